Source: an optimization exercise on an open RTL-to-GDS flow (aim: small area and a short achievable clock period). Production flows keep margins and buffers that such runs may drop.
At most, simulation tests tie the RTL to the original design; equivalence was not proved.
The runs stand in the order in which they began. Some may have run side by side, so a run need not build on the results above it, and the first need not be the original design.
The series may have gaps, and a smaller design here may also do less where the tests do not look.
No functional check of the RTL was part of runs 4 to 6, 24 and 31.
Power is estimated from default activity; no workload was simulated.

### flow/design.v
module add1(
	input clk,
	input operation,
	input [15:0] x,y,
	output [15:0] z,	
	input [2:0]counter
	);
parameter add =0;
parameter multiply =1;
parameter mantissa_width 	= 10; 
parameter exp_width		    = 5;
parameter exponent_bias 	= 15;
wire x_sign, y_sign;
wire [exp_width-1:0] 		x_exp	,y_exp;
wire [mantissa_width-1:0] 	x_m	,y_m;
reg [mantissa_width:0] 		x_m_d	,y_m_d;
reg [mantissa_width+1:0] 	x_m_d_s	,y_m_d_s;
reg z_sign;
reg [exp_width-1:0] 		z_exp;
reg [mantissa_width-1:0]	z_m; 
reg [mantissa_width:0] 		z_m_d;  
reg carry;
assign {x_sign,x_exp,x_m} = x;
assign {y_sign,y_exp,y_m} = y;
assign z = {z_sign,z_exp,z_m};
wire [mantissa_width:0] x_m_h, y_m_h; 
reg [mantissa_width+1:0] z_m_h;
assign x_m_h = {1'b1,x_m};
assign y_m_h = {1'b1,y_m};
reg [(mantissa_width*2)+1:0] z_mult;  
always @ (posedge clk)
begin
	x_m_d_s = 0;
	y_m_d_s = 0;
	if(!counter)
	case (operation)
		add:
		begin 
			if (x_exp > y_exp) begin
				z_exp = x_exp;
				y_m_d = y_m_h>>	(x_exp-y_exp);
				x_m_d = x_m_h;				
				if (x_sign)		 
					z_sign = 1'b1;
				else z_sign = 1'b0;					
			end
			else if (x_exp < y_exp) begin
				z_exp = y_exp;
				x_m_d = x_m_h>>	(y_exp-x_exp);
				y_m_d = y_m_h;
				if (y_sign)
					z_sign = 1'b1;
				else z_sign = 1'b0;					
			end
			else  
			begin
				y_m_d = y_m_h;
				x_m_d = x_m_h;
				z_exp = x_exp;  
				z_sign = 1'b0;
			end
			if(x_sign!=y_sign)
			begin			
				if (x_sign) 
				begin 
					x_m_d = ~x_m_d + 1;
 					x_m_d_s ={1,x_m_d};
					y_m_d_s =y_m_d;	
				end
				if (y_sign) 
				begin
					y_m_d = ~y_m_d + 1;
					y_m_d_s = {1,y_m_d};  
					x_m_d_s = x_m_d;
				end
				z_m_h = y_m_d_s + x_m_d_s;
				z_m_h = ~z_m_h + 1;
			end
			else z_m_h = y_m_d + x_m_d;
			if (z_m_h[mantissa_width+1]==1) begin  
				z_m =z_m_h>>1'b1;
				z_exp = z_exp+1;
				if (z_m_h[0])	 
					z_m=z_m+1;
			end
			else if (z_m_h[mantissa_width]==1) begin  
			z_m =z_m_h;
			end
			else if (z_m_h[mantissa_width-1]==1)begin  
				z_m =z_m_h<<1'b1;
				z_exp = z_exp-1;
			end
			else if (z_m_h[mantissa_width-2]==1)begin  
				z_m =z_m_h<<1'd2;
				z_exp = z_exp-2;
			end
			if (z_m_h == 0 && z_sign ==0) begin
				z_exp =0;
				z_m =0;
			end
			if (x==0 && y==0) begin
				z_exp =0;
				z_m =0;
				z_sign =0;
			end
		end
		multiply:
		begin 
			z_exp = x_exp+y_exp-exponent_bias;
			z_mult = x_m_h*y_m_h;			
			z_m_h = z_mult[(mantissa_width*2)+1:mantissa_width];
			if (z_m_h[mantissa_width+1]==1) begin  
				z_m =z_m_h>>1'b1;
				z_exp = z_exp+1;
			end
			else if (z_m_h[mantissa_width]==1) begin  
				z_m =z_m_h;
			end
			else if (z_m_h[mantissa_width-1]==1)begin  
				z_m =z_m_h<<1'b1;
				z_exp = z_exp-1;
			end
			else if (z_m_h[mantissa_width-2]==1)begin  
				z_m =z_m_h<<1'd2;
				z_exp = z_exp-2;
			end
			z_sign = x_sign^y_sign;
			if (x==0||y==0) begin
				z_exp =0;
				z_m =0;
				z_sign =0;
			end
		end
		default: begin end
	endcase
end
endmodule
### flow/run.sh
#!/bin/bash
# synth_recipe.tcl (not shown) runs the flow's synth.tcl, then flattens the netlist and writes it again
# the make line also repeats each setting of config.mk as NAME=value (left out here)
make -C /OpenROAD-flow-scripts/flow DESIGN_CONFIG=/design/flow/config.mk WORK_HOME=/design/flow/orfs CLKGATE_MAP_FILE= SYNTH_SCRIPT=/design/flow/synth_recipe.tcl finish
### flow/config.mk
export PLATFORM = sky130hd
export DESIGN_NAME = add1
export DESIGN_NICKNAME = add1
export VERILOG_FILES = /design/flow/design.v
export SDC_FILE = /design/flow/constraint.sdc
export NUM_CORES = 4
export LEC_CHECK = 0
export CAP_MARGIN = 20
export CORE_MARGIN = 2
export CORE_UTILIZATION = 40
export PLACE_DENSITY = 0.6
export SLEW_MARGIN = 20
### flow/constraint.sdc
create_clock -name core_clock -period 8.5 [get_ports {clk}]
set_input_delay 1.7000 -clock core_clock [delete_from_list [all_inputs] [get_ports {clk}]]
set_output_delay 1.7000 -clock core_clock [all_outputs]
set_load 0.01 [all_outputs]
==> flow_summary_export.csv, run 1 <==
group,metric,value,unit
run_status,status,"complete, no violations",
timing,fin_hold_ws,2.24,ns
grt,grt_use_total,23.7,%
timing,finalSetupViolations,0,
grt,grt_max_degree,28,
power,powerDensity,318,nW/um^2
floorplanning,dieWidth,157,um
finish,fin_nets,1590,
finish,multiInputGateArea,8280,sq um
drt,wl_per_cell,17.5,um
cts,numClockSinks,16,
setup_path,slowest_delay,0.54,ns
drt,first_pass_iters,5,
floorplanning,core_region_area,23300,sq um
finish,seq_area,480,sq um
min_path,hp-start,"counter[2]",
finish,diodes,0,
finish,final_util,50.7,%
grt,grt_first_pass_wirelength,47000,um
grt,grt_pass1_vias,9007,
logic_synthesis,async_reset_ff_share,0,%
timing,rsz0062_at_grt,"no",
timing,tightest_slew,0.916,ns
finish,drive_above_1_share,20.1,%
drt,num_vias,9307,
timing,slew_headroom,38.5,%
logic_synthesis,synth_edf_count,16,
logic_synthesis,netlist_area,9390,sq um
finish,final_common_cell,"buf_4",
power,leakagePower,5.53,nW
cts,cts_buffers,3,
power,finalPower,3.74,mW
drt,via_per_inst,5.55,
setup_path,cp_slowest_cell,"clkdlybuf4s50_1",
cts,hold_buffers,0,
logic_synthesis,synth-seq-area-share,5.11,%
logic_synthesis,ys_ff_latch,16,
min_path,min_to,"z_exp[4]",
finish,design_area,11800,sq um
grt,overflow,0,
grt,antenna_found_initial,0,
setup_path,cp.required,8.50,ns
timing,finalHoldViolations,0,
setup_path,worstPathMaxFanout,19,
setup_path,crit_arrival,8.18,ns
floorplanning,num_rows,56,
logic_synthesis,synthCells,1165,
cts,cts.reportedPaths.clkPinSlew,0.05,ns
logic_synthesis,synth-main-ff-cell,"edfxtp_1",
setup_path,cpMostUsedCell,"buf_4",
timing,min_period_over_period,96.2,%
floorplanning,start_util,40.4,%
setup_path,endpoint_kind,"register",
drt,drcViolationCount,0,
logic_synthesis,ys_warn_count,3,
cts,clockBufferDepth,2,
min_path,hold_depth,2,
setup_path,path_class,"in2reg",
run,maxCapViolCount,0,
floorplanning,num_io_pins,53,
placement,placed_cell_area,11600,sq um
placement,gp_congestion,0.934,
timing,fin_crit,8.18,ns
placement,dpl.hpwl,24800,um
cts,clockRootBuffer,"clkbuf_16",
cts,cts_tree,"yes",
timing,fmax,0.122,GHz
drt,drtIter0Drc,563,
finish,final_cell_mix,"buf_4 (194), inv_1 (128), ha_1 (107)",
drt,ant_nets,0,
finish,fillers,2294,
cts,cts-htree-levels,1,
floorplanning,die-area,24700,sq um
min_path,hp-class,"in2reg",
floorplanning,fp.dieH,157,um
drt,routed_wl,29400,um
logic_synthesis,ys_types,93,
finish,area_growth,25.5,%
placement,io_buffers,52,
power,irDropWorstVdd,264,uV
timing,slew_violations,0,
setup_path,critPathLaunchType,"input port",
logic_synthesis,avgSynthCellArea,8.06,sq um
synthesized netlist by cell type, drive strengths merged (6+ instances only):
master / number / area, sq um
or3: 10 / 67.6
fa: 84 / 1680
nand4: 14 / 87.6
clkbuf: 46 / 173
a22oi: 8 / 60.1
nor2b: 9 / 56.3
ha: 108 / 1350
buf: 13 / 78.8
xor2: 21 / 184
o21ai: 40 / 200
nand2b: 10 / 65.1
nand3: 24 / 125
xnor2: 39 / 342
nor2: 71 / 267
nand2: 107 / 412
mux2i: 30 / 304
nor4: 15 / 93.8
a21oi: 56 / 284
and3: 6 / 37.5
o31ai: 11 / 96.3
o22ai: 18 / 113
a211o: 6 / 52.6
o211ai: 9 / 72.6
a21o: 32 / 240
mux2: 8 / 93.8
and2: 67 / 419
edfxtp: 16 / 480
a211oi: 17 / 145
nor3: 29 / 145
o21a: 8 / 60.1
a31oi: 13 / 133
inv: 128 / 480
mux4: 11 / 248
worst max-delay path by stage:
stage	from	end	cells past startpoint
2_1_floorplan	x[10]	z_m[0]	26
3_3_place_gp	y[10]	z_m[3]	23
3_5_place_dp	y[10]	z_m[3]	23
4_1_cts	y[10]	z_m[3]	25
5_1_grt	y[12]	z_m[1]	28
6_report	y[11]	z_m[1]	29
cells by family (layout without fill, tap and decap cells):
| logic type | after synthesis | in the layout | synth area share (%) |
|---|---|---|---|
| simple gates | 388 | 388 | 21.1 |
| compound gates | 272 | 272 | 21.2 |
| fa+ha+maj | 192 | 192 | 32.3 |
| buf+inv | 188 | 382 | 7.83 |
| xor+xnor | 60 | 60 | 5.59 |
| mux | 49 | 49 | 6.87 |
| flops | 16 | 16 | 5.11 |
state kept, by name, indices dropped and copies added (netlist names):
register	flops
z_m	10
z_sign	1
z_exp	5
critical path, delay by kind of cell:
family	cells	cell delay (ns)
compound gates	10	2.10
buf+inv	8	1.70
simple gates	7	1.45
fa+ha+maj	2	0.70
mux	1	0.32
xor+xnor	1	0.18
per-layer routing:
metal,vias up,part of all wire (%),GRT usage (%)
li1,4504,-,-
met2,326,44,38.1
met3,43,6.1,1.68
met5,-,0,0
met4,0,2.1,4.89
met1,4434,48,34.9
through the flow:
stage,TNS [ns],worst slack [ns],std cells
floorplan,0,0.0497,1165
global route,0,0.0131,1678
CTS,0,0.125,1674
finish,0,0.325,1678
global placement,-2.08,-0.201,1670
detailed placement,-3.91,-0.301,1670
cell type report:
type | count | share of cell area (%)
flip-flops and latches | 16 | 4.08
clock buffers | 3 | 0.637
well taps | 319 | 3.39
inverters | 129 | 4.11
multi-input cells | 961 | 70.3
repair buffers | 250 | 17.5
where the power goes:
part / total [mW] / internal [mW] / leakage, nW / switching (mW)
Sequential: 0.143 / 0.139 / 0.142 / 0.00456
Clock: 0.0893 / 0.0616 / 0.0370 / 0.0277
Combinational: 3.51 / 1.57 / 5.35 / 1.94
repair_timing:
action / in CTS / in global routing
endpoints found under the setup margin: 10 / 25
endpoints found under the hold margin: 0 / 0
setup buffers: 1 / 4
resized for setup: 0 / 25
pin swaps: 1 / 7
==> inputs of run 2 (changes only) <==
==> flow/design.v (replaced) <==
module add1(
	input clk,
	input operation,
	input [15:0] x,y,
	output [15:0] z,
	input [2:0]counter
	);
wire xs = x[15], ys = y[15];
wire [4:0] xe = x[14:10], ye = y[14:10];
wire [10:0] X = {1'b1, x[9:0]};
wire [10:0] Y = {1'b1, y[9:0]};
reg z_sign;
reg [4:0] z_exp;
reg [9:0] z_m;
assign z = {z_sign, z_exp, z_m};
wire [9:0] xm = x[9:0], ym = y[9:0];
wire pp0_0 = xm[0] & ym[0];
wire pp0_1 = xm[0] & ym[1];
wire pp0_2 = xm[0] & ym[2];
wire pp0_3 = xm[0] & ym[3];
wire pp0_4 = xm[0] & ym[4];
wire pp0_5 = xm[0] & ym[5];
wire pp0_6 = xm[0] & ym[6];
wire pp0_7 = xm[0] & ym[7];
wire pp0_8 = xm[0] & ym[8];
wire pp0_9 = xm[0] & ym[9];
wire pp1_0 = xm[1] & ym[0];
wire pp1_1 = xm[1] & ym[1];
wire pp1_2 = xm[1] & ym[2];
wire pp1_3 = xm[1] & ym[3];
wire pp1_4 = xm[1] & ym[4];
wire pp1_5 = xm[1] & ym[5];
wire pp1_6 = xm[1] & ym[6];
wire pp1_7 = xm[1] & ym[7];
wire pp1_8 = xm[1] & ym[8];
wire pp1_9 = xm[1] & ym[9];
wire pp2_0 = xm[2] & ym[0];
wire pp2_1 = xm[2] & ym[1];
wire pp2_2 = xm[2] & ym[2];
wire pp2_3 = xm[2] & ym[3];
wire pp2_4 = xm[2] & ym[4];
wire pp2_5 = xm[2] & ym[5];
wire pp2_6 = xm[2] & ym[6];
wire pp2_7 = xm[2] & ym[7];
wire pp2_8 = xm[2] & ym[8];
wire pp2_9 = xm[2] & ym[9];
wire pp3_0 = xm[3] & ym[0];
wire pp3_1 = xm[3] & ym[1];
wire pp3_2 = xm[3] & ym[2];
wire pp3_3 = xm[3] & ym[3];
wire pp3_4 = xm[3] & ym[4];
wire pp3_5 = xm[3] & ym[5];
wire pp3_6 = xm[3] & ym[6];
wire pp3_7 = xm[3] & ym[7];
wire pp3_8 = xm[3] & ym[8];
wire pp3_9 = xm[3] & ym[9];
wire pp4_0 = xm[4] & ym[0];
wire pp4_1 = xm[4] & ym[1];
wire pp4_2 = xm[4] & ym[2];
wire pp4_3 = xm[4] & ym[3];
wire pp4_4 = xm[4] & ym[4];
wire pp4_5 = xm[4] & ym[5];
wire pp4_6 = xm[4] & ym[6];
wire pp4_7 = xm[4] & ym[7];
wire pp4_8 = xm[4] & ym[8];
wire pp4_9 = xm[4] & ym[9];
wire pp5_0 = xm[5] & ym[0];
wire pp5_1 = xm[5] & ym[1];
wire pp5_2 = xm[5] & ym[2];
wire pp5_3 = xm[5] & ym[3];
wire pp5_4 = xm[5] & ym[4];
wire pp5_5 = xm[5] & ym[5];
wire pp5_6 = xm[5] & ym[6];
wire pp5_7 = xm[5] & ym[7];
wire pp5_8 = xm[5] & ym[8];
wire pp5_9 = xm[5] & ym[9];
wire pp6_0 = xm[6] & ym[0];
wire pp6_1 = xm[6] & ym[1];
wire pp6_2 = xm[6] & ym[2];
wire pp6_3 = xm[6] & ym[3];
wire pp6_4 = xm[6] & ym[4];
wire pp6_5 = xm[6] & ym[5];
wire pp6_6 = xm[6] & ym[6];
wire pp6_7 = xm[6] & ym[7];
wire pp6_8 = xm[6] & ym[8];
wire pp6_9 = xm[6] & ym[9];
wire pp7_0 = xm[7] & ym[0];
wire pp7_1 = xm[7] & ym[1];
wire pp7_2 = xm[7] & ym[2];
wire pp7_3 = xm[7] & ym[3];
wire pp7_4 = xm[7] & ym[4];
wire pp7_5 = xm[7] & ym[5];
wire pp7_6 = xm[7] & ym[6];
wire pp7_7 = xm[7] & ym[7];
wire pp7_8 = xm[7] & ym[8];
wire pp7_9 = xm[7] & ym[9];
wire pp8_0 = xm[8] & ym[0];
wire pp8_1 = xm[8] & ym[1];
wire pp8_2 = xm[8] & ym[2];
wire pp8_3 = xm[8] & ym[3];
wire pp8_4 = xm[8] & ym[4];
wire pp8_5 = xm[8] & ym[5];
wire pp8_6 = xm[8] & ym[6];
wire pp8_7 = xm[8] & ym[7];
wire pp8_8 = xm[8] & ym[8];
wire pp8_9 = xm[8] & ym[9];
wire pp9_0 = xm[9] & ym[0];
wire pp9_1 = xm[9] & ym[1];
wire pp9_2 = xm[9] & ym[2];
wire pp9_3 = xm[9] & ym[3];
wire pp9_4 = xm[9] & ym[4];
wire pp9_5 = xm[9] & ym[5];
wire pp9_6 = xm[9] & ym[6];
wire pp9_7 = xm[9] & ym[7];
wire pp9_8 = xm[9] & ym[8];
wire pp9_9 = xm[9] & ym[9];
wire t1, t2; assign t1 = pp0_9 ^ pp1_8; assign t2 = pp0_9 & pp1_8;
wire t3, t4; assign t3 = pp1_9 ^ pp2_8 ^ pp3_7; assign t4 = (pp1_9 & pp2_8) | (pp1_9 & pp3_7) | (pp2_8 & pp3_7);
wire t5, t6; assign t5 = pp4_6 ^ pp5_5; assign t6 = pp4_6 & pp5_5;
wire t7, t8; assign t7 = pp2_9 ^ pp3_8 ^ pp4_7; assign t8 = (pp2_9 & pp3_8) | (pp2_9 & pp4_7) | (pp3_8 & pp4_7);
wire t9, t10; assign t9 = pp5_6 ^ pp6_5; assign t10 = pp5_6 & pp6_5;
wire t11, t12; assign t11 = pp3_9 ^ pp4_8 ^ pp5_7; assign t12 = (pp3_9 & pp4_8) | (pp3_9 & pp5_7) | (pp4_8 & pp5_7);
wire t13, t14; assign t13 = pp0_6 ^ pp1_5; assign t14 = pp0_6 & pp1_5;
wire t15, t16; assign t15 = pp0_7 ^ pp1_6 ^ pp2_5; assign t16 = (pp0_7 & pp1_6) | (pp0_7 & pp2_5) | (pp1_6 & pp2_5);
wire t17, t18; assign t17 = pp3_4 ^ pp4_3; assign t18 = pp3_4 & pp4_3;
wire t19, t20; assign t19 = pp0_8 ^ pp1_7 ^ pp2_6; assign t20 = (pp0_8 & pp1_7) | (pp0_8 & pp2_6) | (pp1_7 & pp2_6);
wire t21, t22; assign t21 = pp3_5 ^ pp4_4 ^ pp5_3; assign t22 = (pp3_5 & pp4_4) | (pp3_5 & pp5_3) | (pp4_4 & pp5_3);
wire t23, t24; assign t23 = pp6_2 ^ pp7_1; assign t24 = pp6_2 & pp7_1;
wire t25, t26; assign t25 = pp2_7 ^ pp3_6 ^ pp4_5; assign t26 = (pp2_7 & pp3_6) | (pp2_7 & pp4_5) | (pp3_6 & pp4_5);
wire t27, t28; assign t27 = pp5_4 ^ pp6_3 ^ pp7_2; assign t28 = (pp5_4 & pp6_3) | (pp5_4 & pp7_2) | (pp6_3 & pp7_2);
wire t29, t30; assign t29 = pp8_1 ^ pp9_0 ^ t1; assign t30 = (pp8_1 & pp9_0) | (pp8_1 & t1) | (pp9_0 & t1);
wire t31, t32; assign t31 = pp6_4 ^ pp7_3 ^ pp8_2; assign t32 = (pp6_4 & pp7_3) | (pp6_4 & pp8_2) | (pp7_3 & pp8_2);
wire t33, t34; assign t33 = pp9_1 ^ xm[0] ^ ym[0]; assign t34 = (pp9_1 & xm[0]) | (pp9_1 & ym[0]) | (xm[0] & ym[0]);
wire t35, t36; assign t35 = t2 ^ t3 ^ t5; assign t36 = (t2 & t3) | (t2 & t5) | (t3 & t5);
wire t37, t38; assign t37 = pp7_4 ^ pp8_3 ^ pp9_2; assign t38 = (pp7_4 & pp8_3) | (pp7_4 & pp9_2) | (pp8_3 & pp9_2);
wire t39, t40; assign t39 = xm[1] ^ ym[1] ^ t4; assign t40 = (xm[1] & ym[1]) | (xm[1] & t4) | (ym[1] & t4);
wire t41, t42; assign t41 = t6 ^ t7 ^ t9; assign t42 = (t6 & t7) | (t6 & t9) | (t7 & t9);
wire t43, t44; assign t43 = pp6_6 ^ pp7_5 ^ pp8_4; assign t44 = (pp6_6 & pp7_5) | (pp6_6 & pp8_4) | (pp7_5 & pp8_4);
wire t45, t46; assign t45 = pp9_3 ^ xm[2] ^ ym[2]; assign t46 = (pp9_3 & xm[2]) | (pp9_3 & ym[2]) | (xm[2] & ym[2]);
wire t47, t48; assign t47 = t8 ^ t10 ^ t11; assign t48 = (t8 & t10) | (t8 & t11) | (t10 & t11);
wire t49, t50; assign t49 = pp4_9 ^ pp5_8 ^ pp6_7; assign t50 = (pp4_9 & pp5_8) | (pp4_9 & pp6_7) | (pp5_8 & pp6_7);
wire t51, t52; assign t51 = pp7_6 ^ pp8_5 ^ pp9_4; assign t52 = (pp7_6 & pp8_5) | (pp7_6 & pp9_4) | (pp8_5 & pp9_4);
wire t53, t54; assign t53 = xm[3] ^ ym[3] ^ t12; assign t54 = (xm[3] & ym[3]) | (xm[3] & t12) | (ym[3] & t12);
wire t55, t56; assign t55 = pp5_9 ^ pp6_8 ^ pp7_7; assign t56 = (pp5_9 & pp6_8) | (pp5_9 & pp7_7) | (pp6_8 & pp7_7);
wire t57, t58; assign t57 = pp8_6 ^ pp9_5 ^ xm[4]; assign t58 = (pp8_6 & pp9_5) | (pp8_6 & xm[4]) | (pp9_5 & xm[4]);
wire t59, t60; assign t59 = pp6_9 ^ pp7_8 ^ pp8_7; assign t60 = (pp6_9 & pp7_8) | (pp6_9 & pp8_7) | (pp7_8 & pp8_7);
wire t61, t62; assign t61 = pp0_4 ^ pp1_3; assign t62 = pp0_4 & pp1_3;
wire t63, t64; assign t63 = pp0_5 ^ pp1_4 ^ pp2_3; assign t64 = (pp0_5 & pp1_4) | (pp0_5 & pp2_3) | (pp1_4 & pp2_3);
wire t65, t66; assign t65 = pp3_2 ^ pp4_1; assign t66 = pp3_2 & pp4_1;
wire t67, t68; assign t67 = pp2_4 ^ pp3_3 ^ pp4_2; assign t68 = (pp2_4 & pp3_3) | (pp2_4 & pp4_2) | (pp3_3 & pp4_2);
wire t69, t70; assign t69 = pp5_1 ^ pp6_0 ^ t13; assign t70 = (pp5_1 & pp6_0) | (pp5_1 & t13) | (pp6_0 & t13);
wire t71, t72; assign t71 = pp5_2 ^ pp6_1 ^ pp7_0; assign t72 = (pp5_2 & pp6_1) | (pp5_2 & pp7_0) | (pp6_1 & pp7_0);
wire t73, t74; assign t73 = t14 ^ t15 ^ t17; assign t74 = (t14 & t15) | (t14 & t17) | (t15 & t17);
wire t75, t76; assign t75 = pp8_0 ^ t16 ^ t18; assign t76 = (pp8_0 & t16) | (pp8_0 & t18) | (t16 & t18);
wire t77, t78; assign t77 = t19 ^ t21 ^ t23; assign t78 = (t19 & t21) | (t19 & t23) | (t21 & t23);
wire t79, t80; assign t79 = t20 ^ t22 ^ t24; assign t80 = (t20 & t22) | (t20 & t24) | (t22 & t24);
wire t81, t82; assign t81 = t25 ^ t27 ^ t29; assign t82 = (t25 & t27) | (t25 & t29) | (t27 & t29);
wire t83, t84; assign t83 = t26 ^ t28 ^ t30; assign t84 = (t26 & t28) | (t26 & t30) | (t28 & t30);
wire t85, t86; assign t85 = t31 ^ t33 ^ t35; assign t86 = (t31 & t33) | (t31 & t35) | (t33 & t35);
wire t87, t88; assign t87 = t32 ^ t34 ^ t36; assign t88 = (t32 & t34) | (t32 & t36) | (t34 & t36);
wire t89, t90; assign t89 = t37 ^ t39 ^ t41; assign t90 = (t37 & t39) | (t37 & t41) | (t39 & t41);
wire t91, t92; assign t91 = t38 ^ t40 ^ t42; assign t92 = (t38 & t40) | (t38 & t42) | (t40 & t42);
wire t93, t94; assign t93 = t43 ^ t45 ^ t47; assign t94 = (t43 & t45) | (t43 & t47) | (t45 & t47);
wire t95, t96; assign t95 = t44 ^ t46 ^ t48; assign t96 = (t44 & t46) | (t44 & t48) | (t46 & t48);
wire t97, t98; assign t97 = t49 ^ t51 ^ t53; assign t98 = (t49 & t51) | (t49 & t53) | (t51 & t53);
wire t99, t100; assign t99 = ym[4] ^ t50 ^ t52; assign t100 = (ym[4] & t50) | (ym[4] & t52) | (t50 & t52);
wire t101, t102; assign t101 = t54 ^ t55 ^ t57; assign t102 = (t54 & t55) | (t54 & t57) | (t55 & t57);
wire t103, t104; assign t103 = pp9_6 ^ xm[5] ^ ym[5]; assign t104 = (pp9_6 & xm[5]) | (pp9_6 & ym[5]) | (xm[5] & ym[5]);
wire t105, t106; assign t105 = t56 ^ t58 ^ t59; assign t106 = (t56 & t58) | (t56 & t59) | (t58 & t59);
wire t107, t108; assign t107 = pp7_9 ^ pp8_8 ^ pp9_7; assign t108 = (pp7_9 & pp8_8) | (pp7_9 & pp9_7) | (pp8_8 & pp9_7);
wire t109, t110; assign t109 = xm[6] ^ ym[6] ^ t60; assign t110 = (xm[6] & ym[6]) | (xm[6] & t60) | (ym[6] & t60);
wire t111, t112; assign t111 = pp8_9 ^ pp9_8 ^ xm[7]; assign t112 = (pp8_9 & pp9_8) | (pp8_9 & xm[7]) | (pp9_8 & xm[7]);
wire t113, t114; assign t113 = pp0_3 ^ pp1_2; assign t114 = pp0_3 & pp1_2;
wire t115, t116; assign t115 = pp2_2 ^ pp3_1 ^ pp4_0; assign t116 = (pp2_2 & pp3_1) | (pp2_2 & pp4_0) | (pp3_1 & pp4_0);
wire t117, t118; assign t117 = pp5_0 ^ t62 ^ t63; assign t118 = (pp5_0 & t62) | (pp5_0 & t63) | (t62 & t63);
wire t119, t120; assign t119 = t64 ^ t66 ^ t67; assign t120 = (t64 & t66) | (t64 & t67) | (t66 & t67);
wire t121, t122; assign t121 = t68 ^ t70 ^ t71; assign t122 = (t68 & t70) | (t68 & t71) | (t70 & t71);
wire t123, t124; assign t123 = t72 ^ t74 ^ t75; assign t124 = (t72 & t74) | (t72 & t75) | (t74 & t75);
wire t125, t126; assign t125 = t76 ^ t78 ^ t79; assign t126 = (t76 & t78) | (t76 & t79) | (t78 & t79);
wire t127, t128; assign t127 = t80 ^ t82 ^ t83; assign t128 = (t80 & t82) | (t80 & t83) | (t82 & t83);
wire t129, t130; assign t129 = t84 ^ t86 ^ t87; assign t130 = (t84 & t86) | (t84 & t87) | (t86 & t87);
wire t131, t132; assign t131 = t88 ^ t90 ^ t91; assign t132 = (t88 & t90) | (t88 & t91) | (t90 & t91);
wire t133, t134; assign t133 = t92 ^ t94 ^ t95; assign t134 = (t92 & t94) | (t92 & t95) | (t94 & t95);
wire t135, t136; assign t135 = t96 ^ t98 ^ t99; assign t136 = (t96 & t98) | (t96 & t99) | (t98 & t99);
wire t137, t138; assign t137 = t100 ^ t102 ^ t103; assign t138 = (t100 & t102) | (t100 & t103) | (t102 & t103);
wire t139, t140; assign t139 = t104 ^ t106 ^ t107; assign t140 = (t104 & t106) | (t104 & t107) | (t106 & t107);
wire t141, t142; assign t141 = ym[7] ^ t108 ^ t110; assign t142 = (ym[7] & t108) | (ym[7] & t110) | (t108 & t110);
wire t143, t144; assign t143 = pp9_9 ^ xm[8] ^ ym[8]; assign t144 = (pp9_9 & xm[8]) | (pp9_9 & ym[8]) | (xm[8] & ym[8]);
wire t145, t146; assign t145 = pp0_2 ^ pp1_1; assign t146 = pp0_2 & pp1_1;
wire t147, t148; assign t147 = pp2_1 ^ pp3_0 ^ t113; assign t148 = (pp2_1 & pp3_0) | (pp2_1 & t113) | (pp3_0 & t113);
wire t149, t150; assign t149 = t61 ^ t114 ^ t115; assign t150 = (t61 & t114) | (t61 & t115) | (t114 & t115);
wire t151, t152; assign t151 = t65 ^ t116 ^ t117; assign t152 = (t65 & t116) | (t65 & t117) | (t116 & t117);
wire t153, t154; assign t153 = t69 ^ t118 ^ t119; assign t154 = (t69 & t118) | (t69 & t119) | (t118 & t119);
wire t155, t156; assign t155 = t73 ^ t120 ^ t121; assign t156 = (t73 & t120) | (t73 & t121) | (t120 & t121);
wire t157, t158; assign t157 = t77 ^ t122 ^ t123; assign t158 = (t77 & t122) | (t77 & t123) | (t122 & t123);
wire t159, t160; assign t159 = t81 ^ t124 ^ t125; assign t160 = (t81 & t124) | (t81 & t125) | (t124 & t125);
wire t161, t162; assign t161 = t85 ^ t126 ^ t127; assign t162 = (t85 & t126) | (t85 & t127) | (t126 & t127);
wire t163, t164; assign t163 = t89 ^ t128 ^ t129; assign t164 = (t89 & t128) | (t89 & t129) | (t128 & t129);
wire t165, t166; assign t165 = t93 ^ t130 ^ t131; assign t166 = (t93 & t130) | (t93 & t131) | (t130 & t131);
wire t167, t168; assign t167 = t97 ^ t132 ^ t133; assign t168 = (t97 & t132) | (t97 & t133) | (t132 & t133);
wire t169, t170; assign t169 = t101 ^ t134 ^ t135; assign t170 = (t101 & t134) | (t101 & t135) | (t134 & t135);
wire t171, t172; assign t171 = t105 ^ t136 ^ t137; assign t172 = (t105 & t136) | (t105 & t137) | (t136 & t137);
wire t173, t174; assign t173 = t109 ^ t138 ^ t139; assign t174 = (t109 & t138) | (t109 & t139) | (t138 & t139);
wire t175, t176; assign t175 = t111 ^ t140 ^ t141; assign t176 = (t111 & t140) | (t111 & t141) | (t140 & t141);
wire t177, t178; assign t177 = t112 ^ t142 ^ t143; assign t178 = (t112 & t142) | (t112 & t143) | (t142 & t143);
wire t179, t180; assign t179 = xm[9] ^ ym[9] ^ t144; assign t180 = (xm[9] & ym[9]) | (xm[9] & t144) | (ym[9] & t144);
wire [21:0] mr0 = {1'b0, 1'b1, t178, t176, t174, t172, t170, t168, t166, t164, t162, t160, t158, t156, t154, t152, t150, t148, t146, pp2_0, pp0_1, pp0_0};
wire [21:0] mr1 = {1'b0, t180, t179, t177, t175, t173, t171, t169, t167, t165, t163, t161, t159, t157, t155, t153, t151, t149, t147, t145, pp1_0, 1'b0};
wire [21:0] P = mr0 + mr1;
wire mh = P[21];
wire [9:0] m_man = mh ? P[20:11] : P[19:10];
wire [4:0] m_e0 = xe + ye + 5'd17;
wire [4:0] m_e1 = xe + ye + 5'd18;
wire [4:0] m_exp = mh ? m_e1 : m_e0;
wire m_zero = (x == 16'h0000) | (y == 16'h0000);
wire [5:0] dxy = {1'b0, xe} - {1'b0, ye};
wire [5:0] dyx = {1'b0, ye} - {1'b0, xe};
wire gt = dyx[5];                  
wire lt = dxy[5] ;                  
wire [4:0] sh = lt ? dyx[4:0] : dxy[4:0];
wire [10:0] B = lt ? Y : X;
wire [10:0] Sm = lt ? X : Y;
wire [10:0] S = Sm >> sh;
wire [4:0] ea = lt ? ye : xe;
wire sa = gt ? xs : (lt ? ys : 1'b0);
wire negB = lt ? ys : xs;
wire diff = xs ^ ys;
wire inv = diff;                
wire cin = diff & negB;         
wire oinv = diff & ~negB;       
wire [11:0] Sx = {1'b0, S} ^ {12{inv}};
wire [11:0] sum = {1'b0, B} + Sx + {11'd0, cin};
wire [11:0] H0 = sum ^ {12{oinv}};
wire Szero = (S == 11'd0);
wire [11:0] H = {H0[11] & ~(oinv & Szero), H0[10:0]};
reg [9:0] a_man;
reg [4:0] a_exp;
reg a_keep;
always @* begin
	a_keep = 1'b0;
	a_man = H[9:0];
	a_exp = ea;
	if (H[11]) begin
		a_man = H[10:1] + {9'd0, H[0]};
		a_exp = ea + 5'd1;
	end else if (H[10]) begin
		a_man = H[9:0];
	end else if (H[9]) begin
		a_man = {H[8:0], 1'b0};
		a_exp = ea - 5'd1;
	end else if (H[8]) begin
		a_man = H[9:0];
		a_exp = ea - 5'd2;
	end else begin
		a_keep = 1'b1;
	end
	if (H == 12'd0 && !sa) begin
		a_exp = 5'd0;
		a_man = 10'd0;
		a_keep = 1'b0;
	end
end
wire a_zero = (x == 16'h0000) & (y == 16'h0000);
always @(posedge clk) begin
	if (counter == 3'd0) begin
		if (operation) begin
			z_sign <= m_zero ? 1'b0 : xs ^ ys;
			z_exp <= m_zero ? 5'd0 : m_exp;
			z_m <= m_zero ? 10'd0 : m_man;
		end else begin
			z_sign <= a_zero ? 1'b0 : sa;
			z_exp <= a_zero ? 5'd0 : a_exp;
			if (a_zero) z_m <= 10'd0;
			else if (!a_keep) z_m <= a_man;
		end
	end
end
endmodule
==> run 2 against run 1 <==
Against the previous run: core utilization shrank 4.5 points; sequential share of layout area grew 1.5 points; cell area decreased by 27%; sequential power fell by 9%; largest cell class unchanged; cell count fell by 26%; highest routed layer unchanged; die area down 20%; still clean; worst hold slack gained 0.00098 ns; via count down 29%; non-clock buffer count decreased by 148; global-route usage is 2.3 points lower.
==> flow_summary_export.csv, run 2 <==
group,metric,value,unit
drt,drtIter0Drc,588,
placement,gp_congestion,0.888,
timing,tns,0,ns
finish,largest_register_ffs,10,
run_status,status,"complete, no violations",
logic_synthesis,synth-seq-area-share,6.42,%
cts,hold_buffers,0,
floorplanning,dieWidth,141,um
grt,antenna_found_initial,0,
logic_synthesis,synth_top_area_share,22.5,%
logic_synthesis,netlist_area,7480,sq um
setup_path,crit_arrival,7.89,ns
logic_synthesis,synth_area_leaders,"fa_1 (22%), ha_1 (11%), inv_1 (7.9%), edfxtp_1 (6.4%), nand2_1 (4.5%)",
logic_synthesis,synth_edf_count,16,
finish,area_growth,14.2,%
floorplanning,die-area,19800,sq um
timing,min_period_over_period,94.0,%
grt,grt_use_total,21.4,%
drt,first_pass_iters,5,
min_path,hold_depth,2,
setup_path,worstPathMaxFanout,10,
drt,met2_length,8950,um
logic_synthesis,synthCells,946,
logic_synthesis,synth-xor-area-share,6.05,%
floorplanning,fp.dieH,141,um
logic_synthesis,avgSynthCellArea,7.91,sq um
cts,clockRootBuffer,"clkbuf_16",
timing,slew_violations,0,
cts,cts_buffers,3,
cts,post_cts_buffers,0,
setup_path,cp.depth,25,
finish,fillers,1891,
finish,diodes,0,
drt,via_per_inst,5.35,
drt,wl_met3,1230,um
logic_synthesis,muxShareOfSynthArea,7.31,%
setup_path,slowest_delay,0.53,ns
logic_synthesis,synth_fa_ha_area_share,33.3,%
logic_synthesis,ys_warn_count,1,
placement,placed_cell_area,8460,sq um
finish,design_area,8540,sq um
min_path,hp-class,"in2reg",
power,leakagePower,4.04,nW
floorplanning,core_region_area,18500,sq um
logic_synthesis,ys_types,74,
drt,routed_wl,20900,um
drt,num_vias,6630,
grt,overflow,0,
finish,final_cell_mix,"inv_1 (157), nand2_1 (90), fa_1 (84)",
logic_synthesis,yosysTopAreaCell,"fa_1",
setup_path,cp_slowest_cell,"clkdlybuf4s50_1",
timing,fin_crit,7.99,ns
drt,wl_per_cell,16.9,um
floorplanning,start_util,40.4,%
timing,slew_headroom,29.1,%
setup_path,cp_top_family,"compound AO/OA/AOI/OAI gates",
power,irDropWorstVdd,116,uV
placement,dpl.hpwl,17300,um
finish,final_common_cell,"inv_1",
logic_synthesis,yosys-top-cells-count,"inv_1 (157), nand2_1 (90), fa_1 (84)",
cts,cts_tree,"yes",
logic_synthesis,synth-compound-area-share,16.6,%
setup_path,endpoint_kind,"register",
setup_path,path_class,"in2reg",
setup_path,cp.buffers_inverters,2,
finish,fin_nets,1192,
timing,finalSetupViolations,0,
drt,top_layer,"met4",
drt,ant_nets,0,
drt,wl_met1,10400,um
run,maxCapViolCount,0,
cts,clockBufferDepth,2,
logic_synthesis,synth_top_family_by_area,"adder cells",
setup_path,critPathLaunchType,"input port",
placement,io_buffers,52,
grt,grt_max_degree,30,
logic_synthesis,yosysMostFrequentCell,"inv_1",
timing,finalHoldViolations,0,
drt,drcViolationCount,0,
setup_path,cp.required,8.39,ns
power,powerDensity,257,nW/um^2
cts,cts.reportedPaths.clkPinSlew,0.04,ns
timing,rsz0062_at_grt,"no",
logic_synthesis,yosys.area_share.simple,19.6,%
finish,drive_above_1_share,8.26,%
cts,cts-htree-levels,1,
cts,numClockSinks,16,
floorplanning,num_rows,50,
logic_synthesis,async_reset_ff_share,0,%
timing,fmax,0.125,GHz
floorplanning,num_io_pins,53,
grt,grt_pass1_vias,6477,
logic_synthesis,ys_ff_latch,16,
logic_synthesis,synth-main-ff-cell,"edfxtp_1",
timing,tightest_slew,1.06,ns
timing,fin_hold_ws,2.24,ns
grt,grt_first_pass_wirelength,34300,um
[run 2: layer usage]
| layer | vias to the layer above | track usage (%) |
|---|---|---|
| met5 | - | 0 |
| met4 | 0 | 3.89 |
| met2 | 199 | 32.9 |
| li1 | 3255 | - |
| met1 | 3150 | 32.3 |
| met3 | 26 | 2.82 |
[run 2: path summary, 6_finish.rpt]
check | from | endpoint
min | counter[2] | z_exp[3]
max | y[14] | z_m[8]
[run 2: area by class of cell]
| class | count | area [sq um] | share of cell area (%) |
|---|---|---|---|
| multi-input cells | 726 | 6210 | 72.6 |
| clock buffers | 3 | 75.1 | 0.879 |
| well taps | 234 | 293 | 3.43 |
| inverters | 157 | 589 | 6.90 |
| flip-flops and latches | 16 | 480 | 5.62 |
| clock inverters | 1 | 3.75 | 0.0439 |
| repair buffers | 102 | 896 | 10.5 |
[run 2: timing repair]
action / 4_1_cts / 5_1_grt
endpoints found under the hold margin: 0 / 0
setup endpoints to repair: 0 / 1
gates resized for setup: 0 / 1
[run 2: through the flow]
step | utilization [%] | setup slack, ns | total power [mW] | instances
after global placement | 45.7 | 0.288 | 2.08 | 1235
after CTS | 46.1 | 0.444 | 2.19 | 1239
final | 46.1 | 0.508 | 2.20 | 1239
after floorplan | - | 0.928 | 1.61 | 946
after global routing | 46.1 | 0.0568 | 2.45 | 1239
after detailed placement | 45.7 | 0.190 | 2.09 | 1235
[run 2: cells by family (layout without fill, tap and decap cells)]
family | count (synthesis) | after routing
and+or+nand+nor | 294 | 294
buffers and inverters | 204 | 263
AOI/OAI and AO/OA | 185 | 185
adders and majority gates | 149 | 149
xor gates and xnor gates | 50 | 50
muxes | 48 | 48
DFF | 16 | 16
[run 2: power breakdown]
| part | internal, mW | total (mW) | switching, mW |
|---|---|---|---|
| clock | 0.0622 | 0.0887 | 0.0266 |
| combinational | 0.856 | 1.98 | 1.12 |
| sequential | 0.127 | 0.130 | 0.00311 |
| total | 1.05 | 2.20 | 1.15 |
==> inputs of run 3 (changes only) <==
==> flow/flow/run.sh (new file) <==
#!/bin/bash
# Own layout flow: the standard ORFS flow, with two changes:
#  - synthesis is synth_recipe.tcl unchanged except that the final ABC mapping uses
#    flow/abc.script (delay-constrained mapping with area recovery);
#  - ports are buffered with sky130_fd_sc_hd__buf_1 instead of the default buffer.
# Each tool's output goes to its own log in this folder and in orfs/logs.
set -euo pipefail
W=$PWD
# synthesis script: ORFS synth.tcl with the abc call taking our script
python3 - "$FLOW_HOME/scripts/synth.tcl" "$W/flow_synth_mod.tcl" <<'PY'
import sys
s = open(sys.argv[1]).read()
old = "  log_cmd abc {*}$abc_args\n"
assert s.count(old) == 1
new = "  set abc_args [lreplace $abc_args 1 1 $::env(MY_ABC_SCRIPT)]\n" + old
open(sys.argv[2], "w").write(s.replace(old, new))
PY
sed "s#source \$::env(SCRIPTS_DIR)/synth.tcl#source $W/flow_synth_mod.tcl#" synth_recipe.tcl > flow_synth.tcl
grep -q "flow_synth_mod.tcl" flow_synth.tcl
export MY_ABC_SCRIPT=$W/flow/abc.script
bash standard.sh SYNTH_SCRIPT=$W/flow_synth.tcl "BUFFER_PORTS_ARGS=-buffer_cell sky130_fd_sc_hd__buf_1" finish > flow_orfs.log 2>&1
test -f out/final.def
==> flow/flow/abc.script (new file) <==
strash
dch
map -D 5000
buffer -c
topo
stime -c
upsize -c
dnsize -c
==> flow/standard.sh (new file) <==
#!/bin/bash
# synth_recipe.tcl (not shown) runs the flow's synth.tcl, then flattens the netlist and writes it again
# the make line also repeats each setting of config.mk as NAME=value (left out here)
make -C /OpenROAD-flow-scripts/flow DESIGN_CONFIG=/design/flow/config.mk WORK_HOME=/design/flow/orfs CLKGATE_MAP_FILE= SYNTH_SCRIPT=/design/flow/synth_recipe.tcl "${@:-finish}"
removed: flow/run.sh
==> run 3 against run 2 <==
Against the previous run: die area decreased by 10%; critical path type unchanged; worst setup slack gained 0.20 ns; clock power decreased by 1%; core utilization is 2.1 points lower; highest routed layer unchanged; sequential power barely moved; first-iteration DRC count down 23%.
==> flow_summary_export.csv, run 3 <==
group,metric,value,unit
placement,gp_congestion,0.879,
finish,drive_above_1_share,7.04,%
finish,stdcell_count,1200,
timing,setup_slack,0.708,ns
cts,cts-htree-levels,1,
setup_path,crit_arrival,7.73,ns
cts,hold_buffers,0,
logic_synthesis,synth-seq-area-share,7.15,%
power,irDropWorstVdd,117,uV
timing,fmax,0.128,GHz
min_path,hp-class,"in2reg",
floorplanning,core_region_area,16500,sq um
logic_synthesis,netlist_area,6720,sq um
setup_path,endpoint_kind,"register",
drt,drcViolationCount,0,
drt,ant_nets,0,
floorplanning,die-area,17800,sq um
setup_path,path_class,"in2reg",
run_status,status,"complete, no violations",
logic_synthesis,synth_area_leaders,"fa_1 (25%), ha_1 (12%), inv_1 (10%), nand2_1 (7.5%), edfxtp_1 (7.2%)",
cts,clockRootBuffer,"clkbuf_16",
finish,area_growth,8.33,%
finish,final_util,44.0,%
placement,placed_cell_area,7170,sq um
floorplanning,num_rows,47,
timing,tightest_slew,0.908,ns
placement,dpl.hpwl,14700,um
drt,via_per_inst,5.03,
finish,final_common_cell,"inv_1",
drt,drtIter0Drc,451,
logic_synthesis,yosysTopAreaCell,"fa_1",
setup_path,cp.buffers_inverters,7,
power,finalPower,1.92,mW
logic_synthesis,async_reset_ff_share,0,%
finish,fin_nets,1167,
drt,routed_wl,17600,um
timing,slew_violations,0,
placement,post-place-ws,0.222,ns
placement,dp_cells,1195,
power,powerDensity,264,nW/um^2
finish,design_area,7280,sq um
floorplanning,dieWidth,134,um
placement,io_buffers,52,
setup_path,worstPathMaxFanout,38,
timing,fin_crit,7.79,ns
setup_path,critPathLaunchType,"input port",
grt,overflow,0,
grt,grt_pass1_vias,5833,
finish,final_cell_mix,"inv_1 (182), nand2_1 (135), nor2_1 (119)",
logic_synthesis,synthCells,931,
grt,antenna_found_initial,0,
timing,finalHoldViolations,0,
drt,num_vias,6034,
cts,numClockSinks,16,
finish,multiInputGateArea,5350,sq um
cts,cts_buffers,3,
grt,grt_use_total,20.2,%
timing,slew_headroom,39.0,%
setup_path,cp_top_family,"simple AND/OR/NAND/NOR gates",
finish,fillers,1734,
timing,finalSetupViolations,0,
logic_synthesis,synth_top_area_share,25.0,%
cts,clockBufferDepth,2,
setup_path,cp.required,8.44,ns
timing,tns,0,ns
cts,cts_tree,"yes",
run,maxCapViolCount,0,
setup_path,cp_slowest_cell,"ha_2",
logic_synthesis,yosys-top-cells-count,"inv_1 (182), nand2_1 (135), nor2_1 (119)",
grt,grt_first_pass_wirelength,29500,um
timing,min_period_over_period,91.7,%
drt,first_pass_iters,5,
logic_synthesis,ys_warn_count,1,
grt,grt_max_degree,39,
logic_synthesis,avgSynthCellArea,7.22,sq um
setup_path,slowest_delay,0.42,ns
floorplanning,num_io_pins,53,
finish,largest_register_ffs,10,
logic_synthesis,synth-main-ff-cell,"edfxtp_1",
logic_synthesis,synth_edf_count,16,
cts,cts.reportedPaths.clkPinSlew,0.05,ns
logic_synthesis,ys_types,52,
cts,cts_resized,0,
logic_synthesis,yosysMostFrequentCell,"inv_1",
finish,diodes,0,
logic_synthesis,ys_ff_latch,16,
power,leakagePower,3.59,nW
cts,post_cts_buffers,0,
timing,fin_hold_ws,1.86,ns
floorplanning,start_util,40.7,%
drt,wl_per_cell,14.7,um
floorplanning,fp.dieH,134,um
setup_path,cpMostUsedCell,"a21oi_1",
finish,seq_area,480,sq um
==> run 3: cell types whose count changed after synthesis, moves of 25 or more <==
cell,previous run,this run
nor2_1,66,119
and2_1,53,2
nand2_1,90,135
mux2i_1,31,3
inv_1,157,182
o21ai_0,36,61
==> run 3: worst paths after layout <==
path	from	to	slack, ns	depth (start not counted)
worst max-delay path	y[13]	z_m[8]	0.71	36
worst min-delay path	counter[0]	z_exp[2]	1.86	2
==> run 3: cell families after synthesis <==
kind of cell             synth area share, %
adder cells (fa/ha/maj)                 37.1
buffers and inverters                   13.7
multiplexers                           0.447
AO/OA/AOI/OAI                           14.7
XOR/XNOR                                6.71
flip-flops                              7.15
AND/OR/NAND/NOR                         20.2
==> run 3: per-layer routing <==
layer	wire, um	track usage, %	part of all wire [%]
met1	8550	29.7	49
met4	277	3.37	1.6
met3	908	2.25	5.2
met2	7880	32.6	45
met5	0	0	0
==> run 3: final cells by class <==
cell class | instances | area share (%)
multi-input combinational | 688 | 73.5
inverter | 205 | 10.6
sequential | 16 | 6.60
timing repair buffer | 67 | 4.40
tap | 220 | 3.78
clock buffer | 3 | 1.03
clock inverter | 1 | 0.0516
==> run 3: report_power, final <==
part	switching, mW	internal (mW)
clock	0.0255	0.0621
combinational	1.08	0.623
sequential	0.00287	0.127
==> inputs of run 4 (changes only) <==
--- a/flow/design.v
+++ b/flow/design.v
@@ -15,4 +15,277 @@
 assign z = {z_sign, z_exp, z_m};
 wire [9:0] xm = x[9:0], ym = y[9:0];
+wire [21:0] mr0, mr1;
+add1_mtree u_mt (.xm(xm), .ym(ym), .mr0(mr0), .mr1(mr1));
+wire mc_g0 = mr0[0] & mr1[0];
+wire mc_p0 = mr0[0] ^ mr1[0];
+wire mc_g1 = mr0[1] & mr1[1];
+wire mc_p1 = mr0[1] ^ mr1[1];
+wire mc_g2 = mr0[2] & mr1[2];
+wire mc_p2 = mr0[2] ^ mr1[2];
+wire mc_g3 = mr0[3] & mr1[3];
+wire mc_p3 = mr0[3] ^ mr1[3];
+wire mc_g4 = mr0[4] & mr1[4];
+wire mc_p4 = mr0[4] ^ mr1[4];
+wire mc_g5 = mr0[5] & mr1[5];
+wire mc_p5 = mr0[5] ^ mr1[5];
+wire mc_g6 = mr0[6] & mr1[6];
+wire mc_p6 = mr0[6] ^ mr1[6];
+wire mc_g7 = mr0[7] & mr1[7];
+wire mc_p7 = mr0[7] ^ mr1[7];
+wire mc_g8 = mr0[8] & mr1[8];
+wire mc_p8 = mr0[8] ^ mr1[8];
+wire mc_g9 = mr0[9] & mr1[9];
+wire mc_p9 = mr0[9] ^ mr1[9];
+wire mc_g10 = mr0[10] & mr1[10];
+wire mc_p10 = mr0[10] ^ mr1[10];
+wire mc_g11 = mr0[11] & mr1[11];
+wire mc_p11 = mr0[11] ^ mr1[11];
+wire mc_g12 = mr0[12] & mr1[12];
+wire mc_p12 = mr0[12] ^ mr1[12];
+wire mc_g13 = mr0[13] & mr1[13];
+wire mc_p13 = mr0[13] ^ mr1[13];
+wire mc_g14 = mr0[14] & mr1[14];
+wire mc_p14 = mr0[14] ^ mr1[14];
+wire mc_g15 = mr0[15] & mr1[15];
+wire mc_p15 = mr0[15] ^ mr1[15];
+wire mc_g16 = mr0[16] & mr1[16];
+wire mc_p16 = mr0[16] ^ mr1[16];
+wire mc_g17 = mr0[17] & mr1[17];
+wire mc_p17 = mr0[17] ^ mr1[17];
+wire mc_g18 = mr0[18] & mr1[18];
+wire mc_p18 = mr0[18] ^ mr1[18];
+wire mc_g19 = mr0[19] & mr1[19];
+wire mc_p19 = mr0[19] ^ mr1[19];
+wire mc_g20 = mr0[20] & mr1[20];
+wire mc_p20 = mr0[20] ^ mr1[20];
+wire mc_g21 = mr0[21] & mr1[21];
+wire mc_p21 = mr0[21] ^ mr1[21];
+wire mc_G0_1 = mc_g1 | (mc_p1 & mc_g0);
+wire mc_P0_1 = mc_p1 & mc_p0;
+wire mc_G0_3 = mc_g3 | (mc_p3 & mc_g2);
+wire mc_P0_3 = mc_p3 & mc_p2;
+wire mc_G0_5 = mc_g5 | (mc_p5 & mc_g4);
+wire mc_P0_5 = mc_p5 & mc_p4;
+wire mc_G0_7 = mc_g7 | (mc_p7 & mc_g6);
+wire mc_P0_7 = mc_p7 & mc_p6;
+wire mc_G0_9 = mc_g9 | (mc_p9 & mc_g8);
+wire mc_P0_9 = mc_p9 & mc_p8;
+wire mc_G0_11 = mc_g11 | (mc_p11 & mc_g10);
+wire mc_P0_11 = mc_p11 & mc_p10;
+wire mc_G0_13 = mc_g13 | (mc_p13 & mc_g12);
+wire mc_P0_13 = mc_p13 & mc_p12;
+wire mc_G0_15 = mc_g15 | (mc_p15 & mc_g14);
+wire mc_P0_15 = mc_p15 & mc_p14;
+wire mc_G0_17 = mc_g17 | (mc_p17 & mc_g16);
+wire mc_P0_17 = mc_p17 & mc_p16;
+wire mc_G0_19 = mc_g19 | (mc_p19 & mc_g18);
+wire mc_P0_19 = mc_p19 & mc_p18;
+wire mc_G0_21 = mc_g21 | (mc_p21 & mc_g20);
+wire mc_P0_21 = mc_p21 & mc_p20;
+wire mc_G1_2 = mc_g2 | (mc_p2 & mc_G0_1);
+wire mc_P1_2 = mc_p2 & mc_P0_1;
+wire mc_G1_3 = mc_G0_3 | (mc_P0_3 & mc_G0_1);
+wire mc_P1_3 = mc_P0_3 & mc_P0_1;
+wire mc_G1_6 = mc_g6 | (mc_p6 & mc_G0_5);
+wire mc_P1_6 = mc_p6 & mc_P0_5;
+wire mc_G1_7 = mc_G0_7 | (mc_P0_7 & mc_G0_5);
+wire mc_P1_7 = mc_P0_7 & mc_P0_5;
+wire mc_G1_10 = mc_g10 | (mc_p10 & mc_G0_9);
+wire mc_P1_10 = mc_p10 & mc_P0_9;
+wire mc_G1_11 = mc_G0_11 | (mc_P0_11 & mc_G0_9);
+wire mc_P1_11 = mc_P0_11 & mc_P0_9;
+wire mc_G1_14 = mc_g14 | (mc_p14 & mc_G0_13);
+wire mc_P1_14 = mc_p14 & mc_P0_13;
+wire mc_G1_15 = mc_G0_15 | (mc_P0_15 & mc_G0_13);
+wire mc_P1_15 = mc_P0_15 & mc_P0_13;
+wire mc_G1_18 = mc_g18 | (mc_p18 & mc_G0_17);
+wire mc_P1_18 = mc_p18 & mc_P0_17;
+wire mc_G1_19 = mc_G0_19 | (mc_P0_19 & mc_G0_17);
+wire mc_P1_19 = mc_P0_19 & mc_P0_17;
+wire mc_G2_4 = mc_g4 | (mc_p4 & mc_G1_3);
+wire mc_P2_4 = mc_p4 & mc_P1_3;
+wire mc_G2_5 = mc_G0_5 | (mc_P0_5 & mc_G1_3);
+wire mc_P2_5 = mc_P0_5 & mc_P1_3;
+wire mc_G2_6 = mc_G1_6 | (mc_P1_6 & mc_G1_3);
+wire mc_P2_6 = mc_P1_6 & mc_P1_3;
+wire mc_G2_7 = mc_G1_7 | (mc_P1_7 & mc_G1_3);
+wire mc_P2_7 = mc_P1_7 & mc_P1_3;
+wire mc_G2_12 = mc_g12 | (mc_p12 & mc_G1_11);
+wire mc_P2_12 = mc_p12 & mc_P1_11;
+wire mc_G2_13 = mc_G0_13 | (mc_P0_13 & mc_G1_11);
+wire mc_P2_13 = mc_P0_13 & mc_P1_11;
+wire mc_G2_14 = mc_G1_14 | (mc_P1_14 & mc_G1_11);
+wire mc_P2_14 = mc_P1_14 & mc_P1_11;
+wire mc_G2_15 = mc_G1_15 | (mc_P1_15 & mc_G1_11);
+wire mc_P2_15 = mc_P1_15 & mc_P1_11;
+wire mc_G2_20 = mc_g20 | (mc_p20 & mc_G1_19);
+wire mc_P2_20 = mc_p20 & mc_P1_19;
+wire mc_G2_21 = mc_G0_21 | (mc_P0_21 & mc_G1_19);
+wire mc_P2_21 = mc_P0_21 & mc_P1_19;
+wire mc_G3_8 = mc_g8 | (mc_p8 & mc_G2_7);
+wire mc_P3_8 = mc_p8 & mc_P2_7;
+wire mc_G3_9 = mc_G0_9 | (mc_P0_9 & mc_G2_7);
+wire mc_P3_9 = mc_P0_9 & mc_P2_7;
+wire mc_G3_10 = mc_G1_10 | (mc_P1_10 & mc_G2_7);
+wire mc_P3_10 = mc_P1_10 & mc_P2_7;
+wire mc_G3_11 = mc_G1_11 | (mc_P1_11 & mc_G2_7);
+wire mc_P3_11 = mc_P1_11 & mc_P2_7;
+wire mc_G3_12 = mc_G2_12 | (mc_P2_12 & mc_G2_7);
+wire mc_P3_12 = mc_P2_12 & mc_P2_7;
+wire mc_G3_13 = mc_G2_13 | (mc_P2_13 & mc_G2_7);
+wire mc_P3_13 = mc_P2_13 & mc_P2_7;
+wire mc_G3_14 = mc_G2_14 | (mc_P2_14 & mc_G2_7);
+wire mc_P3_14 = mc_P2_14 & mc_P2_7;
+wire mc_G3_15 = mc_G2_15 | (mc_P2_15 & mc_G2_7);
+wire mc_P3_15 = mc_P2_15 & mc_P2_7;
+wire mc_G4_16 = mc_g16 | (mc_p16 & mc_G3_15);
+wire mc_P4_16 = mc_p16 & mc_P3_15;
+wire mc_G4_17 = mc_G0_17 | (mc_P0_17 & mc_G3_15);
+wire mc_P4_17 = mc_P0_17 & mc_P3_15;
+wire mc_G4_18 = mc_G1_18 | (mc_P1_18 & mc_G3_15);
+wire mc_P4_18 = mc_P1_18 & mc_P3_15;
+wire mc_G4_19 = mc_G1_19 | (mc_P1_19 & mc_G3_15);
+wire mc_P4_19 = mc_P1_19 & mc_P3_15;
+wire mc_G4_20 = mc_G2_20 | (mc_P2_20 & mc_G3_15);
+wire mc_P4_20 = mc_P2_20 & mc_P3_15;
+wire mc_G4_21 = mc_G2_21 | (mc_P2_21 & mc_G3_15);
+wire mc_P4_21 = mc_P2_21 & mc_P3_15;
+wire [21:0] P = {(mc_p21 ^ mc_G4_20), (mc_p20 ^ mc_G4_19), (mc_p19 ^ mc_G4_18), (mc_p18 ^ mc_G4_17), (mc_p17 ^ mc_G4_16), (mc_p16 ^ mc_G3_15), (mc_p15 ^ mc_G3_14), (mc_p14 ^ mc_G3_13), (mc_p13 ^ mc_G3_12), (mc_p12 ^ mc_G3_11), (mc_p11 ^ mc_G3_10), (mc_p10 ^ mc_G3_9), (mc_p9 ^ mc_G3_8), (mc_p8 ^ mc_G2_7), (mc_p7 ^ mc_G2_6), (mc_p6 ^ mc_G2_5), (mc_p5 ^ mc_G2_4), (mc_p4 ^ mc_G1_3), (mc_p3 ^ mc_G1_2), (mc_p2 ^ mc_G0_1), (mc_p1 ^ mc_g0), (mc_p0 ^ 1'b0)};
+wire mh = P[21];
+wire [9:0] m_man = mh ? P[20:11] : P[19:10];
+wire [4:0] m_e0 = xe + ye + 5'd17;
+wire [4:0] m_e1 = xe + ye + 5'd18;
+wire [4:0] m_exp = mh ? m_e1 : m_e0;
+wire m_zero = (x == 16'h0000) | (y == 16'h0000);
+wire [5:0] dxy = {1'b0, xe} - {1'b0, ye};
+wire [5:0] dyx = {1'b0, ye} - {1'b0, xe};
+wire gt = dyx[5];                  
+wire lt = dxy[5] ;                  
+wire [4:0] sh = lt ? dyx[4:0] : dxy[4:0];
+wire [10:0] B = lt ? Y : X;
+wire [10:0] Sm = lt ? X : Y;
+wire [10:0] S = Sm >> sh;
+wire [4:0] ea = lt ? ye : xe;
+wire sa = gt ? xs : (lt ? ys : 1'b0);
+wire negB = lt ? ys : xs;
+wire diff = xs ^ ys;
+wire inv = diff;                
+wire cin = diff & negB;         
+wire oinv = diff & ~negB;       
+wire [11:0] Sx = {1'b0, S} ^ {12{inv}};
+wire [11:0] Ba = {1'b0, B};
+wire ac_g0 = Ba[0] & Sx[0];
+wire ac_p0 = Ba[0] ^ Sx[0];
+wire ac_g1 = Ba[1] & Sx[1];
+wire ac_p1 = Ba[1] ^ Sx[1];
+wire ac_g2 = Ba[2] & Sx[2];
+wire ac_p2 = Ba[2] ^ Sx[2];
+wire ac_g3 = Ba[3] & Sx[3];
+wire ac_p3 = Ba[3] ^ Sx[3];
+wire ac_g4 = Ba[4] & Sx[4];
+wire ac_p4 = Ba[4] ^ Sx[4];
+wire ac_g5 = Ba[5] & Sx[5];
+wire ac_p5 = Ba[5] ^ Sx[5];
+wire ac_g6 = Ba[6] & Sx[6];
+wire ac_p6 = Ba[6] ^ Sx[6];
+wire ac_g7 = Ba[7] & Sx[7];
+wire ac_p7 = Ba[7] ^ Sx[7];
+wire ac_g8 = Ba[8] & Sx[8];
+wire ac_p8 = Ba[8] ^ Sx[8];
+wire ac_g9 = Ba[9] & Sx[9];
+wire ac_p9 = Ba[9] ^ Sx[9];
+wire ac_g10 = Ba[10] & Sx[10];
+wire ac_p10 = Ba[10] ^ Sx[10];
+wire ac_g11 = Ba[11] & Sx[11];
+wire ac_p11 = Ba[11] ^ Sx[11];
+wire ac_G0c = ac_g0 | (ac_p0 & cin);
+wire ac_G0_1 = ac_g1 | (ac_p1 & ac_G0c);
+wire ac_P0_1 = ac_p1 & ac_p0;
+wire ac_G0_3 = ac_g3 | (ac_p3 & ac_g2);
+wire ac_P0_3 = ac_p3 & ac_p2;
+wire ac_G0_5 = ac_g5 | (ac_p5 & ac_g4);
+wire ac_P0_5 = ac_p5 & ac_p4;
+wire ac_G0_7 = ac_g7 | (ac_p7 & ac_g6);
+wire ac_P0_7 = ac_p7 & ac_p6;
+wire ac_G0_9 = ac_g9 | (ac_p9 & ac_g8);
+wire ac_P0_9 = ac_p9 & ac_p8;
+wire ac_G0_11 = ac_g11 | (ac_p11 & ac_g10);
+wire ac_P0_11 = ac_p11 & ac_p10;
+wire ac_G1_2 = ac_g2 | (ac_p2 & ac_G0_1);
+wire ac_P1_2 = ac_p2 & ac_P0_1;
+wire ac_G1_3 = ac_G0_3 | (ac_P0_3 & ac_G0_1);
+wire ac_P1_3 = ac_P0_3 & ac_P0_1;
+wire ac_G1_6 = ac_g6 | (ac_p6 & ac_G0_5);
+wire ac_P1_6 = ac_p6 & ac_P0_5;
+wire ac_G1_7 = ac_G0_7 | (ac_P0_7 & ac_G0_5);
+wire ac_P1_7 = ac_P0_7 & ac_P0_5;
+wire ac_G1_10 = ac_g10 | (ac_p10 & ac_G0_9);
+wire ac_P1_10 = ac_p10 & ac_P0_9;
+wire ac_G1_11 = ac_G0_11 | (ac_P0_11 & ac_G0_9);
+wire ac_P1_11 = ac_P0_11 & ac_P0_9;
+wire ac_G2_4 = ac_g4 | (ac_p4 & ac_G1_3);
+wire ac_P2_4 = ac_p4 & ac_P1_3;
+wire ac_G2_5 = ac_G0_5 | (ac_P0_5 & ac_G1_3);
+wire ac_P2_5 = ac_P0_5 & ac_P1_3;
+wire ac_G2_6 = ac_G1_6 | (ac_P1_6 & ac_G1_3);
+wire ac_P2_6 = ac_P1_6 & ac_P1_3;
+wire ac_G2_7 = ac_G1_7 | (ac_P1_7 & ac_G1_3);
+wire ac_P2_7 = ac_P1_7 & ac_P1_3;
+wire ac_G3_8 = ac_g8 | (ac_p8 & ac_G2_7);
+wire ac_P3_8 = ac_p8 & ac_P2_7;
+wire ac_G3_9 = ac_G0_9 | (ac_P0_9 & ac_G2_7);
+wire ac_P3_9 = ac_P0_9 & ac_P2_7;
+wire ac_G3_10 = ac_G1_10 | (ac_P1_10 & ac_G2_7);
+wire ac_P3_10 = ac_P1_10 & ac_P2_7;
+wire ac_G3_11 = ac_G1_11 | (ac_P1_11 & ac_G2_7);
+wire ac_P3_11 = ac_P1_11 & ac_P2_7;
+wire [11:0] sum = {(ac_p11 ^ ac_G3_10), (ac_p10 ^ ac_G3_9), (ac_p9 ^ ac_G3_8), (ac_p8 ^ ac_G2_7), (ac_p7 ^ ac_G2_6), (ac_p6 ^ ac_G2_5), (ac_p5 ^ ac_G2_4), (ac_p4 ^ ac_G1_3), (ac_p3 ^ ac_G1_2), (ac_p2 ^ ac_G0_1), (ac_p1 ^ ac_G0c), (ac_p0 ^ cin)};
+wire [11:0] H0 = sum ^ {12{oinv}};
+wire Szero = (S == 11'd0);
+wire [11:0] H = {H0[11] & ~(oinv & Szero), H0[10:0]};
+reg [9:0] a_man;
+reg [4:0] a_exp;
+reg a_keep;
+always @* begin
+	a_keep = 1'b0;
+	a_man = H[9:0];
+	a_exp = ea;
+	if (H[11]) begin
+		a_man = H[10:1] + {9'd0, H[0]};
+		a_exp = ea + 5'd1;
+	end else if (H[10]) begin
+		a_man = H[9:0];
+	end else if (H[9]) begin
+		a_man = {H[8:0], 1'b0};
+		a_exp = ea - 5'd1;
+	end else if (H[8]) begin
+		a_man = H[9:0];
+		a_exp = ea - 5'd2;
+	end else begin
+		a_keep = 1'b1;
+	end
+	if (H == 12'd0 && !sa) begin
+		a_exp = 5'd0;
+		a_man = 10'd0;
+		a_keep = 1'b0;
+	end
+end
+wire a_zero = (x == 16'h0000) & (y == 16'h0000);
+always @(posedge clk) begin
+	if (counter == 3'd0) begin
+		if (operation) begin
+			z_sign <= m_zero ? 1'b0 : xs ^ ys;
+			z_exp <= m_zero ? 5'd0 : m_exp;
+			z_m <= m_zero ? 10'd0 : m_man;
+		end else begin
+			z_sign <= a_zero ? 1'b0 : sa;
+			z_exp <= a_zero ? 5'd0 : a_exp;
+			if (a_zero) z_m <= 10'd0;
+			else if (!a_keep) z_m <= a_man;
+		end
+	end
+end
+endmodule
+module add1_mtree(input [9:0] xm, input [9:0] ym, output [21:0] mr0, output [21:0] mr1);
 wire pp0_0 = xm[0] & ym[0];
 wire pp0_1 = xm[0] & ym[1];
@@ -205,74 +478,5 @@
 wire t177, t178; assign t177 = t112 ^ t142 ^ t143; assign t178 = (t112 & t142) | (t112 & t143) | (t142 & t143);
 wire t179, t180; assign t179 = xm[9] ^ ym[9] ^ t144; assign t180 = (xm[9] & ym[9]) | (xm[9] & t144) | (ym[9] & t144);
-wire [21:0] mr0 = {1'b0, 1'b1, t178, t176, t174, t172, t170, t168, t166, t164, t162, t160, t158, t156, t154, t152, t150, t148, t146, pp2_0, pp0_1, pp0_0};
-wire [21:0] mr1 = {1'b0, t180, t179, t177, t175, t173, t171, t169, t167, t165, t163, t161, t159, t157, t155, t153, t151, t149, t147, t145, pp1_0, 1'b0};
-wire [21:0] P = mr0 + mr1;
-wire mh = P[21];
-wire [9:0] m_man = mh ? P[20:11] : P[19:10];
-wire [4:0] m_e0 = xe + ye + 5'd17;
-wire [4:0] m_e1 = xe + ye + 5'd18;
-wire [4:0] m_exp = mh ? m_e1 : m_e0;
-wire m_zero = (x == 16'h0000) | (y == 16'h0000);
-wire [5:0] dxy = {1'b0, xe} - {1'b0, ye};
-wire [5:0] dyx = {1'b0, ye} - {1'b0, xe};
-wire gt = dyx[5];                  
-wire lt = dxy[5] ;                  
-wire [4:0] sh = lt ? dyx[4:0] : dxy[4:0];
-wire [10:0] B = lt ? Y : X;
-wire [10:0] Sm = lt ? X : Y;
-wire [10:0] S = Sm >> sh;
-wire [4:0] ea = lt ? ye : xe;
-wire sa = gt ? xs : (lt ? ys : 1'b0);
-wire negB = lt ? ys : xs;
-wire diff = xs ^ ys;
-wire inv = diff;                
-wire cin = diff & negB;         
-wire oinv = diff & ~negB;       
-wire [11:0] Sx = {1'b0, S} ^ {12{inv}};
-wire [11:0] sum = {1'b0, B} + Sx + {11'd0, cin};
-wire [11:0] H0 = sum ^ {12{oinv}};
-wire Szero = (S == 11'd0);
-wire [11:0] H = {H0[11] & ~(oinv & Szero), H0[10:0]};
-reg [9:0] a_man;
-reg [4:0] a_exp;
-reg a_keep;
-always @* begin
-	a_keep = 1'b0;
-	a_man = H[9:0];
-	a_exp = ea;
-	if (H[11]) begin
-		a_man = H[10:1] + {9'd0, H[0]};
-		a_exp = ea + 5'd1;
-	end else if (H[10]) begin
-		a_man = H[9:0];
-	end else if (H[9]) begin
-		a_man = {H[8:0], 1'b0};
-		a_exp = ea - 5'd1;
-	end else if (H[8]) begin
-		a_man = H[9:0];
-		a_exp = ea - 5'd2;
-	end else begin
-		a_keep = 1'b1;
-	end
-	if (H == 12'd0 && !sa) begin
-		a_exp = 5'd0;
-		a_man = 10'd0;
-		a_keep = 1'b0;
-	end
-end
-wire a_zero = (x == 16'h0000) & (y == 16'h0000);
-always @(posedge clk) begin
-	if (counter == 3'd0) begin
-		if (operation) begin
-			z_sign <= m_zero ? 1'b0 : xs ^ ys;
-			z_exp <= m_zero ? 5'd0 : m_exp;
-			z_m <= m_zero ? 10'd0 : m_man;
-		end else begin
-			z_sign <= a_zero ? 1'b0 : sa;
-			z_exp <= a_zero ? 5'd0 : a_exp;
-			if (a_zero) z_m <= 10'd0;
-			else if (!a_keep) z_m <= a_man;
-		end
-	end
-end
+assign mr0 = {1'b0, 1'b1, t178, t176, t174, t172, t170, t168, t166, t164, t162, t160, t158, t156, t154, t152, t150, t148, t146, pp2_0, pp0_1, pp0_0};
+assign mr1 = {1'b0, t180, t179, t177, t175, t173, t171, t169, t167, t165, t163, t161, t159, t157, t155, t153, t151, t149, t147, t145, pp1_0, 1'b0};
 endmodule
==> flow/flow/run.sh (replaced) <==
#!/bin/bash
# Own layout flow: the standard ORFS flow (standard.sh) with these changes:
#  - synthesis is synth_recipe.tcl with ORFS synth.tcl patched (flow/patch_synth.py) so that
#    full/half adder cells are extracted only in the multiplier's reduction tree module
#    (add1_mtree), the design is flattened before flip-flop mapping, and the final ABC
#    mapping uses flow/abc.script (delay-constrained mapping with area recovery);
#  - ports are buffered with sky130_fd_sc_hd__buf_1.
# Registers and their names are those of the standard synthesis.
# Each tool's output goes to a log in this folder (and ORFS's own logs under orfs/logs).
set -euo pipefail
W=$PWD
python3 flow/patch_synth.py "$FLOW_HOME/scripts/synth.tcl" "$W/flow_synth_mod.tcl" > patch.log 2>&1
sed "s#source \$::env(SCRIPTS_DIR)/synth.tcl#source $W/flow_synth_mod.tcl#" synth_recipe.tcl > flow_synth.tcl
grep -q "flow_synth_mod.tcl" flow_synth.tcl
export MY_ABC_SCRIPT=$W/flow/abc.script
export MY_FA_MODULE=add1_mtree
bash standard.sh SYNTH_SCRIPT=$W/flow_synth.tcl synth > flow_synth.log 2>&1
bash standard.sh SYNTH_SCRIPT=$W/flow_synth.tcl "BUFFER_PORTS_ARGS=-buffer_cell sky130_fd_sc_hd__buf_1" finish > flow_layout.log 2>&1
test -f out/final.def
==> flow/flow/abc.script (replaced) <==
strash
dch
map -D 4000
buffer -c
topo
stime -c
upsize -c
dnsize -c
==> flow/flow/patch_synth.py (new file) <==
import sys
s = open(sys.argv[1]).read()
def rep(old, new):
    global s
    assert s.count(old) == 1, old
    s = s.replace(old, new)
# keep hierarchy through the fine step so adder extraction can be limited to one module
rep("  synth -flatten -run :fine {*}$synth_full_args\n", "  synth -run :fine {*}$synth_full_args\n")
# extract full/half adders only in the multiplier's reduction tree module
rep("  extract_fa {*}[dont_use_extract_fa_args]\n", "  extract_fa {*}[dont_use_extract_fa_args] $::env(MY_FA_MODULE)\n")
# then flatten before flip-flop mapping and the final ABC mapping
rep("# Technology mapping of latches\n", "flatten\nopt_clean -purge\n# Technology mapping of latches\n")
rep("  log_cmd abc {*}$abc_args\n", "  set abc_args [lreplace $abc_args 1 1 $::env(MY_ABC_SCRIPT)]\n  log_cmd abc {*}$abc_args\n")
open(sys.argv[2], 'w').write(s)
==> run 4 against run 3 <==
Against the previous run: still clean on timing, DRC and antenna; sequential power shrank 3%; global-route usage is 1.7 points higher; routed wire length down 2.2%; area after synthesis decreased by 9.9%; highest routed layer unchanged.
==> flow_summary_export.csv, run 4 <==
group,metric,value,unit
run_status,status,"complete, no violations",
cts,numClockSinks,16,
power,leakagePower,3.08,nW
run,maxCapViolCount,0,
logic_synthesis,yosysTopAreaCell,"fa_1",
floorplanning,die-area,16100,sq um
logic_synthesis,async_reset_ff_share,0,%
min_path,hp-class,"in2reg",
cts,cts_buffers,3,
logic_synthesis,netlist_area,6050,sq um
floorplanning,fp.dieH,127,um
setup_path,cp_slowest_cell,"fa_1",
cts,cts.reportedPaths.clkPinSlew,0.04,ns
timing,setup_slack,0.713,ns
drt,wl_per_cell,15.4,um
timing,fmax,0.128,GHz
logic_synthesis,ys_warn_count,1,
floorplanning,start_util,41.3,%
cts,cts-htree-levels,1,
placement,io_buffers,52,
power,p_sw_share,56.0,%
drt,num_vias,5727,
placement,dpl.hpwl,14700,um
finish,final_cell_mix,"inv_1 (151), nand2_1 (148), nor2_1 (147)",
cts,clockBufferDepth,2,
power,pwr-share-comb,86.7,%
power,irDropWorstVdd,106,uV
floorplanning,core_region_area,14600,sq um
timing,fin_crit,7.79,ns
setup_path,slowest_delay,0.41,ns
drt,routed_wl,17200,um
setup_path,crit_arrival,7.77,ns
setup_path,path_class,"in2reg",
drt,ant_nets,0,
setup_path,worstPathMaxFanout,9,
finish,area_growth,9.39,%
placement,post-place-ws,0.361,ns
power,pwr-share-clk,5.5,%
timing,finalSetupViolations,0,
setup_path,cp.required,8.49,ns
logic_synthesis,synth_edf_count,16,
finish,final_util,45.2,%
timing,tightest_slew,0.862,ns
cts,cts_tree,"yes",
cts,clockRootBuffer,"clkbuf_16",
logic_synthesis,synth_area_leaders,"fa_1 (26%), inv_1 (9.4%), nand2_1 (9.2%), nor2_1 (9.1%), edfxtp_1 (7.9%)",
logic_synthesis,synthCells,875,
power,p_switching,0.898,mW
finish,diodes,0,
grt,grt_max_degree,35,
drt,drcViolationCount,0,
finish,final_common_cell,"inv_1",
grt,grt_pass1_vias,5479,
drt,via_per_inst,5.12,
grt,grt_use_total,21.9,%
placement,gp_congestion,0.941,
logic_synthesis,ys_types,57,
logic_synthesis,yosysMostFrequentCell,"inv_1",
timing,slew_violations,0,
setup_path,endpoint_kind,"register",
grt,antenna_found_initial,0,
grt,grt_first_pass_wirelength,28200,um
timing,tns,0,ns
finish,fin_nets,1068,
logic_synthesis,yosys-top-cells-count,"inv_1 (151), nand2_1 (148), nor2_1 (147)",
power,powerDensity,242,nW/um^2
logic_synthesis,synth_top_area_share,26.5,%
finish,largest_register_ffs,10,
logic_synthesis,synth-main-ff-cell,"edfxtp_1",
timing,rsz0062_at_grt,"no",
logic_synthesis,avgSynthCellArea,6.92,sq um
finish,drive_above_1_share,7.49,%
drt,first_pass_iters,5,
timing,finalHoldViolations,0,
timing,slew_headroom,42.1,%
floorplanning,num_rows,44,
drt,drtIter0Drc,527,
finish,fillers,1574,
power,seqPwrFrac,7.9,%
power,p_int,0.705,mW
grt,overflow,0,
timing,min_period_over_period,91.6,%
floorplanning,num_io_pins,53,
floorplanning,dieWidth,127,um
logic_synthesis,synth-seq-area-share,7.94,%
setup_path,critPathLaunchType,"input port",
logic_synthesis,ys_ff_latch,16,
## run 4: timing repair
action                     in CTS  in global routing
resized for setup               0                  1
setup endpoints to repair       0                  1
buffers inserted                0                  0
hold buffers                    0                  0
## run 4: cell families after synthesis
family	share of synthesized area, %
muxes	0.496
buffers and inverters	12.1
and+or+nand+nor	24.9
adders and majority gates	29.4
DFF	7.94
xor gates and xnor gates	8.56
AOI/OAI and AO/OA	16.6
## run 4: worst max-delay path: cells and delay by family
kind	cells	cell delay [ns]
compound gates	15	2.33
simple gates	12	1.42
fa+ha+maj	3	1.19
buf+inv	7	1.13
## run 4: path summary, 6_finish.rpt
check	startpoint	end	slack, ns	cells past startpoint
min	counter[2]	z_exp[4]	1.85	2
max	x[2]	z_exp[4]	0.71	37
## run 4: power groups by stage
| stage | clock network [mW] | registers [mW] | logic, mW |
|---|---|---|---|
| 4_1_cts | 0.0886 | 0.127 | 1.39 |
| 2_1_floorplan | 0 | 0.136 | 1.08 |
| 3_3_place_gp | 0 | 0.128 | 1.38 |
| 6_report | 0.0874 | 0.126 | 1.39 |
| 5_1_grt | 0.0926 | 0.127 | 1.58 |
| 3_5_place_dp | 0 | 0.128 | 1.39 |
## run 4: cell type report
| type | count | area, sq um | share of cell area [%] |
|---|---|---|---|
| clock buffer | 3 | 75.1 | 1.13 |
| tap | 184 | 230 | 3.48 |
| multi-input combinational | 674 | 4840 | 73.1 |
| timing repair buffer | 74 | 360 | 5.44 |
| sequential | 16 | 480 | 7.26 |
| inverter | 168 | 634 | 9.58 |
## run 4: metal layers
| metal | track usage [%] | share of wire, % | vias up |
|---|---|---|---|
| li1 | - | - | 2884 |
| met1 | 31.6 | 47 | 2625 |
| met2 | 35.9 | 46 | 197 |
| met3 | 1.59 | 5.6 | 21 |
| met4 | 5.62 | 2.0 | 0 |
| met5 | 0 | 0 | - |
## run 4: per-stage QoR
stage	cell area (sq um)	power (mW)	hold WS [ns]	instances
after floorplan	6050	1.22	1.92	875
after global placement	6540	1.50	2.11	1116
after detailed placement	6540	1.51	2.11	1116
after CTS	6620	1.61	1.86	1119
after global routing	6620	1.80	1.89	1119
final	6620	1.60	1.85	1119
==> inputs of run 5 (changes only) <==
==> flow/design.v (replaced) <==
module add1(
	input clk,
	input operation,
	input [15:0] x,y,
	output [15:0] z,
	input [2:0]counter
	);
wire xs = x[15], ys = y[15];
wire [4:0] xe = x[14:10], ye = y[14:10];
wire [10:0] X = {1'b1, x[9:0]};
wire [10:0] Y = {1'b1, y[9:0]};
reg z_sign;
reg [4:0] z_exp;
reg [9:0] z_m;
assign z = {z_sign, z_exp, z_m};
wire [9:0] xm = x[9:0], ym = y[9:0];
wire ppn0_0 = ~(xm[0] & ym[0]);
wire ppn0_1 = ~(xm[0] & ym[1]);
wire ppn0_2 = ~(xm[0] & ym[2]);
wire ppn0_3 = ~(xm[0] & ym[3]);
wire ppn0_4 = ~(xm[0] & ym[4]);
wire ppn0_5 = ~(xm[0] & ym[5]);
wire ppn0_6 = ~(xm[0] & ym[6]);
wire ppn0_7 = ~(xm[0] & ym[7]);
wire ppn0_8 = ~(xm[0] & ym[8]);
wire ppn0_9 = ~(xm[0] & ym[9]);
wire ppn1_0 = ~(xm[1] & ym[0]);
wire ppn1_1 = ~(xm[1] & ym[1]);
wire ppn1_2 = ~(xm[1] & ym[2]);
wire ppn1_3 = ~(xm[1] & ym[3]);
wire ppn1_4 = ~(xm[1] & ym[4]);
wire ppn1_5 = ~(xm[1] & ym[5]);
wire ppn1_6 = ~(xm[1] & ym[6]);
wire ppn1_7 = ~(xm[1] & ym[7]);
wire ppn1_8 = ~(xm[1] & ym[8]);
wire ppn1_9 = ~(xm[1] & ym[9]);
wire ppn2_0 = ~(xm[2] & ym[0]);
wire ppn2_1 = ~(xm[2] & ym[1]);
wire ppn2_2 = ~(xm[2] & ym[2]);
wire ppn2_3 = ~(xm[2] & ym[3]);
wire ppn2_4 = ~(xm[2] & ym[4]);
wire ppn2_5 = ~(xm[2] & ym[5]);
wire ppn2_6 = ~(xm[2] & ym[6]);
wire ppn2_7 = ~(xm[2] & ym[7]);
wire ppn2_8 = ~(xm[2] & ym[8]);
wire ppn2_9 = ~(xm[2] & ym[9]);
wire ppn3_0 = ~(xm[3] & ym[0]);
wire ppn3_1 = ~(xm[3] & ym[1]);
wire ppn3_2 = ~(xm[3] & ym[2]);
wire ppn3_3 = ~(xm[3] & ym[3]);
wire ppn3_4 = ~(xm[3] & ym[4]);
wire ppn3_5 = ~(xm[3] & ym[5]);
wire ppn3_6 = ~(xm[3] & ym[6]);
wire ppn3_7 = ~(xm[3] & ym[7]);
wire ppn3_8 = ~(xm[3] & ym[8]);
wire ppn3_9 = ~(xm[3] & ym[9]);
wire ppn4_0 = ~(xm[4] & ym[0]);
wire ppn4_1 = ~(xm[4] & ym[1]);
wire ppn4_2 = ~(xm[4] & ym[2]);
wire ppn4_3 = ~(xm[4] & ym[3]);
wire ppn4_4 = ~(xm[4] & ym[4]);
wire ppn4_5 = ~(xm[4] & ym[5]);
wire ppn4_6 = ~(xm[4] & ym[6]);
wire ppn4_7 = ~(xm[4] & ym[7]);
wire ppn4_8 = ~(xm[4] & ym[8]);
wire ppn4_9 = ~(xm[4] & ym[9]);
wire ppn5_0 = ~(xm[5] & ym[0]);
wire ppn5_1 = ~(xm[5] & ym[1]);
wire ppn5_2 = ~(xm[5] & ym[2]);
wire ppn5_3 = ~(xm[5] & ym[3]);
wire ppn5_4 = ~(xm[5] & ym[4]);
wire ppn5_5 = ~(xm[5] & ym[5]);
wire ppn5_6 = ~(xm[5] & ym[6]);
wire ppn5_7 = ~(xm[5] & ym[7]);
wire ppn5_8 = ~(xm[5] & ym[8]);
wire ppn5_9 = ~(xm[5] & ym[9]);
wire ppn6_0 = ~(xm[6] & ym[0]);
wire ppn6_1 = ~(xm[6] & ym[1]);
wire ppn6_2 = ~(xm[6] & ym[2]);
wire ppn6_3 = ~(xm[6] & ym[3]);
wire ppn6_4 = ~(xm[6] & ym[4]);
wire ppn6_5 = ~(xm[6] & ym[5]);
wire ppn6_6 = ~(xm[6] & ym[6]);
wire ppn6_7 = ~(xm[6] & ym[7]);
wire ppn6_8 = ~(xm[6] & ym[8]);
wire ppn6_9 = ~(xm[6] & ym[9]);
wire ppn7_0 = ~(xm[7] & ym[0]);
wire ppn7_1 = ~(xm[7] & ym[1]);
wire ppn7_2 = ~(xm[7] & ym[2]);
wire ppn7_3 = ~(xm[7] & ym[3]);
wire ppn7_4 = ~(xm[7] & ym[4]);
wire ppn7_5 = ~(xm[7] & ym[5]);
wire ppn7_6 = ~(xm[7] & ym[6]);
wire ppn7_7 = ~(xm[7] & ym[7]);
wire ppn7_8 = ~(xm[7] & ym[8]);
wire ppn7_9 = ~(xm[7] & ym[9]);
wire ppn8_0 = ~(xm[8] & ym[0]);
wire ppn8_1 = ~(xm[8] & ym[1]);
wire ppn8_2 = ~(xm[8] & ym[2]);
wire ppn8_3 = ~(xm[8] & ym[3]);
wire ppn8_4 = ~(xm[8] & ym[4]);
wire ppn8_5 = ~(xm[8] & ym[5]);
wire ppn8_6 = ~(xm[8] & ym[6]);
wire ppn8_7 = ~(xm[8] & ym[7]);
wire ppn8_8 = ~(xm[8] & ym[8]);
wire ppn8_9 = ~(xm[8] & ym[9]);
wire ppn9_0 = ~(xm[9] & ym[0]);
wire ppn9_1 = ~(xm[9] & ym[1]);
wire ppn9_2 = ~(xm[9] & ym[2]);
wire ppn9_3 = ~(xm[9] & ym[3]);
wire ppn9_4 = ~(xm[9] & ym[4]);
wire ppn9_5 = ~(xm[9] & ym[5]);
wire ppn9_6 = ~(xm[9] & ym[6]);
wire ppn9_7 = ~(xm[9] & ym[7]);
wire ppn9_8 = ~(xm[9] & ym[8]);
wire ppn9_9 = ~(xm[9] & ym[9]);
wire [9:0] xmn = ~xm, ymn = ~ym;
wire tn1 = ~(ppn0_9 ^ ppn1_8);
wire tn2 = ppn0_9 | ppn1_8;
wire tn3, tn4;
add1_fa u_tn3 (.A(ppn1_9), .B(ppn2_8), .CIN(ppn3_7), .COUT(tn4), .SUM(tn3));
wire tn5 = ~(ppn4_6 ^ ppn5_5);
wire tn6 = ppn4_6 | ppn5_5;
wire tn7, tn8;
add1_fa u_tn7 (.A(ppn2_9), .B(ppn3_8), .CIN(ppn4_7), .COUT(tn8), .SUM(tn7));
wire tn9 = ~(ppn5_6 ^ ppn6_5);
wire tn10 = ppn5_6 | ppn6_5;
wire tn11, tn12;
add1_fa u_tn11 (.A(ppn3_9), .B(ppn4_8), .CIN(ppn5_7), .COUT(tn12), .SUM(tn11));
wire tn13 = ~(ppn0_6 ^ ppn1_5);
wire tn14 = ppn0_6 | ppn1_5;
wire tn15, tn16;
add1_fa u_tn15 (.A(ppn0_7), .B(ppn1_6), .CIN(ppn2_5), .COUT(tn16), .SUM(tn15));
wire tn17 = ~(ppn3_4 ^ ppn4_3);
wire tn18 = ppn3_4 | ppn4_3;
wire tn19, tn20;
add1_fa u_tn19 (.A(ppn0_8), .B(ppn1_7), .CIN(ppn2_6), .COUT(tn20), .SUM(tn19));
wire tn21, tn22;
add1_fa u_tn21 (.A(ppn3_5), .B(ppn4_4), .CIN(ppn5_3), .COUT(tn22), .SUM(tn21));
wire tn23 = ~(ppn6_2 ^ ppn7_1);
wire tn24 = ppn6_2 | ppn7_1;
wire tn25, tn26;
add1_fa u_tn25 (.A(ppn2_7), .B(ppn3_6), .CIN(ppn4_5), .COUT(tn26), .SUM(tn25));
wire tn27, tn28;
add1_fa u_tn27 (.A(ppn5_4), .B(ppn6_3), .CIN(ppn7_2), .COUT(tn28), .SUM(tn27));
wire tn29, tn30;
add1_fa u_tn29 (.A(ppn8_1), .B(ppn9_0), .CIN(tn1), .COUT(tn30), .SUM(tn29));
wire tn31, tn32;
add1_fa u_tn31 (.A(ppn6_4), .B(ppn7_3), .CIN(ppn8_2), .COUT(tn32), .SUM(tn31));
wire tn33, tn34;
add1_fa u_tn33 (.A(ppn9_1), .B(xmn[0]), .CIN(ymn[0]), .COUT(tn34), .SUM(tn33));
wire tn35, tn36;
add1_fa u_tn35 (.A(tn2), .B(tn3), .CIN(tn5), .COUT(tn36), .SUM(tn35));
wire tn37, tn38;
add1_fa u_tn37 (.A(ppn7_4), .B(ppn8_3), .CIN(ppn9_2), .COUT(tn38), .SUM(tn37));
wire tn39, tn40;
add1_fa u_tn39 (.A(xmn[1]), .B(ymn[1]), .CIN(tn4), .COUT(tn40), .SUM(tn39));
wire tn41, tn42;
add1_fa u_tn41 (.A(tn6), .B(tn7), .CIN(tn9), .COUT(tn42), .SUM(tn41));
wire tn43, tn44;
add1_fa u_tn43 (.A(ppn6_6), .B(ppn7_5), .CIN(ppn8_4), .COUT(tn44), .SUM(tn43));
wire tn45, tn46;
add1_fa u_tn45 (.A(ppn9_3), .B(xmn[2]), .CIN(ymn[2]), .COUT(tn46), .SUM(tn45));
wire tn47, tn48;
add1_fa u_tn47 (.A(tn8), .B(tn10), .CIN(tn11), .COUT(tn48), .SUM(tn47));
wire tn49, tn50;
add1_fa u_tn49 (.A(ppn4_9), .B(ppn5_8), .CIN(ppn6_7), .COUT(tn50), .SUM(tn49));
wire tn51, tn52;
add1_fa u_tn51 (.A(ppn7_6), .B(ppn8_5), .CIN(ppn9_4), .COUT(tn52), .SUM(tn51));
wire tn53, tn54;
add1_fa u_tn53 (.A(xmn[3]), .B(ymn[3]), .CIN(tn12), .COUT(tn54), .SUM(tn53));
wire tn55, tn56;
add1_fa u_tn55 (.A(ppn5_9), .B(ppn6_8), .CIN(ppn7_7), .COUT(tn56), .SUM(tn55));
wire tn57, tn58;
add1_fa u_tn57 (.A(ppn8_6), .B(ppn9_5), .CIN(xmn[4]), .COUT(tn58), .SUM(tn57));
wire tn59, tn60;
add1_fa u_tn59 (.A(ppn6_9), .B(ppn7_8), .CIN(ppn8_7), .COUT(tn60), .SUM(tn59));
wire tn61 = ~(ppn0_4 ^ ppn1_3);
wire tn62 = ppn0_4 | ppn1_3;
wire tn63, tn64;
add1_fa u_tn63 (.A(ppn0_5), .B(ppn1_4), .CIN(ppn2_3), .COUT(tn64), .SUM(tn63));
wire tn65 = ~(ppn3_2 ^ ppn4_1);
wire tn66 = ppn3_2 | ppn4_1;
wire tn67, tn68;
add1_fa u_tn67 (.A(ppn2_4), .B(ppn3_3), .CIN(ppn4_2), .COUT(tn68), .SUM(tn67));
wire tn69, tn70;
add1_fa u_tn69 (.A(ppn5_1), .B(ppn6_0), .CIN(tn13), .COUT(tn70), .SUM(tn69));
wire tn71, tn72;
add1_fa u_tn71 (.A(ppn5_2), .B(ppn6_1), .CIN(ppn7_0), .COUT(tn72), .SUM(tn71));
wire tn73, tn74;
add1_fa u_tn73 (.A(tn14), .B(tn15), .CIN(tn17), .COUT(tn74), .SUM(tn73));
wire tn75, tn76;
add1_fa u_tn75 (.A(ppn8_0), .B(tn16), .CIN(tn18), .COUT(tn76), .SUM(tn75));
wire tn77, tn78;
add1_fa u_tn77 (.A(tn19), .B(tn21), .CIN(tn23), .COUT(tn78), .SUM(tn77));
wire tn79, tn80;
add1_fa u_tn79 (.A(tn20), .B(tn22), .CIN(tn24), .COUT(tn80), .SUM(tn79));
wire tn81, tn82;
add1_fa u_tn81 (.A(tn25), .B(tn27), .CIN(tn29), .COUT(tn82), .SUM(tn81));
wire tn83, tn84;
add1_fa u_tn83 (.A(tn26), .B(tn28), .CIN(tn30), .COUT(tn84), .SUM(tn83));
wire tn85, tn86;
add1_fa u_tn85 (.A(tn31), .B(tn33), .CIN(tn35), .COUT(tn86), .SUM(tn85));
wire tn87, tn88;
add1_fa u_tn87 (.A(tn32), .B(tn34), .CIN(tn36), .COUT(tn88), .SUM(tn87));
wire tn89, tn90;
add1_fa u_tn89 (.A(tn37), .B(tn39), .CIN(tn41), .COUT(tn90), .SUM(tn89));
wire tn91, tn92;
add1_fa u_tn91 (.A(tn38), .B(tn40), .CIN(tn42), .COUT(tn92), .SUM(tn91));
wire tn93, tn94;
add1_fa u_tn93 (.A(tn43), .B(tn45), .CIN(tn47), .COUT(tn94), .SUM(tn93));
wire tn95, tn96;
add1_fa u_tn95 (.A(tn44), .B(tn46), .CIN(tn48), .COUT(tn96), .SUM(tn95));
wire tn97, tn98;
add1_fa u_tn97 (.A(tn49), .B(tn51), .CIN(tn53), .COUT(tn98), .SUM(tn97));
wire tn99, tn100;
add1_fa u_tn99 (.A(ymn[4]), .B(tn50), .CIN(tn52), .COUT(tn100), .SUM(tn99));
wire tn101, tn102;
add1_fa u_tn101 (.A(tn54), .B(tn55), .CIN(tn57), .COUT(tn102), .SUM(tn101));
wire tn103, tn104;
add1_fa u_tn103 (.A(ppn9_6), .B(xmn[5]), .CIN(ymn[5]), .COUT(tn104), .SUM(tn103));
wire tn105, tn106;
add1_fa u_tn105 (.A(tn56), .B(tn58), .CIN(tn59), .COUT(tn106), .SUM(tn105));
wire tn107, tn108;
add1_fa u_tn107 (.A(ppn7_9), .B(ppn8_8), .CIN(ppn9_7), .COUT(tn108), .SUM(tn107));
wire tn109, tn110;
add1_fa u_tn109 (.A(xmn[6]), .B(ymn[6]), .CIN(tn60), .COUT(tn110), .SUM(tn109));
wire tn111, tn112;
add1_fa u_tn111 (.A(ppn8_9), .B(ppn9_8), .CIN(xmn[7]), .COUT(tn112), .SUM(tn111));
wire tn113 = ~(ppn0_3 ^ ppn1_2);
wire tn114 = ppn0_3 | ppn1_2;
wire tn115, tn116;
add1_fa u_tn115 (.A(ppn2_2), .B(ppn3_1), .CIN(ppn4_0), .COUT(tn116), .SUM(tn115));
wire tn117, tn118;
add1_fa u_tn117 (.A(ppn5_0), .B(tn62), .CIN(tn63), .COUT(tn118), .SUM(tn117));
wire tn119, tn120;
add1_fa u_tn119 (.A(tn64), .B(tn66), .CIN(tn67), .COUT(tn120), .SUM(tn119));
wire tn121, tn122;
add1_fa u_tn121 (.A(tn68), .B(tn70), .CIN(tn71), .COUT(tn122), .SUM(tn121));
wire tn123, tn124;
add1_fa u_tn123 (.A(tn72), .B(tn74), .CIN(tn75), .COUT(tn124), .SUM(tn123));
wire tn125, tn126;
add1_fa u_tn125 (.A(tn76), .B(tn78), .CIN(tn79), .COUT(tn126), .SUM(tn125));
wire tn127, tn128;
add1_fa u_tn127 (.A(tn80), .B(tn82), .CIN(tn83), .COUT(tn128), .SUM(tn127));
wire tn129, tn130;
add1_fa u_tn129 (.A(tn84), .B(tn86), .CIN(tn87), .COUT(tn130), .SUM(tn129));
wire tn131, tn132;
add1_fa u_tn131 (.A(tn88), .B(tn90), .CIN(tn91), .COUT(tn132), .SUM(tn131));
wire tn133, tn134;
add1_fa u_tn133 (.A(tn92), .B(tn94), .CIN(tn95), .COUT(tn134), .SUM(tn133));
wire tn135, tn136;
add1_fa u_tn135 (.A(tn96), .B(tn98), .CIN(tn99), .COUT(tn136), .SUM(tn135));
wire tn137, tn138;
add1_fa u_tn137 (.A(tn100), .B(tn102), .CIN(tn103), .COUT(tn138), .SUM(tn137));
wire tn139, tn140;
add1_fa u_tn139 (.A(tn104), .B(tn106), .CIN(tn107), .COUT(tn140), .SUM(tn139));
wire tn141, tn142;
add1_fa u_tn141 (.A(ymn[7]), .B(tn108), .CIN(tn110), .COUT(tn142), .SUM(tn141));
wire tn143, tn144;
add1_fa u_tn143 (.A(ppn9_9), .B(xmn[8]), .CIN(ymn[8]), .COUT(tn144), .SUM(tn143));
wire tn145 = ~(ppn0_2 ^ ppn1_1);
wire tn146 = ppn0_2 | ppn1_1;
wire tn147, tn148;
add1_fa u_tn147 (.A(ppn2_1), .B(ppn3_0), .CIN(tn113), .COUT(tn148), .SUM(tn147));
wire tn149, tn150;
add1_fa u_tn149 (.A(tn61), .B(tn114), .CIN(tn115), .COUT(tn150), .SUM(tn149));
wire tn151, tn152;
add1_fa u_tn151 (.A(tn65), .B(tn116), .CIN(tn117), .COUT(tn152), .SUM(tn151));
wire tn153, tn154;
add1_fa u_tn153 (.A(tn69), .B(tn118), .CIN(tn119), .COUT(tn154), .SUM(tn153));
wire tn155, tn156;
add1_fa u_tn155 (.A(tn73), .B(tn120), .CIN(tn121), .COUT(tn156), .SUM(tn155));
wire tn157, tn158;
add1_fa u_tn157 (.A(tn77), .B(tn122), .CIN(tn123), .COUT(tn158), .SUM(tn157));
wire tn159, tn160;
add1_fa u_tn159 (.A(tn81), .B(tn124), .CIN(tn125), .COUT(tn160), .SUM(tn159));
wire tn161, tn162;
add1_fa u_tn161 (.A(tn85), .B(tn126), .CIN(tn127), .COUT(tn162), .SUM(tn161));
wire tn163, tn164;
add1_fa u_tn163 (.A(tn89), .B(tn128), .CIN(tn129), .COUT(tn164), .SUM(tn163));
wire tn165, tn166;
add1_fa u_tn165 (.A(tn93), .B(tn130), .CIN(tn131), .COUT(tn166), .SUM(tn165));
wire tn167, tn168;
add1_fa u_tn167 (.A(tn97), .B(tn132), .CIN(tn133), .COUT(tn168), .SUM(tn167));
wire tn169, tn170;
add1_fa u_tn169 (.A(tn101), .B(tn134), .CIN(tn135), .COUT(tn170), .SUM(tn169));
wire tn171, tn172;
add1_fa u_tn171 (.A(tn105), .B(tn136), .CIN(tn137), .COUT(tn172), .SUM(tn171));
wire tn173, tn174;
add1_fa u_tn173 (.A(tn109), .B(tn138), .CIN(tn139), .COUT(tn174), .SUM(tn173));
wire tn175, tn176;
add1_fa u_tn175 (.A(tn111), .B(tn140), .CIN(tn141), .COUT(tn176), .SUM(tn175));
wire tn177, tn178;
add1_fa u_tn177 (.A(tn112), .B(tn142), .CIN(tn143), .COUT(tn178), .SUM(tn177));
wire tn179, tn180;
add1_fa u_tn179 (.A(xmn[9]), .B(ymn[9]), .CIN(tn144), .COUT(tn180), .SUM(tn179));
wire [21:0] mr0 = {1'b0, ~tn180, ~tn178, ~tn176, ~tn174, ~tn172, ~tn170, ~tn168, ~tn166, ~tn164, ~tn162, ~tn160, ~tn158, ~tn156, ~tn154, ~tn152, ~tn150, ~tn148, ~tn146, ~ppn2_0, ~ppn0_1, ~ppn0_0};
wire [21:0] mr1 = {1'b0, 1'b1, ~tn179, ~tn177, ~tn175, ~tn173, ~tn171, ~tn169, ~tn167, ~tn165, ~tn163, ~tn161, ~tn159, ~tn157, ~tn155, ~tn153, ~tn151, ~tn149, ~tn147, ~tn145, ~ppn1_0, 1'b0};
wire [4:0] m_e0 = xe + ye + 5'd17;
wire [4:0] m_e1 = xe + ye + 5'd18;
wire [9:0] m_man;
wire [4:0] m_exp;
add1_mcpa u_mcpa (.mr0(mr0), .mr1(mr1), .e0(m_e0), .e1(m_e1), .m_man(m_man), .m_exp(m_exp));
wire m_zero = (x == 16'h0000) | (y == 16'h0000);
wire [5:0] dxy = {1'b0, xe} - {1'b0, ye};
wire [5:0] dyx = {1'b0, ye} - {1'b0, xe};
wire gt = dyx[5];                  
wire lt = dxy[5] ;                  
wire [4:0] sh = lt ? dyx[4:0] : dxy[4:0];
wire [10:0] B = lt ? Y : X;
wire [10:0] Sm = lt ? X : Y;
wire [10:0] S = Sm >> sh;
wire [4:0] ea = lt ? ye : xe;
wire sa = gt ? xs : (lt ? ys : 1'b0);
wire negB = lt ? ys : xs;
wire diff = xs ^ ys;
wire inv = diff;                
wire cin = diff & negB;         
wire oinv = diff & ~negB;       
wire [11:0] Sx = {1'b0, S} ^ {12{inv}};
wire [11:0] Ba = {1'b0, B};
wire ac_g0 = Ba[0] & Sx[0];
wire ac_p0 = Ba[0] ^ Sx[0];
wire ac_g1 = Ba[1] & Sx[1];
wire ac_p1 = Ba[1] ^ Sx[1];
wire ac_g2 = Ba[2] & Sx[2];
wire ac_p2 = Ba[2] ^ Sx[2];
wire ac_g3 = Ba[3] & Sx[3];
wire ac_p3 = Ba[3] ^ Sx[3];
wire ac_g4 = Ba[4] & Sx[4];
wire ac_p4 = Ba[4] ^ Sx[4];
wire ac_g5 = Ba[5] & Sx[5];
wire ac_p5 = Ba[5] ^ Sx[5];
wire ac_g6 = Ba[6] & Sx[6];
wire ac_p6 = Ba[6] ^ Sx[6];
wire ac_g7 = Ba[7] & Sx[7];
wire ac_p7 = Ba[7] ^ Sx[7];
wire ac_g8 = Ba[8] & Sx[8];
wire ac_p8 = Ba[8] ^ Sx[8];
wire ac_g9 = Ba[9] & Sx[9];
wire ac_p9 = Ba[9] ^ Sx[9];
wire ac_g10 = Ba[10] & Sx[10];
wire ac_p10 = Ba[10] ^ Sx[10];
wire ac_g11 = Ba[11] & Sx[11];
wire ac_p11 = Ba[11] ^ Sx[11];
wire ac_G0c = ac_g0 | (ac_p0 & cin);
wire ac_G0_1 = ac_g1 | (ac_p1 & ac_G0c);
wire ac_P0_1 = ac_p1 & ac_p0;
wire ac_G0_3 = ac_g3 | (ac_p3 & ac_g2);
wire ac_P0_3 = ac_p3 & ac_p2;
wire ac_G0_5 = ac_g5 | (ac_p5 & ac_g4);
wire ac_P0_5 = ac_p5 & ac_p4;
wire ac_G0_7 = ac_g7 | (ac_p7 & ac_g6);
wire ac_P0_7 = ac_p7 & ac_p6;
wire ac_G0_9 = ac_g9 | (ac_p9 & ac_g8);
wire ac_P0_9 = ac_p9 & ac_p8;
wire ac_G0_11 = ac_g11 | (ac_p11 & ac_g10);
wire ac_P0_11 = ac_p11 & ac_p10;
wire ac_G1_2 = ac_g2 | (ac_p2 & ac_G0_1);
wire ac_P1_2 = ac_p2 & ac_P0_1;
wire ac_G1_3 = ac_G0_3 | (ac_P0_3 & ac_G0_1);
wire ac_P1_3 = ac_P0_3 & ac_P0_1;
wire ac_G1_6 = ac_g6 | (ac_p6 & ac_G0_5);
wire ac_P1_6 = ac_p6 & ac_P0_5;
wire ac_G1_7 = ac_G0_7 | (ac_P0_7 & ac_G0_5);
wire ac_P1_7 = ac_P0_7 & ac_P0_5;
wire ac_G1_10 = ac_g10 | (ac_p10 & ac_G0_9);
wire ac_P1_10 = ac_p10 & ac_P0_9;
wire ac_G1_11 = ac_G0_11 | (ac_P0_11 & ac_G0_9);
wire ac_P1_11 = ac_P0_11 & ac_P0_9;
wire ac_G2_4 = ac_g4 | (ac_p4 & ac_G1_3);
wire ac_P2_4 = ac_p4 & ac_P1_3;
wire ac_G2_5 = ac_G0_5 | (ac_P0_5 & ac_G1_3);
wire ac_P2_5 = ac_P0_5 & ac_P1_3;
wire ac_G2_6 = ac_G1_6 | (ac_P1_6 & ac_G1_3);
wire ac_P2_6 = ac_P1_6 & ac_P1_3;
wire ac_G2_7 = ac_G1_7 | (ac_P1_7 & ac_G1_3);
wire ac_P2_7 = ac_P1_7 & ac_P1_3;
wire ac_G3_8 = ac_g8 | (ac_p8 & ac_G2_7);
wire ac_P3_8 = ac_p8 & ac_P2_7;
wire ac_G3_9 = ac_G0_9 | (ac_P0_9 & ac_G2_7);
wire ac_P3_9 = ac_P0_9 & ac_P2_7;
wire ac_G3_10 = ac_G1_10 | (ac_P1_10 & ac_G2_7);
wire ac_P3_10 = ac_P1_10 & ac_P2_7;
wire ac_G3_11 = ac_G1_11 | (ac_P1_11 & ac_G2_7);
wire ac_P3_11 = ac_P1_11 & ac_P2_7;
wire [11:0] sum = {(ac_p11 ^ ac_G3_10), (ac_p10 ^ ac_G3_9), (ac_p9 ^ ac_G3_8), (ac_p8 ^ ac_G2_7), (ac_p7 ^ ac_G2_6), (ac_p6 ^ ac_G2_5), (ac_p5 ^ ac_G2_4), (ac_p4 ^ ac_G1_3), (ac_p3 ^ ac_G1_2), (ac_p2 ^ ac_G0_1), (ac_p1 ^ ac_G0c), (ac_p0 ^ cin)};
wire [11:0] H0 = sum ^ {12{oinv}};
wire Szero = (S == 11'd0);
wire [11:0] H = {H0[11] & ~(oinv & Szero), H0[10:0]};
reg [9:0] a_man;
reg [4:0] a_exp;
reg a_keep;
always @* begin
	a_keep = 1'b0;
	a_man = H[9:0];
	a_exp = ea;
	if (H[11]) begin
		a_man = H[10:1] + {9'd0, H[0]};
		a_exp = ea + 5'd1;
	end else if (H[10]) begin
		a_man = H[9:0];
	end else if (H[9]) begin
		a_man = {H[8:0], 1'b0};
		a_exp = ea - 5'd1;
	end else if (H[8]) begin
		a_man = H[9:0];
		a_exp = ea - 5'd2;
	end else begin
		a_keep = 1'b1;
	end
	if (H == 12'd0 && !sa) begin
		a_exp = 5'd0;
		a_man = 10'd0;
		a_keep = 1'b0;
	end
end
wire a_zero = (x == 16'h0000) & (y == 16'h0000);
always @(posedge clk) begin
	if (counter == 3'd0) begin
		if (operation) begin
			z_sign <= m_zero ? 1'b0 : xs ^ ys;
			z_exp <= m_zero ? 5'd0 : m_exp;
			z_m <= m_zero ? 10'd0 : m_man;
		end else begin
			z_sign <= a_zero ? 1'b0 : sa;
			z_exp <= a_zero ? 5'd0 : a_exp;
			if (a_zero) z_m <= 10'd0;
			else if (!a_keep) z_m <= a_man;
		end
	end
end
endmodule
module add1_mcpa(input [21:0] mr0, input [21:0] mr1, input [4:0] e0, input [4:0] e1,
                 output [9:0] m_man, output [4:0] m_exp);
wire mc_g0 = mr0[0] & mr1[0];
wire mc_p0 = mr0[0] ^ mr1[0];
wire mc_g1 = mr0[1] & mr1[1];
wire mc_p1 = mr0[1] ^ mr1[1];
wire mc_g2 = mr0[2] & mr1[2];
wire mc_p2 = mr0[2] ^ mr1[2];
wire mc_g3 = mr0[3] & mr1[3];
wire mc_p3 = mr0[3] ^ mr1[3];
wire mc_g4 = mr0[4] & mr1[4];
wire mc_p4 = mr0[4] ^ mr1[4];
wire mc_g5 = mr0[5] & mr1[5];
wire mc_p5 = mr0[5] ^ mr1[5];
wire mc_g6 = mr0[6] & mr1[6];
wire mc_p6 = mr0[6] ^ mr1[6];
wire mc_g7 = mr0[7] & mr1[7];
wire mc_p7 = mr0[7] ^ mr1[7];
wire mc_g8 = mr0[8] & mr1[8];
wire mc_p8 = mr0[8] ^ mr1[8];
wire mc_g9 = mr0[9] & mr1[9];
wire mc_p9 = mr0[9] ^ mr1[9];
wire mc_g10 = mr0[10] & mr1[10];
wire mc_p10 = mr0[10] ^ mr1[10];
wire mc_g11 = mr0[11] & mr1[11];
wire mc_p11 = mr0[11] ^ mr1[11];
wire mc_g12 = mr0[12] & mr1[12];
wire mc_p12 = mr0[12] ^ mr1[12];
wire mc_g13 = mr0[13] & mr1[13];
wire mc_p13 = mr0[13] ^ mr1[13];
wire mc_g14 = mr0[14] & mr1[14];
wire mc_p14 = mr0[14] ^ mr1[14];
wire mc_g15 = mr0[15] & mr1[15];
wire mc_p15 = mr0[15] ^ mr1[15];
wire mc_g16 = mr0[16] & mr1[16];
wire mc_p16 = mr0[16] ^ mr1[16];
wire mc_g17 = mr0[17] & mr1[17];
wire mc_p17 = mr0[17] ^ mr1[17];
wire mc_g18 = mr0[18] & mr1[18];
wire mc_p18 = mr0[18] ^ mr1[18];
wire mc_g19 = mr0[19] & mr1[19];
wire mc_p19 = mr0[19] ^ mr1[19];
wire mc_g20 = mr0[20] & mr1[20];
wire mc_p20 = mr0[20] ^ mr1[20];
wire mc_g21 = mr0[21] & mr1[21];
wire mc_p21 = mr0[21] ^ mr1[21];
wire mc_G0_1 = mc_g1 | (mc_p1 & mc_g0);
wire mc_P0_1 = mc_p1 & mc_p0;
wire mc_G0_3 = mc_g3 | (mc_p3 & mc_g2);
wire mc_P0_3 = mc_p3 & mc_p2;
wire mc_G0_5 = mc_g5 | (mc_p5 & mc_g4);
wire mc_P0_5 = mc_p5 & mc_p4;
wire mc_G0_7 = mc_g7 | (mc_p7 & mc_g6);
wire mc_P0_7 = mc_p7 & mc_p6;
wire mc_G0_9 = mc_g9 | (mc_p9 & mc_g8);
wire mc_P0_9 = mc_p9 & mc_p8;
wire mc_G0_11 = mc_g11 | (mc_p11 & mc_g10);
wire mc_P0_11 = mc_p11 & mc_p10;
wire mc_G0_13 = mc_g13 | (mc_p13 & mc_g12);
wire mc_P0_13 = mc_p13 & mc_p12;
wire mc_G0_15 = mc_g15 | (mc_p15 & mc_g14);
wire mc_P0_15 = mc_p15 & mc_p14;
wire mc_G0_17 = mc_g17 | (mc_p17 & mc_g16);
wire mc_P0_17 = mc_p17 & mc_p16;
wire mc_G0_19 = mc_g19 | (mc_p19 & mc_g18);
wire mc_P0_19 = mc_p19 & mc_p18;
wire mc_G0_21 = mc_g21 | (mc_p21 & mc_g20);
wire mc_P0_21 = mc_p21 & mc_p20;
wire mc_G1_2 = mc_g2 | (mc_p2 & mc_G0_1);
wire mc_P1_2 = mc_p2 & mc_P0_1;
wire mc_G1_3 = mc_G0_3 | (mc_P0_3 & mc_G0_1);
wire mc_P1_3 = mc_P0_3 & mc_P0_1;
wire mc_G1_6 = mc_g6 | (mc_p6 & mc_G0_5);
wire mc_P1_6 = mc_p6 & mc_P0_5;
wire mc_G1_7 = mc_G0_7 | (mc_P0_7 & mc_G0_5);
wire mc_P1_7 = mc_P0_7 & mc_P0_5;
wire mc_G1_10 = mc_g10 | (mc_p10 & mc_G0_9);
wire mc_P1_10 = mc_p10 & mc_P0_9;
wire mc_G1_11 = mc_G0_11 | (mc_P0_11 & mc_G0_9);
wire mc_P1_11 = mc_P0_11 & mc_P0_9;
wire mc_G1_14 = mc_g14 | (mc_p14 & mc_G0_13);
wire mc_P1_14 = mc_p14 & mc_P0_13;
wire mc_G1_15 = mc_G0_15 | (mc_P0_15 & mc_G0_13);
wire mc_P1_15 = mc_P0_15 & mc_P0_13;
wire mc_G1_18 = mc_g18 | (mc_p18 & mc_G0_17);
wire mc_P1_18 = mc_p18 & mc_P0_17;
wire mc_G1_19 = mc_G0_19 | (mc_P0_19 & mc_G0_17);
wire mc_P1_19 = mc_P0_19 & mc_P0_17;
wire mc_G2_4 = mc_g4 | (mc_p4 & mc_G1_3);
wire mc_P2_4 = mc_p4 & mc_P1_3;
wire mc_G2_5 = mc_G0_5 | (mc_P0_5 & mc_G1_3);
wire mc_P2_5 = mc_P0_5 & mc_P1_3;
wire mc_G2_6 = mc_G1_6 | (mc_P1_6 & mc_G1_3);
wire mc_P2_6 = mc_P1_6 & mc_P1_3;
wire mc_G2_7 = mc_G1_7 | (mc_P1_7 & mc_G1_3);
wire mc_P2_7 = mc_P1_7 & mc_P1_3;
wire mc_G2_12 = mc_g12 | (mc_p12 & mc_G1_11);
wire mc_P2_12 = mc_p12 & mc_P1_11;
wire mc_G2_13 = mc_G0_13 | (mc_P0_13 & mc_G1_11);
wire mc_P2_13 = mc_P0_13 & mc_P1_11;
wire mc_G2_14 = mc_G1_14 | (mc_P1_14 & mc_G1_11);
wire mc_P2_14 = mc_P1_14 & mc_P1_11;
wire mc_G2_15 = mc_G1_15 | (mc_P1_15 & mc_G1_11);
wire mc_P2_15 = mc_P1_15 & mc_P1_11;
wire mc_G2_20 = mc_g20 | (mc_p20 & mc_G1_19);
wire mc_P2_20 = mc_p20 & mc_P1_19;
wire mc_G2_21 = mc_G0_21 | (mc_P0_21 & mc_G1_19);
wire mc_P2_21 = mc_P0_21 & mc_P1_19;
wire mc_G3_8 = mc_g8 | (mc_p8 & mc_G2_7);
wire mc_P3_8 = mc_p8 & mc_P2_7;
wire mc_G3_9 = mc_G0_9 | (mc_P0_9 & mc_G2_7);
wire mc_P3_9 = mc_P0_9 & mc_P2_7;
wire mc_G3_10 = mc_G1_10 | (mc_P1_10 & mc_G2_7);
wire mc_P3_10 = mc_P1_10 & mc_P2_7;
wire mc_G3_11 = mc_G1_11 | (mc_P1_11 & mc_G2_7);
wire mc_P3_11 = mc_P1_11 & mc_P2_7;
wire mc_G3_12 = mc_G2_12 | (mc_P2_12 & mc_G2_7);
wire mc_P3_12 = mc_P2_12 & mc_P2_7;
wire mc_G3_13 = mc_G2_13 | (mc_P2_13 & mc_G2_7);
wire mc_P3_13 = mc_P2_13 & mc_P2_7;
wire mc_G3_14 = mc_G2_14 | (mc_P2_14 & mc_G2_7);
wire mc_P3_14 = mc_P2_14 & mc_P2_7;
wire mc_G3_15 = mc_G2_15 | (mc_P2_15 & mc_G2_7);
wire mc_P3_15 = mc_P2_15 & mc_P2_7;
wire mc_G4_16 = mc_g16 | (mc_p16 & mc_G3_15);
wire mc_P4_16 = mc_p16 & mc_P3_15;
wire mc_G4_17 = mc_G0_17 | (mc_P0_17 & mc_G3_15);
wire mc_P4_17 = mc_P0_17 & mc_P3_15;
wire mc_G4_18 = mc_G1_18 | (mc_P1_18 & mc_G3_15);
wire mc_P4_18 = mc_P1_18 & mc_P3_15;
wire mc_G4_19 = mc_G1_19 | (mc_P1_19 & mc_G3_15);
wire mc_P4_19 = mc_P1_19 & mc_P3_15;
wire mc_G4_20 = mc_G2_20 | (mc_P2_20 & mc_G3_15);
wire mc_P4_20 = mc_P2_20 & mc_P3_15;
wire mc_G4_21 = mc_G2_21 | (mc_P2_21 & mc_G3_15);
wire mc_P4_21 = mc_P2_21 & mc_P3_15;
wire [21:0] P = {(mc_p21 ^ mc_G4_20), (mc_p20 ^ mc_G4_19), (mc_p19 ^ mc_G4_18), (mc_p18 ^ mc_G4_17), (mc_p17 ^ mc_G4_16), (mc_p16 ^ mc_G3_15), (mc_p15 ^ mc_G3_14), (mc_p14 ^ mc_G3_13), (mc_p13 ^ mc_G3_12), (mc_p12 ^ mc_G3_11), (mc_p11 ^ mc_G3_10), (mc_p10 ^ mc_G3_9), (mc_p9 ^ mc_G3_8), (mc_p8 ^ mc_G2_7), (mc_p7 ^ mc_G2_6), (mc_p6 ^ mc_G2_5), (mc_p5 ^ mc_G2_4), (mc_p4 ^ mc_G1_3), (mc_p3 ^ mc_G1_2), (mc_p2 ^ mc_G0_1), (mc_p1 ^ mc_g0), (mc_p0 ^ 1'b0)};
wire mh = P[21];
assign m_man = mh ? P[20:11] : P[19:10];
assign m_exp = mh ? e1 : e0;
endmodule
module add1_fa(input A, input B, input CIN, output COUT, output SUM);
assign SUM = A ^ B ^ CIN;
assign COUT = (A & B) | (A & CIN) | (B & CIN);
endmodule
==> flow/flow/run.sh (replaced) <==
#!/bin/bash
# Own layout flow: the standard ORFS flow (standard.sh) with these changes:
#  - synthesis is synth_recipe.tcl with ORFS synth.tcl patched by flow/patch_synth.py:
#    the RTL's full adder module add1_fa becomes the library full adder cell, no other
#    adder extraction, modules kept apart until after ABC (synth_recipe.tcl flattens them
#    at the end), and ABC maps add1_mcpa (the multiplier's final adder) with
#    flow/abc_fast.script and the rest with flow/abc.script;
#  - ports are buffered with sky130_fd_sc_hd__buf_1.
# The registers and their names are those of the standard synthesis.
# Each tool's output goes to a log in this folder (and ORFS's own logs under orfs/logs).
set -euo pipefail
W=$PWD
python3 flow/patch_synth.py "$FLOW_HOME/scripts/synth.tcl" "$W/flow_synth_mod.tcl" > patch.log 2>&1
sed "s#source \$::env(SCRIPTS_DIR)/synth.tcl#source $W/flow_synth_mod.tcl#" synth_recipe.tcl > flow_synth.tcl
grep -q "flow_synth_mod.tcl" flow_synth.tcl
export MY_ABC_SCRIPT=$W/flow/abc.script
export MY_ABC_SCRIPT_FAST=$W/flow/abc_fast.script
export MY_FAST_MODULES=add1_mcpa
bash standard.sh SYNTH_SCRIPT=$W/flow_synth.tcl synth > flow_synth.log 2>&1
bash standard.sh SYNTH_SCRIPT=$W/flow_synth.tcl "BUFFER_PORTS_ARGS=-buffer_cell sky130_fd_sc_hd__buf_1" finish > flow_layout.log 2>&1
test -f out/final.def
==> flow/flow/abc.script (replaced) <==
strash
dch
map -D 4500
buffer -c
topo
stime -c
upsize -c
dnsize -c
==> flow/flow/abc_fast.script (new file) <==
strash
dch
map -D 1500
buffer -c
topo
stime -c
upsize -c
dnsize -c
==> flow/flow/patch_synth.py (replaced) <==
import sys
s = open(sys.argv[1]).read()
def rep(old, new):
    global s
    assert s.count(old) == 1, old
    s = s.replace(old, new)
# the design's full adder module (add1_fa) becomes the library's full adder cell
rep("hierarchy -check -top $::env(DESIGN_NAME)\n",
    "hierarchy -check -top $::env(DESIGN_NAME)\n"
    "chtype -map add1_fa sky130_fd_sc_hd__fa_1\n"
    "hierarchy -check -top $::env(DESIGN_NAME)\n")
# keep the design's modules apart until after ABC (synth_recipe.tcl flattens at the end)
rep("  synth -flatten -run :fine {*}$synth_full_args\n", "  synth -run :fine {*}$synth_full_args\n")
# no other adder extraction
rep("  extract_fa {*}[dont_use_extract_fa_args]\n", "")
# final ABC mapping: the fast modules with one script, the rest with another
rep("  log_cmd abc {*}$abc_args\n",
    "  foreach m $::env(MY_FAST_MODULES) {\n"
    "    log_cmd abc {*}[lreplace $abc_args 1 1 $::env(MY_ABC_SCRIPT_FAST)] $m\n"
    "  }\n"
    "  log_cmd abc {*}[lreplace $abc_args 1 1 $::env(MY_ABC_SCRIPT)] $::env(DESIGN_NAME)\n")
open(sys.argv[2], 'w').write(s)
==> run 5 against run 4 <==
Against the previous run: critical path type unchanged; clock power grew 2.9%; non-clock buffer count fell by 14; first-iteration DRC count fell by 7.0%; global-route usage up 1.1 points; die area increased by 3.5%.
==> flow_summary_export.csv, run 5 <==
group,metric,value,unit
cts,cts.reportedPaths.clkPinSlew,0.05,ns
logic_synthesis,muxShareOfSynthArea,0.319,%
grt,grt_max_degree,54,
setup_path,critPathLaunchType,"input port",
power,powerDensity,281,nW/um^2
power,leakagePower,2.96,nW
grt,antenna_found_initial,0,
grt,grt_use_total,23.0,%
finish,final_cell_mix,"nand2_1 (216), inv_1 (145), nor2_1 (123)",
timing,fmax,0.131,GHz
timing,tightest_slew,0.906,ns
finish,seq_area,480,sq um
timing,fin_crit,7.64,ns
drt,routed_wl,18200,um
logic_synthesis,synth_area_leaders,"fa_1 (26%), nand2_1 (13%), inv_1 (8.7%), edfxtp_1 (7.7%), nor2_1 (7.4%)",
cts,cts_buffers,3,
timing,finalSetupViolations,0,
drt,top_layer,"met4",
finish,final_common_cell,"nand2_1",
drt,first_pass_iters,5,
floorplanning,num_io_pins,53,
timing,min_period_over_period,89.9,%
power,finalPower,1.88,mW
logic_synthesis,ys_ff_latch,16,
drt,num_vias,6163,
timing,tns,0,ns
timing,rsz0062_at_grt,"no",
timing,fin_hold_ws,1.86,ns
power,irDropWorstVdd,178,uV
floorplanning,fp.dieH,129,um
drt,wl_per_cell,15.3,um
setup_path,cp.required,8.45,ns
timing,setup_slack,0.862,ns
run_status,status,"complete, no violations",
setup_path,endpoint_kind,"register",
logic_synthesis,yosys-top-cells-count,"nand2_1 (216), inv_1 (145), nor2_1 (123)",
logic_synthesis,ys_types,63,
floorplanning,dieWidth,129,um
placement,dpl.hpwl,14800,um
run,maxCapViolCount,0,
floorplanning,start_util,41.1,%
logic_synthesis,ys_warn_count,1,
placement,gp_congestion,0.916,
logic_synthesis,yosysMostFrequentCell,"nand2_1",
logic_synthesis,synth-xor-area-share,8.42,%
finish,largest_register_ffs,10,
setup_path,startpoint,"x[13]",
setup_path,worstPathMaxFanout,53,
min_path,hold_depth,2,
logic_synthesis,synth_fa_ha_area_share,25.5,%
finish,drive_above_1_share,5.93,%
floorplanning,die-area,16700,sq um
finish,fillers,1620,
setup_path,slowest_delay,0.43,ns
cts,numClockSinks,16,
cts,hold_buffers,0,
logic_synthesis,synth-main-ff-cell,"edfxtp_1",
drt,drtIter0Drc,490,
drt,ant_nets,0,
placement,post-place-ws,0.654,ns
finish,design_area,6710,sq um
logic_synthesis,synth-seq-area-share,7.66,%
logic_synthesis,avgSynthCellArea,6.63,sq um
timing,slew_headroom,39.2,%
setup_path,cpMostUsedCell,"nor2_1",
setup_path,cp_slowest_cell,"buf_4",
logic_synthesis,yosys.area_share.simple,28.5,%
logic_synthesis,synthCells,946,
logic_synthesis,synth_top_family_by_area,"simple AND/OR/NAND/NOR gates",
drt,via_per_inst,5.18,
logic_synthesis,netlist_area,6270,sq um
logic_synthesis,synth-compound-area-share,17.3,%
drt,wl_met1,8290,um
placement,placed_cell_area,6630,sq um
logic_synthesis,synth_edf_count,16,
cts,cts_tree,"yes",
grt,grt_pass1_vias,6131,
finish,multiInputGateArea,5040,sq um
finish,fin_nets,1096,
min_path,min_to,"z_sign",
cts,clockRootBuffer,"clkbuf_16",
timing,slew_violations,0,
cts,clockBufferDepth,2,
grt,grt_first_pass_wirelength,30500,um
cts,cts-htree-levels,1,
cts,cts_resized,0,
placement,io_buffers,52,
finish,area_growth,7.03,%
cts,post_cts_buffers,0,
finish,diodes,0,
min_path,hp-class,"in2reg",
drt,met2_length,8430,um
grt,overflow,0,
min_path,hp-start,"counter[0]",
setup_path,crit_arrival,7.59,ns
drt,wl_met3,1190,um
logic_synthesis,synth_top_area_share,25.5,%
logic_synthesis,async_reset_ff_share,0,%
floorplanning,num_rows,45,
timing,finalHoldViolations,0,
setup_path,path_class,"in2reg",
floorplanning,core_region_area,15300,sq um
logic_synthesis,yosysTopAreaCell,"fa_1",
drt,drcViolationCount,0,
==> run 5: through the flow <==
| step | instances | utilization (%) |
|---|---|---|
| 2_1_floorplan | 949 | - |
| 3_3_place_gp | 1185 | 43.5 |
| 3_5_place_dp | 1185 | 43.5 |
| 4_1_cts | 1189 | 44.0 |
| 5_1_grt | 1189 | 44.0 |
| 6_report | 1189 | 44.0 |
==> run 5: worst max path at each step <==
stage               endpoint  slack, ns  cells past startpoint
detailed placement    z_m[4]       0.65                     33
global route          z_m[0]       0.22                     33
CTS                   z_m[1]       0.89                     33
floorplan             z_m[0]       1.38                     33
global placement      z_m[1]       0.63                     33
finish                z_m[4]       0.86                     33
==> run 5: final cells by class <==
class / instances / area share [%]
inverter: 158 / 8.84
sequential: 16 / 7.16
multi-input combinational: 740 / 75.1
clock inverter: 1 / 0.0559
timing repair buffer: 60 / 3.80
clock buffer: 3 / 1.12
tap: 211 / 3.94
==> run 5: logic make-up after synthesis <==
kind of cell,Yosys count
xor gates and xnor gates,56
other,2
adders and majority gates,80
DFF,16
muxes,2
AOI/OAI and AO/OA,178
and+or+nand+nor,419
buffers and inverters,193
==> run 5: critical path: cells and delay by family <==
family                 cells  cell delay, ns
XOR/XNOR                   4            1.02
AO/OA/AOI/OAI              9            1.61
buffers and inverters      9            1.44
AND/OR/NAND/NOR           11            1.84
==> run 5: per-module statistics from Yosys, one instance, submodules excluded <==
module,times used,cells,cell area [sq um],flops+latches
add1_mcpa,1,164,882,0
add1,1,782,5390,16
==> run 5: layer usage <==
metal	global-route usage, %	vias to the layer above
met1	32.5	2863
met5	0	-
met4	3.45	0
li1	-	3067
met3	3.18	24
met2	38.5	209
==> run 5: where the power goes <==
part	total [mW]	internal, mW	switching (mW)
Clock	0.0899	0.0622	0.0277
Combinational	1.66	0.594	1.07
Sequential	0.130	0.126	0.00462
Total	1.88	0.782	1.10
==> inputs of run 6 (changes only) <==
==> flow/flow/abc.script (replaced) <==
strash
dch
map -D 3000
buffer -c
topo
stime -c
upsize -c
dnsize -c
==> run 6 against run 5 <==
Against the previous run: still clean on timing, DRC and antenna; synthesized cell count up 3.2%; non-clock buffer count is 3 higher; first-iteration DRC count is 13% higher; die area up 5.2%; worst hold slack better by 0.0082 ns; fmax up 4.2%; core utilization about the same; clock power rose by 4.1%; sequential cell count did not move; largest power group unchanged.
==> flow_summary_export.csv, run 6 <==
group,metric,value,unit
run_status,status,"complete, no violations",
setup_path,critPathLaunchType,"input port",
power,finalPower,2.01,mW
logic_synthesis,yosys-top-cells-count,"nand2_1 (244), inv_1 (129), nor2_1 (112)",
setup_path,endpoint_kind,"register",
logic_synthesis,synth-seq-area-share,7.28,%
logic_synthesis,synthCells,976,
drt,drtIter0Drc,554,
floorplanning,num_rows,46,
power,powerDensity,285,nW/um^2
floorplanning,dieWidth,132,um
setup_path,crit_arrival,7.20,ns
power,seqPwrFrac,6.5,%
cts,numClockSinks,16,
power,pwr-share-clk,4.7,%
setup_path,worstPathMaxFanout,53,
drt,ant_nets,0,
timing,slew_headroom,31.7,%
grt,overflow,0,
logic_synthesis,yosysTopAreaCell,"fa_1",
setup_path,cp.required,8.37,ns
floorplanning,die-area,17600,sq um
placement,dpl.hpwl,16200,um
finish,fin_nets,1123,
finish,drive_above_1_share,6.37,%
finish,largest_register_ffs,10,
logic_synthesis,synth_edf_count,16,
logic_synthesis,ys_types,67,
logic_synthesis,ys_ff_latch,16,
cts,cts.reportedPaths.clkPinSlew,0.05,ns
drt,via_per_inst,5.32,
setup_path,path_class,"in2reg",
power,irDropWorstVdd,233,uV
floorplanning,num_io_pins,53,
floorplanning,core_region_area,16000,sq um
drt,num_vias,6502,
finish,final_cell_mix,"nand2_1 (244), inv_1 (129), nor2_1 (112)",
drt,wl_per_cell,16.4,um
grt,grt_pass1_vias,6298,
finish,final_common_cell,"nand2_1",
power,p_switching,1.19,mW
logic_synthesis,synth_area_leaders,"fa_1 (24%), nand2_1 (14%), inv_1 (7.3%), edfxtp_1 (7.3%), nor2_1 (6.4%)",
drt,drcViolationCount,0,
grt,grt_first_pass_wirelength,33100,um
placement,io_buffers,52,
timing,tns,0,ns
floorplanning,fp.dieH,132,um
drt,routed_wl,20000,um
cts,cts_buffers,3,
power,leakagePower,3.12,nW
timing,min_period_over_period,86.2,%
timing,slew_violations,0,
logic_synthesis,avgSynthCellArea,6.77,sq um
power,p_sw_share,59.3,%
cts,clockBufferDepth,2,
timing,fin_crit,7.33,ns
grt,grt_max_degree,54,
cts,post_cts_buffers,0,
run,maxCapViolCount,0,
finish,area_growth,6.56,%
logic_synthesis,yosysMostFrequentCell,"nand2_1",
cts,cts-htree-levels,1,
logic_synthesis,ys_warn_count,1,
floorplanning,start_util,41.3,%
cts,cts_resized,0,
timing,tightest_slew,1.02,ns
placement,gp_congestion,0.944,
cts,clockRootBuffer,"clkbuf_16",
drt,first_pass_iters,5,
logic_synthesis,async_reset_ff_share,0,%
timing,fmax,0.136,GHz
finish,final_util,44.0,%
min_path,hp-class,"in2reg",
grt,antenna_found_initial,1,
grt,grt_use_total,23.2,%
logic_synthesis,synth-main-ff-cell,"edfxtp_1",
logic_synthesis,synth_top_area_share,24.3,%
power,p_int,0.816,mW
timing,rsz0062_at_grt,"no",
cts,hold_buffers,0,
power,pwr-share-comb,88.9,%
timing,finalSetupViolations,0,
cts,cts_tree,"yes",
timing,finalHoldViolations,0,
logic_synthesis,netlist_area,6600,sq um
## run 6: cell count changes after synthesis, moves of 9 or more
cell	before	now
nand3_1	17	32
nor2_1	123	112
inv_1	145	129
a21oi_1	44	32
o21ai_0	73	50
xor2_1	38	29
o21ai_1	7	32
nand2_1	216	244
## run 6: logic make-up after synthesis
| family | Yosys count | synth area share, % |
|---|---|---|
| flip-flops | 16 | 7.28 |
| buffers and inverters | 180 | 11.1 |
| AND/OR/NAND/NOR | 469 | 31.3 |
| adder cells (fa/ha/maj) | 80 | 24.3 |
| multiplexers | 2 | 0.303 |
| other | 2 | 0.114 |
| XOR/XNOR | 50 | 8.83 |
| AO/OA/AOI/OAI | 177 | 16.9 |
## run 6: power by group through the flow
stage / Combinational [mW] / Clock [mW] / Sequential, mW
global placement: 1.77 / 0 / 0.132
finish: 1.78 / 0.0936 / 0.130
detailed placement: 1.77 / 0 / 0.132
floorplan: 1.37 / 0 / 0.136
CTS: 1.78 / 0.0942 / 0.130
global route: 2.01 / 0.0976 / 0.131
## run 6: worst max-delay path: stages
cell and delay [ns]:
buf_1 0.29, inv_1 0.10, nand2_1 0.17, a21oi_1 0.11, nand2_1 0.08, nand2_2 0.08
nor2_8 0.51, nor2_1 0.14, a21oi_4 0.18, xor2_2 0.34, o21ai_0 0.22, o211ai_1 0.22
nand2_1 0.11, xor2_1 0.18, nand2_1 0.15, a31oi_4 0.13, o311ai_4 0.37, a31oi_4 0.22
o21ai_2 0.22, nand2_1 0.07, nand3_1 0.08, nand2_2 0.22, nor2_2 0.24, a31oi_2 0.24
a31oi_1 0.80
## run 6: final cells by class
cell class	count	area (sq um)
Inverter	139	524
Multi-Input combinational cell	783	5400
Clock inverter	1	3.75
Tap cell	216	270
Sequential cell	16	480
Timing Repair Buffer	63	278
Antenna cell	1	2.50
Fill cell	1740	8960
Clock buffer	3	75.1
## run 6: layer usage
layer / vias up / track usage [%] / part of all wire [%] / wire, um
met5: - / 0 / 0 / 0
met3: 26 / 2.95 / 6.9 / 1390
li1: 3212 / - / - / -
met1: 3022 / 34.6 / 46 / 9260
met4: 0 / 4.48 / 2.2 / 446
met2: 242 / 36.3 / 45 / 8930
## run 6: per-stage QoR
stage	hold slack, ns	cells	instance area, sq um	worst slack (ns)
final	1.86	1222	7040	1.17
after global routing	1.90	1222	7040	0.516
after CTS	1.87	1221	7030	1.18
after detailed placement	2.13	1217	6960	0.959
after global placement	2.10	1217	6960	1.01
after floorplan	1.92	979	6620	2.15
## run 6: path summary, 6_finish.rpt
check / startpoint / end / slack (ns) / depth (start not counted)
max: y[11] / z_m[6] / 1.17 / 25
min: counter[2] / z_exp[3] / 1.86 / 2
## run 6: per-module statistics from Yosys (local to each module, per instance)
module / flops+latches / cell area, sq um
add1_mcpa: 0 / 882
add1: 16 / 5720
==> inputs of run 7 (changes only) <==
--- a/flow/design.v
+++ b/flow/design.v
@@ -310,15 +310,16 @@
 wire [4:0] sh = lt ? dyx[4:0] : dxy[4:0];
 wire [10:0] B = lt ? Y : X;
-wire [10:0] Sm = lt ? X : Y;
-wire [10:0] S = Sm >> sh;
+wire [10:0] Xsh = X >> dyx[4:0];
+wire [10:0] Ysh = Y >> dxy[4:0];
+wire [10:0] S = lt ? Xsh : Ysh;
 wire [4:0] ea = lt ? ye : xe;
 wire sa = gt ? xs : (lt ? ys : 1'b0);
 wire negB = lt ? ys : xs;
 wire diff = xs ^ ys;
-wire inv = diff;                
-wire cin = diff & negB;         
-wire oinv = diff & ~negB;       
-wire [11:0] Sx = {1'b0, S} ^ {12{inv}};
-wire [11:0] Ba = {1'b0, B};
+wire invS = diff & negB;        
+wire invB = diff & ~negB;       
+wire cin = diff;
+wire [11:0] Sx = {1'b0, S} ^ {12{invS}};
+wire [11:0] Ba = {1'b0, B} ^ {12{invB}};
 wire ac_g0 = Ba[0] & Sx[0];
 wire ac_p0 = Ba[0] ^ Sx[0];
@@ -387,7 +388,6 @@
 wire ac_P3_11 = ac_P1_11 & ac_P2_7;
 wire [11:0] sum = {(ac_p11 ^ ac_G3_10), (ac_p10 ^ ac_G3_9), (ac_p9 ^ ac_G3_8), (ac_p8 ^ ac_G2_7), (ac_p7 ^ ac_G2_6), (ac_p6 ^ ac_G2_5), (ac_p5 ^ ac_G2_4), (ac_p4 ^ ac_G1_3), (ac_p3 ^ ac_G1_2), (ac_p2 ^ ac_G0_1), (ac_p1 ^ ac_G0c), (ac_p0 ^ cin)};
-wire [11:0] H0 = sum ^ {12{oinv}};
-wire Szero = (S == 11'd0);
-wire [11:0] H = {H0[11] & ~(oinv & Szero), H0[10:0]};
+wire Szero = (sh > 5'd10);
+wire [11:0] H = {sum[11] & ~(invB & Szero), sum[10:0]};
 reg [9:0] a_man;
 reg [4:0] a_exp;
==> flow/flow/abc.script (replaced) <==
strash
dch
map -D 4500
buffer -c
topo
stime -c
upsize -c
dnsize -c
==> run 7 against run 6 <==
Against the previous run: worst setup slack worse by 0.0084 ns; fmax is 0.12% lower; sequential share of layout area is 0.074 points lower; critical path depth is 12 higher; still clean on timing, DRC and antenna; critical endpoint is now z_m[5]; routed wire length is 1.3% higher; sequential cell count stayed put; worst hold slack better by 0.030 ns; cell area is 1.1% higher.
==> flow_summary_export.csv, run 7 <==
group,metric,value,unit
drt,via_per_inst,5.28,
logic_synthesis,yosys-top-cells-count,"nand2_1 (247), inv_1 (127), nor2_1 (118)",
setup_path,slowest_delay,0.70,ns
placement,dpl.hpwl,16200,um
power,irDropWorstVdd,147,uV
logic_synthesis,synth_area_leaders,"fa_1 (24%), nand2_1 (14%), edfxtp_1 (7.2%), inv_1 (7.1%), nor2_1 (6.6%)",
timing,tightest_slew,0.914,ns
logic_synthesis,ys_types,61,
setup_path,endpoint_kind,"register",
setup_path,critPathLaunchType,"input port",
logic_synthesis,yosysTopAreaCell,"fa_1",
floorplanning,num_io_pins,53,
timing,finalHoldViolations,0,
cts,clockBufferDepth,2,
cts,cts_buffers,3,
drt,drtIter0Drc,629,
setup_path,crit_arrival,7.20,ns
setup_path,path_class,"in2reg",
logic_synthesis,avgSynthCellArea,6.51,sq um
drt,num_vias,6719,
finish,fin_nets,1172,
placement,io_buffers,52,
setup_path,startpoint,"y[11]",
drt,first_pass_iters,5,
drt,wl_per_cell,15.9,um
logic_synthesis,synth-main-ff-cell,"edfxtp_1",
grt,grt_max_degree,46,
power,p_switching,1.09,mW
logic_synthesis,synth-seq-area-share,7.19,%
finish,drive_above_1_share,9.59,%
cts,numClockSinks,16,
grt,grt_use_met2,41.9,%
floorplanning,num_rows,47,
cts,clockRootBuffer,"clkbuf_16",
cts,cts_resized,0,
cts,cts-htree-levels,1,
finish,final_common_cell,"nand2_1",
floorplanning,dieWidth,133,um
power,seqPwrFrac,6.8,%
timing,fin_hold_ws,1.89,ns
power,pwr-share-comb,88.5,%
power,leakagePower,3.12,nW
placement,placed_cell_area,7040,sq um
finish,seq_area,480,sq um
grt,grt_first_pass_wirelength,33700,um
timing,slew_violations,0,
drt,ant_nets,0,
logic_synthesis,netlist_area,6680,sq um
timing,fmax,0.136,GHz
logic_synthesis,yosysMostFrequentCell,"nand2_1",
cts,cts_tree,"yes",
logic_synthesis,synth_top_area_share,24.0,%
run,maxCapViolCount,0,
timing,tns,0,ns
cts,cts.reportedPaths.clkPinSlew,0.04,ns
power,p_sw_share,59.1,%
grt,overflow,0,
run_status,status,"complete, no violations",
min_path,hp-class,"in2reg",
power,finalPower,1.85,mW
cts,hold_buffers,0,
setup_path,cp_slowest_cell,"a21boi_1",
grt,antenna_found_initial,0,
setup_path,cpMostUsedCell,"inv_2",
placement,gp_congestion,0.948,
timing,finalSetupViolations,0,
logic_synthesis,synth_edf_count,16,
floorplanning,core_region_area,16500,sq um
drt,routed_wl,20300,um
timing,fin_crit,7.34,ns
timing,slew_headroom,38.9,%
finish,final_cell_mix,"nand2_1 (247), inv_1 (127), nor2_1 (118)",
logic_synthesis,synthCells,1026,
grt,grt_busiest_layer,"met2",
setup_path,cp-endpoint,"z_m[5]",
logic_synthesis,ys_ff_latch,16,
finish,largest_register_ffs,10,
setup_path,worstPathMaxFanout,25,
finish,area_growth,6.44,%
cts,post_cts_buffers,0,
finish,multiInputGateArea,5410,sq um
logic_synthesis,async_reset_ff_share,0,%
floorplanning,die-area,17800,sq um
logic_synthesis,ys_warn_count,1,
drt,drcViolationCount,0,
grt,met3_usage,1.64,%
timing,rsz0062_at_grt,"no",
grt,grt_pass1_vias,6602,
power,p_int,0.758,mW
grt,grt_use_total,23.5,%
finish,fillers,1792,
finish,diodes,0,
timing,min_period_over_period,86.3,%
power,pwr-share-clk,4.7,%
finish,design_area,7110,sq um
grt,met1_usage,31.2,%
setup_path,cp.required,8.36,ns
floorplanning,start_util,40.6,%
floorplanning,fp.dieH,133,um
power,powerDensity,260,nW/um^2
[run 7: cell count changes after synthesis, sizes merged, moves of 9 or more]
cell / change
a21oi: +9
inv: +23
nand3: -10
nand4: -9
nor2: +17
o21ai: +10
xor2: +11
[run 7: critical path: cells and delay by family]
kind                      cells  cell delay, ns
AOI/OAI and AO/OA             4            1.16
xor gates and xnor gates      1            0.29
buffers and inverters         8            0.95
and+or+nand+nor              24            3.11
[run 7: area by class of cell]
cell class                 instances  share of cell area (%)
inverter                         163                    8.64
timing repair buffer              61                    3.69
clock buffer                       3                    1.06
multi-input combinational        810                    76.0
tap                              220                    3.87
sequential                        16                    6.75
[run 7: per-module statistics from Yosys, one instance, submodules excluded]
module,flops+latches,cell area (sq um),cells inside
add1_mcpa,0,882,164
add1,16,5800,862
[run 7: layer usage]
| metal | routed length, um | vias up |
|---|---|---|
| met5 | 0 | - |
| met2 | 9880 | 263 |
| li1 | - | 3310 |
| met3 | 1300 | 30 |
| met4 | 405 | 0 |
| met1 | 8700 | 3116 |
[run 7: worst min-delay path by stage]
stage / from / end / slack, ns / cells after the start
floorplan: operation / z_m[0] / 1.92 / 1
global placement: counter[2] / z_sign / 2.14 / 3
detailed placement: counter[2] / z_sign / 2.14 / 3
CTS: counter[2] / z_sign / 1.90 / 3
global route: counter[2] / z_exp[0] / 1.92 / 3
finish: counter[2] / z_exp[4] / 1.89 / 3
[run 7: logic make-up after synthesis]
| logic type | synth area share (%) |
|---|---|
| compound gates | 17.0 |
| xor+xnor | 7.19 |
| fa+ha+maj | 24.0 |
| buf+inv | 12.1 |
| flops | 7.19 |
| mux | 0.300 |
| other cells | 0.112 |
| simple gates | 32.2 |
[run 7: power groups by stage]
| stage | Combinational [mW] | Sequential, mW | Clock, mW |
|---|---|---|---|
| after global routing | 1.88 | 0.127 | 0.0919 |
| after global placement | 1.62 | 0.127 | 0 |
| final | 1.64 | 0.126 | 0.0864 |
| after floorplan | 1.27 | 0.133 | 0 |
| after detailed placement | 1.63 | 0.127 | 0 |
| after CTS | 1.63 | 0.126 | 0.0874 |
[run 7: through the flow]
stage          cells  setup slack [ns]  util [%]
2_1_floorplan   1029              2.17         -
6_report        1273              1.16      43.2
3_3_place_gp    1270              1.01      42.8
4_1_cts         1273              1.15      43.2
3_5_place_dp    1270             0.913      42.8
5_1_grt         1273             0.550      43.2
==> inputs of run 8 (changes only) <==
==> flow/flow/abc.script (replaced) <==
strash
dch
map -D 6000
buffer -c
topo
stime -c
upsize -c
dnsize -c
==> run 8 against run 7 <==
Against the previous run: critical endpoint unchanged; routed wire length did not move; via count did not move; global-route usage did not move; first-iteration DRC count did not move; total power did not move; worst setup slack did not move; synthesized cell count did not move; core utilization did not move; combinational power barely moved.
==> flow_summary_export.csv, run 8 <==
group,metric,value,unit
floorplanning,core_region_area,16500,sq um
placement,dpl.hpwl,16200,um
logic_synthesis,ys_ff_latch,16,
power,leakagePower,3.12,nW
drt,drtIter0Drc,629,
finish,diodes,0,
logic_synthesis,synth-seq-area-share,7.19,%
timing,slew_violations,0,
setup_path,path_class,"in2reg",
drt,drcViolationCount,0,
floorplanning,num_io_pins,53,
finish,final_common_cell,"nand2_1",
drt,via_per_inst,5.28,
min_path,hp-start,"counter[2]",
setup_path,slowest_delay,0.70,ns
timing,finalHoldViolations,0,
cts,clockBufferDepth,2,
logic_synthesis,synthCells,1026,
logic_synthesis,yosys-top-cells-count,"nand2_1 (247), inv_1 (127), nor2_1 (118)",
floorplanning,die-area,17800,sq um
finish,final_cell_mix,"nand2_1 (247), inv_1 (127), nor2_1 (118)",
cts,clockRootBuffer,"clkbuf_16",
setup_path,cp_slowest_cell,"a21boi_1",
cts,hold_buffers,0,
cts,cts_buffers,3,
setup_path,crit_arrival,7.20,ns
finish,area_growth,6.44,%
drt,ant_nets,0,
logic_synthesis,yosysMostFrequentCell,"nand2_1",
power,finalPower,1.85,mW
setup_path,critPathLaunchType,"input port",
floorplanning,num_rows,47,
timing,tns,0,ns
timing,fin_crit,7.34,ns
logic_synthesis,netlist_area,6680,sq um
finish,drive_above_1_share,9.59,%
finish,largest_register_ffs,10,
grt,grt_use_total,23.5,%
grt,grt_max_degree,46,
timing,tightest_slew,0.914,ns
logic_synthesis,synth_top_area_share,24.0,%
timing,finalSetupViolations,0,
logic_synthesis,synth_area_leaders,"fa_1 (24%), nand2_1 (14%), edfxtp_1 (7.2%), inv_1 (7.1%), nor2_1 (6.6%)",
power,irDropWorstVdd,147,uV
finish,fin_nets,1172,
logic_synthesis,synth-main-ff-cell,"edfxtp_1",
cts,cts.reportedPaths.clkPinSlew,0.04,ns
cts,cts_resized,0,
cts,numClockSinks,16,
drt,routed_wl,20300,um
setup_path,cp.required,8.36,ns
grt,overflow,0,
grt,antenna_found_initial,0,
grt,grt_pass1_vias,6602,
setup_path,cpMostUsedCell,"inv_2",
placement,io_buffers,52,
grt,grt_first_pass_wirelength,33700,um
timing,fmax,0.136,GHz
drt,wl_per_cell,15.9,um
logic_synthesis,yosysTopAreaCell,"fa_1",
timing,rsz0062_at_grt,"no",
setup_path,endpoint_kind,"register",
logic_synthesis,ys_warn_count,1,
floorplanning,fp.dieH,133,um
cts,cts_tree,"yes",
cts,cts-htree-levels,1,
setup_path,startpoint,"y[11]",
setup_path,worstPathMaxFanout,25,
logic_synthesis,synth_edf_count,16,
logic_synthesis,ys_types,61,
run_status,status,"complete, no violations",
timing,min_period_over_period,86.3,%
logic_synthesis,avgSynthCellArea,6.51,sq um
power,powerDensity,260,nW/um^2
floorplanning,dieWidth,133,um
min_path,hp-class,"in2reg",
run,maxCapViolCount,0,
drt,first_pass_iters,5,
drt,num_vias,6719,
placement,gp_congestion,0.948,
logic_synthesis,async_reset_ff_share,0,%
timing,slew_headroom,38.9,%
floorplanning,start_util,40.6,%
cts,post_cts_buffers,0,
==> run 8: cell counts in the layout (fill, tap and decap cells not counted) <==
No cell type changed its count.
==> run 8: final timing paths <==
check	endpoint	cells past startpoint	slack, ns
setup / recovery	z_m[5]	37	1.16
hold / removal	z_exp[4]	3	1.89
==> run 8: cell families after synthesis <==
family / share of synthesized area, %
flops: 7.19
fa+ha+maj: 24.0
other cells: 0.112
simple gates: 32.2
buf+inv: 12.1
mux: 0.300
xor+xnor: 7.19
compound gates: 17.0
==> run 8: per-layer routing <==
| metal | GRT usage (%) | vias to the layer above | part of all wire, % |
|---|---|---|---|
| met2 | 41.9 | 263 | 49 |
| met3 | 1.64 | 30 | 6.4 |
| li1 | - | 3310 | - |
| met1 | 31.2 | 3116 | 43 |
| met4 | 5.38 | 0 | 2.0 |
| met5 | 0 | - | 0 |
==> run 8: metrics by stage <==
| stage | hold WS [ns] | std cells | area (sq um) | setup slack [ns] | util, % |
|---|---|---|---|---|---|
| 2_1_floorplan | 1.92 | 1029 | 6700 | 2.17 | - |
| 3_3_place_gp | 2.14 | 1270 | 7040 | 1.01 | 42.8 |
| 3_5_place_dp | 2.14 | 1270 | 7040 | 0.913 | 42.8 |
| 4_1_cts | 1.90 | 1273 | 7110 | 1.15 | 43.2 |
| 5_1_grt | 1.92 | 1273 | 7110 | 0.550 | 43.2 |
| 6_report | 1.89 | 1273 | 7110 | 1.16 | 43.2 |
==> run 8: modules after synthesis, one instance, submodules excluded <==
| module | cell area (sq um) | cells inside | flip-flops and latches | copies in the design |
|---|---|---|---|---|
| add1_mcpa | 882 | 164 | 0 | 1 |
| add1 | 5800 | 862 | 16 | 1 |
==> run 8: power by group <==
group | internal [mW] | switching (mW)
logic | 0.575 | 1.07
clock network | 0.0614 | 0.0250
registers | 0.122 | 0.00383
==> run 8: cell type report <==
cell class / count / area (sq um)
well taps: 220 / 275
flip-flops and latches: 16 / 480
multi-input cells: 810 / 5410
clock buffers: 3 / 75.1
fillers: 1792 / 9350
repair buffers: 61 / 263
inverters: 163 / 614
==> run 8: critical path, delay by kind of cell <==
kind	cells	cell delay, ns
buf+inv	8	0.95
simple gates	24	3.11
xor+xnor	1	0.29
compound gates	4	1.16
==> inputs of run 9 (changes only) <==
==> flow/flow/abc.script (replaced) <==
strash
dch
map -D 4500
buffer -c
topo
stime -c
upsize -c
dnsize -c
--- a/flow/config.mk
+++ b/flow/config.mk
@@ -10,3 +10,4 @@
 export CORE_UTILIZATION = 40
 export PLACE_DENSITY = 0.6
+export SETUP_SLACK_MARGIN = 1.5
 export SLEW_MARGIN = 20
==> run 9 against run 8 <==
Against the previous run: area after synthesis is the same; critical endpoint is now z_m[8]; first-iteration DRC count shrank 7.9%; highest routed layer unchanged; die area is the same; global-route usage is essentially flat; total power grew 1.3%; worst hold slack gained 0.0015 ns; clock power is essentially flat.
==> flow_summary_export.csv, run 9 <==
group,metric,value,unit
cts,clockBufferDepth,2,
logic_synthesis,yosys-top-cells-count,"nand2_1 (247), inv_1 (127), nor2_1 (118)",
setup_path,cp_top_family,"simple AND/OR/NAND/NOR gates",
run,maxCapViolCount,0,
logic_synthesis,yosysMostFrequentCell,"nand2_1",
finish,fillers,1776,
min_path,hp-start,"counter[2]",
timing,tns,0,ns
placement,post-place-ws,0.913,ns
floorplanning,fp.dieH,133,um
cts,cts_buffers,3,
logic_synthesis,synthCells,1026,
cts,cts.reportedPaths.clkPinSlew,0.04,ns
timing,slew_headroom,42.1,%
timing,fmax,0.152,GHz
power,powerDensity,257,nW/um^2
setup_path,cpMostUsedCell,"nand2_2",
logic_synthesis,ys_warn_count,1,
power,irDropWorstVdd,149,uV
setup_path,worstPathMaxFanout,25,
timing,setup_slack,1.91,ns
floorplanning,core_region_area,16500,sq um
floorplanning,die-area,17800,sq um
drt,num_vias,6734,
timing,rsz0062_at_grt,"no",
timing,finalSetupViolations,0,
floorplanning,start_util,40.6,%
placement,dp_cells,1270,
grt,grt_pass1_vias,6599,
finish,largest_register_ffs,10,
grt,grt_max_degree,46,
drt,ant_nets,0,
finish,fin_nets,1185,
setup_path,endpoint_kind,"register",
grt,grt_busiest_layer,"met2",
grt,grt_use_total,23.5,%
logic_synthesis,synth_area_leaders,"fa_1 (24%), nand2_1 (14%), edfxtp_1 (7.2%), inv_1 (7.1%), nor2_1 (6.6%)",
drt,routed_wl,20500,um
timing,min_period_over_period,77.6,%
logic_synthesis,synth_top_area_share,24.0,%
finish,stdcell_count,1286,
min_path,hp-class,"in2reg",
timing,fin_crit,6.59,ns
setup_path,critPathLaunchType,"input port",
grt,met3_usage,1.64,%
grt,grt_first_pass_wirelength,33700,um
floorplanning,num_rows,47,
finish,diodes,0,
setup_path,crit_arrival,6.55,ns
timing,finalHoldViolations,0,
drt,first_pass_iters,5,
power,leakagePower,3.23,nW
grt,grt_use_met2,41.9,%
placement,io_buffers,52,
logic_synthesis,synth_edf_count,16,
timing,slew_violations,0,
grt,antenna_found_initial,0,
grt,overflow,0,
setup_path,path_class,"in2reg",
drt,via_per_inst,5.24,
logic_synthesis,ys_ff_latch,16,
drt,drtIter0Drc,579,
finish,design_area,7300,sq um
grt,met1_usage,31.3,%
setup_path,cp_slowest_cell,"or2_4",
setup_path,cp.buffers_inverters,10,
logic_synthesis,ys_types,61,
logic_synthesis,synth-main-ff-cell,"edfxtp_1",
logic_synthesis,netlist_area,6680,sq um
logic_synthesis,avgSynthCellArea,6.51,sq um
finish,drive_above_1_share,12.0,%
cts,numClockSinks,16,
placement,gp_congestion,0.948,
cts,clockRootBuffer,"clkbuf_16",
min_path,hold_depth,3,
cts,hold_buffers,0,
run_status,status,"complete, no violations",
setup_path,slowest_delay,0.27,ns
drt,wl_per_cell,15.9,um
drt,drcViolationCount,0,
cts,cts-htree-levels,1,
cts,cts_tree,"yes",
timing,tightest_slew,0.869,ns
finish,final_common_cell,"nand2_1",
min_path,min_to,"z_sign",
setup_path,cp.required,8.46,ns
floorplanning,num_io_pins,53,
logic_synthesis,async_reset_ff_share,0,%
placement,placed_cell_area,7040,sq um
placement,dpl.hpwl,16200,um
floorplanning,dieWidth,133,um
finish,area_growth,9.15,%
finish,final_cell_mix,"nand2_1 (244), inv_1 (127), nor2_1 (117)",
logic_synthesis,yosysTopAreaCell,"fa_1",
logic_synthesis,synth-seq-area-share,7.19,%
-- run 9: cells by family after synthesis --
logic type      share of synthesized area (%)
simple gates                             32.2
fa+ha+maj                                24.0
compound gates                           17.0
mux                                     0.300
buf+inv                                  12.1
flops                                    7.19
xor+xnor                                 7.19
other cells                             0.112
-- run 9: routing by layer --
layer	share of wire, %	wire [um]
met1	44	8990
met2	49	10100
met3	4.9	1010
met4	1.9	394
met5	0	0
-- run 9: power breakdown --
part / leakage, nW / internal (mW) / switching, mW
Clock: 0.0370 / 0.0614 / 0.0253
Sequential: 0.144 / 0.122 / 0.00373
Combinational: 3.05 / 0.590 / 1.07
Total: 3.23 / 0.773 / 1.10
-- run 9: timing repair --
| item | 4_1_cts | 5_1_grt |
|---|---|---|
| endpoints found under the setup margin | 10 | 25 |
| pin swaps | 0 | 4 |
| resized for setup | 3 | 20 |
| setup buffers | 0 | 13 |
-- run 9: layout make-up --
class | instances | area, sq um | share of cell area [%]
multi-input cells | 810 | 5460 | 74.9
inverters | 163 | 621 | 8.51
flip-flops and latches | 16 | 480 | 6.59
repair buffers | 74 | 383 | 5.25
well taps | 220 | 275 | 3.77
clock buffers | 3 | 75.1 | 1.03
-- run 9: stage by stage --
step	total power [mW]	utilization (%)	hold WS, ns
after floorplan	1.40	-	1.92
after global placement	1.75	42.8	2.14
after detailed placement	1.76	42.8	2.14
after CTS	1.85	43.3	1.90
after global routing	2.12	44.3	1.92
final	1.88	44.3	1.90
-- run 9: worst min-delay path: stages --
cell	delay, ns
buf_1	0.07
nor3_1	0.04
buf_4	0.15
-- run 9: modules after synthesis, one instance, submodules excluded --
module,copies in the design,cells
add1_mcpa,1,164
add1,1,862
-- run 9: how the worst max path moves through the flow --
| stage | startpoint | endpoint | slack [ns] | cells after the start |
|---|---|---|---|---|
| finish | y[11] | z_m[8] | 1.91 | 40 |
| CTS | y[10] | z_m[7] | 1.55 | 32 |
| global placement | y[11] | z_m[0] | 1.01 | 37 |
| global route | x[11] | z_m[5] | 1.51 | 40 |
| floorplan | x[1] | z_m[1] | 2.17 | 22 |
| detailed placement | y[11] | z_m[4] | 0.91 | 37 |
==> inputs of run 10 (changes only) <==
--- a/flow/config.mk
+++ b/flow/config.mk
@@ -10,4 +10,4 @@
 export CORE_UTILIZATION = 40
 export PLACE_DENSITY = 0.6
-export SETUP_SLACK_MARGIN = 1.5
+export SETUP_SLACK_MARGIN = 3.0
 export SLEW_MARGIN = 20
==> run 10 against run 9 <==
Against the previous run: area after synthesis did not move; cell area grew 22%; non-clock buffer count increased by 53; worst setup slack gained 0.56 ns; global-route usage rose by 0.83 points; combinational power rose by 34%; largest power group unchanged.
==> flow_summary_export.csv, run 10 <==
group,metric,value,unit
timing,min_period_over_period,71.0,%
cts,cts-htree-levels,1,
cts,numClockSinks,16,
cts,clockBufferDepth,2,
grt,antenna_found_initial,0,
run,maxCapViolCount,0,
floorplanning,num_rows,47,
timing,rsz0062_at_grt,"yes",
setup_path,crit_arrival,5.99,ns
drt,num_vias,7166,
run_status,status,"complete, no violations",
logic_synthesis,synth_edf_count,16,
floorplanning,dieWidth,133,um
power,pwr-share-comb,91.2,%
logic_synthesis,synth-seq-area-share,7.19,%
floorplanning,fp.dieH,133,um
drt,wl_per_cell,16.7,um
logic_synthesis,ys_ff_latch,16,
logic_synthesis,async_reset_ff_share,0,%
cts,cts_buffers,3,
timing,tns,0,ns
setup_path,critPathLaunchType,"input port",
placement,gp_congestion,0.920,
timing,slew_headroom,49.9,%
logic_synthesis,yosys-top-cells-count,"nand2_1 (247), inv_1 (127), nor2_1 (118)",
logic_synthesis,yosysTopAreaCell,"fa_1",
power,pwr-share-clk,3.6,%
drt,drtIter0Drc,534,
grt,grt_max_degree,22,
power,leakagePower,3.81,nW
floorplanning,core_region_area,16500,sq um
setup_path,path_class,"in2reg",
drt,first_pass_iters,8,
grt,grt_use_total,24.3,%
cts,cts_tree,"yes",
power,seqPwrFrac,5.2,%
setup_path,worstPathMaxFanout,5,
power,p_sw_share,55.8,%
placement,post-place-ws,1.26,ns
timing,tightest_slew,0.750,ns
finish,largest_register_ffs,10,
power,irDropWorstVdd,191,uV
timing,slew_violations,0,
logic_synthesis,yosysMostFrequentCell,"nand2_1",
logic_synthesis,netlist_area,6680,sq um
finish,final_cell_mix,"nand2_1 (217), inv_1 (110), nor2_1 (91)",
logic_synthesis,ys_warn_count,1,
cts,clockRootBuffer,"clkbuf_16",
placement,dpl.hpwl,16300,um
grt,grt_pass1_vias,6751,
finish,stdcell_count,1347,
logic_synthesis,synth-main-ff-cell,"edfxtp_1",
finish,area_growth,33.1,%
power,powerDensity,274,nW/um^2
placement,dp_cells,1264,
finish,drive_above_1_share,30.3,%
power,finalPower,2.44,mW
finish,fin_nets,1245,
power,p_int,1.08,mW
floorplanning,start_util,40.6,%
floorplanning,die-area,17800,sq um
setup_path,endpoint_kind,"register",
cts,cts.reportedPaths.clkPinSlew,0.04,ns
min_path,hp-class,"in2reg",
timing,setup_slack,2.46,ns
setup_path,cp.required,8.45,ns
logic_synthesis,ys_types,61,
timing,finalSetupViolations,0,
drt,drcViolationCount,0,
drt,ant_nets,0,
finish,diodes,0,
placement,placed_cell_area,7140,sq um
timing,fin_hold_ws,1.89,ns
logic_synthesis,synth_top_area_share,24.0,%
finish,multiInputGateArea,6270,sq um
placement,io_buffers,52,
logic_synthesis,synthCells,1026,
floorplanning,num_io_pins,53,
finish,final_common_cell,"nand2_1",
logic_synthesis,synth_area_leaders,"fa_1 (24%), nand2_1 (14%), edfxtp_1 (7.2%), inv_1 (7.1%), nor2_1 (6.6%)",
timing,finalHoldViolations,0,
finish,seq_area,480,sq um
drt,routed_wl,22500,um
finish,design_area,8900,sq um
timing,fin_crit,6.04,ns
drt,via_per_inst,5.32,
timing,fmax,0.166,GHz
power,p_switching,1.36,mW
finish,final_util,54.0,%
grt,overflow,0,
logic_synthesis,avgSynthCellArea,6.51,sq um
grt,grt_first_pass_wirelength,34500,um
finish,fillers,1618,
## run 10: worst max-delay path: stages
cell	delay (ns)
buf_6	0.09
buf_6	0.12
buf_4	0.14
buf_4	0.15
nand4_1	0.15
nand2_1	0.11
fa_2	0.35
fa_2	0.54
fa_2	0.44
fa_1	0.50
inv_2	0.06
nor2_4	0.12
o21ai_2	0.09
a31oi_4	0.18
nor2_4	0.06
nor4_4	0.31
buf_4	0.19
nor2_1	0.04
nor2_1	0.11
xor2_1	0.25
mux2i_1	0.12
inv_1	0.07
o32ai_2	0.08
## run 10: layer usage
| metal | routed length [um] | share of wire [%] | up-vias | track usage (%) |
|---|---|---|---|---|
| li1 | - | - | 3474 | - |
| met4 | 726 | 3.2 | 0 | 6.97 |
| met3 | 1320 | 5.9 | 45 | 2.09 |
| met1 | 9310 | 41 | 3375 | 32.3 |
| met5 | 0 | 0 | - | 0 |
| met2 | 11200 | 50 | 272 | 42.6 |
## run 10: final timing paths
kind,startpoint,end,cells after the start
hold / removal,counter[2],z_sign,3
setup / recovery,x[4],z_m[6],23
## run 10: final cells by class
cell class,count,area share (%)
Multi-Input combinational cell,816,70.4
Tap cell,220,3.09
Clock buffer,3,0.844
Timing Repair inverter,1,0.0985
Timing Repair Buffer,127,11.8
Clock inverter,1,0.0422
Inverter,163,8.30
Sequential cell,16,5.40
## run 10: modules after synthesis, one instance, submodules excluded
module,cell area (sq um),flip-flops and latches,cells
add1,5800,16,862
add1_mcpa,882,0,164
## run 10: kinds of logic (layout without fill, tap and decap cells)
logic type | Yosys count | in the layout | synth area share, %
fa+ha+maj | 80 | 80 | 24.0
flops | 16 | 16 | 7.19
xor+xnor | 54 | 54 | 7.19
simple gates | 475 | 481 | 32.2
compound gates | 194 | 194 | 17.0
mux | 2 | 2 | 0.300
buf+inv | 203 | 295 | 12.1
other cells | 2 | 5 | 0.112
## run 10: power by group through the flow
| stage | logic, mW | registers (mW) | clock network (mW) |
|---|---|---|---|
| 6_report | 2.22 | 0.126 | 0.0889 |
| 5_1_grt | 2.46 | 0.127 | 0.0941 |
| 4_1_cts | 1.92 | 0.126 | 0.0907 |
| 3_5_place_dp | 1.66 | 0.127 | 0 |
| 3_3_place_gp | 1.65 | 0.127 | 0 |
| 2_1_floorplan | 1.31 | 0.133 | 0 |
## run 10: timing repair
action                                  in CTS  in global routing
hold buffers                                 0                  0
pin swaps                                   31                 32
resized for setup                          112                171
cloned                                       4                  5
buffers inserted                            32                 38
endpoints found under the setup margin      25                 25
==> inputs of run 11 (changes only) <==
--- a/flow/config.mk
+++ b/flow/config.mk
@@ -8,6 +8,6 @@
 export CAP_MARGIN = 20
 export CORE_MARGIN = 2
-export CORE_UTILIZATION = 40
-export PLACE_DENSITY = 0.6
+export CORE_UTILIZATION = 70
+export PLACE_DENSITY = 0.85
 export SETUP_SLACK_MARGIN = 3.0
 export SLEW_MARGIN = 20
==> run 11 against run 10 <==
Against the previous run: the flow now stops in global routing (5_1_grt); synthesized cell count did not move; area after synthesis did not move.
==> flow_summary_export.csv, run 11 <==
group,metric,value,unit
cts,clockRootBuffer,"clkbuf_8",
cts,hold_buffers,0,
cts,numClockSinks,16,
cts,cts-htree-levels,1,
grt,grt_max_degree,23,
logic_synthesis,yosys-top-cells-count,"nand2_1 (247), inv_1 (127), nor2_1 (118)",
run_status,status,"stopped before the end",
floorplanning,fp.dieH,102,um
logic_synthesis,synth-compound-area-share,17.0,%
cts,clockBufferDepth,2,
logic_synthesis,synth-seq-area-share,7.19,%
logic_synthesis,avgSynthCellArea,6.51,sq um
run_status,error,"[ERROR GRT-0232] Routing congestion too high. Check the congestion heatmap in the GUI.",
placement,dpl.hpwl,14800,um
grt,grt_use_total,101,%
logic_synthesis,netlist_area,6680,sq um
logic_synthesis,muxShareOfSynthArea,0.300,%
logic_synthesis,synthCells,1026,
logic_synthesis,yosysMostFrequentCell,"nand2_1",
logic_synthesis,synth-main-ff-cell,"edfxtp_1",
logic_synthesis,yosys.area_share.simple,32.2,%
floorplanning,start_util,72.3,%
timing,worst_endpoint,"z_m[6]$_DFFE_PP_/DE",
timing,worst_endpoint_kind,"register input",
logic_synthesis,ys_warn_count,1,
cts,cts_buffers,3,
floorplanning,num_rows,35,
floorplanning,num_io_pins,53,
placement,io_buffers,52,
logic_synthesis,synth_edf_count,16,
floorplanning,dieWidth,102,um
logic_synthesis,yosysTopAreaCell,"fa_1",
logic_synthesis,synth-xor-area-share,7.19,%
run_status,lastStage,"global routing (5_1_grt)",
logic_synthesis,async_reset_ff_share,0,%
logic_synthesis,synth_area_leaders,"fa_1 (24%), nand2_1 (14%), edfxtp_1 (7.2%), inv_1 (7.1%), nor2_1 (6.6%)",
logic_synthesis,synth_top_area_share,24.0,%
grt,overflow,1037,
logic_synthesis,synth_fa_ha_area_share,24.0,%
placement,gp_congestion,0.993,
logic_synthesis,synth_top_family_by_area,"simple AND/OR/NAND/NOR gates",
logic_synthesis,ys_types,61,
logic_synthesis,ys_ff_latch,16,
-- run 11: power groups by stage --
stage | Clock (mW) | Combinational, mW | Sequential [mW]
floorplan | 0 | 1.31 | 0.133
global placement | 0 | 1.61 | 0.127
detailed placement | 0 | 1.63 | 0.127
CTS | 0.0571 | 1.99 | 0.126
-- run 11: logic make-up after synthesis --
group,Yosys count
AO/OA/AOI/OAI,194
other,2
AND/OR/NAND/NOR,475
multiplexers,2
adder cells (fa/ha/maj),80
flip-flops,16
buffers and inverters,203
XOR/XNOR,54
-- run 11: how the worst max path moves through the flow --
stage | endpoint | cells past startpoint | slack [ns]
after floorplan | z_m[1] | 23 | 2.55
after global placement | z_m[1] | 37 | 1.34
after detailed placement | z_m[7] | 37 | 1.28
after CTS | z_m[5] | 20 | 2.59
-- run 11: what timing repair did --
action                                 CTS
buffers inserted                        80
endpoints found under the hold margin    0
cloned                                   8
pin swaps                               45
gates resized for setup                187
setup endpoints to repair               25
-- run 11: per-stage QoR --
stage	worst slack, ns	utilization (%)	instances	power, mW	cell area [sq um]
floorplan	2.55	-	1029	1.44	6950
CTS	2.59	91.0	1265	2.18	8410
global placement	1.34	76.0	1173	1.73	7030
detailed placement	1.28	76.0	1173	1.76	7030
-- run 11: metal layers --
layer,global-route usage [%],GRT overflow
met2,139,782
met5,28.8,1
met4,122,243
met3,70.4,5
met1,86.7,6
-- run 11: Yosys stat by module (local to each module, per instance) --
module | cells inside | copies in the design | cell area (sq um) | flops+latches
add1_mcpa | 164 | 1 | 882 | 0
add1 | 862 | 1 | 5800 | 16
==> inputs of run 12 (changes only) <==
--- a/flow/config.mk
+++ b/flow/config.mk
@@ -8,6 +8,6 @@
 export CAP_MARGIN = 20
 export CORE_MARGIN = 2
-export CORE_UTILIZATION = 70
-export PLACE_DENSITY = 0.85
-export SETUP_SLACK_MARGIN = 3.0
+export CORE_UTILIZATION = 60
+export PLACE_DENSITY = 0.75
+export SETUP_SLACK_MARGIN = 1.5
 export SLEW_MARGIN = 20
==> run 12 against run 11 <==
Against the previous run: now clean on timing, DRC and antenna; synthesized cell count unchanged; area after synthesis unchanged.
==> flow_summary_export.csv, run 12 <==
group,metric,value,unit
drt,routed_wl,18700,um
cts,cts-htree-levels,1,
min_path,hp-class,"in2reg",
finish,diodes,0,
logic_synthesis,ys_ff_latch,16,
drt,wl_per_cell,15.6,um
setup_path,endpoint_kind,"register",
timing,finalHoldViolations,0,
logic_synthesis,synth_top_area_share,24.0,%
cts,clockBufferDepth,2,
cts,clockRootBuffer,"clkbuf_8",
setup_path,cp.required,8.47,ns
floorplanning,start_util,61.7,%
logic_synthesis,yosysMostFrequentCell,"nand2_1",
timing,min_period_over_period,77.4,%
timing,fmax,0.152,GHz
finish,largest_register_ffs,10,
timing,rsz0062_at_grt,"no",
setup_path,worstPathMaxFanout,20,
logic_synthesis,synth-seq-area-share,7.19,%
finish,multiInputGateArea,5440,sq um
finish,stdcell_count,1194,
timing,finalSetupViolations,0,
logic_synthesis,ys_warn_count,1,
timing,fin_hold_ws,1.87,ns
logic_synthesis,synth_area_leaders,"fa_1 (24%), nand2_1 (14%), edfxtp_1 (7.2%), inv_1 (7.1%), nor2_1 (6.6%)",
cts,cts_tree,"yes",
setup_path,path_class,"in2reg",
run,maxCapViolCount,0,
finish,fillers,1100,
logic_synthesis,synth-main-ff-cell,"edfxtp_1",
drt,wl_met3,1410,um
placement,dpl.hpwl,15100,um
drt,top_layer,"met4",
logic_synthesis,ys_types,61,
drt,wl_met1,7490,um
logic_synthesis,avgSynthCellArea,6.51,sq um
logic_synthesis,async_reset_ff_share,0,%
grt,grt_first_pass_wirelength,30200,um
timing,slew_headroom,34.0,%
grt,grt_use_total,32.2,%
drt,via_per_inst,5.70,
cts,cts_buffers,3,
placement,gp_congestion,0.944,
setup_path,cpMostUsedCell,"fa_1",
cts,cts.reportedPaths.clkPinSlew,0.06,ns
floorplanning,fp.dieH,110,um
power,powerDensity,257,nW/um^2
finish,seq_area,480,sq um
timing,tightest_slew,0.982,ns
logic_synthesis,synth_edf_count,16,
setup_path,critPathLaunchType,"input port",
setup_path,cp-endpoint,"z_m[8]",
placement,io_buffers,52,
grt,antenna_found_initial,0,
drt,drtIter0Drc,579,
floorplanning,num_io_pins,53,
setup_path,slowest_delay,0.60,ns
run_status,status,"complete, no violations",
grt,grt_pass1_vias,6421,
setup_path,worstPathCellList,"buf_1 -> clkinv_1 -> fa_1 -> fa_1 -> fa_1 -> fa_1 -> inv_1 -> nor2_1 -> nor4_2 -> nand3_1 -> nor2_1 -> nor4_4 -> o21ai_1 -> nand2_1 -> nand2_2 -> inv_2 -> nand2_1 -> o21ai_1 -> inv_1 -> o21ai_1",
placement,post-place-ws,0.992,ns
setup_path,crit_arrival,6.55,ns
cts,numClockSinks,16,
cts,hold_buffers,0,
setup_path,cp_slowest_cell,"fa_1",
timing,tns,0,ns
drt,drcViolationCount,0,
grt,overflow,0,
finish,area_growth,5.65,%
setup_path,cp_top_family,"adder cells",
setup_path,cp.depth,20,
power,finalPower,1.81,mW
drt,first_pass_iters,6,
finish,final_common_cell,"nand2_1",
grt,grt_max_degree,46,
timing,setup_slack,1.92,ns
logic_synthesis,yosysTopAreaCell,"fa_1",
drt,ant_nets,0,
floorplanning,die-area,12000,sq um
finish,drive_above_1_share,11.4,%
logic_synthesis,synthCells,1026,
power,leakagePower,3.16,nW
setup_path,startpoint,"y[2]",
finish,final_cell_mix,"nand2_1 (245), inv_1 (127), nor2_1 (118)",
timing,slew_violations,0,
floorplanning,core_region_area,10800,sq um
floorplanning,num_rows,38,
floorplanning,dieWidth,110,um
placement,dp_cells,1182,
logic_synthesis,netlist_area,6680,sq um
power,irDropWorstVdd,259,uV
timing,fin_crit,6.58,ns
logic_synthesis,yosys-top-cells-count,"nand2_1 (247), inv_1 (127), nor2_1 (118)",
drt,num_vias,6801,
finish,fin_nets,1173,
setup_path,cp.buffers_inverters,5,
drt,met2_length,9170,um
run 12: cell families (layout without fill, tap and decap cells):
kind of cell	Yosys count	count (layout)	share of synthesized area (%)
and+or+nand+nor	475	475	32.2
muxes	2	2	0.300
adders and majority gates	80	80	24.0
other	2	5	0.112
AOI/OAI and AO/OA	194	194	17.0
DFF	16	16	7.19
xor gates and xnor gates	54	54	7.19
buffers and inverters	203	228	12.1
run 12: worst min-delay path by stage:
| stage | start | cells past startpoint | slack (ns) | to |
|---|---|---|---|---|
| detailed placement | counter[2] | 2 | 2.11 | z_exp[0] |
| global placement | counter[2] | 2 | 2.11 | z_exp[0] |
| global route | counter[2] | 2 | 1.89 | z_exp[0] |
| finish | counter[2] | 2 | 1.87 | z_exp[0] |
| CTS | counter[2] | 2 | 1.87 | z_exp[0] |
| floorplan | operation | 1 | 1.92 | z_m[0] |
run 12: cell type report:
class | instances | share of cell area, %
Inverter | 163 | 8.89
Timing Repair Buffer | 62 | 4.22
Tap cell | 140 | 2.48
Multi-Input combinational cell | 810 | 77.0
Sequential cell | 16 | 6.80
Clock buffer | 3 | 0.585
run 12: modules after synthesis, one instance, submodules excluded:
module | flops+latches | cells | times used
add1_mcpa | 0 | 164 | 1
add1 | 16 | 862 | 1
run 12: power by group:
part / switching, mW / internal [mW]
sequential: 0.00332 / 0.121
combinational: 1.05 / 0.586
clock: 0.0229 / 0.0313
run 12: metrics by stage:
stage               instance area, sq um  utilization [%]
global route                        7060             65.1
finish                              7060             65.1
detailed placement                  6880             63.5
floorplan                           6700                -
global placement                    6880             63.5
CTS                                 6930             63.9
run 12: per-layer routing:
layer / up-vias / GRT usage [%]
met1: 3112 / 41.3
met5: - / 0
met2: 319 / 58.0
met4: 0 / 10.0
met3: 50 / 2.19
li1: 3320 / -
run 12: timing repair:
| item | 4_1_cts | 5_1_grt |
|---|---|---|
| buffers inserted | 0 | 9 |
| gates resized for setup | 2 | 21 |
| setup endpoints to repair | 10 | 25 |
| pin swaps | 0 | 4 |
==> inputs of run 13 (changes only) <==
--- a/flow/design.v
+++ b/flow/design.v
@@ -305,10 +305,9 @@
 wire m_zero = (x == 16'h0000) | (y == 16'h0000);
 wire [5:0] dxy = {1'b0, xe} - {1'b0, ye};
-wire [5:0] dyx = {1'b0, ye} - {1'b0, xe};
-wire gt = dyx[5];                  
-wire lt = dxy[5] ;                  
-wire [4:0] sh = lt ? dyx[4:0] : dxy[4:0];
+wire lt = dxy[5];                           
+wire gt = ~dxy[5] & (dxy[4:0] != 5'd0);     
+wire [4:0] dyxm1 = ~dxy[4:0];
 wire [10:0] B = lt ? Y : X;
-wire [10:0] Xsh = X >> dyx[4:0];
+wire [10:0] Xsh = {1'b0, X[10:1]} >> dyxm1;
 wire [10:0] Ysh = Y >> dxy[4:0];
 wire [10:0] S = lt ? Xsh : Ysh;
@@ -388,5 +387,5 @@
 wire ac_P3_11 = ac_P1_11 & ac_P2_7;
 wire [11:0] sum = {(ac_p11 ^ ac_G3_10), (ac_p10 ^ ac_G3_9), (ac_p9 ^ ac_G3_8), (ac_p8 ^ ac_G2_7), (ac_p7 ^ ac_G2_6), (ac_p6 ^ ac_G2_5), (ac_p5 ^ ac_G2_4), (ac_p4 ^ ac_G1_3), (ac_p3 ^ ac_G1_2), (ac_p2 ^ ac_G0_1), (ac_p1 ^ ac_G0c), (ac_p0 ^ cin)};
-wire Szero = (sh > 5'd10);
+wire Szero = lt ? (dyxm1 > 5'd9) : (dxy[4:0] > 5'd10);
 wire [11:0] H = {sum[11] & ~(invB & Szero), sum[10:0]};
 reg [9:0] a_man;
==> run 13 against run 12 <==
Against the previous run: still clean on timing, DRC and antenna; combinational power barely moved; sequential cell count did not move; clock power rose by 7.6%; non-clock buffer count rose by 2; critical path depth rose by 17; highest routed layer unchanged.
==> flow_summary_export.csv, run 13 <==
group,metric,value,unit
drt,drcViolationCount,0,
cts,cts_tree,"yes",
floorplanning,die-area,11700,sq um
setup_path,cp_slowest_cell,"xor2_2",
placement,io_buffers,52,
logic_synthesis,async_reset_ff_share,0,%
logic_synthesis,synth_edf_count,16,
timing,fmax,0.150,GHz
setup_path,slowest_delay,0.36,ns
logic_synthesis,avgSynthCellArea,6.67,sq um
finish,final_cell_mix,"nand2_1 (229), inv_1 (127), nor2_1 (111)",
drt,num_vias,6684,
power,leakagePower,3.05,nW
cts,numClockSinks,16,
setup_path,worstPathMaxFanout,15,
floorplanning,num_io_pins,53,
setup_path,cp.required,8.48,ns
setup_path,crit_arrival,6.63,ns
finish,largest_register_ffs,10,
grt,grt_first_pass_wirelength,30100,um
placement,placed_cell_area,6730,sq um
cts,clockBufferDepth,2,
min_path,hp-start,"counter[1]",
floorplanning,start_util,60.9,%
run,maxCapViolCount,0,
drt,via_per_inst,5.80,
drt,ant_nets,0,
min_path,hold_depth,2,
setup_path,critPathLaunchType,"input port",
setup_path,path_class,"in2reg",
logic_synthesis,synth-main-ff-cell,"edfxtp_1",
finish,design_area,6920,sq um
cts,clockRootBuffer,"clkbuf_8",
drt,wl_per_cell,15.9,um
placement,dpl.hpwl,14300,um
timing,slew_headroom,38.5,%
power,powerDensity,259,nW/um^2
logic_synthesis,synth_top_area_share,24.6,%
timing,finalHoldViolations,0,
timing,slew_violations,0,
power,irDropWorstVdd,360,uV
logic_synthesis,ys_ff_latch,16,
finish,drive_above_1_share,10.1,%
finish,area_growth,6.32,%
setup_path,endpoint_kind,"register",
grt,overflow,0,
cts,cts-htree-levels,1,
grt,grt_use_total,32.5,%
timing,tightest_slew,0.916,ns
grt,antenna_found_initial,0,
timing,rsz0062_at_grt,"no",
grt,grt_pass1_vias,6192,
drt,first_pass_iters,5,
setup_path,cpMostUsedCell,"inv_2",
floorplanning,fp.dieH,108,um
cts,hold_buffers,0,
min_path,min_to,"z_exp[3]",
timing,min_period_over_period,78.3,%
finish,diodes,0,
logic_synthesis,netlist_area,6510,sq um
logic_synthesis,yosysMostFrequentCell,"nand2_1",
floorplanning,core_region_area,10700,sq um
logic_synthesis,yosys-top-cells-count,"nand2_1 (229), inv_1 (127), nor2_1 (112)",
floorplanning,dieWidth,108,um
cts,cts_buffers,3,
logic_synthesis,synth-seq-area-share,7.38,%
floorplanning,num_rows,38,
logic_synthesis,ys_types,62,
finish,fin_nets,1130,
drt,routed_wl,18300,um
logic_synthesis,yosysTopAreaCell,"fa_1",
placement,gp_congestion,0.959,
cts,cts.reportedPaths.clkPinSlew,0.07,ns
logic_synthesis,synth_area_leaders,"fa_1 (25%), nand2_1 (13%), edfxtp_1 (7.4%), inv_1 (7.3%), nor2_1 (6.5%)",
grt,grt_max_degree,37,
timing,fin_crit,6.65,ns
drt,drtIter0Drc,561,
logic_synthesis,ys_warn_count,1,
timing,finalSetupViolations,0,
logic_synthesis,synthCells,977,
finish,final_common_cell,"nand2_1",
timing,tns,0,ns
run_status,status,"complete, no violations",
min_path,hp-class,"in2reg",
## run 13: kinds of logic after synthesis
kind of cell / Yosys count / share of synthesized area, %
other: 2 / 0.115
multiplexers: 2 / 0.307
adder cells (fa/ha/maj): 80 / 24.6
AO/OA/AOI/OAI: 186 / 17.4
XOR/XNOR: 55 / 7.51
buffers and inverters: 188 / 11.5
flip-flops: 16 / 7.38
AND/OR/NAND/NOR: 448 / 31.1
## run 13: how the worst max path moves through the flow
stage | slack (ns) | endpoint | depth (start not counted) | from
floorplan | 2.17 | z_m[1] | 22 | x[1]
global placement | 1.04 | z_m[0] | 38 | x[11]
detailed placement | 0.87 | z_m[8] | 38 | y[11]
CTS | 1.51 | z_exp[2] | 21 | x[3]
global route | 1.43 | z_m[1] | 39 | x[11]
finish | 1.85 | z_exp[2] | 37 | y[11]
## run 13: metrics by stage
stage	std cells	util [%]	hold slack, ns	worst slack (ns)	power, mW
floorplan	980	-	1.92	2.17	1.37
global placement	1138	62.9	2.10	1.04	1.67
detailed placement	1138	62.9	2.10	0.866	1.68
CTS	1142	63.5	1.86	1.51	1.75
global route	1152	64.7	1.88	1.43	2.01
finish	1152	64.7	1.85	1.85	1.79
## run 13: per-module statistics from Yosys (local to each module, per instance)
module | area, sq um | copies in the design
add1 | 5630 | 1
add1_mcpa | 882 | 1
## run 13: cell type report
type	instances	area, sq um
Multi-Input combinational cell	777	5340
Fill cell	1043	3770
Inverter	151	577
Sequential cell	16	480
Timing Repair Buffer	64	312
Tap cell	140	175
Clock buffer	3	41.3
Clock inverter	1	3.75
## run 13: metal layers
metal,up-vias,global-route usage [%],wire length (um),share of wire [%]
li1,3197,-,-,-
met1,3111,43.5,7470,41
met2,328,56.5,8920,49
met3,48,2.23,1360,7.4
met4,0,10.2,584,3.2
met5,-,0,0,0
## run 13: report_power, final
part | leakage [nW] | switching (mW) | total, mW | internal, mW
clock network | 0.0231 | 0.0263 | 0.0583 | 0.0320
registers | 0.144 | 0.00320 | 0.125 | 0.122
logic | 2.88 | 1.03 | 1.61 | 0.582
## run 13: critical path, delay by kind of cell
family	cells	cell delay [ns]
compound gates	9	1.25
simple gates	18	2.27
buf+inv	7	0.66
xor+xnor	3	0.74
## run 13: timing repair
action / CTS / global route
endpoints found under the setup margin: 13 / 25
setup buffers: 0 / 9
gates resized for setup: 5 / 16
cloned: 0 / 1
pin swaps: 0 / 4
==> inputs of run 14 (changes only) <==
==> flow/flow/abc.script (replaced) <==
strash
dch
map -D 3500
buffer -c
topo
stime -c
upsize -c
dnsize -c
==> run 14 against run 13 <==
Against the previous run: non-clock buffer count decreased by 11; fmax fell by 0.64%; via count decreased by 1.6%; area after synthesis increased by 0.86%; still clean on timing, DRC and antenna; critical endpoint is now z_exp[3]; critical path depth shrank 17.
==> flow_summary_export.csv, run 14 <==
group,metric,value,unit
run_status,status,"complete, no violations",
timing,rsz0062_at_grt,"no",
drt,drcViolationCount,0,
finish,drive_above_1_share,9.69,%
logic_synthesis,synthCells,970,
placement,gp_congestion,0.945,
logic_synthesis,synth_edf_count,16,
logic_synthesis,synth_top_area_share,24.4,%
grt,grt_first_pass_wirelength,30200,um
cts,clockRootBuffer,"clkbuf_8",
logic_synthesis,synth-main-ff-cell,"edfxtp_1",
logic_synthesis,avgSynthCellArea,6.77,sq um
setup_path,worstPathCellList,"buf_1 -> inv_1 -> fa_1 -> fa_1 -> fa_1 -> fa_1 -> inv_1 -> nor2_1 -> nor2_1 -> nand3_1 -> nor2_1 -> nor4_4 -> o21ai_1 -> nand2_1 -> nand2_2 -> inv_2 -> nand2_1 -> nand2_1 -> inv_1 -> o22ai_1",
grt,grt_use_total,33.2,%
timing,slew_headroom,40.7,%
setup_path,cpMostUsedCell,"fa_1",
finish,fin_nets,1110,
finish,final_cell_mix,"nand2_1 (230), inv_1 (127), nor2_1 (102)",
placement,dpl.hpwl,15200,um
power,leakagePower,3.02,nW
run,maxCapViolCount,0,
placement,io_buffers,52,
finish,diodes,0,
cts,cts-htree-levels,1,
timing,min_period_over_period,78.8,%
logic_synthesis,ys_types,62,
logic_synthesis,yosysMostFrequentCell,"nand2_1",
setup_path,critPathLaunchType,"input port",
grt,grt_pass1_vias,5982,
drt,via_per_inst,5.82,
drt,wl_per_cell,16.9,um
logic_synthesis,yosysTopAreaCell,"fa_1",
power,pwr-share-clk,2.9,%
floorplanning,die-area,11800,sq um
floorplanning,fp.dieH,109,um
setup_path,endpoint_kind,"register",
floorplanning,num_rows,38,
grt,overflow,0,
drt,drtIter0Drc,709,
setup_path,cp_top_family,"adder cells",
min_path,hp-start,"counter[2]",
timing,tns,0,ns
drt,num_vias,6580,
logic_synthesis,netlist_area,6570,sq um
logic_synthesis,synth_area_leaders,"fa_1 (24%), nand2_1 (13%), edfxtp_1 (7.3%), inv_1 (7.3%), nor2_1 (5.8%)",
power,powerDensity,274,nW/um^2
logic_synthesis,ys_warn_count,1,
setup_path,slowest_delay,0.61,ns
placement,dp_cells,1127,
cts,clockBufferDepth,2,
drt,ant_nets,0,
floorplanning,num_io_pins,53,
logic_synthesis,yosys-top-cells-count,"nand2_1 (231), inv_1 (127), nor2_1 (102)",
setup_path,startpoint,"y[3]",
finish,seq_area,480,sq um
finish,area_growth,4.55,%
finish,final_common_cell,"nand2_1",
timing,slew_violations,0,
cts,cts_tree,"yes",
setup_path,cp.required,8.56,ns
power,seqPwrFrac,6.6,%
setup_path,cp.buffers_inverters,5,
grt,grt_max_degree,38,
cts,cts_buffers,3,
drt,routed_wl,19100,um
setup_path,path_class,"in2reg",
power,p_sw_share,59.7,%
power,pwr-share-comb,90.4,%
setup_path,cp_slowest_cell,"buf_1",
timing,fin_crit,6.70,ns
finish,multiInputGateArea,5420,sq um
cts,numClockSinks,16,
finish,largest_register_ffs,10,
placement,placed_cell_area,6770,sq um
floorplanning,dieWidth,109,um
cts,cts.reportedPaths.clkPinSlew,0.06,ns
logic_synthesis,async_reset_ff_share,0,%
timing,finalHoldViolations,0,
timing,tightest_slew,0.889,ns
finish,fillers,1051,
floorplanning,core_region_area,10700,sq um
power,p_switching,1.13,mW
grt,antenna_found_initial,0,
timing,finalSetupViolations,0,
power,irDropWorstVdd,300,uV
power,p_int,0.759,mW
floorplanning,start_util,61.1,%
logic_synthesis,synth-seq-area-share,7.31,%
drt,first_pass_iters,5,
finish,stdcell_count,1131,
finish,design_area,6870,sq um
logic_synthesis,ys_ff_latch,16,
setup_path,crit_arrival,6.75,ns
min_path,hp-class,"in2reg",
timing,fmax,0.149,GHz
setup_path,worstPathMaxFanout,20,
[run 14: changes by cell type after synthesis, moves of 4 or more]
cell	delta
nand3_1	-11
xor2_1	+4
o21ai_1	+9
nand2_2	+9
o22ai_1	+4
o211ai_1	+4
o21ai_0	-8
nor2_1	-10
a211oi_1	-4
inv_2	-7
[run 14: final cells by class]
cell class,instances,area share [%]
repair buffers,53,3.15
multi-input cells,777,78.9
clock buffers,3,0.601
well taps,140,2.55
flip-flops and latches,16,7.00
inverters,142,7.83
[run 14: per-stage QoR]
step | hold slack (ns) | power [mW] | worst slack, ns | utilization, %
floorplan | 1.98 | 1.42 | 2.14 | -
global placement | 2.14 | 1.76 | 1.45 | 63.0
global route | 1.92 | 2.08 | 1.48 | 63.9
finish | 1.89 | 1.89 | 1.80 | 63.9
detailed placement | 2.14 | 1.79 | 1.19 | 63.0
CTS | 1.89 | 1.85 | 1.62 | 63.4
[run 14: modules after synthesis, one instance, submodules excluded]
module,cells inside,copies in the design,flops+latches,area (sq um)
add1,806,1,16,5690
add1_mcpa,164,1,0,882
[run 14: what timing repair did]
| action | in CTS | in global routing |
|---|---|---|
| cloned | 0 | 1 |
| setup endpoints to repair | 10 | 25 |
| hold buffers | 0 | 0 |
| setup buffers | 0 | 0 |
| pin swaps | 0 | 1 |
| resized for setup | 1 | 15 |
[run 14: worst min-delay path, delay by kind of cell]
family	cells	cell delay [ns]
buf+inv	2	0.23
simple gates	1	0.04
[run 14: cell families (layout without fill, tap and decap cells)]
family,Yosys count,in the layout,share of synthesized area [%]
AND/OR/NAND/NOR,435,436,30.2
AO/OA/AOI/OAI,191,191,17.6
buffers and inverters,181,198,11.1
adder cells (fa/ha/maj),81,81,24.6
XOR/XNOR,61,61,8.76
flip-flops,16,16,7.31
multiplexers,3,3,0.457
other,2,5,0.114
[run 14: final timing paths]
| path | to | slack, ns | cells past startpoint |
|---|---|---|---|
| hold / removal | z_exp[1] | 1.89 | 3 |
| setup / recovery | z_exp[3] | 1.80 | 20 |
[run 14: power groups by stage]
| stage | clock (mW) | combinational, mW | sequential, mW |
|---|---|---|---|
| 2_1_floorplan | 0 | 1.29 | 0.134 |
| 3_3_place_gp | 0 | 1.63 | 0.127 |
| 3_5_place_dp | 0 | 1.67 | 0.127 |
| 4_1_cts | 0.0556 | 1.67 | 0.126 |
| 5_1_grt | 0.0574 | 1.90 | 0.127 |
| 6_report | 0.0551 | 1.70 | 0.125 |
[run 14: layer usage]
layer / up-vias / GRT usage, % / part of all wire, %
li1: 3154 / - / -
met1: 2984 / 49.8 / 43
met2: 397 / 50.6 / 43
met3: 45 / 5.74 / 12
met4: 0 / 6.41 / 2.4
met5: - / 0 / 0
==> inputs of run 15 (changes only) <==
--- a/flow/design.v
+++ b/flow/design.v
@@ -296,11 +296,11 @@
 wire tn179, tn180;
 add1_fa u_tn179 (.A(xmn[9]), .B(ymn[9]), .CIN(tn144), .COUT(tn180), .SUM(tn179));
-wire [21:0] mr0 = {1'b0, ~tn180, ~tn178, ~tn176, ~tn174, ~tn172, ~tn170, ~tn168, ~tn166, ~tn164, ~tn162, ~tn160, ~tn158, ~tn156, ~tn154, ~tn152, ~tn150, ~tn148, ~tn146, ~ppn2_0, ~ppn0_1, ~ppn0_0};
-wire [21:0] mr1 = {1'b0, 1'b1, ~tn179, ~tn177, ~tn175, ~tn173, ~tn171, ~tn169, ~tn167, ~tn165, ~tn163, ~tn161, ~tn159, ~tn157, ~tn155, ~tn153, ~tn151, ~tn149, ~tn147, ~tn145, ~ppn1_0, 1'b0};
+wire [21:0] mr0n = {1'b1, tn180, tn178, tn176, tn174, tn172, tn170, tn168, tn166, tn164, tn162, tn160, tn158, tn156, tn154, tn152, tn150, tn148, tn146, ppn2_0, ppn0_1, ppn0_0};
+wire [21:0] mr1n = {1'b1, 1'b0, tn179, tn177, tn175, tn173, tn171, tn169, tn167, tn165, tn163, tn161, tn159, tn157, tn155, tn153, tn151, tn149, tn147, tn145, ppn1_0, 1'b1};
 wire [4:0] m_e0 = xe + ye + 5'd17;
 wire [4:0] m_e1 = xe + ye + 5'd18;
 wire [9:0] m_man;
 wire [4:0] m_exp;
-add1_mcpa u_mcpa (.mr0(mr0), .mr1(mr1), .e0(m_e0), .e1(m_e1), .m_man(m_man), .m_exp(m_exp));
+add1_mcpa u_mcpa (.mr0n(mr0n), .mr1n(mr1n), .e0(m_e0), .e1(m_e1), .m_man(m_man), .m_exp(m_exp));
 wire m_zero = (x == 16'h0000) | (y == 16'h0000);
 wire [5:0] dxy = {1'b0, xe} - {1'b0, ye};
@@ -432,6 +432,7 @@
 end
 endmodule
-module add1_mcpa(input [21:0] mr0, input [21:0] mr1, input [4:0] e0, input [4:0] e1,
+module add1_mcpa(input [21:0] mr0n, input [21:0] mr1n, input [4:0] e0, input [4:0] e1,
                  output [9:0] m_man, output [4:0] m_exp);
+wire [21:0] mr0 = ~mr0n, mr1 = ~mr1n;
 wire mc_g0 = mr0[0] & mr1[0];
 wire mc_p0 = mr0[0] ^ mr1[0];
==> flow/flow/abc.script (replaced) <==
strash
dch
map -D 4500
buffer -c
topo
stime -c
upsize -c
dnsize -c
--- a/flow/config.mk
+++ b/flow/config.mk
@@ -10,4 +10,4 @@
 export CORE_UTILIZATION = 60
 export PLACE_DENSITY = 0.75
-export SETUP_SLACK_MARGIN = 1.5
+export SETUP_SLACK_MARGIN = 2.0
 export SLEW_MARGIN = 20
==> run 15 against run 14 <==
Against the previous run: still clean on timing, DRC and antenna; die area down 3.1%; global-route usage up 1.6 points; routed wire length up 11%; via count up 7.0%; combinational power up 17%; sequential power about the same; cell area up 10%; count of clock-buffer cells in the layout unchanged; core utilization up 9.5 points; total power up 15%; fmax up 3.0%; clock power up 7.4%.
==> flow_summary_export.csv, run 15 <==
group,metric,value,unit
run_status,status,"complete, no violations",
floorplanning,num_rows,37,
logic_synthesis,ys_ff_latch,16,
timing,tightest_slew,0.785,ns
cts,hold_buffers,0,
timing,min_period_over_period,76.5,%
logic_synthesis,ys_warn_count,1,
logic_synthesis,async_reset_ff_share,0,%
placement,io_buffers,52,
floorplanning,core_region_area,10300,sq um
drt,via_per_inst,6.04,
finish,final_common_cell,"nand2_1",
drt,ant_nets,0,
power,irDropWorstVdd,616,uV
placement,dp_cells,1110,
timing,setup_slack,2.00,ns
min_path,hp-class,"in2reg",
setup_path,critPathLaunchType,"input port",
floorplanning,num_io_pins,53,
finish,final_cell_mix,"nand2_1 (237), inv_1 (103), nor2_1 (91)",
cts,cts_tree,"yes",
min_path,hp-start,"counter[2]",
run,maxCapViolCount,0,
drt,drcViolationCount,0,
placement,post-place-ws,0.938,ns
logic_synthesis,synth_area_leaders,"fa_1 (25%), nand2_1 (15%), edfxtp_1 (7.6%), o21ai_0 (6.5%), inv_1 (6.3%)",
setup_path,cp_slowest_cell,"or2_4",
setup_path,cp.required,8.48,ns
min_path,min_to,"z_exp[3]",
placement,placed_cell_area,6580,sq um
timing,tns,0,ns
logic_synthesis,yosysTopAreaCell,"fa_1",
logic_synthesis,netlist_area,6360,sq um
floorplanning,dieWidth,107,um
finish,diodes,0,
logic_synthesis,avgSynthCellArea,6.67,sq um
timing,slew_headroom,47.5,%
grt,grt_first_pass_wirelength,31400,um
logic_synthesis,synth_top_area_share,25.2,%
timing,fmax,0.154,GHz
drt,drtIter0Drc,704,
setup_path,path_class,"in2reg",
setup_path,slowest_delay,0.30,ns
floorplanning,start_util,61.6,%
logic_synthesis,synthCells,953,
placement,dpl.hpwl,14900,um
logic_synthesis,synth-seq-area-share,7.56,%
floorplanning,fp.dieH,107,um
timing,slew_violations,0,
finish,design_area,7580,sq um
logic_synthesis,muxShareOfSynthArea,0.157,%
placement,gp_congestion,0.949,
setup_path,worstPathMaxFanout,6,
timing,finalHoldViolations,0,
logic_synthesis,synth_fa_ha_area_share,25.2,%
floorplanning,die-area,11400,sq um
cts,clockRootBuffer,"clkbuf_8",
finish,drive_above_1_share,19.0,%
setup_path,crit_arrival,6.48,ns
logic_synthesis,synth_top_family_by_area,"simple AND/OR/NAND/NOR gates",
setup_path,endpoint_kind,"register",
logic_synthesis,synth-compound-area-share,18.4,%
cts,cts-htree-levels,1,
timing,finalSetupViolations,0,
logic_synthesis,yosys.area_share.simple,30.6,%
timing,fin_crit,6.50,ns
logic_synthesis,ys_types,58,
grt,overflow,0,
logic_synthesis,synth-xor-area-share,7.83,%
finish,area_growth,19.2,%
power,powerDensity,287,nW/um^2
drt,wl_per_cell,18.1,um
min_path,hold_depth,3,
grt,grt_max_degree,32,
finish,fin_nets,1148,
logic_synthesis,synth-main-ff-cell,"edfxtp_1",
cts,numClockSinks,16,
drt,num_vias,7043,
drt,routed_wl,21100,um
grt,antenna_found_initial,0,
cts,cts_buffers,3,
grt,grt_pass1_vias,6300,
logic_synthesis,yosysMostFrequentCell,"nand2_1",
grt,grt_use_total,34.7,%
logic_synthesis,synth_edf_count,16,
power,leakagePower,3.20,nW
drt,first_pass_iters,9,
power,finalPower,2.17,mW
finish,largest_register_ffs,10,
finish,stdcell_count,1166,
cts,clockBufferDepth,2,
cts,cts.reportedPaths.clkPinSlew,0.07,ns
timing,rsz0062_at_grt,"yes",
logic_synthesis,yosys-top-cells-count,"nand2_1 (248), inv_1 (107), nor2_1 (107)",
==> run 15: how the worst max path moves through the flow <==
stage,from,to,cells past startpoint
after global routing,x[10],z_exp[4],34
after global placement,y[11],z_m[2],35
final,y[11],z_m[9],39
after floorplan,x[1],z_m[7],19
after CTS,x[1],z_m[5],21
after detailed placement,y[11],z_m[9],37
==> run 15: cells by family (layout without fill, tap and decap cells) <==
family,after synthesis,after routing
other cells,2,5
mux,1,1
buf+inv,157,227
flops,16,16
compound gates,194,195
simple gates,450,453
xor+xnor,53,53
fa+ha+maj,80,80
==> run 15: critical path, delay by kind of cell <==
family          cells  cell delay (ns)
compound gates      9             0.87
xor+xnor            2             0.41
simple gates       19             2.70
buf+inv             9             0.81
==> run 15: report_power, final <==
part / switching [mW] / leakage (nW) / internal (mW)
logic: 1.24 / 3.03 / 0.753
registers: 0.00340 / 0.143 / 0.122
clock network: 0.0271 / 0.0231 / 0.0321
total: 1.27 / 3.20 / 0.907
==> run 15: final cells by class <==
cell class / instances / area (sq um)
clock buffer: 3 / 41.3
clock inverter: 1 / 3.75
fill: 864 / 2750
inverter: 117 / 475
multi-input combinational: 787 / 5650
sequential: 16 / 480
tap: 136 / 170
timing repair buffer: 106 / 758
==> run 15: layer usage <==
metal  GRT usage (%)  wire (um)  vias to the layer above
li1                -          -                     3256
met1            46.2       7790                     3227
met2            59.8      10100                      465
met3            4.01       2010                       95
met4            10.2       1190                        0
met5               0          0                        -
==> run 15: what timing repair did <==
item	4_1_cts	5_1_grt
gates cloned	0	5
pin swaps	6	52
setup endpoints to repair	25	25
gates resized for setup	26	138
buffers inserted	8	39
==> run 15: through the flow <==
step                util (%)  hold WS, ns
CTS                     66.0         1.90
global route            73.4         1.94
finish                  73.4         1.91
global placement        63.7         2.14
floorplan                  -         1.98
detailed placement      63.7         2.14
==> run 15: modules after synthesis, one instance, submodules excluded <==
module / times used / cells / flip-flops and latches
add1_mcpa: 1 / 174 / 0
add1: 1 / 779 / 16
==> inputs of run 16 (changes only) <==
--- a/flow/config.mk
+++ b/flow/config.mk
@@ -10,4 +10,4 @@
 export CORE_UTILIZATION = 60
 export PLACE_DENSITY = 0.75
-export SETUP_SLACK_MARGIN = 2.0
+export SETUP_SLACK_MARGIN = 2.5
 export SLEW_MARGIN = 20
==> run 16 against run 15 <==
Against the previous run: worst hold slack lost 0.057 ns; worst setup slack lost 0.044 ns; critical path type unchanged; count of clock-buffer cells in the layout is the same; non-clock buffer count grew 22; synthesized cell count is the same; sequential power is essentially flat; combinational power grew 4%; area after synthesis is the same.
==> flow_summary_export.csv, run 16 <==
group,metric,value,unit
setup_path,endpoint_kind,"register",
finish,fillers,770,
drt,drtIter0Drc,1027,
logic_synthesis,synth_top_area_share,25.2,%
cts,cts.reportedPaths.clkPinSlew,0.06,ns
setup_path,path_class,"in2reg",
min_path,hp-class,"in2reg",
logic_synthesis,yosysTopAreaCell,"fa_1",
floorplanning,num_io_pins,53,
floorplanning,fp.dieH,107,um
power,irDropWorstVdd,477,uV
setup_path,cp_slowest_cell,"nor2_1",
finish,final_util,77.3,%
grt,grt_max_degree,20,
drt,via_per_inst,6.29,
drt,num_vias,7482,
timing,fmax,0.153,GHz
timing,finalHoldViolations,0,
placement,gp_congestion,0.961,
finish,multiInputGateArea,5810,sq um
timing,finalSetupViolations,0,
timing,slew_violations,0,
timing,tns,0,ns
setup_path,worstPathMaxFanout,7,
placement,dpl.hpwl,15200,um
finish,largest_register_ffs,10,
drt,wl_per_cell,19.7,um
cts,cts-htree-levels,1,
logic_synthesis,ys_warn_count,1,
timing,setup_slack,1.95,ns
timing,min_period_over_period,77.0,%
logic_synthesis,ys_types,58,
finish,fin_nets,1171,
grt,overflow,0,
logic_synthesis,synth-main-ff-cell,"edfxtp_1",
timing,fin_crit,6.55,ns
logic_synthesis,yosys-top-cells-count,"nand2_1 (248), inv_1 (107), nor2_1 (107)",
logic_synthesis,synth-seq-area-share,7.56,%
drt,routed_wl,23400,um
power,p_sw_share,57.7,%
timing,tightest_slew,0.857,ns
finish,final_common_cell,"nand2_1",
logic_synthesis,avgSynthCellArea,6.67,sq um
setup_path,slowest_delay,0.34,ns
logic_synthesis,synth_edf_count,16,
logic_synthesis,async_reset_ff_share,0,%
floorplanning,num_rows,37,
floorplanning,dieWidth,107,um
finish,seq_area,480,sq um
floorplanning,die-area,11400,sq um
cts,clockBufferDepth,2,
placement,post-place-ws,0.825,ns
power,leakagePower,3.41,nW
logic_synthesis,synth_area_leaders,"fa_1 (25%), nand2_1 (15%), edfxtp_1 (7.6%), o21ai_0 (6.5%), inv_1 (6.3%)",
grt,antenna_found_initial,0,
drt,ant_nets,0,
logic_synthesis,synthCells,953,
setup_path,crit_arrival,6.60,ns
floorplanning,start_util,61.6,%
placement,io_buffers,52,
power,pwr-share-comb,91.9,%
cts,cts_buffers,3,
finish,area_growth,25.5,%
logic_synthesis,netlist_area,6360,sq um
grt,grt_use_total,37.9,%
setup_path,cp.required,8.56,ns
finish,diodes,0,
min_path,hold_depth,2,
drt,drcViolationCount,0,
timing,rsz0062_at_grt,"yes",
power,powerDensity,282,nW/um^2
drt,first_pass_iters,14,
run,maxCapViolCount,0,
power,seqPwrFrac,5.6,%
logic_synthesis,ys_ff_latch,16,
cts,numClockSinks,16,
timing,slew_headroom,42.7,%
setup_path,cpMostUsedCell,"nor2_1",
cts,clockRootBuffer,"clkbuf_8",
logic_synthesis,yosysMostFrequentCell,"nand2_1",
finish,final_cell_mix,"nand2_1 (232), inv_1 (102), nor2_1 (88)",
power,p_switching,1.30,mW
setup_path,critPathLaunchType,"input port",
cts,cts_tree,"yes",
power,pwr-share-clk,2.5,%
power,p_int,0.952,mW
floorplanning,core_region_area,10300,sq um
run_status,status,"complete, no violations",
power,finalPower,2.25,mW
finish,drive_above_1_share,22.6,%
grt,grt_first_pass_wirelength,34100,um
grt,grt_pass1_vias,6972,
==> run 16: cell types whose count changed in the layout (fill, tap and decap cells not counted), moves of 5 or more <==
| cell | delta |
|---|---|
| buf_2 | +9 |
| buf_6 | +7 |
| nand2_1 | -5 |
| clkbuf_2 | -7 |
| buf_4 | +14 |
==> run 16: cell families (layout without fill, tap and decap cells) <==
group | after synthesis | count (layout) | share of synthesized area (%)
AND/OR/NAND/NOR | 450 | 453 | 30.6
AO/OA/AOI/OAI | 194 | 195 | 18.4
buffers and inverters | 157 | 249 | 10.2
adder cells (fa/ha/maj) | 80 | 80 | 25.2
XOR/XNOR | 53 | 54 | 7.83
flip-flops | 16 | 16 | 7.56
other | 2 | 5 | 0.118
multiplexers | 1 | 1 | 0.157
==> run 16: stage by stage <==
stage / hold slack, ns / cells / area, sq um
floorplan: 1.98 / 956 / 6490
global placement: 2.10 / 1112 / 6630
detailed placement: 2.11 / 1112 / 6630
CTS: 1.90 / 1168 / 7470
global route: 1.86 / 1189 / 7980
finish: 1.86 / 1189 / 7980
==> run 16: final timing paths <==
kind	startpoint	endpoint	slack, ns
max	x[10]	z_exp[4]	1.95
min	counter[1]	z_sign	1.86
==> run 16: layout make-up <==
type                    count  share of cell area [%]
repair buffers            128                    12.6
well taps                 136                    2.13
clock buffers               3                   0.517
flip-flops and latches     16                    6.02
inverters                 117                    5.88
clock inverters             1                  0.0470
multi-input cells         788                    72.8
==> run 16: Yosys stat by module (local to each module, per instance) <==
module | cells | copies in the design | cell area (sq um)
add1_mcpa | 174 | 1 | 892
add1 | 779 | 1 | 5470
==> run 16: critical path, delay by kind of cell <==
kind	cells	cell delay [ns]
AO/OA/AOI/OAI	7	1.16
XOR/XNOR	1	0.19
buffers and inverters	7	1.01
AND/OR/NAND/NOR	19	2.52
==> run 16: power by group through the flow <==
stage	clock network, mW	logic (mW)	registers (mW)
6_report	0.0572	2.07	0.126
5_1_grt	0.0579	2.24	0.128
4_1_cts	0.0556	1.78	0.126
3_5_place_dp	0	1.59	0.127
3_3_place_gp	0	1.58	0.127
2_1_floorplan	0	1.25	0.134
==> run 16: timing repair <==
action,4_1_cts,5_1_grt
pin swaps,53,38
setup buffers,47,20
resized for setup,108,75
setup endpoints to repair,25,25
hold buffers,0,0
gates cloned,5,1
==> run 16: layer usage <==
metal / vias to the layer above / wire length, um / part of all wire, % / track usage, %
met5: - / 0 / 0 / 0
met4: 0 / 1510 / 6.4 / 14.9
met3: 155 / 2290 / 9.8 / 4.80
met2: 548 / 11200 / 48 / 67.5
met1: 3489 / 8410 / 36 / 46.6
li1: 3290 / - / - / -
==> inputs of run 17 (changes only) <==
--- a/flow/flow/run.sh
+++ b/flow/flow/run.sh
@@ -18,4 +18,4 @@
 export MY_FAST_MODULES=add1_mcpa
 bash standard.sh SYNTH_SCRIPT=$W/flow_synth.tcl synth > flow_synth.log 2>&1
-bash standard.sh SYNTH_SCRIPT=$W/flow_synth.tcl "BUFFER_PORTS_ARGS=-buffer_cell sky130_fd_sc_hd__buf_1" finish > flow_layout.log 2>&1
+bash standard.sh SYNTH_SCRIPT=$W/flow_synth.tcl "BUFFER_PORTS_ARGS=-buffer_cell sky130_fd_sc_hd__buf_1" SKIP_INCREMENTAL_REPAIR=1 finish > flow_layout.log 2>&1
 test -f out/final.def
==> run 17 against run 16 <==
Against the previous run: still clean on timing, DRC and antenna; count of clock-buffer cells in the layout is the same; first-iteration DRC count shrank 37%; core utilization shrank 4.9 points; routed wire length shrank 9.9%; cell count shrank 1.8%; critical path depth grew 2; die area is the same; area after synthesis is the same; highest routed layer unchanged; via count shrank 5.6%; largest power group unchanged; non-clock buffer count shrank 21.
==> flow_summary_export.csv, run 17 <==
group,metric,value,unit
cts,cts_buffers,3,
logic_synthesis,ys_warn_count,1,
finish,fin_nets,1150,
floorplanning,dieWidth,107,um
cts,post_cts_buffers,47,
timing,fmax,0.153,GHz
logic_synthesis,ys_ff_latch,16,
timing,fin_crit,6.53,ns
placement,io_buffers,52,
timing,setup_slack,1.97,ns
cts,hold_buffers,0,
drt,first_pass_iters,13,
logic_synthesis,synth_fa_ha_area_share,25.2,%
logic_synthesis,async_reset_ff_share,0,%
logic_synthesis,yosys.area_share.simple,30.6,%
logic_synthesis,yosysTopAreaCell,"fa_1",
logic_synthesis,synth-compound-area-share,18.4,%
logic_synthesis,synthCells,953,
finish,largest_register_ffs,10,
drt,ant_nets,0,
floorplanning,die-area,11400,sq um
setup_path,worstPathMaxFanout,7,
cts,cts_resized,108,
cts,clockBufferDepth,2,
drt,drtIter0Drc,643,
finish,fillers,898,
run,maxCapViolCount,0,
setup_path,cp-endpoint,"z_exp[1]",
grt,overflow,0,
setup_path,crit_arrival,6.50,ns
grt,grt_pass1_vias,6972,
floorplanning,core_region_area,10300,sq um
setup_path,cp_slowest_cell,"nor2_1",
logic_synthesis,netlist_area,6360,sq um
cts,cts_tree,"yes",
timing,finalHoldViolations,0,
power,leakagePower,3.20,nW
run_status,status,"complete, no violations",
timing,fin_hold_ws,1.91,ns
setup_path,endpoint_kind,"register",
logic_synthesis,yosysMostFrequentCell,"nand2_1",
power,irDropWorstVdd,429,uV
cts,cts-htree-levels,1,
cts,numClockSinks,16,
finish,diodes,0,
drt,wl_per_cell,18.1,um
logic_synthesis,synth_top_area_share,25.2,%
power,powerDensity,270,nW/um^2
placement,dpl.hpwl,15200,um
min_path,hp-class,"in2reg",
timing,tightest_slew,1.17,ns
logic_synthesis,synth-xor-area-share,7.83,%
grt,grt_first_pass_wirelength,34100,um
logic_synthesis,synth_area_leaders,"fa_1 (25%), nand2_1 (15%), edfxtp_1 (7.6%), o21ai_0 (6.5%), inv_1 (6.3%)",
finish,drive_above_1_share,17.0,%
floorplanning,start_util,61.6,%
timing,min_period_over_period,76.9,%
logic_synthesis,synth_top_family_by_area,"simple AND/OR/NAND/NOR gates",
grt,antenna_found_initial,0,
setup_path,slowest_delay,0.32,ns
floorplanning,fp.dieH,107,um
finish,final_util,72.4,%
setup_path,startpoint,"y[11]",
logic_synthesis,synth-main-ff-cell,"edfxtp_1",
logic_synthesis,avgSynthCellArea,6.67,sq um
logic_synthesis,synth-seq-area-share,7.56,%
drt,drcViolationCount,0,
floorplanning,num_rows,37,
timing,finalSetupViolations,0,
finish,final_common_cell,"nand2_1",
finish,area_growth,17.5,%
cts,cts.reportedPaths.clkPinSlew,0.06,ns
drt,routed_wl,21100,um
logic_synthesis,synth_edf_count,16,
setup_path,path_class,"in2reg",
drt,num_vias,7063,
timing,slew_headroom,21.3,%
logic_synthesis,ys_types,58,
timing,tns,0,ns
placement,post-place-ws,0.825,ns
timing,slew_violations,0,
logic_synthesis,yosys-top-cells-count,"nand2_1 (248), inv_1 (107), nor2_1 (107)",
setup_path,cp.required,8.47,ns
setup_path,critPathLaunchType,"input port",
placement,gp_congestion,0.961,
grt,grt_max_degree,20,
power,finalPower,2.01,mW
logic_synthesis,muxShareOfSynthArea,0.157,%
drt,via_per_inst,6.05,
cts,clockRootBuffer,"clkbuf_8",
finish,final_cell_mix,"nand2_1 (241), inv_1 (104), nor2_1 (97)",
grt,grt_use_total,37.9,%
floorplanning,num_io_pins,53,
run 17: cell counts after synthesis:
Identical to the previous run, type by type.
run 17: cells by family after synthesis:
| kind of cell | Yosys count |
|---|---|
| AOI/OAI and AO/OA | 194 |
| xor gates and xnor gates | 53 |
| adders and majority gates | 80 |
| buffers and inverters | 157 |
| DFF | 16 |
| muxes | 1 |
| other | 2 |
| and+or+nand+nor | 450 |
run 17: area by class of cell:
cell class                 instances  area (sq um)  share of cell area (%)
multi-input combinational        788          5560                    74.4
inverter                         117           455                    6.10
sequential                        16           480                    6.43
clock inverter                     1          3.75                  0.0502
timing repair buffer             107           764                    10.2
clock buffer                       3          41.3                   0.553
tap                              136           170                    2.28
run 17: critical path: cells and delay by family:
kind | cells | cell delay [ns]
AND/OR/NAND/NOR | 18 | 2.45
AO/OA/AOI/OAI | 10 | 1.46
buffers and inverters | 7 | 0.70
XOR/XNOR | 1 | 0.16
run 17: how the worst min path moves through the flow:
stage / start / endpoint / cells past startpoint
after floorplan: counter[2] / z_exp[0] / 1
after global placement: counter[0] / z_exp[3] / 2
after detailed placement: counter[1] / z_exp[3] / 2
after CTS: counter[1] / z_exp[3] / 2
after global routing: counter[1] / z_exp[3] / 2
final: counter[1] / z_exp[3] / 2
run 17: metrics by stage:
stage,cell area [sq um],std cells
after floorplan,6490,956
after global placement,6630,1112
after detailed placement,6630,1112
after CTS,7470,1168
after global routing,7470,1168
final,7470,1168
run 17: per-layer routing:
metal,up-vias,track usage (%),routed length (um)
li1,3259,-,-
met1,3244,46.6,7870
met2,456,67.5,10300
met3,104,4.80,2000
met4,0,14.9,982
met5,-,0,0
run 17: per-module statistics from Yosys, one instance, submodules excluded:
module | copies in the design | flip-flops and latches | cells
add1 | 1 | 16 | 779
add1_mcpa | 1 | 0 | 174
run 17: where the power goes:
| part | internal (mW) | total (mW) | switching (mW) |
|---|---|---|---|
| Sequential | 0.122 | 0.126 | 0.00345 |
| Clock | 0.0320 | 0.0574 | 0.0254 |
| Combinational | 0.696 | 1.83 | 1.14 |
| Total | 0.851 | 2.01 | 1.16 |
==> inputs of run 18 (changes only) <==
--- a/flow/config.mk
+++ b/flow/config.mk
@@ -10,4 +10,4 @@
 export CORE_UTILIZATION = 60
 export PLACE_DENSITY = 0.75
-export SETUP_SLACK_MARGIN = 2.5
+export SETUP_SLACK_MARGIN = 2.0
 export SLEW_MARGIN = 20
==> run 18 against run 17 <==
Against the previous run: area after synthesis is the same; critical path depth rose by 2; worst setup slack got worse by 0.063 ns; via count is 7.6% lower; clock power grew 3%; core utilization is 6.4 points lower; routed wire length is 12% lower; sequential power hardly changed; cell area decreased by 8.8%; critical endpoint is now z_m[8]; highest routed layer unchanged.
==> flow_summary_export.csv, run 18 <==
group,metric,value,unit
grt,met1_usage,46.2,%
cts,clockBufferDepth,2,
logic_synthesis,synth-seq-area-share,7.56,%
grt,grt_pass1_vias,6300,
drt,wl_per_cell,16.6,um
power,leakagePower,2.88,nW
finish,largest_register_ffs,10,
finish,area_growth,7.14,%
grt,met3_usage,4.01,%
logic_synthesis,yosysTopAreaCell,"fa_1",
grt,grt_busiest_layer,"met2",
placement,io_buffers,52,
floorplanning,fp.dieH,107,um
floorplanning,die-area,11400,sq um
timing,fmax,0.152,GHz
logic_synthesis,avgSynthCellArea,6.67,sq um
cts,cts-htree-levels,1,
setup_path,slowest_delay,0.27,ns
placement,dpl.hpwl,14900,um
logic_synthesis,async_reset_ff_share,0,%
logic_synthesis,synth_top_area_share,25.2,%
finish,fin_nets,1104,
min_path,hp-start,"counter[2]",
grt,grt_first_pass_wirelength,31400,um
timing,slew_violations,0,
timing,slew_headroom,47.4,%
finish,stdcell_count,1122,
drt,ant_nets,0,
floorplanning,num_rows,37,
drt,routed_wl,18600,um
placement,dp_cells,1110,
power,pwr-share-clk,3.2,%
min_path,hp-class,"in2reg",
grt,grt_max_degree,32,
setup_path,endpoint_kind,"register",
power,p_int,0.748,mW
power,pwr-share-comb,90.1,%
power,powerDensity,272,nW/um^2
setup_path,cp.required,8.48,ns
logic_synthesis,synth_area_leaders,"fa_1 (25%), nand2_1 (15%), edfxtp_1 (7.6%), o21ai_0 (6.5%), inv_1 (6.3%)",
setup_path,cp_slowest_cell,"or2_4",
power,irDropWorstVdd,573,uV
floorplanning,num_io_pins,53,
drt,drcViolationCount,0,
run,maxCapViolCount,0,
drt,via_per_inst,5.82,
timing,min_period_over_period,77.6,%
cts,clockRootBuffer,"clkbuf_8",
setup_path,cpMostUsedCell,"nor2_1",
power,p_switching,1.11,mW
logic_synthesis,ys_ff_latch,16,
cts,cts_resized,26,
grt,grt_use_total,34.7,%
placement,gp_congestion,0.949,
grt,antenna_found_initial,0,
floorplanning,start_util,61.6,%
cts,cts_buffers,3,
logic_synthesis,synth_edf_count,16,
drt,drtIter0Drc,613,
cts,hold_buffers,0,
cts,post_cts_buffers,8,
cts,cts.reportedPaths.clkPinSlew,0.07,ns
setup_path,path_class,"in2reg",
timing,fin_crit,6.60,ns
logic_synthesis,netlist_area,6360,sq um
timing,finalSetupViolations,0,
setup_path,crit_arrival,6.57,ns
placement,post-place-ws,0.938,ns
grt,grt_use_met2,59.8,%
timing,tns,0,ns
logic_synthesis,yosys-top-cells-count,"nand2_1 (248), inv_1 (107), nor2_1 (107)",
setup_path,startpoint,"y[11]",
setup_path,critPathLaunchType,"input port",
finish,diodes,0,
finish,drive_above_1_share,8.92,%
floorplanning,dieWidth,107,um
cts,numClockSinks,16,
floorplanning,core_region_area,10300,sq um
timing,tightest_slew,0.790,ns
power,seqPwrFrac,6.8,%
logic_synthesis,yosysMostFrequentCell,"nand2_1",
run_status,status,"complete, no violations",
grt,overflow,0,
logic_synthesis,synthCells,953,
finish,final_cell_mix,"nand2_1 (246), inv_1 (107), nor2_1 (103)",
timing,setup_slack,1.90,ns
timing,finalHoldViolations,0,
cts,cts_tree,"yes",
logic_synthesis,ys_warn_count,1,
logic_synthesis,ys_types,58,
setup_path,worstPathMaxFanout,31,
finish,final_common_cell,"nand2_1",
drt,num_vias,6527,
logic_synthesis,synth-main-ff-cell,"edfxtp_1",
power,p_sw_share,59.7,%
drt,first_pass_iters,5,
run 18: cell counts after synthesis:
No cell type changed its count.
run 18: cell type report:
| class | instances | area, sq um |
|---|---|---|
| sequential | 16 | 480 |
| clock inverter | 1 | 3.75 |
| fill | 997 | 3510 |
| timing repair buffer | 66 | 352 |
| clock buffer | 3 | 41.3 |
| tap | 136 | 170 |
| inverter | 117 | 442 |
| multi-input combinational | 783 | 5320 |
run 18: Yosys stat by module, one instance, submodules excluded:
module | cell area [sq um] | cells inside | times used | flip-flops and latches
add1 | 5470 | 779 | 1 | 16
add1_mcpa | 892 | 174 | 1 | 0
run 18: final timing paths:
check / to / slack [ns] / depth (start not counted)
setup / recovery: z_m[8] / 1.90 / 38
hold / removal: z_exp[2] / 1.91 / 3
run 18: stage by stage:
stage / utilization [%] / area (sq um) / power (mW) / hold slack, ns
2_1_floorplan: - / 6370 / 1.35 / 1.98
3_3_place_gp: 63.7 / 6580 / 1.70 / 2.14
3_5_place_dp: 63.7 / 6580 / 1.71 / 2.14
4_1_cts: 66.0 / 6810 / 1.83 / 1.90
5_1_grt: 66.0 / 6810 / 2.06 / 1.93
6_report: 66.0 / 6810 / 1.85 / 1.91
run 18: cell families after synthesis:
logic type                 Yosys count  share of synthesized area, %
xor gates and xnor gates            53                          7.83
and+or+nand+nor                    450                          30.6
muxes                                1                         0.157
DFF                                 16                          7.56
AOI/OAI and AO/OA                  194                          18.4
other                                2                         0.118
buffers and inverters              157                          10.2
adders and majority gates           80                          25.2
run 18: power groups by stage:
| stage | Combinational, mW | Sequential (mW) | Clock, mW |
|---|---|---|---|
| finish | 1.67 | 0.125 | 0.0592 |
| global route | 1.87 | 0.126 | 0.0626 |
| CTS | 1.65 | 0.126 | 0.0588 |
| detailed placement | 1.58 | 0.127 | 0 |
| global placement | 1.58 | 0.127 | 0 |
| floorplan | 1.21 | 0.134 | 0 |
run 18: critical path, delay by kind of cell:
family	cells	cell delay, ns
xor+xnor	1	0.14
compound gates	8	0.96
simple gates	23	3.11
buf+inv	6	0.64
run 18: layer usage:
layer | part of all wire (%) | wire length [um] | vias up
met2 | 48 | 8960 | 326
met5 | 0 | 0 | -
li1 | - | - | 3160
met4 | 3.4 | 627 | 0
met3 | 8.0 | 1490 | 50
met1 | 41 | 7570 | 2991
==> inputs of run 19 (changes only) <==
--- a/flow/design.v
+++ b/flow/design.v
@@ -296,11 +296,11 @@
 wire tn179, tn180;
 add1_fa u_tn179 (.A(xmn[9]), .B(ymn[9]), .CIN(tn144), .COUT(tn180), .SUM(tn179));
-wire [21:0] mr0n = {1'b1, tn180, tn178, tn176, tn174, tn172, tn170, tn168, tn166, tn164, tn162, tn160, tn158, tn156, tn154, tn152, tn150, tn148, tn146, ppn2_0, ppn0_1, ppn0_0};
-wire [21:0] mr1n = {1'b1, 1'b0, tn179, tn177, tn175, tn173, tn171, tn169, tn167, tn165, tn163, tn161, tn159, tn157, tn155, tn153, tn151, tn149, tn147, tn145, ppn1_0, 1'b1};
+wire [21:0] mr0 = {1'b0, ~tn180, ~tn178, ~tn176, ~tn174, ~tn172, ~tn170, ~tn168, ~tn166, ~tn164, ~tn162, ~tn160, ~tn158, ~tn156, ~tn154, ~tn152, ~tn150, ~tn148, ~tn146, ~ppn2_0, ~ppn0_1, ~ppn0_0};
+wire [21:0] mr1 = {1'b0, 1'b1, ~tn179, ~tn177, ~tn175, ~tn173, ~tn171, ~tn169, ~tn167, ~tn165, ~tn163, ~tn161, ~tn159, ~tn157, ~tn155, ~tn153, ~tn151, ~tn149, ~tn147, ~tn145, ~ppn1_0, 1'b0};
 wire [4:0] m_e0 = xe + ye + 5'd17;
 wire [4:0] m_e1 = xe + ye + 5'd18;
 wire [9:0] m_man;
 wire [4:0] m_exp;
-add1_mcpa u_mcpa (.mr0n(mr0n), .mr1n(mr1n), .e0(m_e0), .e1(m_e1), .m_man(m_man), .m_exp(m_exp));
+add1_mcpa u_mcpa (.mr0(mr0), .mr1(mr1), .e0(m_e0), .e1(m_e1), .m_man(m_man), .m_exp(m_exp));
 wire m_zero = (x == 16'h0000) | (y == 16'h0000);
 wire [5:0] dxy = {1'b0, xe} - {1'b0, ye};
@@ -432,7 +432,6 @@
 end
 endmodule
-module add1_mcpa(input [21:0] mr0n, input [21:0] mr1n, input [4:0] e0, input [4:0] e1,
+module add1_mcpa(input [21:0] mr0, input [21:0] mr1, input [4:0] e0, input [4:0] e1,
                  output [9:0] m_man, output [4:0] m_exp);
-wire [21:0] mr0 = ~mr0n, mr1 = ~mr1n;
 wire mc_g0 = mr0[0] & mr1[0];
 wire mc_p0 = mr0[0] ^ mr1[0];
--- a/flow/flow/run.sh
+++ b/flow/flow/run.sh
@@ -18,4 +18,4 @@
 export MY_FAST_MODULES=add1_mcpa
 bash standard.sh SYNTH_SCRIPT=$W/flow_synth.tcl synth > flow_synth.log 2>&1
-bash standard.sh SYNTH_SCRIPT=$W/flow_synth.tcl "BUFFER_PORTS_ARGS=-buffer_cell sky130_fd_sc_hd__buf_1" SKIP_INCREMENTAL_REPAIR=1 finish > flow_layout.log 2>&1
+bash standard.sh SYNTH_SCRIPT=$W/flow_synth.tcl "BUFFER_PORTS_ARGS=-buffer_cell sky130_fd_sc_hd__buf_1" finish > flow_layout.log 2>&1
 test -f out/final.def
==> run 19 against run 18 <==
Against the previous run: sequential share of layout area fell by 0.39 points; fmax rose by 5.9%; die area rose by 2.4%; highest routed layer unchanged; synthesized cell count rose by 2.5%; worst setup slack improved by 0.37 ns; combinational power barely moved; area after synthesis rose by 2.4%; still clean on timing, DRC and antenna.
==> flow_summary_export.csv, run 19 <==
group,metric,value,unit
logic_synthesis,yosysMostFrequentCell,"nand2_1",
logic_synthesis,ys_types,62,
finish,stdcell_count,1167,
cts,cts.reportedPaths.clkPinSlew,0.07,ns
logic_synthesis,yosysTopAreaCell,"fa_1",
timing,fin_crit,6.23,ns
drt,first_pass_iters,8,
timing,rsz0062_at_grt,"yes",
timing,tns,0,ns
finish,seq_area,480,sq um
timing,setup_slack,2.27,ns
logic_synthesis,synth_area_leaders,"fa_1 (25%), nand2_1 (13%), edfxtp_1 (7.4%), inv_1 (7.3%), nor2_1 (6.5%)",
timing,slew_headroom,38.3,%
min_path,hold_depth,2,
min_path,min_to,"z_exp[3]",
grt,grt_first_pass_wirelength,30400,um
power,powerDensity,261,nW/um^2
min_path,hp-start,"counter[1]",
cts,cts-htree-levels,1,
grt,overflow,0,
drt,via_per_inst,5.76,
logic_synthesis,async_reset_ff_share,0,%
timing,tightest_slew,0.919,ns
logic_synthesis,synth-main-ff-cell,"edfxtp_1",
floorplanning,num_io_pins,53,
power,leakagePower,3.18,nW
run,maxCapViolCount,0,
cts,numClockSinks,16,
logic_synthesis,ys_warn_count,1,
cts,cts_tree,"yes",
drt,drtIter0Drc,556,
logic_synthesis,synthCells,977,
floorplanning,start_util,60.9,%
finish,multiInputGateArea,5490,sq um
placement,io_buffers,52,
grt,grt_use_total,32.9,%
logic_synthesis,ys_ff_latch,16,
cts,hold_buffers,0,
grt,grt_max_degree,37,
logic_synthesis,synth_top_area_share,24.6,%
drt,drcViolationCount,0,
drt,num_vias,6722,
timing,finalHoldViolations,0,
setup_path,worstPathMaxFanout,7,
floorplanning,fp.dieH,108,um
run_status,status,"complete, no violations",
setup_path,cp.required,8.48,ns
timing,min_period_over_period,73.3,%
finish,final_cell_mix,"nand2_1 (228), inv_1 (127), nor2_1 (106)",
setup_path,critPathLaunchType,"input port",
cts,clockBufferDepth,2,
power,finalPower,1.89,mW
logic_synthesis,synth_edf_count,16,
power,irDropWorstVdd,318,uV
setup_path,slowest_delay,0.31,ns
finish,final_util,67.4,%
finish,drive_above_1_share,13.4,%
placement,dpl.hpwl,14300,um
placement,dp_cells,1138,
cts,cts_buffers,3,
logic_synthesis,netlist_area,6510,sq um
timing,finalSetupViolations,0,
setup_path,crit_arrival,6.21,ns
logic_synthesis,yosys-top-cells-count,"nand2_1 (229), inv_1 (127), nor2_1 (112)",
timing,fmax,0.160,GHz
finish,design_area,7210,sq um
setup_path,path_class,"in2reg",
floorplanning,dieWidth,108,um
setup_path,endpoint_kind,"register",
finish,area_growth,10.8,%
min_path,hp-class,"in2reg",
floorplanning,num_rows,38,
floorplanning,core_region_area,10700,sq um
drt,ant_nets,0,
drt,wl_per_cell,16.0,um
logic_synthesis,synth-seq-area-share,7.38,%
grt,antenna_found_initial,0,
setup_path,cp_slowest_cell,"o32ai_1",
grt,grt_pass1_vias,6275,
placement,post-place-ws,0.866,ns
placement,gp_congestion,0.959,
finish,largest_register_ffs,10,
finish,final_common_cell,"nand2_1",
timing,slew_violations,0,
setup_path,cpMostUsedCell,"nor2_4",
logic_synthesis,avgSynthCellArea,6.67,sq um
drt,routed_wl,18700,um
timing,fin_hold_ws,1.85,ns
finish,diodes,0,
cts,clockRootBuffer,"clkbuf_8",
floorplanning,die-area,11700,sq um
finish,fin_nets,1145,
placement,placed_cell_area,6730,sq um
finish,fillers,977,
==> run 19: cell types whose count changed after synthesis, sizes merged, moves of 3 or more <==
cell	delta
xnor2	+3
nand2	-15
o211ai	-4
or2	-6
nor4	+4
inv	+33
a22oi	+3
o21ai	-3
o221ai	+3
a21oi	-5
o22ai	-8
nor2	+15
a211oi	+7
o2111ai	-3
==> run 19: cells by family after synthesis <==
logic type                 after synthesis  synth area share (%)
AOI/OAI and AO/OA                      186                  17.4
xor gates and xnor gates                55                  7.51
adders and majority gates               80                  24.6
buffers and inverters                  188                  11.5
DFF                                     16                  7.38
muxes                                    2                 0.307
other                                    2                 0.115
and+or+nand+nor                        448                  31.1
==> run 19: critical path, delay by kind of cell <==
kind	cells	cell delay, ns
compound gates	8	1.19
simple gates	16	1.65
buf+inv	6	0.74
xor+xnor	4	0.89
==> run 19: final cells by class <==
class	instances	share of cell area [%]
tap	140	2.43
sequential	16	6.66
multi-input combinational	778	76.0
clock buffer	3	0.572
inverter	151	8.03
clock inverter	1	0.0520
timing repair buffer	78	6.21
==> run 19: worst max-delay path by stage <==
stage,startpoint,endpoint,slack [ns],cells past startpoint
floorplan,x[1],z_m[1],2.17,22
global placement,x[11],z_m[0],1.04,38
detailed placement,y[11],z_m[8],0.87,38
CTS,y[11],z_m[0],2.02,39
global route,x[11],z_m[5],1.97,36
finish,x[11],z_exp[2],2.27,34
==> run 19: layer usage <==
layer / wire length, um / global-route usage [%]
met5: 0 / 0
met4: 648 / 10.4
met3: 1190 / 2.17
met2: 9170 / 57.7
met1: 7700 / 43.6
==> run 19: power breakdown <==
part	leakage [nW]	internal, mW	switching (mW)	total, mW
registers	0.144	0.122	0.00314	0.125
logic	3.02	0.637	1.06	1.70
clock network	0.0231	0.0321	0.0267	0.0588
==> run 19: modules after synthesis (local to each module, per instance) <==
module | flops+latches | cell area (sq um) | times used | cells inside
add1_mcpa | 0 | 882 | 1 | 164
add1 | 16 | 5630 | 1 | 813
==> run 19: timing repair <==
item                       CTS  global route
resized for setup           21            48
gates cloned                 1             1
setup buffers                4            19
setup endpoints to repair   25            25
pin swaps                    4            10
==> inputs of run 20 (changes only) <==
--- a/flow/design.v
+++ b/flow/design.v
@@ -296,11 +296,11 @@
 wire tn179, tn180;
 add1_fa u_tn179 (.A(xmn[9]), .B(ymn[9]), .CIN(tn144), .COUT(tn180), .SUM(tn179));
-wire [21:0] mr0 = {1'b0, ~tn180, ~tn178, ~tn176, ~tn174, ~tn172, ~tn170, ~tn168, ~tn166, ~tn164, ~tn162, ~tn160, ~tn158, ~tn156, ~tn154, ~tn152, ~tn150, ~tn148, ~tn146, ~ppn2_0, ~ppn0_1, ~ppn0_0};
-wire [21:0] mr1 = {1'b0, 1'b1, ~tn179, ~tn177, ~tn175, ~tn173, ~tn171, ~tn169, ~tn167, ~tn165, ~tn163, ~tn161, ~tn159, ~tn157, ~tn155, ~tn153, ~tn151, ~tn149, ~tn147, ~tn145, ~ppn1_0, 1'b0};
+wire [21:0] mr0n = {1'b1, tn180, tn178, tn176, tn174, tn172, tn170, tn168, tn166, tn164, tn162, tn160, tn158, tn156, tn154, tn152, tn150, tn148, tn146, ppn2_0, ppn0_1, ppn0_0};
+wire [21:0] mr1n = {1'b1, 1'b0, tn179, tn177, tn175, tn173, tn171, tn169, tn167, tn165, tn163, tn161, tn159, tn157, tn155, tn153, tn151, tn149, tn147, tn145, ppn1_0, 1'b1};
 wire [4:0] m_e0 = xe + ye + 5'd17;
 wire [4:0] m_e1 = xe + ye + 5'd18;
 wire [9:0] m_man;
 wire [4:0] m_exp;
-add1_mcpa u_mcpa (.mr0(mr0), .mr1(mr1), .e0(m_e0), .e1(m_e1), .m_man(m_man), .m_exp(m_exp));
+add1_mcpa u_mcpa (.mr0n(mr0n), .mr1n(mr1n), .e0(m_e0), .e1(m_e1), .m_man(m_man), .m_exp(m_exp));
 wire m_zero = (x == 16'h0000) | (y == 16'h0000);
 wire [5:0] dxy = {1'b0, xe} - {1'b0, ye};
@@ -432,6 +432,7 @@
 end
 endmodule
-module add1_mcpa(input [21:0] mr0, input [21:0] mr1, input [4:0] e0, input [4:0] e1,
+module add1_mcpa(input [21:0] mr0n, input [21:0] mr1n, input [4:0] e0, input [4:0] e1,
                  output [9:0] m_man, output [4:0] m_exp);
+wire [21:0] mr0 = ~mr0n, mr1 = ~mr1n;
 wire mc_g0 = mr0[0] & mr1[0];
 wire mc_p0 = mr0[0] ^ mr1[0];
--- a/flow/flow/run.sh
+++ b/flow/flow/run.sh
@@ -18,4 +18,4 @@
 export MY_FAST_MODULES=add1_mcpa
 bash standard.sh SYNTH_SCRIPT=$W/flow_synth.tcl synth > flow_synth.log 2>&1
-bash standard.sh SYNTH_SCRIPT=$W/flow_synth.tcl "BUFFER_PORTS_ARGS=-buffer_cell sky130_fd_sc_hd__buf_1" finish > flow_layout.log 2>&1
+bash standard.sh SYNTH_SCRIPT=$W/flow_synth.tcl "BUFFER_PORTS_ARGS=-buffer_cell sky130_fd_sc_hd__buf_1" SKIP_INCREMENTAL_REPAIR=1 finish > flow_layout.log 2>&1
 test -f out/final.def
==> flow/flow/abc.script (replaced) <==
strash
dch
map -D 3500
buffer -c
topo
stime -c
upsize -c
dnsize -c
--- a/flow/config.mk
+++ b/flow/config.mk
@@ -8,6 +8,6 @@
 export CAP_MARGIN = 20
 export CORE_MARGIN = 2
-export CORE_UTILIZATION = 60
-export PLACE_DENSITY = 0.75
+export CORE_UTILIZATION = 65
+export PLACE_DENSITY = 0.8
 export SETUP_SLACK_MARGIN = 2.0
 export SLEW_MARGIN = 20
==> run 20 against run 19 <==
Against the previous run: largest cell class unchanged; die area down 7.5%; combinational power decreased by 4%; count of clock-buffer cells in the layout unchanged; clock power is 7.7% lower; largest power group unchanged; still clean on timing, DRC and antenna.
==> flow_summary_export.csv, run 20 <==
group,metric,value,unit
cts,cts-htree-levels,1,
cts,cts.reportedPaths.clkPinSlew,0.06,ns
finish,largest_register_ffs,10,
floorplanning,num_io_pins,53,
placement,io_buffers,52,
timing,slew_violations,0,
drt,drtIter0Drc,566,
finish,drive_above_1_share,10.2,%
logic_synthesis,yosys.area_share.simple,30.9,%
min_path,hp-class,"in2reg",
logic_synthesis,avgSynthCellArea,6.79,sq um
setup_path,slowest_delay,0.58,ns
floorplanning,fp.dieH,104,um
placement,dpl.hpwl,14600,um
setup_path,startpoint,"y[11]",
power,finalPower,1.82,mW
logic_synthesis,synth_edf_count,16,
logic_synthesis,synth-seq-area-share,7.38,%
finish,final_cell_mix,"nand2_1 (258), inv_1 (101), nor2_1 (81)",
floorplanning,die-area,10800,sq um
timing,finalHoldViolations,0,
setup_path,endpoint_kind,"register",
logic_synthesis,synthCells,958,
cts,post_cts_buffers,2,
setup_path,path_class,"in2reg",
setup_path,cp.required,8.41,ns
logic_synthesis,muxShareOfSynthArea,0.154,%
setup_path,cp_slowest_cell,"nand2_1",
logic_synthesis,async_reset_ff_share,0,%
logic_synthesis,ys_warn_count,1,
logic_synthesis,ys_types,62,
logic_synthesis,ys_ff_latch,16,
drt,num_vias,6597,
timing,finalSetupViolations,0,
timing,slew_headroom,46.3,%
cts,cts_buffers,3,
cts,cts_tree,"yes",
timing,tns,0,ns
drt,drcViolationCount,0,
timing,fmax,0.152,GHz
setup_path,cpMostUsedCell,"nand2_1",
setup_path,cp_top_family,"simple AND/OR/NAND/NOR gates",
drt,routed_wl,18200,um
drt,via_per_inst,5.92,
drt,first_pass_iters,7,
grt,grt_pass1_vias,6307,
logic_synthesis,synth_top_family_by_area,"simple AND/OR/NAND/NOR gates",
grt,grt_use_total,35.0,%
timing,tightest_slew,0.806,ns
drt,wl_per_cell,16.4,um
grt,grt_max_degree,39,
power,powerDensity,267,nW/um^2
grt,overflow,0,
logic_synthesis,yosys-top-cells-count,"nand2_1 (259), inv_1 (101), nor2_1 (82)",
logic_synthesis,synth_fa_ha_area_share,24.6,%
setup_path,cp.buffers_inverters,6,
finish,final_common_cell,"nand2_1",
logic_synthesis,yosysTopAreaCell,"fa_1",
logic_synthesis,synth_area_leaders,"fa_1 (25%), nand2_1 (15%), edfxtp_1 (7.4%), inv_1 (5.8%), o21ai_0 (5.1%)",
grt,antenna_found_initial,0,
logic_synthesis,yosysMostFrequentCell,"nand2_1",
logic_synthesis,synth-xor-area-share,7.75,%
cts,clockRootBuffer,"clkbuf_8",
floorplanning,core_region_area,9730,sq um
floorplanning,start_util,66.9,%
cts,hold_buffers,0,
setup_path,cp.depth,28,
cts,numClockSinks,16,
setup_path,crit_arrival,6.49,ns
run,maxCapViolCount,0,
drt,ant_nets,0,
power,leakagePower,2.89,nW
finish,area_growth,4.44,%
logic_synthesis,synth-compound-area-share,18.6,%
setup_path,critPathLaunchType,"input port",
cts,cts_resized,21,
finish,diodes,0,
logic_synthesis,synth_top_area_share,24.6,%
placement,gp_congestion,1.00,
power,irDropWorstVdd,322,uV
finish,fin_nets,1100,
floorplanning,num_rows,36,
timing,min_period_over_period,77.4,%
run_status,status,"complete, no violations",
setup_path,worstPathMaxFanout,20,
floorplanning,dieWidth,104,um
cts,clockBufferDepth,2,
timing,fin_crit,6.58,ns
logic_synthesis,netlist_area,6510,sq um
setup_path,cp-endpoint,"z_m[4]",
logic_synthesis,synth-main-ff-cell,"edfxtp_1",
grt,grt_first_pass_wirelength,30900,um
==> run 20: how the worst min path moves through the flow <==
stage / startpoint / endpoint / depth (start not counted)
6_report: counter[2] / z_exp[0] / 3
3_3_place_gp: counter[2] / z_exp[3] / 3
5_1_grt: counter[2] / z_exp[0] / 3
3_5_place_dp: counter[2] / z_exp[3] / 3
4_1_cts: counter[2] / z_exp[4] / 3
2_1_floorplan: counter[2] / z_exp[0] / 1
==> run 20: through the flow <==
stage	worst slack, ns	instance area (sq um)	hold WS [ns]	utilization [%]	std cells
global placement	1.32	6680	2.14	68.6	1109
global route	1.38	6800	1.91	69.8	1114
CTS	2.02	6800	1.90	69.8	1114
floorplan	2.05	6520	1.98	-	961
detailed placement	1.30	6680	2.14	68.6	1109
finish	1.92	6800	1.90	69.8	1114
==> run 20: cell type report <==
| cell class | instances | area (sq um) |
|---|---|---|
| Clock buffer | 3 | 41.3 |
| Multi-Input combinational cell | 786 | 5400 |
| Timing Repair Buffer | 59 | 273 |
| Fill cell | 889 | 2930 |
| Sequential cell | 16 | 480 |
| Inverter | 117 | 439 |
| Tap cell | 133 | 166 |
==> run 20: Yosys stat by module, one instance, submodules excluded <==
module / flip-flops and latches / cells inside / copies in the design
add1_mcpa: 0 / 174 / 1
add1: 16 / 784 / 1
==> run 20: metal layers <==
metal  track usage (%)  wire length (um)  up-vias
met2              59.4              8800      372
li1                  -                 -     3147
met5                 0                 0        -
met1              45.9              7240     3022
met3              2.94              1480       56
met4              15.2               723        0
==> run 20: power breakdown <==
group          total [mW]  switching [mW]  internal (mW)
combinational        1.64            1.05          0.589
sequential          0.124         0.00295          0.121
clock              0.0543          0.0229         0.0314
==> run 20: cells by family after synthesis <==
logic type | Yosys count
AOI/OAI and AO/OA | 199
xor gates and xnor gates | 52
adders and majority gates | 80
buffers and inverters | 159
DFF | 16
muxes | 1
other | 2
and+or+nand+nor | 449
==> inputs of run 21 (changes only) <==
==> flow/flow/abc.script (replaced) <==
strash
dch
map -D 3000
buffer -c
topo
stime -c
upsize -c
dnsize -c
--- a/flow/config.mk
+++ b/flow/config.mk
@@ -8,6 +8,6 @@
 export CAP_MARGIN = 20
 export CORE_MARGIN = 2
-export CORE_UTILIZATION = 65
-export PLACE_DENSITY = 0.8
+export CORE_UTILIZATION = 60
+export PLACE_DENSITY = 0.75
 export SETUP_SLACK_MARGIN = 2.0
 export SLEW_MARGIN = 20
==> run 21 against run 20 <==
Against the previous run: sequential share of layout area about the same; count of clock-buffer cells in the layout unchanged; fmax down 0.27%; sequential power about the same; worst setup slack worse by 0.018 ns; global-route usage increased by 0.065 points; clock power up 4.4%; cell count is 1.5% higher; routed wire length is 4.9% higher; synthesized cell count up 1.6%; core utilization decreased by 4.8 points; critical endpoint is now z_m[7]; largest power group unchanged; highest routed layer unchanged.
==> flow_summary_export.csv, run 21 <==
group,metric,value,unit
run_status,status,"complete, no violations",
drt,routed_wl,19100,um
placement,post-place-ws,1.20,ns
setup_path,endpoint_kind,"register",
floorplanning,num_rows,37,
finish,fillers,994,
drt,num_vias,6720,
floorplanning,start_util,62.2,%
cts,hold_buffers,0,
power,irDropWorstVdd,346,uV
logic_synthesis,ys_types,64,
logic_synthesis,synth_top_area_share,24.8,%
min_path,hp-class,"in2reg",
timing,fin_hold_ws,1.84,ns
setup_path,crit_arrival,6.60,ns
cts,cts-htree-levels,1,
timing,slew_violations,0,
placement,gp_congestion,0.950,
drt,wl_per_cell,16.9,um
finish,final_common_cell,"nand2_1",
finish,design_area,6750,sq um
timing,tightest_slew,0.896,ns
drt,ant_nets,0,
logic_synthesis,synth_edf_count,16,
floorplanning,dieWidth,108,um
placement,dpl.hpwl,15500,um
drt,drtIter0Drc,643,
timing,fin_crit,6.59,ns
timing,tns,0,ns
logic_synthesis,ys_ff_latch,16,
logic_synthesis,synthCells,973,
grt,grt_pass1_vias,6414,
placement,placed_cell_area,6650,sq um
timing,finalHoldViolations,0,
logic_synthesis,yosysMostFrequentCell,"nand2_1",
cts,cts.reportedPaths.clkPinSlew,0.06,ns
run,maxCapViolCount,0,
finish,largest_register_ffs,10,
grt,grt_use_total,35.0,%
cts,post_cts_buffers,2,
finish,seq_area,480,sq um
floorplanning,num_io_pins,53,
finish,area_growth,4.60,%
logic_synthesis,yosysTopAreaCell,"fa_1",
logic_synthesis,avgSynthCellArea,6.63,sq um
cts,clockBufferDepth,2,
setup_path,path_class,"in2reg",
timing,setup_slack,1.91,ns
finish,multiInputGateArea,5400,sq um
timing,fmax,0.152,GHz
drt,via_per_inst,5.94,
logic_synthesis,synth_area_leaders,"fa_1 (25%), nand2_1 (18%), edfxtp_1 (7.4%), o21ai_0 (6.0%), inv_1 (5.6%)",
logic_synthesis,yosys-top-cells-count,"nand2_1 (305), inv_1 (97), fa_1 (80)",
logic_synthesis,synth-main-ff-cell,"edfxtp_1",
cts,cts_resized,19,
finish,fin_nets,1113,
logic_synthesis,netlist_area,6450,sq um
floorplanning,core_region_area,10400,sq um
logic_synthesis,async_reset_ff_share,0,%
setup_path,cp.required,8.51,ns
grt,grt_max_degree,40,
timing,slew_headroom,39.8,%
power,leakagePower,2.91,nW
setup_path,worstPathMaxFanout,14,
cts,clockRootBuffer,"clkbuf_8",
timing,finalSetupViolations,0,
placement,dp_cells,1125,
timing,min_period_over_period,77.6,%
power,powerDensity,259,nW/um^2
finish,drive_above_1_share,8.45,%
cts,numClockSinks,16,
cts,cts_tree,"yes",
floorplanning,die-area,11600,sq um
floorplanning,fp.dieH,108,um
logic_synthesis,ys_warn_count,1,
placement,io_buffers,52,
logic_synthesis,synth-seq-area-share,7.45,%
drt,first_pass_iters,6,
grt,antenna_found_initial,1,
grt,grt_first_pass_wirelength,31700,um
cts,cts_buffers,3,
power,finalPower,1.75,mW
finish,final_cell_mix,"nand2_1 (303), inv_1 (97), fa_1 (80)",
finish,stdcell_count,1131,
grt,overflow,0,
drt,drcViolationCount,0,
setup_path,critPathLaunchType,"input port",
finish,final_util,65.1,%
## run 21: changes by cell type in the layout (fill, tap and decap cells not counted), sizes merged, moves of 4 or more
cell / previous run / this run
a32o: 0 / 5
xor2: 34 / 30
a21oi: 43 / 39
inv: 116 / 109
nor2: 96 / 84
nand3: 23 / 28
o211ai: 7 / 12
nand2: 273 / 313
o22ai: 26 / 14
## run 21: final timing paths
| path | startpoint | to | slack (ns) | depth (start not counted) |
|---|---|---|---|---|
| worst min-delay path | counter[0] | z_exp[3] | 1.84 | 2 |
| worst max-delay path | x[2] | z_m[7] | 1.91 | 20 |
## run 21: cells by family after synthesis
| kind of cell | share of synthesized area (%) |
|---|---|
| compound gates | 18.7 |
| xor+xnor | 7.02 |
| fa+ha+maj | 24.8 |
| buf+inv | 9.60 |
| flops | 7.45 |
| mux | 0.155 |
| other cells | 0.116 |
| simple gates | 32.2 |
## run 21: where the power goes
group          leakage (nW)  internal [mW]  total [mW]  switching, mW
logic                  2.75          0.564        1.57           1.00
registers             0.143          0.121       0.124        0.00358
clock network        0.0216         0.0314      0.0567         0.0253
## run 21: cell type report
type,count,share of cell area [%]
Clock buffer,3,0.612
Tap cell,136,2.52
Timing Repair Buffer,56,3.62
Sequential cell,16,7.12
Inverter,110,6.14
Multi-Input combinational cell,809,80.0
Antenna cell,1,0.0371
## run 21: worst max-delay path: stages
cell and delay, ns:
buf_2 0.24, nand2_1 0.12, fa_1 0.59, fa_1 0.45
fa_1 0.42, fa_1 0.56, fa_1 0.45, nor2_1 0.14
inv_1 0.07, nand2_1 0.13, nor2_1 0.07, nand3_1 0.13
nor2_1 0.08, a311oi_2 0.26, o31ai_4 0.16, nand3_2 0.09
and2_4 0.20, xor2_4 0.33, o21ai_0 0.18, a32o_1 0.22
## run 21: routing by layer
metal	part of all wire [%]	global-route usage, %	routed length (um)
met1	39	44.0	7450
met5	0	0	0
met2	48	60.7	9130
met3	8.2	4.06	1560
met4	5.2	15.2	1000
## run 21: modules after synthesis (local to each module, per instance)
| module | flip-flops and latches | cells | copies in the design |
|---|---|---|---|
| add1 | 16 | 799 | 1 |
| add1_mcpa | 0 | 174 | 1 |
==> inputs of run 22 (changes only) <==
==> flow/flow/abc.script (replaced) <==
strash
dch
map -D 2500
buffer -c
topo
stime -c
upsize -c
dnsize -c
==> run 22 against run 21 <==
Against the previous run: still clean; synthesized cell count increased by 6.9%; core utilization fell by 1.1 points; area after synthesis increased by 7.9%; die area increased by 7.6%; cell count grew 6.4%; clock power grew 55%.
==> flow_summary_export.csv, run 22 <==
group,metric,value,unit
setup_path,cp_slowest_cell,"fa_1",
setup_path,slowest_delay,0.60,ns
setup_path,cpMostUsedCell,"fa_1",
run,maxCapViolCount,0,
timing,fin_crit,6.47,ns
logic_synthesis,ys_warn_count,1,
setup_path,path_class,"in2reg",
cts,clockRootBuffer,"clkbuf_16",
logic_synthesis,netlist_area,6960,sq um
drt,routed_wl,21000,um
logic_synthesis,synth_edf_count,16,
power,irDropWorstVdd,318,uV
logic_synthesis,ys_types,76,
setup_path,worstPathCellList,"buf_2 -> nand2_1 -> fa_1 -> fa_1 -> fa_1 -> fa_1 -> fa_1 -> and2_2 -> nor3_1 -> nand2_1 -> o31ai_4 -> nand3_2 -> and2_4 -> xor2_4 -> o21ai_0 -> a32o_1",
floorplanning,num_io_pins,53,
logic_synthesis,synth-seq-area-share,6.90,%
timing,finalHoldViolations,0,
finish,area_growth,4.53,%
finish,largest_register_ffs,10,
drt,drcViolationCount,0,
placement,post-place-ws,1.36,ns
cts,clockBufferDepth,2,
setup_path,worstPathMaxFanout,13,
drt,drtIter0Drc,708,
logic_synthesis,avgSynthCellArea,6.69,sq um
cts,hold_buffers,0,
run_status,status,"complete, no violations",
logic_synthesis,synth-main-ff-cell,"edfxtp_1",
finish,fin_nets,1179,
setup_path,cp.required,8.49,ns
setup_path,crit_arrival,6.46,ns
drt,num_vias,7220,
cts,post_cts_buffers,3,
timing,finalSetupViolations,0,
finish,final_cell_mix,"nand2_1 (332), inv_1 (88), nor2_1 (80), fa_1 (80), o21ai_0 (57)",
logic_synthesis,yosysTopAreaCell,"fa_1",
logic_synthesis,synth_top_area_share,23.0,%
floorplanning,die-area,12500,sq um
timing,fmax,0.155,GHz
power,powerDensity,254,nW/um^2
setup_path,endpoint_kind,"register",
grt,grt_max_degree,35,
grt,grt_first_pass_wirelength,34800,um
cts,cts_buffers,3,
logic_synthesis,yosysMostFrequentCell,"nand2_1",
timing,slew_headroom,48.4,%
drt,via_per_inst,6.00,
logic_synthesis,yosys-top-cells-count,"nand2_1 (332), inv_1 (88), nor2_1 (81)",
drt,ant_nets,0,
grt,antenna_found_initial,0,
cts,numClockSinks,16,
timing,min_period_over_period,76.1,%
placement,gp_congestion,1.01,
floorplanning,start_util,61.2,%
cts,cts_resized,16,
grt,grt_pass1_vias,7124,
floorplanning,fp.dieH,112,um
power,leakagePower,3.12,nW
finish,drive_above_1_share,9.53,%
logic_synthesis,synthCells,1040,
timing,tns,0,ns
timing,slew_violations,0,
floorplanning,core_region_area,11400,sq um
cts,cts_tree,"yes",
logic_synthesis,ys_ff_latch,16,
floorplanning,dieWidth,112,um
timing,tightest_slew,0.774,ns
setup_path,startpoint,"y[9]",
grt,overflow,0,
drt,wl_per_cell,17.4,um
logic_synthesis,synth_area_leaders,"fa_1 (23%), nand2_1 (18%), edfxtp_1 (6.9%), inv_1 (4.7%), nor2_1 (4.4%)",
grt,grt_use_total,34.4,%
timing,setup_slack,2.03,ns
min_path,hp-class,"in2reg",
setup_path,critPathLaunchType,"input port",
min_path,hp-start,"operation",
cts,cts-htree-levels,1,
floorplanning,num_rows,39,
placement,io_buffers,52,
drt,first_pass_iters,5,
finish,diodes,0,
placement,dpl.hpwl,17100,um
finish,final_common_cell,"nand2_1",
cts,cts.reportedPaths.clkPinSlew,0.05,ns
logic_synthesis,async_reset_ff_share,0,%
## run 22: cell types whose count changed after synthesis, sizes merged, moves of 5 or more
cell | previous run | this run
xnor2 | 17 | 12
nand4 | 19 | 28
and2 | 7 | 12
buf | 18 | 23
nor2 | 84 | 91
inv | 109 | 97
nand2 | 313 | 348
nand3 | 28 | 43
## run 22: layout make-up
type	instances	area (sq um)
multi-input cells	885	5910
fillers	1116	4090
flip-flops and latches	16	480
inverters	98	368
repair buffers	58	268
well taps	143	179
clock buffers	3	75.1
## run 22: where the power goes
group          switching [mW]  internal [mW]  leakage [nW]
combinational            1.07          0.575          2.94
clock                  0.0262         0.0615        0.0370
sequential            0.00325          0.119         0.143
total                    1.10          0.755          3.12
## run 22: cells by family (layout without fill, tap and decap cells)
group	after synthesis	count (layout)	share of synthesized area, %
flops	16	16	6.90
mux	2	2	0.288
other cells	2	5	0.108
simple gates	551	551	35.4
compound gates	209	209	20.1
fa+ha+maj	80	80	23.0
xor+xnor	38	38	5.27
buf+inv	142	159	8.95
## run 22: worst paths after layout
check,end,slack (ns),cells after the start
setup / recovery,z_m[3],2.03,16
hold / removal,z_m[4],1.89,2
## run 22: per-layer routing
layer  vias to the layer above  share of wire [%]  track usage (%)
met5                         -                  0                0
met4                         0                4.6             12.3
met3                        71                7.1             4.74
met2                       295                 49             62.3
met1                      3372                 39             41.7
li1                       3482                  -                -
## run 22: through the flow
| stage | hold slack (ns) | cell area, sq um | total power [mW] | instances | util, % |
|---|---|---|---|---|---|
| floorplan | 1.91 | 6970 | 1.35 | 1043 | - |
| global placement | 2.13 | 7120 | 1.67 | 1197 | 62.6 |
| detailed placement | 2.13 | 7120 | 1.69 | 1197 | 62.6 |
| CTS | 1.89 | 7280 | 1.83 | 1203 | 64.0 |
| global route | 1.92 | 7280 | 2.06 | 1203 | 64.0 |
| finish | 1.89 | 7280 | 1.85 | 1203 | 64.0 |
## run 22: worst max-delay path, delay by kind of cell
family	cells	cell delay, ns
and+or+nand+nor	6	1.06
xor gates and xnor gates	1	0.31
buffers and inverters	1	0.25
adders and majority gates	5	2.44
AOI/OAI and AO/OA	3	0.69
## run 22: modules after synthesis (local to each module, per instance)
module / cell area (sq um) / flip-flops and latches
add1: 6070 / 16
add1_mcpa: 892 / 0
==> inputs of run 23 (changes only) <==
--- a/flow/flow/run.sh
+++ b/flow/flow/run.sh
@@ -6,7 +6,5 @@
 #    at the end), and ABC maps add1_mcpa (the multiplier's final adder) with
 #    flow/abc_fast.script and the rest with flow/abc.script;
-#  - ports are buffered with sky130_fd_sc_hd__buf_1.
-# The registers and their names are those of the standard synthesis.
-# Each tool's output goes to a log in this folder (and ORFS's own logs under orfs/logs).
+#  - ports are buffered with sky130_fd_sc_hd__buf_1;
 set -euo pipefail
 W=$PWD
==> flow/flow/abc.script (replaced) <==
strash
dch
map -D 3000
buffer -c
topo
stime -c
upsize -c
dnsize -c
--- a/flow/config.mk
+++ b/flow/config.mk
@@ -8,6 +8,6 @@
 export CAP_MARGIN = 20
 export CORE_MARGIN = 2
-export CORE_UTILIZATION = 60
-export PLACE_DENSITY = 0.75
+export CORE_UTILIZATION = 55
+export PLACE_DENSITY = 0.7
 export SETUP_SLACK_MARGIN = 2.0
 export SLEW_MARGIN = 20
==> run 23 against run 22 <==
Against the previous run: count of clock-buffer cells in the layout stayed put; die area is 1.1% higher; cell area is 5.7% lower; synthesized cell count is 6.4% lower; still clean; worst hold slack worse by 0.023 ns; via count is 8.3% lower; worst setup slack worse by 0.085 ns; global-route usage is 2.8 points lower; sequential power hardly changed; total power is 2.5% lower; highest routed layer unchanged.
==> flow_summary_export.csv, run 23 <==
group,metric,value,unit
grt,antenna_found_initial,0,
setup_path,cp.required,8.48,ns
drt,num_vias,6620,
logic_synthesis,synth-main-ff-cell,"edfxtp_1",
finish,largest_register_ffs,10,
grt,overflow,0,
run_status,status,"complete, no violations",
setup_path,crit_arrival,6.54,ns
timing,slew_violations,0,
floorplanning,start_util,56.5,%
drt,drcViolationCount,0,
grt,grt_max_degree,40,
logic_synthesis,async_reset_ff_share,0,%
logic_synthesis,yosys-top-cells-count,"nand2_1 (305), inv_1 (97), fa_1 (80)",
floorplanning,fp.dieH,112,um
drt,wl_per_cell,16.8,um
timing,min_period_over_period,77.1,%
finish,final_common_cell,"nand2_1",
setup_path,path_class,"in2reg",
finish,seq_area,480,sq um
timing,tns,0,ns
cts,numClockSinks,16,
drt,routed_wl,19300,um
floorplanning,num_rows,39,
logic_synthesis,yosysTopAreaCell,"fa_1",
timing,fmax,0.153,GHz
grt,grt_pass1_vias,6453,
cts,cts_resized,16,
logic_synthesis,netlist_area,6450,sq um
setup_path,worstPathMaxFanout,12,
placement,gp_congestion,0.974,
logic_synthesis,ys_ff_latch,16,
cts,clockBufferDepth,2,
drt,via_per_inst,5.78,
run,maxCapViolCount,0,
placement,io_buffers,52,
cts,cts_tree,"yes",
floorplanning,core_region_area,11400,sq um
logic_synthesis,synthCells,973,
timing,setup_slack,1.95,ns
cts,post_cts_buffers,4,
logic_synthesis,ys_warn_count,1,
timing,finalHoldViolations,0,
grt,grt_first_pass_wirelength,32300,um
timing,fin_crit,6.55,ns
logic_synthesis,synth_edf_count,16,
power,finalPower,1.80,mW
timing,finalSetupViolations,0,
cts,cts_buffers,3,
setup_path,critPathLaunchType,"input port",
finish,area_growth,6.42,%
logic_synthesis,ys_types,64,
power,leakagePower,2.96,nW
drt,first_pass_iters,8,
drt,ant_nets,0,
floorplanning,num_io_pins,53,
cts,cts-htree-levels,1,
logic_synthesis,yosysMostFrequentCell,"nand2_1",
grt,grt_use_total,31.6,%
finish,fillers,1123,
timing,tightest_slew,0.908,ns
cts,hold_buffers,0,
finish,diodes,0,
floorplanning,dieWidth,112,um
logic_synthesis,synth-seq-area-share,7.45,%
cts,cts.reportedPaths.clkPinSlew,0.05,ns
logic_synthesis,synth_area_leaders,"fa_1 (25%), nand2_1 (18%), edfxtp_1 (7.4%), o21ai_0 (6.0%), inv_1 (5.6%)",
finish,fin_nets,1120,
finish,multiInputGateArea,5410,sq um
power,powerDensity,263,nW/um^2
drt,drtIter0Drc,589,
min_path,hp-class,"in2reg",
placement,dpl.hpwl,15500,um
floorplanning,die-area,12600,sq um
finish,drive_above_1_share,8.58,%
logic_synthesis,avgSynthCellArea,6.63,sq um
power,irDropWorstVdd,291,uV
logic_synthesis,synth_top_area_share,24.8,%
cts,clockRootBuffer,"clkbuf_16",
placement,post-place-ws,1.19,ns
finish,final_cell_mix,"nand2_1 (304), inv_1 (97), fa_1 (80)",
timing,slew_headroom,39.0,%
setup_path,endpoint_kind,"register",
run 23: cell count changes after synthesis, moves of 5 or more:
cell     previous run  this run
nand2_1           332       305
nand2_2            12         7
nand3_1            36        26
buf_4               7         2
inv_1              88        97
nand4_1            27        18
o21ai_0            57        77
nor2_1             81        75
o21ai_1            30        15
run 23: layout make-up:
cell class	count	share of cell area [%]
clock buffer	3	1.09
clock inverter	1	0.0547
inverter	110	6.01
multi-input combinational	810	78.8
sequential	16	7.00
tap	143	2.61
timing repair buffer	62	4.41
run 23: path summary, 6_finish.rpt:
path | endpoint | start | depth (start not counted) | slack (ns)
worst min-delay path | z_exp[2] | counter[0] | 2 | 1.86
worst max-delay path | z_m[2] | x[1] | 20 | 1.95
run 23: layer usage:
layer / routed length (um) / global-route usage [%] / vias to the layer above / share of wire [%]
li1: - / - / 3215 / -
met1: 7990 / 41.5 / 3084 / 41
met2: 9620 / 57.0 / 269 / 50
met3: 1090 / 2.27 / 52 / 5.6
met4: 584 / 7.97 / 0 / 3.0
met5: 0 / 0 / - / 0
run 23: critical path: stages:
cell and delay (ns):
buf_2 0.21, nand2_1 0.12, fa_1 0.59, fa_1 0.45, fa_1 0.41, fa_1 0.50, fa_1 0.57, and2_2 0.18
nor2_2 0.05, a221oi_2 0.31, nor2_1 0.09, a311oi_2 0.28, o31ai_4 0.16, nand3_2 0.08, and2_4 0.22, xor2_4 0.24
buf_4 0.17, o21ai_0 0.09, nand2_1 0.07, o21ai_1 0.06
run 23: modules after synthesis, one instance, submodules excluded:
module     area (sq um)  flops+latches  cells  copies in the design
add1_mcpa           892              0    174                     1
add1               5560             16    799                     1
run 23: logic make-up (layout without fill, tap and decap cells):
logic type | after synthesis | count (layout) | synth area share [%]
simple gates | 481 | 481 | 32.2
compound gates | 195 | 195 | 18.7
buf+inv | 151 | 176 | 9.60
fa+ha+maj | 80 | 80 | 24.8
xor+xnor | 47 | 48 | 7.02
flops | 16 | 16 | 7.45
other cells | 2 | 5 | 0.116
mux | 1 | 1 | 0.155
run 23: power by group:
part | internal [mW] | switching, mW
Clock | 0.0623 | 0.0278
Combinational | 0.580 | 1.01
Sequential | 0.121 | 0.00334
Total | 0.763 | 1.04
run 23: per-stage QoR:
stage          instance area (sq um)  cells  hold slack, ns  util [%]
5_1_grt                         6870   1145            1.88      60.1
4_1_cts                         6870   1145            1.86      60.1
3_5_place_dp                    6690   1136            2.11      58.6
3_3_place_gp                    6690   1136            2.10      58.6
6_report                        6870   1145            1.86      60.1
2_1_floorplan                   6470    976            1.91         -
==> inputs of run 24 (changes only) <==
--- a/flow/design.v
+++ b/flow/design.v
@@ -479,95 +479,77 @@
 wire mc_g21 = mr0[21] & mr1[21];
 wire mc_p21 = mr0[21] ^ mr1[21];
-wire mc_G0_1 = mc_g1 | (mc_p1 & mc_g0);
-wire mc_P0_1 = mc_p1 & mc_p0;
-wire mc_G0_3 = mc_g3 | (mc_p3 & mc_g2);
-wire mc_P0_3 = mc_p3 & mc_p2;
-wire mc_G0_5 = mc_g5 | (mc_p5 & mc_g4);
-wire mc_P0_5 = mc_p5 & mc_p4;
-wire mc_G0_7 = mc_g7 | (mc_p7 & mc_g6);
-wire mc_P0_7 = mc_p7 & mc_p6;
-wire mc_G0_9 = mc_g9 | (mc_p9 & mc_g8);
-wire mc_P0_9 = mc_p9 & mc_p8;
-wire mc_G0_11 = mc_g11 | (mc_p11 & mc_g10);
-wire mc_P0_11 = mc_p11 & mc_p10;
-wire mc_G0_13 = mc_g13 | (mc_p13 & mc_g12);
-wire mc_P0_13 = mc_p13 & mc_p12;
-wire mc_G0_15 = mc_g15 | (mc_p15 & mc_g14);
-wire mc_P0_15 = mc_p15 & mc_p14;
-wire mc_G0_17 = mc_g17 | (mc_p17 & mc_g16);
-wire mc_P0_17 = mc_p17 & mc_p16;
-wire mc_G0_19 = mc_g19 | (mc_p19 & mc_g18);
-wire mc_P0_19 = mc_p19 & mc_p18;
-wire mc_G0_21 = mc_g21 | (mc_p21 & mc_g20);
-wire mc_P0_21 = mc_p21 & mc_p20;
-wire mc_G1_2 = mc_g2 | (mc_p2 & mc_G0_1);
-wire mc_P1_2 = mc_p2 & mc_P0_1;
-wire mc_G1_3 = mc_G0_3 | (mc_P0_3 & mc_G0_1);
-wire mc_P1_3 = mc_P0_3 & mc_P0_1;
-wire mc_G1_6 = mc_g6 | (mc_p6 & mc_G0_5);
-wire mc_P1_6 = mc_p6 & mc_P0_5;
-wire mc_G1_7 = mc_G0_7 | (mc_P0_7 & mc_G0_5);
-wire mc_P1_7 = mc_P0_7 & mc_P0_5;
-wire mc_G1_10 = mc_g10 | (mc_p10 & mc_G0_9);
-wire mc_P1_10 = mc_p10 & mc_P0_9;
-wire mc_G1_11 = mc_G0_11 | (mc_P0_11 & mc_G0_9);
-wire mc_P1_11 = mc_P0_11 & mc_P0_9;
-wire mc_G1_14 = mc_g14 | (mc_p14 & mc_G0_13);
-wire mc_P1_14 = mc_p14 & mc_P0_13;
-wire mc_G1_15 = mc_G0_15 | (mc_P0_15 & mc_G0_13);
-wire mc_P1_15 = mc_P0_15 & mc_P0_13;
-wire mc_G1_18 = mc_g18 | (mc_p18 & mc_G0_17);
-wire mc_P1_18 = mc_p18 & mc_P0_17;
-wire mc_G1_19 = mc_G0_19 | (mc_P0_19 & mc_G0_17);
-wire mc_P1_19 = mc_P0_19 & mc_P0_17;
-wire mc_G2_4 = mc_g4 | (mc_p4 & mc_G1_3);
-wire mc_P2_4 = mc_p4 & mc_P1_3;
-wire mc_G2_5 = mc_G0_5 | (mc_P0_5 & mc_G1_3);
-wire mc_P2_5 = mc_P0_5 & mc_P1_3;
-wire mc_G2_6 = mc_G1_6 | (mc_P1_6 & mc_G1_3);
-wire mc_P2_6 = mc_P1_6 & mc_P1_3;
-wire mc_G2_7 = mc_G1_7 | (mc_P1_7 & mc_G1_3);
-wire mc_P2_7 = mc_P1_7 & mc_P1_3;
-wire mc_G2_12 = mc_g12 | (mc_p12 & mc_G1_11);
-wire mc_P2_12 = mc_p12 & mc_P1_11;
-wire mc_G2_13 = mc_G0_13 | (mc_P0_13 & mc_G1_11);
-wire mc_P2_13 = mc_P0_13 & mc_P1_11;
-wire mc_G2_14 = mc_G1_14 | (mc_P1_14 & mc_G1_11);
-wire mc_P2_14 = mc_P1_14 & mc_P1_11;
-wire mc_G2_15 = mc_G1_15 | (mc_P1_15 & mc_G1_11);
-wire mc_P2_15 = mc_P1_15 & mc_P1_11;
-wire mc_G2_20 = mc_g20 | (mc_p20 & mc_G1_19);
-wire mc_P2_20 = mc_p20 & mc_P1_19;
-wire mc_G2_21 = mc_G0_21 | (mc_P0_21 & mc_G1_19);
-wire mc_P2_21 = mc_P0_21 & mc_P1_19;
-wire mc_G3_8 = mc_g8 | (mc_p8 & mc_G2_7);
-wire mc_P3_8 = mc_p8 & mc_P2_7;
-wire mc_G3_9 = mc_G0_9 | (mc_P0_9 & mc_G2_7);
-wire mc_P3_9 = mc_P0_9 & mc_P2_7;
-wire mc_G3_10 = mc_G1_10 | (mc_P1_10 & mc_G2_7);
-wire mc_P3_10 = mc_P1_10 & mc_P2_7;
-wire mc_G3_11 = mc_G1_11 | (mc_P1_11 & mc_G2_7);
-wire mc_P3_11 = mc_P1_11 & mc_P2_7;
-wire mc_G3_12 = mc_G2_12 | (mc_P2_12 & mc_G2_7);
-wire mc_P3_12 = mc_P2_12 & mc_P2_7;
-wire mc_G3_13 = mc_G2_13 | (mc_P2_13 & mc_G2_7);
-wire mc_P3_13 = mc_P2_13 & mc_P2_7;
-wire mc_G3_14 = mc_G2_14 | (mc_P2_14 & mc_G2_7);
-wire mc_P3_14 = mc_P2_14 & mc_P2_7;
-wire mc_G3_15 = mc_G2_15 | (mc_P2_15 & mc_G2_7);
-wire mc_P3_15 = mc_P2_15 & mc_P2_7;
-wire mc_G4_16 = mc_g16 | (mc_p16 & mc_G3_15);
-wire mc_P4_16 = mc_p16 & mc_P3_15;
-wire mc_G4_17 = mc_G0_17 | (mc_P0_17 & mc_G3_15);
-wire mc_P4_17 = mc_P0_17 & mc_P3_15;
-wire mc_G4_18 = mc_G1_18 | (mc_P1_18 & mc_G3_15);
-wire mc_P4_18 = mc_P1_18 & mc_P3_15;
-wire mc_G4_19 = mc_G1_19 | (mc_P1_19 & mc_G3_15);
-wire mc_P4_19 = mc_P1_19 & mc_P3_15;
-wire mc_G4_20 = mc_G2_20 | (mc_P2_20 & mc_G3_15);
-wire mc_P4_20 = mc_P2_20 & mc_P3_15;
-wire mc_G4_21 = mc_G2_21 | (mc_P2_21 & mc_G3_15);
-wire mc_P4_21 = mc_P2_21 & mc_P3_15;
-wire [21:0] P = {(mc_p21 ^ mc_G4_20), (mc_p20 ^ mc_G4_19), (mc_p19 ^ mc_G4_18), (mc_p18 ^ mc_G4_17), (mc_p17 ^ mc_G4_16), (mc_p16 ^ mc_G3_15), (mc_p15 ^ mc_G3_14), (mc_p14 ^ mc_G3_13), (mc_p13 ^ mc_G3_12), (mc_p12 ^ mc_G3_11), (mc_p11 ^ mc_G3_10), (mc_p10 ^ mc_G3_9), (mc_p9 ^ mc_G3_8), (mc_p8 ^ mc_G2_7), (mc_p7 ^ mc_G2_6), (mc_p6 ^ mc_G2_5), (mc_p5 ^ mc_G2_4), (mc_p4 ^ mc_G1_3), (mc_p3 ^ mc_G1_2), (mc_p2 ^ mc_G0_1), (mc_p1 ^ mc_g0), (mc_p0 ^ 1'b0)};
+wire mc_G1 = mc_g1 | (mc_p1 & mc_g0);
+wire mc_P1 = mc_p1 & mc_p0;
+wire mc_G2 = mc_g3 | (mc_p3 & mc_g2);
+wire mc_P2 = mc_p3 & mc_p2;
+wire mc_G3 = mc_g5 | (mc_p5 & mc_g4);
+wire mc_P3 = mc_p5 & mc_p4;
+wire mc_G4 = mc_g7 | (mc_p7 & mc_g6);
+wire mc_P4 = mc_p7 & mc_p6;
+wire mc_G5 = mc_g9 | (mc_p9 & mc_g8);
+wire mc_P5 = mc_p9 & mc_p8;
+wire mc_G6 = mc_g11 | (mc_p11 & mc_g10);
+wire mc_P6 = mc_p11 & mc_p10;
+wire mc_G7 = mc_g13 | (mc_p13 & mc_g12);
+wire mc_P7 = mc_p13 & mc_p12;
+wire mc_G8 = mc_g15 | (mc_p15 & mc_g14);
+wire mc_P8 = mc_p15 & mc_p14;
+wire mc_G9 = mc_g17 | (mc_p17 & mc_g16);
+wire mc_P9 = mc_p17 & mc_p16;
+wire mc_G10 = mc_g19 | (mc_p19 & mc_g18);
+wire mc_P10 = mc_p19 & mc_p18;
+wire mc_G11 = mc_g21 | (mc_p21 & mc_g20);
+wire mc_P11 = mc_p21 & mc_p20;
+wire mc_G12 = mc_G2 | (mc_P2 & mc_G1);
+wire mc_P12 = mc_P2 & mc_P1;
+wire mc_G13 = mc_G4 | (mc_P4 & mc_G3);
+wire mc_P13 = mc_P4 & mc_P3;
+wire mc_G14 = mc_G6 | (mc_P6 & mc_G5);
+wire mc_P14 = mc_P6 & mc_P5;
+wire mc_G15 = mc_G8 | (mc_P8 & mc_G7);
+wire mc_P15 = mc_P8 & mc_P7;
+wire mc_G16 = mc_G10 | (mc_P10 & mc_G9);
+wire mc_P16 = mc_P10 & mc_P9;
+wire mc_G17 = mc_G13 | (mc_P13 & mc_G12);
+wire mc_P17 = mc_P13 & mc_P12;
+wire mc_G18 = mc_G15 | (mc_P15 & mc_G14);
+wire mc_P18 = mc_P15 & mc_P14;
+wire mc_G19 = mc_G18 | (mc_P18 & mc_G17);
+wire mc_P19 = mc_P18 & mc_P17;
+wire mc_G20 = mc_G14 | (mc_P14 & mc_G17);
+wire mc_P20 = mc_P14 & mc_P17;
+wire mc_G21 = mc_G16 | (mc_P16 & mc_G19);
+wire mc_P21 = mc_P16 & mc_P19;
+wire mc_G22 = mc_G3 | (mc_P3 & mc_G12);
+wire mc_P22 = mc_P3 & mc_P12;
+wire mc_G23 = mc_G5 | (mc_P5 & mc_G17);
+wire mc_P23 = mc_P5 & mc_P17;
+wire mc_G24 = mc_G7 | (mc_P7 & mc_G20);
+wire mc_P24 = mc_P7 & mc_P20;
+wire mc_G25 = mc_G9 | (mc_P9 & mc_G19);
+wire mc_P25 = mc_P9 & mc_P19;
+wire mc_G26 = mc_G11 | (mc_P11 & mc_G21);
+wire mc_P26 = mc_P11 & mc_P21;
+wire mc_G27 = mc_g2 | (mc_p2 & mc_G1);
+wire mc_P27 = mc_p2 & mc_P1;
+wire mc_G28 = mc_g4 | (mc_p4 & mc_G12);
+wire mc_P28 = mc_p4 & mc_P12;
+wire mc_G29 = mc_g6 | (mc_p6 & mc_G22);
+wire mc_P29 = mc_p6 & mc_P22;
+wire mc_G30 = mc_g8 | (mc_p8 & mc_G17);
+wire mc_P30 = mc_p8 & mc_P17;
+wire mc_G31 = mc_g10 | (mc_p10 & mc_G23);
+wire mc_P31 = mc_p10 & mc_P23;
+wire mc_G32 = mc_g12 | (mc_p12 & mc_G20);
+wire mc_P32 = mc_p12 & mc_P20;
+wire mc_G33 = mc_g14 | (mc_p14 & mc_G24);
+wire mc_P33 = mc_p14 & mc_P24;
+wire mc_G34 = mc_g16 | (mc_p16 & mc_G19);
+wire mc_P34 = mc_p16 & mc_P19;
+wire mc_G35 = mc_g18 | (mc_p18 & mc_G25);
+wire mc_P35 = mc_p18 & mc_P25;
+wire mc_G36 = mc_g20 | (mc_p20 & mc_G21);
+wire mc_P36 = mc_p20 & mc_P21;
+wire [21:0] P = {(mc_p21 ^ mc_G36), (mc_p20 ^ mc_G21), (mc_p19 ^ mc_G35), (mc_p18 ^ mc_G25), (mc_p17 ^ mc_G34), (mc_p16 ^ mc_G19), (mc_p15 ^ mc_G33), (mc_p14 ^ mc_G24), (mc_p13 ^ mc_G32), (mc_p12 ^ mc_G20), (mc_p11 ^ mc_G31), (mc_p10 ^ mc_G23), (mc_p9 ^ mc_G30), (mc_p8 ^ mc_G17), (mc_p7 ^ mc_G29), (mc_p6 ^ mc_G22), (mc_p5 ^ mc_G28), (mc_p4 ^ mc_G12), (mc_p3 ^ mc_G27), (mc_p2 ^ mc_G1), (mc_p1 ^ mc_g0), (mc_p0 ^ 1'b0)};
 wire mh = P[21];
 assign m_man = mh ? P[20:11] : P[19:10];
--- a/flow/config.mk
+++ b/flow/config.mk
@@ -8,6 +8,6 @@
 export CAP_MARGIN = 20
 export CORE_MARGIN = 2
-export CORE_UTILIZATION = 55
-export PLACE_DENSITY = 0.7
+export CORE_UTILIZATION = 60
+export PLACE_DENSITY = 0.75
 export SETUP_SLACK_MARGIN = 2.0
 export SLEW_MARGIN = 20
==> run 24 against run 23 <==
Against the previous run: worst hold slack improved by 0.024 ns; total power fell by 2.6%; global-route usage rose by 2.3 points; die area fell by 8.2%; cell area fell by 1.8%; cell count fell by 0.87%; combinational power barely moved.
==> flow_summary_export.csv, run 24 <==
group,metric,value,unit
floorplanning,die-area,11600,sq um
floorplanning,core_region_area,10400,sq um
timing,tightest_slew,0.789,ns
power,p_int,0.696,mW
floorplanning,dieWidth,108,um
timing,slew_violations,0,
setup_path,startpoint,"y[9]",
min_path,hp-class,"in2reg",
logic_synthesis,yosysTopAreaCell,"fa_1",
grt,grt_first_pass_wirelength,30800,um
logic_synthesis,netlist_area,6440,sq um
cts,post_cts_buffers,2,
cts,clockRootBuffer,"clkbuf_8",
timing,min_period_over_period,77.2,%
grt,grt_use_total,33.9,%
floorplanning,start_util,62.1,%
setup_path,endpoint_kind,"register",
finish,drive_above_1_share,8.51,%
drt,drtIter0Drc,630,
logic_synthesis,ys_ff_latch,16,
timing,finalHoldViolations,0,
placement,io_buffers,52,
power,pwr-share-comb,89.9,%
logic_synthesis,avgSynthCellArea,6.60,sq um
setup_path,crit_arrival,6.67,ns
setup_path,cp.required,8.61,ns
min_path,hp-start,"counter[2]",
setup_path,path_class,"in2reg",
logic_synthesis,synth_top_area_share,24.9,%
floorplanning,fp.dieH,108,um
finish,area_growth,4.70,%
cts,numClockSinks,16,
placement,placed_cell_area,6640,sq um
logic_synthesis,yosys-top-cells-count,"nand2_1 (304), inv_1 (95), fa_1 (80)",
floorplanning,num_rows,37,
grt,grt_pass1_vias,6174,
grt,antenna_found_initial,0,
placement,dpl.hpwl,15200,um
power,p_sw_share,60.4,%
finish,final_cell_mix,"nand2_1 (302), inv_1 (95), fa_1 (80)",
power,irDropWorstVdd,506,uV
power,p_switching,1.06,mW
placement,gp_congestion,0.976,
power,powerDensity,261,nW/um^2
grt,grt_max_degree,39,
floorplanning,num_io_pins,53,
logic_synthesis,ys_types,63,
timing,tns,0,ns
power,seqPwrFrac,6.9,%
finish,design_area,6740,sq um
setup_path,slowest_delay,0.58,ns
power,pwr-share-clk,3.2,%
timing,fmax,0.152,GHz
power,leakagePower,2.95,nW
finish,fillers,1040,
finish,diodes,0,
logic_synthesis,synth_area_leaders,"fa_1 (25%), nand2_1 (18%), edfxtp_1 (7.5%), inv_1 (5.5%), o21ai_0 (5.1%)",
drt,ant_nets,0,
cts,cts_resized,18,
drt,first_pass_iters,5,
setup_path,cp.buffers_inverters,2,
cts,cts_tree,"yes",
finish,fin_nets,1117,
run_status,status,"complete, no violations",
cts,cts_buffers,3,
logic_synthesis,async_reset_ff_share,0,%
drt,via_per_inst,5.79,
logic_synthesis,synth_edf_count,16,
cts,cts-htree-levels,1,
grt,overflow,0,
timing,slew_headroom,47.4,%
run,maxCapViolCount,0,
timing,finalSetupViolations,0,
logic_synthesis,ys_warn_count,1,
setup_path,cp_top_family,"adder cells",
cts,hold_buffers,0,
timing,fin_crit,6.56,ns
logic_synthesis,synth-main-ff-cell,"edfxtp_1",
drt,num_vias,6575,
cts,cts.reportedPaths.clkPinSlew,0.06,ns
setup_path,worstPathMaxFanout,19,
logic_synthesis,synthCells,976,
drt,routed_wl,18600,um
setup_path,critPathLaunchType,"input port",
logic_synthesis,synth-seq-area-share,7.46,%
drt,drcViolationCount,0,
setup_path,worstPathCellList,"buf_2 -> nand2_1 -> fa_1 -> fa_1 -> fa_1 -> fa_1 -> fa_1 -> and2_0 -> nor2_1 -> inv_1 -> nor2_1 -> nand3_1 -> nor2_2 -> nand3_1 -> nand3_2 -> nand3_2 -> nand2_1 -> nand2_1 -> nand3_2 -> nand2_4 -> o31ai_1 -> nand2_1 -> o21ai_1",
finish,final_common_cell,"nand2_1",
setup_path,cp_slowest_cell,"fa_1",
cts,clockBufferDepth,2,
setup_path,cpMostUsedCell,"fa_1",
logic_synthesis,yosysMostFrequentCell,"nand2_1",
drt,wl_per_cell,16.4,um
finish,largest_register_ffs,10,
[run 24: cell types whose count changed in the layout (fill, tap and decap cells not counted), moves of 3 or more]
cell,before,now
a21oi_1,37,40
buf_1,42,39
buf_2,7,13
buf_4,12,3
clkbuf_16,3,0
clkbuf_8,0,3
nand3_1,26,37
nand3_2,1,4
nor3_1,8,5
o21ai_0,77,66
[run 24: modules after synthesis, one instance, submodules excluded]
module / cells / area (sq um)
add1: 799 / 5560
add1_mcpa: 177 / 882
[run 24: power by group through the flow]
| stage | Sequential, mW | Clock [mW] | Combinational, mW |
|---|---|---|---|
| 3_3_place_gp | 0.123 | 0 | 1.53 |
| 2_1_floorplan | 0.129 | 0 | 1.18 |
| 3_5_place_dp | 0.123 | 0 | 1.54 |
| 4_1_cts | 0.121 | 0.0578 | 1.55 |
| 5_1_grt | 0.122 | 0.0610 | 1.76 |
| 6_report | 0.121 | 0.0568 | 1.58 |
[run 24: final timing paths]
kind                       end  slack, ns  cells past startpoint
worst max-delay path    z_m[9]       1.94                     23
worst min-delay path  z_exp[4]       1.89                      3
[run 24: cells by family (layout without fill, tap and decap cells)]
| kind of cell | count (synthesis) | count (layout) | synth area share [%] |
|---|---|---|---|
| muxes | 1 | 1 | 0.155 |
| buffers and inverters | 151 | 169 | 9.54 |
| DFF | 16 | 16 | 7.46 |
| adders and majority gates | 80 | 80 | 24.9 |
| other | 2 | 7 | 0.117 |
| xor gates and xnor gates | 43 | 43 | 6.08 |
| and+or+nand+nor | 489 | 489 | 33.0 |
| AOI/OAI and AO/OA | 194 | 194 | 18.8 |
[run 24: stage by stage]
stage	hold slack (ns)	power (mW)	setup slack (ns)	utilization, %	instances
after floorplan	1.91	1.31	2.21	-	981
after global placement	2.13	1.65	1.34	64.0	1129
after detailed placement	2.13	1.66	1.31	64.0	1129
after CTS	1.88	1.73	2.01	65.0	1135
after global routing	1.91	1.94	1.56	65.0	1135
final	1.89	1.76	1.94	65.0	1135
[run 24: routing by layer]
layer,wire [um],vias up,track usage (%),share of wire (%)
met3,1170,48,4.54,6.3
met2,9110,253,58.2,49
met1,7660,3043,44.0,41
met4,704,0,11.9,3.8
met5,0,-,0,0
li1,-,3231,-,-
[run 24: cell type report]
type,count,area (sq um),area share (%)
multi-input combinational,814,5380,79.8
clock inverter,1,3.75,0.0557
timing repair buffer,56,254,3.77
sequential,16,480,7.12
clock buffer,3,41.3,0.612
inverter,109,410,6.09
tap,136,170,2.52
==> inputs of run 25 (changes only) <==
--- a/flow/design.v
+++ b/flow/design.v
@@ -434,5 +434,6 @@
 module add1_mcpa(input [21:0] mr0n, input [21:0] mr1n, input [4:0] e0, input [4:0] e1,
                  output [9:0] m_man, output [4:0] m_exp);
-wire [21:0] mr0 = ~mr0n, mr1 = ~mr1n;
+wire [21:0] mr0 = {1'b0, ~mr0n[20], ~mr0n[19], ~mr0n[18], ~mr0n[17], ~mr0n[16], ~mr0n[15], ~mr0n[14], ~mr0n[13], ~mr0n[12], ~mr0n[11], ~mr0n[10], ~mr0n[9], ~mr0n[8], ~mr0n[7], ~mr0n[6], ~mr0n[5], ~mr0n[4], ~mr0n[3], ~mr0n[2], ~mr0n[1], ~mr0n[0]};
+wire [21:0] mr1 = {1'b0, 1'b1, ~mr1n[19], ~mr1n[18], ~mr1n[17], ~mr1n[16], ~mr1n[15], ~mr1n[14], ~mr1n[13], ~mr1n[12], ~mr1n[11], ~mr1n[10], ~mr1n[9], ~mr1n[8], ~mr1n[7], ~mr1n[6], ~mr1n[5], ~mr1n[4], ~mr1n[3], ~mr1n[2], ~mr1n[1], 1'b0};
 wire mc_g0 = mr0[0] & mr1[0];
 wire mc_p0 = mr0[0] ^ mr1[0];
@@ -479,77 +480,95 @@
 wire mc_g21 = mr0[21] & mr1[21];
 wire mc_p21 = mr0[21] ^ mr1[21];
-wire mc_G1 = mc_g1 | (mc_p1 & mc_g0);
-wire mc_P1 = mc_p1 & mc_p0;
-wire mc_G2 = mc_g3 | (mc_p3 & mc_g2);
-wire mc_P2 = mc_p3 & mc_p2;
-wire mc_G3 = mc_g5 | (mc_p5 & mc_g4);
-wire mc_P3 = mc_p5 & mc_p4;
-wire mc_G4 = mc_g7 | (mc_p7 & mc_g6);
-wire mc_P4 = mc_p7 & mc_p6;
-wire mc_G5 = mc_g9 | (mc_p9 & mc_g8);
-wire mc_P5 = mc_p9 & mc_p8;
-wire mc_G6 = mc_g11 | (mc_p11 & mc_g10);
-wire mc_P6 = mc_p11 & mc_p10;
-wire mc_G7 = mc_g13 | (mc_p13 & mc_g12);
-wire mc_P7 = mc_p13 & mc_p12;
-wire mc_G8 = mc_g15 | (mc_p15 & mc_g14);
-wire mc_P8 = mc_p15 & mc_p14;
-wire mc_G9 = mc_g17 | (mc_p17 & mc_g16);
-wire mc_P9 = mc_p17 & mc_p16;
-wire mc_G10 = mc_g19 | (mc_p19 & mc_g18);
-wire mc_P10 = mc_p19 & mc_p18;
-wire mc_G11 = mc_g21 | (mc_p21 & mc_g20);
-wire mc_P11 = mc_p21 & mc_p20;
-wire mc_G12 = mc_G2 | (mc_P2 & mc_G1);
-wire mc_P12 = mc_P2 & mc_P1;
-wire mc_G13 = mc_G4 | (mc_P4 & mc_G3);
-wire mc_P13 = mc_P4 & mc_P3;
-wire mc_G14 = mc_G6 | (mc_P6 & mc_G5);
-wire mc_P14 = mc_P6 & mc_P5;
-wire mc_G15 = mc_G8 | (mc_P8 & mc_G7);
-wire mc_P15 = mc_P8 & mc_P7;
-wire mc_G16 = mc_G10 | (mc_P10 & mc_G9);
-wire mc_P16 = mc_P10 & mc_P9;
-wire mc_G17 = mc_G13 | (mc_P13 & mc_G12);
-wire mc_P17 = mc_P13 & mc_P12;
-wire mc_G18 = mc_G15 | (mc_P15 & mc_G14);
-wire mc_P18 = mc_P15 & mc_P14;
-wire mc_G19 = mc_G18 | (mc_P18 & mc_G17);
-wire mc_P19 = mc_P18 & mc_P17;
-wire mc_G20 = mc_G14 | (mc_P14 & mc_G17);
-wire mc_P20 = mc_P14 & mc_P17;
-wire mc_G21 = mc_G16 | (mc_P16 & mc_G19);
-wire mc_P21 = mc_P16 & mc_P19;
-wire mc_G22 = mc_G3 | (mc_P3 & mc_G12);
-wire mc_P22 = mc_P3 & mc_P12;
-wire mc_G23 = mc_G5 | (mc_P5 & mc_G17);
-wire mc_P23 = mc_P5 & mc_P17;
-wire mc_G24 = mc_G7 | (mc_P7 & mc_G20);
-wire mc_P24 = mc_P7 & mc_P20;
-wire mc_G25 = mc_G9 | (mc_P9 & mc_G19);
-wire mc_P25 = mc_P9 & mc_P19;
-wire mc_G26 = mc_G11 | (mc_P11 & mc_G21);
-wire mc_P26 = mc_P11 & mc_P21;
-wire mc_G27 = mc_g2 | (mc_p2 & mc_G1);
-wire mc_P27 = mc_p2 & mc_P1;
-wire mc_G28 = mc_g4 | (mc_p4 & mc_G12);
-wire mc_P28 = mc_p4 & mc_P12;
-wire mc_G29 = mc_g6 | (mc_p6 & mc_G22);
-wire mc_P29 = mc_p6 & mc_P22;
-wire mc_G30 = mc_g8 | (mc_p8 & mc_G17);
-wire mc_P30 = mc_p8 & mc_P17;
-wire mc_G31 = mc_g10 | (mc_p10 & mc_G23);
-wire mc_P31 = mc_p10 & mc_P23;
-wire mc_G32 = mc_g12 | (mc_p12 & mc_G20);
-wire mc_P32 = mc_p12 & mc_P20;
-wire mc_G33 = mc_g14 | (mc_p14 & mc_G24);
-wire mc_P33 = mc_p14 & mc_P24;
-wire mc_G34 = mc_g16 | (mc_p16 & mc_G19);
-wire mc_P34 = mc_p16 & mc_P19;
-wire mc_G35 = mc_g18 | (mc_p18 & mc_G25);
-wire mc_P35 = mc_p18 & mc_P25;
-wire mc_G36 = mc_g20 | (mc_p20 & mc_G21);
-wire mc_P36 = mc_p20 & mc_P21;
-wire [21:0] P = {(mc_p21 ^ mc_G36), (mc_p20 ^ mc_G21), (mc_p19 ^ mc_G35), (mc_p18 ^ mc_G25), (mc_p17 ^ mc_G34), (mc_p16 ^ mc_G19), (mc_p15 ^ mc_G33), (mc_p14 ^ mc_G24), (mc_p13 ^ mc_G32), (mc_p12 ^ mc_G20), (mc_p11 ^ mc_G31), (mc_p10 ^ mc_G23), (mc_p9 ^ mc_G30), (mc_p8 ^ mc_G17), (mc_p7 ^ mc_G29), (mc_p6 ^ mc_G22), (mc_p5 ^ mc_G28), (mc_p4 ^ mc_G12), (mc_p3 ^ mc_G27), (mc_p2 ^ mc_G1), (mc_p1 ^ mc_g0), (mc_p0 ^ 1'b0)};
+wire mc_G0_1 = mc_g1 | (mc_p1 & mc_g0);
+wire mc_P0_1 = mc_p1 & mc_p0;
+wire mc_G0_3 = mc_g3 | (mc_p3 & mc_g2);
+wire mc_P0_3 = mc_p3 & mc_p2;
+wire mc_G0_5 = mc_g5 | (mc_p5 & mc_g4);
+wire mc_P0_5 = mc_p5 & mc_p4;
+wire mc_G0_7 = mc_g7 | (mc_p7 & mc_g6);
+wire mc_P0_7 = mc_p7 & mc_p6;
+wire mc_G0_9 = mc_g9 | (mc_p9 & mc_g8);
+wire mc_P0_9 = mc_p9 & mc_p8;
+wire mc_G0_11 = mc_g11 | (mc_p11 & mc_g10);
+wire mc_P0_11 = mc_p11 & mc_p10;
+wire mc_G0_13 = mc_g13 | (mc_p13 & mc_g12);
+wire mc_P0_13 = mc_p13 & mc_p12;
+wire mc_G0_15 = mc_g15 | (mc_p15 & mc_g14);
+wire mc_P0_15 = mc_p15 & mc_p14;
+wire mc_G0_17 = mc_g17 | (mc_p17 & mc_g16);
+wire mc_P0_17 = mc_p17 & mc_p16;
+wire mc_G0_19 = mc_g19 | (mc_p19 & mc_g18);
+wire mc_P0_19 = mc_p19 & mc_p18;
+wire mc_G0_21 = mc_g21 | (mc_p21 & mc_g20);
+wire mc_P0_21 = mc_p21 & mc_p20;
+wire mc_G1_2 = mc_g2 | (mc_p2 & mc_G0_1);
+wire mc_P1_2 = mc_p2 & mc_P0_1;
+wire mc_G1_3 = mc_G0_3 | (mc_P0_3 & mc_G0_1);
+wire mc_P1_3 = mc_P0_3 & mc_P0_1;
+wire mc_G1_6 = mc_g6 | (mc_p6 & mc_G0_5);
+wire mc_P1_6 = mc_p6 & mc_P0_5;
+wire mc_G1_7 = mc_G0_7 | (mc_P0_7 & mc_G0_5);
+wire mc_P1_7 = mc_P0_7 & mc_P0_5;
+wire mc_G1_10 = mc_g10 | (mc_p10 & mc_G0_9);
+wire mc_P1_10 = mc_p10 & mc_P0_9;
+wire mc_G1_11 = mc_G0_11 | (mc_P0_11 & mc_G0_9);
+wire mc_P1_11 = mc_P0_11 & mc_P0_9;
+wire mc_G1_14 = mc_g14 | (mc_p14 & mc_G0_13);
+wire mc_P1_14 = mc_p14 & mc_P0_13;
+wire mc_G1_15 = mc_G0_15 | (mc_P0_15 & mc_G0_13);
+wire mc_P1_15 = mc_P0_15 & mc_P0_13;
+wire mc_G1_18 = mc_g18 | (mc_p18 & mc_G0_17);
+wire mc_P1_18 = mc_p18 & mc_P0_17;
+wire mc_G1_19 = mc_G0_19 | (mc_P0_19 & mc_G0_17);
+wire mc_P1_19 = mc_P0_19 & mc_P0_17;
+wire mc_G2_4 = mc_g4 | (mc_p4 & mc_G1_3);
+wire mc_P2_4 = mc_p4 & mc_P1_3;
+wire mc_G2_5 = mc_G0_5 | (mc_P0_5 & mc_G1_3);
+wire mc_P2_5 = mc_P0_5 & mc_P1_3;
+wire mc_G2_6 = mc_G1_6 | (mc_P1_6 & mc_G1_3);
+wire mc_P2_6 = mc_P1_6 & mc_P1_3;
+wire mc_G2_7 = mc_G1_7 | (mc_P1_7 & mc_G1_3);
+wire mc_P2_7 = mc_P1_7 & mc_P1_3;
+wire mc_G2_12 = mc_g12 | (mc_p12 & mc_G1_11);
+wire mc_P2_12 = mc_p12 & mc_P1_11;
+wire mc_G2_13 = mc_G0_13 | (mc_P0_13 & mc_G1_11);
+wire mc_P2_13 = mc_P0_13 & mc_P1_11;
+wire mc_G2_14 = mc_G1_14 | (mc_P1_14 & mc_G1_11);
+wire mc_P2_14 = mc_P1_14 & mc_P1_11;
+wire mc_G2_15 = mc_G1_15 | (mc_P1_15 & mc_G1_11);
+wire mc_P2_15 = mc_P1_15 & mc_P1_11;
+wire mc_G2_20 = mc_g20 | (mc_p20 & mc_G1_19);
+wire mc_P2_20 = mc_p20 & mc_P1_19;
+wire mc_G2_21 = mc_G0_21 | (mc_P0_21 & mc_G1_19);
+wire mc_P2_21 = mc_P0_21 & mc_P1_19;
+wire mc_G3_8 = mc_g8 | (mc_p8 & mc_G2_7);
+wire mc_P3_8 = mc_p8 & mc_P2_7;
+wire mc_G3_9 = mc_G0_9 | (mc_P0_9 & mc_G2_7);
+wire mc_P3_9 = mc_P0_9 & mc_P2_7;
+wire mc_G3_10 = mc_G1_10 | (mc_P1_10 & mc_G2_7);
+wire mc_P3_10 = mc_P1_10 & mc_P2_7;
+wire mc_G3_11 = mc_G1_11 | (mc_P1_11 & mc_G2_7);
+wire mc_P3_11 = mc_P1_11 & mc_P2_7;
+wire mc_G3_12 = mc_G2_12 | (mc_P2_12 & mc_G2_7);
+wire mc_P3_12 = mc_P2_12 & mc_P2_7;
+wire mc_G3_13 = mc_G2_13 | (mc_P2_13 & mc_G2_7);
+wire mc_P3_13 = mc_P2_13 & mc_P2_7;
+wire mc_G3_14 = mc_G2_14 | (mc_P2_14 & mc_G2_7);
+wire mc_P3_14 = mc_P2_14 & mc_P2_7;
+wire mc_G3_15 = mc_G2_15 | (mc_P2_15 & mc_G2_7);
+wire mc_P3_15 = mc_P2_15 & mc_P2_7;
+wire mc_G4_16 = mc_g16 | (mc_p16 & mc_G3_15);
+wire mc_P4_16 = mc_p16 & mc_P3_15;
+wire mc_G4_17 = mc_G0_17 | (mc_P0_17 & mc_G3_15);
+wire mc_P4_17 = mc_P0_17 & mc_P3_15;
+wire mc_G4_18 = mc_G1_18 | (mc_P1_18 & mc_G3_15);
+wire mc_P4_18 = mc_P1_18 & mc_P3_15;
+wire mc_G4_19 = mc_G1_19 | (mc_P1_19 & mc_G3_15);
+wire mc_P4_19 = mc_P1_19 & mc_P3_15;
+wire mc_G4_20 = mc_G2_20 | (mc_P2_20 & mc_G3_15);
+wire mc_P4_20 = mc_P2_20 & mc_P3_15;
+wire mc_G4_21 = mc_G2_21 | (mc_P2_21 & mc_G3_15);
+wire mc_P4_21 = mc_P2_21 & mc_P3_15;
+wire [21:0] P = {(mc_p21 ^ mc_G4_20), (mc_p20 ^ mc_G4_19), (mc_p19 ^ mc_G4_18), (mc_p18 ^ mc_G4_17), (mc_p17 ^ mc_G4_16), (mc_p16 ^ mc_G3_15), (mc_p15 ^ mc_G3_14), (mc_p14 ^ mc_G3_13), (mc_p13 ^ mc_G3_12), (mc_p12 ^ mc_G3_11), (mc_p11 ^ mc_G3_10), (mc_p10 ^ mc_G3_9), (mc_p9 ^ mc_G3_8), (mc_p8 ^ mc_G2_7), (mc_p7 ^ mc_G2_6), (mc_p6 ^ mc_G2_5), (mc_p5 ^ mc_G2_4), (mc_p4 ^ mc_G1_3), (mc_p3 ^ mc_G1_2), (mc_p2 ^ mc_G0_1), (mc_p1 ^ mc_g0), (mc_p0 ^ 1'b0)};
 wire mh = P[21];
 assign m_man = mh ? P[20:11] : P[19:10];
==> run 25 against run 24 <==
Against the previous run: first-iteration DRC count is 4.0% lower; fmax is 0.93% higher; synthesized cell count is 2.5% lower; largest cell class unchanged; global-route usage is 0.66 points lower; sequential cell count stayed put.
==> flow_summary_export.csv, run 25 <==
group,metric,value,unit
run_status,status,"complete, no violations",
cts,post_cts_buffers,0,
floorplanning,core_region_area,10700,sq um
finish,seq_area,480,sq um
drt,drcViolationCount,0,
grt,antenna_found_initial,0,
cts,numClockSinks,16,
cts,cts_tree,"yes",
floorplanning,dieWidth,108,um
timing,setup_slack,2.00,ns
drt,first_pass_iters,5,
floorplanning,num_rows,38,
min_path,hold_depth,2,
finish,fillers,1053,
timing,slew_violations,0,
setup_path,path_class,"in2reg",
setup_path,worstPathMaxFanout,17,
cts,clockBufferDepth,2,
drt,num_vias,6522,
floorplanning,num_io_pins,53,
finish,area_growth,3.14,%
timing,tns,0,ns
cts,cts-htree-levels,1,
grt,overflow,0,
finish,largest_register_ffs,10,
logic_synthesis,ys_warn_count,1,
setup_path,cp.required,8.50,ns
placement,dpl.hpwl,15000,um
timing,finalHoldViolations,0,
setup_path,critPathLaunchType,"input port",
logic_synthesis,netlist_area,6530,sq um
logic_synthesis,synthCells,952,
grt,grt_first_pass_wirelength,30400,um
cts,cts.reportedPaths.clkPinSlew,0.06,ns
placement,post-place-ws,1.45,ns
cts,cts_buffers,3,
finish,fin_nets,1083,
setup_path,endpoint_kind,"register",
finish,final_common_cell,"nand2_1",
floorplanning,die-area,11700,sq um
finish,drive_above_1_share,8.51,%
setup_path,crit_arrival,6.49,ns
power,powerDensity,263,nW/um^2
drt,drtIter0Drc,605,
placement,gp_congestion,0.948,
drt,routed_wl,18700,um
cts,hold_buffers,0,
run,maxCapViolCount,0,
logic_synthesis,avgSynthCellArea,6.86,sq um
timing,tightest_slew,0.914,ns
cts,clockRootBuffer,"clkbuf_8",
floorplanning,fp.dieH,108,um
power,irDropWorstVdd,367,uV
timing,finalSetupViolations,0,
power,leakagePower,2.78,nW
timing,fmax,0.154,GHz
grt,grt_pass1_vias,6195,
drt,wl_per_cell,16.9,um
finish,diodes,0,
min_path,hp-start,"operation",
timing,slew_headroom,38.6,%
finish,multiInputGateArea,5470,sq um
drt,ant_nets,0,
drt,via_per_inst,5.91,
timing,fin_crit,6.50,ns
grt,grt_use_total,33.3,%
timing,min_period_over_period,76.5,%
placement,io_buffers,52,
floorplanning,start_util,60.8,%
finish,final_cell_mix,"nand2_1 (301), inv_1 (80), fa_1 (80)",
grt,grt_max_degree,35,
min_path,min_to,"z_m[5]",
cts,cts_resized,13,
min_path,hp-class,"in2reg",
==> run 25: metal layers <==
layer	GRT usage (%)	vias to the layer above	part of all wire, %
met3	3.07	43	6.3
met5	0	-	0
met1	44.1	3060	42
met4	9.89	0	3.2
met2	58.1	265	48
li1	-	3154	-
==> run 25: final cells by class <==
type	instances	area share, %
multi-input combinational	798	81.2
timing repair buffer	53	3.19
inverter	94	5.27
sequential	16	7.13
clock buffer	3	0.613
tap	140	2.60
==> run 25: worst max-delay path by stage <==
stage                     start        to  slack [ns]  depth (start not counted)
after floorplan            x[2]    z_m[4]        2.29                         22
after global placement    y[10]    z_m[1]        1.52                         22
after detailed placement  y[10]    z_m[3]        1.45                         23
after CTS                  x[6]  z_exp[0]        2.07                         22
after global routing      x[11]    z_m[2]        1.53                         25
final                      x[6]  z_exp[0]        2.00                         22
==> run 25: power breakdown <==
part           total (mW)  leakage, nW  internal (mW)  switching, mW
combinational        1.59         2.62          0.576           1.02
sequential          0.124        0.143          0.121        0.00312
clock              0.0543       0.0216         0.0313         0.0229
==> run 25: per-stage QoR <==
step / cells / power [mW] / cell area, sq um / hold WS [ns] / utilization (%)
3_3_place_gp: 1101 / 1.68 / 6670 / 2.09 / 62.1
2_1_floorplan: 952 / 1.40 / 6530 / 1.91 / -
4_1_cts: 1104 / 1.75 / 6740 / 1.83 / 62.7
3_5_place_dp: 1101 / 1.69 / 6670 / 2.09 / 62.1
6_report: 1104 / 1.77 / 6740 / 1.83 / 62.7
5_1_grt: 1104 / 1.97 / 6740 / 1.88 / 62.7
==> run 25: critical path: stages <==
cell and delay [ns]:
buf_1 0.45, inv_1 0.30, o22ai_1 0.27, nand2_1 0.10, fa_1 0.46, fa_1 0.40, fa_1 0.53, fa_1 0.42
and2_1 0.16, nor2_1 0.15, nand2_1 0.09, nor2_1 0.19, nand2_1 0.08, o22ai_1 0.17, a21oi_2 0.05, nand2_2 0.14
a21oi_2 0.09, nand2_4 0.18, inv_4 0.10, nand2_1 0.07, nand2_1 0.12, a32o_1 0.24
==> inputs of run 26 (changes only) <==
==> flow/flow/abc.script (replaced) <==
strash
dch
map -D 3500
buffer -c
topo
stime -c
upsize -c
dnsize -c
==> run 26 against run 25 <==
Against the previous run: still clean on timing, DRC and antenna; worst setup slack lost 0.10 ns; count of clock-buffer cells in the layout did not move; routed wire length rose by 2.4%; total power increased by 1.4%; critical path depth shrank 1; global-route usage up 1.3 points; core utilization up 1.2 points; worst hold slack gained 0.034 ns; sequential cell count is the same; largest power group unchanged.
==> flow_summary_export.csv, run 26 <==
group,metric,value,unit
grt,grt_pass1_vias,6185,
setup_path,endpoint_kind,"register",
logic_synthesis,netlist_area,6360,sq um
placement,io_buffers,52,
placement,gp_congestion,0.979,
cts,numClockSinks,16,
drt,drcViolationCount,0,
cts,hold_buffers,0,
timing,finalHoldViolations,0,
run,maxCapViolCount,0,
drt,first_pass_iters,5,
timing,fin_crit,6.60,ns
finish,fin_nets,1037,
logic_synthesis,synthCells,901,
cts,cts_tree,"yes",
grt,grt_first_pass_wirelength,30900,um
timing,min_period_over_period,77.7,%
power,leakagePower,2.66,nW
drt,wl_per_cell,18.2,um
timing,tns,0,ns
drt,ant_nets,0,
drt,routed_wl,19100,um
floorplanning,num_rows,37,
cts,clockRootBuffer,"clkbuf_8",
timing,slew_violations,0,
finish,final_cell_mix,"nand2_1 (271), fa_1 (80), inv_1 (74)",
min_path,hold_depth,2,
cts,clockBufferDepth,2,
cts,cts-htree-levels,1,
min_path,min_to,"z_sign",
floorplanning,start_util,61.6,%
floorplanning,num_io_pins,53,
finish,diodes,0,
setup_path,path_class,"in2reg",
power,irDropWorstVdd,390,uV
finish,fillers,1002,
power,powerDensity,273,nW/um^2
finish,final_common_cell,"nand2_1",
grt,overflow,0,
placement,dpl.hpwl,15700,um
cts,cts_buffers,3,
grt,antenna_found_initial,0,
grt,grt_use_total,34.6,%
min_path,hp-class,"in2reg",
floorplanning,fp.dieH,107,um
finish,design_area,6600,sq um
min_path,hp-start,"counter[0]",
finish,multiInputGateArea,5350,sq um
logic_synthesis,ys_warn_count,1,
cts,post_cts_buffers,0,
floorplanning,core_region_area,10300,sq um
setup_path,critPathLaunchType,"input port",
setup_path,worstPathMaxFanout,17,
drt,drtIter0Drc,584,
cts,cts_resized,14,
finish,drive_above_1_share,9.80,%
finish,seq_area,480,sq um
drt,via_per_inst,6.08,
cts,cts.reportedPaths.clkPinSlew,0.06,ns
timing,fmax,0.151,GHz
floorplanning,dieWidth,107,um
logic_synthesis,avgSynthCellArea,7.06,sq um
grt,grt_max_degree,34,
placement,placed_cell_area,6520,sq um
finish,largest_register_ffs,10,
timing,finalSetupViolations,0,
drt,num_vias,6406,
setup_path,crit_arrival,6.59,ns
timing,slew_headroom,35.9,%
floorplanning,die-area,11400,sq um
run_status,status,"complete, no violations",
setup_path,cp.required,8.49,ns
finish,area_growth,3.74,%
timing,tightest_slew,0.954,ns
## run 26: area by class of cell
| cell class | instances | area share, % |
|---|---|---|
| sequential | 16 | 7.29 |
| tap | 136 | 2.58 |
| multi-input combinational | 756 | 81.0 |
| clock buffer | 3 | 0.626 |
| timing repair buffer | 54 | 3.36 |
| inverter | 89 | 5.10 |
## run 26: how the worst max path moves through the flow
stage               slack, ns  cells after the start        to  startpoint
floorplan                2.29                     22    z_m[8]        x[2]
detailed placement       1.28                     30    z_m[8]       y[11]
global route             1.35                     29  z_exp[1]       y[11]
CTS                      2.00                     21    z_m[7]        x[6]
finish                   1.90                     21    z_m[7]        x[6]
global placement         1.52                     30    z_m[5]       y[11]
## run 26: critical path, stage by stage
cell     delay [ns]
buf_1          0.50
inv_1          0.33
o22ai_1        0.23
nand2_1        0.10
fa_1           0.47
fa_1           0.41
fa_1           0.46
fa_1           0.58
xor2_1         0.27
nand2_1        0.12
nor2_1         0.21
nand2_1        0.09
o22ai_1        0.16
a21oi_2        0.06
nand2_2        0.14
a21oi_2        0.10
nand2_4        0.18
inv_4          0.10
nand2_1        0.08
nand2_1        0.08
a32o_1         0.22
## run 26: metrics by stage
| step | std cells | total power, mW | hold WS [ns] | utilization [%] | setup slack [ns] |
|---|---|---|---|---|---|
| after floorplan | 901 | 1.39 | 1.91 | - | 2.29 |
| after global placement | 1051 | 1.67 | 2.10 | 63.2 | 1.52 |
| after detailed placement | 1051 | 1.72 | 2.11 | 63.2 | 1.28 |
| after CTS | 1054 | 1.78 | 1.87 | 63.9 | 2.00 |
| after global routing | 1054 | 1.98 | 1.88 | 63.9 | 1.35 |
| final | 1054 | 1.80 | 1.87 | 63.9 | 1.90 |
## run 26: where the power goes
group | internal, mW | switching, mW
clock | 0.0313 | 0.0222
combinational | 0.587 | 1.03
sequential | 0.122 | 0.00300
## run 26: routing by layer
layer  share of wire (%)  up-vias  track usage (%)  wire (um)
met5                   0        -                0          0
met4                 3.7        0             11.1        710
met3                 9.5       51             5.41       1820
met2                  45      338             55.1       8620
met1                  42     3032             48.5       7980
li1                    -     2985                -          -
==> inputs of run 27 (changes only) <==
==> flow/flow/abc.script (replaced) <==
strash
dch
map -D 4000
buffer -c
topo
stime -c
upsize -c
dnsize -c
==> run 27 against run 26 <==
Against the previous run: sequential share of layout area decreased by 0.095 points; worst hold slack got worse by 0.0016 ns; synthesized cell count increased by 1.2%; die area decreased by 1.1%; combinational power about the same; worst setup slack improved by 0.015 ns; global-route usage increased by 0.71 points; core utilization increased by 1.4 points; count of clock-buffer cells in the layout unchanged; critical endpoint is now z_m[2]; highest routed layer unchanged.
==> flow_summary_export.csv, run 27 <==
group,metric,value,unit
finish,diodes,0,
floorplanning,num_rows,37,
cts,post_cts_buffers,6,
cts,hold_buffers,0,
finish,largest_register_ffs,10,
floorplanning,dieWidth,106,um
power,irDropWorstVdd,455,uV
drt,ant_nets,0,
floorplanning,fp.dieH,106,um
power,finalPower,1.83,mW
drt,drtIter0Drc,531,
timing,finalSetupViolations,0,
finish,fin_nets,1051,
cts,cts.reportedPaths.clkPinSlew,0.06,ns
setup_path,cp-endpoint,"z_m[2]",
timing,min_period_over_period,77.5,%
cts,clockRootBuffer,"clkbuf_8",
timing,fmax,0.152,GHz
placement,io_buffers,52,
timing,setup_slack,1.91,ns
finish,fillers,958,
finish,final_common_cell,"nand2_1",
timing,tightest_slew,0.958,ns
cts,cts_buffers,3,
cts,cts-htree-levels,1,
setup_path,worstPathMaxFanout,17,
grt,grt_first_pass_wirelength,31800,um
timing,fin_crit,6.59,ns
power,powerDensity,274,nW/um^2
cts,cts_tree,"yes",
floorplanning,start_util,61.4,%
run_status,status,"complete, no violations",
placement,gp_congestion,1.00,
finish,area_growth,6.37,%
cts,numClockSinks,16,
floorplanning,core_region_area,10200,sq um
cts,cts_resized,36,
setup_path,startpoint,"x[9]",
setup_path,endpoint_kind,"register",
floorplanning,num_io_pins,53,
drt,drcViolationCount,0,
drt,routed_wl,19300,um
drt,first_pass_iters,8,
power,leakagePower,2.78,nW
placement,dp_cells,1058,
setup_path,path_class,"in2reg",
setup_path,cp.required,8.55,ns
run,maxCapViolCount,0,
grt,grt_max_degree,33,
drt,wl_per_cell,18.0,um
finish,final_util,65.3,%
logic_synthesis,avgSynthCellArea,6.89,sq um
logic_synthesis,ys_warn_count,1,
timing,slew_headroom,35.7,%
setup_path,critPathLaunchType,"input port",
floorplanning,die-area,11300,sq um
grt,grt_pass1_vias,6491,
placement,dpl.hpwl,15000,um
logic_synthesis,synthCells,912,
drt,via_per_inst,6.02,
drt,num_vias,6440,
finish,final_cell_mix,"nand2_1 (248), inv_1 (91), fa_1 (80)",
timing,slew_violations,0,
setup_path,crit_arrival,6.63,ns
finish,stdcell_count,1069,
cts,clockBufferDepth,2,
logic_synthesis,netlist_area,6280,sq um
grt,antenna_found_initial,0,
finish,drive_above_1_share,11.3,%
timing,finalHoldViolations,0,
grt,grt_use_total,35.3,%
min_path,hp-class,"in2reg",
timing,tns,0,ns
grt,overflow,0,
placement,post-place-ws,0.947,ns
## run 27: report_power, final
part           internal, mW  switching (mW)
Clock                0.0319          0.0242
Sequential            0.122         0.00327
Combinational         0.596            1.06
Total                 0.750            1.08
## run 27: area by class of cell
type / count / area (sq um) / area share, %
repair buffers: 59 / 270 / 4.04
clock buffers: 3 / 41.3 / 0.618
inverters: 109 / 419 / 6.27
well taps: 136 / 170 / 2.55
multi-input cells: 745 / 5300 / 79.3
flip-flops and latches: 16 / 480 / 7.19
clock inverters: 1 / 3.75 / 0.0562
## run 27: critical path, cell delays in order
cell,delay [ns]
buf_1,0.64
nand2_1,0.18
fa_1,0.53
fa_1,0.55
fa_1,0.46
fa_1,0.52
inv_1,0.06
nor2_1,0.14
inv_1,0.06
nand2_1,0.16
nor2_1,0.08
a21oi_2,0.16
o22ai_1,0.10
a21oi_2,0.12
nand2_2,0.11
a21oi_2,0.20
nand2_4,0.17
inv_4,0.19
nand2_1,0.07
o21ai_0,0.12
inv_1,0.07
o22ai_1,0.25
## run 27: worst min path at each step
stage                          start        to  depth (start not counted)
final                     counter[2]  z_exp[0]                          2
after global placement    counter[2]  z_exp[1]                          2
after floorplan           counter[2]  z_exp[0]                          1
after global routing      counter[2]  z_exp[0]                          2
after detailed placement  counter[2]  z_exp[2]                          2
after CTS                 counter[2]  z_exp[2]                          2
## run 27: stage by stage
step | hold slack, ns | area, sq um
finish | 1.87 | 6680
global placement | 2.10 | 6450
detailed placement | 2.11 | 6450
floorplan | 1.98 | 6280
global route | 1.89 | 6680
CTS | 1.87 | 6680
## run 27: routing by layer
layer / global-route usage (%) / wire (um)
met5: 0 / 0
met1: 45.1 / 7720
met4: 13.8 / 816
met3: 2.70 / 1390
met2: 62.1 / 9350
==> inputs of run 28 (changes only) <==
--- a/flow/design.v
+++ b/flow/design.v
@@ -300,7 +300,6 @@
 wire [4:0] m_e0 = xe + ye + 5'd17;
 wire [4:0] m_e1 = xe + ye + 5'd18;
-wire [9:0] m_man;
-wire [4:0] m_exp;
-add1_mcpa u_mcpa (.mr0n(mr0n), .mr1n(mr1n), .e0(m_e0), .e1(m_e1), .m_man(m_man), .m_exp(m_exp));
+wire [9:0] zm_d;
+wire [4:0] ze_d;
 wire m_zero = (x == 16'h0000) | (y == 16'h0000);
 wire [5:0] dxy = {1'b0, xe} - {1'b0, ye};
@@ -417,21 +416,19 @@
 end
 wire a_zero = (x == 16'h0000) & (y == 16'h0000);
+add1_mcpa u_mcpa (.mr0n(mr0n), .mr1n(mr1n), .e0(m_e0), .e1(m_e1),
+                  .op(operation), .m_zero(m_zero), .a_zero(a_zero), .a_man(a_man), .a_exp(a_exp),
+                  .zm_d(zm_d), .ze_d(ze_d));
 always @(posedge clk) begin
 	if (counter == 3'd0) begin
-		if (operation) begin
-			z_sign <= m_zero ? 1'b0 : xs ^ ys;
-			z_exp <= m_zero ? 5'd0 : m_exp;
-			z_m <= m_zero ? 10'd0 : m_man;
-		end else begin
-			z_sign <= a_zero ? 1'b0 : sa;
-			z_exp <= a_zero ? 5'd0 : a_exp;
-			if (a_zero) z_m <= 10'd0;
-			else if (!a_keep) z_m <= a_man;
-		end
+		if (operation) z_sign <= m_zero ? 1'b0 : xs ^ ys;
+		else z_sign <= a_zero ? 1'b0 : sa;
+		z_exp <= ze_d;
+		if (operation | a_zero | ~a_keep) z_m <= zm_d;
 	end
 end
 endmodule
 module add1_mcpa(input [21:0] mr0n, input [21:0] mr1n, input [4:0] e0, input [4:0] e1,
-                 output [9:0] m_man, output [4:0] m_exp);
+                 input op, input m_zero, input a_zero, input [9:0] a_man, input [4:0] a_exp,
+                 output [9:0] zm_d, output [4:0] ze_d);
 wire [21:0] mr0 = {1'b0, ~mr0n[20], ~mr0n[19], ~mr0n[18], ~mr0n[17], ~mr0n[16], ~mr0n[15], ~mr0n[14], ~mr0n[13], ~mr0n[12], ~mr0n[11], ~mr0n[10], ~mr0n[9], ~mr0n[8], ~mr0n[7], ~mr0n[6], ~mr0n[5], ~mr0n[4], ~mr0n[3], ~mr0n[2], ~mr0n[1], ~mr0n[0]};
 wire [21:0] mr1 = {1'b0, 1'b1, ~mr1n[19], ~mr1n[18], ~mr1n[17], ~mr1n[16], ~mr1n[15], ~mr1n[14], ~mr1n[13], ~mr1n[12], ~mr1n[11], ~mr1n[10], ~mr1n[9], ~mr1n[8], ~mr1n[7], ~mr1n[6], ~mr1n[5], ~mr1n[4], ~mr1n[3], ~mr1n[2], ~mr1n[1], 1'b0};
@@ -572,6 +569,8 @@
 wire [21:0] P = {(mc_p21 ^ mc_G4_20), (mc_p20 ^ mc_G4_19), (mc_p19 ^ mc_G4_18), (mc_p18 ^ mc_G4_17), (mc_p17 ^ mc_G4_16), (mc_p16 ^ mc_G3_15), (mc_p15 ^ mc_G3_14), (mc_p14 ^ mc_G3_13), (mc_p13 ^ mc_G3_12), (mc_p12 ^ mc_G3_11), (mc_p11 ^ mc_G3_10), (mc_p10 ^ mc_G3_9), (mc_p9 ^ mc_G3_8), (mc_p8 ^ mc_G2_7), (mc_p7 ^ mc_G2_6), (mc_p6 ^ mc_G2_5), (mc_p5 ^ mc_G2_4), (mc_p4 ^ mc_G1_3), (mc_p3 ^ mc_G1_2), (mc_p2 ^ mc_G0_1), (mc_p1 ^ mc_g0), (mc_p0 ^ 1'b0)};
 wire mh = P[21];
-assign m_man = mh ? P[20:11] : P[19:10];
-assign m_exp = mh ? e1 : e0;
+wire [9:0] m_man = mh ? P[20:11] : P[19:10];
+wire [4:0] m_exp = mh ? e1 : e0;
+assign zm_d = op ? (m_zero ? 10'd0 : m_man) : (a_zero ? 10'd0 : a_man);
+assign ze_d = op ? (m_zero ? 5'd0 : m_exp) : (a_zero ? 5'd0 : a_exp);
 endmodule
 module add1_fa(input A, input B, input CIN, output COUT, output SUM);
==> flow/flow/abc.script (replaced) <==
strash
dch
map -D 3500
buffer -c
topo
stime -c
upsize -c
dnsize -c
==> run 28 against run 27 <==
Against the previous run: first-iteration DRC count rose by 4.0%; worst setup slack lost 0.012 ns; highest routed layer unchanged; still clean on timing, DRC and antenna; critical path type unchanged; area after synthesis down 1.1%; sequential cell count is the same.
==> flow_summary_export.csv, run 28 <==
group,metric,value,unit
power,irDropWorstVdd,573,uV
timing,tns,0,ns
power,powerDensity,270,nW/um^2
placement,io_buffers,52,
finish,final_common_cell,"nand2_1",
setup_path,worstPathMaxFanout,27,
placement,gp_congestion,0.985,
drt,drcViolationCount,0,
power,p_sw_share,58.8,%
floorplanning,start_util,61.0,%
floorplanning,die-area,11200,sq um
cts,cts.reportedPaths.clkPinSlew,0.06,ns
drt,via_per_inst,6.08,
floorplanning,core_region_area,10200,sq um
placement,post-place-ws,1.30,ns
setup_path,cpMostUsedCell,"nand2_1",
drt,num_vias,6480,
grt,grt_use_total,34.5,%
drt,first_pass_iters,7,
cts,cts_tree,"yes",
logic_synthesis,netlist_area,6210,sq um
floorplanning,num_rows,37,
finish,final_cell_mix,"nand2_1 (247), nor2_1 (90), o21ai_0 (88)",
drt,wl_per_cell,18.0,um
setup_path,slowest_delay,0.36,ns
grt,grt_pass1_vias,6333,
drt,top_layer,"met4",
floorplanning,num_io_pins,53,
grt,overflow,0,
grt,grt_first_pass_wirelength,30900,um
cts,clockRootBuffer,"clkbuf_8",
floorplanning,dieWidth,106,um
finish,diodes,0,
cts,hold_buffers,0,
finish,final_util,63.6,%
power,finalPower,1.75,mW
grt,antenna_found_initial,0,
cts,clockBufferDepth,2,
logic_synthesis,avgSynthCellArea,6.81,sq um
timing,fmax,0.152,GHz
run,maxCapViolCount,0,
timing,min_period_over_period,77.6,%
logic_synthesis,synthCells,912,
drt,drtIter0Drc,552,
power,seqPwrFrac,7.2,%
drt,met2_length,9400,um
cts,cts-htree-levels,1,
timing,setup_slack,1.90,ns
power,p_switching,1.03,mW
timing,finalHoldViolations,0,
cts,cts_buffers,3,
drt,wl_met3,1450,um
cts,post_cts_buffers,2,
setup_path,crit_arrival,6.59,ns
run_status,status,"complete, no violations",
power,leakagePower,2.66,nW
finish,design_area,6480,sq um
logic_synthesis,ys_warn_count,1,
drt,wl_met1,7360,um
drt,routed_wl,19100,um
setup_path,cp_top_family,"simple AND/OR/NAND/NOR gates",
setup_path,cp.buffers_inverters,6,
timing,fin_crit,6.60,ns
setup_path,path_class,"in2reg",
placement,dpl.hpwl,15200,um
timing,slew_violations,0,
timing,slew_headroom,30.8,%
placement,placed_cell_area,6390,sq um
setup_path,endpoint_kind,"register",
timing,tightest_slew,1.03,ns
setup_path,cp_slowest_cell,"nand2_2",
floorplanning,fp.dieH,106,um
finish,fillers,936,
finish,drive_above_1_share,7.53,%
cts,numClockSinks,16,
finish,largest_register_ffs,10,
grt,grt_max_degree,39,
min_path,hp-class,"in2reg",
finish,area_growth,4.27,%
cts,cts_resized,16,
power,pwr-share-clk,3.2,%
timing,finalSetupViolations,0,
setup_path,critPathLaunchType,"input port",
power,p_int,0.720,mW
drt,ant_nets,0,
finish,fin_nets,1048,
setup_path,cp.required,8.49,ns
power,pwr-share-comb,89.6,%
==> run 28: cell count changes in the layout (fill, tap and decap cells not counted), moves of 6 or more <==
cell,before,now
a32o_1,1,7
inv_1,91,76
inv_2,14,7
nand2_4,8,1
nand3_1,14,22
nor2_1,78,90
o21ai_0,66,88
o22ai_1,26,16
==> run 28: worst paths after layout <==
path	depth (start not counted)	to	slack [ns]	start
worst max-delay path	36	z_exp[0]	1.90	x[11]
worst min-delay path	2	z_sign	1.85	operation
==> run 28: metal layers <==
metal | vias to the layer above | global-route usage [%]
met3 | 76 | 3.65
li1 | 3025 | -
met4 | 0 | 14.1
met1 | 3018 | 43.5
met5 | - | 0
met2 | 361 | 60.4
==> run 28: cell type report <==
| cell class | count | area, sq um | area share [%] |
|---|---|---|---|
| clock buffers | 3 | 41.3 | 0.637 |
| multi-input cells | 764 | 5190 | 80.1 |
| flip-flops and latches | 16 | 480 | 7.42 |
| well taps | 136 | 170 | 2.63 |
| repair buffers | 59 | 263 | 4.06 |
| inverters | 87 | 333 | 5.14 |
==> run 28: power by group through the flow <==
| stage | Sequential, mW | Clock (mW) | Combinational (mW) |
|---|---|---|---|
| after floorplan | 0.134 | 0 | 1.20 |
| after global placement | 0.127 | 0 | 1.48 |
| after detailed placement | 0.127 | 0 | 1.53 |
| after CTS | 0.125 | 0.0556 | 1.55 |
| after global routing | 0.126 | 0.0589 | 1.73 |
| final | 0.125 | 0.0562 | 1.57 |
==> run 28: metrics by stage <==
stage	hold slack, ns	instances
floorplan	1.92	912
global placement	2.11	1060
detailed placement	2.11	1060
CTS	1.86	1065
global route	1.89	1065
finish	1.85	1065
==> inputs of run 29 (changes only) <==
==> flow/flow/abc_fast.script (replaced) <==
strash
dch
map -D 1000
buffer -c
topo
stime -c
upsize -c
dnsize -c
==> run 29 against run 28 <==
Against the previous run: cell area grew 3.9%; clock power down 0.7%; first-iteration DRC count rose by 17%; largest power group unchanged.
==> flow_summary_export.csv, run 29 <==
group,metric,value,unit
grt,grt_first_pass_wirelength,30900,um
timing,finalSetupViolations,0,
floorplanning,fp.dieH,108,um
run_status,status,"complete, no violations",
drt,routed_wl,18900,um
setup_path,crit_arrival,6.57,ns
timing,finalHoldViolations,0,
timing,fin_crit,6.57,ns
setup_path,endpoint_kind,"register",
min_path,hold_depth,3,
cts,numClockSinks,16,
cts,post_cts_buffers,1,
power,seqPwrFrac,6.8,%
setup_path,cp-endpoint,"z_exp[0]",
setup_path,critPathLaunchType,"input port",
drt,via_per_inst,5.95,
finish,drive_above_1_share,7.20,%
finish,final_util,64.6,%
finish,area_growth,3.80,%
setup_path,cp_slowest_cell,"nand2_1",
cts,cts_tree,"yes",
setup_path,slowest_delay,0.47,ns
cts,clockRootBuffer,"clkbuf_8",
grt,grt_max_degree,40,
drt,drtIter0Drc,647,
timing,slew_violations,0,
grt,grt_use_total,33.7,%
power,p_int,0.710,mW
setup_path,cpMostUsedCell,"nand2_1",
placement,io_buffers,52,
power,p_switching,1.07,mW
placement,dp_cells,1132,
logic_synthesis,avgSynthCellArea,6.60,sq um
finish,stdcell_count,1136,
min_path,hp-class,"in2reg",
finish,diodes,0,
placement,gp_congestion,1.01,
timing,fin_hold_ws,1.90,ns
power,powerDensity,264,nW/um^2
cts,hold_buffers,0,
finish,final_common_cell,"nand2_1",
setup_path,worstPathMaxFanout,20,
setup_path,path_class,"in2reg",
floorplanning,core_region_area,10400,sq um
cts,clockBufferDepth,2,
placement,dpl.hpwl,15300,um
power,pwr-share-comb,90.1,%
finish,fillers,1043,
grt,antenna_found_initial,0,
power,irDropWorstVdd,292,uV
finish,fin_nets,1119,
timing,tns,0,ns
finish,design_area,6730,sq um
timing,setup_slack,1.93,ns
drt,drcViolationCount,0,
floorplanning,num_rows,37,
finish,final_cell_mix,"nand2_1 (285), o21ai_0 (88), nor2_1 (88)",
setup_path,cp.required,8.50,ns
power,finalPower,1.78,mW
timing,tightest_slew,1.04,ns
cts,cts_resized,6,
setup_path,startpoint,"x[11]",
timing,slew_headroom,30.7,%
cts,cts.reportedPaths.clkPinSlew,0.06,ns
placement,post-place-ws,1.44,ns
cts,cts-htree-levels,1,
run,maxCapViolCount,0,
grt,overflow,0,
setup_path,cp_top_family,"simple AND/OR/NAND/NOR gates",
setup_path,cp.buffers_inverters,5,
logic_synthesis,synthCells,983,
drt,num_vias,6756,
drt,wl_per_cell,16.6,um
drt,first_pass_iters,5,
drt,ant_nets,0,
placement,placed_cell_area,6660,sq um
setup_path,cp.depth,35,
power,pwr-share-clk,3.1,%
floorplanning,num_io_pins,53,
finish,largest_register_ffs,10,
cts,cts_buffers,3,
logic_synthesis,ys_warn_count,1,
power,p_sw_share,60.0,%
logic_synthesis,netlist_area,6480,sq um
floorplanning,die-area,11700,sq um
timing,min_period_over_period,77.3,%
timing,fmax,0.152,GHz
grt,grt_pass1_vias,6289,
floorplanning,start_util,62.2,%
floorplanning,dieWidth,108,um
power,leakagePower,2.84,nW
run 29: worst min-delay path by stage:
stage	end	from
after floorplan	z_sign	operation
after global placement	z[1]	z_m[1]
after detailed placement	z[1]	z_m[1]
after CTS	z_exp[3]	counter[2]
after global routing	z_exp[2]	counter[2]
final	z_exp[3]	counter[2]
run 29: worst min-delay path: cells and delay by family:
kind                   cells  cell delay [ns]
buffers and inverters      2             0.23
AND/OR/NAND/NOR            1             0.04
run 29: area by class of cell:
| class | count | area, sq um | share of cell area [%] |
|---|---|---|---|
| multi-input combinational | 827 | 5430 | 80.6 |
| timing repair buffer | 59 | 251 | 3.74 |
| sequential | 16 | 480 | 7.14 |
| inverter | 95 | 360 | 5.35 |
| tap | 136 | 170 | 2.53 |
| clock buffer | 3 | 41.3 | 0.613 |
run 29: power groups by stage:
| stage | Clock (mW) | Sequential, mW | Combinational, mW |
|---|---|---|---|
| after floorplan | 0 | 0.128 | 1.27 |
| after global placement | 0 | 0.122 | 1.56 |
| after detailed placement | 0 | 0.122 | 1.58 |
| after CTS | 0.0564 | 0.120 | 1.59 |
| after global routing | 0.0589 | 0.122 | 1.82 |
| final | 0.0558 | 0.120 | 1.60 |
run 29: per-layer routing:
layer | wire [um] | vias up | global-route usage [%]
met5 | 0 | - | 0
met4 | 469 | 0 | 9.71
met3 | 1850 | 42 | 6.03
met2 | 8020 | 375 | 50.6
met1 | 8560 | 3066 | 50.1
li1 | - | 3273 | -
==> inputs of run 30 (changes only) <==
==> flow/flow/abc.script (replaced) <==
strash
dch
map -D 3000
buffer -c
topo
stime -c
upsize -c
dnsize -c
==> flow/flow/abc_fast.script (replaced) <==
strash
dch
map -D 1500
buffer -c
topo
stime -c
upsize -c
dnsize -c
==> run 30 against run 29 <==
Against the previous run: routed wire length rose by 5.6%; sequential share of layout area rose by 0.075 points; cell area fell by 1.0%; combinational power barely moved; die area fell by 0.56%; area after synthesis fell by 0.58%; clock power fell by 1%; total power rose by 1.1%; critical path depth fell by 19; largest cell class unchanged; sequential power rose by 4%.
==> flow_summary_export.csv, run 30 <==
group,metric,value,unit
timing,slew_headroom,35.7,%
cts,numClockSinks,16,
floorplanning,num_rows,37,
cts,clockRootBuffer,"clkbuf_8",
finish,area_growth,3.32,%
floorplanning,die-area,11600,sq um
min_path,hp-class,"in2reg",
setup_path,path_class,"in2reg",
placement,io_buffers,52,
power,p_switching,1.07,mW
grt,grt_first_pass_wirelength,32400,um
power,p_sw_share,59.5,%
cts,cts-htree-levels,1,
finish,final_cell_mix,"nand2_1 (256), nor2_1 (85), fa_1 (80)",
drt,routed_wl,19900,um
placement,dpl.hpwl,16000,um
grt,grt_pass1_vias,6343,
timing,setup_slack,1.82,ns
timing,min_period_over_period,78.6,%
power,leakagePower,2.75,nW
cts,cts_resized,12,
floorplanning,num_io_pins,53,
finish,drive_above_1_share,8.56,%
grt,grt_max_degree,37,
power,powerDensity,270,nW/um^2
grt,grt_use_total,35.6,%
finish,design_area,6660,sq um
floorplanning,dieWidth,108,um
placement,gp_congestion,1.03,
drt,drtIter0Drc,670,
floorplanning,start_util,62.2,%
cts,clockBufferDepth,2,
drt,num_vias,6598,
cts,cts.reportedPaths.clkPinSlew,0.06,ns
finish,fillers,932,
logic_synthesis,synthCells,931,
logic_synthesis,netlist_area,6450,sq um
cts,cts_tree,"yes",
logic_synthesis,avgSynthCellArea,6.92,sq um
timing,finalHoldViolations,0,
drt,wl_per_cell,18.4,um
timing,tns,0,ns
finish,final_common_cell,"nand2_1",
cts,post_cts_buffers,0,
finish,diodes,0,
timing,finalSetupViolations,0,
setup_path,startpoint,"y[2]",
timing,fin_crit,6.68,ns
setup_path,endpoint_kind,"register",
drt,ant_nets,0,
timing,slew_violations,0,
power,p_int,0.728,mW
drt,first_pass_iters,6,
cts,cts_buffers,3,
setup_path,worstPathMaxFanout,15,
drt,via_per_inst,6.10,
placement,placed_cell_area,6600,sq um
timing,fmax,0.150,GHz
setup_path,crit_arrival,6.67,ns
run_status,status,"complete, no violations",
timing,tightest_slew,0.962,ns
cts,hold_buffers,0,
setup_path,cp-endpoint,"z_m[3]",
finish,largest_register_ffs,10,
power,pwr-share-comb,90.0,%
floorplanning,fp.dieH,108,um
grt,overflow,0,
setup_path,critPathLaunchType,"input port",
finish,fin_nets,1064,
power,irDropWorstVdd,521,uV
run,maxCapViolCount,0,
floorplanning,core_region_area,10400,sq um
logic_synthesis,ys_warn_count,1,
drt,drcViolationCount,0,
setup_path,cp.required,8.49,ns
power,seqPwrFrac,7.0,%
power,pwr-share-clk,3.1,%
grt,antenna_found_initial,0,
placement,post-place-ws,1.37,ns
power,finalPower,1.80,mW
run 30: final cells by class:
class                      count  area, sq um  area share [%]
tap                          136          170            2.55
clock inverter                 1         3.75          0.0564
multi-input combinational    787         5420            81.3
clock buffer                   3         41.3           0.620
inverter                      85          322            4.83
timing repair buffer          54          226            3.40
sequential                    16          480            7.21
run 30: how the worst min path moves through the flow:
stage	cells after the start	end	slack [ns]	startpoint
3_3_place_gp	2	z_exp[0]	2.10	counter[2]
4_1_cts	2	z_exp[4]	1.85	counter[2]
6_report	2	z_exp[4]	1.85	counter[2]
2_1_floorplan	1	z_sign	1.92	operation
5_1_grt	2	z_exp[3]	1.87	counter[2]
3_5_place_dp	2	z_exp[0]	2.10	counter[2]
run 30: per-stage QoR:
stage | std cells | hold WS [ns] | utilization, %
3_5_place_dp | 1078 | 2.10 | 63.6
3_3_place_gp | 1078 | 2.10 | 63.6
4_1_cts | 1082 | 1.85 | 64.2
5_1_grt | 1082 | 1.87 | 64.2
2_1_floorplan | 931 | 1.92 | -
6_report | 1082 | 1.85 | 64.2
run 30: worst max-delay path: stages:
cell      delay [ns]
buf_1           0.52
clkinv_1        0.45
fa_1            0.55
fa_1            0.55
fa_1            0.43
fa_1            0.53
xor2_1          0.23
inv_2           0.10
nor2_4          0.10
nand2_2         0.08
o41ai_4         0.55
nand2_4         0.10
nand4_4         0.18
inv_4           0.12
or2_1           0.24
a32o_1          0.24
run 30: per-layer routing:
| metal | track usage, % | vias up | wire length, um | share of wire, % |
|---|---|---|---|---|
| met1 | 48.0 | 3065 | 7950 | 40 |
| met5 | 0 | - | 0 | 0 |
| met4 | 8.52 | 0 | 627 | 3.1 |
| met2 | 61.9 | 374 | 9730 | 49 |
| li1 | - | 3096 | - | - |
| met3 | 3.09 | 63 | 1640 | 8.2 |
run 30: power by group through the flow:
stage	clock network (mW)	registers (mW)	logic, mW
finish	0.0552	0.125	1.62
global route	0.0597	0.126	1.79
CTS	0.0560	0.125	1.59
detailed placement	0	0.127	1.58
global placement	0	0.126	1.54
floorplan	0	0.133	1.24
==> inputs of run 31 (changes only) <==
--- a/flow/design.v
+++ b/flow/design.v
@@ -388,35 +388,9 @@
 wire Szero = lt ? (dyxm1 > 5'd9) : (dxy[4:0] > 5'd10);
 wire [11:0] H = {sum[11] & ~(invB & Szero), sum[10:0]};
-reg [9:0] a_man;
-reg [4:0] a_exp;
-reg a_keep;
-always @* begin
-	a_keep = 1'b0;
-	a_man = H[9:0];
-	a_exp = ea;
-	if (H[11]) begin
-		a_man = H[10:1] + {9'd0, H[0]};
-		a_exp = ea + 5'd1;
-	end else if (H[10]) begin
-		a_man = H[9:0];
-	end else if (H[9]) begin
-		a_man = {H[8:0], 1'b0};
-		a_exp = ea - 5'd1;
-	end else if (H[8]) begin
-		a_man = H[9:0];
-		a_exp = ea - 5'd2;
-	end else begin
-		a_keep = 1'b1;
-	end
-	if (H == 12'd0 && !sa) begin
-		a_exp = 5'd0;
-		a_man = 10'd0;
-		a_keep = 1'b0;
-	end
-end
+wire a_keep;
 wire a_zero = (x == 16'h0000) & (y == 16'h0000);
 add1_mcpa u_mcpa (.mr0n(mr0n), .mr1n(mr1n), .e0(m_e0), .e1(m_e1),
-                  .op(operation), .m_zero(m_zero), .a_zero(a_zero), .a_man(a_man), .a_exp(a_exp),
-                  .zm_d(zm_d), .ze_d(ze_d));
+                  .op(operation), .m_zero(m_zero), .a_zero(a_zero), .H(H), .sa(sa), .ea(ea),
+                  .zm_d(zm_d), .ze_d(ze_d), .a_keep(a_keep));
 always @(posedge clk) begin
 	if (counter == 3'd0) begin
@@ -429,6 +403,6 @@
 endmodule
 module add1_mcpa(input [21:0] mr0n, input [21:0] mr1n, input [4:0] e0, input [4:0] e1,
-                 input op, input m_zero, input a_zero, input [9:0] a_man, input [4:0] a_exp,
-                 output [9:0] zm_d, output [4:0] ze_d);
+                 input op, input m_zero, input a_zero, input [11:0] H, input sa, input [4:0] ea,
+                 output [9:0] zm_d, output [4:0] ze_d, output reg a_keep);
 wire [21:0] mr0 = {1'b0, ~mr0n[20], ~mr0n[19], ~mr0n[18], ~mr0n[17], ~mr0n[16], ~mr0n[15], ~mr0n[14], ~mr0n[13], ~mr0n[12], ~mr0n[11], ~mr0n[10], ~mr0n[9], ~mr0n[8], ~mr0n[7], ~mr0n[6], ~mr0n[5], ~mr0n[4], ~mr0n[3], ~mr0n[2], ~mr0n[1], ~mr0n[0]};
 wire [21:0] mr1 = {1'b0, 1'b1, ~mr1n[19], ~mr1n[18], ~mr1n[17], ~mr1n[16], ~mr1n[15], ~mr1n[14], ~mr1n[13], ~mr1n[12], ~mr1n[11], ~mr1n[10], ~mr1n[9], ~mr1n[8], ~mr1n[7], ~mr1n[6], ~mr1n[5], ~mr1n[4], ~mr1n[3], ~mr1n[2], ~mr1n[1], 1'b0};
@@ -571,4 +545,30 @@
 wire [9:0] m_man = mh ? P[20:11] : P[19:10];
 wire [4:0] m_exp = mh ? e1 : e0;
+reg [9:0] a_man;
+reg [4:0] a_exp;
+always @* begin
+	a_keep = 1'b0;
+	a_man = H[9:0];
+	a_exp = ea;
+	if (H[11]) begin
+		a_man = H[10:1] + {9'd0, H[0]};
+		a_exp = ea + 5'd1;
+	end else if (H[10]) begin
+		a_man = H[9:0];
+	end else if (H[9]) begin
+		a_man = {H[8:0], 1'b0};
+		a_exp = ea - 5'd1;
+	end else if (H[8]) begin
+		a_man = H[9:0];
+		a_exp = ea - 5'd2;
+	end else begin
+		a_keep = 1'b1;
+	end
+	if (H == 12'd0 && !sa) begin
+		a_exp = 5'd0;
+		a_man = 10'd0;
+		a_keep = 1'b0;
+	end
+end
 assign zm_d = op ? (m_zero ? 10'd0 : m_man) : (a_zero ? 10'd0 : a_man);
 assign ze_d = op ? (m_zero ? 5'd0 : m_exp) : (a_zero ? 5'd0 : a_exp);
==> flow/flow/abc.script (replaced) <==
strash
dch
map -D 3500
buffer -c
topo
stime -c
upsize -c
dnsize -c
==> run 31 against run 30 <==
Against the previous run: fmax increased by 0.68%; clock power grew 2%; die area fell by 3.8%; synthesized cell count fell by 4.8%; still clean; combinational power about the same; routed wire length is 0.81% higher; core utilization about the same.
==> flow_summary_export.csv, run 31 <==
group,metric,value,unit
grt,grt_first_pass_wirelength,32100,um
floorplanning,die-area,11200,sq um
grt,antenna_found_initial,1,
finish,area_growth,5.64,%
logic_synthesis,avgSynthCellArea,6.99,sq um
timing,tns,0,ns
floorplanning,dieWidth,106,um
cts,cts_tree,"yes",
floorplanning,core_region_area,10200,sq um
finish,final_common_cell,"nand2_1",
cts,clockBufferDepth,2,
run,maxCapViolCount,0,
timing,slew_violations,0,
power,leakagePower,2.65,nW
grt,overflow,0,
grt,grt_pass1_vias,6506,
power,p_int,0.734,mW
floorplanning,fp.dieH,106,um
finish,fin_nets,1033,
power,p_switching,1.08,mW
drt,wl_per_cell,19.1,um
cts,cts.reportedPaths.clkPinSlew,0.06,ns
setup_path,endpoint_kind,"register",
timing,finalHoldViolations,0,
cts,cts_resized,12,
setup_path,critPathLaunchType,"input port",
floorplanning,num_io_pins,53,
drt,drtIter0Drc,650,
placement,io_buffers,52,
cts,post_cts_buffers,1,
grt,grt_max_degree,38,
power,pwr-share-clk,3.1,%
timing,fmax,0.151,GHz
drt,drcViolationCount,0,
timing,finalSetupViolations,0,
finish,design_area,6540,sq um
floorplanning,start_util,60.8,%
drt,ant_nets,0,
setup_path,worstPathMaxFanout,15,
drt,first_pass_iters,5,
cts,cts_buffers,3,
drt,num_vias,6518,
placement,gp_congestion,0.994,
power,seqPwrFrac,7.0,%
finish,largest_register_ffs,10,
timing,tightest_slew,0.895,ns
power,irDropWorstVdd,145,uV
run_status,status,"complete, no violations",
power,pwr-share-comb,89.9,%
timing,fin_crit,6.64,ns
logic_synthesis,synthCells,886,
logic_synthesis,ys_warn_count,2,
cts,hold_buffers,0,
finish,seq_area,480,sq um
power,p_sw_share,59.6,%
finish,final_cell_mix,"nand2_1 (215), nor2_1 (96), inv_1 (80), fa_1 (80), o21ai_0 (66)",
timing,min_period_over_period,78.1,%
timing,slew_headroom,40.3,%
setup_path,crit_arrival,6.62,ns
setup_path,path_class,"in2reg",
logic_synthesis,netlist_area,6190,sq um
placement,dpl.hpwl,16000,um
power,powerDensity,278,nW/um^2
finish,multiInputGateArea,5200,sq um
setup_path,cp.required,8.49,ns
floorplanning,num_rows,37,
drt,via_per_inst,6.20,
grt,grt_use_total,36.5,%
finish,fillers,957,
cts,cts-htree-levels,1,
cts,numClockSinks,16,
placement,placed_cell_area,6460,sq um
drt,routed_wl,20100,um
min_path,hp-class,"in2reg",
cts,clockRootBuffer,"clkbuf_8",
finish,drive_above_1_share,9.84,%
==> run 31: power groups by stage <==
| stage | clock (mW) | combinational (mW) | sequential [mW] |
|---|---|---|---|
| 6_report | 0.0561 | 1.64 | 0.127 |
| 5_1_grt | 0.0606 | 1.78 | 0.129 |
| 4_1_cts | 0.0561 | 1.58 | 0.128 |
| 3_5_place_dp | 0 | 1.57 | 0.129 |
| 3_3_place_gp | 0 | 1.53 | 0.129 |
| 2_1_floorplan | 0 | 1.21 | 0.136 |
==> run 31: final cells by class <==
cell class	count	share of cell area [%]
Antenna cell	1	0.0382
Timing Repair Buffer	63	4.42
Inverter	95	5.45
Multi-Input combinational cell	737	79.5
Clock buffer	3	0.631
Tap cell	136	2.60
Clock inverter	1	0.0574
Sequential cell	16	7.34
==> run 31: stage by stage <==
stage	cells	power [mW]	utilization, %	hold WS [ns]	setup slack, ns
6_report	1052	1.82	64.3	1.90	1.86
5_1_grt	1051	1.97	64.2	1.91	1.44
4_1_cts	1051	1.76	64.2	1.90	2.04
3_5_place_dp	1046	1.70	63.4	2.14	1.50
3_3_place_gp	1046	1.66	63.4	2.14	1.57
2_1_floorplan	886	1.34	-	1.95	2.30
==> run 31: worst max-delay path, stage by stage <==
cell,delay [ns]
buf_1,0.22
inv_1,0.12
nor2_1,0.23
inv_1,0.09
nand2_1,0.10
nand2_1,0.07
nand2_1,0.36
inv_2,0.19
o311ai_0,0.41
a32oi_1,0.22
xnor2_2,0.18
maj3_2,0.33
nand3_2,0.07
nand2_2,0.07
maj3_1,0.39
xor2_2,0.32
nand2_1,0.18
nor2_1,0.20
nand2_1,0.13
nor2_1,0.23
nand2_1,0.11
nor2_1,0.16
nand2_1,0.10
inv_1,0.08
o21ai_0,0.07
a32o_1,0.30
==> run 31: path summary, 6_finish.rpt <==
path / slack [ns] / depth (start not counted) / end / from
worst min-delay path: 1.90 / 3 / z_exp[0] / counter[2]
worst max-delay path: 1.86 / 26 / z_m[8] / x[12]
==> run 31: per-layer routing <==
metal / up-vias / global-route usage [%] / part of all wire [%]
met5: - / 3.33 / 0.21
met2: 372 / 58.7 / 46
met3: 87 / 8.04 / 9.8
met1: 3075 / 46.7 / 39
li1: 2982 / - / -
met4: 2 / 17.1 / 5.2
==> inputs of run 32 (changes only) <==
==> flow/design.v: back to that of run 28 <==
--- a/flow/flow/run.sh
+++ b/flow/flow/run.sh
@@ -4,5 +4,6 @@
 #    the RTL's full adder module add1_fa becomes the library full adder cell, no other
 #    adder extraction, modules kept apart until after ABC (synth_recipe.tcl flattens them
-#    at the end), and ABC maps add1_mcpa (the multiplier's final adder) with
+#    at the end), and ABC maps add1_mcpa (the multiplier's final adder and the
+#    selection of the next register values) with
 #    flow/abc_fast.script and the rest with flow/abc.script;
 #  - ports are buffered with sky130_fd_sc_hd__buf_1;
==> run 32 against run 31 <==
Against the previous run: still clean on timing, DRC and antenna; die area up 0.29%; routed wire length down 4.8%; combinational power decreased by 4%; synthesized cell count increased by 2.9%; fmax rose by 0.56%; non-clock buffer count fell by 4; critical path depth is 10 higher; sequential cell count stayed put; count of clock-buffer cells in the layout stayed put; worst setup slack improved by 0.037 ns; cell count rose by 1.2%; cell area decreased by 0.99%; largest cell class unchanged.
==> flow_summary_export.csv, run 32 <==
group,metric,value,unit
setup_path,cpMostUsedCell,"nand2_1",
min_path,hp-class,"in2reg",
drt,wl_per_cell,18.0,um
floorplanning,core_region_area,10200,sq um
logic_synthesis,synthCells,912,
logic_synthesis,avgSynthCellArea,6.81,sq um
finish,stdcell_count,1065,
drt,drtIter0Drc,552,
power,p_int,0.720,mW
power,powerDensity,270,nW/um^2
finish,largest_register_ffs,10,
setup_path,crit_arrival,6.59,ns
min_path,hold_depth,2,
timing,setup_slack,1.90,ns
setup_path,endpoint_kind,"register",
logic_synthesis,ys_warn_count,1,
floorplanning,fp.dieH,106,um
floorplanning,num_io_pins,53,
power,seqPwrFrac,7.2,%
setup_path,cp_top_family,"simple AND/OR/NAND/NOR gates",
power,p_sw_share,58.8,%
finish,final_cell_mix,"nand2_1 (247), nor2_1 (90), o21ai_0 (88)",
placement,post-place-ws,1.30,ns
run,maxCapViolCount,0,
setup_path,worstPathMaxFanout,27,
floorplanning,dieWidth,106,um
floorplanning,num_rows,37,
cts,cts_buffers,3,
power,p_switching,1.03,mW
finish,area_growth,4.27,%
timing,slew_violations,0,
finish,final_common_cell,"nand2_1",
setup_path,startpoint,"x[11]",
grt,overflow,0,
setup_path,critPathLaunchType,"input port",
drt,ant_nets,0,
timing,fin_crit,6.60,ns
setup_path,slowest_delay,0.36,ns
timing,tns,0,ns
placement,dp_cells,1060,
cts,cts.reportedPaths.clkPinSlew,0.06,ns
setup_path,cp.buffers_inverters,6,
cts,cts-htree-levels,1,
finish,fin_nets,1048,
cts,numClockSinks,16,
min_path,min_to,"z_sign",
cts,post_cts_buffers,2,
placement,io_buffers,52,
drt,first_pass_iters,7,
timing,fmax,0.152,GHz
power,pwr-share-comb,89.6,%
grt,grt_use_total,34.5,%
cts,clockRootBuffer,"clkbuf_8",
timing,tightest_slew,1.03,ns
drt,num_vias,6480,
logic_synthesis,netlist_area,6210,sq um
grt,grt_max_degree,39,
finish,drive_above_1_share,7.53,%
cts,cts_resized,16,
grt,grt_pass1_vias,6333,
cts,clockBufferDepth,2,
floorplanning,die-area,11200,sq um
setup_path,cp.required,8.49,ns
timing,slew_headroom,30.8,%
drt,drcViolationCount,0,
grt,antenna_found_initial,0,
setup_path,cp_slowest_cell,"nand2_2",
cts,cts_tree,"yes",
grt,grt_first_pass_wirelength,30900,um
drt,routed_wl,19100,um
power,pwr-share-clk,3.2,%
run_status,status,"complete, no violations",
timing,finalSetupViolations,0,
placement,gp_congestion,0.985,
timing,finalHoldViolations,0,
power,irDropWorstVdd,573,uV
setup_path,path_class,"in2reg",
finish,final_util,63.6,%
min_path,hp-start,"operation",
floorplanning,start_util,61.0,%
placement,dpl.hpwl,15200,um
finish,diodes,0,
timing,min_period_over_period,77.6,%
power,leakagePower,2.66,nW
cts,hold_buffers,0,
drt,via_per_inst,6.08,
run 32: worst max path at each step:
stage,to,slack [ns],cells past startpoint
finish,z_exp[0],1.90,36
global placement,z_exp[4],1.38,34
floorplan,z_m[3],2.22,18
global route,z_exp[0],1.36,36
CTS,z_exp[0],2.00,36
detailed placement,z_exp[4],1.30,34
run 32: final cells by class:
class	count	area (sq um)
inverter	87	333
clock buffer	3	41.3
timing repair buffer	59	263
fill	936	3710
tap	136	170
sequential	16	480
multi-input combinational	764	5190
run 32: layer usage:
layer	vias up	routed length [um]	share of wire (%)	GRT usage, %
met1	3018	7360	38	43.5
li1	3025	-	-	-
met2	361	9400	49	60.4
met4	0	935	4.9	14.1
met3	76	1450	7.6	3.65
met5	-	0	0	0
run 32: per-stage QoR:
stage	hold WS (ns)	total power, mW	instance area, sq um
3_3_place_gp	2.11	1.61	6390
6_report	1.85	1.75	6480
2_1_floorplan	1.92	1.33	6210
4_1_cts	1.86	1.73	6480
3_5_place_dp	2.11	1.65	6390
5_1_grt	1.89	1.91	6480
run 32: power groups by stage:
| stage | clock network, mW | registers [mW] | logic (mW) |
|---|---|---|---|
| after floorplan | 0 | 0.134 | 1.20 |
| after global placement | 0 | 0.127 | 1.48 |
| after detailed placement | 0 | 0.127 | 1.53 |
| after CTS | 0.0556 | 0.125 | 1.55 |
| after global routing | 0.0589 | 0.126 | 1.73 |
| final | 0.0562 | 0.125 | 1.57 |
==> inputs of run 33 (changes only) <==
--- a/flow/flow/run.sh
+++ b/flow/flow/run.sh
@@ -4,6 +4,5 @@
 #    the RTL's full adder module add1_fa becomes the library full adder cell, no other
 #    adder extraction, modules kept apart until after ABC (synth_recipe.tcl flattens them
-#    at the end), and ABC maps add1_mcpa (the multiplier's final adder and the
-#    selection of the next register values) with
+#    at the end), and ABC maps add1_mcpa (the multiplier's final adder) with
 #    flow/abc_fast.script and the rest with flow/abc.script;
 #  - ports are buffered with sky130_fd_sc_hd__buf_1;
--- a/flow/config.mk
+++ b/flow/config.mk
@@ -10,4 +10,4 @@
 export CORE_UTILIZATION = 60
 export PLACE_DENSITY = 0.75
-export SETUP_SLACK_MARGIN = 2.0
+export SETUP_SLACK_MARGIN = 2.5
 export SLEW_MARGIN = 20
==> run 33 against run 32 <==
Against the previous run: area after synthesis unchanged; critical endpoint is now z_exp[2]; global-route usage increased by 3.5 points; die area unchanged; critical path type unchanged; sequential share of layout area decreased by 0.68 points; non-clock buffer count increased by 33; routed wire length increased by 8.3%; largest power group unchanged; highest routed layer unchanged; synthesized cell count unchanged; critical path depth decreased by 4; fmax increased by 6.0%.
==> flow_summary_export.csv, run 33 <==
group,metric,value,unit
finish,multiInputGateArea,5410,sq um
cts,post_cts_buffers,30,
timing,fmax,0.161,GHz
logic_synthesis,netlist_area,6210,sq um
setup_path,cp_slowest_cell,"xnor2_1",
finish,fillers,864,
floorplanning,dieWidth,106,um
drt,drtIter0Drc,879,
drt,via_per_inst,6.16,
placement,post-place-ws,1.51,ns
power,irDropWorstVdd,518,uV
logic_synthesis,avgSynthCellArea,6.81,sq um
floorplanning,fp.dieH,106,um
timing,tns,0,ns
cts,numClockSinks,16,
drt,first_pass_iters,6,
timing,fin_crit,6.22,ns
grt,grt_first_pass_wirelength,33700,um
cts,cts_tree,"yes",
setup_path,critPathLaunchType,"input port",
power,leakagePower,2.94,nW
logic_synthesis,synthCells,912,
setup_path,cp.required,8.51,ns
finish,seq_area,480,sq um
floorplanning,num_io_pins,53,
finish,diodes,0,
cts,cts_buffers,3,
grt,grt_max_degree,34,
drt,ant_nets,0,
setup_path,crit_arrival,6.23,ns
cts,clockRootBuffer,"clkbuf_8",
setup_path,path_class,"in2reg",
setup_path,cp_top_family,"simple AND/OR/NAND/NOR gates",
finish,fin_nets,1084,
setup_path,slowest_delay,0.46,ns
drt,routed_wl,20700,um
floorplanning,die-area,11200,sq um
setup_path,cpMostUsedCell,"nand2_2",
finish,final_common_cell,"nand2_1",
drt,num_vias,6793,
cts,clockBufferDepth,2,
grt,overflow,0,
drt,wl_per_cell,18.8,um
timing,finalHoldViolations,0,
placement,dpl.hpwl,15300,um
finish,area_growth,14.7,%
min_path,hp-class,"in2reg",
finish,final_util,70.0,%
cts,cts.reportedPaths.clkPinSlew,0.06,ns
finish,final_cell_mix,"nand2_1 (242), nor2_1 (83), o21ai_0 (76)",
timing,min_period_over_period,73.2,%
setup_path,worstPathMaxFanout,9,
timing,slew_violations,0,
grt,grt_use_total,38.0,%
finish,largest_register_ffs,10,
floorplanning,num_rows,37,
grt,grt_pass1_vias,6688,
setup_path,cp.buffers_inverters,6,
timing,finalSetupViolations,0,
cts,cts_resized,110,
grt,antenna_found_initial,0,
setup_path,endpoint_kind,"register",
finish,drive_above_1_share,15.8,%
run_status,status,"complete, no violations",
timing,tightest_slew,1.10,ns
timing,setup_slack,2.28,ns
power,powerDensity,278,nW/um^2
finish,stdcell_count,1102,
timing,slew_headroom,26.4,%
placement,io_buffers,52,
logic_synthesis,ys_warn_count,1,
placement,dp_cells,1063,
floorplanning,core_region_area,10200,sq um
run,maxCapViolCount,0,
power,finalPower,1.98,mW
cts,cts-htree-levels,1,
placement,gp_congestion,1.02,
drt,drcViolationCount,0,
floorplanning,start_util,61.0,%
cts,hold_buffers,0,
## run 33: per-layer routing
metal,routed length (um),global-route usage [%],share of wire (%),up-vias
met1,7970,49.6,38,3225
met2,10200,66.3,49,397
met5,0,0,0,-
met4,834,12.4,4.0,0
li1,-,-,-,3100
met3,1730,3.59,8.3,71
## run 33: worst paths after layout
kind | cells past startpoint | start | slack [ns] | end
max | 32 | x[11] | 2.28 | z_exp[2]
min | 3 | counter[2] | 1.89 | z_exp[1]
## run 33: final cells by class
type	count	share of cell area (%)
timing repair buffer	92	9.37
timing repair inverter	1	0.0878
clock buffer	3	0.579
multi-input combinational	766	75.9
clock inverter	1	0.0527
inverter	87	4.88
tap	136	2.39
sequential	16	6.74
## run 33: where the power goes
part	internal, mW	switching (mW)	total [mW]
clock	0.0321	0.0265	0.0585
sequential	0.122	0.00370	0.126
combinational	0.702	1.10	1.80
total	0.856	1.13	1.98
## run 33: tightest hold or removal path, cell delays in order
cell	delay, ns
buf_1	0.07
nor3_1	0.04
buf_4	0.16
## run 33: stage by stage
stage	hold WS, ns	area (sq um)
floorplan	1.92	6320
global placement	2.14	6440
detailed placement	2.14	6440
CTS	1.89	7130
global route	1.90	7130
finish	1.89	7130
==> inputs of run 34 (changes only) <==
--- a/flow/config.mk
+++ b/flow/config.mk
@@ -10,4 +10,4 @@
 export CORE_UTILIZATION = 60
 export PLACE_DENSITY = 0.75
-export SETUP_SLACK_MARGIN = 2.5
+export SETUP_SLACK_MARGIN = 1.5
 export SLEW_MARGIN = 20
==> run 34 against run 33 <==
Against the previous run: via count fell by 4.3%; die area did not move; critical path depth rose by 2; first-iteration DRC count fell by 29%; critical path type unchanged; sequential cell count did not move; non-clock buffer count fell by 35.
==> flow_summary_export.csv, run 34 <==
group,metric,value,unit
run_status,status,"complete, no violations",
timing,min_period_over_period,84.2,%
setup_path,cp.buffers_inverters,5,
floorplanning,die-area,11200,sq um
floorplanning,fp.dieH,106,um
drt,via_per_inst,6.11,
timing,finalHoldViolations,0,
finish,fin_nets,1046,
grt,grt_max_degree,39,
placement,dpl.hpwl,15200,um
cts,cts_tree,"yes",
timing,fmax,0.140,GHz
floorplanning,dieWidth,106,um
placement,gp_congestion,0.985,
setup_path,cp-endpoint,"z_exp[4]",
cts,cts-htree-levels,1,
grt,grt_first_pass_wirelength,30800,um
timing,fin_crit,7.16,ns
logic_synthesis,netlist_area,6210,sq um
grt,overflow,0,
placement,dp_cells,1060,
finish,seq_area,480,sq um
grt,met3_usage,3.53,%
setup_path,path_class,"in2reg",
drt,ant_nets,0,
cts,clockRootBuffer,"clkbuf_8",
drt,first_pass_iters,6,
timing,fin_hold_ws,1.86,ns
grt,grt_use_met2,59.9,%
cts,post_cts_buffers,0,
setup_path,worstPathMaxFanout,27,
timing,finalSetupViolations,0,
grt,grt_use_total,34.3,%
floorplanning,start_util,61.0,%
grt,grt_pass1_vias,6296,
floorplanning,num_io_pins,53,
min_path,hp-class,"in2reg",
setup_path,endpoint_kind,"register",
drt,routed_wl,19200,um
floorplanning,core_region_area,10200,sq um
setup_path,cp_slowest_cell,"nand2_1",
finish,final_common_cell,"nand2_1",
setup_path,cp_top_family,"simple AND/OR/NAND/NOR gates",
setup_path,cp.depth,34,
finish,diodes,0,
finish,multiInputGateArea,5180,sq um
logic_synthesis,synthCells,912,
power,irDropWorstVdd,576,uV
timing,tns,0,ns
logic_synthesis,ys_warn_count,1,
setup_path,cp.required,8.58,ns
cts,cts_resized,0,
placement,io_buffers,52,
setup_path,slowest_delay,0.61,ns
setup_path,crit_arrival,7.24,ns
cts,hold_buffers,0,
finish,final_util,63.2,%
logic_synthesis,avgSynthCellArea,6.81,sq um
power,leakagePower,2.62,nW
placement,placed_cell_area,6390,sq um
cts,numClockSinks,16,
grt,antenna_found_initial,0,
setup_path,critPathLaunchType,"input port",
setup_path,cpMostUsedCell,"nand2_1",
finish,largest_register_ffs,10,
finish,drive_above_1_share,5.72,%
timing,slew_headroom,28.4,%
finish,final_cell_mix,"nand2_1 (249), nor2_1 (90), o21ai_0 (88)",
setup_path,startpoint,"x[11]",
drt,drcViolationCount,0,
finish,fillers,941,
run,maxCapViolCount,0,
power,powerDensity,271,nW/um^2
timing,tightest_slew,1.07,ns
grt,grt_busiest_layer,"met2",
cts,clockBufferDepth,2,
finish,design_area,6430,sq um
cts,cts.reportedPaths.clkPinSlew,0.06,ns
drt,num_vias,6499,
drt,wl_per_cell,18.0,um
cts,cts_buffers,3,
timing,slew_violations,0,
finish,stdcell_count,1063,
finish,area_growth,3.56,%
floorplanning,num_rows,37,
grt,met1_usage,43.5,%
drt,drtIter0Drc,624,
-- run 34: area by class of cell --
cell class / instances / share of cell area, %
well taps: 136 / 2.64
repair buffers: 57 / 3.62
flip-flops and latches: 16 / 7.47
multi-input cells: 764 / 80.5
inverters: 87 / 5.11
clock buffers: 3 / 0.642
-- run 34: worst min path at each step --
stage          cells after the start  endpoint  slack, ns        from
2_1_floorplan                      1    z_sign       1.92   operation
3_3_place_gp                       2    z_sign       2.11   operation
3_5_place_dp                       2    z_sign       2.11   operation
4_1_cts                            2    z_sign       1.86   operation
5_1_grt                            2  z_exp[0]       1.89  counter[0]
6_report                           2    z_sign       1.86   operation
-- run 34: metrics by stage --
step           worst slack (ns)  total power, mW
6_report                   1.34             1.75
4_1_cts                    1.54             1.72
3_5_place_dp               1.30             1.65
2_1_floorplan              2.22             1.33
3_3_place_gp               1.38             1.61
5_1_grt                   0.843             1.91
-- run 34: power breakdown --
group	leakage, nW	switching, mW	internal (mW)
Clock	0.0216	0.0245	0.0314
Combinational	2.46	1.00	0.562
Sequential	0.145	0.00316	0.122
-- run 34: per-layer routing --
metal | vias to the layer above | routed length [um]
met3 | 72 | 1430
met5 | - | 0
met4 | 0 | 956
met2 | 380 | 9420
met1 | 3022 | 7370
li1 | 3025 | -
==> inputs of run 35 (changes only) <==
--- a/flow/flow/run.sh
+++ b/flow/flow/run.sh
@@ -4,5 +4,6 @@
 #    the RTL's full adder module add1_fa becomes the library full adder cell, no other
 #    adder extraction, modules kept apart until after ABC (synth_recipe.tcl flattens them
-#    at the end), and ABC maps add1_mcpa (the multiplier's final adder) with
+#    at the end), and ABC maps add1_mcpa (the multiplier's final adder and the
+#    selection of the next register values) with
 #    flow/abc_fast.script and the rest with flow/abc.script;
 #  - ports are buffered with sky130_fd_sc_hd__buf_1;
--- a/flow/config.mk
+++ b/flow/config.mk
@@ -8,6 +8,6 @@
 export CAP_MARGIN = 20
 export CORE_MARGIN = 2
-export CORE_UTILIZATION = 60
-export PLACE_DENSITY = 0.75
-export SETUP_SLACK_MARGIN = 1.5
+export CORE_UTILIZATION = 55
+export PLACE_DENSITY = 0.7
+export SETUP_SLACK_MARGIN = 2.0
 export SLEW_MARGIN = 20
==> run 35 against run 34 <==
Against the previous run: still clean; cell count grew 0.47%; worst hold slack worse by 0.013 ns; count of clock-buffer cells in the layout stayed put; synthesized cell count stayed put; via count down 0.52%; cell area grew 0.99%; non-clock buffer count is the same; sequential cell count unchanged; first-iteration DRC count rose by 7.2%; area after synthesis unchanged; sequential share of layout area decreased by 0.073 points; routed wire length fell by 0.74%; largest cell class unchanged; highest routed layer unchanged.
==> flow_summary_export.csv, run 35 <==
group,metric,value,unit
run_status,status,"complete, no violations",
finish,fin_nets,1046,
setup_path,crit_arrival,6.62,ns
power,p_switching,0.999,mW
floorplanning,dieWidth,110,um
setup_path,cp.required,8.50,ns
cts,cts_resized,13,
drt,via_per_inst,6.05,
power,leakagePower,2.67,nW
finish,area_growth,4.59,%
setup_path,worstPathMaxFanout,20,
power,pwr-share-comb,87.6,%
timing,tns,0,ns
finish,diodes,0,
grt,overflow,0,
grt,antenna_found_initial,0,
power,pwr-share-clk,5.2,%
finish,design_area,6500,sq um
setup_path,path_class,"in2reg",
timing,finalSetupViolations,0,
drt,ant_nets,0,
drt,first_pass_iters,6,
min_path,hp-class,"in2reg",
floorplanning,num_rows,38,
floorplanning,start_util,56.8,%
grt,grt_first_pass_wirelength,30200,um
finish,final_common_cell,"nand2_1",
finish,largest_register_ffs,10,
timing,finalHoldViolations,0,
drt,drcViolationCount,0,
logic_synthesis,netlist_area,6210,sq um
drt,wl_per_cell,17.8,um
setup_path,cpMostUsedCell,"nand2_1",
power,powerDensity,268,nW/um^2
power,irDropWorstVdd,235,uV
placement,gp_congestion,0.991,
cts,cts-htree-levels,1,
setup_path,critPathLaunchType,"input port",
drt,routed_wl,19000,um
finish,final_cell_mix,"nand2_1 (248), nor2_1 (90), o21ai_0 (88)",
timing,slew_headroom,38.1,%
grt,grt_max_degree,39,
timing,tightest_slew,0.924,ns
setup_path,slowest_delay,0.47,ns
floorplanning,fp.dieH,110,um
placement,io_buffers,52,
setup_path,cp_slowest_cell,"nand2_1",
logic_synthesis,synthCells,912,
cts,numClockSinks,16,
cts,post_cts_buffers,0,
timing,fin_crit,6.62,ns
grt,grt_pass1_vias,6079,
drt,num_vias,6465,
logic_synthesis,ys_warn_count,1,
cts,cts_buffers,3,
power,p_sw_share,57.3,%
placement,placed_cell_area,6400,sq um
timing,fmax,0.151,GHz
cts,clockRootBuffer,"clkbuf_16",
timing,slew_violations,0,
power,p_int,0.745,mW
run,maxCapViolCount,0,
setup_path,endpoint_kind,"register",
floorplanning,die-area,12200,sq um
drt,drtIter0Drc,669,
floorplanning,core_region_area,10900,sq um
cts,cts_tree,"yes",
placement,dpl.hpwl,15100,um
power,seqPwrFrac,7.2,%
cts,hold_buffers,0,
finish,drive_above_1_share,7.00,%
timing,min_period_over_period,77.9,%
cts,cts.reportedPaths.clkPinSlew,0.05,ns
grt,grt_use_total,32.0,%
finish,fillers,1069,
floorplanning,num_io_pins,53,
cts,clockBufferDepth,2,
logic_synthesis,avgSynthCellArea,6.81,sq um
[run 35: path summary, 6_finish.rpt]
kind                   start  endpoint  cells after the start
setup / recovery       x[11]    z_m[0]                     34
hold / removal    counter[2]  z_exp[0]                      2
[run 35: cell type report]
type	instances	area, sq um	share of cell area [%]
timing repair buffer	57	246	3.79
clock buffer	3	75.1	1.16
sequential	16	480	7.39
clock inverter	1	3.75	0.0578
tap	140	175	2.70
inverter	87	329	5.06
multi-input combinational	764	5190	79.8
[run 35: through the flow]
stage               util, %  instances  hold slack (ns)  power, mW  setup slack [ns]
floorplan                 -        912             1.92       1.33              2.22
detailed placement     58.5       1064             2.10       1.63              1.44
CTS                    59.4       1068             1.85       1.72              1.99
global placement       58.5       1064             2.10       1.58              1.55
finish                 59.4       1068             1.85       1.74              1.88
global route           59.4       1068             1.88       1.92              1.21
[run 35: power groups by stage]
stage	combinational, mW	clock [mW]	sequential (mW)
2_1_floorplan	1.20	0	0.134
3_3_place_gp	1.45	0	0.126
3_5_place_dp	1.50	0	0.127
4_1_cts	1.51	0.0914	0.126
5_1_grt	1.70	0.0961	0.127
6_report	1.53	0.0915	0.125
[run 35: layer usage]
metal  up-vias  part of all wire [%]  track usage, %
met1      3029                    42            45.2
met4         0                   3.0            9.64
li1       3024                     -               -
met2       364                    45            51.3
met5         -                     0               0
met3        48                   9.7            4.17
[run 35: critical path: cells and delay by family]
| family | cells | cell delay [ns] |
|---|---|---|
| buffers and inverters | 5 | 0.80 |
| AND/OR/NAND/NOR | 21 | 2.82 |
| XOR/XNOR | 1 | 0.16 |
| AO/OA/AOI/OAI | 7 | 1.11 |
==> inputs of run 36 (changes only) <==
--- a/flow/config.mk
+++ b/flow/config.mk
@@ -8,6 +8,6 @@
 export CAP_MARGIN = 20
 export CORE_MARGIN = 2
-export CORE_UTILIZATION = 55
-export PLACE_DENSITY = 0.7
+export CORE_UTILIZATION = 65
+export PLACE_DENSITY = 0.8
 export SETUP_SLACK_MARGIN = 2.0
 export SLEW_MARGIN = 20
==> run 36 against run 35 <==
Against the previous run: still clean on timing, DRC and antenna; worst setup slack worse by 0.0046 ns; fmax is essentially flat; sequential power about the same; count of clock-buffer cells in the layout stayed put; non-clock buffer count increased by 2; largest power group unchanged.
==> flow_summary_export.csv, run 36 <==
group,metric,value,unit
setup_path,crit_arrival,6.61,ns
timing,fmax,0.151,GHz
placement,dpl.hpwl,14700,um
grt,overflow,0,
floorplanning,core_region_area,9240,sq um
floorplanning,num_rows,35,
grt,grt_pass1_vias,6018,
timing,slew_headroom,33.2,%
drt,num_vias,6417,
timing,tightest_slew,0.999,ns
timing,tns,0,ns
finish,final_cell_mix,"nand2_1 (249), nor2_1 (90), o21ai_0 (88)",
cts,post_cts_buffers,1,
cts,cts_buffers,3,
setup_path,endpoint_kind,"register",
cts,clockRootBuffer,"clkbuf_8",
floorplanning,die-area,10400,sq um
floorplanning,fp.dieH,102,um
grt,antenna_found_initial,0,
cts,cts-htree-levels,1,
drt,drcViolationCount,0,
setup_path,slowest_delay,0.43,ns
setup_path,startpoint,"x[11]",
run,maxCapViolCount,0,
timing,slew_violations,0,
drt,drtIter0Drc,531,
cts,cts.reportedPaths.clkPinSlew,0.06,ns
logic_synthesis,netlist_area,6210,sq um
setup_path,cpMostUsedCell,"nand2_1",
setup_path,cp.buffers_inverters,7,
finish,drive_above_1_share,6.99,%
finish,diodes,0,
setup_path,cp.required,8.48,ns
floorplanning,dieWidth,102,um
setup_path,path_class,"in2reg",
setup_path,cp_top_family,"simple AND/OR/NAND/NOR gates",
min_path,hp-class,"in2reg",
setup_path,worstPathMaxFanout,27,
logic_synthesis,synthCells,912,
cts,clockBufferDepth,2,
placement,gp_congestion,0.986,
finish,final_util,70.0,%
grt,grt_first_pass_wirelength,29100,um
drt,via_per_inst,6.06,
power,irDropWorstVdd,359,uV
timing,finalHoldViolations,0,
floorplanning,num_io_pins,53,
finish,area_growth,4.17,%
drt,first_pass_iters,8,
min_path,hold_depth,2,
min_path,min_to,"z_sign",
logic_synthesis,ys_warn_count,1,
setup_path,critPathLaunchType,"input port",
finish,final_common_cell,"nand2_1",
placement,io_buffers,52,
drt,ant_nets,0,
timing,min_period_over_period,78.0,%
cts,cts_tree,"yes",
timing,finalSetupViolations,0,
power,powerDensity,269,nW/um^2
cts,hold_buffers,0,
drt,wl_per_cell,17.5,um
cts,numClockSinks,16,
cts,cts_resized,10,
grt,grt_max_degree,39,
finish,fin_nets,1048,
setup_path,cp_slowest_cell,"o21ai_0",
power,leakagePower,2.66,nW
run_status,status,"complete, no violations",
logic_synthesis,avgSynthCellArea,6.81,sq um
finish,largest_register_ffs,10,
drt,routed_wl,18500,um
timing,fin_crit,6.63,ns
min_path,hp-start,"counter[0]",
floorplanning,start_util,67.2,%
grt,grt_use_total,36.4,%
timing,fin_hold_ws,1.88,ns
run 36: worst max path at each step:
| stage | depth (start not counted) | end |
|---|---|---|
| floorplan | 18 | z_m[3] |
| global placement | 18 | z_m[3] |
| detailed placement | 17 | z_m[3] |
| CTS | 36 | z_exp[0] |
| global route | 32 | z_exp[0] |
| finish | 36 | z_exp[0] |
run 36: where the power goes:
group          switching (mW)  internal, mW
Sequential            0.00302         0.122
Combinational           0.989         0.568
Clock                  0.0248        0.0320
run 36: through the flow:
step	worst slack (ns)	area (sq um)	instances	total power [mW]
finish	1.87	6470	1059	1.74
global route	1.44	6470	1059	1.90
CTS	2.03	6470	1059	1.70
detailed placement	1.56	6390	1054	1.63
global placement	1.70	6390	1054	1.59
floorplan	2.22	6210	912	1.33
run 36: cell type report:
cell class              instances  area, sq um
fillers                       798         2770
multi-input cells             764         5180
well taps                     129          161
flip-flops and latches         16          480
clock buffers                   3         41.3
repair buffers                 59          272
clock inverters                 1         3.75
inverters                      87          333
run 36: routing by layer:
| layer | GRT usage, % | part of all wire, % |
|---|---|---|
| met1 | 45.3 | 39 |
| met2 | 63.2 | 48 |
| met3 | 4.62 | 7.7 |
| met4 | 16.4 | 5.2 |
| met5 | 0 | 0 |

-- separate check: timing with driven ports --
In the flow no input, the clock included, has a driving cell. The finished layouts below were timed again as built, in two steps.
Step 1 sets driving cells, clkbuf_16 on the clock port and buf_2 on the other inputs (assumed; they add their load-dependent delay and slew).
Step 2, shift: input delay + t, output delay - t, t = (earliest + latest rising clock arrival at the registers) / 2. This alone moves slack from input paths to output paths.
Three values: ideal ports, drivers, drivers and shift; two values: the first two.
run	shift t [ns]	slack for setup (ns)	worst setup path after step 2	worst slew at a driven data input, ns
run 1	0.273	0.325 / 0.329 / 0.056	input to register	0.05
run 2	0.268	0.508 / 0.503 / 0.236	input to register	0.04
run 3	0.264	0.708 / 0.709 / 0.445	input to register	0.05
run 4	0.274	0.713 / 0.719 / 0.445	input to register	0.06
run 5	0.273	0.862 / 0.857 / 0.585	input to register	0.04
run 6	0.280	1.170 / 1.175 / 0.895	input to register	0.10
run 7	0.264	1.162 / 1.160 / 0.896	input to register	0.04
run 8	0.264	1.162 / 1.160 / 0.896	input to register	0.04
run 9	0.265	1.908 / 1.909 / 1.645	input to register	0.04
run 10	0.271	2.463 / 2.382 / 2.111	input to register	0.13
run 12	0.258	1.922 / 1.915 / 1.657	input to register	0.04
run 13	0.274	1.846 / 1.848 / 1.574	input to register	0.04
run 14	0.268	1.803 / 1.800 / 1.532	input to register	0.07
run 15	0.271	1.999 / 1.953 / 1.682	input to register	0.07
run 16	0.271	1.955 / 1.958 / 1.687	input to register	0.09
run 17	0.272	1.967 / 1.951 / 1.679	input to register	0.09
run 18	0.272	1.903 / 1.875 / 1.603	input to register	0.06
run 19	0.276	2.269 / 2.273 / 1.997	input to register	0.04
run 20	0.268	1.924 / 1.926 / 1.658	input to register	0.04
run 21	0.270	1.906 / 1.906 / 1.636	input to register	0.08
run 22	0.267	2.031 / 2.030 / 1.764	input to register	0.03
run 23	0.268	1.946 / 1.946 / 1.678	input to register	0.05
run 24	0.273	1.941 / 1.916 / 1.643	input to register	0.05
run 25	0.265	2.002 / 2.000 / 1.735	input to register	0.06
run 26	0.266	1.898 / 1.898 / 1.632	input to register	0.03
run 27	0.263	1.913 / 1.906 / 1.643	input to register	0.04
run 28	0.267	1.901 / 1.895 / 1.629	input to register	0.03
run 29	0.268	1.929 / 1.917 / 1.649	input to register	0.05
run 30	0.262	1.818 / 1.814 / 1.552	input to register	0.05
run 31	0.268	1.864 / 1.858 / 1.590	input to register	0.04
run 32	0.267	1.901 / 1.895 / 1.629	input to register	0.03
run 33	0.274	2.275 / 2.270 / 1.996	input to register	0.06
run 34	0.267	1.342 / 1.336 / 1.070	input to register	0.03
run 35	0.273	1.876 / 1.880 / 1.608	input to register	0.05
run 36	0.267	1.872 / 1.872 / 1.605	input to register	0.05
After both steps every run listed still meets setup and hold. The setup slack of run 10, which loses most, moves by -0.081 ns with the drivers and by -0.352 ns with both steps.
